Background: an optimization exercise with open tools, aiming at small area and a short achievable clock period. Do not read the settings as production practice. Where RTL was checked, it was by simulation tests only, not by an equivalence proof against the original. The runs stand in the order in which they began. Some may have run side by side, so a run need not build on the results above it, and the first need not be the original design. The series may have gaps, and a smaller design here may also do less where the tests do not look. For runs 2 to 5, 7 to 11, 20, 24 to 26, 29 and 30, only the layout was checked, not whether the RTL still works. The clock port is modelled as an ideal driver; clocking choices that lean on that would not hold on a real chip. No activity file was given, so power comes from the tool's default toggle rates.

===== design/flow/config.mk =====
export PLATFORM = sky130hd
export DESIGN_NAME = top
export DESIGN_NICKNAME = top
export VERILOG_FILES = /design/flow/design.v
export SDC_FILE = /design/flow/constraint.sdc
export NUM_CORES = 8
export LEC_CHECK = 0
export CAP_MARGIN = 40
export CORE_MARGIN = 2
export CORE_UTILIZATION = 30
export SLEW_MARGIN = 40

===== design/flow/constraint.sdc =====
create_clock -name core_clock -period 13.0 [get_ports {clk_in}]
set_input_delay 2.6000 -clock core_clock [delete_from_list [all_inputs] [get_ports {clk_in}]]
set_output_delay 2.6000 -clock core_clock [all_outputs]
set_load 0.01 [all_outputs]

===== design/flow/design.v =====
module PE (
    clk_in,
    activation_in,
    weight_in,
    psum_in,
    activation_out,
    psum_out
);
parameter WIDTH = 14;
input                  clk_in;
input      [9-1:0]     activation_in;
input      [9-1:0]     weight_in;
input      [WIDTH-1:0] psum_in;
output reg [WIDTH-1:0] psum_out;
output reg [9-1:0]     activation_out;
reg                    partial_product [0:9-1];
reg        [4-1:0]     population_count;
integer i;
always @(*) begin
    for (i = 0; i < 9; i = i + 1) begin
        partial_product[i] = activation_in[i] ~^ weight_in[i];
    end
end
always @(*) begin
    population_count = partial_product[0] +
                       partial_product[1] +
                       partial_product[2] +
                       partial_product[3] +
                       partial_product[4] +
                       partial_product[5] +
                       partial_product[6] +
                       partial_product[7] +
                       partial_product[8];    
end
always @(*) begin
    psum_out = $signed(2 * population_count - 4'd9) + psum_in;
end
always @(posedge clk_in) begin
    activation_out <= activation_in;
end
endmodule
module PE_column (
    clk_in,
    activation_in,
    weight_in,
    psum_in,
    psum_out
);
parameter WIDTH = 14;
parameter O_CH  = 64;
input                            clk_in;
input      [9-1:0]               activation_in;  
input      [9*O_CH-1:0]          weight_in;
input      [WIDTH*O_CH-1:0]      psum_in;
output     [WIDTH*O_CH-1:0]      psum_out;
wire       [9-1:0] activation[0:O_CH];
integer i, j;
assign activation[0] = activation_in;
generate
    genvar k;
    for (k = 0; k < O_CH; k = k + 1) begin : PE
        PE PE (
            .clk_in(clk_in),
            .activation_in(activation[k]),
            .weight_in(weight_in[9*(O_CH-k)-1-:9]),
            .psum_in(psum_in[WIDTH*(O_CH-k)-1-:WIDTH]),
            .activation_out(activation[k+1]),
            .psum_out(psum_out[WIDTH*(O_CH-k)-1-:WIDTH])
        );
    end
endgenerate
endmodule
module top (
    clk_in,
    rst_in,          
    data_in,         
    load_weight_in,  
    in_valid_in,     
    pop_in,          
    sum_out
);
parameter WIDTH = 14;
parameter OUT_ROW_LENGTH = 4;
parameter O_CH = 64;
input                            clk_in, rst_in;
input      [9-1:0]               data_in;  
input                            load_weight_in;  
input                            in_valid_in;
input                            pop_in;
output     [WIDTH-1:0]           sum_out;  
reg        [6-1:0]               weight_count_w;  
reg        [6-1:0]               weight_count_r;  
reg        [9-1:0]               weight_w[0:O_CH-1];
reg        [9-1:0]               weight_r[0:O_CH-1];
reg                              in_valid_r[0:O_CH-2];
reg        [WIDTH-1:0]           psum_w[0:O_CH-1][0:OUT_ROW_LENGTH-1];  
reg        [WIDTH-1:0]           psum_r[0:O_CH-1][0:OUT_ROW_LENGTH-1];
reg        [9-1:0]               PE_column_activation_input;  
reg        [9*O_CH-1:0]          PE_column_weight_input;  
reg        [WIDTH*O_CH-1:0]      PE_column_psum_input;  
wire       [WIDTH*O_CH-1:0]      PE_column_psum_output;  
reg        [8-1:0]               pop_count_w;  
reg        [8-1:0]               pop_count_r;  
integer                          i, j, m, n, p, q, r, s, t, u, v, w, x, y, z, a;
always @(*) begin
    if (load_weight_in == 1'b1) begin
        weight_count_w = weight_count_r + 1;
    end
    else begin
        weight_count_w = 6'd0;
    end
end
always @(posedge clk_in) begin
    weight_count_r <= weight_count_w;
end
always @(*) begin
    for (i = 0; i < O_CH; i = i + 1) begin
        weight_w[i] = weight_r[i];
    end
    if (load_weight_in == 1'b1) begin
        weight_w[weight_count_r] = data_in;
    end
end
always @(posedge clk_in) begin
    for (j = 0; j < O_CH; j = j + 1) begin
        weight_r[j] <= weight_w[j];
    end
end
always @(posedge clk_in) begin
    if (rst_in == 1'b0) begin
       for (a = 0; a <= O_CH-2; a = a + 1) begin
            in_valid_r[a] <= 1'b0;
        end 
    end
    else begin
        in_valid_r[0] <= in_valid_in;
        for (m = 1; m <= O_CH-2; m = m + 1) begin
            in_valid_r[m] <= in_valid_r[m-1];
        end
    end
end
always @(*) begin
    for (n = 0; n <= O_CH-1; n = n + 1) begin
        for (p = 0; p <= OUT_ROW_LENGTH-1; p = p + 1) begin
            psum_w[n][p] = psum_r[n][p];
        end
    end
    if (in_valid_in == 1'b1) begin
        psum_w[0][0] = PE_column_psum_output[WIDTH*O_CH-1-:WIDTH];
        for (q = 1; q <= OUT_ROW_LENGTH-1; q = q + 1) begin
            psum_w[0][q] = psum_r[0][q-1];
        end
    end
    for (r = 1; r <= O_CH-1; r = r + 1) begin
        if (in_valid_r[r-1] == 1'b1) begin
            psum_w[r][0] = PE_column_psum_output[WIDTH*(O_CH-r)-1-:WIDTH];
            for (s = 1; s <= OUT_ROW_LENGTH-1; s = s + 1) begin
                psum_w[r][s] = psum_r[r][s-1];
            end    
        end
    end
end
always @(posedge clk_in) begin
    if (rst_in == 1'b0) begin
        for (t = 0; t <= O_CH-1; t = t + 1) begin
            for (u = 0; u <= OUT_ROW_LENGTH-1; u = u + 1) begin
                psum_r[t][u] <= {WIDTH{1'b0}};
            end
        end
    end
    else begin
        for (v = 0; v <= O_CH-1; v = v + 1) begin
            for (w = 0; w <= OUT_ROW_LENGTH-1; w = w + 1) begin
                psum_r[v][w] <= psum_w[v][w];
            end
        end
    end
end
always @(*) begin
    if (in_valid_in == 1'b1) begin
        PE_column_activation_input = data_in;
    end
    else begin
        PE_column_activation_input = 9'd0;
    end
end
always @(*) begin
    for (x = 0; x < O_CH; x = x + 1) begin
        PE_column_weight_input[9*(O_CH-x)-1-:9] = weight_r[x];
    end
end
always @(*) begin
    for (y = 0; y <= O_CH-1; y = y + 1) begin
        PE_column_psum_input[WIDTH*(O_CH-y)-1-:WIDTH] = psum_r[y][OUT_ROW_LENGTH-1];
    end
end
PE_column PE_column (
    .clk_in(clk_in),
    .activation_in(PE_column_activation_input),
    .weight_in(PE_column_weight_input),
    .psum_in(PE_column_psum_input),
    .psum_out(PE_column_psum_output)
);
always @(*) begin
    if (pop_in == 1'b1) begin
        pop_count_w = pop_count_r + 1;
    end
    else begin
        pop_count_w = 8'd0;
    end
end
always @(posedge clk_in) begin
    pop_count_r <= pop_count_w;
end
assign sum_out = psum_r[pop_count_r[7:2]][2'd3-pop_count_r[1:0]];
endmodule

===== design/flow/run.sh =====
#!/bin/bash
# synth_recipe.tcl (not shown) runs the flow's synth.tcl, then flattens the netlist and writes it again
# the make line also repeats each setting of config.mk as NAME=value (left out here)
make -C /OpenROAD-flow-scripts/flow DESIGN_CONFIG=/design/flow/config.mk WORK_HOME=/design/flow/orfs CLKGATE_MAP_FILE= SYNTH_SCRIPT=/design/flow/synth_recipe.tcl finish

==> results of run 1 <==
==> kinds of logic (layout without fill, tap and decap cells) <==
kind of cell             after synthesis  in the layout  share of synthesized area, %
AND/OR/NAND/NOR                     6653           6653                          15.5
flip-flops                          4804           4804                          42.0
AO/OA/AOI/OAI                       4310           4310                          12.6
multiplexers                        3226           3226                          13.3
buffers and inverters               2191           3293                          3.48
XOR/XNOR                            1374           1374                          4.95
adder cells (fa/ha/maj)             1352           1352                          8.15
other                                  0            552                             0
==> cell type report <==
type,instances,area [um2]
clock inverters,238,3400
diodes,552,1380
clock buffers,884,17700
flip-flops and latches,4804,102000
well taps,10800,13500
fillers,81100,518000
inverters,861,3230
repair buffers,1310,11300
multi-input cells,16900,136000
==> synthesized netlist by cell type, types with 27 or more instances <==
cell type,number
a31oi_1,86
o21ai_0,556
a22o_1,207
o211ai_1,98
mux2i_1,3222
dfxtp_1,4228
or2_2,30
buf_1,114
or4_1,27
a221oi_1,115
nor2_1,841
xor2_1,581
a32oi_1,88
nor4_1,123
o21a_1,189
and2_1,117
a22oi_1,1271
nand2b_1,109
or3_1,75
nand3_1,307
nor3b_1,69
o22ai_1,224
a41o_1,42
ha_1,968
a21oi_1,584
nand4_1,196
nor2b_1,3436
a211oi_1,147
nor3_1,430
and3_1,91
a222oi_1,134
buf_2,110
a21boi_0,70
fa_1,384
clkbuf_1,1089
inv_1,860
nand3b_1,147
nand2_1,587
edfxtp_1,576
xnor2_1,793
o211a_1,93
o41ai_1,128
o21bai_1,61
a21o_1,85
==> layer usage <==
layer	share of wire (%)	up-vias	global-route usage (%)
met1	40	122000	63.1
li1	-	87400	-
met2	35	22300	61.4
met4	7.9	164	33.2
met3	17	4994	34.0
met5	0.24	-	5.19
==> worst max-delay path by stage <==
| stage | slack, ns | start | cells past startpoint | end |
|---|---|---|---|---|
| final | 2.53 | pop_count_r[3] | 13 | sum_out[4] |
| after detailed placement | 3.52 | in_valid_in | 23 | psum_r[0][13] |
| after floorplan | 4.71 | in_valid_in | 22 | psum_r[0][12] |
| after global routing | 3.05 | pop_count_r[5] | 13 | sum_out[4] |
| after global placement | 3.10 | in_valid_in | 23 | psum_r[0][13] |
| after CTS | 3.04 | pop_count_r[5] | 13 | sum_out[4] |
==> power by group <==
group / switching (mW) / total [mW] / leakage (nW) / internal (mW)
Clock: 7.97 / 18.5 / 10.3 / 10.5
Sequential: 0.393 / 15.7 / 39.6 / 15.3
Combinational: 17.8 / 25.7 / 49.6 / 7.88
Total: 26.1 / 59.8 / 99.5 / 33.7
==> worst reg2reg max path, delay by kind of cell, from the launching register on <==
kind	cells	cell delay (ns)
AO/OA/AOI/OAI	5	2.75
XOR/XNOR	4	1.27
adder cells (fa/ha/maj)	6	3.47
buffers and inverters	2	0.12
flip-flops	1	0.38
AND/OR/NAND/NOR	1	0.11
==> sequential cells by signal, indices dropped and copies added, names as in the netlist <==
register                        flops
psum_r                           3584
weight_r                          576
PE_column.PE.PE.activation_out    567
in_valid_r                         63
pop_count_r                         8
weight_count_r                      6
==> impl_metrics.json, run 1 <==
{
  "synthTopCellsByArea": "dfxtp_1, mux2i_1, nor2b_1",
  "slew-limit-headroom_pct": 20.3,
  "dp_hpwl_um": 1770000,
  "io_buffer_count": 27,
  "antenna_found_initial": 653,
  "synth_top_area_share_pct": 34.8,
  "fmax_mhz": 95.6,
  "final_common_cell": "dfxtp_1",
  "regToRegSetupSlack_ns": 4.83,
  "cts_max_path_buffers": 4,
  "min_path_type": "reg2reg",
  "timing.rr.start": "weight_r[19][3]",
  "boundaryPins": 28,
  "worst_slew_pin_slew_ns": 1.19,
  "area_growth_pct": 18.9,
  "grt_max_degree": 202,
  "dp.cells": 34600,
  "place_ws_ns": 3.52,
  "postLayoutCoreUtil_pct": 35.8,
  "fin_crit_ns": 10.47,
  "syn_avg_cell_area_um2": 10.2,
  "cts_buffers": 614,
  "fin_crit_sh_pct": 80.5,
  "drive_gt1_share_pct": 12.6,
  "path_cells": "buf_4 -> nand3b_4 -> buf_4 -> nor2_4 -> buf_4 -> nor4_1 -> nand4_1 -> nor3_1 -> nand4_1 -> nor4b_4 -> buf_4 -> a2111o_1 -> clkdlybuf4s50_1",
  "synthesis.area_mm2": 0.243,
  "synth-main-ff-cell": "dfxtp_1",
  "ys_async_sr_fraction_pct": 0,
  "synth_edf_count": 576,
  "worstRegToRegCells": 18,
  "maxSlewViolCount": 0,
  "die_y_um": 904,
  "final_cell_mix": "dfxtp_1, nor2b_1, mux2i_1, a22oi_1, buf_4",
  "ctsHoldBuffers": 0,
  "clockRootBuffer": "clkbuf_16",
  "cp.required_ns": 10.40,
  "yosysWarnings": 9,
  "status": "complete, no violations",
  "final_area_mm2": 0.289,
  "cp-end-kind": "primary output",
  "drt-total-wl_um": 2170000,
  "rsz0062_at_grt": "no",
  "setup_tns_ns": 0,
  "setup_violations": 0,
  "drv_cap": 0,
  "viasPerCell": 6.51,
  "hold_viol_final": 0,
  "ir_drop_v": 0.000280,
  "cts_resized": 0,
  "nets": 25900,
  "p_leak_nw": 99.5,
  "hold_end": "PE_column.PE[9].PE.activation_out[5]",
  "post_drt_wl_per_cell_um": 59.8,
  "cts.sinks": 4804,
  "synth_seq_cells": 4804,
  "syn_inst": 23900,
  "die_w_um": 904,
  "instances_no_fill": 36400,
  "initial_utilization_pct": 30.1,
  "cp_num_buf_inv": 5,
  "yosysSeqAreaShare_pct": 42.0,
  "whs_ns": 0.345,
  "grt_pass1_wl_um": 2580000,
  "num_vias": 237000,
  "rows": 330,
  "clk_latency_ns": 1.23,
  "holdCritStartpoint": "PE_column.PE[8].PE.activation_out[5]",
  "cts-htree-levels": 6,
  "yosysUniqueCellTypes": 94,
  "powerDensity_mw_per_mm2": 207,
  "placedInstanceArea_mm2": 0.266,
  "die-area_mm2": 0.817,
  "drc_errors": 0,
  "grt_remaining_overflow": 0,
  "core_area_mm2": 0.807,
  "drt_iter0_drc": 45500,
  "drtAntennaViolNets": 0,
  "rr_endpoint": "psum_r[76][10]",
  "finalWorstSetupSlack_ns": 2.53,
  "drtPass1Iterations": 10,
  "yosysTopAreaCell": "dfxtp_1",
  "place.gp.congestion": 1.21,
  "grt_pass1_vias": 196000,
  "cpMostUsedCell": "buf_4",
  "path_max_fanout": 24,
  "crit_type": "reg2out",
  "track_usage_pct": 50.7,
  "cts_setup_buffers": 0,
  "max_stage_delay_ns": 0.89,
  "start_kind": "flop",
  "finalClockSkew_ns": 0.0947,
  "crit_arrival_ns": 7.87,
  "cp_top_family": "buffers and inverters",
  "slowest_stage": "a2111o_1",
  "p_total_mw": 59.8,
  "hold_depth": 0,
  "clkSlewWorstSetupHoldPaths_ns": 0.06,
  "cts_tree": "yes"
}
==> inputs of run 2 (changes only) <==
==> design/flow/design.v (replaced) <==
module PE (
    activation_in,
    weight_in,
    psum_in,
    psum_out
);
parameter WIDTH = 14;
input      [9-1:0]     activation_in;
input      [9-1:0]     weight_in;
input      [WIDTH-1:0] psum_in;
output     [WIDTH-1:0] psum_out;
wire       [9-1:0]     match = activation_in ~^ weight_in;
wire       [4-1:0]     population_count = match[0] + match[1] + match[2] +
                                          match[3] + match[4] + match[5] +
                                          match[6] + match[7] + match[8];
assign psum_out = psum_in + {population_count, 1'b0} - 9;
endmodule
module PE_column (
    clk_in,
    rst_in,
    active_in,
    activation_in,
    load_in,
    data_in,
    sel_in,
    zero_out,
    psum_out
);
parameter WIDTH = 14;
input                    clk_in;
input                    rst_in;
input                    active_in;
input      [9-1:0]       activation_in;
input                    load_in;
input      [9-1:0]       data_in;
input      [2-1:0]       sel_in;
output                   zero_out;
output     [WIDTH-1:0]   psum_out;
reg        [9-1:0]       weight_r;
reg        [4-1:0]       zero_r;
reg        [WIDTH-1:0]   psum_r [0:3];
wire       [WIDTH-1:0]   oldest = zero_r[3] ? {WIDTH{1'b0}} : psum_r[3];
wire       [WIDTH-1:0]   sum;
PE #(.WIDTH(WIDTH)) PE (
    .activation_in(activation_in),
    .weight_in(weight_r),
    .psum_in(oldest),
    .psum_out(sum)
);
always @(posedge clk_in) begin
    if (load_in) weight_r <= data_in;
end
always @(posedge clk_in) begin
    if (!rst_in) zero_r <= 4'b1111;
    else if (active_in) zero_r <= {zero_r[2:0], 1'b0};
end
always @(posedge clk_in) begin
    if (active_in) begin
        psum_r[0] <= sum;
        psum_r[1] <= psum_r[0];
        psum_r[2] <= psum_r[1];
        psum_r[3] <= psum_r[2];
    end
end
assign zero_out = zero_r[~sel_in];
assign psum_out = psum_r[~sel_in];
endmodule
module top (
    clk_in,
    rst_in,
    data_in,
    load_weight_in,
    in_valid_in,
    pop_in,
    sum_out
);
parameter WIDTH = 14;
parameter O_CH = 64;
input                            clk_in, rst_in;
input      [9-1:0]               data_in;
input                            load_weight_in;
input                            in_valid_in;
input                            pop_in;
output     [WIDTH-1:0]           sum_out;
reg        [6-1:0]               weight_count_r;
reg        [8-1:0]               pop_count_r;
reg        [9-1:0]               activation_r [1:O_CH-1];
reg                              in_valid_r   [1:O_CH-1];
wire       [WIDTH-1:0]           row_sum  [0:O_CH-1];
wire                             row_zero [0:O_CH-1];
always @(posedge clk_in) begin
    weight_count_r <= load_weight_in ? weight_count_r + 6'd1 : 6'd0;
    pop_count_r    <= pop_in ? pop_count_r + 8'd1 : 8'd0;
end
integer m;
always @(posedge clk_in) begin
    activation_r[1] <= data_in;
    in_valid_r[1]   <= rst_in & in_valid_in;
    for (m = 2; m < O_CH; m = m + 1) begin
        activation_r[m] <= activation_r[m-1];
        in_valid_r[m]   <= rst_in & in_valid_r[m-1];
    end
end
genvar k;
generate
    for (k = 0; k < O_CH; k = k + 1) begin : ROW
        PE_column #(.WIDTH(WIDTH)) PE_column (
            .clk_in(clk_in),
            .rst_in(rst_in),
            .active_in(k == 0 ? in_valid_in : in_valid_r[k == 0 ? 1 : k]),
            .activation_in(k == 0 ? data_in : activation_r[k == 0 ? 1 : k]),
            .load_in(load_weight_in && weight_count_r == k),
            .data_in(data_in),
            .sel_in(pop_count_r[1:0]),
            .zero_out(row_zero[k]),
            .psum_out(row_sum[k])
        );
    end
endgenerate
wire [5:0] row_sel = pop_count_r[7:2];
assign sum_out = row_zero[row_sel] ? {WIDTH{1'b0}} : row_sum[row_sel];
endmodule
==> run 2 against run 1 <==
  * Still clean
  * Wire length decreased by 58%
  * Sequential share of layout area increased by 18 points
  * Final area down 7.9%
  * Sequential power grew 17%
  * Critical path depth fell by 2
  * Global-route usage is 28 points lower
  * Setup slack gained 0.49 ns
  * Synthesized cell count decreased by 26%
  * Maximum frequency grew 5.0%
  * Critical path type unchanged
  * Critical endpoint is now sum_out[13]
==> impl_metrics.json, run 2 <==
{
  "cts.sinks": 5060,
  "min_path_type": "reg2reg",
  "fmax_mhz": 100,
  "dp_hpwl_um": 681000,
  "drive_gt1_share_pct": 8.81,
  "synthTopCellsByArea": "edfxtp_1, dfxtp_1, ha_1",
  "antenna_found_initial": 125,
  "die-area_mm2": 0.779,
  "grt_max_degree": 136,
  "cp.required_ns": 10.40,
  "instances_no_fill": 28800,
  "p_leak_nw": 99.7,
  "synth_most_common_cell": "edfxtp_1",
  "hold_viol_final": 0,
  "regToRegSetupSlack_ns": 6.10,
  "slowest_stage": "nor4_1",
  "drtPass1Iterations": 17,
  "drt-total-wl_um": 923000,
  "clockRootBuffer": "clkbuf_16",
  "setup.worst_path.end": "sum_out[13]",
  "drc_errors": 0,
  "nFillCells": 74500,
  "synth_top_area_share_pct": 53.9,
  "area_growth_pct": 14.8,
  "timing.rr.start": "ROW[17].PE_column.weight_r[3]",
  "place.gp.congestion": 1.06,
  "reg_top3": "ROW.PE_column.psum_r: 3584 flops, ROW.PE_column.weight_r: 576 flops, activation_r: 567 flops",
  "max_stage_delay_ns": 0.79,
  "fin_crit_ns": 9.97,
  "seqCellArea_mm2": 0.143,
  "multi_input_area_mm2": 0.0813,
  "yosysUniqueCellTypes": 86,
  "drtAntennaViolNets": 0,
  "start_kind": "flop",
  "io_buffer_count": 27,
  "yosysTopAreaCell": "edfxtp_1",
  "cp-end-kind": "primary output",
  "die_w_um": 883,
  "synth_seq_cells": 5060,
  "rsz0062_at_grt": "no",
  "cts_buffers": 555,
  "ys_async_sr_fraction_pct": 0,
  "maxSlewViolCount": 0,
  "syn_inst": 17700,
  "rows": 322,
  "clkSlewWorstSetupHoldPaths_ns": 0.06,
  "setup_tns_ns": 0,
  "place_ws_ns": 4.24,
  "regMostFlops": "ROW.PE_column.psum_r",
  "nets": 19600,
  "whs_ns": 0.349,
  "core_area_mm2": 0.769,
  "synthTopCellsByCount": "edfxtp_1, inv_1, ha_1",
  "synth_edf_count": 4160,
  "viasPerCell": 5.53,
  "die_y_um": 883,
  "drv_cap": 0,
  "crit_type": "reg2out",
  "synthesis.area_mm2": 0.232,
  "finalClockSkew_ns": 0.0712,
  "path_max_fanout": 108,
  "worstRegToRegCells": 20,
  "cts_max_path_buffers": 4,
  "yosysWarnings": 7,
  "ctsHoldBuffers": 0,
  "boundaryPins": 28,
  "cts_setup_buffers": 0,
  "grt_pass1_vias": 149000,
  "path_cells": "ha_4 -> inv_8 -> buf_12 -> buf_4 -> o21ai_0 -> o22ai_1 -> nor4_1 -> o2111ai_1 -> nor3_1 -> a221oi_1 -> clkdlybuf4s50_1",
  "track_usage_pct": 22.8,
  "final_cell_mix": "edfxtp_1, inv_1, ha_1, xnor2_1, nand2_1",
  "cts-htree-levels": 6,
  "cts_tree": "yes",
  "syn_avg_cell_area_um2": 13.1,
  "synth-main-ff-cell": "edfxtp_1",
  "final_common_cell": "edfxtp_1",
  "drt_iter0_drc": 27800,
  "grt_pass1_wl_um": 1240000,
  "rr_endpoint": "ROW[17].PE_column.psum_r[0][13]",
  "status": "complete, no violations",
  "clk_latency_ns": 1.14,
  "startpoint": "pop_count_r[0]",
  "dp.cells": 27700,
  "crit_arrival_ns": 7.37,
  "grt_remaining_overflow": 0,
  "cts_resized": 0,
  "finalWorstSetupSlack_ns": 3.03,
  "post_drt_wl_per_cell_um": 32.1,
  "yosysSeqAreaShare_pct": 61.7,
  "worst_slew_pin_slew_ns": 1.07,
  "initial_utilization_pct": 30.1,
  "setup_violations": 0,
  "powerDensity_mw_per_mm2": 166,
  "slew-limit-headroom_pct": 28.7,
  "num_vias": 159000,
  "largest_reg_flops": 3584,
  "fin_crit_sh_pct": 76.7,
  "ir_drop_v": 0.000170
}
## run 2: changes by cell type in the layout (fill, tap and decap cells not counted), moves of 290 or more
cell	change
mux2i_1	-3032
nor2b_1	-3183
buf_4	-758
a22oi_1	-1036
a21oi_1	+290
dfxtp_1	-3148
edfxtp_1	+3584
inv_1	+773
diode_2	-458
nand2b_1	+684
a222oi_1	+724
## run 2: per-layer routing
metal	global-route usage (%)	wire length, um
met5	0	306
met4	15.0	73200
met3	7.94	127000
met2	32.3	378000
met1	29.5	345000
## run 2: report_power, final
group,internal [mW],switching [mW]
registers,18.2,0.136
logic,3.56,6.28
clock network,8.94,7.02
total,30.7,13.4
## run 2: kinds of logic after synthesis
logic type	share of synthesized area, %
AO/OA/AOI/OAI	10.9
XOR/XNOR	5.36
adder cells (fa/ha/maj)	9.58
buffers and inverters	3.81
flip-flops	61.7
multiplexers	0.821
AND/OR/NAND/NOR	7.81
## run 2: through the flow
stage / total power, mW / util (%) / area (um2)
finish: 44.1 / 34.6 / 266000
global route: 45.4 / 34.6 / 266000
CTS: 43.9 / 34.5 / 265000
detailed placement: 28.2 / 32.2 / 248000
global placement: 28.0 / 32.0 / 246000
floorplan: 24.3 / - / 232000
## run 2: critical path, delay by kind of cell (launching register included)
kind | cells | cell delay [ns]
flip-flops | 1 | 0.66
AO/OA/AOI/OAI | 4 | 1.79
adder cells (fa/ha/maj) | 1 | 0.69
AND/OR/NAND/NOR | 2 | 1.30
buffers and inverters | 4 | 1.63
## run 2: cell type report
| cell class | count | area share (%) |
|---|---|---|
| diodes | 94 | 0.0884 |
| clock buffers | 749 | 5.73 |
| clock inverters | 261 | 1.02 |
| inverters | 1626 | 2.30 |
| multi-input cells | 10300 | 30.5 |
| flip-flops and latches | 5060 | 53.8 |
| well taps | 10200 | 4.80 |
| repair buffers | 486 | 1.74 |
## run 2: worst min path at each step
stage               slack (ns)             endpoint  cells past startpoint                 from
floorplan                 0.35  activation_r[10][0]                      0   activation_r[9][0]
CTS                       0.35  activation_r[10][3]                      0   activation_r[9][3]
finish                    0.35  activation_r[46][7]                      0  activation_r[45][7]
global route              0.36  activation_r[42][7]                      0  activation_r[41][7]
global placement          0.35   activation_r[2][3]                      0   activation_r[1][3]
detailed placement        0.35  activation_r[21][3]                      0  activation_r[20][3]
==> inputs of run 3 (changes only) <==
==> design/flow/design.v (replaced) <==
module PE_count (
    activation_in,
    weight_in,
    e_out
);
input      [9-1:0]     activation_in;
input      [9-1:0]     weight_in;
output     [4-1:0]     e_out;
wire       [9-1:0]     m = activation_in ~^ weight_in;
wire       [4-1:0]     population_count;
PE_popcount PE_popcount (.m(m), .count(population_count));
assign e_out = population_count - 4'd5;
endmodule
module PE_popcount (
    m,
    count
);
input      [9-1:0]     m;
output     [4-1:0]     count;
function [1:0] fa;   
    input x, y, z;
    fa = {(x & y) | (x & z) | (y & z), x ^ y ^ z};
endfunction
wire       [1:0]       f1 = fa(m[0], m[1], m[2]);
wire       [1:0]       f2 = fa(m[3], m[4], m[5]);
wire       [1:0]       f3 = fa(m[6], m[7], m[8]);
wire       [1:0]       f4 = fa(f1[0], f2[0], f3[0]);     
wire       [1:0]       f5 = fa(f1[1], f2[1], f3[1]);     
wire                   h_s = f4[1] ^ f5[0];              
wire                   h_c = f4[1] & f5[0];              
assign count = {f5[1] & h_c, f5[1] ^ h_c, h_s, f4[0]};
endmodule
module PE (
    e_in,
    psum_in,
    psum_out
);
parameter WIDTH = 14;
input      [4-1:0]     e_in;
input      [WIDTH-1:0] psum_in;
output     [WIDTH-1:0] psum_out;
wire       [WIDTH-2:0] u = psum_in[WIDTH-1:1];
wire                   b = psum_in[0];
wire       [4:0]       c;
wire       [3:0]       lo;
assign c[0] = b;
genvar i;
generate
    for (i = 0; i < 4; i = i + 1) begin : LO
        assign lo[i]  = u[i] ^ e_in[i] ^ c[i];
        assign c[i+1] = (u[i] & e_in[i]) | (u[i] & c[i]) | (e_in[i] & c[i]);
    end
endgenerate
wire                   up = c[4] & ~e_in[3];
wire                   dn = ~c[4] & e_in[3];
wire       [WIDTH-6:0] hi = u[WIDTH-2:4];
wire       [WIDTH-5:0] all1, all0;
wire       [WIDTH-6:0] hi_out;
assign all1[0] = 1'b1;
assign all0[0] = 1'b1;
generate
    for (i = 0; i < WIDTH-5; i = i + 1) begin : HI
        assign all1[i+1]  = all1[i] & hi[i];
        assign all0[i+1]  = all0[i] & ~hi[i];
        assign hi_out[i]  = hi[i] ^ ((up & all1[i]) | (dn & all0[i]));
    end
endgenerate
assign psum_out = {hi_out, lo, ~b};
endmodule
module PE_fast (
    activation_in,
    weight_in,
    psum_in,
    psum_out
);
parameter WIDTH = 14;
input      [9-1:0]     activation_in;
input      [9-1:0]     weight_in;
input      [WIDTH-1:0] psum_in;
output reg [WIDTH-1:0] psum_out;
wire       [4-1:0]     population_count;
reg        [10-1:0]    one_hot;
PE_popcount PE_popcount (.m(activation_in ~^ weight_in), .count(population_count));
integer p;
always @(*) begin
    for (p = 0; p < 10; p = p + 1)
        one_hot[p] = (population_count == p);
    psum_out = {WIDTH{1'b0}};
    for (p = 0; p < 10; p = p + 1)
        psum_out = psum_out | ({WIDTH{one_hot[p]}} & (psum_in + 2 * p - 9));
end
endmodule
module PE_column (
    clk_in,
    rst_in,
    active_in,
    activation_in,
    load_in,
    data_in,
    count_out,
    e_out,
    psum_out,
    sum_out
);
parameter WIDTH = 14;
parameter FIRST = 0;
input                    clk_in;
input                    rst_in;
input                    active_in;       
input      [9-1:0]       activation_in;   
input                    load_in;         
input      [9-1:0]       data_in;
output     [3-1:0]       count_out;
output     [4-1:0]       e_out;           
output     [4*WIDTH-1:0] psum_out;        
output     [WIDTH-1:0]   sum_out;         
reg        [9-1:0]       weight_r;
wire       [9-1:0]       weight_next = ({9{load_in}} & data_in) | ({9{~load_in}} & weight_r);
reg        [3-1:0]       count_r;
reg        [WIDTH-1:0]   psum_r [0:3];
wire       [WIDTH-1:0]   oldest = {WIDTH{count_r[2]}} & psum_r[3];
wire       [WIDTH-1:0]   sum;
always @(posedge clk_in) begin
    weight_r <= weight_next;
end
generate
    if (FIRST) begin : F
        assign e_out = 4'd0;
        PE_fast #(.WIDTH(WIDTH)) PE (
            .activation_in(activation_in),
            .weight_in(weight_r),
            .psum_in(oldest),
            .psum_out(sum)
        );
    end
    else begin : N
        wire [4-1:0] e;
        reg  [4-1:0] e_r;
        PE_count PE_count (
            .activation_in(activation_in),
            .weight_in(weight_next),
            .e_out(e)
        );
        always @(posedge clk_in) begin
            e_r <= e;
        end
        assign e_out = e_r;
        PE #(.WIDTH(WIDTH)) PE (
            .e_in(e_r),
            .psum_in(oldest),
            .psum_out(sum)
        );
    end
endgenerate
always @(posedge clk_in) begin
    if (!rst_in) count_r <= 3'd0;
    else if (active_in && !count_r[2]) count_r <= count_r + 3'd1;
end
always @(posedge clk_in) begin
    if (active_in) begin
        psum_r[0] <= sum;
        psum_r[1] <= psum_r[0];
        psum_r[2] <= psum_r[1];
        psum_r[3] <= psum_r[2];
    end
end
assign count_out = count_r;
assign psum_out = {psum_r[3], psum_r[2], psum_r[1], psum_r[0]};
assign sum_out  = sum;
endmodule
module top (
    clk_in,
    rst_in,
    data_in,
    load_weight_in,
    in_valid_in,
    pop_in,
    sum_out
);
parameter WIDTH = 14;
parameter O_CH = 64;
input                            clk_in, rst_in;
input      [9-1:0]               data_in;
input                            load_weight_in;
input                            in_valid_in;
input                            pop_in;
output     [WIDTH-1:0]           sum_out;
reg        [6-1:0]               weight_count_r;
reg        [8-1:0]               pop_count_r;      
reg        [6-1:0]               next_row_r;       
reg                              next_row0_r;      
reg        [4-1:0]               pixel_r;          
reg        [WIDTH-1:0]           out_r;
reg        [9-1:0]               activation_r [1:O_CH-2];
reg                              in_valid_r   [1:O_CH-1];
wire       [4*WIDTH-1:0]         row_psum  [0:O_CH-1];
wire       [3-1:0]               row_count [0:O_CH-1];
wire       [4-1:0]               row_e     [0:O_CH-1];
wire       [WIDTH-1:0]           row_sum   [0:O_CH-1];
wire                             row_active [0:O_CH-1];
always @(posedge clk_in) begin
    weight_count_r <= load_weight_in ? weight_count_r + 6'd1 : 6'd0;
end
integer m;
always @(posedge clk_in) begin
    activation_r[1] <= data_in;
    for (m = 2; m <= O_CH-2; m = m + 1) begin
        activation_r[m] <= activation_r[m-1];
    end
    in_valid_r[1] <= rst_in & in_valid_in;
    for (m = 2; m <= O_CH-1; m = m + 1) begin
        in_valid_r[m] <= rst_in & in_valid_r[m-1];
    end
end
genvar k;
generate
    for (k = 0; k < O_CH; k = k + 1) begin : ROW
        assign row_active[k] = (k == 0) ? in_valid_in : in_valid_r[(k == 0) ? 1 : k];
        PE_column #(.WIDTH(WIDTH), .FIRST(k == 0)) PE_column (
            .clk_in(clk_in),
            .rst_in(rst_in),
            .active_in(row_active[k]),
            .activation_in((k <= 1) ? data_in : activation_r[(k <= 1) ? 1 : k-1]),
            .load_in(load_weight_in && weight_count_r == k),
            .data_in(data_in),
            .count_out(row_count[k]),
            .e_out(row_e[k]),
            .psum_out(row_psum[k]),
            .sum_out(row_sum[k])
        );
    end
endgenerate
always @(posedge clk_in) begin
    pop_count_r <= pop_in ? pop_count_r + 8'd1 : 8'd0;
    next_row_r  <= pop_in ? next_row_plus[7:2] : 6'd0;
    next_row0_r <= pop_in ? (next_row_plus[7:2] == 6'd0) : 1'b1;
    pixel_r     <= pop_in ? {pixel_r[2:0], pixel_r[3]} : 4'b0001;
end
wire       [8-1:0]               next_row_plus = pop_count_r + 8'd2;
function [WIDTH-1:0] next_sum;
    input [4*WIDTH-1:0] psum;
    input [3-1:0]       count;
    input [WIDTH-1:0]   sum;
    input               active;
    input [4-1:0]       slot_oh;
    reg   [4*WIDTH-1:0] cleared;
    reg   [WIDTH-1:0]   idle, moved;
    integer j;
    begin
        for (j = 0; j < 4; j = j + 1)
            cleared[j*WIDTH +: WIDTH] = {WIDTH{count > j}} & psum[j*WIDTH +: WIDTH];
        idle  = {WIDTH{1'b0}};
        moved = {WIDTH{slot_oh[0]}} & sum;
        for (j = 0; j < 4; j = j + 1)
            idle = idle | ({WIDTH{slot_oh[j]}} & cleared[j*WIDTH +: WIDTH]);
        for (j = 1; j < 4; j = j + 1)
            moved = moved | ({WIDTH{slot_oh[j]}} & cleared[(j-1)*WIDTH +: WIDTH]);
        next_sum = active ? moved : idle;
    end
endfunction
reg        [4*WIDTH-1:0]         sel_psum;
reg        [3-1:0]               sel_count;
reg        [4-1:0]               sel_e;
reg                              sel_active;
integer r;
always @(*) begin
    sel_psum   = {4*WIDTH{1'b0}};
    sel_count  = 3'd0;
    sel_e      = 4'd0;
    sel_active = 1'b0;
    for (r = 1; r < O_CH; r = r + 1) begin
        if (next_row_r == r) begin
            sel_psum   = sel_psum   | row_psum[r];
            sel_count  = sel_count  | row_count[r];
            sel_e      = sel_e      | row_e[r];
            sel_active = sel_active | row_active[r];
        end
    end
end
wire       [WIDTH-1:0]           sel_sum;
PE #(.WIDTH(WIDTH)) PE (
    .e_in(sel_e),
    .psum_in({WIDTH{sel_count[2]}} & sel_psum[4*WIDTH-1:3*WIDTH]),
    .psum_out(sel_sum)
);
wire       [4-1:0]               next_slot = {pixel_r[3], pixel_r[0], pixel_r[1], pixel_r[2]};
always @(posedge clk_in) begin
    if (!rst_in)
        out_r <= {WIDTH{1'b0}};
    else if (!pop_in)
        out_r <= next_sum(row_psum[0], row_count[0], row_sum[0], in_valid_in, 4'b1000);
    else if (next_row0_r)
        out_r <= next_sum(row_psum[0], row_count[0], row_sum[0], in_valid_in, next_slot);
    else
        out_r <= next_sum(sel_psum, sel_count, sel_sum, sel_active, next_slot);
end
assign sum_out = out_r;
endmodule
==> design/flow/flow/run.sh (new file) <==
#!/bin/bash
# Layout: the standard ORFS flow (standard.sh), with repair_timing aiming
# for extra setup slack so that the achieved period shrinks, and a leaner
# clock tree. The SDC (clock period, I/O delays, loads) is the standard flow's, unchanged.
set -euo pipefail
bash standard.sh \
    SETUP_SLACK_MARGIN=8.5 \
    finish > orfs_make.log 2>&1
==> design/flow/standard.sh (new file) <==
#!/bin/bash
# synth_recipe.tcl (not shown) runs the flow's synth.tcl, then flattens the netlist and writes it again
# the make line also repeats each setting of config.mk as NAME=value (left out here)
make -C /OpenROAD-flow-scripts/flow DESIGN_CONFIG=/design/flow/config.mk WORK_HOME=/design/flow/orfs CLKGATE_MAP_FILE= SYNTH_SCRIPT=/design/flow/synth_recipe.tcl "${@:-finish}"
--- a/design/flow/config.mk
+++ b/design/flow/config.mk
@@ -6,6 +6,6 @@
 export NUM_CORES = 8
 export LEC_CHECK = 0
-export CAP_MARGIN = 40
+export CAP_MARGIN = 20
 export CORE_MARGIN = 2
-export CORE_UTILIZATION = 30
-export SLEW_MARGIN = 40
+export CORE_UTILIZATION = 55
+export SLEW_MARGIN = 20
removed: design/flow/run.sh
==> run 3 against run 2 <==
  * The flow now stops in global routing
  * Synthesized cell count decreased by 0.31%
  * Area after synthesis decreased by 1.3%
==> impl_metrics.json, run 3 <==
{
  "grt_max_degree": 87,
  "failed_stage": "global routing",
  "track_usage_pct": 88.3,
  "tool.error": "[ERROR GRT-0116] Global routing finished with congestion. Check the congestion regions in the DRC Viewer.",
  "dp.cells": 22700,
  "yosysSeqAreaShare_pct": 61.8,
  "die_w_um": 649,
  "yosys.area_share.simple_pct": 10.2,
  "synth-main-ff-cell": "edfxtp_1",
  "rows": 236,
  "synth_top_family_by_area": "simple AND/OR/NAND/NOR gates",
  "initial_utilization_pct": 55.3,
  "io_buffer_count": 27,
  "syn_avg_cell_area_um2": 13.0,
  "synthesis.area_mm2": 0.229,
  "synth_most_common_cell": "edfxtp_1",
  "die_y_um": 649,
  "synthTopCellsByCount": "edfxtp_1, dfxtp_1, a22oi_1",
  "clockRootBuffer": "clkbuf_16",
  "ctsHoldBuffers": 0,
  "synth_compound_area_share_pct": 10.2,
  "ys_async_sr_fraction_pct": 0,
  "yosysUniqueCellTypes": 90,
  "synthXorXnorAreaFrac_pct": 4.28,
  "boundaryPins": 28,
  "cts-htree-levels": 6,
  "grt_remaining_overflow": 6021,
  "cts_max_path_buffers": 4,
  "muxShareOfSynthArea_pct": 3.28,
  "grt_pass1_wl_um": 2530000,
  "place_ws_ns": 4.92,
  "synth_seq_cells": 5264,
  "cts_buffers": 553,
  "syn_inst": 17600,
  "status": "did not finish",
  "placedInstanceArea_mm2": 0.244,
  "grt_pass1_vias": 230000,
  "dp_hpwl_um": 1130000,
  "yosysWarnings": 11,
  "synth_top_area_share_pct": 47.2,
  "synth_adder_area_share_pct": 7.21,
  "place.gp.congestion": 1.29,
  "synth_edf_count": 3593,
  "yosysTopAreaCell": "edfxtp_1",
  "cts.sinks": 5264,
  "synthTopCellsByArea": "edfxtp_1, dfxtp_1, fa_1"
}
-- run 3: cell count changes after synthesis, sizes merged, moves of 331 or more --
cell and change:
nand2b -721, a22oi +1237, and2 +347, ha -764, a222oi -815, edfxtp -567
xnor2 -591, nand3 +814, inv -879, o22ai -349, dfxtp +771, nor2 -331
a21oi -401, mux2 +584
-- run 3: repair_timing --
item | CTS
endpoints found under the setup margin | 870
resized for setup | 2056
setup buffers | 651
pin swaps | 492
cloned | 70
-- run 3: layer usage --
layer	GRT usage, %	GRT overflow
met3	80.3	415
met1	88.9	336
met2	97.7	3373
met4	86.4	1858
met5	58.4	39
-- run 3: logic make-up after synthesis --
group / after synthesis
buffers and inverters: 1755
multiplexers: 676
AO/OA/AOI/OAI: 3296
adder cells (fa/ha/maj): 973
AND/OR/NAND/NOR: 4536
flip-flops: 5264
XOR/XNOR: 1117
-- run 3: stage by stage --
| step | util, % | hold WS (ns) |
|---|---|---|
| 3_5_place_dp | 59.0 | 0.353 |
| 2_1_floorplan | - | 0.349 |
| 3_3_place_gp | 59.0 | 0.352 |
| 4_1_cts | 67.5 | 0.350 |
-- run 3: worst max path at each step --
stage | from | end | slack [ns] | cells past startpoint
2_1_floorplan | data_in[1] | out_r[6] | 6.66 | 20
3_3_place_gp | next_row_r[2] | out_r[11] | 5.03 | 19
3_5_place_dp | next_row_r[2] | out_r[11] | 4.92 | 20
4_1_cts | next_row_r[1] | out_r[11] | 7.42 | 20
-- run 3: power by group through the flow --
stage	sequential [mW]	combinational, mW	clock, mW
floorplan	19.4	4.76	0
global placement	20.7	8.41	0
detailed placement	20.7	8.80	0
CTS	20.3	10.5	16.4
==> inputs of run 4 (changes only) <==
--- a/design/flow/design.v
+++ b/design/flow/design.v
@@ -6,16 +6,34 @@
 input      [9-1:0]     activation_in;
 input      [9-1:0]     weight_in;
-output     [4-1:0]     e_out;
-wire       [9-1:0]     m = activation_in ~^ weight_in;
-wire       [4-1:0]     population_count;
-PE_popcount PE_popcount (.m(m), .count(population_count));
-assign e_out = population_count - 4'd5;
+output reg [4-1:0]     e_out;
+wire       [4-1:0]     partial;
+PE_popcount PE_popcount (.m(activation_in ~^ weight_in), .partial(partial));
+always @(*) begin
+    case (partial)
+        4'b0000: e_out = 4'd11;   
+        4'b0001: e_out = 4'd12;
+        4'b0010: e_out = 4'd13;
+        4'b0011: e_out = 4'd14;
+        4'b0100: e_out = 4'd13;
+        4'b0101: e_out = 4'd14;
+        4'b0110: e_out = 4'd15;
+        4'b0111: e_out = 4'd0;
+        4'b1000: e_out = 4'd15;
+        4'b1001: e_out = 4'd0;
+        4'b1010: e_out = 4'd1;
+        4'b1011: e_out = 4'd2;
+        4'b1100: e_out = 4'd1;
+        4'b1101: e_out = 4'd2;
+        4'b1110: e_out = 4'd3;
+        default: e_out = 4'd4;
+    endcase
+end
 endmodule
 module PE_popcount (
     m,
-    count
+    partial
 );
 input      [9-1:0]     m;
-output     [4-1:0]     count;
+output     [4-1:0]     partial;
 function [1:0] fa;   
     input x, y, z;
@@ -27,7 +45,5 @@
 wire       [1:0]       f4 = fa(f1[0], f2[0], f3[0]);     
 wire       [1:0]       f5 = fa(f1[1], f2[1], f3[1]);     
-wire                   h_s = f4[1] ^ f5[0];              
-wire                   h_c = f4[1] & f5[0];              
-assign count = {f5[1] & h_c, f5[1] ^ h_c, h_s, f4[0]};
+assign partial = {f5[1], f5[0], f4[1], f4[0]};
 endmodule
 module PE (
@@ -79,11 +95,27 @@
 input      [WIDTH-1:0] psum_in;
 output reg [WIDTH-1:0] psum_out;
-wire       [4-1:0]     population_count;
+wire       [4-1:0]     partial;
 reg        [10-1:0]    one_hot;
-PE_popcount PE_popcount (.m(activation_in ~^ weight_in), .count(population_count));
+PE_popcount PE_popcount (.m(activation_in ~^ weight_in), .partial(partial));
 integer p;
 always @(*) begin
-    for (p = 0; p < 10; p = p + 1)
-        one_hot[p] = (population_count == p);
+    case (partial)   
+        4'b0000: one_hot = 10'b0000000001;
+        4'b0001: one_hot = 10'b0000000010;
+        4'b0010: one_hot = 10'b0000000100;
+        4'b0011: one_hot = 10'b0000001000;
+        4'b0100: one_hot = 10'b0000000100;
+        4'b0101: one_hot = 10'b0000001000;
+        4'b0110: one_hot = 10'b0000010000;
+        4'b0111: one_hot = 10'b0000100000;
+        4'b1000: one_hot = 10'b0000010000;
+        4'b1001: one_hot = 10'b0000100000;
+        4'b1010: one_hot = 10'b0001000000;
+        4'b1011: one_hot = 10'b0010000000;
+        4'b1100: one_hot = 10'b0001000000;
+        4'b1101: one_hot = 10'b0010000000;
+        4'b1110: one_hot = 10'b0100000000;
+        default: one_hot = 10'b1000000000;
+    endcase
     psum_out = {WIDTH{1'b0}};
     for (p = 0; p < 10; p = p + 1)
@@ -186,8 +218,6 @@
 input                            pop_in;
 output     [WIDTH-1:0]           sum_out;
-reg        [6-1:0]               weight_count_r;
-reg        [8-1:0]               pop_count_r;      
-reg        [6-1:0]               next_row_r;       
-reg                              next_row0_r;      
+reg        [O_CH-1:0]            weight_row_r;     
+reg        [O_CH-1:0]            next_row_r;       
 reg        [4-1:0]               pixel_r;          
 reg        [WIDTH-1:0]           out_r;
@@ -200,5 +230,6 @@
 wire                             row_active [0:O_CH-1];
 always @(posedge clk_in) begin
-    weight_count_r <= load_weight_in ? weight_count_r + 6'd1 : 6'd0;
+    weight_row_r <= load_weight_in ? {weight_row_r[O_CH-2:0], weight_row_r[O_CH-1]}
+                                   : {{O_CH-1{1'b0}}, 1'b1};
 end
 integer m;
@@ -222,5 +253,5 @@
             .active_in(row_active[k]),
             .activation_in((k <= 1) ? data_in : activation_r[(k <= 1) ? 1 : k-1]),
-            .load_in(load_weight_in && weight_count_r == k),
+            .load_in(load_weight_in && weight_row_r[k]),
             .data_in(data_in),
             .count_out(row_count[k]),
@@ -232,10 +263,8 @@
 endgenerate
 always @(posedge clk_in) begin
-    pop_count_r <= pop_in ? pop_count_r + 8'd1 : 8'd0;
-    next_row_r  <= pop_in ? next_row_plus[7:2] : 6'd0;
-    next_row0_r <= pop_in ? (next_row_plus[7:2] == 6'd0) : 1'b1;
+    next_row_r  <= !pop_in ? {{O_CH-1{1'b0}}, 1'b1} :
+                   pixel_r[2] ? {next_row_r[O_CH-2:0], next_row_r[O_CH-1]} : next_row_r;
     pixel_r     <= pop_in ? {pixel_r[2:0], pixel_r[3]} : 4'b0001;
 end
-wire       [8-1:0]               next_row_plus = pop_count_r + 8'd2;
 function [WIDTH-1:0] next_sum;
     input [4*WIDTH-1:0] psum;
@@ -270,5 +299,5 @@
     sel_active = 1'b0;
     for (r = 1; r < O_CH; r = r + 1) begin
-        if (next_row_r == r) begin
+        if (next_row_r[r]) begin
             sel_psum   = sel_psum   | row_psum[r];
             sel_count  = sel_count  | row_count[r];
@@ -278,10 +307,6 @@
     end
 end
-wire       [WIDTH-1:0]           sel_sum;
-PE #(.WIDTH(WIDTH)) PE (
-    .e_in(sel_e),
-    .psum_in({WIDTH{sel_count[2]}} & sel_psum[4*WIDTH-1:3*WIDTH]),
-    .psum_out(sel_sum)
-);
+wire       [WIDTH-1:0]           sel_sum = ({WIDTH{sel_count[2]}} & sel_psum[4*WIDTH-1:3*WIDTH]) +
+                                           {{WIDTH-5{sel_e[3]}}, sel_e, 1'b1};
 wire       [4-1:0]               next_slot = {pixel_r[3], pixel_r[0], pixel_r[1], pixel_r[2]};
 always @(posedge clk_in) begin
@@ -290,5 +315,5 @@
     else if (!pop_in)
         out_r <= next_sum(row_psum[0], row_count[0], row_sum[0], in_valid_in, 4'b1000);
-    else if (next_row0_r)
+    else if (next_row_r[0])
         out_r <= next_sum(row_psum[0], row_count[0], row_sum[0], in_valid_in, next_slot);
     else
--- a/design/flow/config.mk
+++ b/design/flow/config.mk
@@ -8,4 +8,4 @@
 export CAP_MARGIN = 20
 export CORE_MARGIN = 2
-export CORE_UTILIZATION = 55
+export CORE_UTILIZATION = 48
 export SLEW_MARGIN = 20
==> run 4 against run 3 <==
  * The run again fails in global routing
  * Synthesized cell count decreased by 1.9%
  * Area after synthesis grew 1.3%
==> impl_metrics.json, run 4 <==
{
  "status": "did not finish",
  "failed_stage": "global routing",
  "tool.error": "[ERROR GRT-0116] Global routing finished with congestion. Check the congestion regions in the DRC Viewer.",
  "track_usage_pct": 74.6,
  "synth_seq_cells": 5371,
  "synth-main-ff-cell": "edfxtp_1",
  "die_w_um": 699,
  "initial_utilization_pct": 48.1,
  "yosysSeqAreaShare_pct": 61.9,
  "yosysWarnings": 12,
  "place.gp.congestion": 1.19,
  "ys_async_sr_fraction_pct": 0,
  "synthTopCellsByCount": "edfxtp_1, dfxtp_1, nand2_1",
  "syn_avg_cell_area_um2": 13.4,
  "synth_edf_count": 3593,
  "synthTopCellsByArea": "edfxtp_1, dfxtp_1, fa_1",
  "die_y_um": 699,
  "cts-htree-levels": 6,
  "syn_inst": 17300,
  "synth_top_area_share_pct": 46.6,
  "synth_most_common_cell": "edfxtp_1",
  "cts.sinks": 5371,
  "clockRootBuffer": "clkbuf_16",
  "yosysTopAreaCell": "edfxtp_1",
  "cts_buffers": 579,
  "grt_max_degree": 135,
  "cts_max_path_buffers": 4,
  "grt_pass1_vias": 205000,
  "io_buffer_count": 27,
  "grt_pass1_wl_um": 2390000,
  "synthesis.area_mm2": 0.232,
  "ctsHoldBuffers": 0,
  "boundaryPins": 28,
  "grt_remaining_overflow": 481,
  "yosysUniqueCellTypes": 90,
  "rows": 255,
  "dp_hpwl_um": 1170000
}
-- run 4: power groups by stage --
| stage | registers, mW | logic (mW) | clock network [mW] |
|---|---|---|---|
| global placement | 20.5 | 5.74 | 0 |
| detailed placement | 20.5 | 5.90 | 0 |
| CTS | 20.2 | 6.81 | 17.1 |
| floorplan | 19.5 | 2.91 | 0 |
-- run 4: per-layer routing --
| layer | track usage (%) | GRT overflow |
|---|---|---|
| met1 | 76.1 | 2 |
| met2 | 86.9 | 242 |
| met3 | 64.1 | 3 |
| met4 | 70.2 | 234 |
| met5 | 36.0 | 0 |
-- run 4: timing repair --
action | 4_1_cts
setup buffers | 395
setup endpoints to repair | 732
resized for setup | 1893
gates cloned | 34
pin swaps | 353
-- run 4: logic make-up after synthesis --
group,Yosys count,share of synthesized area [%]
adders and majority gates,1033,7.44
DFF,5371,61.9
buffers and inverters,1922,3.17
and+or+nand+nor,3408,7.58
xor gates and xnor gates,836,3.17
muxes,764,3.94
AOI/OAI and AO/OA,3950,12.8
-- run 4: stage by stage --
stage | cell area (um2) | utilization (%) | total power [mW] | instances | worst slack [ns]
global placement | 246000 | 51.0 | 26.2 | 23500 | 5.01
detailed placement | 246000 | 51.0 | 26.4 | 23500 | 5.24
floorplan | 235000 | - | 22.4 | 17300 | 6.88
CTS | 276000 | 57.4 | 44.1 | 25000 | 7.73
-- run 4: worst max-delay path by stage --
| stage | endpoint | startpoint |
|---|---|---|
| 3_3_place_gp | out_r[9] | data_in[6] |
| 2_1_floorplan | out_r[8] | data_in[6] |
| 3_5_place_dp | out_r[9] | data_in[6] |
| 4_1_cts | out_r[12] | data_in[4] |
==> inputs of run 5 (changes only) <==
--- a/design/flow/design.v
+++ b/design/flow/design.v
@@ -2,31 +2,10 @@
     activation_in,
     weight_in,
-    e_out
+    partial_out
 );
 input      [9-1:0]     activation_in;
 input      [9-1:0]     weight_in;
-output reg [4-1:0]     e_out;
-wire       [4-1:0]     partial;
-PE_popcount PE_popcount (.m(activation_in ~^ weight_in), .partial(partial));
-always @(*) begin
-    case (partial)
-        4'b0000: e_out = 4'd11;   
-        4'b0001: e_out = 4'd12;
-        4'b0010: e_out = 4'd13;
-        4'b0011: e_out = 4'd14;
-        4'b0100: e_out = 4'd13;
-        4'b0101: e_out = 4'd14;
-        4'b0110: e_out = 4'd15;
-        4'b0111: e_out = 4'd0;
-        4'b1000: e_out = 4'd15;
-        4'b1001: e_out = 4'd0;
-        4'b1010: e_out = 4'd1;
-        4'b1011: e_out = 4'd2;
-        4'b1100: e_out = 4'd1;
-        4'b1101: e_out = 4'd2;
-        4'b1110: e_out = 4'd3;
-        default: e_out = 4'd4;
-    endcase
-end
+output     [4-1:0]     partial_out;
+PE_popcount PE_popcount (.m(activation_in ~^ weight_in), .partial(partial_out));
 endmodule
 module PE_popcount (
@@ -48,12 +27,34 @@
 endmodule
 module PE (
-    e_in,
+    partial_in,
     psum_in,
-    psum_out
+    psum_out,
+    e_out
 );
 parameter WIDTH = 14;
-input      [4-1:0]     e_in;
+input      [4-1:0]     partial_in;
 input      [WIDTH-1:0] psum_in;
 output     [WIDTH-1:0] psum_out;
+output reg [4-1:0]     e_out;
+always @(*) begin
+    case (partial_in)
+        4'b0000: e_out = 4'd11;   
+        4'b0001: e_out = 4'd12;
+        4'b0010: e_out = 4'd13;
+        4'b0011: e_out = 4'd14;
+        4'b0100: e_out = 4'd13;
+        4'b0101: e_out = 4'd14;
+        4'b0110: e_out = 4'd15;
+        4'b0111: e_out = 4'd0;
+        4'b1000: e_out = 4'd15;
+        4'b1001: e_out = 4'd0;
+        4'b1010: e_out = 4'd1;
+        4'b1011: e_out = 4'd2;
+        4'b1100: e_out = 4'd1;
+        4'b1101: e_out = 4'd2;
+        4'b1110: e_out = 4'd3;
+        default: e_out = 4'd4;
+    endcase
+end
 wire       [WIDTH-2:0] u = psum_in[WIDTH-1:1];
 wire                   b = psum_in[0];
@@ -64,10 +65,10 @@
 generate
     for (i = 0; i < 4; i = i + 1) begin : LO
-        assign lo[i]  = u[i] ^ e_in[i] ^ c[i];
-        assign c[i+1] = (u[i] & e_in[i]) | (u[i] & c[i]) | (e_in[i] & c[i]);
+        assign lo[i]  = u[i] ^ e_out[i] ^ c[i];
+        assign c[i+1] = (u[i] & e_out[i]) | (u[i] & c[i]) | (e_out[i] & c[i]);
     end
 endgenerate
-wire                   up = c[4] & ~e_in[3];
-wire                   dn = ~c[4] & e_in[3];
+wire                   up = c[4] & ~e_out[3];
+wire                   dn = ~c[4] & e_out[3];
 wire       [WIDTH-6:0] hi = u[WIDTH-2:4];
 wire       [WIDTH-5:0] all1, all0;
@@ -84,4 +85,15 @@
 assign psum_out = {hi_out, lo, ~b};
 endmodule
+module PE_quick (
+    e_in,
+    psum_in,
+    psum_out
+);
+parameter WIDTH = 14;
+input      [4-1:0]     e_in;
+input      [WIDTH-1:0] psum_in;
+output     [WIDTH-1:0] psum_out;
+assign psum_out = psum_in + {{WIDTH-5{e_in[3]}}, e_in, 1'b1};
+endmodule
 module PE_fast (
     activation_in,
@@ -94,33 +106,61 @@
 input      [9-1:0]     weight_in;
 input      [WIDTH-1:0] psum_in;
-output reg [WIDTH-1:0] psum_out;
-wire       [4-1:0]     partial;
-reg        [10-1:0]    one_hot;
-PE_popcount PE_popcount (.m(activation_in ~^ weight_in), .partial(partial));
+output     [WIDTH-1:0] psum_out;
+wire       [6-1:0]     groups;
+wire       [10*WIDTH-1:0] candidates;
+PE_groups PE_groups (.m(activation_in ~^ weight_in), .groups(groups));
+PE_candidates #(.WIDTH(WIDTH)) PE_candidates (.psum_in(psum_in), .candidates(candidates));
+PE_pick #(.WIDTH(WIDTH)) PE_pick (.groups(groups), .candidates(candidates), .psum_out(psum_out));
+endmodule
+module PE_groups (
+    m,
+    groups
+);
+input      [9-1:0]     m;
+output     [6-1:0]     groups;
+function [1:0] fa;   
+    input x, y, z;
+    fa = {(x & y) | (x & z) | (y & z), x ^ y ^ z};
+endfunction
+assign groups = {fa(m[6], m[7], m[8]), fa(m[3], m[4], m[5]), fa(m[0], m[1], m[2])};
+endmodule
+module PE_candidates (
+    psum_in,
+    candidates
+);
+parameter WIDTH = 14;
+input      [WIDTH-1:0] psum_in;
+output reg [10*WIDTH-1:0] candidates;
 integer p;
 always @(*) begin
-    case (partial)   
-        4'b0000: one_hot = 10'b0000000001;
-        4'b0001: one_hot = 10'b0000000010;
-        4'b0010: one_hot = 10'b0000000100;
-        4'b0011: one_hot = 10'b0000001000;
-        4'b0100: one_hot = 10'b0000000100;
-        4'b0101: one_hot = 10'b0000001000;
-        4'b0110: one_hot = 10'b0000010000;
-        4'b0111: one_hot = 10'b0000100000;
-        4'b1000: one_hot = 10'b0000010000;
-        4'b1001: one_hot = 10'b0000100000;
-        4'b1010: one_hot = 10'b0001000000;
-        4'b1011: one_hot = 10'b0010000000;
-        4'b1100: one_hot = 10'b0001000000;
-        4'b1101: one_hot = 10'b0010000000;
-        4'b1110: one_hot = 10'b0100000000;
-        default: one_hot = 10'b1000000000;
-    endcase
-    psum_out = {WIDTH{1'b0}};
     for (p = 0; p < 10; p = p + 1)
-        psum_out = psum_out | ({WIDTH{one_hot[p]}} & (psum_in + 2 * p - 9));
+        candidates[p*WIDTH +: WIDTH] = psum_in + 2 * p - 9;
 end
 endmodule
+module PE_pick (
+    groups,
+    candidates,
+    psum_out
+);
+parameter WIDTH = 14;
+input      [6-1:0]     groups;
+input      [10*WIDTH-1:0] candidates;
+output     [WIDTH-1:0] psum_out;
+wire       [1:0]       ga = groups[1:0];
+wire       [1:0]       gb = groups[3:2];
+wire       [1:0]       gc = groups[5:4];
+wire       [7*WIDTH-1:0] x;    
+wire       [4*WIDTH-1:0] y;    
+genvar s;
+generate
+    for (s = 0; s < 7; s = s + 1) begin : X
+        assign x[s*WIDTH +: WIDTH] = candidates[(s + gc)*WIDTH +: WIDTH];
+    end
+    for (s = 0; s < 4; s = s + 1) begin : Y
+        assign y[s*WIDTH +: WIDTH] = x[(s + gb)*WIDTH +: WIDTH];
+    end
+endgenerate
+assign psum_out = y[ga*WIDTH +: WIDTH];
+endmodule
 module PE_column (
     clk_in,
@@ -172,14 +212,14 @@
             .activation_in(activation_in),
             .weight_in(weight_next),
-            .e_out(e)
+            .partial_out(e)
         );
         always @(posedge clk_in) begin
             e_r <= e;
         end
-        assign e_out = e_r;
         PE #(.WIDTH(WIDTH)) PE (
-            .e_in(e_r),
+            .partial_in(e_r),
             .psum_in(oldest),
-            .psum_out(sum)
+            .psum_out(sum),
+            .e_out(e_out)
         );
     end
@@ -267,57 +307,170 @@
     pixel_r     <= pop_in ? {pixel_r[2:0], pixel_r[3]} : 4'b0001;
 end
-function [WIDTH-1:0] next_sum;
+wire       [4*WIDTH-1:0]         sel_psum;
+wire       [3-1:0]               sel_count;
+wire       [4-1:0]               sel_e;
+wire                             sel_active;
+wire       [(O_CH-1)*4*WIDTH-1:0] all_psum;
+wire       [(O_CH-1)*3-1:0]      all_count;
+wire       [(O_CH-1)*4-1:0]      all_e;
+wire       [O_CH-2:0]            all_active;
+generate
+    for (k = 1; k < O_CH; k = k + 1) begin : GATHER
+        assign all_psum[(k-1)*4*WIDTH +: 4*WIDTH] = row_psum[k];
+        assign all_count[(k-1)*3 +: 3]            = row_count[k];
+        assign all_e[(k-1)*4 +: 4]                = row_e[k];
+        assign all_active[k-1]                    = row_active[k];
+    end
+endgenerate
+read_mux #(.WIDTH(WIDTH), .ROWS(O_CH-1)) read_mux (
+    .select(next_row_r[O_CH-1:1]),
+    .psum_in(all_psum), .count_in(all_count), .e_in(all_e), .active_in(all_active),
+    .psum_out(sel_psum), .count_out(sel_count), .e_out(sel_e), .active_out(sel_active)
+);
+wire       [WIDTH-1:0]           sel_sum;
+PE_quick #(.WIDTH(WIDTH)) PE_quick (
+    .e_in(sel_e),
+    .psum_in({WIDTH{sel_count[2]}} & sel_psum[4*WIDTH-1:3*WIDTH]),
+    .psum_out(sel_sum)
+);
+wire       [4-1:0]               next_slot = {pixel_r[3], pixel_r[0], pixel_r[1], pixel_r[2]};
+wire       [WIDTH-1:0]           early;
+wire                             take_row0_sum, take_sel_sum;
+read_terms #(.WIDTH(WIDTH)) read_terms (
+    .rst_in(rst_in), .pop_in(pop_in), .row0_in(next_row_r[0]), .slot_in(next_slot),
+    .row0_psum(row_psum[0]), .row0_count(row_count[0]), .row0_active(in_valid_in),
+    .sel_psum(sel_psum), .sel_count(sel_count), .sel_active(sel_active),
+    .early(early), .take_row0_sum(take_row0_sum), .take_sel_sum(take_sel_sum)
+);
+always @(posedge clk_in) begin
+    out_r <= early | ({WIDTH{take_row0_sum}} & row_sum[0]) | ({WIDTH{take_sel_sum}} & sel_sum);
+end
+assign sum_out = out_r;
+endmodule
+module read_mux (
+    select,
+    psum_in,
+    count_in,
+    e_in,
+    active_in,
+    psum_out,
+    count_out,
+    e_out,
+    active_out
+);
+parameter WIDTH = 14;
+parameter ROWS = 63;
+localparam D = 4*WIDTH + 3 + 4 + 1;   
+input      [ROWS-1:0]            select;
+input      [ROWS*4*WIDTH-1:0]    psum_in;
+input      [ROWS*3-1:0]          count_in;
+input      [ROWS*4-1:0]          e_in;
+input      [ROWS-1:0]            active_in;
+output     [4*WIDTH-1:0]         psum_out;
+output     [3-1:0]               count_out;
+output     [4-1:0]               e_out;
+output                           active_out;
+wire       [64*D-1:0]            rows;
+wire       [64-1:0]              sel = {{64-ROWS{1'b0}}, select};
+genvar r;
+generate
+    for (r = 0; r < 64; r = r + 1) begin : ROW
+        if (r < ROWS)
+            assign rows[r*D +: D] = {active_in[r], e_in[r*4 +: 4], count_in[r*3 +: 3],
+                                     psum_in[r*4*WIDTH +: 4*WIDTH]};
+        else
+            assign rows[r*D +: D] = {D{1'b0}};
+    end
+endgenerate
+wire       [32*D-1:0]            l1;    
+wire       [8*D-1:0]             l2;    
+wire       [4*D-1:0]             l3;    
+wire       [D-1:0]               l4;
+generate
+    for (r = 0; r < 32; r = r + 1) begin : L1
+        read_aoi #(.D(D)) node (.s0(sel[2*r]), .d0(rows[2*r*D +: D]),
+                                .s1(sel[2*r+1]), .d1(rows[(2*r+1)*D +: D]),
+                                .y(l1[r*D +: D]));
+    end
+    for (r = 0; r < 8; r = r + 1) begin : L2
+        read_nand4 #(.D(D)) node (.a(l1[4*r*D +: D]), .b(l1[(4*r+1)*D +: D]),
+                                  .c(l1[(4*r+2)*D +: D]), .d(l1[(4*r+3)*D +: D]),
+                                  .y(l2[r*D +: D]));
+    end
+    for (r = 0; r < 4; r = r + 1) begin : L3
+        read_nor2 #(.D(D)) node (.a(l2[2*r*D +: D]), .b(l2[(2*r+1)*D +: D]),
+                                 .y(l3[r*D +: D]));
+    end
+endgenerate
+read_nand4 #(.D(D)) L4 (.a(l3[0 +: D]), .b(l3[D +: D]), .c(l3[2*D +: D]), .d(l3[3*D +: D]),
+                        .y(l4));
+assign {active_out, e_out, count_out, psum_out} = l4;
+endmodule
+module read_aoi (s0, d0, s1, d1, y);
+parameter D = 1;
+input            s0, s1;
+input  [D-1:0]   d0, d1;
+output [D-1:0]   y;
+assign y = ~(({D{s0}} & d0) | ({D{s1}} & d1));
+endmodule
+module read_nand4 (a, b, c, d, y);
+parameter D = 1;
+input  [D-1:0]   a, b, c, d;
+output [D-1:0]   y;
+assign y = ~(a & b & c & d);
+endmodule
+module read_nor2 (a, b, y);
+parameter D = 1;
+input  [D-1:0]   a, b;
+output [D-1:0]   y;
+assign y = ~(a | b);
+endmodule
+module read_terms (
+    rst_in,
+    pop_in,
+    row0_in,
+    slot_in,
+    row0_psum,
+    row0_count,
+    row0_active,
+    sel_psum,
+    sel_count,
+    sel_active,
+    early,
+    take_row0_sum,
+    take_sel_sum
+);
+parameter WIDTH = 14;
+input                            rst_in, pop_in, row0_in;
+input      [4-1:0]               slot_in;
+input      [4*WIDTH-1:0]         row0_psum, sel_psum;
+input      [3-1:0]               row0_count, sel_count;
+input                            row0_active, sel_active;
+output     [WIDTH-1:0]           early;
+output                           take_row0_sum, take_sel_sum;
+function [WIDTH-1:0] kept;    
     input [4*WIDTH-1:0] psum;
     input [3-1:0]       count;
-    input [WIDTH-1:0]   sum;
     input               active;
-    input [4-1:0]       slot_oh;
-    reg   [4*WIDTH-1:0] cleared;
-    reg   [WIDTH-1:0]   idle, moved;
+    input [4-1:0]       slot;
+    reg   [WIDTH-1:0]   v;
     integer j;
     begin
-        for (j = 0; j < 4; j = j + 1)
-            cleared[j*WIDTH +: WIDTH] = {WIDTH{count > j}} & psum[j*WIDTH +: WIDTH];
-        idle  = {WIDTH{1'b0}};
-        moved = {WIDTH{slot_oh[0]}} & sum;
-        for (j = 0; j < 4; j = j + 1)
-            idle = idle | ({WIDTH{slot_oh[j]}} & cleared[j*WIDTH +: WIDTH]);
-        for (j = 1; j < 4; j = j + 1)
-            moved = moved | ({WIDTH{slot_oh[j]}} & cleared[(j-1)*WIDTH +: WIDTH]);
-        next_sum = active ? moved : idle;
-    end
-endfunction
-reg        [4*WIDTH-1:0]         sel_psum;
-reg        [3-1:0]               sel_count;
-reg        [4-1:0]               sel_e;
-reg                              sel_active;
-integer r;
-always @(*) begin
-    sel_psum   = {4*WIDTH{1'b0}};
-    sel_count  = 3'd0;
-    sel_e      = 4'd0;
-    sel_active = 1'b0;
-    for (r = 1; r < O_CH; r = r + 1) begin
-        if (next_row_r[r]) begin
-            sel_psum   = sel_psum   | row_psum[r];
-            sel_count  = sel_count  | row_count[r];
-            sel_e      = sel_e      | row_e[r];
-            sel_active = sel_active | row_active[r];
+        v = {WIDTH{1'b0}};
+        for (j = 0; j < 4; j = j + 1) begin
+            if (!active && count > j)
+                v = v | ({WIDTH{slot[j]}} & psum[j*WIDTH +: WIDTH]);
+            if (active && j > 0 && count > j - 1)
+                v = v | ({WIDTH{slot[j]}} & psum[(j-1)*WIDTH +: WIDTH]);
         end
+        kept = v;
     end
-end
-wire       [WIDTH-1:0]           sel_sum = ({WIDTH{sel_count[2]}} & sel_psum[4*WIDTH-1:3*WIDTH]) +
-                                           {{WIDTH-5{sel_e[3]}}, sel_e, 1'b1};
-wire       [4-1:0]               next_slot = {pixel_r[3], pixel_r[0], pixel_r[1], pixel_r[2]};
-always @(posedge clk_in) begin
-    if (!rst_in)
-        out_r <= {WIDTH{1'b0}};
-    else if (!pop_in)
-        out_r <= next_sum(row_psum[0], row_count[0], row_sum[0], in_valid_in, 4'b1000);
-    else if (next_row_r[0])
-        out_r <= next_sum(row_psum[0], row_count[0], row_sum[0], in_valid_in, next_slot);
-    else
-        out_r <= next_sum(sel_psum, sel_count, sel_sum, sel_active, next_slot);
-end
-assign sum_out = out_r;
+endfunction
+wire       [4-1:0]               slot = pop_in ? slot_in : 4'b1000;
+wire                             use_row0 = !pop_in || row0_in;
+assign early = {WIDTH{rst_in}} &
+               (use_row0 ? kept(row0_psum, row0_count, row0_active, slot)
+                         : kept(sel_psum, sel_count, sel_active, slot));
+assign take_row0_sum = rst_in & use_row0 & row0_active & slot[0];
+assign take_sel_sum  = rst_in & !use_row0 & sel_active & slot[0];
 endmodule
==> design/flow/flow/run.sh (replaced) <==
#!/bin/bash
# Layout: the standard ORFS flow (standard.sh) with these changes to how
# the layout is made; the SDC (clock period, I/O delays, loads) is the standard flow's.
#  - repair_timing aims for extra setup slack, so the achieved period shrinks,
#    and may swap cells across footprints;
#  - the clock tree uses larger sink clusters and no dummy loads;
#  - the port buffers are buf_4 cells.
# ORFS's own logs are in orfs/logs; make's output is in orfs_make.log.
set -euo pipefail
bash standard.sh \
    SETUP_SLACK_MARGIN=8.5 \
    MATCH_CELL_FOOTPRINT=0 \
    BUFFER_PORTS_ARGS="-buffer_cell sky130_fd_sc_hd__buf_4" \
    CTS_ARGS="-sink_clustering_enable -repair_clock_nets -dont_use_dummy_load -sink_clustering_size 20 -sink_clustering_max_diameter 100" \
    finish > orfs_make.log 2>&1
--- a/design/flow/config.mk
+++ b/design/flow/config.mk
@@ -8,4 +8,5 @@
 export CAP_MARGIN = 20
 export CORE_MARGIN = 2
-export CORE_UTILIZATION = 48
+export CORE_UTILIZATION = 40
 export SLEW_MARGIN = 20
+export SYNTH_HIERARCHICAL = 1
==> run 5 against run 4 <==
  * Now clean on timing, DRC and antenna
  * Area after synthesis up 4.2%
  * Synthesized cell count down 2.9%
==> impl_metrics.json, run 5 <==
{
  "status": "complete, no violations",
  "ir_drop_v": 0.000106,
  "die-area_mm2": 0.610,
  "crit_arrival_ns": 5.71,
  "antenna_found_initial": 29,
  "grt_pass1_vias": 135000,
  "cts_max_path_buffers": 4,
  "nFillCells": 54400,
  "startpoint": "next_row_r[2]",
  "clkSlewWorstSetupHoldPaths_ns": 0.08,
  "boundaryPins": 28,
  "die_w_um": 781,
  "max_stage_delay_ns": 0.95,
  "cp.required_ns": 13.88,
  "io_buffer_count": 27,
  "fin_crit_ns": 4.83,
  "initial_utilization_pct": 40.1,
  "instances_no_fill": 24800,
  "drtAntennaViolNets": 0,
  "placedInstanceArea_mm2": 0.249,
  "grt_remaining_overflow": 0,
  "slowest_stage": "nor2_1",
  "cts_tree": "yes",
  "cts.sinks": 5371,
  "hold_depth": 0,
  "grt_max_degree": 99,
  "drv_cap": 0,
  "yosysWarnings": 22,
  "track_usage_pct": 21.9,
  "slew-limit-headroom_pct": 13.2,
  "clk_latency_ns": 1.00,
  "cts_buffers": 311,
  "timing.rr.start": "next_row_r[2]",
  "clockRootBuffer": "clkbuf_16",
  "whs_ns": 0.289,
  "post_drt_wl_per_cell_um": 28.0,
  "worst_slew_pin_slew_ns": 1.30,
  "setup_tns_ns": 0,
  "hold_viol_final": 0,
  "cpMostUsedCell": "nand4_1",
  "core_area_mm2": 0.602,
  "drc_errors": 0,
  "grt_pass1_wl_um": 983000,
  "fmax_mhz": 207,
  "path_max_fanout": 61,
  "final_common_cell": "edfxtp_1",
  "dp.cells": 24400,
  "path_cells": "buf_4 -> a22oi_1 -> nand4_1 -> nor2_1 -> nand4_1 -> and2_1 -> ha_1 -> a21oi_1 -> nand2_1 -> o31a_1 -> o41ai_4 -> xnor2_2 -> a221o_1",
  "drive_gt1_share_pct": 17.6,
  "powerDensity_mw_per_mm2": 129,
  "ctsHoldBuffers": 0,
  "rsz0062_at_grt": "yes",
  "holdCritStartpoint": "activation_r[45][5]",
  "min_path_type": "reg2reg",
  "start_kind": "flop",
  "drtPass1Iterations": 6,
  "viasPerCell": 5.60,
  "setup_violations": 0,
  "reg_top3": "ROW.PE_column.psum_r: 3584 flops, ROW.PE_column.weight_r: 567 flops, activation_r: 558 flops",
  "syn_avg_cell_area_um2": 14.4,
  "cp-end-kind": "flop",
  "synthesis.area_mm2": 0.241,
  "hold_end": "activation_r[46][5]",
  "final_cell_mix": "edfxtp_1, a22oi_1, dfxtp_1, inv_1, and2_1",
  "finalClockSkew_ns": 0.158,
  "dp_hpwl_um": 494000,
  "crit_type": "reg2reg",
  "rows": 285,
  "die_y_um": 781,
  "rr_endpoint": "out_r[13]",
  "syn_inst": 16800,
  "postLayoutCoreUtil_pct": 43.0,
  "p_leak_nw": 87.7,
  "final_area_mm2": 0.259,
  "drt-total-wl_um": 694000,
  "largest_reg_flops": 3584,
  "fin_crit_sh_pct": 37.1,
  "area_growth_pct": 7.12,
  "maxSlewViolCount": 0,
  "regToRegSetupSlack_ns": 8.17,
  "worstRegToRegCells": 13,
  "num_vias": 139000,
  "cts-htree-levels": 5,
  "nets": 17700,
  "place.gp.congestion": 0.905,
  "regMostFlops": "ROW.PE_column.psum_r",
  "drt_iter0_drc": 15500
}
## run 5: critical path: cells and delay by family, from the launching register on
family                   cells  cell delay (ns)
buffers and inverters        1             0.34
adder cells (fa/ha/maj)      1             0.38
flip-flops                   1             0.38
AND/OR/NAND/NOR              5             2.18
XOR/XNOR                     1             0.21
AO/OA/AOI/OAI                5             1.25
## run 5: layer usage
layer	up-vias	global-route usage [%]	part of all wire (%)
met5	-	0	0.0078
met4	8	9.96	5.4
met3	961	3.28	7.3
met2	5169	32.9	44
met1	71500	31.3	44
li1	61200	-	-
## run 5: area by class of cell
type | instances | area (um2) | share of cell area, %
tap | 8036 | 10100 | 3.89
clock buffer | 311 | 7780 | 3.01
timing repair inverter | 1 | 5.00 | 0.00193
multi-input combinational | 9626 | 89900 | 34.8
antenna | 10 | 25.0 | 0.00967
inverter | 1055 | 3960 | 1.53
timing repair buffer | 363 | 3230 | 1.25
sequential | 5371 | 144000 | 55.6
## run 5: worst max-delay path by stage
stage,to,slack [ns],depth (start not counted)
floorplan,out_r[6],8.00,10
global placement,out_r[10],5.69,10
detailed placement,out_r[10],5.63,10
CTS,out_r[8],8.41,11
global route,out_r[13],8.29,11
finish,out_r[13],8.17,13
## run 5: power breakdown
part | total [mW] | switching (mW) | internal [mW] | leakage (nW)
Clock | 9.77 | 5.51 | 4.26 | 3.83
Combinational | 4.58 | 2.65 | 1.93 | 36.9
Sequential | 19.1 | 0.432 | 18.7 | 47.0
Total | 33.5 | 8.59 | 24.9 | 87.7
## run 5: repair_timing
| action | CTS | global route |
|---|---|---|
| buffers inserted | 12 | 21 |
| endpoints found under the setup margin | 237 | 69 |
| cloned | 8 | 22 |
| endpoints found under the hold margin | 0 | 0 |
| gates resized for setup | 140 | 69 |
| pin swaps | 26 | 46 |
## run 5: through the flow
stage | power (mW) | setup slack (ns)
floorplan | 22.5 | 8.00
global placement | 23.8 | 5.69
detailed placement | 23.9 | 5.63
CTS | 33.6 | 8.41
global route | 34.7 | 8.29
finish | 33.5 | 8.17
==> inputs of run 6 (changes only) <==
--- a/design/flow/design.v
+++ b/design/flow/design.v
@@ -361,5 +361,4 @@
 parameter WIDTH = 14;
 parameter ROWS = 63;
-localparam D = 4*WIDTH + 3 + 4 + 1;   
 input      [ROWS-1:0]            select;
 input      [ROWS*4*WIDTH-1:0]    psum_in;
@@ -367,62 +366,21 @@
 input      [ROWS*4-1:0]          e_in;
 input      [ROWS-1:0]            active_in;
-output     [4*WIDTH-1:0]         psum_out;
-output     [3-1:0]               count_out;
-output     [4-1:0]               e_out;
-output                           active_out;
-wire       [64*D-1:0]            rows;
-wire       [64-1:0]              sel = {{64-ROWS{1'b0}}, select};
-genvar r;
-generate
-    for (r = 0; r < 64; r = r + 1) begin : ROW
-        if (r < ROWS)
-            assign rows[r*D +: D] = {active_in[r], e_in[r*4 +: 4], count_in[r*3 +: 3],
-                                     psum_in[r*4*WIDTH +: 4*WIDTH]};
-        else
-            assign rows[r*D +: D] = {D{1'b0}};
+output reg [4*WIDTH-1:0]         psum_out;
+output reg [3-1:0]               count_out;
+output reg [4-1:0]               e_out;
+output reg                       active_out;
+integer r;
+always @(*) begin
+    psum_out   = {4*WIDTH{1'b0}};
+    count_out  = 3'd0;
+    e_out      = 4'd0;
+    active_out = 1'b0;
+    for (r = 0; r < ROWS; r = r + 1) begin
+        psum_out   = psum_out   | ({4*WIDTH{select[r]}} & psum_in[r*4*WIDTH +: 4*WIDTH]);
+        count_out  = count_out  | ({3{select[r]}} & count_in[r*3 +: 3]);
+        e_out      = e_out      | ({4{select[r]}} & e_in[r*4 +: 4]);
+        active_out = active_out | (select[r] & active_in[r]);
     end
-endgenerate
-wire       [32*D-1:0]            l1;    
-wire       [8*D-1:0]             l2;    
-wire       [4*D-1:0]             l3;    
-wire       [D-1:0]               l4;
-generate
-    for (r = 0; r < 32; r = r + 1) begin : L1
-        read_aoi #(.D(D)) node (.s0(sel[2*r]), .d0(rows[2*r*D +: D]),
-                                .s1(sel[2*r+1]), .d1(rows[(2*r+1)*D +: D]),
-                                .y(l1[r*D +: D]));
-    end
-    for (r = 0; r < 8; r = r + 1) begin : L2
-        read_nand4 #(.D(D)) node (.a(l1[4*r*D +: D]), .b(l1[(4*r+1)*D +: D]),
-                                  .c(l1[(4*r+2)*D +: D]), .d(l1[(4*r+3)*D +: D]),
-                                  .y(l2[r*D +: D]));
-    end
-    for (r = 0; r < 4; r = r + 1) begin : L3
-        read_nor2 #(.D(D)) node (.a(l2[2*r*D +: D]), .b(l2[(2*r+1)*D +: D]),
-                                 .y(l3[r*D +: D]));
-    end
-endgenerate
-read_nand4 #(.D(D)) L4 (.a(l3[0 +: D]), .b(l3[D +: D]), .c(l3[2*D +: D]), .d(l3[3*D +: D]),
-                        .y(l4));
-assign {active_out, e_out, count_out, psum_out} = l4;
-endmodule
-module read_aoi (s0, d0, s1, d1, y);
-parameter D = 1;
-input            s0, s1;
-input  [D-1:0]   d0, d1;
-output [D-1:0]   y;
-assign y = ~(({D{s0}} & d0) | ({D{s1}} & d1));
-endmodule
-module read_nand4 (a, b, c, d, y);
-parameter D = 1;
-input  [D-1:0]   a, b, c, d;
-output [D-1:0]   y;
-assign y = ~(a & b & c & d);
-endmodule
-module read_nor2 (a, b, y);
-parameter D = 1;
-input  [D-1:0]   a, b;
-output [D-1:0]   y;
-assign y = ~(a | b);
+end
 endmodule
 module read_terms (
==> run 6 against run 5 <==
  * Sequential power about the same
  * Clock skew decreased by 0.031 ns
  * Critical path depth unchanged
  * Largest power group unchanged
  * Highest routed layer unchanged
==> impl_metrics.json, run 6 <==
{
  "status": "complete, no violations",
  "crit_arrival_ns": 6.16,
  "drt-total-wl_um": 722000,
  "drtAntennaViolNets": 0,
  "area_growth_pct": 9.25,
  "clk_latency_ns": 1.04,
  "rr_endpoint": "out_r[12]",
  "rsz0062_at_grt": "yes",
  "syn_inst": 16200,
  "holdCritStartpoint": "activation_r[50][4]",
  "reg_top3": "ROW.PE_column.psum_r: 3584 flops, ROW.PE_column.weight_r: 567 flops, activation_r: 558 flops",
  "max_stage_delay_ns": 0.95,
  "cts.sinks": 5371,
  "path_cells": "buf_6 -> a22o_1 -> a221oi_2 -> nand4_1 -> or4_4 -> and2_1 -> ha_1 -> a21o_1 -> a211oi_4 -> nor2_2 -> a31oi_4 -> xnor2_2 -> a221o_1",
  "cp.required_ns": 13.84,
  "maxSlewViolCount": 0,
  "fin_crit_sh_pct": 40.9,
  "setup_tns_ns": 0,
  "rows": 282,
  "grtUsageMet2_pct": 35.0,
  "gr-usage-met3_pct": 5.14,
  "synthesis.area_mm2": 0.237,
  "drv_cap": 0,
  "grt_pass1_vias": 133000,
  "dp.cells": 23500,
  "final_cell_mix": "edfxtp_1, dfxtp_1, and2_1, inv_1, a22o_1",
  "hold_viol_final": 0,
  "p_total_mw": 34.7,
  "grt_max_degree": 104,
  "drc_errors": 0,
  "initial_utilization_pct": 40.2,
  "path_max_fanout": 47,
  "cts_buffers": 312,
  "cts_max_path_buffers": 4,
  "grt.busiest_layer": "met2",
  "slew-limit-headroom_pct": 14.3,
  "io_buffer_count": 27,
  "worstRegToRegCells": 13,
  "cts_tree": "yes",
  "clockRootBuffer": "clkbuf_16",
  "postLayoutCoreUtil_pct": 43.9,
  "place_ws_ns": 5.20,
  "drtPass1Iterations": 7,
  "drive_gt1_share_pct": 17.4,
  "regMostFlops": "ROW.PE_column.psum_r",
  "instances_no_fill": 24200,
  "largest_reg_flops": 3584,
  "track_usage_pct": 23.1,
  "die_w_um": 774,
  "drt_iter0_drc": 17400,
  "finalClockSkew_ns": 0.127,
  "met1_usage_pct": 32.6,
  "place.gp.congestion": 1.02,
  "cp_num_buf_inv": 1,
  "worst_slew_pin_slew_ns": 1.29,
  "num_vias": 138000,
  "min_path_type": "reg2reg",
  "cp_top_family": "simple AND/OR/NAND/NOR gates",
  "syn_avg_cell_area_um2": 14.6,
  "clkSlewWorstSetupHoldPaths_ns": 0.09,
  "grt_pass1_wl_um": 1000000,
  "setup_violations": 0,
  "post_drt_wl_per_cell_um": 29.9,
  "powerDensity_mw_per_mm2": 134,
  "slowest_stage": "or4_4",
  "regToRegSetupSlack_ns": 7.68,
  "viasPerCell": 5.72,
  "boundaryPins": 28,
  "finalWorstSetupSlack_ns": 7.68,
  "fin_crit_ns": 5.32,
  "cts-htree-levels": 5,
  "fmax_mhz": 188,
  "p_leak_nw": 89.3,
  "nets": 17100,
  "dp_hpwl_um": 526000,
  "crit_type": "reg2reg",
  "hold_end": "activation_r[51][4]",
  "core_area_mm2": 0.590,
  "antenna_found_initial": 101,
  "start_kind": "flop",
  "final_common_cell": "edfxtp_1",
  "grt_remaining_overflow": 0,
  "ir_drop_v": 0.000111,
  "cp-end-kind": "flop",
  "hold_depth": 0,
  "timing.rr.start": "next_row_r[62]",
  "die_y_um": 774,
  "die-area_mm2": 0.598,
  "yosysWarnings": 23
}
-- run 6: what timing repair did --
item                       4_1_cts  5_1_grt
hold buffers                     0        0
gates cloned                    14       11
pin swaps                       77       53
setup buffers                   47       43
resized for setup              415      210
setup endpoints to repair      262       50
hold endpoints to repair         0        0
-- run 6: through the flow --
step	hold slack, ns	area (um2)
after global routing	0.333	258000
after CTS	0.328	257000
after global placement	0.354	247000
final	0.329	259000
after detailed placement	0.356	247000
after floorplan	0.350	240000
-- run 6: routing by layer --
metal  share of wire (%)  vias to the layer above  wire length, um
met1                  43                    71200           309000
li1                    -                    60200                -
met4                 3.8                       40            27300
met2                  45                     5830           321000
met3                 8.8                      939            63800
met5               0.043                        -              310
-- run 6: how the worst max path moves through the flow --
stage / from / end / slack, ns / cells past startpoint
floorplan: data_in[8] / out_r[6] / 8.00 / 10
detailed placement: data_in[6] / out_r[10] / 5.20 / 10
finish: next_row_r[62] / out_r[12] / 7.68 / 13
global placement: data_in[6] / out_r[10] / 5.26 / 10
global route: ROW[25].PE_column.N.e_r[0] / out_r[12] / 7.70 / 19
CTS: ROW[55].PE_column.N.e_r[0] / out_r[12] / 7.70 / 18
-- run 6: report_power, final --
part	switching (mW)	internal, mW	leakage, nW
Sequential	0.596	18.7	47.0
Clock	5.54	4.28	3.85
Combinational	3.32	2.24	38.5
Total	9.46	25.2	89.3
-- run 6: layout make-up --
cell class,count,area [um2]
clock buffer,312,7810
fill,52500,331000
timing repair buffer,421,4210
antenna,213,533
tap,7810,9770
inverter,1055,3990
multi-input combinational,8969,88600
sequential,5371,144000
==> inputs of run 7 (changes only) <==
==> design/flow/design.v: back to that of run 5 <==
--- a/design/flow/config.mk
+++ b/design/flow/config.mk
@@ -8,5 +8,5 @@
 export CAP_MARGIN = 20
 export CORE_MARGIN = 2
-export CORE_UTILIZATION = 40
+export CORE_UTILIZATION = 50
 export SLEW_MARGIN = 20
 export SYNTH_HIERARCHICAL = 1
==> run 7 against run 6 <==
  * Wire length fell by 4.2%
  * Area after synthesis rose by 1.9%
  * Utilization rose by 9.3 points
  * Critical endpoint is now out_r[4]
  * Largest power group unchanged
==> impl_metrics.json, run 7 <==
{
  "drive_gt1_share_pct": 17.2,
  "drtPass1Iterations": 6,
  "place.gp.congestion": 0.958,
  "post_drt_wl_per_cell_um": 29.9,
  "drc_errors": 0,
  "fmax_mhz": 205,
  "initial_utilization_pct": 50.1,
  "p_total_mw": 33.5,
  "syn_inst": 16800,
  "clockRootBuffer": "clkbuf_16",
  "cts_buffers": 309,
  "postLayoutCoreUtil_pct": 53.2,
  "cts.sinks": 5371,
  "drv_cap": 0,
  "num_vias": 138000,
  "p_leak_nw": 87.4,
  "setup_violations": 0,
  "maxSlewViolCount": 0,
  "die_y_um": 699,
  "max_stage_delay_ns": 1.00,
  "rsz0062_at_grt": "yes",
  "area_growth_pct": 6.05,
  "cts-htree-levels": 5,
  "final_common_cell": "edfxtp_1",
  "final_cell_mix": "edfxtp_1, a22oi_1, dfxtp_1, inv_1, and2_1",
  "path_cells": "buf_16 -> xnor2_4 -> fa_4 -> buf_16 -> buf_8 -> clkbuf_16 -> buf_12 -> mux4_2 -> o32a_1 -> o2111a_2 -> a221o_1",
  "hold_viol_final": 0,
  "placedInstanceArea_mm2": 0.247,
  "worst_slew_pin_slew_ns": 1.33,
  "crit_arrival_ns": 5.74,
  "start_kind": "input pin",
  "drt_iter0_drc": 15800,
  "syn_avg_cell_area_um2": 14.4,
  "cp.required_ns": 13.86,
  "die-area_mm2": 0.489,
  "cpMostUsedCell": "buf_16",
  "reg_top3": "ROW.PE_column.psum_r: 3584 flops, ROW.PE_column.weight_r: 567 flops, activation_r: 558 flops",
  "clkSlewWorstSetupHoldPaths_ns": 0.08,
  "whs_ns": 0.310,
  "drt-total-wl_um": 691000,
  "viasPerCell": 5.97,
  "track_usage_pct": 27.6,
  "core_area_mm2": 0.482,
  "boundaryPins": 28,
  "grt_max_degree": 194,
  "antenna_found_initial": 36,
  "rows": 255,
  "slew-limit-headroom_pct": 11.1,
  "cp-end-kind": "flop",
  "fin_crit_ns": 4.88,
  "die_w_um": 699,
  "cp_num_buf_inv": 5,
  "largest_reg_flops": 3584,
  "finalClockSkew_ns": 0.115,
  "regMostFlops": "ROW.PE_column.psum_r",
  "min_path_type": "reg2reg",
  "io_buffer_count": 27,
  "grt_pass1_wl_um": 980000,
  "cts_max_path_buffers": 4,
  "cts_tree": "yes",
  "setup_tns_ns": 0,
  "synthesis.area_mm2": 0.241,
  "status": "complete, no violations",
  "nets": 17600,
  "fin_crit_sh_pct": 37.5,
  "grt_remaining_overflow": 0,
  "grt_pass1_vias": 134000,
  "powerDensity_mw_per_mm2": 131,
  "clk_latency_ns": 1.02,
  "ir_drop_v": 0.000110,
  "drtAntennaViolNets": 0,
  "slowest_stage": "fa_4",
  "cp_top_family": "adder cells",
  "dp_hpwl_um": 499000,
  "path_max_fanout": 5,
  "crit_type": "in2reg",
  "final_area_mm2": 0.256,
  "yosysWarnings": 22
}
[run 7: where the power goes]
part / switching, mW / internal (mW)
Combinational: 2.68 / 1.96
Clock: 5.48 / 4.24
Sequential: 0.436 / 18.7
[run 7: final timing paths]
kind | depth (start not counted) | from | endpoint | slack, ns
worst min register to register | 0 | activation_r[40][3] | activation_r[41][3] | 0.31
worst max register to register | 11 | next_row_r[2] | out_r[10] | 8.24
worst max-delay path | 11 | data_in[6] | out_r[4] | 8.12
worst min-delay path | 0 | activation_r[40][3] | activation_r[41][3] | 0.31
[run 7: timing repair]
action | 4_1_cts | 5_1_grt
setup buffers | 19 | 7
gates cloned | 10 | 1
endpoints found under the setup margin | 227 | 43
hold buffers | 0 | 0
pin swaps | 21 | 22
resized for setup | 151 | 50
[run 7: per-stage QoR]
| stage | std cells | setup WS, ns |
|---|---|---|
| after global placement | 22700 | 5.70 |
| after CTS | 23100 | 8.24 |
| after global routing | 23100 | 8.17 |
| after floorplan | 16800 | 8.00 |
| after detailed placement | 22700 | 5.69 |
| final | 23100 | 8.12 |
[run 7: metal layers]
layer	track usage, %	part of all wire [%]	vias to the layer above
li1	-	-	61100
met1	40.4	44	70800
met2	40.5	43	5305
met3	6.06	8.6	823
met4	10.1	4.3	6
met5	0	0.037	-
[run 7: cell type report]
type,count,area [um2]
tap,6425,8040
sequential,5371,144000
multi-input combinational,9609,89800
inverter,1055,3960
antenna,8,20.0
fill,40100,226000
clock buffer,309,7730
timing repair buffer,320,2820
==> inputs of run 8 (changes only) <==
--- a/design/flow/design.v
+++ b/design/flow/design.v
@@ -87,4 +87,5 @@
 module PE_quick (
     e_in,
+    valid_in,
     psum_in,
     psum_out
@@ -92,7 +93,64 @@
 parameter WIDTH = 14;
 input      [4-1:0]     e_in;
+input                  valid_in;       
 input      [WIDTH-1:0] psum_in;
 output     [WIDTH-1:0] psum_out;
-assign psum_out = psum_in + {{WIDTH-5{e_in[3]}}, e_in, 1'b1};
+wire       [4:0]       lo;
+wire                   up, dn;
+wire       [WIDTH-6:0] hi_up, hi_dn;
+PE_quick_lo PE_quick_lo (.e_in(e_in), .psum_in(psum_in[4:0]), .lo(lo), .up(up), .dn(dn));
+PE_quick_hi #(.WIDTH(WIDTH)) PE_quick_hi (.hi(psum_in[WIDTH-1:5]), .hi_up(hi_up), .hi_dn(hi_dn));
+PE_quick_pick #(.WIDTH(WIDTH)) PE_quick_pick (
+    .e_in(e_in), .valid_in(valid_in), .lo(lo), .up(up), .dn(dn),
+    .hi(psum_in[WIDTH-1:5]), .hi_up(hi_up), .hi_dn(hi_dn), .psum_out(psum_out)
+);
+endmodule
+module PE_quick_lo (
+    e_in,
+    psum_in,
+    lo,
+    up,
+    dn
+);
+input      [4-1:0]     e_in;
+input      [4:0]       psum_in;
+output     [4:0]       lo;
+output                 up, dn;
+wire       [6:0]       t = {2'b00, psum_in} + {{2{e_in[3]}}, e_in, 1'b1};    
+assign lo = t[4:0];
+assign up = ~t[6] & t[5];
+assign dn = t[6];
+endmodule
+module PE_quick_hi (
+    hi,
+    hi_up,
+    hi_dn
+);
+parameter WIDTH = 14;
+input      [WIDTH-6:0] hi;
+output     [WIDTH-6:0] hi_up, hi_dn;
+assign hi_up = hi + 1'b1;
+assign hi_dn = hi - 1'b1;
+endmodule
+module PE_quick_pick (
+    e_in,
+    valid_in,
+    lo,
+    up,
+    dn,
+    hi,
+    hi_up,
+    hi_dn,
+    psum_out
+);
+parameter WIDTH = 14;
+input      [4-1:0]     e_in;
+input                  valid_in;
+input      [4:0]       lo;
+input                  up, dn;
+input      [WIDTH-6:0] hi, hi_up, hi_dn;
+output     [WIDTH-1:0] psum_out;
+wire       [WIDTH-1:0] full = {up ? hi_up : (dn ? hi_dn : hi), lo};
+assign psum_out = valid_in ? full : {{WIDTH-5{e_in[3]}}, e_in, 1'b1};
 endmodule
 module PE_fast (
@@ -331,5 +389,6 @@
 PE_quick #(.WIDTH(WIDTH)) PE_quick (
     .e_in(sel_e),
-    .psum_in({WIDTH{sel_count[2]}} & sel_psum[4*WIDTH-1:3*WIDTH]),
+    .valid_in(sel_count[2]),
+    .psum_in(sel_psum[4*WIDTH-1:3*WIDTH]),
     .psum_out(sel_sum)
 );
--- a/design/flow/config.mk
+++ b/design/flow/config.mk
@@ -8,5 +8,5 @@
 export CAP_MARGIN = 20
 export CORE_MARGIN = 2
-export CORE_UTILIZATION = 50
+export CORE_UTILIZATION = 40
 export SLEW_MARGIN = 20
 export SYNTH_HIERARCHICAL = 1
==> run 8 against run 7 <==
  * Still clean on timing, DRC and antenna
  * First-iteration DRC count increased by 5.4%
  * Non-clock buffer count increased by 83
  * Combinational power increased by 3%
  * Register-to-register slack got worse by 0.06 ns
  * Synthesized cell count increased by 0.10%
  * Sequential share of layout area decreased by 0.70 points
  * Highest routed layer unchanged
==> impl_metrics.json, run 8 <==
{
  "status": "complete, no violations",
  "swShare_pct": 25.9,
  "finalClockSkew_ns": 0.109,
  "final_common_cell": "edfxtp_1",
  "io_buffer_count": 27,
  "drtPass1Iterations": 6,
  "switchingPower_mw": 8.72,
  "power_frac_seq_pct": 56.8,
  "clockRootBuffer": "clkbuf_16",
  "p_int_mw": 25.0,
  "grt_pass1_wl_um": 988000,
  "setup_tns_ns": 0,
  "whs_ns": 0.329,
  "crit_arrival_ns": 5.67,
  "die_w_um": 781,
  "syn_avg_cell_area_um2": 14.4,
  "track_usage_pct": 22.0,
  "ctsHoldBuffers": 0,
  "fmax_mhz": 207,
  "cts_buffers": 311,
  "worst_slew_pin_slew_ns": 1.30,
  "pwr-share-clk_pct": 29.0,
  "initial_utilization_pct": 40.1,
  "drtAntennaViolNets": 0,
  "dp_hpwl_um": 503000,
  "place.gp.congestion": 0.941,
  "instances_no_fill": 24800,
  "ir_drop_v": 0.000102,
  "crit_type": "reg2reg",
  "rsz0062_at_grt": "yes",
  "post_drt_wl_per_cell_um": 28.1,
  "setup_violations": 0,
  "boundaryPins": 28,
  "yosysWarnings": 22,
  "place_ws_ns": 6.28,
  "maxSlewViolCount": 0,
  "slew-limit-headroom_pct": 13.2,
  "hold_viol_final": 0,
  "path_max_fanout": 45,
  "nFillCells": 54000,
  "nets": 17700,
  "pwr-share-comb_pct": 14.2,
  "antenna_found_initial": 31,
  "area_growth_pct": 7.28,
  "num_vias": 139000,
  "die-area_mm2": 0.611,
  "cts.sinks": 5371,
  "rows": 285,
  "syn_inst": 16800,
  "postLayoutCoreUtil_pct": 43.1,
  "core_area_mm2": 0.602,
  "finalWorstSetupSlack_ns": 8.18,
  "fin_crit_sh_pct": 37.1,
  "clkSlewWorstSetupHoldPaths_ns": 0.08,
  "die_y_um": 781,
  "grt_remaining_overflow": 0,
  "fin_crit_ns": 4.82,
  "p_leak_nw": 88.0,
  "drc_errors": 0,
  "powerDensity_mw_per_mm2": 130,
  "viasPerCell": 5.62,
  "start_kind": "flop",
  "drt-total-wl_um": 697000,
  "grt_max_degree": 81,
  "reg_top3": "ROW.PE_column.psum_r: 3584 flops, ROW.PE_column.weight_r: 567 flops, activation_r: 558 flops",
  "drv_cap": 0,
  "grt_pass1_vias": 136000,
  "cp.required_ns": 13.85,
  "cp-end-kind": "flop",
  "clk_latency_ns": 1.02,
  "dp.cells": 24400,
  "final_cell_mix": "edfxtp_1, a22oi_1, dfxtp_1, inv_1, and2_1",
  "startpoint": "next_row_r[56]",
  "cts_max_path_buffers": 4,
  "largest_reg_flops": 3584,
  "synthesis.area_mm2": 0.242,
  "cts_tree": "yes",
  "timing.rr.start": "next_row_r[56]",
  "drt_iter0_drc": 16700,
  "drive_gt1_share_pct": 17.9,
  "holdCritStartpoint": "activation_r[9][5]",
  "regMostFlops": "ROW.PE_column.psum_r",
  "min_path_type": "reg2reg",
  "cts-htree-levels": 5
}
run 8: final timing paths:
check | endpoint | slack, ns | cells past startpoint
worst max-delay path | out_r[11] | 8.18 | 10
worst min-delay path | activation_r[10][5] | 0.33 | 0
worst max register to register | out_r[11] | 8.18 | 10
worst min register to register | activation_r[10][5] | 0.33 | 0
run 8: worst max-delay path, cell delays in order, from the launching register on:
cell	delay [ns]
dfxtp_2	0.48
buf_4	0.40
a22oi_1	0.31
nand4_1	0.51
nor2_4	0.68
nand4_1	0.34
o311a_4	0.61
a221oi_1	0.54
buf_4	0.25
o22ai_1	0.12
a221o_1	0.33
run 8: repair_timing:
item	CTS	global route
buffers inserted	41	6
endpoints found under the setup margin	242	71
pin swaps	35	15
cloned	7	4
gates resized for setup	215	54
run 8: final cells by class:
class | count | area, um2 | share of cell area (%)
flip-flops and latches | 5371 | 144000 | 55.4
multi-input cells | 9616 | 90100 | 34.7
well taps | 8036 | 10100 | 3.88
clock buffers | 311 | 7780 | 3.00
inverters | 1058 | 3980 | 1.53
repair buffers | 403 | 3650 | 1.41
diodes | 14 | 35.0 | 0.0135
run 8: power by group through the flow:
stage	clock network, mW	logic, mW	registers [mW]
finish	9.78	4.78	19.1
global route	10.5	5.21	19.2
CTS	9.98	4.69	19.1
detailed placement	0	4.48	19.5
global placement	0	4.40	19.5
floorplan	0	3.22	19.3
run 8: routing by layer:
layer / track usage [%] / vias to the layer above / part of all wire [%]
met2: 33.9 / 5262 / 45
met1: 31.5 / 71900 / 44
met5: 0 / - / 0.0090
met4: 7.47 / 12 / 3.9
met3: 3.87 / 856 / 7.8
li1: - / 61300 / -
run 8: through the flow:
stage | power [mW] | area (um2)
after floorplan | 22.5 | 245000
after global placement | 23.9 | 250000
after detailed placement | 24.0 | 250000
after CTS | 33.8 | 259000
after global routing | 34.9 | 259000
final | 33.7 | 259000
==> inputs of run 9 (changes only) <==
--- a/design/flow/design.v
+++ b/design/flow/design.v
@@ -165,21 +165,56 @@
 input      [WIDTH-1:0] psum_in;
 output     [WIDTH-1:0] psum_out;
-wire       [6-1:0]     groups;
 wire       [10*WIDTH-1:0] candidates;
-PE_groups PE_groups (.m(activation_in ~^ weight_in), .groups(groups));
 PE_candidates #(.WIDTH(WIDTH)) PE_candidates (.psum_in(psum_in), .candidates(candidates));
-PE_pick #(.WIDTH(WIDTH)) PE_pick (.groups(groups), .candidates(candidates), .psum_out(psum_out));
+wire       [7*WIDTH-1:0] x;    
+wire       [4*WIDTH-1:0] y;    
+genvar s;
+generate
+    for (s = 0; s < 7; s = s + 1) begin : X
+        wire [4-1:0] c;
+        PE_count3 #(.COPY(s)) count_c (.a(activation_in[8:6]), .w(weight_in[8:6]), .one_hot(c));
+        PE_pick4 #(.WIDTH(WIDTH)) pick (.one_hot(c), .in(candidates[s*WIDTH +: 4*WIDTH]),
+                                        .out(x[s*WIDTH +: WIDTH]));
+    end
+    for (s = 0; s < 4; s = s + 1) begin : Y
+        wire [4-1:0] b;
+        PE_count3 #(.COPY(s)) count_b (.a(activation_in[5:3]), .w(weight_in[5:3]), .one_hot(b));
+        PE_pick4 #(.WIDTH(WIDTH)) pick (.one_hot(b), .in(x[s*WIDTH +: 4*WIDTH]),
+                                        .out(y[s*WIDTH +: WIDTH]));
+    end
+endgenerate
+wire       [4-1:0]     a;
+PE_count3 #(.COPY(0)) count_a (.a(activation_in[2:0]), .w(weight_in[2:0]), .one_hot(a));
+PE_pick4 #(.WIDTH(WIDTH)) pick (.one_hot(a), .in(y), .out(psum_out));
 endmodule
-module PE_groups (
-    m,
-    groups
-);
-input      [9-1:0]     m;
-output     [6-1:0]     groups;
-function [1:0] fa;   
-    input x, y, z;
-    fa = {(x & y) | (x & z) | (y & z), x ^ y ^ z};
-endfunction
-assign groups = {fa(m[6], m[7], m[8]), fa(m[3], m[4], m[5]), fa(m[0], m[1], m[2])};
+module PE_count3 (
+    a,
+    w,
+    one_hot
+);
+parameter COPY = 0;
+input      [3-1:0]     a, w;
+output reg [4-1:0]     one_hot;
+wire       [3-1:0]     m = a ~^ w;
+always @(*) begin
+    case (m)
+        3'b000:                   one_hot = 4'b0001;
+        3'b001, 3'b010, 3'b100:   one_hot = 4'b0010;
+        3'b011, 3'b101, 3'b110:   one_hot = 4'b0100;
+        default:                  one_hot = 4'b1000;
+    endcase
+end
+endmodule
+module PE_pick4 (
+    one_hot,
+    in,
+    out
+);
+parameter WIDTH = 14;
+input      [4-1:0]     one_hot;
+input      [4*WIDTH-1:0] in;
+output     [WIDTH-1:0] out;
+assign out = ({WIDTH{one_hot[0]}} & in[0 +: WIDTH]) | ({WIDTH{one_hot[1]}} & in[WIDTH +: WIDTH]) |
+             ({WIDTH{one_hot[2]}} & in[2*WIDTH +: WIDTH]) | ({WIDTH{one_hot[3]}} & in[3*WIDTH +: WIDTH]);
 endmodule
 module PE_candidates (
@@ -196,29 +231,4 @@
 end
 endmodule
-module PE_pick (
-    groups,
-    candidates,
-    psum_out
-);
-parameter WIDTH = 14;
-input      [6-1:0]     groups;
-input      [10*WIDTH-1:0] candidates;
-output     [WIDTH-1:0] psum_out;
-wire       [1:0]       ga = groups[1:0];
-wire       [1:0]       gb = groups[3:2];
-wire       [1:0]       gc = groups[5:4];
-wire       [7*WIDTH-1:0] x;    
-wire       [4*WIDTH-1:0] y;    
-genvar s;
-generate
-    for (s = 0; s < 7; s = s + 1) begin : X
-        assign x[s*WIDTH +: WIDTH] = candidates[(s + gc)*WIDTH +: WIDTH];
-    end
-    for (s = 0; s < 4; s = s + 1) begin : Y
-        assign y[s*WIDTH +: WIDTH] = x[(s + gb)*WIDTH +: WIDTH];
-    end
-endgenerate
-assign psum_out = y[ga*WIDTH +: WIDTH];
-endmodule
 module PE_column (
     clk_in,
@@ -318,4 +328,7 @@
 reg        [O_CH-1:0]            weight_row_r;     
 reg        [O_CH-1:0]            next_row_r;       
+reg        [O_CH-1:0]            next2_row_r;      
+reg        [3-1:0]               ctl_count_r;      
+reg                              ctl_active_r;     
 reg        [4-1:0]               pixel_r;          
 reg        [WIDTH-1:0]           out_r;
@@ -363,26 +376,46 @@
     next_row_r  <= !pop_in ? {{O_CH-1{1'b0}}, 1'b1} :
                    pixel_r[2] ? {next_row_r[O_CH-2:0], next_row_r[O_CH-1]} : next_row_r;
+    next2_row_r <= !pop_in ? {{O_CH-1{1'b0}}, 1'b1} :
+                   pixel_r[1] ? {next2_row_r[O_CH-2:0], next2_row_r[O_CH-1]} : next2_row_r;
     pixel_r     <= pop_in ? {pixel_r[2:0], pixel_r[3]} : 4'b0001;
 end
+wire       [3-1:0]               pre_count;
+wire                             pre_active, pre_active_above;
+wire       [(O_CH-1)*3-1:0]      all_count;
+wire       [O_CH-2:0]            all_active, all_active_above;
+generate
+    for (k = 1; k < O_CH; k = k + 1) begin : GATHER_CTL
+        assign all_count[(k-1)*3 +: 3]  = row_count[k];
+        assign all_active[k-1]          = row_active[k];
+        assign all_active_above[k-1]    = (k == 1) ? 1'b0 : row_active[(k == 1) ? 0 : k-1];
+    end
+endgenerate
+read_ctl #(.ROWS(O_CH-1)) read_ctl (
+    .select(next2_row_r[O_CH-1:1]),
+    .count_in(all_count), .active_in(all_active), .above_in(all_active_above),
+    .count_out(pre_count), .active_out(pre_active), .above_out(pre_active_above)
+);
+always @(posedge clk_in) begin
+    ctl_active_r <= rst_in & (next2_row_r[1] ? in_valid_in : pre_active_above);
+    if (!rst_in) ctl_count_r <= 3'd0;
+    else if (pre_active && !pre_count[2]) ctl_count_r <= pre_count + 3'd1;
+    else ctl_count_r <= pre_count;
+end
 wire       [4*WIDTH-1:0]         sel_psum;
-wire       [3-1:0]               sel_count;
 wire       [4-1:0]               sel_e;
-wire                             sel_active;
+wire       [3-1:0]               sel_count = ctl_count_r;
+wire                             sel_active = ctl_active_r;
 wire       [(O_CH-1)*4*WIDTH-1:0] all_psum;
-wire       [(O_CH-1)*3-1:0]      all_count;
 wire       [(O_CH-1)*4-1:0]      all_e;
-wire       [O_CH-2:0]            all_active;
 generate
     for (k = 1; k < O_CH; k = k + 1) begin : GATHER
         assign all_psum[(k-1)*4*WIDTH +: 4*WIDTH] = row_psum[k];
-        assign all_count[(k-1)*3 +: 3]            = row_count[k];
         assign all_e[(k-1)*4 +: 4]                = row_e[k];
-        assign all_active[k-1]                    = row_active[k];
     end
 endgenerate
 read_mux #(.WIDTH(WIDTH), .ROWS(O_CH-1)) read_mux (
     .select(next_row_r[O_CH-1:1]),
-    .psum_in(all_psum), .count_in(all_count), .e_in(all_e), .active_in(all_active),
-    .psum_out(sel_psum), .count_out(sel_count), .e_out(sel_e), .active_out(sel_active)
+    .psum_in(all_psum), .e_in(all_e),
+    .psum_out(sel_psum), .e_out(sel_e)
 );
 wire       [WIDTH-1:0]           sel_sum;
@@ -410,24 +443,16 @@
     select,
     psum_in,
-    count_in,
     e_in,
-    active_in,
     psum_out,
-    count_out,
-    e_out,
-    active_out
+    e_out
 );
 parameter WIDTH = 14;
 parameter ROWS = 63;
-localparam D = 4*WIDTH + 3 + 4 + 1;   
+localparam D = 4*WIDTH + 4;   
 input      [ROWS-1:0]            select;
 input      [ROWS*4*WIDTH-1:0]    psum_in;
-input      [ROWS*3-1:0]          count_in;
 input      [ROWS*4-1:0]          e_in;
-input      [ROWS-1:0]            active_in;
 output     [4*WIDTH-1:0]         psum_out;
-output     [3-1:0]               count_out;
 output     [4-1:0]               e_out;
-output                           active_out;
 wire       [64*D-1:0]            rows;
 wire       [64-1:0]              sel = {{64-ROWS{1'b0}}, select};
@@ -436,6 +461,5 @@
     for (r = 0; r < 64; r = r + 1) begin : ROW
         if (r < ROWS)
-            assign rows[r*D +: D] = {active_in[r], e_in[r*4 +: 4], count_in[r*3 +: 3],
-                                     psum_in[r*4*WIDTH +: 4*WIDTH]};
+            assign rows[r*D +: D] = {e_in[r*4 +: 4], psum_in[r*4*WIDTH +: 4*WIDTH]};
         else
             assign rows[r*D +: D] = {D{1'b0}};
@@ -464,5 +488,32 @@
 read_nand4 #(.D(D)) L4 (.a(l3[0 +: D]), .b(l3[D +: D]), .c(l3[2*D +: D]), .d(l3[3*D +: D]),
                         .y(l4));
-assign {active_out, e_out, count_out, psum_out} = l4;
+assign {e_out, psum_out} = l4;
+endmodule
+module read_ctl (
+    select,
+    count_in,
+    active_in,
+    above_in,
+    count_out,
+    active_out,
+    above_out
+);
+parameter ROWS = 63;
+input      [ROWS-1:0]            select;
+input      [ROWS*3-1:0]          count_in;
+input      [ROWS-1:0]            active_in, above_in;
+output reg [3-1:0]               count_out;
+output reg                       active_out, above_out;
+integer r;
+always @(*) begin
+    count_out  = 3'd0;
+    active_out = 1'b0;
+    above_out  = 1'b0;
+    for (r = 0; r < ROWS; r = r + 1) begin
+        count_out  = count_out  | ({3{select[r]}} & count_in[r*3 +: 3]);
+        active_out = active_out | (select[r] & active_in[r]);
+        above_out  = above_out  | (select[r] & above_in[r]);
+    end
+end
 endmodule
 module read_aoi (s0, d0, s1, d1, y);
==> run 9 against run 8 <==
  * Still clean on timing, DRC and antenna
  * Total power up 0.63%
  * Sequential cell count up 68
  * Maximum frequency up 5.0%
  * Final cell count up 2.2%
==> impl_metrics.json, run 9 <==
{
  "status": "complete, no violations",
  "initial_utilization_pct": 40.2,
  "setup_violations": 0,
  "cts.sinks": 5439,
  "grt_pass1_vias": 140000,
  "clk_latency_ns": 1.05,
  "clockRootBuffer": "clkbuf_16",
  "area_growth_pct": 6.76,
  "largest_reg_flops": 3584,
  "drt-total-wl_um": 757000,
  "slew-limit-headroom_pct": 12.6,
  "grt_max_degree": 195,
  "finalWorstSetupSlack_ns": 8.41,
  "post_drt_wl_per_cell_um": 29.9,
  "fin_crit_ns": 4.59,
  "synthesis.area_mm2": 0.246,
  "cp-end-kind": "flop",
  "cp.required_ns": 13.93,
  "worst_slew_pin_slew_ns": 1.31,
  "drc_errors": 0,
  "drtAntennaViolNets": 0,
  "rsz0062_at_grt": "no",
  "final_cell_mix": "edfxtp_1, a22oi_1, dfxtp_1, inv_1, and2_1",
  "grt_pass1_wl_um": 1060000,
  "cts_buffers": 316,
  "min_path_type": "reg2reg",
  "drv_cap": 0,
  "crit_arrival_ns": 5.51,
  "finalClockSkew_ns": 0.119,
  "drt_iter0_drc": 18200,
  "place.gp.congestion": 1.02,
  "hold_viol_final": 0,
  "powerDensity_mw_per_mm2": 129,
  "drive_gt1_share_pct": 16.6,
  "viasPerCell": 5.73,
  "syn_avg_cell_area_um2": 14.2,
  "regMostFlops": "ROW.PE_column.psum_r",
  "place_ws_ns": 6.96,
  "dp_hpwl_um": 549000,
  "setup_tns_ns": 0,
  "crit_type": "in2reg",
  "instances_no_fill": 25400,
  "nets": 18200,
  "die_w_um": 788,
  "path_max_fanout": 30,
  "cts_max_path_buffers": 4,
  "dp.cells": 25000,
  "grt_remaining_overflow": 0,
  "drtPass1Iterations": 10,
  "num_vias": 145000,
  "p_leak_nw": 89.5,
  "syn_inst": 17400,
  "track_usage_pct": 23.5,
  "maxSlewViolCount": 0,
  "die-area_mm2": 0.621,
  "boundaryPins": 28,
  "rows": 287,
  "reg_top3": "ROW.PE_column.psum_r: 3584 flops, ROW.PE_column.weight_r: 567 flops, activation_r: 558 flops",
  "fin_crit_sh_pct": 35.3,
  "start_kind": "input pin",
  "die_y_um": 788,
  "cts-htree-levels": 5,
  "final_common_cell": "edfxtp_1",
  "yosysWarnings": 29,
  "ir_drop_v": 0.000106,
  "clkSlewWorstSetupHoldPaths_ns": 0.09,
  "antenna_found_initial": 51,
  "io_buffer_count": 27,
  "postLayoutCoreUtil_pct": 42.9,
  "core_area_mm2": 0.612,
  "ctsHoldBuffers": 0,
  "cts_tree": "yes",
  "fmax_mhz": 218
}
==> run 9: cell count changes in the layout (fill, tap and decap cells not counted), sizes merged, moves of 68 or more <==
cell	before	now
mux4	93	0
nand2	358	526
a221oi	28	101
a22oi	2048	2256
a22o	63	138
dfxtp	1778	1846
==> run 9: repair_timing <==
action	CTS	global route
endpoints found under the setup margin	164	56
resized for setup	138	145
buffers inserted	24	9
pin swaps	31	18
cloned	1	4
==> run 9: worst max-delay path, stage by stage <==
cell and delay [ns]:
buf_6 0.28, nor2b_4 0.70, a211oi_4 0.31, a221oi_1 0.99, o22ai_1 0.23, a221o_1 0.31
==> run 9: layout make-up <==
cell class	count	area (um2)
fillers	55300	349000
flip-flops and latches	5439	145000
multi-input cells	10100	92300
well taps	8092	10100
clock buffers	316	7910
inverters	1055	3960
repair buffers	345	2890
diodes	11	27.5
repair inverters	1	5.00
==> run 9: final timing paths <==
path | from | to | slack, ns | depth (start not counted)
max | pop_in | out_r[9] | 8.41 | 6
min | activation_r[50][2] | activation_r[51][2] | 0.31 | 0
max reg2reg | next_row_r[5] | out_r[3] | 8.45 | 11
min reg2reg | activation_r[50][2] | activation_r[51][2] | 0.31 | 0
==> run 9: power by group <==
group	switching (mW)	internal [mW]	leakage, nW	total, mW
Combinational	2.76	1.83	38.1	4.59
Sequential	0.477	18.9	47.5	19.4
Clock	5.62	4.33	3.89	9.95
==> run 9: through the flow <==
step / instance area (um2) / power, mW / hold WS [ns]
floorplan: 249000 / 22.7 / 0.350
detailed placement: 253000 / 24.2 / 0.358
CTS: 262000 / 34.0 / 0.320
finish: 262000 / 33.9 / 0.313
global placement: 253000 / 24.1 / 0.358
global route: 262000 / 35.1 / 0.324
==> run 9: metal layers <==
| layer | GRT usage [%] | up-vias | share of wire (%) |
|---|---|---|---|
| met5 | 0 | - | 0.012 |
| met4 | 10.2 | 10 | 5.3 |
| met3 | 5.37 | 1064 | 9.1 |
| met2 | 34.7 | 6351 | 43 |
| met1 | 33.1 | 74600 | 43 |
| li1 | - | 63200 | - |
==> inputs of run 10 (changes only) <==
--- a/design/flow/design.v
+++ b/design/flow/design.v
@@ -234,4 +234,5 @@
     clk_in,
     rst_in,
+    cleared_in,
     active_in,
     activation_in,
@@ -247,4 +248,5 @@
 input                    clk_in;
 input                    rst_in;
+input                    cleared_in;      
 input                    active_in;       
 input      [9-1:0]       activation_in;   
@@ -258,6 +260,9 @@
 wire       [9-1:0]       weight_next = ({9{load_in}} & data_in) | ({9{~load_in}} & weight_r);
 reg        [3-1:0]       count_r;
+wire       [3-1:0]       count = {3{~cleared_in}} & count_r;
+wire       [3-1:0]       count_next = (active_in && !count[2]) ? count + 3'd1 : count;
+reg                      full_r;          
 reg        [WIDTH-1:0]   psum_r [0:3];
-wire       [WIDTH-1:0]   oldest = {WIDTH{count_r[2]}} & psum_r[3];
+wire       [WIDTH-1:0]   oldest = {WIDTH{full_r}} & psum_r[3];
 wire       [WIDTH-1:0]   sum;
 always @(posedge clk_in) begin
@@ -294,6 +299,6 @@
 endgenerate
 always @(posedge clk_in) begin
-    if (!rst_in) count_r <= 3'd0;
-    else if (active_in && !count_r[2]) count_r <= count_r + 3'd1;
+    count_r <= count_next;
+    full_r  <= rst_in & count_next[2];
 end
 always @(posedge clk_in) begin
@@ -305,5 +310,5 @@
     end
 end
-assign count_out = count_r;
+assign count_out = count;
 assign psum_out = {psum_r[3], psum_r[2], psum_r[1], psum_r[0]};
 assign sum_out  = sum;
@@ -333,6 +338,7 @@
 reg        [4-1:0]               pixel_r;          
 reg        [WIDTH-1:0]           out_r;
+reg                              cleared_r;        
 reg        [9-1:0]               activation_r [1:O_CH-2];
-reg                              in_valid_r   [1:O_CH-1];
+reg                              in_valid_r   [1:O_CH-1];   
 wire       [4*WIDTH-1:0]         row_psum  [0:O_CH-1];
 wire       [3-1:0]               row_count [0:O_CH-1];
@@ -346,11 +352,12 @@
 integer m;
 always @(posedge clk_in) begin
+    cleared_r <= ~rst_in;
     activation_r[1] <= data_in;
     for (m = 2; m <= O_CH-2; m = m + 1) begin
         activation_r[m] <= activation_r[m-1];
     end
-    in_valid_r[1] <= rst_in & in_valid_in;
+    in_valid_r[1] <= in_valid_in;
     for (m = 2; m <= O_CH-1; m = m + 1) begin
-        in_valid_r[m] <= rst_in & in_valid_r[m-1];
+        in_valid_r[m] <= row_active[m-1];
     end
 end
@@ -358,8 +365,9 @@
 generate
     for (k = 0; k < O_CH; k = k + 1) begin : ROW
-        assign row_active[k] = (k == 0) ? in_valid_in : in_valid_r[(k == 0) ? 1 : k];
+        assign row_active[k] = (k == 0) ? in_valid_in : in_valid_r[(k == 0) ? 1 : k] & ~cleared_r;
         PE_column #(.WIDTH(WIDTH), .FIRST(k == 0)) PE_column (
             .clk_in(clk_in),
             .rst_in(rst_in),
+            .cleared_in(cleared_r),
             .active_in(row_active[k]),
             .activation_in((k <= 1) ? data_in : activation_r[(k <= 1) ? 1 : k-1]),
@@ -427,14 +435,28 @@
 );
 wire       [4-1:0]               next_slot = {pixel_r[3], pixel_r[0], pixel_r[1], pixel_r[2]};
-wire       [WIDTH-1:0]           early;
-wire                             take_row0_sum, take_sel_sum;
-read_terms #(.WIDTH(WIDTH)) read_terms (
-    .rst_in(rst_in), .pop_in(pop_in), .row0_in(next_row_r[0]), .slot_in(next_slot),
-    .row0_psum(row_psum[0]), .row0_count(row_count[0]), .row0_active(in_valid_in),
-    .sel_psum(sel_psum), .sel_count(sel_count), .sel_active(sel_active),
-    .early(early), .take_row0_sum(take_row0_sum), .take_sel_sum(take_sel_sum)
+wire       [WIDTH-1:0]           row0_pop, row0_hold, sel_kept;
+wire                             row0_take, sel_take;
+read_kept #(.WIDTH(WIDTH)) read_row0 (
+    .psum(row_psum[0]), .count(row_count[0]), .active(in_valid_in), .slot(next_slot),
+    .kept(row0_pop), .take(row0_take)
+);
+read_kept #(.WIDTH(WIDTH)) read_row0_hold (
+    .psum(row_psum[0]), .count(row_count[0]), .active(in_valid_in), .slot(4'b1000),
+    .kept(row0_hold), .take()
+);
+read_kept #(.WIDTH(WIDTH)) read_sel (
+    .psum(sel_psum), .count(sel_count), .active(sel_active), .slot(next_slot),
+    .kept(sel_kept), .take(sel_take)
+);
+wire       [WIDTH-1:0]           out_next;
+read_final #(.WIDTH(WIDTH)) read_final (
+    .rst_in(rst_in), .pop_in(pop_in), .row0_in(next_row_r[0]),
+    .row0_pop(row0_pop), .row0_take(row0_take), .row0_sum(row_sum[0]),
+    .row0_hold(row0_hold),
+    .sel_kept(sel_kept), .sel_take(sel_take), .sel_sum(sel_sum),
+    .out_next(out_next)
 );
 always @(posedge clk_in) begin
-    out_r <= early | ({WIDTH{take_row0_sum}} & row_sum[0]) | ({WIDTH{take_sel_sum}} & sel_sum);
+    out_r <= out_next;
 end
 assign sum_out = out_r;
@@ -536,51 +558,52 @@
 assign y = ~(a | b);
 endmodule
-module read_terms (
+module read_kept (
+    psum,
+    count,
+    active,
+    slot,
+    kept,
+    take
+);
+parameter WIDTH = 14;
+input      [4*WIDTH-1:0]         psum;
+input      [3-1:0]               count;
+input                            active;
+input      [4-1:0]               slot;
+output reg [WIDTH-1:0]           kept;
+output                           take;
+integer j;
+always @(*) begin
+    kept = {WIDTH{1'b0}};
+    for (j = 0; j < 4; j = j + 1) begin
+        if (!active && count > j)
+            kept = kept | ({WIDTH{slot[j]}} & psum[j*WIDTH +: WIDTH]);
+        if (active && j > 0 && count > j - 1)
+            kept = kept | ({WIDTH{slot[j]}} & psum[(j-1)*WIDTH +: WIDTH]);
+    end
+end
+assign take = active & slot[0];
+endmodule
+module read_final (
     rst_in,
     pop_in,
     row0_in,
-    slot_in,
-    row0_psum,
-    row0_count,
-    row0_active,
-    sel_psum,
-    sel_count,
-    sel_active,
-    early,
-    take_row0_sum,
-    take_sel_sum
+    row0_pop,
+    row0_take,
+    row0_sum,
+    row0_hold,
+    sel_kept,
+    sel_take,
+    sel_sum,
+    out_next
 );
 parameter WIDTH = 14;
 input                            rst_in, pop_in, row0_in;
-input      [4-1:0]               slot_in;
-input      [4*WIDTH-1:0]         row0_psum, sel_psum;
-input      [3-1:0]               row0_count, sel_count;
-input                            row0_active, sel_active;
-output     [WIDTH-1:0]           early;
-output                           take_row0_sum, take_sel_sum;
-function [WIDTH-1:0] kept;    
-    input [4*WIDTH-1:0] psum;
-    input [3-1:0]       count;
-    input               active;
-    input [4-1:0]       slot;
-    reg   [WIDTH-1:0]   v;
-    integer j;
-    begin
-        v = {WIDTH{1'b0}};
-        for (j = 0; j < 4; j = j + 1) begin
-            if (!active && count > j)
-                v = v | ({WIDTH{slot[j]}} & psum[j*WIDTH +: WIDTH]);
-            if (active && j > 0 && count > j - 1)
-                v = v | ({WIDTH{slot[j]}} & psum[(j-1)*WIDTH +: WIDTH]);
-        end
-        kept = v;
-    end
-endfunction
-wire       [4-1:0]               slot = pop_in ? slot_in : 4'b1000;
-wire                             use_row0 = !pop_in || row0_in;
-assign early = {WIDTH{rst_in}} &
-               (use_row0 ? kept(row0_psum, row0_count, row0_active, slot)
-                         : kept(sel_psum, sel_count, sel_active, slot));
-assign take_row0_sum = rst_in & use_row0 & row0_active & slot[0];
-assign take_sel_sum  = rst_in & !use_row0 & sel_active & slot[0];
+input      [WIDTH-1:0]           row0_pop, row0_sum, row0_hold;
+input                            row0_take, sel_take;
+input      [WIDTH-1:0]           sel_kept, sel_sum;
+output     [WIDTH-1:0]           out_next;
+wire       [WIDTH-1:0]           row0 = row0_pop | ({WIDTH{row0_take}} & row0_sum);
+wire       [WIDTH-1:0]           sel  = sel_kept | ({WIDTH{sel_take}} & sel_sum);
+assign out_next = {WIDTH{rst_in}} & (pop_in ? (row0_in ? row0 : sel) : row0_hold);
 endmodule
==> run 10 against run 9 <==
  * Still clean on timing, DRC and antenna
  * Non-clock buffer count grew 60
  * Sequential share of layout area shrank 0.61 points
  * Sequential power is essentially flat
  * Clock skew grew 0.0027 ns
  * Final area grew 1.9%
  * Clock power is essentially flat
  * Synthesized cell count grew 1.7%
  * Critical path type is now reg2reg
==> impl_metrics.json, run 10 <==
{
  "status": "complete, no violations",
  "clk_latency_ns": 1.04,
  "yosysWarnings": 28,
  "drive_gt1_share_pct": 17.5,
  "wl_met1_um": 309000,
  "die-area_mm2": 0.628,
  "drt_iter0_drc": 16700,
  "clockRootBuffer": "clkbuf_16",
  "cts_max_path_buffers": 4,
  "cts-htree-levels": 5,
  "cp.required_ns": 13.84,
  "grt_max_degree": 87,
  "fin_crit_ns": 4.70,
  "setup_tns_ns": 0,
  "cp-end-kind": "flop",
  "highest_layer": "met5",
  "reg_top3": "ROW.PE_column.psum_r: 3584 flops, ROW.PE_column.weight_r: 567 flops, activation_r: 558 flops",
  "drc_errors": 0,
  "nets": 18600,
  "worst_slew_pin_slew_ns": 1.33,
  "die_w_um": 792,
  "core_area_mm2": 0.619,
  "drtPass1Iterations": 7,
  "whs_ns": 0.292,
  "finalClockSkew_ns": 0.121,
  "track_usage_pct": 22.7,
  "timing.rr.start": "ROW[22].PE_column.N.e_r[0]",
  "drt-total-wl_um": 740000,
  "place_ws_ns": 6.31,
  "route.met2.wl_um": 335000,
  "wl_met3_um": 57600,
  "regMostFlops": "ROW.PE_column.psum_r",
  "p_leak_nw": 90.7,
  "post_drt_wl_per_cell_um": 28.5,
  "hold_viol_final": 0,
  "boundaryPins": 28,
  "grt_pass1_vias": 144000,
  "cts_buffers": 317,
  "place.gp.congestion": 0.970,
  "num_vias": 146000,
  "viasPerCell": 5.64,
  "initial_utilization_pct": 40.1,
  "powerDensity_mw_per_mm2": 128,
  "dp.cells": 25500,
  "setup_violations": 0,
  "finalWorstSetupSlack_ns": 8.30,
  "startpoint": "ROW[22].PE_column.N.e_r[0]",
  "syn_avg_cell_area_um2": 14.1,
  "cts.sinks": 5504,
  "crit_type": "reg2reg",
  "dp_hpwl_um": 530000,
  "cts_tree": "yes",
  "area_growth_pct": 7.58,
  "fmax_mhz": 213,
  "clkSlewWorstSetupHoldPaths_ns": 0.08,
  "fin_crit_sh_pct": 36.2,
  "ctsHoldBuffers": 0,
  "ir_drop_v": 0.000104,
  "grt_remaining_overflow": 0,
  "syn_inst": 17700,
  "maxSlewViolCount": 0,
  "io_buffer_count": 27,
  "holdCritStartpoint": "activation_r[35][4]",
  "crit_arrival_ns": 5.55,
  "largest_reg_flops": 3584,
  "antenna_found_initial": 43,
  "slew-limit-headroom_pct": 11.3,
  "rows": 289,
  "final_cell_mix": "edfxtp_1, dfxtp_1, a22oi_1, inv_1, and2_1",
  "drv_cap": 0,
  "rsz0062_at_grt": "yes",
  "grt_pass1_wl_um": 1050000,
  "p_total_mw": 34.3,
  "min_path_type": "reg2reg",
  "final_common_cell": "edfxtp_1",
  "synthesis.area_mm2": 0.249,
  "start_kind": "flop",
  "path_max_fanout": 5,
  "drtAntennaViolNets": 0,
  "die_y_um": 792,
  "instances_no_fill": 25900
}
## run 10: cell types whose count changed in the layout (fill, tap and decap cells not counted), sizes merged, moves of 56 or more
cell | previous run | this run
nand4bb | 65 | 1
o21ai | 148 | 81
a21oi | 77 | 11
and2 | 1154 | 1094
nor2b | 261 | 321
a21boi | 0 | 65
inv | 1054 | 1192
a22o | 138 | 216
mux2i | 407 | 350
buf | 341 | 397
a32o | 0 | 64
dfxtp | 1846 | 1911
nand2b | 13 | 137
o21bai | 0 | 64
## run 10: path summary, 6_finish.rpt
kind              cells past startpoint  slack [ns]                   to
setup reg to reg                     20        8.30            out_r[11]
hold / removal                        0        0.29  activation_r[36][4]
setup / recovery                     20        8.30            out_r[11]
hold reg to reg                       0        0.29  activation_r[36][4]
## run 10: worst max-delay path: stages (launching register included)
cell and delay [ns]:
dfxtp_4 0.36, inv_1 0.04, ha_1 0.20, inv_1 0.06
a21o_1 0.10, o21a_1 0.19, inv_2 0.09, a22oi_2 0.16
nand4_1 0.38, nor2_4 0.55, nand4_1 0.22, buf_4 0.20
ha_4 0.24, nand3b_1 0.18, o22ai_2 0.23, mux2i_4 0.31
nand2b_4 0.22, o211ai_2 0.13, a211oi_4 0.36, a31oi_1 0.07
a22o_1 0.27
## run 10: layer usage
metal	vias up	global-route usage (%)
li1	64300	-
met1	75100	31.0
met2	5660	35.6
met3	1049	4.19
met4	6	9.75
met5	-	0
## run 10: what timing repair did
action / in CTS / in global routing
pin swaps: 48 / 51
resized for setup: 268 / 138
gates cloned: 5 / 6
hold endpoints to repair: 0 / 0
setup buffers: 57 / 22
endpoints found under the setup margin: 141 / 42
## run 10: per-stage QoR
stage	util [%]	instance area, um2
floorplan	-	252000
global placement	41.5	257000
detailed placement	41.5	257000
CTS	43.0	266000
global route	43.2	267000
finish	43.2	267000
## run 10: report_power, final
group	internal [mW]	switching, mW	total [mW]	leakage [nW]
registers	19.1	0.419	19.5	45.7
clock network	4.34	5.65	10.0	3.91
logic	1.99	2.75	4.74	41.1
total	25.4	8.82	34.3	90.7
## run 10: final cells by class
class	instances	area, um2
fill	56100	352000
sequential	5504	146000
multi-input combinational	10200	94600
tap	8293	10400
clock buffer	317	7930
inverter	1193	4480
timing repair buffer	405	3620
antenna	23	57.6
timing repair inverter	1	5.00
==> inputs of run 11 (changes only) <==
--- a/design/flow/flow/run.sh
+++ b/design/flow/flow/run.sh
@@ -9,5 +9,5 @@
 set -euo pipefail
 bash standard.sh \
-    SETUP_SLACK_MARGIN=8.5 \
+    SETUP_SLACK_MARGIN=9.2 \
     MATCH_CELL_FOOTPRINT=0 \
     BUFFER_PORTS_ARGS="-buffer_cell sky130_fd_sc_hd__buf_4" \
==> run 11 against run 10 <==
  * Still clean on timing, DRC and antenna
  * Maximum frequency grew 4.0%
  * Clock power is essentially flat
  * Total power grew 2.8%
  * Area after synthesis is the same
  * Critical path depth shrank 2
  * Final cell count grew 1.0%
  * Clock skew grew 0.058 ns
  * Sequential share of layout area shrank 1.9 points
  * Die area is the same
  * Setup slack gained 0.18 ns
  * Critical path type unchanged
  * Highest routed layer unchanged
==> impl_metrics.json, run 11 <==
{
  "place.gp.congestion": 0.930,
  "cpMostUsedCell": "nand4_1",
  "worst_slew_pin_slew_ns": 1.31,
  "ctsHoldBuffers": 0,
  "crit_arrival_ns": 5.36,
  "cts_max_path_buffers": 4,
  "powerDensity_mw_per_mm2": 127,
  "drtPass1Iterations": 9,
  "drc_errors": 0,
  "cts_buffers": 317,
  "drtAntennaViolNets": 0,
  "final_area_mm2": 0.277,
  "cts-htree-levels": 5,
  "num_vias": 147000,
  "ir_drop_v": 0.000118,
  "placedInstanceArea_mm2": 0.257,
  "whs_ns": 0.265,
  "grt_pass1_wl_um": 1040000,
  "start_kind": "flop",
  "cp_num_buf_inv": 1,
  "area_growth_pct": 11.6,
  "path_cells": "inv_1 -> ha_1 -> mux2i_1 -> xor2_1 -> a22oi_2 -> nand4_1 -> nor2_4 -> nand4_1 -> ha_4 -> o21ai_4 -> a21oi_4 -> or3_4 -> and2_4 -> mux2i_4 -> o211ai_2 -> a211oi_4 -> a31oi_1 -> a22o_1",
  "boundaryPins": 28,
  "initial_utilization_pct": 40.1,
  "cp_top_family": "simple AND/OR/NAND/NOR gates",
  "fin_crit_ns": 4.52,
  "setup_violations": 0,
  "clkSlewWorstSetupHoldPaths_ns": 0.08,
  "regToRegSetupSlack_ns": 8.48,
  "antenna_found_initial": 45,
  "max_stage_delay_ns": 0.42,
  "setup_tns_ns": 0,
  "post_drt_wl_per_cell_um": 28.5,
  "nets": 18800,
  "drive_gt1_share_pct": 24.9,
  "viasPerCell": 5.62,
  "clockRootBuffer": "clkbuf_16",
  "status": "complete, no violations",
  "crit_type": "reg2reg",
  "final_common_cell": "edfxtp_1",
  "grt_remaining_overflow": 0,
  "maxSlewViolCount": 0,
  "fin_crit_sh_pct": 34.8,
  "io_buffer_count": 27,
  "slew-limit-headroom_pct": 12.5,
  "syn_avg_cell_area_um2": 14.1,
  "drv_cap": 0,
  "syn_inst": 17700,
  "die_y_um": 792,
  "timing.rr.start": "ROW[24].PE_column.N.e_r[0]",
  "slowest_stage": "or3_4",
  "hold_depth": 0,
  "finalClockSkew_ns": 0.180,
  "regMostFlops": "ROW.PE_column.psum_r",
  "yosysWarnings": 28,
  "final_cell_mix": "edfxtp_1, dfxtp_1, a22oi_1, inv_1, and2_1",
  "worstRegToRegCells": 18,
  "cp.required_ns": 13.84,
  "drt-total-wl_um": 748000,
  "clk_latency_ns": 1.04,
  "cp-end-kind": "flop",
  "die-area_mm2": 0.628,
  "dp_hpwl_um": 525000,
  "fmax_mhz": 221,
  "reg_top3": "ROW.PE_column.psum_r: 3584 flops, ROW.PE_column.weight_r: 567 flops, activation_r: 558 flops",
  "cts.sinks": 5504,
  "postLayoutCoreUtil_pct": 44.8,
  "rows": 289,
  "rsz0062_at_grt": "yes",
  "holdCritStartpoint": "activation_r[33][3]",
  "largest_reg_flops": 3584,
  "track_usage_pct": 22.7,
  "min_path_type": "reg2reg",
  "cts_tree": "yes",
  "synthesis.area_mm2": 0.249,
  "drt_iter0_drc": 16900,
  "path_max_fanout": 5,
  "core_area_mm2": 0.619,
  "p_leak_nw": 93.7,
  "hold_viol_final": 0,
  "grt_max_degree": 83,
  "rr_endpoint": "out_r[13]",
  "die_w_um": 792,
  "grt_pass1_vias": 143000,
  "hold_end": "activation_r[34][3]",
  "cp.depth": 18
}
run 11: worst register-to-register path, stage by stage (launching register included):
cell,delay [ns]
dfxtp_4,0.36
inv_1,0.04
ha_1,0.20
mux2i_1,0.17
xor2_1,0.19
a22oi_2,0.25
nand4_1,0.32
nor2_4,0.41
nand4_1,0.26
ha_4,0.29
o21ai_4,0.16
a21oi_4,0.05
or3_4,0.42
and2_4,0.24
mux2i_4,0.22
o211ai_2,0.14
a211oi_4,0.38
a31oi_1,0.08
a22o_1,0.23
run 11: how the worst max path moves through the flow:
stage	from	endpoint	slack [ns]
2_1_floorplan	cleared_r	ctl_count_r[1]	8.15
3_3_place_gp	data_in[4]	out_r[10]	6.65
3_5_place_dp	data_in[4]	out_r[0]	6.67
4_1_cts	next_row_r[9]	out_r[13]	8.61
5_1_grt	next_row_r[21]	out_r[13]	8.46
6_report	ROW[24].PE_column.N.e_r[0]	out_r[13]	8.48
run 11: per-layer routing:
layer  wire length (um)  track usage [%]  vias up  part of all wire, %
met5                 74                0        -               0.0099
met4              31700             7.71       12                  4.2
met3              54500             3.64      960                  7.3
met2             335000             35.1     5510                   45
met1             327000             32.4    75700                   44
li1                   -                -    65000                    -
run 11: metrics by stage:
| stage | setup slack [ns] | cells | total power [mW] |
|---|---|---|---|
| after global routing | 8.46 | 26200 | 36.4 |
| after detailed placement | 6.67 | 25500 | 24.4 |
| after CTS | 8.61 | 26000 | 34.8 |
| after global placement | 6.65 | 25500 | 24.3 |
| after floorplan | 8.15 | 17700 | 23.0 |
| final | 8.48 | 26200 | 35.2 |
run 11: timing repair:
item                       4_1_cts  5_1_grt
setup endpoints to repair      529      370
cloned                          67       33
gates resized for setup       1034     1015
pin swaps                      183      420
buffers inserted               107      123
run 11: power breakdown:
group	total [mW]	internal [mW]	switching, mW
logic	5.61	2.48	3.13
clock network	10.0	4.34	5.66
registers	19.6	19.1	0.464
total	35.2	26.0	9.26
run 11: area by class of cell:
type | count | area [um2]
antenna | 59 | 148
clock buffer | 317 | 7930
fill | 55200 | 342000
inverter | 1193 | 4530
multi-input combinational | 10300 | 101000
sequential | 5504 | 147000
tap | 8293 | 10400
timing repair buffer | 578 | 6510
==> inputs of run 12 (changes only) <==
--- a/design/flow/design.v
+++ b/design/flow/design.v
@@ -233,5 +233,4 @@
 module PE_column (
     clk_in,
-    rst_in,
     cleared_in,
     active_in,
@@ -247,5 +246,4 @@
 parameter FIRST = 0;
 input                    clk_in;
-input                    rst_in;
 input                    cleared_in;      
 input                    active_in;       
@@ -261,8 +259,6 @@
 reg        [3-1:0]       count_r;
 wire       [3-1:0]       count = {3{~cleared_in}} & count_r;
-wire       [3-1:0]       count_next = (active_in && !count[2]) ? count + 3'd1 : count;
-reg                      full_r;          
 reg        [WIDTH-1:0]   psum_r [0:3];
-wire       [WIDTH-1:0]   oldest = {WIDTH{full_r}} & psum_r[3];
+wire       [WIDTH-1:0]   oldest = {WIDTH{count[2]}} & psum_r[3];
 wire       [WIDTH-1:0]   sum;
 always @(posedge clk_in) begin
@@ -299,6 +295,5 @@
 endgenerate
 always @(posedge clk_in) begin
-    count_r <= count_next;
-    full_r  <= rst_in & count_next[2];
+    count_r <= (active_in && !count[2]) ? count + 3'd1 : count;
 end
 always @(posedge clk_in) begin
@@ -368,5 +363,4 @@
         PE_column #(.WIDTH(WIDTH), .FIRST(k == 0)) PE_column (
             .clk_in(clk_in),
-            .rst_in(rst_in),
             .cleared_in(cleared_r),
             .active_in(row_active[k]),
@@ -435,28 +429,14 @@
 );
 wire       [4-1:0]               next_slot = {pixel_r[3], pixel_r[0], pixel_r[1], pixel_r[2]};
-wire       [WIDTH-1:0]           row0_pop, row0_hold, sel_kept;
-wire                             row0_take, sel_take;
-read_kept #(.WIDTH(WIDTH)) read_row0 (
-    .psum(row_psum[0]), .count(row_count[0]), .active(in_valid_in), .slot(next_slot),
-    .kept(row0_pop), .take(row0_take)
-);
-read_kept #(.WIDTH(WIDTH)) read_row0_hold (
-    .psum(row_psum[0]), .count(row_count[0]), .active(in_valid_in), .slot(4'b1000),
-    .kept(row0_hold), .take()
-);
-read_kept #(.WIDTH(WIDTH)) read_sel (
-    .psum(sel_psum), .count(sel_count), .active(sel_active), .slot(next_slot),
-    .kept(sel_kept), .take(sel_take)
-);
-wire       [WIDTH-1:0]           out_next;
-read_final #(.WIDTH(WIDTH)) read_final (
-    .rst_in(rst_in), .pop_in(pop_in), .row0_in(next_row_r[0]),
-    .row0_pop(row0_pop), .row0_take(row0_take), .row0_sum(row_sum[0]),
-    .row0_hold(row0_hold),
-    .sel_kept(sel_kept), .sel_take(sel_take), .sel_sum(sel_sum),
-    .out_next(out_next)
+wire       [WIDTH-1:0]           early;
+wire                             take_row0_sum, take_sel_sum;
+read_terms #(.WIDTH(WIDTH)) read_terms (
+    .rst_in(rst_in), .pop_in(pop_in), .row0_in(next_row_r[0]), .slot_in(next_slot),
+    .row0_psum(row_psum[0]), .row0_count(row_count[0]), .row0_active(in_valid_in),
+    .sel_psum(sel_psum), .sel_count(sel_count), .sel_active(sel_active),
+    .early(early), .take_row0_sum(take_row0_sum), .take_sel_sum(take_sel_sum)
 );
 always @(posedge clk_in) begin
-    out_r <= out_next;
+    out_r <= early | ({WIDTH{take_row0_sum}} & row_sum[0]) | ({WIDTH{take_sel_sum}} & sel_sum);
 end
 assign sum_out = out_r;
@@ -558,52 +538,51 @@
 assign y = ~(a | b);
 endmodule
-module read_kept (
-    psum,
-    count,
-    active,
-    slot,
-    kept,
-    take
-);
-parameter WIDTH = 14;
-input      [4*WIDTH-1:0]         psum;
-input      [3-1:0]               count;
-input                            active;
-input      [4-1:0]               slot;
-output reg [WIDTH-1:0]           kept;
-output                           take;
-integer j;
-always @(*) begin
-    kept = {WIDTH{1'b0}};
-    for (j = 0; j < 4; j = j + 1) begin
-        if (!active && count > j)
-            kept = kept | ({WIDTH{slot[j]}} & psum[j*WIDTH +: WIDTH]);
-        if (active && j > 0 && count > j - 1)
-            kept = kept | ({WIDTH{slot[j]}} & psum[(j-1)*WIDTH +: WIDTH]);
-    end
-end
-assign take = active & slot[0];
-endmodule
-module read_final (
+module read_terms (
     rst_in,
     pop_in,
     row0_in,
-    row0_pop,
-    row0_take,
-    row0_sum,
-    row0_hold,
-    sel_kept,
-    sel_take,
-    sel_sum,
-    out_next
+    slot_in,
+    row0_psum,
+    row0_count,
+    row0_active,
+    sel_psum,
+    sel_count,
+    sel_active,
+    early,
+    take_row0_sum,
+    take_sel_sum
 );
 parameter WIDTH = 14;
 input                            rst_in, pop_in, row0_in;
-input      [WIDTH-1:0]           row0_pop, row0_sum, row0_hold;
-input                            row0_take, sel_take;
-input      [WIDTH-1:0]           sel_kept, sel_sum;
-output     [WIDTH-1:0]           out_next;
-wire       [WIDTH-1:0]           row0 = row0_pop | ({WIDTH{row0_take}} & row0_sum);
-wire       [WIDTH-1:0]           sel  = sel_kept | ({WIDTH{sel_take}} & sel_sum);
-assign out_next = {WIDTH{rst_in}} & (pop_in ? (row0_in ? row0 : sel) : row0_hold);
+input      [4-1:0]               slot_in;
+input      [4*WIDTH-1:0]         row0_psum, sel_psum;
+input      [3-1:0]               row0_count, sel_count;
+input                            row0_active, sel_active;
+output     [WIDTH-1:0]           early;
+output                           take_row0_sum, take_sel_sum;
+function [WIDTH-1:0] kept;    
+    input [4*WIDTH-1:0] psum;
+    input [3-1:0]       count;
+    input               active;
+    input [4-1:0]       slot;
+    reg   [WIDTH-1:0]   v;
+    integer j;
+    begin
+        v = {WIDTH{1'b0}};
+        for (j = 0; j < 4; j = j + 1) begin
+            if (!active && count > j)
+                v = v | ({WIDTH{slot[j]}} & psum[j*WIDTH +: WIDTH]);
+            if (active && j > 0 && count > j - 1)
+                v = v | ({WIDTH{slot[j]}} & psum[(j-1)*WIDTH +: WIDTH]);
+        end
+        kept = v;
+    end
+endfunction
+wire       [4-1:0]               slot = pop_in ? slot_in : 4'b1000;
+wire                             use_row0 = !pop_in || row0_in;
+assign early = {WIDTH{rst_in}} &
+               (use_row0 ? kept(row0_psum, row0_count, row0_active, slot)
+                         : kept(sel_psum, sel_count, sel_active, slot));
+assign take_row0_sum = rst_in & use_row0 & row0_active & slot[0];
+assign take_sel_sum  = rst_in & !use_row0 & sel_active & slot[0];
 endmodule
--- a/design/flow/flow/run.sh
+++ b/design/flow/flow/run.sh
@@ -9,5 +9,5 @@
 set -euo pipefail
 bash standard.sh \
-    SETUP_SLACK_MARGIN=9.2 \
+    SETUP_SLACK_MARGIN=8.0 \
     MATCH_CELL_FOOTPRINT=0 \
     BUFFER_PORTS_ARGS="-buffer_cell sky130_fd_sc_hd__buf_4" \
==> run 12 against run 11 <==
  * Clock skew fell by 0.066 ns
  * Die area fell by 2.1%
  * Via count fell by 1.1%
  * Synthesized cell count fell by 1.7%
  * Final area fell by 6.9%
  * Critical path depth fell by 4
  * Sequential share of layout area rose by 3.3 points
  * Utilization fell by 2.2 points
  * Register-to-register slack got worse by 0.55 ns
  * Setup slack got worse by 0.55 ns
  * Still clean
==> impl_metrics.json, run 12 <==
{
  "clkSlewWorstSetupHoldPaths_ns": 0.09,
  "postLayoutCoreUtil_pct": 42.6,
  "final_common_cell": "edfxtp_1",
  "syn_avg_cell_area_um2": 14.0,
  "cts_max_path_buffers": 4,
  "crit_arrival_ns": 5.97,
  "nets": 18200,
  "clk_latency_ns": 1.05,
  "path_max_fanout": 52,
  "regMostFlops": "ROW.PE_column.psum_r",
  "core_area_mm2": 0.606,
  "post_drt_wl_per_cell_um": 29.4,
  "drtPass1Iterations": 7,
  "finalClockSkew_ns": 0.114,
  "maxSlewViolCount": 0,
  "rr_endpoint": "out_r[13]",
  "final_cell_mix": "edfxtp_1, a22oi_1, dfxtp_1, xnor2_1, and2_1",
  "ir_drop_v": 0.000113,
  "p_leak_nw": 85.5,
  "placedInstanceArea_mm2": 0.250,
  "initial_utilization_pct": 40.1,
  "viasPerCell": 5.73,
  "clockRootBuffer": "clkbuf_16",
  "startpoint": "next_row_r[53]",
  "cts_tree": "yes",
  "setup.worst_path.end": "out_r[13]",
  "timing.rr.start": "next_row_r[53]",
  "boundaryPins": 28,
  "regToRegSetupSlack_ns": 7.93,
  "synthesis.area_mm2": 0.243,
  "syn_inst": 17400,
  "die_y_um": 784,
  "whs_ns": 0.303,
  "area_growth_pct": 6.16,
  "final_area_mm2": 0.258,
  "rows": 286,
  "fin_crit_sh_pct": 39.0,
  "grt_pass1_wl_um": 1050000,
  "cts-htree-levels": 5,
  "largest_reg_flops": 3584,
  "rsz0062_at_grt": "yes",
  "yosysWarnings": 29,
  "grt_pass1_vias": 141000,
  "slew-limit-headroom_pct": 4.44,
  "drt-total-wl_um": 746000,
  "dp_hpwl_um": 546000,
  "drv_cap": 0,
  "cp.required_ns": 13.89,
  "cts_buffers": 315,
  "place.gp.congestion": 0.985,
  "cts.sinks": 5440,
  "track_usage_pct": 23.4,
  "hold_viol_final": 0,
  "die-area_mm2": 0.614,
  "drive_gt1_share_pct": 15.0,
  "nFillCells": 55400,
  "worst_slew_pin_slew_ns": 1.43,
  "die_w_um": 784,
  "status": "complete, no violations",
  "fin_crit_ns": 5.07,
  "fmax_mhz": 197,
  "crit_type": "reg2reg",
  "start_kind": "flop",
  "grt_max_degree": 81,
  "drc_errors": 0,
  "antenna_found_initial": 77,
  "grt_remaining_overflow": 0,
  "drt_iter0_drc": 17300,
  "powerDensity_mw_per_mm2": 131,
  "worstRegToRegCells": 14,
  "min_path_type": "reg2reg",
  "setup_tns_ns": 0,
  "io_buffer_count": 27,
  "cp-end-kind": "flop",
  "setup_violations": 0,
  "drtAntennaViolNets": 0,
  "reg_top3": "ROW.PE_column.psum_r: 3584 flops, ROW.PE_column.weight_r: 567 flops, activation_r: 558 flops",
  "num_vias": 145000
}
==> run 12: metal layers <==
layer	global-route usage [%]	up-vias	wire length, um
met2	36.2	5868	334000
met5	0	-	80
met3	3.99	1068	59500
met1	33.0	75100	319000
li1	-	63500	-
met4	9.05	12	33700
==> run 12: where the power goes <==
group          switching [mW]  internal, mW  total [mW]
clock network            5.57          4.32        9.89
registers               0.415          18.9        19.3
logic                    2.75          1.77        4.52
total                    8.74          25.0        33.7
==> run 12: how the worst min path moves through the flow <==
stage | slack, ns | to | cells after the start | start
final | 0.30 | activation_r[2][7] | 0 | activation_r[1][7]
after CTS | 0.31 | activation_r[2][7] | 0 | activation_r[1][7]
after floorplan | 0.35 | activation_r[10][0] | 0 | activation_r[9][0]
after global routing | 0.31 | activation_r[2][7] | 0 | activation_r[1][7]
after detailed placement | 0.35 | activation_r[24][3] | 0 | activation_r[23][3]
after global placement | 0.35 | activation_r[26][3] | 0 | activation_r[25][3]
==> run 12: cell type report <==
| type | count | area (um2) | share of cell area [%] |
|---|---|---|---|
| inverter | 1056 | 3970 | 1.54 |
| multi-input combinational | 10100 | 88000 | 34.1 |
| antenna | 23 | 57.6 | 0.0223 |
| tap | 8064 | 10100 | 3.91 |
| sequential | 5440 | 145000 | 56.1 |
| clock buffer | 315 | 7880 | 3.05 |
| timing repair inverter | 1 | 5.00 | 0.00194 |
| timing repair buffer | 375 | 3260 | 1.26 |
==> run 12: worst max-delay path, cell delays in order (launching register included) <==
cell and delay (ns):
dfxtp_2 0.40, buf_4 0.35, a22oi_2 0.29, nand4_1 0.31, nor2_1 1.02, nand4_1 0.50
inv_1 0.17, fa_1 0.22, nand2b_2 0.14, a21oi_1 0.10, or3_1 0.37, and2_2 0.33
mux2i_1 0.30, o211ai_2 0.12, a221o_1 0.33
==> run 12: repair_timing <==
| action | in CTS | in global routing |
|---|---|---|
| cloned | 5 | 6 |
| endpoints found under the setup margin | 312 | 101 |
| pin swaps | 2 | 3 |
| gates resized for setup | 45 | 25 |
| hold buffers | 0 | 0 |
| buffers inserted | 5 | 10 |
==> run 12: stage by stage <==
step	total power, mW	instances	setup WS [ns]
3_5_place_dp	24.1	25000	6.69
2_1_floorplan	22.6	17400	6.13
3_3_place_gp	24.0	25000	6.76
6_report	33.7	25400	7.93
5_1_grt	34.9	25300	7.99
4_1_cts	33.9	25300	8.01
==> inputs of run 13 (changes only) <==
--- a/design/flow/flow/run.sh
+++ b/design/flow/flow/run.sh
@@ -9,7 +9,7 @@
 set -euo pipefail
 bash standard.sh \
-    SETUP_SLACK_MARGIN=8.0 \
+    SETUP_SLACK_MARGIN=8.5 \
     MATCH_CELL_FOOTPRINT=0 \
     BUFFER_PORTS_ARGS="-buffer_cell sky130_fd_sc_hd__buf_4" \
-    CTS_ARGS="-sink_clustering_enable -repair_clock_nets -dont_use_dummy_load -sink_clustering_size 20 -sink_clustering_max_diameter 100" \
+    CTS_ARGS="-sink_clustering_enable -repair_clock_nets -dont_use_dummy_load -sink_clustering_size 25 -sink_clustering_max_diameter 110" \
     finish > orfs_make.log 2>&1
==> run 13 against run 12 <==
  * Final area up 0.14%
  * Register-to-register slack better by 0.52 ns
  * First-iteration DRC count rose by 1.0%
  * Sequential power hardly changed
  * Wire length up 0.42%
  * Final cell count is essentially flat
  * Global-route usage barely moved
  * Via count about the same
  * Maximum frequency grew 10%
  * Synthesized cell count stayed put
  * Combinational power grew 2%
  * Critical path depth is 2 lower
==> impl_metrics.json, run 13 <==
{
  "grt_remaining_overflow": 0,
  "powerDensity_mw_per_mm2": 126,
  "grtUsageMet2_pct": 36.4,
  "crit_arrival_ns": 5.45,
  "yosysWarnings": 29,
  "slew-limit-headroom_pct": 12.7,
  "grt_pass1_wl_um": 1050000,
  "clk_latency_ns": 1.06,
  "fmax_mhz": 218,
  "cts_buffers": 245,
  "rsz0062_at_grt": "yes",
  "worst_slew_pin_slew_ns": 1.31,
  "drv_cap": 0,
  "fin_crit_sh_pct": 35.3,
  "fin_crit_ns": 4.59,
  "cts_max_path_buffers": 4,
  "syn_inst": 17400,
  "drive_gt1_share_pct": 16.5,
  "boundaryPins": 28,
  "hold_viol_final": 0,
  "clkSlewWorstSetupHoldPaths_ns": 0.10,
  "hold_depth": 0,
  "maxSlewViolCount": 0,
  "whs_ns": 0.306,
  "timing.rr.start": "next_row_r[45]",
  "viasPerCell": 5.74,
  "dp.cells": 25000,
  "num_vias": 145000,
  "drc_errors": 0,
  "io_buffer_count": 27,
  "path_max_fanout": 14,
  "cts-htree-levels": 4,
  "p_leak_nw": 85.4,
  "track_usage_pct": 23.5,
  "clockRootBuffer": "clkbuf_16",
  "cts.sinks": 5440,
  "regMostFlops": "ROW.PE_column.psum_r",
  "cp.required_ns": 13.86,
  "finalClockSkew_ns": 0.128,
  "setup_tns_ns": 0,
  "post_drt_wl_per_cell_um": 29.6,
  "die_y_um": 784,
  "min_path_type": "reg2reg",
  "antenna_found_initial": 76,
  "setup_violations": 0,
  "final_cell_mix": "edfxtp_1, a22oi_1, dfxtp_1, xnor2_1, and2_1",
  "place.gp.congestion": 0.985,
  "synthesis.area_mm2": 0.243,
  "die-area_mm2": 0.614,
  "drtPass1Iterations": 8,
  "start_kind": "input pin",
  "grt_pass1_vias": 141000,
  "setup.worst_path.end": "out_r[9]",
  "area_growth_pct": 6.31,
  "ir_drop_v": 0.000129,
  "final_common_cell": "edfxtp_1",
  "cts_tree": "yes",
  "met1_usage_pct": 32.7,
  "grt.busiest_layer": "met2",
  "regToRegSetupSlack_ns": 8.45,
  "reg_top3": "ROW.PE_column.psum_r: 3584 flops, ROW.PE_column.weight_r: 567 flops, activation_r: 558 flops",
  "die_w_um": 784,
  "dp_hpwl_um": 546000,
  "worstRegToRegCells": 12,
  "rows": 286,
  "syn_avg_cell_area_um2": 14.0,
  "largest_reg_flops": 3584,
  "crit_type": "in2reg",
  "status": "complete, no violations",
  "grt_max_degree": 81,
  "drt_iter0_drc": 17400,
  "gr-usage-met3_pct": 4.38,
  "drt-total-wl_um": 749000,
  "startpoint": "data_in[8]",
  "rr_endpoint": "out_r[13]",
  "core_area_mm2": 0.606,
  "nets": 18200,
  "initial_utilization_pct": 40.1,
  "cp-end-kind": "flop",
  "drtAntennaViolNets": 0,
  "instances_no_fill": 25300
}
-- run 13: layout make-up --
type	instances	area, um2
inverters	1056	3970
repair buffers	423	4170
flip-flops and latches	5440	145000
fillers	55400	348000
well taps	8064	10100
diodes	23	57.6
multi-input cells	10100	89200
repair inverters	1	5.00
clock buffers	245	6130
-- run 13: report_power, final --
part	internal, mW	leakage (nW)	total, mW	switching (mW)
registers	18.9	45.2	19.3	0.416
clock network	3.36	3.02	8.70	5.34
logic	1.83	37.1	4.62	2.79
-- run 13: metal layers --
metal / wire length (um) / vias to the layer above
li1: - / 63400
met1: 317000 / 75100
met2: 335000 / 5894
met3: 62200 / 1052
met4: 34400 / 20
met5: 380 / -
-- run 13: worst max-delay path: stages --
cell	delay, ns
clkbuf_8	0.18
xnor2_4	0.36
xnor2_2	0.16
o21ai_1	0.08
buf_4	0.22
a22oi_2	0.35
nand2_2	0.19
a22oi_1	0.20
nand2_1	0.07
a22oi_1	0.28
nand2_2	0.16
a221o_1	0.36
-- run 13: how the worst min path moves through the flow --
stage / start / end
detailed placement: activation_r[23][3] / activation_r[24][3]
finish: activation_r[46][3] / activation_r[47][3]
CTS: activation_r[46][3] / activation_r[47][3]
global placement: activation_r[25][3] / activation_r[26][3]
global route: activation_r[46][5] / activation_r[47][5]
floorplan: activation_r[9][0] / activation_r[10][0]
-- run 13: per-stage QoR --
step	area, um2	worst slack (ns)	total power, mW	util, %
2_1_floorplan	244000	6.13	22.6	-
3_3_place_gp	249000	6.76	24.0	41.2
3_5_place_dp	250000	6.69	24.1	41.2
4_1_cts	257000	8.44	32.7	42.4
5_1_grt	259000	8.41	33.8	42.7
6_report	259000	8.41	32.6	42.7
-- run 13: timing repair --
action	4_1_cts	5_1_grt
setup endpoints to repair	681	277
pin swaps	14	45
hold buffers	0	0
buffers inserted	35	18
cloned	16	8
resized for setup	219	293
==> inputs of run 14 (changes only) <==
--- a/design/flow/flow/run.sh
+++ b/design/flow/flow/run.sh
@@ -9,7 +9,7 @@
 set -euo pipefail
 bash standard.sh \
-    SETUP_SLACK_MARGIN=8.5 \
+    SETUP_SLACK_MARGIN=9.0 \
     MATCH_CELL_FOOTPRINT=0 \
     BUFFER_PORTS_ARGS="-buffer_cell sky130_fd_sc_hd__buf_4" \
-    CTS_ARGS="-sink_clustering_enable -repair_clock_nets -dont_use_dummy_load -sink_clustering_size 25 -sink_clustering_max_diameter 110" \
+    CTS_ARGS="-sink_clustering_enable -repair_clock_nets -dont_use_dummy_load -sink_clustering_size 22 -sink_clustering_max_diameter 105" \
     finish > orfs_make.log 2>&1
--- a/design/flow/config.mk
+++ b/design/flow/config.mk
@@ -11,2 +11,3 @@
 export SLEW_MARGIN = 20
 export SYNTH_HIERARCHICAL = 1
+export TNS_END_PERCENT = 30
==> run 14 against run 13 <==
  * Sequential cell count did not move
  * Non-clock buffer count rose by 459
  * Count of clock-buffer cells in the layout rose by 44
  * Largest cell class unchanged
==> impl_metrics.json, run 14 <==
{
  "ir_drop_v": 0.000112,
  "grt_pass1_wl_um": 1080000,
  "synthesis.area_mm2": 0.243,
  "placedInstanceArea_mm2": 0.250,
  "worst_slew_pin_slew_ns": 1.36,
  "nets": 18700,
  "cp_num_buf_inv": 2,
  "drive_gt1_share_pct": 24.6,
  "fin_crit_sh_pct": 34.4,
  "nFillCells": 54400,
  "slowest_stage": "a221o_1",
  "timing.rr.start": "next_row_r[17]",
  "cts_tree": "yes",
  "start_kind": "input pin",
  "clk_latency_ns": 1.03,
  "cts-htree-levels": 5,
  "cpMostUsedCell": "a22oi_1",
  "p_leak_nw": 89.3,
  "initial_utilization_pct": 40.1,
  "grt_pass1_vias": 144000,
  "drtPass1Iterations": 10,
  "final_cell_mix": "edfxtp_1, a22oi_1, dfxtp_1, xnor2_1, and2_1",
  "maxSlewViolCount": 0,
  "syn_avg_cell_area_um2": 14.0,
  "drv_cap": 0,
  "area_growth_pct": 11.1,
  "setup_violations": 0,
  "slew-limit-headroom_pct": 8.74,
  "boundaryPins": 28,
  "regToRegSetupSlack_ns": 8.72,
  "cp.depth": 12,
  "dp.cells": 25000,
  "worstRegToRegCells": 14,
  "drt-total-wl_um": 782000,
  "drtAntennaViolNets": 0,
  "die_y_um": 784,
  "dp_hpwl_um": 546000,
  "finalClockSkew_ns": 0.106,
  "powerDensity_mw_per_mm2": 126,
  "path_cells": "buf_16 -> xnor2_4 -> xnor2_4 -> mux2i_4 -> buf_6 -> a22oi_1 -> nand2_1 -> a22oi_1 -> nand2_1 -> a22oi_1 -> nand2_2 -> a221o_1",
  "grt_max_degree": 81,
  "die-area_mm2": 0.614,
  "status": "complete, no violations",
  "min_path_type": "reg2reg",
  "drc_errors": 0,
  "cts_buffers": 289,
  "final_area_mm2": 0.270,
  "reg_top3": "ROW.PE_column.psum_r: 3584 flops, ROW.PE_column.weight_r: 567 flops, activation_r: 558 flops",
  "drt_iter0_drc": 17800,
  "post_drt_wl_per_cell_um": 30.2,
  "syn_inst": 17400,
  "track_usage_pct": 24.3,
  "io_buffer_count": 27,
  "startpoint": "data_in[8]",
  "yosysWarnings": 29,
  "cts_max_path_buffers": 4,
  "core_area_mm2": 0.606,
  "path_max_fanout": 7,
  "rr_endpoint": "out_r[11]",
  "die_w_um": 784,
  "cp_top_family": "compound AO/OA/AOI/OAI gates",
  "final_common_cell": "edfxtp_1",
  "cp.required_ns": 13.88,
  "clockRootBuffer": "clkbuf_16",
  "rsz0062_at_grt": "yes",
  "crit_type": "in2reg",
  "num_vias": 149000,
  "regMostFlops": "ROW.PE_column.psum_r",
  "cp-end-kind": "flop",
  "largest_reg_flops": 3584,
  "rows": 286,
  "fmax_mhz": 223,
  "max_stage_delay_ns": 0.41,
  "hold_depth": 0,
  "setup_tns_ns": 0,
  "hold_viol_final": 0,
  "grt_remaining_overflow": 0,
  "clkSlewWorstSetupHoldPaths_ns": 0.09,
  "cts.sinks": 5440,
  "instances_no_fill": 25900,
  "place.gp.congestion": 0.985,
  "antenna_found_initial": 77,
  "crit_arrival_ns": 5.36,
  "viasPerCell": 5.76,
  "fin_crit_ns": 4.48,
  "setup.worst_path.end": "out_r[1]"
}
[run 14: how the worst min path moves through the flow]
stage,startpoint,slack [ns],to
CTS,activation_r[1][7],0.30,activation_r[2][7]
detailed placement,activation_r[23][3],0.35,activation_r[24][3]
finish,activation_r[1][7],0.30,activation_r[2][7]
floorplan,activation_r[9][0],0.35,activation_r[10][0]
global placement,activation_r[25][3],0.35,activation_r[26][3]
global route,activation_r[1][7],0.30,activation_r[2][7]
[run 14: area by class of cell]
type                            instances  area [um2]  area share (%)
Sequential cell                      5440      145000            53.7
Multi-Input combinational cell      10100       94000            34.8
Tap cell                             8064       10100            3.73
Timing Repair Buffer                  882        9490            3.51
Clock buffer                          289        7230            2.68
Inverter                             1056        4120            1.52
Antenna cell                           34        85.1          0.0315
Timing Repair inverter                  1        5.00         0.00185
[run 14: metal layers]
metal	routed length (um)	GRT usage (%)	up-vias
li1	-	-	64500
met1	330000	34.0	77000
met2	346000	37.0	6479
met3	67300	4.60	1169
met4	38600	10.2	8
met5	57	0	-
[run 14: where the power goes]
| part | switching, mW | internal, mW |
|---|---|---|
| registers | 0.404 | 18.9 |
| clock network | 5.51 | 3.98 |
| logic | 3.05 | 2.22 |
[run 14: timing repair]
action / CTS / global route
cloned: 48 / 18
hold buffers: 0 / 0
setup endpoints to repair: 850 / 608
buffers inserted: 236 / 245
pin swaps: 227 / 290
gates resized for setup: 1289 / 965
[run 14: metrics by stage]
step	setup slack (ns)	hold slack (ns)	total power, mW	util (%)
floorplan	6.13	0.350	22.6	-
global placement	6.76	0.354	24.0	41.2
detailed placement	6.69	0.355	24.1	41.2
CTS	8.72	0.303	33.9	43.6
global route	8.63	0.300	35.3	44.6
finish	8.52	0.300	34.1	44.6
==> inputs of run 15 (changes only) <==
--- a/design/flow/config.mk
+++ b/design/flow/config.mk
@@ -11,3 +11,3 @@
 export SLEW_MARGIN = 20
 export SYNTH_HIERARCHICAL = 1
-export TNS_END_PERCENT = 30
+export TNS_END_PERCENT = 10
==> run 15 against run 14 <==
  * Still clean on timing, DRC and antenna
  * Wire length is 1.1% lower
  * Utilization is 0.59 points lower
  * Critical path depth stayed put
  * Final cell count is 0.65% lower
  * Setup slack better by 0.045 ns
  * Largest cell class unchanged
==> impl_metrics.json, run 15 <==
{
  "clk_latency_ns": 1.03,
  "rsz0062_at_grt": "yes",
  "nFillCells": 54600,
  "rows": 286,
  "syn_avg_cell_area_um2": 14.0,
  "post_drt_wl_per_cell_um": 30.1,
  "drive_gt1_share_pct": 21.9,
  "slew-limit-headroom_pct": 9.79,
  "drtAntennaViolNets": 0,
  "fmax_mhz": 226,
  "crit_arrival_ns": 5.27,
  "cts_tree": "yes",
  "die_y_um": 784,
  "placedInstanceArea_mm2": 0.250,
  "syn_inst": 17400,
  "grt_remaining_overflow": 0,
  "final_cell_mix": "edfxtp_1, a22oi_1, dfxtp_1, xnor2_1, and2_1",
  "cp.required_ns": 13.84,
  "fin_crit_sh_pct": 34.1,
  "p_leak_nw": 88.2,
  "die_w_um": 784,
  "boundaryPins": 28,
  "yosysWarnings": 29,
  "setup_violations": 0,
  "crit_type": "in2reg",
  "min_path_type": "reg2reg",
  "cts-htree-levels": 5,
  "drt_iter0_drc": 17300,
  "hold_end": "activation_r[2][7]",
  "grt_max_degree": 81,
  "postLayoutCoreUtil_pct": 44.0,
  "final_area_mm2": 0.267,
  "die-area_mm2": 0.614,
  "hold_depth": 0,
  "fin_crit_ns": 4.43,
  "nets": 18500,
  "place.gp.congestion": 0.985,
  "whs_ns": 0.299,
  "grt_pass1_wl_um": 1070000,
  "hold_viol_final": 0,
  "finalClockSkew_ns": 0.108,
  "area_growth_pct": 9.58,
  "final_common_cell": "edfxtp_1",
  "maxSlewViolCount": 0,
  "drt-total-wl_um": 773000,
  "synthesis.area_mm2": 0.243,
  "num_vias": 148000,
  "reg_top3": "ROW.PE_column.psum_r: 3584 flops, ROW.PE_column.weight_r: 567 flops, activation_r: 558 flops",
  "drv_cap": 0,
  "largest_reg_flops": 3584,
  "path_cells": "buf_16 -> xnor2_4 -> xnor2_4 -> o21ai_4 -> buf_6 -> a22oi_2 -> nand2_2 -> a22oi_1 -> nand2_1 -> a22oi_2 -> nand2_2 -> a221o_1",
  "initial_utilization_pct": 40.1,
  "clkSlewWorstSetupHoldPaths_ns": 0.09,
  "powerDensity_mw_per_mm2": 127,
  "drc_errors": 0,
  "instances_no_fill": 25700,
  "drtPass1Iterations": 7,
  "core_area_mm2": 0.606,
  "path_max_fanout": 7,
  "slowest_stage": "a221o_1",
  "worst_slew_pin_slew_ns": 1.35,
  "rr_endpoint": "out_r[12]",
  "setup_tns_ns": 0,
  "dp_hpwl_um": 546000,
  "cp-end-kind": "flop",
  "regMostFlops": "ROW.PE_column.psum_r",
  "antenna_found_initial": 76,
  "clockRootBuffer": "clkbuf_16",
  "io_buffer_count": 27,
  "dp.cells": 25000,
  "cts_buffers": 289,
  "cts_max_path_buffers": 4,
  "regToRegSetupSlack_ns": 8.71,
  "timing.rr.start": "ROW[50].PE_column.N.e_r[0]",
  "track_usage_pct": 23.9,
  "worstRegToRegCells": 18,
  "max_stage_delay_ns": 0.36,
  "status": "complete, no violations",
  "viasPerCell": 5.74,
  "ir_drop_v": 0.000112,
  "grt_pass1_vias": 143000,
  "holdCritStartpoint": "activation_r[1][7]",
  "start_kind": "input pin",
  "cts.sinks": 5440
}
==> run 15: cell type report <==
class,instances,area (um2),area share [%]
repair buffers,726,7760,2.91
flip-flops and latches,5440,145000,54.4
multi-input cells,10100,92200,34.6
clock buffers,289,7230,2.71
repair inverters,1,5.00,0.00188
inverters,1056,4060,1.52
well taps,8064,10100,3.78
diodes,27,67.6,0.0253
==> run 15: routing by layer <==
metal | part of all wire, % | GRT usage (%)
met5 | 0.12 | 0
met4 | 5.0 | 9.54
met3 | 8.6 | 4.49
met2 | 44 | 36.7
met1 | 42 | 33.5
==> run 15: stage by stage <==
step / total power [mW] / setup WS, ns
after floorplan: 22.6 / 6.13
after global placement: 24.0 / 6.76
after detailed placement: 24.1 / 6.69
after CTS: 33.8 / 8.72
after global routing: 35.0 / 8.64
final: 33.8 / 8.57
==> run 15: what timing repair did <==
item	CTS	global route
buffers inserted	174	156
cloned	30	25
resized for setup	987	673
endpoints found under the hold margin	0	0
hold buffers	0	0
setup endpoints to repair	850	669
pin swaps	167	177
==> run 15: where the power goes <==
| group | internal, mW | switching (mW) |
|---|---|---|
| clock | 3.98 | 5.49 |
| sequential | 18.9 | 0.408 |
| combinational | 2.07 | 2.96 |
==> run 15: how the worst max path moves through the flow <==
| stage | from | to | slack [ns] |
|---|---|---|---|
| floorplan | cleared_r | ctl_count_r[1] | 6.13 |
| global placement | data_in[8] | ROW[22].PE_column.N.e_r[0] | 6.76 |
| detailed placement | cleared_r | ROW[9].PE_column.psum_r[0][11] | 6.69 |
| finish | data_in[6] | out_r[9] | 8.57 |
| global route | data_in[7] | out_r[0] | 8.64 |
| CTS | cleared_r | ROW[23].PE_column.psum_r[0][13] | 8.72 |
==> run 15: critical path, delay by kind of cell <==
family                    cells  cell delay, ns
AOI/OAI and AO/OA             5            1.25
xor gates and xnor gates      2            0.56
and+or+nand+nor               3            0.42
buffers and inverters         2            0.30
==> inputs of run 16 (changes only) <==
--- a/design/flow/flow/run.sh
+++ b/design/flow/flow/run.sh
@@ -9,5 +9,5 @@
 set -euo pipefail
 bash standard.sh \
-    SETUP_SLACK_MARGIN=9.0 \
+    SETUP_SLACK_MARGIN=9.3 \
     MATCH_CELL_FOOTPRINT=0 \
     BUFFER_PORTS_ARGS="-buffer_cell sky130_fd_sc_hd__buf_4" \
--- a/design/flow/config.mk
+++ b/design/flow/config.mk
@@ -11,3 +11,3 @@
 export SLEW_MARGIN = 20
 export SYNTH_HIERARCHICAL = 1
-export TNS_END_PERCENT = 10
+export TNS_END_PERCENT = 5
==> run 16 against run 15 <==
  * Final cell count down 0.22%
  * Critical path depth unchanged
  * Sequential power about the same
  * Critical endpoint is now out_r[4]
  * Final area down 0.48%
  * Via count down 0.24%
  * Total power about the same
  * Clock power about the same
  * Hold slack about the same
==> impl_metrics.json, run 16 <==
{
  "status": "complete, no violations",
  "p_leak_nw": 87.7,
  "crit_type": "in2reg",
  "powerDensity_mw_per_mm2": 127,
  "grt_pass1_wl_um": 1070000,
  "yosysWarnings": 29,
  "slowest_stage": "a221o_1",
  "drive_gt1_share_pct": 21.2,
  "die_w_um": 784,
  "wl_met3_um": 64100,
  "area_growth_pct": 9.06,
  "largest_reg_flops": 3584,
  "regMostFlops": "ROW.PE_column.psum_r",
  "path_max_fanout": 7,
  "drv_cap": 0,
  "rr_endpoint": "ROW[61].PE_column.psum_r[0][13]",
  "finalWorstSetupSlack_ns": 8.59,
  "antenna_found_initial": 74,
  "synthesis.area_mm2": 0.243,
  "syn_avg_cell_area_um2": 14.0,
  "grt_remaining_overflow": 0,
  "route.met2.wl_um": 339000,
  "cts.sinks": 5440,
  "ir_drop_v": 0.000110,
  "boundaryPins": 28,
  "highest_layer": "met5",
  "cp.required_ns": 13.83,
  "initial_utilization_pct": 40.1,
  "rows": 286,
  "p_total_mw": 33.8,
  "die_y_um": 784,
  "syn_inst": 17400,
  "finalClockSkew_ns": 0.0963,
  "cts_max_path_buffers": 4,
  "setup_violations": 0,
  "place.gp.congestion": 0.985,
  "viasPerCell": 5.74,
  "drt-total-wl_um": 764000,
  "holdCritStartpoint": "activation_r[1][7]",
  "postLayoutCoreUtil_pct": 43.8,
  "regToRegSetupSlack_ns": 8.66,
  "power_frac_seq_pct": 57.2,
  "dp_hpwl_um": 546000,
  "crit_arrival_ns": 5.25,
  "clkSlewWorstSetupHoldPaths_ns": 0.08,
  "cp_top_family": "compound AO/OA/AOI/OAI gates",
  "start_kind": "input pin",
  "hold_viol_final": 0,
  "timing.rr.start": "cleared_r",
  "placedInstanceArea_mm2": 0.250,
  "die-area_mm2": 0.614,
  "num_vias": 147000,
  "hold_depth": 0,
  "p_int_mw": 25.0,
  "maxSlewViolCount": 0,
  "worstRegToRegCells": 18,
  "drt_iter0_drc": 17400,
  "track_usage_pct": 23.9,
  "grt_pass1_vias": 143000,
  "max_stage_delay_ns": 0.39,
  "core_area_mm2": 0.606,
  "nets": 18500,
  "switchingPower_mw": 8.84,
  "fmax_mhz": 227,
  "cts-htree-levels": 5,
  "fin_crit_ns": 4.41,
  "min_path_type": "reg2reg",
  "cp_num_buf_inv": 2,
  "drtAntennaViolNets": 0,
  "fin_crit_sh_pct": 34.0,
  "cts_buffers": 289,
  "worst_slew_pin_slew_ns": 1.34,
  "cp-end-kind": "flop",
  "clockRootBuffer": "clkbuf_16",
  "wl_met1_um": 323000,
  "post_drt_wl_per_cell_um": 29.8,
  "slew-limit-headroom_pct": 10.2,
  "clk_latency_ns": 1.03,
  "ctsHoldBuffers": 0,
  "path_cells": "buf_16 -> xnor2_4 -> xnor2_4 -> mux2i_4 -> buf_6 -> a22oi_2 -> nand2_2 -> a22oi_1 -> nand2_1 -> a22oi_2 -> nand2_2 -> a221o_1",
  "swShare_pct": 26.2,
  "final_cell_mix": "edfxtp_1, dfxtp_1, a22oi_1, xnor2_1, and2_1",
  "pwr-share-clk_pct": 28.0,
  "drc_errors": 0,
  "drtPass1Iterations": 12,
  "rsz0062_at_grt": "yes",
  "place_ws_ns": 6.69,
  "final_common_cell": "edfxtp_1",
  "pwr-share-comb_pct": 14.8,
  "grt_max_degree": 81,
  "io_buffer_count": 27,
  "setup_tns_ns": 0,
  "cts_tree": "yes",
  "reg_top3": "ROW.PE_column.psum_r: 3584 flops, ROW.PE_column.weight_r: 567 flops, activation_r: 558 flops",
  "final_area_mm2": 0.265,
  "hold_end": "activation_r[2][7]"
}
## run 16: metal layers
metal  vias up  track usage, %
li1      64000               -
met2      6061            36.7
met3      1182            4.32
met5         -               0
met4        14            9.52
met1     76000            33.5
## run 16: area by class of cell
| type | instances | area (um2) |
|---|---|---|
| diodes | 34 | 85.1 |
| clock buffers | 289 | 7230 |
| fillers | 54700 | 341000 |
| inverters | 1056 | 4040 |
| multi-input cells | 10100 | 91800 |
| flip-flops and latches | 5440 | 145000 |
| well taps | 8064 | 10100 |
| repair buffers | 665 | 6940 |
| repair inverters | 1 | 5.00 |
## run 16: worst max path at each step
| stage | from | endpoint | slack (ns) | depth (start not counted) |
|---|---|---|---|---|
| after floorplan | cleared_r | ctl_count_r[1] | 6.13 | 7 |
| after global placement | data_in[8] | ROW[22].PE_column.N.e_r[0] | 6.76 | 8 |
| after detailed placement | cleared_r | ROW[9].PE_column.psum_r[0][11] | 6.69 | 19 |
| after CTS | cleared_r | ROW[23].PE_column.psum_r[0][13] | 8.72 | 18 |
| after global routing | cleared_r | ROW[52].PE_column.psum_r[0][13] | 8.62 | 19 |
| final | data_in[6] | out_r[4] | 8.59 | 12 |
## run 16: timing repair
action,4_1_cts,5_1_grt
buffers inserted,173,111
endpoints found under the setup margin,1389,796
pin swaps,172,159
endpoints found under the hold margin,0,0
resized for setup,1007,495
cloned,30,8
## run 16: worst reg2reg max path, stage by stage, from the launching register on
cell and delay, ns:
dfxtp_4 0.42, buf_16 0.19, buf_16 0.17, nor2b_2 0.18, buf_4 0.28, and2_1 0.24, inv_2 0.07, fa_1 0.41
inv_1 0.09, fa_1 0.18, inv_1 0.06, fa_1 0.45, inv_1 0.12, fa_2 0.23, ha_1 0.24, and4_2 0.28
and3_2 0.25, a31oi_1 0.16, xnor2_1 0.15
## run 16: power groups by stage
stage | combinational, mW | sequential (mW) | clock (mW)
6_report | 5.00 | 19.3 | 9.47
5_1_grt | 5.43 | 19.4 | 10.2
4_1_cts | 4.82 | 19.3 | 9.66
3_5_place_dp | 4.42 | 19.7 | 0
3_3_place_gp | 4.33 | 19.7 | 0
2_1_floorplan | 3.12 | 19.5 | 0
## run 16: metrics by stage
step	hold WS (ns)	std cells
6_report	0.299	25600
5_1_grt	0.300	25600
4_1_cts	0.303	25500
3_5_place_dp	0.355	25000
3_3_place_gp	0.354	25000
2_1_floorplan	0.350	17400
==> inputs of run 17 (changes only) <==
--- a/design/flow/design.v
+++ b/design/flow/design.v
@@ -233,4 +233,5 @@
 module PE_column (
     clk_in,
+    rst_in,
     cleared_in,
     active_in,
@@ -246,4 +247,5 @@
 parameter FIRST = 0;
 input                    clk_in;
+input                    rst_in;
 input                    cleared_in;      
 input                    active_in;       
@@ -259,6 +261,8 @@
 reg        [3-1:0]       count_r;
 wire       [3-1:0]       count = {3{~cleared_in}} & count_r;
+wire       [3-1:0]       count_next = (active_in && !count[2]) ? count + 3'd1 : count;
+reg                      full_r;          
 reg        [WIDTH-1:0]   psum_r [0:3];
-wire       [WIDTH-1:0]   oldest = {WIDTH{count[2]}} & psum_r[3];
+wire       [WIDTH-1:0]   oldest = {WIDTH{full_r}} & psum_r[3];
 wire       [WIDTH-1:0]   sum;
 always @(posedge clk_in) begin
@@ -295,5 +299,6 @@
 endgenerate
 always @(posedge clk_in) begin
-    count_r <= (active_in && !count[2]) ? count + 3'd1 : count;
+    count_r <= count_next;
+    full_r  <= rst_in & count_next[2];
 end
 always @(posedge clk_in) begin
@@ -328,5 +333,5 @@
 reg        [O_CH-1:0]            weight_row_r;     
 reg        [O_CH-1:0]            next_row_r;       
-reg        [O_CH-1:0]            next2_row_r;      
+wire       [O_CH-1:0]            next2_row;        
 reg        [3-1:0]               ctl_count_r;      
 reg                              ctl_active_r;     
@@ -363,4 +368,5 @@
         PE_column #(.WIDTH(WIDTH), .FIRST(k == 0)) PE_column (
             .clk_in(clk_in),
+            .rst_in(rst_in),
             .cleared_in(cleared_r),
             .active_in(row_active[k]),
@@ -378,8 +384,7 @@
     next_row_r  <= !pop_in ? {{O_CH-1{1'b0}}, 1'b1} :
                    pixel_r[2] ? {next_row_r[O_CH-2:0], next_row_r[O_CH-1]} : next_row_r;
-    next2_row_r <= !pop_in ? {{O_CH-1{1'b0}}, 1'b1} :
-                   pixel_r[1] ? {next2_row_r[O_CH-2:0], next2_row_r[O_CH-1]} : next2_row_r;
     pixel_r     <= pop_in ? {pixel_r[2:0], pixel_r[3]} : 4'b0001;
 end
+assign next2_row = pixel_r[2] ? {next_row_r[O_CH-2:0], next_row_r[O_CH-1]} : next_row_r;
 wire       [3-1:0]               pre_count;
 wire                             pre_active, pre_active_above;
@@ -394,10 +399,10 @@
 endgenerate
 read_ctl #(.ROWS(O_CH-1)) read_ctl (
-    .select(next2_row_r[O_CH-1:1]),
+    .select(next2_row[O_CH-1:1]),
     .count_in(all_count), .active_in(all_active), .above_in(all_active_above),
     .count_out(pre_count), .active_out(pre_active), .above_out(pre_active_above)
 );
 always @(posedge clk_in) begin
-    ctl_active_r <= rst_in & (next2_row_r[1] ? in_valid_in : pre_active_above);
+    ctl_active_r <= rst_in & (next2_row[1] ? in_valid_in : pre_active_above);
     if (!rst_in) ctl_count_r <= 3'd0;
     else if (pre_active && !pre_count[2]) ctl_count_r <= pre_count + 3'd1;
--- a/design/flow/flow/run.sh
+++ b/design/flow/flow/run.sh
@@ -9,5 +9,5 @@
 set -euo pipefail
 bash standard.sh \
-    SETUP_SLACK_MARGIN=9.3 \
+    SETUP_SLACK_MARGIN=9.0 \
     MATCH_CELL_FOOTPRINT=0 \
     BUFFER_PORTS_ARGS="-buffer_cell sky130_fd_sc_hd__buf_4" \
--- a/design/flow/config.mk
+++ b/design/flow/config.mk
@@ -11,3 +11,3 @@
 export SLEW_MARGIN = 20
 export SYNTH_HIERARCHICAL = 1
-export TNS_END_PERCENT = 5
+export TNS_END_PERCENT = 10
==> run 17 against run 16 <==
  * Critical path depth shrank 4
  * Critical endpoint is now out_r[2]
  * Maximum frequency grew 0.97%
  * Sequential share of layout area grew 0.27 points
  * Sequential cell count is the same
  * Clock power grew 0.6%
  * Final cell count shrank 0.61%
  * Still clean on timing, DRC and antenna
  * Largest power group unchanged
  * Critical path type is now reg2reg
  * Hold slack gained 0.030 ns
  * Via count shrank 1.5%
==> impl_metrics.json, run 17 <==
{
  "status": "complete, no violations",
  "crit_type": "reg2reg",
  "grt_pass1_wl_um": 1050000,
  "cp-end-kind": "flop",
  "die_y_um": 788,
  "clockRootBuffer": "clkbuf_16",
  "ctsHoldBuffers": 0,
  "final_cell_mix": "edfxtp_1, a22oi_1, dfxtp_1, xnor2_1, inv_1",
  "grt_max_degree": 68,
  "cts_buffers": 291,
  "setup_violations": 0,
  "grt_remaining_overflow": 0,
  "finalClockSkew_ns": 0.126,
  "min_path_type": "reg2reg",
  "drc_errors": 0,
  "post_drt_wl_per_cell_um": 29.7,
  "largest_reg_flops": 3584,
  "viasPerCell": 5.69,
  "boundaryPins": 28,
  "antenna_found_initial": 65,
  "drt_iter0_drc": 18300,
  "hold_viol_final": 0,
  "initial_utilization_pct": 40.2,
  "fin_crit_sh_pct": 33.6,
  "dp_hpwl_um": 548000,
  "met1_usage_pct": 32.3,
  "fin_crit_ns": 4.37,
  "syn_avg_cell_area_um2": 14.2,
  "reg_top3": "ROW.PE_column.psum_r: 3584 flops, ROW.PE_column.weight_r: 567 flops, activation_r: 558 flops",
  "p_leak_nw": 89.2,
  "drtPass1Iterations": 7,
  "crit_arrival_ns": 5.23,
  "nFillCells": 55000,
  "finalWorstSetupSlack_ns": 8.63,
  "fmax_mhz": 229,
  "cp.required_ns": 13.86,
  "powerDensity_mw_per_mm2": 128,
  "num_vias": 145000,
  "place_ws_ns": 6.71,
  "gr-usage-met3_pct": 4.51,
  "drt-total-wl_um": 757000,
  "grt_pass1_vias": 140000,
  "cts.sinks": 5440,
  "p_total_mw": 33.9,
  "grtUsageMet2_pct": 35.9,
  "cts_max_path_buffers": 4,
  "die-area_mm2": 0.621,
  "drive_gt1_share_pct": 17.6,
  "final_common_cell": "edfxtp_1",
  "clkSlewWorstSetupHoldPaths_ns": 0.09,
  "clk_latency_ns": 1.05,
  "synthesis.area_mm2": 0.246,
  "start_kind": "flop",
  "ir_drop_v": 0.000120,
  "rsz0062_at_grt": "yes",
  "grt.busiest_layer": "met2",
  "place.gp.congestion": 1.02,
  "syn_inst": 17300,
  "maxSlewViolCount": 0,
  "area_growth_pct": 7.49,
  "drv_cap": 0,
  "slew-limit-headroom_pct": 12.4,
  "worst_slew_pin_slew_ns": 1.31,
  "path_max_fanout": 49,
  "setup_tns_ns": 0,
  "io_buffer_count": 27,
  "yosysWarnings": 29,
  "placedInstanceArea_mm2": 0.252,
  "final_area_mm2": 0.264,
  "regMostFlops": "ROW.PE_column.psum_r",
  "cts-htree-levels": 5,
  "die_w_um": 788,
  "nets": 18300,
  "rows": 287,
  "core_area_mm2": 0.612,
  "drtAntennaViolNets": 0,
  "track_usage_pct": 23.4,
  "cts_tree": "yes"
}
==> run 17: worst max-delay path, stage by stage (launching register included) <==
cell and delay (ns):
dfxtp_4 0.45, buf_8 0.24, a22oi_1 0.31, nand4_1 0.32, nor2_1 1.08, nand4_1 0.51, a221oi_1 0.71, o22ai_1 0.20
a221o_1 0.28
==> run 17: final timing paths <==
check                 startpoint                  end  slack [ns]  cells after the start
min reg2reg  activation_r[22][4]  activation_r[23][4]        0.33                      0
max reg2reg       next_row_r[23]             out_r[2]        8.63                      8
max               next_row_r[23]             out_r[2]        8.63                      8
min          activation_r[22][4]  activation_r[23][4]        0.33                      0
==> run 17: power breakdown <==
part	internal (mW)	switching, mW	leakage, nW
Combinational	2.10	2.91	40.4
Sequential	18.9	0.421	45.2
Clock	4.01	5.53	3.59
==> run 17: cell type report <==
cell class | count | area [um2] | area share (%)
antenna | 32 | 80.1 | 0.0303
tap | 8092 | 10100 | 3.83
sequential | 5440 | 145000 | 55.0
clock buffer | 291 | 7280 | 2.76
timing repair buffer | 477 | 4420 | 1.67
timing repair inverter | 1 | 5.00 | 0.00189
inverter | 1121 | 4240 | 1.61
multi-input combinational | 10000 | 92800 | 35.1
==> run 17: repair_timing <==
item | in CTS | in global routing
resized for setup | 377 | 563
pin swaps | 33 | 145
endpoints found under the setup margin | 389 | 429
setup buffers | 47 | 99
gates cloned | 17 | 6
==> run 17: metrics by stage <==
step,util [%],std cells,hold WS (ns)
floorplan,-,17400,0.350
global placement,41.2,25000,0.357
detailed placement,41.2,25000,0.355
CTS,42.7,25400,0.329
global route,43.2,25500,0.329
finish,43.2,25500,0.329
==> run 17: per-layer routing <==
metal / up-vias / share of wire, %
met3: 1101 / 8.1
li1: 63500 / -
met1: 74400 / 42
met4: 24 / 5.5
met5: - / 0.023
met2: 6057 / 44
==> inputs of run 18 (changes only) <==
--- a/design/flow/flow/run.sh
+++ b/design/flow/flow/run.sh
@@ -9,5 +9,5 @@
 set -euo pipefail
 bash standard.sh \
-    SETUP_SLACK_MARGIN=9.0 \
+    SETUP_SLACK_MARGIN=9.3 \
     MATCH_CELL_FOOTPRINT=0 \
     BUFFER_PORTS_ARGS="-buffer_cell sky130_fd_sc_hd__buf_4" \
--- a/design/flow/config.mk
+++ b/design/flow/config.mk
@@ -11,3 +11,3 @@
 export SLEW_MARGIN = 20
 export SYNTH_HIERARCHICAL = 1
-export TNS_END_PERCENT = 10
+export TNS_END_PERCENT = 5
==> run 18 against run 17 <==
  * Via count up 0.39%
  * Global-route usage grew 0.19 points
  * Final area up 0.34%
  * Setup slack improved by 0.017 ns
  * Sequential share of layout area shrank 0.21 points
  * Critical path depth stayed put
  * Clock skew shrank 0.0012 ns
  * Hold slack improved by 0.0013 ns
  * First-iteration DRC count increased by 1.0%
  * Sequential power hardly changed
  * Sequential cell count unchanged
  * Clock power about the same
  * Critical endpoint unchanged
  * Largest cell class unchanged
  * Highest routed layer unchanged
==> impl_metrics.json, run 18 <==
{
  "placedInstanceArea_mm2": 0.252,
  "core_area_mm2": 0.612,
  "nets": 18400,
  "viasPerCell": 5.71,
  "cts_buffers": 291,
  "cpMostUsedCell": "nand4_1",
  "cts_max_path_buffers": 4,
  "instances_no_fill": 25500,
  "ctsHoldBuffers": 0,
  "slew-limit-headroom_pct": 10.7,
  "die-area_mm2": 0.621,
  "area_growth_pct": 7.85,
  "p_int_mw": 24.9,
  "cts.sinks": 5440,
  "slowest_stage": "nor2_1",
  "grt_pass1_wl_um": 1060000,
  "max_stage_delay_ns": 1.09,
  "pwr-share-comb_pct": 14.4,
  "fin_crit_sh_pct": 33.5,
  "grt_max_degree": 68,
  "grt_remaining_overflow": 0,
  "largest_reg_flops": 3584,
  "dp_hpwl_um": 548000,
  "drt-total-wl_um": 762000,
  "worst_slew_pin_slew_ns": 1.34,
  "rows": 287,
  "power_frac_seq_pct": 57.3,
  "drive_gt1_share_pct": 18.0,
  "track_usage_pct": 23.6,
  "clk_latency_ns": 1.04,
  "min_path_type": "reg2reg",
  "crit_arrival_ns": 5.21,
  "start_kind": "flop",
  "p_leak_nw": 90.0,
  "num_vias": 146000,
  "status": "complete, no violations",
  "powerDensity_mw_per_mm2": 127,
  "regMostFlops": "ROW.PE_column.psum_r",
  "cts-htree-levels": 5,
  "clkSlewWorstSetupHoldPaths_ns": 0.09,
  "drtAntennaViolNets": 0,
  "path_max_fanout": 49,
  "dp.cells": 25000,
  "reg_top3": "ROW.PE_column.psum_r: 3584 flops, ROW.PE_column.weight_r: 567 flops, activation_r: 558 flops",
  "die_w_um": 788,
  "rsz0062_at_grt": "yes",
  "final_area_mm2": 0.265,
  "p_total_mw": 33.8,
  "syn_inst": 17300,
  "cts_tree": "yes",
  "cp-end-kind": "flop",
  "swShare_pct": 26.2,
  "hold_viol_final": 0,
  "setup_violations": 0,
  "synthesis.area_mm2": 0.246,
  "fin_crit_ns": 4.35,
  "io_buffer_count": 27,
  "setup_tns_ns": 0,
  "cp_num_buf_inv": 1,
  "place.gp.congestion": 1.02,
  "path_cells": "buf_8 -> a22oi_1 -> nand4_1 -> nor2_1 -> nand4_1 -> a221oi_1 -> o22ai_1 -> a221o_1",
  "crit_type": "reg2reg",
  "ir_drop_v": 0.000119,
  "post_drt_wl_per_cell_um": 29.9,
  "nFillCells": 54900,
  "initial_utilization_pct": 40.2,
  "drt_iter0_drc": 18500,
  "seqCellArea_mm2": 0.145,
  "switchingPower_mw": 8.83,
  "clockRootBuffer": "clkbuf_16",
  "drtPass1Iterations": 8,
  "pwr-share-clk_pct": 28.2,
  "yosysWarnings": 29,
  "fmax_mhz": 230,
  "grt_pass1_vias": 141000,
  "multi_input_area_mm2": 0.0935,
  "final_common_cell": "edfxtp_1",
  "boundaryPins": 28,
  "cp_top_family": "simple AND/OR/NAND/NOR gates",
  "final_cell_mix": "edfxtp_1, a22oi_1, dfxtp_1, inv_1, and2_1",
  "cp.required_ns": 13.85,
  "syn_avg_cell_area_um2": 14.2,
  "die_y_um": 788,
  "finalClockSkew_ns": 0.125,
  "drv_cap": 0,
  "antenna_found_initial": 67,
  "maxSlewViolCount": 0,
  "drc_errors": 0
}
## run 18: worst reg2reg max path, cell delays in order (launching register included)
cell	delay (ns)
dfxtp_4	0.46
buf_8	0.27
a22oi_1	0.35
nand4_1	0.31
nor2_1	1.09
nand4_1	0.52
a221oi_1	0.70
o22ai_1	0.19
a221o_1	0.28
## run 18: power by group through the flow
stage | Sequential (mW) | Clock [mW] | Combinational [mW]
3_3_place_gp | 19.7 | 0 | 4.26
3_5_place_dp | 19.7 | 0 | 4.34
2_1_floorplan | 19.5 | 0 | 3.12
6_report | 19.4 | 9.54 | 4.87
4_1_cts | 19.4 | 9.71 | 4.55
5_1_grt | 19.4 | 10.2 | 5.31
## run 18: path summary, 6_finish.rpt
kind	from	end	slack (ns)	cells after the start
min	activation_r[22][4]	activation_r[23][4]	0.33	0
max reg2reg	next_row_r[23]	out_r[2]	8.65	8
min reg2reg	activation_r[22][4]	activation_r[23][4]	0.33	0
max	next_row_r[23]	out_r[2]	8.65	8
## run 18: cell type report
class	instances	share of cell area (%)
flip-flops and latches	5440	54.8
diodes	30	0.0283
well taps	8092	3.82
repair buffers	468	1.75
clock buffers	291	2.75
repair inverters	1	0.00189
multi-input cells	10100	35.3
inverters	1121	1.60
## run 18: per-stage QoR
stage                     utilization, %  hold WS [ns]  setup slack [ns]
final                               43.3         0.330              8.65
after CTS                           42.9         0.329              8.65
after global placement              41.2         0.357              6.74
after global routing                43.3         0.329              8.66
after floorplan                        -         0.350              8.15
after detailed placement            41.2         0.355              6.71
## run 18: layer usage
metal	vias to the layer above	routed length, um	GRT usage (%)
met5	-	174	0
met4	14	42400	10.6
met3	1122	61500	4.40
met2	6157	338000	36.2
met1	74700	319000	32.6
li1	63600	-	-
## run 18: timing repair
| action | in CTS | in global routing |
|---|---|---|
| setup endpoints to repair | 895 | 683 |
| hold endpoints to repair | 0 | 0 |
| resized for setup | 564 | 467 |
| pin swaps | 99 | 106 |
| setup buffers | 59 | 69 |
| cloned | 50 | 4 |
==> inputs of run 19 (changes only) <==
--- a/design/flow/flow/run.sh
+++ b/design/flow/flow/run.sh
@@ -9,5 +9,5 @@
 set -euo pipefail
 bash standard.sh \
-    SETUP_SLACK_MARGIN=9.3 \
+    SETUP_SLACK_MARGIN=9.0 \
     MATCH_CELL_FOOTPRINT=0 \
     BUFFER_PORTS_ARGS="-buffer_cell sky130_fd_sc_hd__buf_4" \
--- a/design/flow/config.mk
+++ b/design/flow/config.mk
@@ -8,6 +8,6 @@
 export CAP_MARGIN = 20
 export CORE_MARGIN = 2
-export CORE_UTILIZATION = 40
+export CORE_UTILIZATION = 36
 export SLEW_MARGIN = 20
 export SYNTH_HIERARCHICAL = 1
-export TNS_END_PERCENT = 5
+export TNS_END_PERCENT = 10
==> run 19 against run 18 <==
  * Sequential share of layout area is 0.14 points lower
  * Global-route usage is 2.2 points lower
  * Final area increased by 0.26%
  * Maximum frequency fell by 5.2%
  * Critical endpoint is now out_r[7]
  * Area after synthesis unchanged
  * Still clean on timing, DRC and antenna
==> impl_metrics.json, run 19 <==
{
  "ir_drop_v": 0.000106,
  "area_growth_pct": 8.13,
  "worst_slew_pin_slew_ns": 1.38,
  "syn_avg_cell_area_um2": 14.2,
  "rsz0062_at_grt": "yes",
  "cts_max_path_buffers": 4,
  "post_drt_wl_per_cell_um": 29.1,
  "num_vias": 146000,
  "hold_viol_final": 0,
  "drtAntennaViolNets": 0,
  "drtPass1Iterations": 6,
  "die_y_um": 830,
  "core_area_mm2": 0.681,
  "grt_pass1_wl_um": 1070000,
  "rows": 303,
  "largest_reg_flops": 3584,
  "postLayoutCoreUtil_pct": 39.1,
  "startpoint": "next_row_r[50]",
  "grt_remaining_overflow": 0,
  "p_leak_nw": 89.4,
  "path_max_fanout": 51,
  "fin_crit_sh_pct": 35.3,
  "drc_errors": 0,
  "grt_pass1_vias": 142000,
  "min_path_type": "reg2reg",
  "regMostFlops": "ROW.PE_column.psum_r",
  "final_cell_mix": "edfxtp_1, a22oi_1, dfxtp_1, inv_1, xnor2_1",
  "clkSlewWorstSetupHoldPaths_ns": 0.09,
  "cp-end-kind": "flop",
  "cts-htree-levels": 5,
  "timing.rr.start": "next_row_r[50]",
  "hold_depth": 0,
  "cts_tree": "yes",
  "nFillCells": 63400,
  "drv_cap": 0,
  "fmax_mhz": 218,
  "final_common_cell": "edfxtp_1",
  "fin_crit_ns": 4.59,
  "setup_violations": 0,
  "hold_end": "activation_r[54][1]",
  "drt-total-wl_um": 769000,
  "drive_gt1_share_pct": 17.3,
  "die_w_um": 830,
  "antenna_found_initial": 64,
  "crit_arrival_ns": 5.44,
  "slew-limit-headroom_pct": 7.81,
  "yosysWarnings": 29,
  "track_usage_pct": 21.4,
  "clockRootBuffer": "clkbuf_16",
  "cp.required_ns": 13.85,
  "status": "complete, no violations",
  "viasPerCell": 5.53,
  "io_buffer_count": 27,
  "reg_top3": "ROW.PE_column.psum_r: 3584 flops, ROW.PE_column.weight_r: 567 flops, activation_r: 558 flops",
  "ctsHoldBuffers": 0,
  "place.gp.congestion": 0.970,
  "cts_buffers": 290,
  "setup_tns_ns": 0,
  "synthesis.area_mm2": 0.246,
  "maxSlewViolCount": 0,
  "holdCritStartpoint": "activation_r[53][1]",
  "drt_iter0_drc": 17500,
  "initial_utilization_pct": 36.1,
  "rr_endpoint": "out_r[7]",
  "syn_inst": 17300,
  "powerDensity_mw_per_mm2": 127,
  "grt_max_degree": 168,
  "die-area_mm2": 0.689,
  "boundaryPins": 28,
  "worstRegToRegCells": 10,
  "crit_type": "reg2reg",
  "cts.sinks": 5440,
  "dp_hpwl_um": 552000,
  "nets": 18300,
  "clk_latency_ns": 1.03,
  "regToRegSetupSlack_ns": 8.41,
  "start_kind": "flop",
  "finalClockSkew_ns": 0.0941
}
-- run 19: metal layers --
layer / wire length (um) / global-route usage (%) / vias to the layer above
met5: 192 / 0.0758 / -
met4: 42000 / 10.2 / 20
met3: 66100 / 4.40 / 1100
met2: 329000 / 31.5 / 6309
met1: 331000 / 30.1 / 75300
li1: - / - / 63500
-- run 19: worst max-delay path, cell delays in order (launching register included) --
cell	delay [ns]
dfxtp_2	0.46
buf_4	0.36
a22oi_1	0.32
nand4_1	0.60
nor2_1	1.06
nand4_1	0.17
o211ai_1	0.15
o32ai_1	0.12
a221oi_1	0.57
o22ai_1	0.18
a221o_1	0.30
-- run 19: where the power goes --
part,internal [mW],total (mW),leakage [nW],switching [mW]
registers,18.9,19.3,45.2,0.391
logic,2.03,4.92,40.6,2.88
clock network,4.00,9.52,3.57,5.52
-- run 19: through the flow --
step / area [um2] / setup slack (ns) / hold WS, ns / instances / power (mW)
floorplan: 246000 / 8.15 / 0.350 / 17400 / 22.6
global placement: 253000 / 6.58 / 0.356 / 25900 / 24.0
detailed placement: 253000 / 6.62 / 0.356 / 25900 / 24.1
CTS: 264000 / 8.68 / 0.347 / 26300 / 33.8
global route: 266000 / 8.54 / 0.360 / 26400 / 34.9
finish: 266000 / 8.41 / 0.346 / 26400 / 33.7
-- run 19: worst max path at each step --
stage,to,slack [ns]
floorplan,ctl_count_r[1],8.15
global placement,out_r[7],6.58
detailed placement,out_r[7],6.62
CTS,out_r[11],8.68
global route,out_r[11],8.54
finish,out_r[7],8.41
-- run 19: cell type report --
cell class	instances	area, um2	area share, %
timing repair buffer	474	4790	1.80
multi-input combinational	10000	92900	35.0
antenna	58	145	0.0546
tap	8997	11300	4.24
inverter	1121	4220	1.59
sequential	5440	145000	54.6
clock buffer	290	7260	2.73
-- run 19: what timing repair did --
action / in CTS / in global routing
setup buffers: 119 / 30
endpoints found under the setup margin: 405 / 376
resized for setup: 735 / 196
gates cloned: 24 / 2
pin swaps: 151 / 100
==> inputs of run 20 (changes only) <==
--- a/design/flow/design.v
+++ b/design/flow/design.v
@@ -259,8 +259,8 @@
 reg        [9-1:0]       weight_r;
 wire       [9-1:0]       weight_next = ({9{load_in}} & data_in) | ({9{~load_in}} & weight_r);
-reg        [3-1:0]       count_r;
-wire       [3-1:0]       count = {3{~cleared_in}} & count_r;
+reg        [2-1:0]       count_r;
+reg                      full_r;
+wire       [3-1:0]       count = {full_r, {2{~cleared_in}} & count_r};
 wire       [3-1:0]       count_next = (active_in && !count[2]) ? count + 3'd1 : count;
-reg                      full_r;          
 reg        [WIDTH-1:0]   psum_r [0:3];
 wire       [WIDTH-1:0]   oldest = {WIDTH{full_r}} & psum_r[3];
@@ -299,5 +299,5 @@
 endgenerate
 always @(posedge clk_in) begin
-    count_r <= count_next;
+    count_r <= count_next[1:0];
     full_r  <= rst_in & count_next[2];
 end
@@ -331,5 +331,6 @@
 input                            pop_in;
 output     [WIDTH-1:0]           sum_out;
-reg        [O_CH-1:0]            weight_row_r;     
+reg        [6-1:0]               weight_count_r;   
+wire       [O_CH-1:0]            weight_row;       
 reg        [O_CH-1:0]            next_row_r;       
 wire       [O_CH-1:0]            next2_row;        
@@ -347,7 +348,7 @@
 wire                             row_active [0:O_CH-1];
 always @(posedge clk_in) begin
-    weight_row_r <= load_weight_in ? {weight_row_r[O_CH-2:0], weight_row_r[O_CH-1]}
-                                   : {{O_CH-1{1'b0}}, 1'b1};
+    weight_count_r <= load_weight_in ? weight_count_r + 6'd1 : 6'd0;
 end
+decode64 decode64 (.in(weight_count_r), .out(weight_row));
 integer m;
 always @(posedge clk_in) begin
@@ -372,5 +373,5 @@
             .active_in(row_active[k]),
             .activation_in((k <= 1) ? data_in : activation_r[(k <= 1) ? 1 : k-1]),
-            .load_in(load_weight_in && weight_row_r[k]),
+            .load_in(load_weight_in && weight_row[k]),
             .data_in(data_in),
             .count_out(row_count[k]),
@@ -497,4 +498,19 @@
 assign {e_out, psum_out} = l4;
 endmodule
+module decode64 (
+    in,
+    out
+);
+input      [6-1:0]               in;
+output     [64-1:0]              out;
+wire       [8-1:0]               lo = 8'd1 << in[2:0];
+wire       [8-1:0]               hi = 8'd1 << in[5:3];
+genvar i;
+generate
+    for (i = 0; i < 64; i = i + 1) begin : D
+        assign out[i] = hi[i/8] & lo[i%8];
+    end
+endgenerate
+endmodule
 module read_ctl (
     select,
--- a/design/flow/config.mk
+++ b/design/flow/config.mk
@@ -8,5 +8,5 @@
 export CAP_MARGIN = 20
 export CORE_MARGIN = 2
-export CORE_UTILIZATION = 36
+export CORE_UTILIZATION = 40
 export SLEW_MARGIN = 20
 export SYNTH_HIERARCHICAL = 1
==> run 20 against run 19 <==
  * Largest cell class unchanged
  * Area after synthesis down 2.0%
  * Sequential power about the same
  * Critical path type unchanged
  * Global-route usage up 2.8 points
  * Largest power group unchanged
  * Clock skew up 0.025 ns
  * Sequential share of layout area up 0.58 points
  * Synthesized cell count down 1.6%
  * Highest routed layer unchanged
==> impl_metrics.json, run 20 <==
{
  "clockRootBuffer": "clkbuf_16",
  "cp_num_buf_inv": 2,
  "swShare_pct": 27.0,
  "antenna_found_initial": 56,
  "clk_latency_ns": 1.05,
  "nets": 18000,
  "initial_utilization_pct": 40.2,
  "viasPerCell": 5.72,
  "die-area_mm2": 0.608,
  "final_cell_mix": "edfxtp_1, a22oi_1, dfxtp_1, xnor2_1, inv_1",
  "post_drt_wl_per_cell_um": 30.6,
  "cts-htree-levels": 5,
  "final_common_cell": "edfxtp_1",
  "dp_hpwl_um": 554000,
  "cts_buffers": 285,
  "p_leak_nw": 88.4,
  "synthesis.area_mm2": 0.241,
  "track_usage_pct": 24.1,
  "die_y_um": 780,
  "start_kind": "flop",
  "rsz0062_at_grt": "yes",
  "grt_remaining_overflow": 0,
  "nFillCells": 54600,
  "drtPass1Iterations": 8,
  "p_total_mw": 33.9,
  "syn_inst": 17100,
  "largest_reg_flops": 3584,
  "place.gp.congestion": 1.01,
  "drc_errors": 0,
  "drv_cap": 0,
  "ir_drop_v": 0.000102,
  "die_w_um": 780,
  "num_vias": 143000,
  "path_max_fanout": 5,
  "path_cells": "inv_1 -> ha_1 -> mux2i_1 -> xor2_1 -> a22oi_2 -> nand4_1 -> nor2_4 -> nand4_1 -> buf_6 -> ha_4 -> o21ai_4 -> a21oi_4 -> o21ai_1 -> and2_4 -> mux2i_2 -> o211ai_2 -> a221o_1",
  "pwr-share-comb_pct": 16.1,
  "min_path_type": "reg2reg",
  "fmax_mhz": 229,
  "io_buffer_count": 27,
  "powerDensity_mw_per_mm2": 131,
  "core_area_mm2": 0.599,
  "fin_crit_ns": 4.37,
  "regMostFlops": "ROW.PE_column.psum_r",
  "cts.sinks": 5318,
  "finalWorstSetupSlack_ns": 8.63,
  "grt_max_degree": 63,
  "cpMostUsedCell": "nand4_1",
  "drive_gt1_share_pct": 17.9,
  "hold_viol_final": 0,
  "grt_pass1_vias": 139000,
  "grt_pass1_wl_um": 1060000,
  "boundaryPins": 28,
  "worst_slew_pin_slew_ns": 1.42,
  "p_int_mw": 24.7,
  "max_stage_delay_ns": 0.42,
  "syn_avg_cell_area_um2": 14.1,
  "drt-total-wl_um": 766000,
  "finalClockSkew_ns": 0.119,
  "drtAntennaViolNets": 0,
  "cp-end-kind": "flop",
  "cts_tree": "yes",
  "place_ws_ns": 6.83,
  "maxSlewViolCount": 0,
  "pwr-share-clk_pct": 27.6,
  "drt_iter0_drc": 17000,
  "postLayoutCoreUtil_pct": 43.2,
  "area_growth_pct": 7.38,
  "rows": 284,
  "yosysWarnings": 29,
  "cp.required_ns": 13.84,
  "slew-limit-headroom_pct": 5.29,
  "switchingPower_mw": 9.14,
  "setup_tns_ns": 0,
  "fin_crit_sh_pct": 33.6,
  "clkSlewWorstSetupHoldPaths_ns": 0.08,
  "cts_max_path_buffers": 4,
  "slowest_stage": "dfxtp_2",
  "crit_arrival_ns": 5.21,
  "cp_top_family": "compound AO/OA/AOI/OAI gates",
  "crit_type": "reg2reg",
  "setup_violations": 0,
  "ctsHoldBuffers": 0,
  "reg_top3": "ROW.PE_column.psum_r: 3584 flops, ROW.PE_column.weight_r: 567 flops, activation_r: 558 flops",
  "power_frac_seq_pct": 56.3,
  "status": "complete, no violations"
}
[run 20: power groups by stage]
stage,clock network (mW),logic (mW),registers (mW)
detailed placement,0,4.88,19.4
finish,9.34,5.45,19.1
CTS,9.53,5.17,19.1
floorplan,0,3.34,19.2
global placement,0,4.78,19.4
global route,10.0,5.86,19.1
[run 20: layer usage]
layer | global-route usage (%) | vias up | wire, um | share of wire [%]
li1 | - | 62100 | - | -
met1 | 34.1 | 74200 | 327000 | 43
met2 | 36.3 | 5902 | 333000 | 44
met3 | 4.86 | 1060 | 65100 | 8.5
met4 | 10.1 | 14 | 39600 | 5.2
met5 | 0.345 | - | 389 | 0.051
[run 20: timing repair]
item	CTS	global route
resized for setup	521	358
cloned	22	5
pin swaps	116	113
setup endpoints to repair	380	453
buffers inserted	80	44
[run 20: final cells by class]
class / count / area [um2] / share of cell area, %
flip-flops and latches: 5318 / 143000 / 55.2
repair inverters: 1 / 5.00 / 0.00194
clock buffers: 285 / 7130 / 2.76
well taps: 8008 / 10000 / 3.88
inverters: 1057 / 3980 / 1.54
diodes: 27 / 67.6 / 0.0261
repair buffers: 468 / 4760 / 1.84
multi-input cells: 9881 / 89900 / 34.8
[run 20: path summary, 6_finish.rpt]
path	startpoint	end	slack, ns	cells after the start
worst max register to register	ROW[2].PE_column.N.e_r[0]	out_r[8]	8.63	17
worst max-delay path	ROW[2].PE_column.N.e_r[0]	out_r[8]	8.63	17
worst min-delay path	activation_r[27][3]	activation_r[28][3]	0.28	0
worst min register to register	activation_r[27][3]	activation_r[28][3]	0.28	0
[run 20: stage by stage]
| step | hold WS (ns) | cell area, um2 | cells |
|---|---|---|---|
| floorplan | 0.350 | 241000 | 17100 |
| global placement | 0.355 | 246000 | 24600 |
| detailed placement | 0.355 | 246000 | 24600 |
| CTS | 0.312 | 256000 | 25000 |
| global route | 0.303 | 259000 | 25000 |
| finish | 0.284 | 259000 | 25000 |
==> inputs of run 21 (changes only) <==
--- a/design/flow/design.v
+++ b/design/flow/design.v
@@ -331,6 +331,5 @@
 input                            pop_in;
 output     [WIDTH-1:0]           sum_out;
-reg        [6-1:0]               weight_count_r;   
-wire       [O_CH-1:0]            weight_row;       
+reg        [O_CH-1:0]            weight_row_r;     
 reg        [O_CH-1:0]            next_row_r;       
 wire       [O_CH-1:0]            next2_row;        
@@ -348,7 +347,7 @@
 wire                             row_active [0:O_CH-1];
 always @(posedge clk_in) begin
-    weight_count_r <= load_weight_in ? weight_count_r + 6'd1 : 6'd0;
+    weight_row_r <= load_weight_in ? {weight_row_r[O_CH-2:0], weight_row_r[O_CH-1]}
+                                   : {{O_CH-1{1'b0}}, 1'b1};
 end
-decode64 decode64 (.in(weight_count_r), .out(weight_row));
 integer m;
 always @(posedge clk_in) begin
@@ -373,5 +372,5 @@
             .active_in(row_active[k]),
             .activation_in((k <= 1) ? data_in : activation_r[(k <= 1) ? 1 : k-1]),
-            .load_in(load_weight_in && weight_row[k]),
+            .load_in(load_weight_in && weight_row_r[k]),
             .data_in(data_in),
             .count_out(row_count[k]),
@@ -498,19 +497,4 @@
 assign {e_out, psum_out} = l4;
 endmodule
-module decode64 (
-    in,
-    out
-);
-input      [6-1:0]               in;
-output     [64-1:0]              out;
-wire       [8-1:0]               lo = 8'd1 << in[2:0];
-wire       [8-1:0]               hi = 8'd1 << in[5:3];
-genvar i;
-generate
-    for (i = 0; i < 64; i = i + 1) begin : D
-        assign out[i] = hi[i/8] & lo[i%8];
-    end
-endgenerate
-endmodule
 module read_ctl (
     select,
--- a/design/flow/flow/run.sh
+++ b/design/flow/flow/run.sh
@@ -9,5 +9,5 @@
 set -euo pipefail
 bash standard.sh \
-    SETUP_SLACK_MARGIN=9.0 \
+    SETUP_SLACK_MARGIN=8.8 \
     MATCH_CELL_FOOTPRINT=0 \
     BUFFER_PORTS_ARGS="-buffer_cell sky130_fd_sc_hd__buf_4" \
==> run 21 against run 20 <==
  * Now fails the layout checks on max-capacitance violations
  * Area after synthesis increased by 0.42%
  * Sequential cell count up 58
  * Maximum frequency fell by 0.63%
  * Via count is 0.68% higher
  * Die area is 0.42% higher
  * Critical path depth is 8 lower
  * Highest routed layer unchanged
  * Critical path type unchanged
  * Register-to-register slack worse by 0.03 ns
  * Setup slack lost 0.028 ns
  * Final area fell by 0.15%
==> impl_metrics.json, run 21 <==
{
  "slew-limit-headroom_pct": -6.95,
  "setup_tns_ns": 0,
  "wl_met1_um": 323000,
  "path_cells": "buf_4 -> buf_4 -> a22oi_1 -> nand4_1 -> nor2_1 -> nand4_1 -> a221oi_2 -> o22ai_1 -> a221o_1",
  "syn_inst": 17100,
  "nFillCells": 54700,
  "initial_utilization_pct": 40.1,
  "syn_avg_cell_area_um2": 14.1,
  "reg_top3": "ROW.PE_column.psum_r: 3584 flops, ROW.PE_column.weight_r: 567 flops, activation_r: 558 flops",
  "num_vias": 144000,
  "drc_errors": 0,
  "track_usage_pct": 23.8,
  "rows": 285,
  "rsz0062_at_grt": "yes",
  "setup_violations": 0,
  "ctsHoldBuffers": 0,
  "dp_hpwl_um": 545000,
  "drv_cap": 1,
  "io_buffer_count": 27,
  "final_area_mm2": 0.258,
  "wl_met3_um": 71400,
  "fin_crit_sh_pct": 33.8,
  "grt_max_degree": 64,
  "startpoint": "next_row_r[37]",
  "status": "finished with violations",
  "max_stage_delay_ns": 0.97,
  "area_growth_pct": 6.77,
  "synthesis.area_mm2": 0.242,
  "grt_pass1_vias": 140000,
  "route.met2.wl_um": 324000,
  "boundaryPins": 28,
  "placedInstanceArea_mm2": 0.248,
  "cp.required_ns": 13.86,
  "die-area_mm2": 0.611,
  "antenna_found_initial": 56,
  "nets": 18000,
  "viasPerCell": 5.75,
  "finalClockSkew_ns": 0.129,
  "clockRootBuffer": "clkbuf_16",
  "die_y_um": 781,
  "final_cell_mix": "edfxtp_1, a22oi_1, dfxtp_1, xnor2_1, and2_1",
  "cts_tree": "yes",
  "die_w_um": 781,
  "cts_buffers": 285,
  "cts.sinks": 5376,
  "place.gp.congestion": 1.00,
  "start_kind": "flop",
  "cts-htree-levels": 5,
  "grt_remaining_overflow": 0,
  "fin_crit_ns": 4.40,
  "drt-total-wl_um": 754000,
  "violations": "max-capacitance violations",
  "crit_type": "reg2reg",
  "worst_slew_pin_slew_ns": 1.60,
  "cp-end-kind": "flop",
  "drtPass1Iterations": 8,
  "drive_gt1_share_pct": 16.7,
  "drt_iter0_drc": 18300,
  "core_area_mm2": 0.602,
  "yosysWarnings": 29,
  "cts_max_path_buffers": 4,
  "largest_reg_flops": 3584,
  "post_drt_wl_per_cell_um": 30.1,
  "clkSlewWorstSetupHoldPaths_ns": 0.10,
  "maxSlewViolCount": 7,
  "slowest_stage": "nor2_1",
  "regMostFlops": "ROW.PE_column.psum_r",
  "p_leak_nw": 88.6,
  "fmax_mhz": 227,
  "postLayoutCoreUtil_pct": 42.9,
  "drtAntennaViolNets": 0,
  "crit_arrival_ns": 5.26,
  "final_common_cell": "edfxtp_1",
  "highest_layer": "met5",
  "path_max_fanout": 32,
  "hold_viol_final": 0,
  "min_path_type": "reg2reg",
  "holdCritStartpoint": "activation_r[28][4]",
  "powerDensity_mw_per_mm2": 129,
  "timing.rr.start": "next_row_r[37]",
  "clk_latency_ns": 1.06,
  "grt_pass1_wl_um": 1050000,
  "ir_drop_v": 0.000119
}
-- run 21: path summary, 6_finish.rpt --
path	slack (ns)	endpoint	cells after the start
worst max-delay path	8.60	out_r[12]	9
worst min-delay path	0.33	activation_r[29][4]	0
worst max register to register	8.60	out_r[12]	9
worst min register to register	0.33	activation_r[29][4]	0
-- run 21: timing repair --
item,4_1_cts,5_1_grt
cloned,9,6
gates resized for setup,404,118
endpoints found under the setup margin,278,200
pin swaps,57,35
setup buffers,68,14
-- run 21: routing by layer --
layer / vias up / global-route usage, %
li1: 62200 / -
met1: 74500 / 33.7
met2: 6512 / 35.4
met3: 1185 / 5.52
met4: 20 / 8.92
met5: - / 0.893
-- run 21: cell type report --
cell class                 instances  area [um2]  area share [%]
multi-input combinational       9843       89000            34.5
timing repair buffer             456        4070            1.58
tap                             8036       10100            3.89
clock buffer                     285        7130            2.76
sequential                      5376      144000            55.7
antenna                           37        92.6          0.0359
timing repair inverter             1        5.00         0.00194
inverter                        1057        3980            1.54
-- run 21: power breakdown --
| part | leakage, nW | internal (mW) | switching (mW) |
|---|---|---|---|
| combinational | 38.1 | 1.90 | 2.89 |
| clock | 3.51 | 3.93 | 5.45 |
| sequential | 47.0 | 18.7 | 0.480 |
| total | 88.6 | 24.5 | 8.81 |
-- run 21: worst max-delay path: cells and delay by family (launching register included) --
| family | cells | cell delay [ns] |
|---|---|---|
| flip-flops | 1 | 0.32 |
| AO/OA/AOI/OAI | 4 | 1.55 |
| buffers and inverters | 2 | 0.61 |
| AND/OR/NAND/NOR | 3 | 1.69 |
-- run 21: per-stage QoR --
stage / setup WS, ns / total power [mW] / hold WS [ns] / cells
2_1_floorplan: 8.29 / 22.4 / 0.350 / 17200
3_5_place_dp: 6.46 / 24.0 / 0.355 / 24700
3_3_place_gp: 6.53 / 23.9 / 0.354 / 24700
4_1_cts: 8.65 / 33.4 / 0.336 / 25000
5_1_grt: 8.58 / 34.5 / 0.343 / 25100
6_report: 8.60 / 33.4 / 0.332 / 25100
==> inputs of run 22 (changes only) <==
--- a/design/flow/flow/run.sh
+++ b/design/flow/flow/run.sh
@@ -9,5 +9,5 @@
 set -euo pipefail
 bash standard.sh \
-    SETUP_SLACK_MARGIN=8.8 \
+    SETUP_SLACK_MARGIN=9.0 \
     MATCH_CELL_FOOTPRINT=0 \
     BUFFER_PORTS_ARGS="-buffer_cell sky130_fd_sc_hd__buf_4" \
--- a/design/flow/config.mk
+++ b/design/flow/config.mk
@@ -9,4 +9,5 @@
 export CORE_MARGIN = 2
 export CORE_UTILIZATION = 40
+export PLACE_DENSITY = 0.7
 export SLEW_MARGIN = 20
 export SYNTH_HIERARCHICAL = 1
==> run 22 against run 21 <==
  * Hold slack lost 0.043 ns
  * Now clean on timing, DRC and antenna
  * First-iteration DRC count grew 2.3%
  * Clock power shrank 0.9%
  * Final cell count is essentially flat
==> impl_metrics.json, run 22 <==
{
  "drc_errors": 0,
  "synthesis.area_mm2": 0.242,
  "finalClockSkew_ns": 0.110,
  "post_drt_wl_per_cell_um": 29.1,
  "wl_met1_um": 294000,
  "whs_ns": 0.289,
  "setup_tns_ns": 0,
  "initial_utilization_pct": 40.1,
  "powerDensity_mw_per_mm2": 129,
  "highest_layer": "met5",
  "crit_arrival_ns": 5.44,
  "place.gp.congestion": 1.04,
  "worst_slew_pin_slew_ns": 1.26,
  "grt_max_degree": 67,
  "rsz0062_at_grt": "yes",
  "cts_max_path_buffers": 4,
  "postLayoutCoreUtil_pct": 43.2,
  "io_buffer_count": 27,
  "largest_reg_flops": 3584,
  "p_leak_nw": 89.1,
  "grt_pass1_vias": 142000,
  "drt_iter0_drc": 18700,
  "dp_hpwl_um": 519000,
  "reg_top3": "ROW.PE_column.psum_r: 3584 flops, ROW.PE_column.weight_r: 567 flops, activation_r: 558 flops",
  "start_kind": "flop",
  "path_max_fanout": 42,
  "cts_buffers": 285,
  "drv_cap": 0,
  "cts-htree-levels": 5,
  "dp.cells": 24600,
  "final_common_cell": "edfxtp_1",
  "nets": 18000,
  "boundaryPins": 28,
  "setup_violations": 0,
  "route.met2.wl_um": 323000,
  "syn_inst": 17100,
  "cts.sinks": 5376,
  "min_path_type": "reg2reg",
  "status": "complete, no violations",
  "core_area_mm2": 0.602,
  "final_cell_mix": "edfxtp_1, a22oi_1, dfxtp_1, xnor2_1, and2_1",
  "syn_avg_cell_area_um2": 14.1,
  "maxSlewViolCount": 0,
  "clk_latency_ns": 1.01,
  "drtAntennaViolNets": 0,
  "viasPerCell": 5.81,
  "rows": 285,
  "slew-limit-headroom_pct": 15.9,
  "antenna_found_initial": 52,
  "ir_drop_v": 0.000109,
  "yosysWarnings": 29,
  "ctsHoldBuffers": 0,
  "wl_met3_um": 72000,
  "fmax_mhz": 218,
  "die-area_mm2": 0.611,
  "clockRootBuffer": "clkbuf_16",
  "track_usage_pct": 22.9,
  "drtPass1Iterations": 12,
  "clkSlewWorstSetupHoldPaths_ns": 0.09,
  "cp-end-kind": "flop",
  "cts_tree": "yes",
  "nFillCells": 53900,
  "die_w_um": 781,
  "drt-total-wl_um": 730000,
  "instances_no_fill": 25100,
  "fin_crit_sh_pct": 35.2,
  "cp.required_ns": 13.86,
  "grt_remaining_overflow": 0,
  "grt_pass1_wl_um": 1030000,
  "die_y_um": 781,
  "hold_viol_final": 0,
  "fin_crit_ns": 4.58,
  "p_total_mw": 33.6,
  "area_growth_pct": 7.69,
  "num_vias": 146000,
  "crit_type": "reg2reg",
  "regMostFlops": "ROW.PE_column.psum_r",
  "drive_gt1_share_pct": 18.6
}
-- run 22: cell types whose count changed in the layout (fill, tap and decap cells not counted), sizes merged --
cell | previous run | this run
diode | 37 | 29
o21ai | 85 | 87
buf | 448 | 458
nor2b | 259 | 260
clkbuf | 293 | 298
and2 | 1153 | 1154
mux2i | 220 | 217
inv | 1056 | 1054
clkinvlp | 2 | 4
-- run 22: worst paths after layout --
path	from	slack [ns]	endpoint	cells after the start
setup reg to reg	next_row_r[18]	8.42	out_r[2]	8
hold / removal	activation_r[35][4]	0.29	activation_r[36][4]	0
hold reg to reg	activation_r[35][4]	0.29	activation_r[36][4]	0
setup / recovery	next_row_r[18]	8.42	out_r[2]	8
-- run 22: worst max-delay path, stage by stage (launching register included) --
cell and delay, ns:
dfxtp_2 0.49, buf_4 0.40, a22oi_1 0.29, nand4_1 0.27
nor2_1 0.93, nand4_1 0.81, a221oi_2 0.82, o22ai_1 0.15
a221o_1 0.27
-- run 22: timing repair --
action	4_1_cts	5_1_grt
cloned	20	1
buffers inserted	116	38
pin swaps	160	91
resized for setup	738	262
endpoints found under the setup margin	396	436
-- run 22: power breakdown --
| part | leakage [nW] | internal (mW) | switching (mW) |
|---|---|---|---|
| Clock | 3.51 | 3.92 | 5.37 |
| Sequential | 47.0 | 18.7 | 0.428 |
| Combinational | 38.6 | 2.13 | 3.03 |
| Total | 89.1 | 24.8 | 8.83 |
-- run 22: layout make-up --
type                            count  area, um2  area share, %
Inverter                         1057       3980           1.53
Timing Repair Buffer              471       4580           1.76
Sequential cell                  5376     144000           55.3
Tap cell                         8036      10100           3.86
Timing Repair inverter              1       5.00        0.00192
Antenna cell                       29       72.6         0.0279
Clock buffer                      285       7130           2.74
Multi-Input combinational cell   9844      90600           34.8
-- run 22: stage by stage --
stage	area [um2]	setup WS (ns)
after floorplan	243000	8.29
after global placement	248000	6.91
after detailed placement	248000	6.94
after CTS	259000	8.78
after global routing	260000	8.66
final	260000	8.42
-- run 22: metal layers --
layer / global-route usage [%] / vias up
li1: - / 62300
met1: 30.9 / 74800
met2: 34.9 / 7355
met3: 5.78 / 1317
met4: 10.6 / 26
met5: 0.274 / -
==> inputs of run 23 (changes only) <==
--- a/design/flow/flow/run.sh
+++ b/design/flow/flow/run.sh
@@ -5,8 +5,10 @@
 #    and may swap cells across footprints;
 #  - the clock tree uses larger sink clusters and no dummy loads;
-#  - the port buffers are buf_4 cells.
+#  - the port buffers are buf_4 cells;
+#  - fanout is limited to 16 from global placement on (flow/max_fanout.tcl).
 # ORFS's own logs are in orfs/logs; make's output is in orfs_make.log.
 set -euo pipefail
 bash standard.sh \
+    PRE_GLOBAL_PLACE_TCL="$PWD/flow/max_fanout.tcl" \
     SETUP_SLACK_MARGIN=9.0 \
     MATCH_CELL_FOOTPRINT=0 \
==> design/flow/flow/max_fanout.tcl (new file) <==
set_max_fanout 16 [current_design]
--- a/design/flow/config.mk
+++ b/design/flow/config.mk
@@ -9,5 +9,4 @@
 export CORE_MARGIN = 2
 export CORE_UTILIZATION = 40
-export PLACE_DENSITY = 0.7
 export SLEW_MARGIN = 20
 export SYNTH_HIERARCHICAL = 1
==> run 23 against run 22 <==
  * The layout now fails its checks (max-capacitance violations, max-slew violations)
  * Clock power up 0.8%
  * Final area up 1.4%
  * Synthesized cell count unchanged
  * Clock skew up 0.021 ns
  * First-iteration DRC count down 8.8%
  * Maximum frequency up 5.1%
  * Critical path type unchanged
  * Highest routed layer unchanged
==> impl_metrics.json, run 23 <==
{
  "antenna_found_initial": 42,
  "pwr-share-clk_pct": 27.9,
  "powerDensity_mw_per_mm2": 127,
  "grt_max_degree": 61,
  "drv_cap": 2,
  "crit_arrival_ns": 5.22,
  "start_kind": "flop",
  "die_y_um": 781,
  "slew-limit-headroom_pct": -14.1,
  "path_max_fanout": 16,
  "max_stage_delay_ns": 0.44,
  "place.gp.congestion": 1.05,
  "syn_inst": 17100,
  "ir_drop_v": 0.000112,
  "ctsHoldBuffers": 0,
  "path_cells": "buf_4 -> buf_4 -> a22oi_1 -> nand4_1 -> nor2_1 -> nand4_1 -> inv_1 -> ha_4 -> nand3b_1 -> o22ai_2 -> mux2i_4 -> nand2b_4 -> o211ai_2 -> a221o_1",
  "drtPass1Iterations": 7,
  "reg_top3": "ROW.PE_column.psum_r: 3584 flops, ROW.PE_column.weight_r: 567 flops, activation_r: 558 flops",
  "drt_iter0_drc": 17100,
  "fmax_mhz": 229,
  "setup.worst_path.end": "out_r[11]",
  "crit_type": "reg2reg",
  "num_vias": 145000,
  "final_common_cell": "edfxtp_1",
  "setup_violations": 0,
  "violations": "max-capacitance violations, max-slew violations",
  "grt_pass1_vias": 140000,
  "whs_ns": 0.304,
  "switchingPower_mw": 8.80,
  "rows": 285,
  "status": "finished with violations",
  "fin_crit_ns": 4.36,
  "yosysWarnings": 29,
  "dp_hpwl_um": 561000,
  "core_area_mm2": 0.602,
  "fin_crit_sh_pct": 33.5,
  "rsz0062_at_grt": "yes",
  "grt_remaining_overflow": 0,
  "cp-end-kind": "flop",
  "regMostFlops": "ROW.PE_column.psum_r",
  "cts_tree": "yes",
  "maxSlewViolCount": 12,
  "cts.sinks": 5376,
  "nets": 18500,
  "min_path_type": "reg2reg",
  "clk_latency_ns": 1.03,
  "final_cell_mix": "edfxtp_1, a22oi_1, dfxtp_1, and2_1, inv_1",
  "grt_pass1_wl_um": 1030000,
  "track_usage_pct": 23.1,
  "initial_utilization_pct": 40.1,
  "clockRootBuffer": "clkbuf_16",
  "drc_errors": 0,
  "die_w_um": 781,
  "cts-htree-levels": 5,
  "cp_num_buf_inv": 3,
  "power_frac_seq_pct": 57.2,
  "startpoint": "next_row_r[5]",
  "viasPerCell": 5.65,
  "rr_endpoint": "out_r[11]",
  "worst_slew_pin_slew_ns": 1.70,
  "drtAntennaViolNets": 0,
  "area_growth_pct": 9.20,
  "cts_buffers": 285,
  "die-area_mm2": 0.611,
  "clkSlewWorstSetupHoldPaths_ns": 0.10,
  "cts_max_path_buffers": 4,
  "cp_top_family": "simple AND/OR/NAND/NOR gates",
  "drive_gt1_share_pct": 20.9,
  "synthesis.area_mm2": 0.242,
  "drt-total-wl_um": 737000,
  "cp.depth": 14,
  "worstRegToRegCells": 14,
  "p_leak_nw": 92.1,
  "pwr-share-comb_pct": 14.9,
  "regToRegSetupSlack_ns": 8.64,
  "largest_reg_flops": 3584,
  "swShare_pct": 26.2,
  "syn_avg_cell_area_um2": 14.1,
  "cp.required_ns": 13.86,
  "setup_tns_ns": 0,
  "finalClockSkew_ns": 0.131,
  "p_int_mw": 24.8,
  "post_drt_wl_per_cell_um": 28.8,
  "slowest_stage": "dfxtp_1",
  "io_buffer_count": 27,
  "boundaryPins": 28,
  "hold_viol_final": 0,
  "timing.rr.start": "next_row_r[5]"
}
-- run 23: changes by cell type in the layout (fill, tap and decap cells not counted), moves of 28 or more --
| cell | delta |
|---|---|
| buf_4 | +478 |
| mux2_2 | -81 |
| mux2_4 | +81 |
| xnor2_2 | +78 |
| xnor2_1 | -74 |
| nor2b_4 | -62 |
| nor2b_2 | +61 |
| dfxtp_1 | +50 |
| a22oi_1 | +46 |
| a22oi_2 | -46 |
| fa_1 | -30 |
| fa_2 | +30 |
| dfxtp_2 | -28 |
-- run 23: layout make-up --
cell class	instances	area, um2
fillers	53900	338000
clock buffers	285	7130
flip-flops and latches	5376	144000
well taps	8036	10100
repair buffers	957	8210
inverters	1057	3980
multi-input cells	9858	90700
diodes	32	80.1
-- run 23: per-layer routing --
layer,vias up,GRT usage [%],part of all wire (%)
li1,63300,-,-
met1,74400,32.9,43
met2,6050,35.0,44
met3,1056,5.06,9.1
met4,8,7.62,4.1
met5,-,1.20,0.093
-- run 23: worst min path at each step --
| stage | start | endpoint | slack [ns] | depth (start not counted) |
|---|---|---|---|---|
| floorplan | activation_r[9][0] | activation_r[10][0] | 0.35 | 0 |
| global placement | activation_r[1][1] | activation_r[2][1] | 0.36 | 0 |
| detailed placement | activation_r[33][5] | activation_r[34][5] | 0.36 | 0 |
| CTS | activation_r[48][6] | activation_r[49][6] | 0.31 | 0 |
| global route | activation_r[60][4] | activation_r[61][4] | 0.32 | 0 |
| finish | activation_r[3][3] | activation_r[4][3] | 0.30 | 0 |
-- run 23: through the flow --
step / util, % / std cells / setup WS (ns) / power, mW / area, um2
final: 43.8 / 25600 / 8.64 / 33.6 / 264000
after global routing: 43.8 / 25600 / 8.68 / 34.7 / 264000
after CTS: 43.5 / 25500 / 8.73 / 33.5 / 262000
after detailed placement: 41.6 / 25100 / 7.02 / 23.9 / 251000
after global placement: 41.6 / 25100 / 6.79 / 23.9 / 251000
after floorplan: - / 17200 / 8.29 / 22.4 / 243000
-- run 23: what timing repair did --
| item | CTS | global route |
|---|---|---|
| endpoints found under the setup margin | 357 | 408 |
| pin swaps | 150 | 147 |
| cloned | 21 | 16 |
| buffers inserted | 119 | 48 |
| gates resized for setup | 746 | 358 |
-- run 23: power by group through the flow --
stage | Clock, mW | Combinational, mW | Sequential, mW
5_1_grt | 10.1 | 5.41 | 19.2
3_5_place_dp | 0 | 4.36 | 19.6
3_3_place_gp | 0 | 4.29 | 19.6
4_1_cts | 9.54 | 4.73 | 19.2
6_report | 9.36 | 4.99 | 19.2
2_1_floorplan | 0 | 3.09 | 19.3
==> inputs of run 24 (changes only) <==
--- a/design/flow/design.v
+++ b/design/flow/design.v
@@ -464,5 +464,5 @@
 wire       [64*D-1:0]            rows;
 wire       [64-1:0]              sel = {{64-ROWS{1'b0}}, select};
-genvar r;
+genvar r, b;
 generate
     for (r = 0; r < 64; r = r + 1) begin : ROW
@@ -479,7 +479,9 @@
 generate
     for (r = 0; r < 32; r = r + 1) begin : L1
-        read_aoi #(.D(D)) node (.s0(sel[2*r]), .d0(rows[2*r*D +: D]),
-                                .s1(sel[2*r+1]), .d1(rows[(2*r+1)*D +: D]),
-                                .y(l1[r*D +: D]));
+        for (b = 0; b < 3; b = b + 1) begin : S
+            read_aoi #(.D(D/3)) node (.s0(sel[2*r]), .d0(rows[2*r*D + b*(D/3) +: D/3]),
+                                      .s1(sel[2*r+1]), .d1(rows[(2*r+1)*D + b*(D/3) +: D/3]),
+                                      .y(l1[r*D + b*(D/3) +: D/3]));
+        end
     end
     for (r = 0; r < 8; r = r + 1) begin : L2
--- a/design/flow/flow/run.sh
+++ b/design/flow/flow/run.sh
@@ -5,10 +5,8 @@
 #    and may swap cells across footprints;
 #  - the clock tree uses larger sink clusters and no dummy loads;
-#  - the port buffers are buf_4 cells;
-#  - fanout is limited to 16 from global placement on (flow/max_fanout.tcl).
+#  - the port buffers are buf_4 cells.
 # ORFS's own logs are in orfs/logs; make's output is in orfs_make.log.
 set -euo pipefail
 bash standard.sh \
-    PRE_GLOBAL_PLACE_TCL="$PWD/flow/max_fanout.tcl" \
     SETUP_SLACK_MARGIN=9.0 \
     MATCH_CELL_FOOTPRINT=0 \
--- a/design/flow/config.mk
+++ b/design/flow/config.mk
@@ -6,8 +6,8 @@
 export NUM_CORES = 8
 export LEC_CHECK = 0
-export CAP_MARGIN = 20
+export CAP_MARGIN = 30
 export CORE_MARGIN = 2
 export CORE_UTILIZATION = 40
-export SLEW_MARGIN = 20
+export SLEW_MARGIN = 30
 export SYNTH_HIERARCHICAL = 1
 export TNS_END_PERCENT = 10
removed: design/flow/flow/max_fanout.tcl
==> run 24 against run 23 <==
  * Now clean on timing, DRC and antenna
  * Total power decreased by 1.3%
  * Clock power about the same
  * Non-clock buffer count decreased by 486
  * Clock skew decreased by 0.028 ns
  * Setup slack got worse by 0.10 ns
  * Hold slack got worse by 0.027 ns
  * Maximum frequency decreased by 2.3%
  * Register-to-register slack got worse by 0.10 ns
  * Utilization decreased by 0.34 points
==> impl_metrics.json, run 24 <==
{
  "grt_max_degree": 129,
  "cts-htree-levels": 5,
  "drt-total-wl_um": 752000,
  "place.gp.congestion": 0.983,
  "rows": 283,
  "p_leak_nw": 88.9,
  "antenna_found_initial": 68,
  "track_usage_pct": 23.7,
  "cts_max_path_buffers": 4,
  "regMostFlops": "ROW.PE_column.psum_r",
  "min_path_type": "reg2reg",
  "setup_violations": 0,
  "crit_arrival_ns": 5.32,
  "hold_viol_final": 0,
  "boundaryPins": 28,
  "swShare_pct": 25.9,
  "seqCellArea_mm2": 0.144,
  "drc_errors": 0,
  "instances_no_fill": 24900,
  "slew-limit-headroom_pct": 18.8,
  "die-area_mm2": 0.601,
  "clk_latency_ns": 1.03,
  "num_vias": 144000,
  "p_int_mw": 24.5,
  "syn_avg_cell_area_um2": 14.0,
  "grt_pass1_vias": 138000,
  "initial_utilization_pct": 40.1,
  "switchingPower_mw": 8.58,
  "yosysWarnings": 29,
  "cp-end-kind": "flop",
  "grt_remaining_overflow": 0,
  "power_frac_seq_pct": 57.7,
  "finalClockSkew_ns": 0.103,
  "dp.cells": 24400,
  "multi_input_area_mm2": 0.0885,
  "rsz0062_at_grt": "yes",
  "pwr-share-clk_pct": 28.2,
  "whs_ns": 0.277,
  "core_area_mm2": 0.593,
  "path_max_fanout": 56,
  "cts_buffers": 284,
  "regToRegSetupSlack_ns": 8.54,
  "final_common_cell": "edfxtp_1",
  "maxSlewViolCount": 0,
  "fin_crit_sh_pct": 34.3,
  "clockRootBuffer": "clkbuf_16",
  "drv_cap": 0,
  "cp.required_ns": 13.86,
  "fmax_mhz": 224,
  "start_kind": "flop",
  "reg_top3": "ROW.PE_column.psum_r: 3584 flops, ROW.PE_column.weight_r: 567 flops, activation_r: 558 flops",
  "crit_type": "reg2reg",
  "drive_gt1_share_pct": 16.2,
  "io_buffer_count": 27,
  "pwr-share-comb_pct": 14.1,
  "post_drt_wl_per_cell_um": 30.2,
  "powerDensity_mw_per_mm2": 128,
  "setup_tns_ns": 0,
  "viasPerCell": 5.80,
  "place_ws_ns": 6.78,
  "final_cell_mix": "edfxtp_1, a22oi_1, dfxtp_1, xnor2_1, and2_1",
  "finalWorstSetupSlack_ns": 8.54,
  "die_w_um": 776,
  "worst_slew_pin_slew_ns": 1.21,
  "syn_inst": 17000,
  "clkSlewWorstSetupHoldPaths_ns": 0.09,
  "ctsHoldBuffers": 0,
  "drtAntennaViolNets": 0,
  "nets": 18000,
  "cts_tree": "yes",
  "ir_drop_v": 0.000114,
  "drt_iter0_drc": 18800,
  "dp_hpwl_um": 534000,
  "cts.sinks": 5376,
  "status": "complete, no violations",
  "grt_pass1_wl_um": 1040000,
  "largest_reg_flops": 3584,
  "die_y_um": 776,
  "fin_crit_ns": 4.46,
  "area_growth_pct": 8.41,
  "drtPass1Iterations": 10,
  "synthesis.area_mm2": 0.238,
  "nFillCells": 53500
}
-- run 24: routing by layer --
metal / share of wire [%] / global-route usage, % / vias to the layer above
li1: - / - / 62300
met4: 5.0 / 9.12 / 18
met5: 0.016 / 0 / -
met1: 42 / 33.5 / 74300
met2: 44 / 36.2 / 6658
met3: 9.3 / 4.64 / 1224
-- run 24: final cells by class --
| type | instances | share of cell area [%] |
|---|---|---|
| sequential | 5376 | 55.7 |
| multi-input combinational | 9852 | 34.3 |
| tap | 7837 | 3.80 |
| clock buffer | 284 | 2.75 |
| timing repair buffer | 471 | 1.84 |
| inverter | 1057 | 1.54 |
| antenna | 34 | 0.0330 |
| timing repair inverter | 1 | 0.00194 |
-- run 24: metrics by stage --
| step | cell area [um2] | utilization, % | total power [mW] |
|---|---|---|---|
| floorplan | 239000 | - | 22.3 |
| global placement | 246000 | 41.4 | 23.7 |
| detailed placement | 246000 | 41.4 | 23.7 |
| CTS | 255000 | 43.1 | 33.1 |
| global route | 258000 | 43.5 | 34.3 |
| finish | 258000 | 43.5 | 33.1 |
-- run 24: what timing repair did --
action	4_1_cts	5_1_grt
setup buffers	67	62
pin swaps	64	127
gates cloned	16	12
setup endpoints to repair	405	370
gates resized for setup	505	365
-- run 24: worst paths after layout --
check,from,endpoint,cells after the start
setup / recovery,next_row_r[50],out_r[13],13
hold / removal,activation_r[22][1],activation_r[23][1],0
setup reg to reg,next_row_r[50],out_r[13],13
hold reg to reg,activation_r[22][1],activation_r[23][1],0
-- run 24: power groups by stage --
stage | Clock (mW) | Sequential [mW] | Combinational (mW)
after floorplan | 0 | 19.3 | 3.05
after global placement | 0 | 19.5 | 4.16
after detailed placement | 0 | 19.5 | 4.24
after CTS | 9.52 | 19.1 | 4.41
after global routing | 10.0 | 19.2 | 5.05
final | 9.35 | 19.1 | 4.65
-- run 24: critical path, stage by stage (launching register included) --
cell	delay, ns
dfxtp_2	0.43
buf_8	0.25
a22oi_1	0.37
nand4_1	0.40
nor2_2	0.51
nand4_1	0.31
ha_1	0.45
nand2b_2	0.11
a21oi_2	0.08
or3_4	0.40
mux2i_4	0.26
nand2b_4	0.24
o211ai_2	0.08
a221o_1	0.34
==> inputs of run 25 (changes only) <==
--- a/design/flow/design.v
+++ b/design/flow/design.v
@@ -333,4 +333,6 @@
 reg        [O_CH-1:0]            weight_row_r;     
 reg        [O_CH-1:0]            next_row_r;       
+reg        [O_CH-1:0]            next_row_b_r;     
+reg        [O_CH-1:0]            next_row_c_r;     
 wire       [O_CH-1:0]            next2_row;        
 reg        [3-1:0]               ctl_count_r;      
@@ -384,4 +386,8 @@
     next_row_r  <= !pop_in ? {{O_CH-1{1'b0}}, 1'b1} :
                    pixel_r[2] ? {next_row_r[O_CH-2:0], next_row_r[O_CH-1]} : next_row_r;
+    next_row_b_r <= !pop_in ? {{O_CH-1{1'b0}}, 1'b1} :
+                   pixel_r[2] ? {next_row_b_r[O_CH-2:0], next_row_b_r[O_CH-1]} : next_row_b_r;
+    next_row_c_r <= !pop_in ? {{O_CH-1{1'b0}}, 1'b1} :
+                   pixel_r[2] ? {next_row_c_r[O_CH-2:0], next_row_c_r[O_CH-1]} : next_row_c_r;
     pixel_r     <= pop_in ? {pixel_r[2:0], pixel_r[3]} : 4'b0001;
 end
@@ -422,5 +428,5 @@
 endgenerate
 read_mux #(.WIDTH(WIDTH), .ROWS(O_CH-1)) read_mux (
-    .select(next_row_r[O_CH-1:1]),
+    .select({next_row_c_r[O_CH-1:1], next_row_b_r[O_CH-1:1], next_row_r[O_CH-1:1]}),
     .psum_in(all_psum), .e_in(all_e),
     .psum_out(sel_psum), .e_out(sel_e)
@@ -457,5 +463,5 @@
 parameter ROWS = 63;
 localparam D = 4*WIDTH + 4;   
-input      [ROWS-1:0]            select;
+input      [3*ROWS-1:0]          select;      
 input      [ROWS*4*WIDTH-1:0]    psum_in;
 input      [ROWS*4-1:0]          e_in;
@@ -463,5 +469,7 @@
 output     [4-1:0]               e_out;
 wire       [64*D-1:0]            rows;
-wire       [64-1:0]              sel = {{64-ROWS{1'b0}}, select};
+wire       [3*64-1:0]            sel = {{64-ROWS{1'b0}}, select[2*ROWS +: ROWS],
+                                        {64-ROWS{1'b0}}, select[ROWS +: ROWS],
+                                        {64-ROWS{1'b0}}, select[0 +: ROWS]};
 genvar r, b;
 generate
@@ -480,6 +488,6 @@
     for (r = 0; r < 32; r = r + 1) begin : L1
         for (b = 0; b < 3; b = b + 1) begin : S
-            read_aoi #(.D(D/3)) node (.s0(sel[2*r]), .d0(rows[2*r*D + b*(D/3) +: D/3]),
-                                      .s1(sel[2*r+1]), .d1(rows[(2*r+1)*D + b*(D/3) +: D/3]),
+            read_aoi #(.D(D/3)) node (.s0(sel[b*64 + 2*r]), .d0(rows[2*r*D + b*(D/3) +: D/3]),
+                                      .s1(sel[b*64 + 2*r+1]), .d1(rows[(2*r+1)*D + b*(D/3) +: D/3]),
                                       .y(l1[r*D + b*(D/3) +: D/3]));
         end
==> run 25 against run 24 <==
  * Clock power up 2.8%
  * Critical path depth up 6
  * Wire length grew 9.4%
  * First-iteration DRC count rose by 5.1%
  * Largest cell class unchanged
==> impl_metrics.json, run 25 <==
{
  "status": "complete, no violations",
  "path_cells": "inv_2 -> ha_4 -> inv_2 -> a21o_1 -> o21a_4 -> inv_4 -> a22oi_2 -> nand4_1 -> nor2_4 -> nand4_1 -> buf_6 -> buf_4 -> ha_4 -> or3_4 -> mux2i_4 -> nand2b_4 -> buf_12 -> o211ai_4 -> a221o_1",
  "dp_hpwl_um": 595000,
  "path_max_fanout": 5,
  "fin_crit_ns": 4.55,
  "finalClockSkew_ns": 0.126,
  "initial_utilization_pct": 40.1,
  "drtAntennaViolNets": 0,
  "area_growth_pct": 8.72,
  "powerDensity_mw_per_mm2": 129,
  "placedInstanceArea_mm2": 0.251,
  "synthesis.area_mm2": 0.243,
  "crit_type": "reg2reg",
  "p_int_mw": 25.2,
  "whs_ns": 0.327,
  "fmax_mhz": 220,
  "clockRootBuffer": "clkbuf_16",
  "pwr-share-comb_pct": 14.5,
  "start_kind": "flop",
  "final_area_mm2": 0.264,
  "setup_violations": 0,
  "post_drt_wl_per_cell_um": 32.0,
  "regMostFlops": "ROW.PE_column.psum_r",
  "drv_cap": 0,
  "grt_pass1_wl_um": 1130000,
  "slowest_stage": "nand4_1",
  "worst_slew_pin_slew_ns": 1.19,
  "syn_inst": 17400,
  "drive_gt1_share_pct": 16.3,
  "largest_reg_flops": 3584,
  "grt_pass1_vias": 145000,
  "antenna_found_initial": 63,
  "max_stage_delay_ns": 0.55,
  "final_cell_mix": "edfxtp_1, a22oi_1, dfxtp_1, and2_1, xnor2_1",
  "postLayoutCoreUtil_pct": 43.6,
  "dp.cells": 25100,
  "p_total_mw": 34.1,
  "io_buffer_count": 27,
  "yosysWarnings": 29,
  "viasPerCell": 5.83,
  "p_leak_nw": 91.1,
  "cts_max_path_buffers": 4,
  "die_y_um": 783,
  "nFillCells": 54900,
  "cp-end-kind": "flop",
  "grt_remaining_overflow": 0,
  "reg_top3": "ROW.PE_column.psum_r: 3584 flops, ROW.PE_column.weight_r: 567 flops, activation_r: 558 flops",
  "rows": 286,
  "switchingPower_mw": 8.96,
  "cts_buffers": 291,
  "drt-total-wl_um": 822000,
  "crit_arrival_ns": 5.44,
  "die-area_mm2": 0.613,
  "core_area_mm2": 0.606,
  "instances_no_fill": 25700,
  "finalWorstSetupSlack_ns": 8.45,
  "cts_tree": "yes",
  "clkSlewWorstSetupHoldPaths_ns": 0.09,
  "die_w_um": 783,
  "maxSlewViolCount": 0,
  "final_common_cell": "edfxtp_1",
  "boundaryPins": 28,
  "rsz0062_at_grt": "yes",
  "power_frac_seq_pct": 57.3,
  "min_path_type": "reg2reg",
  "ctsHoldBuffers": 0,
  "drc_errors": 0,
  "track_usage_pct": 25.8,
  "cts.sinks": 5504,
  "cts-htree-levels": 5,
  "pwr-share-clk_pct": 28.2,
  "swShare_pct": 26.3,
  "clk_latency_ns": 1.04,
  "slew-limit-headroom_pct": 20.4,
  "cp.required_ns": 13.88,
  "grt_max_degree": 66,
  "setup_tns_ns": 0,
  "fin_crit_sh_pct": 35.0,
  "syn_avg_cell_area_um2": 13.9,
  "num_vias": 150000,
  "ir_drop_v": 0.000112,
  "place_ws_ns": 6.71,
  "hold_viol_final": 0,
  "drtPass1Iterations": 10,
  "drt_iter0_drc": 19800,
  "place.gp.congestion": 1.01,
  "nets": 18500
}
## run 25: what timing repair did
item                       4_1_cts  5_1_grt
gates cloned                    25        4
setup buffers                  100       63
gates resized for setup        569      299
setup endpoints to repair      357      317
pin swaps                       92      116
## run 25: worst max-delay path: cells and delay by family, from the launching register on
family                     cells  cell delay, ns
muxes                          1            0.20
buffers and inverters          6            0.58
adders and majority gates      2            0.32
DFF                            1            0.36
AOI/OAI and AO/OA              5            1.02
and+or+nand+nor                5            1.88
## run 25: path summary, 6_finish.rpt
| check | startpoint | endpoint | slack, ns | cells past startpoint |
|---|---|---|---|---|
| hold reg to reg | activation_r[45][3] | activation_r[46][3] | 0.33 | 0 |
| setup reg to reg | ROW[36].PE_column.N.e_r[0] | out_r[9] | 8.45 | 19 |
| setup / recovery | ROW[36].PE_column.N.e_r[0] | out_r[9] | 8.45 | 19 |
| hold / removal | activation_r[45][3] | activation_r[46][3] | 0.33 | 0 |
## run 25: power by group through the flow
stage | logic (mW) | clock network (mW) | registers (mW)
after floorplan | 3.07 | 0 | 19.7
after global placement | 4.28 | 0 | 20.0
after detailed placement | 4.37 | 0 | 20.0
after CTS | 4.71 | 9.76 | 19.6
after global routing | 5.36 | 10.3 | 19.6
final | 4.95 | 9.61 | 19.6
## run 25: cell type report
| type | instances | area [um2] | area share (%) |
|---|---|---|---|
| Sequential cell | 5504 | 146000 | 55.4 |
| Multi-Input combinational cell | 10100 | 90500 | 34.3 |
| Tap cell | 8064 | 10100 | 3.82 |
| Clock buffer | 291 | 7280 | 2.76 |
| Timing Repair Buffer | 606 | 5630 | 2.13 |
| Inverter | 1057 | 4010 | 1.52 |
| Antenna cell | 32 | 80.1 | 0.0303 |
| Timing Repair inverter | 1 | 5.00 | 0.00190 |
## run 25: metal layers
layer | part of all wire [%] | GRT usage (%) | vias up
met3 | 9.9 | 6.01 | 1283
li1 | - | - | 63800
met5 | 0.032 | 0.0783 | -
met2 | 43 | 38.6 | 7218
met1 | 40 | 35.0 | 77300
met4 | 6.2 | 13.6 | 22
==> inputs of run 26 (changes only) <==
--- a/design/flow/design.v
+++ b/design/flow/design.v
@@ -30,5 +30,5 @@
     psum_in,
     psum_out,
-    e_out
+    low_out
 );
 parameter WIDTH = 14;
@@ -36,5 +36,6 @@
 input      [WIDTH-1:0] psum_in;
 output     [WIDTH-1:0] psum_out;
-output reg [4-1:0]     e_out;
+output     [6-1:0]     low_out;        
+reg        [4-1:0]     e_out;
 always @(*) begin
     case (partial_in)
@@ -84,7 +85,8 @@
 endgenerate
 assign psum_out = {hi_out, lo, ~b};
+assign low_out  = {up, dn, lo};
 endmodule
-module PE_quick (
-    e_in,
+module PE_finish (
+    low_in,
     valid_in,
     psum_in,
@@ -92,33 +94,16 @@
 );
 parameter WIDTH = 14;
-input      [4-1:0]     e_in;
-input                  valid_in;       
+input      [6-1:0]     low_in;         
+input                  valid_in;
 input      [WIDTH-1:0] psum_in;
 output     [WIDTH-1:0] psum_out;
-wire       [4:0]       lo;
-wire                   up, dn;
+wire       [WIDTH-6:0] hi = {WIDTH-5{valid_in}} & psum_in[WIDTH-1:5];
 wire       [WIDTH-6:0] hi_up, hi_dn;
-PE_quick_lo PE_quick_lo (.e_in(e_in), .psum_in(psum_in[4:0]), .lo(lo), .up(up), .dn(dn));
-PE_quick_hi #(.WIDTH(WIDTH)) PE_quick_hi (.hi(psum_in[WIDTH-1:5]), .hi_up(hi_up), .hi_dn(hi_dn));
-PE_quick_pick #(.WIDTH(WIDTH)) PE_quick_pick (
-    .e_in(e_in), .valid_in(valid_in), .lo(lo), .up(up), .dn(dn),
-    .hi(psum_in[WIDTH-1:5]), .hi_up(hi_up), .hi_dn(hi_dn), .psum_out(psum_out)
-);
-endmodule
-module PE_quick_lo (
-    e_in,
-    psum_in,
-    lo,
-    up,
-    dn
+PE_quick_hi #(.WIDTH(WIDTH)) PE_quick_hi (.hi(hi), .hi_up(hi_up), .hi_dn(hi_dn));
+PE_finish_pick #(.WIDTH(WIDTH)) PE_finish_pick (
+    .up(low_in[5]), .dn(low_in[4]), .hi(hi), .hi_up(hi_up), .hi_dn(hi_dn),
+    .hi_out(psum_out[WIDTH-1:5])
 );
-input      [4-1:0]     e_in;
-input      [4:0]       psum_in;
-output     [4:0]       lo;
-output                 up, dn;
-wire       [6:0]       t = {2'b00, psum_in} + {{2{e_in[3]}}, e_in, 1'b1};    
-assign lo = t[4:0];
-assign up = ~t[6] & t[5];
-assign dn = t[6];
+assign psum_out[4:0] = {low_in[3:0], ~(valid_in & psum_in[0])};
 endmodule
 module PE_quick_hi (
@@ -133,8 +118,5 @@
 assign hi_dn = hi - 1'b1;
 endmodule
-module PE_quick_pick (
-    e_in,
-    valid_in,
-    lo,
+module PE_finish_pick (
     up,
     dn,
@@ -142,15 +124,11 @@
     hi_up,
     hi_dn,
-    psum_out
+    hi_out
 );
 parameter WIDTH = 14;
-input      [4-1:0]     e_in;
-input                  valid_in;
-input      [4:0]       lo;
 input                  up, dn;
 input      [WIDTH-6:0] hi, hi_up, hi_dn;
-output     [WIDTH-1:0] psum_out;
-wire       [WIDTH-1:0] full = {up ? hi_up : (dn ? hi_dn : hi), lo};
-assign psum_out = valid_in ? full : {{WIDTH-5{e_in[3]}}, e_in, 1'b1};
+output     [WIDTH-6:0] hi_out;
+assign hi_out = up ? hi_up : (dn ? hi_dn : hi);
 endmodule
 module PE_fast (
@@ -254,5 +232,5 @@
 input      [9-1:0]       data_in;
 output     [3-1:0]       count_out;
-output     [4-1:0]       e_out;           
+output     [6-1:0]       e_out;           
 output     [4*WIDTH-1:0] psum_out;        
 output     [WIDTH-1:0]   sum_out;         
@@ -271,5 +249,5 @@
 generate
     if (FIRST) begin : F
-        assign e_out = 4'd0;
+        assign e_out = 6'd0;
         PE_fast #(.WIDTH(WIDTH)) PE (
             .activation_in(activation_in),
@@ -294,5 +272,5 @@
             .psum_in(oldest),
             .psum_out(sum),
-            .e_out(e_out)
+            .low_out(e_out)
         );
     end
@@ -333,6 +311,4 @@
 reg        [O_CH-1:0]            weight_row_r;     
 reg        [O_CH-1:0]            next_row_r;       
-reg        [O_CH-1:0]            next_row_b_r;     
-reg        [O_CH-1:0]            next_row_c_r;     
 wire       [O_CH-1:0]            next2_row;        
 reg        [3-1:0]               ctl_count_r;      
@@ -345,5 +321,5 @@
 wire       [4*WIDTH-1:0]         row_psum  [0:O_CH-1];
 wire       [3-1:0]               row_count [0:O_CH-1];
-wire       [4-1:0]               row_e     [0:O_CH-1];
+wire       [6-1:0]               row_e     [0:O_CH-1];
 wire       [WIDTH-1:0]           row_sum   [0:O_CH-1];
 wire                             row_active [0:O_CH-1];
@@ -386,8 +362,4 @@
     next_row_r  <= !pop_in ? {{O_CH-1{1'b0}}, 1'b1} :
                    pixel_r[2] ? {next_row_r[O_CH-2:0], next_row_r[O_CH-1]} : next_row_r;
-    next_row_b_r <= !pop_in ? {{O_CH-1{1'b0}}, 1'b1} :
-                   pixel_r[2] ? {next_row_b_r[O_CH-2:0], next_row_b_r[O_CH-1]} : next_row_b_r;
-    next_row_c_r <= !pop_in ? {{O_CH-1{1'b0}}, 1'b1} :
-                   pixel_r[2] ? {next_row_c_r[O_CH-2:0], next_row_c_r[O_CH-1]} : next_row_c_r;
     pixel_r     <= pop_in ? {pixel_r[2:0], pixel_r[3]} : 4'b0001;
 end
@@ -416,23 +388,23 @@
 end
 wire       [4*WIDTH-1:0]         sel_psum;
-wire       [4-1:0]               sel_e;
+wire       [6-1:0]               sel_e;
 wire       [3-1:0]               sel_count = ctl_count_r;
 wire                             sel_active = ctl_active_r;
 wire       [(O_CH-1)*4*WIDTH-1:0] all_psum;
-wire       [(O_CH-1)*4-1:0]      all_e;
+wire       [(O_CH-1)*6-1:0]      all_e;
 generate
     for (k = 1; k < O_CH; k = k + 1) begin : GATHER
         assign all_psum[(k-1)*4*WIDTH +: 4*WIDTH] = row_psum[k];
-        assign all_e[(k-1)*4 +: 4]                = row_e[k];
+        assign all_e[(k-1)*6 +: 6]                = row_e[k];
     end
 endgenerate
 read_mux #(.WIDTH(WIDTH), .ROWS(O_CH-1)) read_mux (
-    .select({next_row_c_r[O_CH-1:1], next_row_b_r[O_CH-1:1], next_row_r[O_CH-1:1]}),
+    .select(next_row_r[O_CH-1:1]),
     .psum_in(all_psum), .e_in(all_e),
     .psum_out(sel_psum), .e_out(sel_e)
 );
 wire       [WIDTH-1:0]           sel_sum;
-PE_quick #(.WIDTH(WIDTH)) PE_quick (
-    .e_in(sel_e),
+PE_finish #(.WIDTH(WIDTH)) PE_finish (
+    .low_in(sel_e),
     .valid_in(sel_count[2]),
     .psum_in(sel_psum[4*WIDTH-1:3*WIDTH]),
@@ -462,19 +434,17 @@
 parameter WIDTH = 14;
 parameter ROWS = 63;
-localparam D = 4*WIDTH + 4;   
-input      [3*ROWS-1:0]          select;      
+localparam D = 4*WIDTH + 6;   
+input      [ROWS-1:0]            select;
 input      [ROWS*4*WIDTH-1:0]    psum_in;
-input      [ROWS*4-1:0]          e_in;
+input      [ROWS*6-1:0]          e_in;
 output     [4*WIDTH-1:0]         psum_out;
-output     [4-1:0]               e_out;
+output     [6-1:0]               e_out;
 wire       [64*D-1:0]            rows;
-wire       [3*64-1:0]            sel = {{64-ROWS{1'b0}}, select[2*ROWS +: ROWS],
-                                        {64-ROWS{1'b0}}, select[ROWS +: ROWS],
-                                        {64-ROWS{1'b0}}, select[0 +: ROWS]};
-genvar r, b;
+wire       [64-1:0]              sel = {{64-ROWS{1'b0}}, select};
+genvar r;
 generate
     for (r = 0; r < 64; r = r + 1) begin : ROW
         if (r < ROWS)
-            assign rows[r*D +: D] = {e_in[r*4 +: 4], psum_in[r*4*WIDTH +: 4*WIDTH]};
+            assign rows[r*D +: D] = {e_in[r*6 +: 6], psum_in[r*4*WIDTH +: 4*WIDTH]};
         else
             assign rows[r*D +: D] = {D{1'b0}};
@@ -487,9 +457,13 @@
 generate
     for (r = 0; r < 32; r = r + 1) begin : L1
-        for (b = 0; b < 3; b = b + 1) begin : S
-            read_aoi #(.D(D/3)) node (.s0(sel[b*64 + 2*r]), .d0(rows[2*r*D + b*(D/3) +: D/3]),
-                                      .s1(sel[b*64 + 2*r+1]), .d1(rows[(2*r+1)*D + b*(D/3) +: D/3]),
-                                      .y(l1[r*D + b*(D/3) +: D/3]));
-        end
+        read_aoi #(.D(21)) node0 (.s0(sel[2*r]), .d0(rows[2*r*D +: 21]),
+                                  .s1(sel[2*r+1]), .d1(rows[(2*r+1)*D +: 21]),
+                                  .y(l1[r*D +: 21]));
+        read_aoi #(.D(21)) node1 (.s0(sel[2*r]), .d0(rows[2*r*D + 21 +: 21]),
+                                  .s1(sel[2*r+1]), .d1(rows[(2*r+1)*D + 21 +: 21]),
+                                  .y(l1[r*D + 21 +: 21]));
+        read_aoi #(.D(D-42)) node2 (.s0(sel[2*r]), .d0(rows[2*r*D + 42 +: D-42]),
+                                    .s1(sel[2*r+1]), .d1(rows[(2*r+1)*D + 42 +: D-42]),
+                                    .y(l1[r*D + 42 +: D-42]));
     end
     for (r = 0; r < 8; r = r + 1) begin : L2
==> run 26 against run 25 <==
  * The layout now fails its checks (max-capacitance violations, max-slew violations)
  * Global-route usage shrank 1.2 points
  * Wire length shrank 4.2%
  * Utilization grew 0.12 points
  * Maximum frequency shrank 4.3%
  * Sequential cell count shrank 128
  * Area after synthesis shrank 1.0%
  * First-iteration DRC count grew 2.4%
  * Count of clock-buffer cells in the layout shrank 6
  * Final area shrank 0.96%
  * Synthesized cell count shrank 0.96%
  * Sequential share of layout area shrank 0.44 points
  * Critical path type unchanged
  * Critical endpoint unchanged
  * Largest power group unchanged
==> impl_metrics.json, run 26 <==
{
  "status": "finished with violations",
  "violations": "max-capacitance violations, max-slew violations",
  "cp-end-kind": "flop",
  "drtAntennaViolNets": 0,
  "clkSlewWorstSetupHoldPaths_ns": 0.09,
  "reg_top3": "ROW.PE_column.psum_r: 3584 flops, ROW.PE_column.weight_r: 567 flops, activation_r: 558 flops",
  "cts_buffers": 285,
  "cts_max_path_buffers": 4,
  "rsz0062_at_grt": "yes",
  "cts-htree-levels": 5,
  "worst_slew_pin_slew_ns": 1.50,
  "syn_inst": 17300,
  "clockRootBuffer": "clkbuf_16",
  "crit_type": "reg2reg",
  "antenna_found_initial": 75,
  "grt_max_degree": 85,
  "postLayoutCoreUtil_pct": 43.7,
  "whs_ns": 0.314,
  "hold_viol_final": 0,
  "final_common_cell": "edfxtp_1",
  "boundaryPins": 28,
  "ctsHoldBuffers": 0,
  "met1_usage_pct": 34.8,
  "drc_errors": 0,
  "viasPerCell": 5.88,
  "min_path_type": "reg2reg",
  "regMostFlops": "ROW.PE_column.psum_r",
  "fmax_mhz": 210,
  "num_vias": 148000,
  "finalClockSkew_ns": 0.102,
  "setup_tns_ns": 0,
  "path_cells": "buf_12 -> and2_4 -> fa_2 -> fa_2 -> inv_2 -> fa_2 -> fa_2 -> ha_4 -> a22oi_2 -> nand4_1 -> nor2_4 -> nand4_1 -> buf_4 -> buf_6 -> mux2i_1 -> o21ai_1 -> a221o_1",
  "drt_iter0_drc": 20300,
  "cts_tree": "yes",
  "grt.busiest_layer": "met2",
  "drt-total-wl_um": 788000,
  "nets": 18000,
  "start_kind": "flop",
  "die-area_mm2": 0.607,
  "initial_utilization_pct": 40.2,
  "gr-usage-met3_pct": 4.88,
  "maxSlewViolCount": 14,
  "area_growth_pct": 8.78,
  "slew-limit-headroom_pct": -0.0613,
  "dp_hpwl_um": 559000,
  "holdCritStartpoint": "activation_r[1][2]",
  "path_max_fanout": 4,
  "grtUsageMet2_pct": 37.1,
  "crit_arrival_ns": 5.66,
  "ir_drop_v": 0.000116,
  "cp_top_family": "simple AND/OR/NAND/NOR gates",
  "grt_pass1_vias": 140000,
  "largest_reg_flops": 3584,
  "post_drt_wl_per_cell_um": 31.3,
  "final_cell_mix": "edfxtp_1, a22oi_1, dfxtp_1, and2_1, xnor2_1",
  "setup_violations": 0,
  "p_total_mw": 33.9,
  "synthesis.area_mm2": 0.240,
  "syn_avg_cell_area_um2": 13.9,
  "die_w_um": 779,
  "track_usage_pct": 24.7,
  "core_area_mm2": 0.598,
  "powerDensity_mw_per_mm2": 129,
  "cp.required_ns": 13.90,
  "yosysWarnings": 29,
  "drive_gt1_share_pct": 17.4,
  "fin_crit_sh_pct": 36.6,
  "io_buffer_count": 27,
  "drv_cap": 1,
  "p_leak_nw": 89.4,
  "die_y_um": 779,
  "cp_num_buf_inv": 4,
  "cts.sinks": 5376,
  "clk_latency_ns": 1.03,
  "slowest_stage": "nand4_1",
  "grt_remaining_overflow": 0,
  "place.gp.congestion": 0.967,
  "timing.rr.start": "ROW[8].PE_column.full_r",
  "max_stage_delay_ns": 0.63,
  "startpoint": "ROW[8].PE_column.full_r",
  "cpMostUsedCell": "fa_2",
  "grt_pass1_wl_um": 1080000,
  "fin_crit_ns": 4.76,
  "rows": 284,
  "drtPass1Iterations": 9,
  "nFillCells": 53900
}
==> run 26: worst paths after layout <==
check,end,slack (ns),cells past startpoint
setup / recovery,out_r[9],8.24,17
hold / removal,activation_r[2][2],0.31,0
setup reg to reg,out_r[9],8.24,17
hold reg to reg,activation_r[2][2],0.31,0
==> run 26: stage by stage <==
step | cell area [um2] | instances | setup WS (ns)
floorplan | 241000 | 17300 | 8.29
detailed placement | 246000 | 24500 | 6.64
finish | 262000 | 25100 | 8.24
global route | 261000 | 25100 | 8.37
global placement | 245000 | 24500 | 6.71
CTS | 256000 | 24900 | 8.45
==> run 26: timing repair <==
action	4_1_cts	5_1_grt
gates resized for setup	640	667
buffers inserted	34	160
cloned	37	24
pin swaps	164	266
endpoints found under the setup margin	523	321
==> run 26: final cells by class <==
cell class / instances / area (um2) / share of cell area, %
Multi-Input combinational cell: 10000 / 90900 / 34.8
Sequential cell: 5376 / 144000 / 55.0
Antenna cell: 42 / 105 / 0.0402
Tap cell: 8008 / 10000 / 3.83
Clock buffer: 285 / 7130 / 2.73
Timing Repair Buffer: 612 / 6450 / 2.47
Inverter: 800 / 3010 / 1.15
Timing Repair inverter: 1 / 5.00 / 0.00191
==> run 26: layer usage <==
| layer | share of wire (%) | routed length (um) | up-vias |
|---|---|---|---|
| met5 | 0.018 | 141 | - |
| met4 | 5.5 | 43500 | 20 |
| met3 | 9.9 | 78000 | 1365 |
| met2 | 43 | 341000 | 7651 |
| met1 | 41 | 325000 | 76100 |
| li1 | - | - | 62700 |
==> run 26: report_power, final <==
| part | switching (mW) | internal [mW] |
|---|---|---|
| registers | 0.381 | 18.7 |
| clock network | 5.47 | 3.93 |
| logic | 3.19 | 2.19 |
==> inputs of run 27 (changes only) <==
==> design/flow/design.v: back to that of run 21 <==
--- a/design/flow/config.mk
+++ b/design/flow/config.mk
@@ -6,8 +6,8 @@
 export NUM_CORES = 8
 export LEC_CHECK = 0
-export CAP_MARGIN = 30
+export CAP_MARGIN = 20
 export CORE_MARGIN = 2
-export CORE_UTILIZATION = 40
-export SLEW_MARGIN = 30
+export CORE_UTILIZATION = 41
+export SLEW_MARGIN = 20
 export SYNTH_HIERARCHICAL = 1
 export TNS_END_PERCENT = 10
==> run 27 against run 26 <==
  * Now clean on timing, DRC and antenna
  * Sequential share of layout area fell by 0.089 points
  * Sequential cell count did not move
  * Non-clock buffer count fell by 94
  * Wire length fell by 1.7%
  * Via count fell by 1.5%
  * First-iteration DRC count fell by 7.0%
  * Register-to-register slack improved by 0.25 ns
  * Combinational power fell by 4.5%
  * Final area rose by 0.18%
  * Synthesized cell count fell by 1.1%
  * Total power fell by 0.52%
  * Largest cell class unchanged
  * Highest routed layer unchanged
==> impl_metrics.json, run 27 <==
{
  "core_area_mm2": 0.589,
  "rsz0062_at_grt": "yes",
  "drtAntennaViolNets": 0,
  "min_path_type": "reg2reg",
  "worstRegToRegCells": 16,
  "crit_arrival_ns": 5.35,
  "hold_viol_final": 0,
  "track_usage_pct": 24.7,
  "start_kind": "flop",
  "p_int_mw": 24.7,
  "die-area_mm2": 0.596,
  "cp.required_ns": 13.84,
  "drc_errors": 0,
  "final_area_mm2": 0.262,
  "path_max_fanout": 44,
  "synthesis.area_mm2": 0.242,
  "nets": 18100,
  "grt_pass1_wl_um": 1060000,
  "startpoint": "next_row_r[30]",
  "setup_violations": 0,
  "p_leak_nw": 90.2,
  "cts.sinks": 5376,
  "power_frac_seq_pct": 56.9,
  "dp_hpwl_um": 553000,
  "syn_inst": 17100,
  "antenna_found_initial": 56,
  "setup_tns_ns": 0,
  "swShare_pct": 26.6,
  "yosysWarnings": 29,
  "finalClockSkew_ns": 0.0968,
  "die_y_um": 772,
  "holdCritStartpoint": "activation_r[44][6]",
  "path_cells": "buf_4 -> buf_12 -> a22oi_1 -> nand4_1 -> nor2_4 -> nand4_1 -> buf_4 -> inv_1 -> fa_1 -> nand2b_2 -> a21oi_4 -> or3_4 -> mux2i_4 -> nand2b_4 -> o211ai_2 -> a221o_1",
  "area_growth_pct": 8.34,
  "postLayoutCoreUtil_pct": 44.5,
  "instances_no_fill": 25000,
  "clk_latency_ns": 1.00,
  "clkSlewWorstSetupHoldPaths_ns": 0.10,
  "initial_utilization_pct": 41.1,
  "pwr-share-clk_pct": 27.9,
  "drt_iter0_drc": 18900,
  "drive_gt1_share_pct": 19.1,
  "status": "complete, no violations",
  "ir_drop_v": 0.000103,
  "slew-limit-headroom_pct": 11.1,
  "cp-end-kind": "flop",
  "cts_buffers": 285,
  "timing.rr.start": "next_row_r[30]",
  "io_buffer_count": 27,
  "slowest_stage": "nor2_4",
  "final_common_cell": "edfxtp_1",
  "drt-total-wl_um": 774000,
  "cts_max_path_buffers": 4,
  "fmax_mhz": 222,
  "cp_top_family": "simple AND/OR/NAND/NOR gates",
  "worst_slew_pin_slew_ns": 1.33,
  "maxSlewViolCount": 0,
  "clockRootBuffer": "clkbuf_16",
  "placedInstanceArea_mm2": 0.247,
  "hold_depth": 0,
  "post_drt_wl_per_cell_um": 31.0,
  "largest_reg_flops": 3584,
  "grt_max_degree": 64,
  "drtPass1Iterations": 8,
  "die_w_um": 772,
  "cp_num_buf_inv": 4,
  "grt_remaining_overflow": 0,
  "pwr-share-comb_pct": 15.2,
  "final_cell_mix": "edfxtp_1, a22oi_1, dfxtp_1, and2_1, inv_1",
  "regMostFlops": "ROW.PE_column.psum_r",
  "reg_top3": "ROW.PE_column.psum_r: 3584 flops, ROW.PE_column.weight_r: 567 flops, activation_r: 558 flops",
  "crit_type": "reg2reg",
  "rows": 282,
  "fin_crit_sh_pct": 34.7,
  "ctsHoldBuffers": 0,
  "boundaryPins": 28,
  "fin_crit_ns": 4.51,
  "place.gp.congestion": 0.985,
  "cts-htree-levels": 5,
  "num_vias": 146000,
  "cp.depth": 16,
  "switchingPower_mw": 8.94,
  "powerDensity_mw_per_mm2": 129,
  "drv_cap": 0,
  "viasPerCell": 5.83,
  "grt_pass1_vias": 139000,
  "cts_tree": "yes",
  "dp.cells": 24400,
  "syn_avg_cell_area_um2": 14.1,
  "max_stage_delay_ns": 0.39
}
## run 27: layout make-up
cell class              count  area (um2)
inverters                1057        3990
fillers                 52500      327000
clock buffers             285        7130
multi-input cells        9877       91800
repair inverters            1        5.00
flip-flops and latches   5376      144000
well taps                7810        9770
diodes                     36        90.1
repair buffers            518        5350
## run 27: metal layers
| layer | up-vias | track usage (%) | share of wire, % |
|---|---|---|---|
| li1 | 62500 | - | - |
| met1 | 75300 | 35.2 | 42 |
| met2 | 6737 | 37.3 | 44 |
| met3 | 1055 | 5.06 | 9.8 |
| met4 | 22 | 8.88 | 4.3 |
| met5 | - | 0 | 0.019 |
## run 27: worst reg2reg max path: cells and delay by family, from the launching register on
kind                       cells  cell delay (ns)
buffers and inverters          4             0.96
and+or+nand+nor                6             1.74
DFF                            1             0.32
AOI/OAI and AO/OA              4             0.80
adders and majority gates      1             0.25
muxes                          1             0.30
## run 27: final timing paths
path	end	slack [ns]
max	out_r[12]	8.49
max reg2reg	out_r[12]	8.49
min	activation_r[45][6]	0.33
min reg2reg	activation_r[45][6]	0.33
## run 27: power groups by stage
stage	combinational (mW)	sequential (mW)	clock (mW)
floorplan	3.09	19.3	0
global placement	4.38	19.5	0
detailed placement	4.46	19.5	0
CTS	4.76	19.1	9.52
global route	5.51	19.2	10.0
finish	5.14	19.2	9.38
## run 27: per-stage QoR
| step | worst slack (ns) | power [mW] | hold WS (ns) |
|---|---|---|---|
| 2_1_floorplan | 8.29 | 22.4 | 0.350 |
| 3_3_place_gp | 6.52 | 23.9 | 0.353 |
| 3_5_place_dp | 6.44 | 24.0 | 0.355 |
| 4_1_cts | 8.65 | 33.4 | 0.341 |
| 5_1_grt | 8.54 | 34.8 | 0.341 |
| 6_report | 8.49 | 33.7 | 0.330 |
## run 27: repair_timing
action,in CTS,in global routing
resized for setup,677,440
cloned,37,37
endpoints found under the setup margin,403,499
pin swaps,147,176
setup buffers,83,82
==> inputs of run 28 (changes only) <==
--- a/design/flow/flow/run.sh
+++ b/design/flow/flow/run.sh
@@ -12,4 +12,4 @@
     MATCH_CELL_FOOTPRINT=0 \
     BUFFER_PORTS_ARGS="-buffer_cell sky130_fd_sc_hd__buf_4" \
-    CTS_ARGS="-sink_clustering_enable -repair_clock_nets -dont_use_dummy_load -sink_clustering_size 22 -sink_clustering_max_diameter 105" \
+    CTS_ARGS="-sink_clustering_enable -repair_clock_nets -dont_use_dummy_load -sink_clustering_size 24 -sink_clustering_max_diameter 108" \
     finish > orfs_make.log 2>&1
--- a/design/flow/config.mk
+++ b/design/flow/config.mk
@@ -8,5 +8,5 @@
 export CAP_MARGIN = 20
 export CORE_MARGIN = 2
-export CORE_UTILIZATION = 41
+export CORE_UTILIZATION = 40
 export SLEW_MARGIN = 20
 export SYNTH_HIERARCHICAL = 1
==> run 28 against run 27 <==
  * Utilization decreased by 1.3 points
  * Synthesized cell count unchanged
  * Final area decreased by 0.65%
  * Hold slack got worse by 0.019 ns
  * Sequential cell count unchanged
  * Sequential power about the same
  * Critical path depth decreased by 6
  * Clock power decreased by 3.5%
  * Sequential share of layout area increased by 0.37 points
  * Wire length decreased by 0.88%
  * Area after synthesis unchanged
  * Clock skew increased by 0.0036 ns
  * Largest power group unchanged
  * Highest routed layer unchanged
==> impl_metrics.json, run 28 <==
{
  "grt_remaining_overflow": 0,
  "worst_slew_pin_slew_ns": 1.43,
  "core_area_mm2": 0.602,
  "drtPass1Iterations": 8,
  "crit_arrival_ns": 5.24,
  "grtUsageMet2_pct": 35.7,
  "viasPerCell": 5.78,
  "syn_inst": 17100,
  "finalWorstSetupSlack_ns": 8.63,
  "initial_utilization_pct": 40.1,
  "grt_pass1_wl_um": 1060000,
  "drv_cap": 0,
  "clk_latency_ns": 1.03,
  "worstRegToRegCells": 10,
  "cp_top_family": "simple AND/OR/NAND/NOR gates",
  "powerDensity_mw_per_mm2": 128,
  "slowest_stage": "nor2_2",
  "dp.cells": 24700,
  "grt_pass1_vias": 140000,
  "final_common_cell": "edfxtp_1",
  "rows": 285,
  "nets": 18100,
  "p_int_mw": 24.4,
  "cts_tree": "yes",
  "cp-end-kind": "flop",
  "final_cell_mix": "edfxtp_1, a22oi_1, dfxtp_1, xnor2_1, and2_1",
  "met1_usage_pct": 34.0,
  "drive_gt1_share_pct": 18.5,
  "rsz0062_at_grt": "yes",
  "antenna_found_initial": 66,
  "cp.required_ns": 13.87,
  "io_buffer_count": 27,
  "swShare_pct": 26.6,
  "timing.rr.start": "next_row_r[63]",
  "grt_max_degree": 64,
  "start_kind": "flop",
  "cts_buffers": 264,
  "gr-usage-met3_pct": 5.69,
  "fin_crit_ns": 4.37,
  "syn_avg_cell_area_um2": 14.1,
  "maxSlewViolCount": 0,
  "cts.sinks": 5376,
  "status": "complete, no violations",
  "pwr-share-comb_pct": 15.1,
  "slew-limit-headroom_pct": 4.97,
  "crit_type": "reg2reg",
  "holdCritStartpoint": "activation_r[10][2]",
  "num_vias": 145000,
  "area_growth_pct": 7.63,
  "regToRegSetupSlack_ns": 8.63,
  "setup_violations": 0,
  "regMostFlops": "ROW.PE_column.psum_r",
  "hold_depth": 0,
  "boundaryPins": 28,
  "cts_max_path_buffers": 4,
  "clockRootBuffer": "clkbuf_16",
  "switchingPower_mw": 8.87,
  "p_leak_nw": 89.2,
  "reg_top3": "ROW.PE_column.psum_r: 3584 flops, ROW.PE_column.weight_r: 567 flops, activation_r: 558 flops",
  "hold_viol_final": 0,
  "min_path_type": "reg2reg",
  "fmax_mhz": 229,
  "fin_crit_sh_pct": 33.6,
  "largest_reg_flops": 3584,
  "drt-total-wl_um": 767000,
  "yosysWarnings": 29,
  "max_stage_delay_ns": 0.85,
  "power_frac_seq_pct": 57.7,
  "synthesis.area_mm2": 0.242,
  "track_usage_pct": 24.0,
  "nFillCells": 54600,
  "rr_endpoint": "out_r[13]",
  "instances_no_fill": 25200,
  "drtAntennaViolNets": 0,
  "post_drt_wl_per_cell_um": 30.5,
  "drc_errors": 0,
  "finalClockSkew_ns": 0.100,
  "pwr-share-clk_pct": 27.2,
  "place_ws_ns": 6.46,
  "setup_tns_ns": 0,
  "die_y_um": 781,
  "path_cells": "buf_6 -> a22oi_2 -> nand4_1 -> nor2_2 -> nand4_1 -> nand2_1 -> o21ai_0 -> o21ai_0 -> a32oi_1 -> a221o_1",
  "cp_num_buf_inv": 1,
  "ir_drop_v": 0.0000979,
  "place.gp.congestion": 1.00,
  "die-area_mm2": 0.611,
  "die_w_um": 781,
  "hold_end": "activation_r[11][2]",
  "grt.busiest_layer": "met2",
  "drt_iter0_drc": 18700,
  "dp_hpwl_um": 545000,
  "cts-htree-levels": 5,
  "clkSlewWorstSetupHoldPaths_ns": 0.10,
  "path_max_fanout": 41
}
-- run 28: changes by cell type in the layout (fill, tap and decap cells not counted), moves of 23 or more --
cell       before   now
a22oi_1      1741  1702
mux2_2        493   567
buf_4         364   410
a22oi_2       515   554
xnor2_2       220   101
clkbuf_16     306   280
xnor2_1       935  1065
buf_12         42    19
mux2_4        204   130
-- run 28: layout make-up --
| class | count | area, um2 | share of cell area [%] |
|---|---|---|---|
| clock buffer | 264 | 6610 | 2.54 |
| tap | 8036 | 10100 | 3.86 |
| antenna | 28 | 70.1 | 0.0269 |
| timing repair inverter | 1 | 5.00 | 0.00192 |
| sequential | 5376 | 144000 | 55.3 |
| timing repair buffer | 548 | 5370 | 2.06 |
| inverter | 1057 | 3980 | 1.53 |
| multi-input combinational | 9858 | 90300 | 34.7 |
-- run 28: worst max-delay path by stage --
stage	start	end	slack (ns)	cells past startpoint
3_3_place_gp	ROW[40].PE_column.N.e_r[0]	out_r[7]	6.53	17
6_report	next_row_r[63]	out_r[13]	8.63	10
2_1_floorplan	load_weight_in	ROW[22].PE_column.N.e_r[0]	8.29	8
5_1_grt	ROW[39].PE_column.N.e_r[1]	out_r[7]	8.64	18
4_1_cts	pixel_r[2]	ctl_count_r[0]	8.67	9
3_5_place_dp	ROW[40].PE_column.N.e_r[0]	out_r[6]	6.46	17
-- run 28: metal layers --
metal	vias to the layer above	share of wire [%]
li1	62400	-
met1	75100	43
met2	6676	43
met3	1166	9.7
met4	14	4.7
met5	-	0.066
-- run 28: what timing repair did --
item	CTS	global route
resized for setup	512	393
hold buffers	0	0
cloned	27	18
pin swaps	89	135
setup buffers	85	74
endpoints found under the setup margin	409	429
-- run 28: stage by stage --
stage	hold WS [ns]	util (%)	area [um2]	total power, mW
finish	0.310	43.2	260000	33.3
global placement	0.354	41.2	248000	23.9
detailed placement	0.355	41.2	248000	24.0
global route	0.318	43.2	260000	34.4
CTS	0.317	42.7	257000	33.1
floorplan	0.350	-	243000	22.4
-- run 28: power groups by stage --
stage	registers [mW]	clock network, mW	logic [mW]
after global placement	19.6	0	4.35
after global routing	19.2	9.72	5.41
after floorplan	19.3	0	3.09
after detailed placement	19.6	0	4.44
after CTS	19.2	9.21	4.71
final	19.2	9.05	5.02
==> inputs of run 29 (changes only) <==
--- a/design/flow/design.v
+++ b/design/flow/design.v
@@ -474,7 +474,9 @@
 endgenerate
 wire       [32*D-1:0]            l1;    
-wire       [8*D-1:0]             l2;    
-wire       [4*D-1:0]             l3;    
-wire       [D-1:0]               l4;
+wire       [16*D-1:0]            l2;    
+wire       [8*D-1:0]             l3;    
+wire       [4*D-1:0]             l4;    
+wire       [2*D-1:0]             l5;    
+wire       [D-1:0]               l6;
 generate
     for (r = 0; r < 32; r = r + 1) begin : L1
@@ -483,17 +485,19 @@
                                 .y(l1[r*D +: D]));
     end
-    for (r = 0; r < 8; r = r + 1) begin : L2
-        read_nand4 #(.D(D)) node (.a(l1[4*r*D +: D]), .b(l1[(4*r+1)*D +: D]),
-                                  .c(l1[(4*r+2)*D +: D]), .d(l1[(4*r+3)*D +: D]),
-                                  .y(l2[r*D +: D]));
-    end
-    for (r = 0; r < 4; r = r + 1) begin : L3
-        read_nor2 #(.D(D)) node (.a(l2[2*r*D +: D]), .b(l2[(2*r+1)*D +: D]),
-                                 .y(l3[r*D +: D]));
+    for (r = 0; r < 16; r = r + 1) begin : L2
+        read_nand2 #(.D(D)) node (.a(l1[2*r*D +: D]), .b(l1[(2*r+1)*D +: D]), .y(l2[r*D +: D]));
+    end
+    for (r = 0; r < 8; r = r + 1) begin : L3
+        read_nor2 #(.D(D)) node (.a(l2[2*r*D +: D]), .b(l2[(2*r+1)*D +: D]), .y(l3[r*D +: D]));
+    end
+    for (r = 0; r < 4; r = r + 1) begin : L4
+        read_nand2 #(.D(D)) node (.a(l3[2*r*D +: D]), .b(l3[(2*r+1)*D +: D]), .y(l4[r*D +: D]));
+    end
+    for (r = 0; r < 2; r = r + 1) begin : L5
+        read_nor2 #(.D(D)) node (.a(l4[2*r*D +: D]), .b(l4[(2*r+1)*D +: D]), .y(l5[r*D +: D]));
     end
 endgenerate
-read_nand4 #(.D(D)) L4 (.a(l3[0 +: D]), .b(l3[D +: D]), .c(l3[2*D +: D]), .d(l3[3*D +: D]),
-                        .y(l4));
-assign {e_out, psum_out} = l4;
+read_nand2 #(.D(D)) L6 (.a(l5[0 +: D]), .b(l5[D +: D]), .y(l6));
+assign {e_out, psum_out} = l6;
 endmodule
 module read_ctl (
@@ -531,9 +535,9 @@
 assign y = ~(({D{s0}} & d0) | ({D{s1}} & d1));
 endmodule
-module read_nand4 (a, b, c, d, y);
+module read_nand2 (a, b, y);
 parameter D = 1;
-input  [D-1:0]   a, b, c, d;
+input  [D-1:0]   a, b;
 output [D-1:0]   y;
-assign y = ~(a & b & c & d);
+assign y = ~(a & b);
 endmodule
 module read_nor2 (a, b, y);
--- a/design/flow/flow/run.sh
+++ b/design/flow/flow/run.sh
@@ -12,4 +12,4 @@
     MATCH_CELL_FOOTPRINT=0 \
     BUFFER_PORTS_ARGS="-buffer_cell sky130_fd_sc_hd__buf_4" \
-    CTS_ARGS="-sink_clustering_enable -repair_clock_nets -dont_use_dummy_load -sink_clustering_size 24 -sink_clustering_max_diameter 108" \
+    CTS_ARGS="-sink_clustering_enable -repair_clock_nets -dont_use_dummy_load -sink_clustering_size 22 -sink_clustering_max_diameter 105" \
     finish > orfs_make.log 2>&1
==> run 29 against run 28 <==
  * Wire length shrank 7.2%
  * First-iteration DRC count shrank 21%
  * Clock skew shrank 0.035 ns
  * Largest power group unchanged
  * Die area grew 1.1%
  * Global-route usage shrank 1.8 points
  * Total power shrank 0.52%
  * Critical path depth is the same
  * Sequential cell count is the same
  * Area after synthesis grew 1.1%
==> impl_metrics.json, run 29 <==
{
  "status": "complete, no violations",
  "fmax_mhz": 225,
  "synthesis.area_mm2": 0.244,
  "post_drt_wl_per_cell_um": 27.3,
  "worstRegToRegCells": 10,
  "grt_pass1_vias": 141000,
  "finalClockSkew_ns": 0.0650,
  "slew-limit-headroom_pct": 9.55,
  "die-area_mm2": 0.618,
  "antenna_found_initial": 34,
  "drv_cap": 0,
  "cts.sinks": 5376,
  "drtPass1Iterations": 8,
  "clockRootBuffer": "clkbuf_16",
  "hold_end": "activation_r[59][1]",
  "start_kind": "flop",
  "clk_latency_ns": 1.00,
  "cp-end-kind": "flop",
  "grt_remaining_overflow": 0,
  "grt_pass1_wl_um": 1010000,
  "min_path_type": "reg2reg",
  "nets": 19000,
  "regMostFlops": "ROW.PE_column.psum_r",
  "viasPerCell": 5.50,
  "track_usage_pct": 22.2,
  "crit_arrival_ns": 5.33,
  "rows": 287,
  "slowest_stage": "nor2_1",
  "powerDensity_mw_per_mm2": 126,
  "cts_buffers": 284,
  "die_y_um": 786,
  "io_buffer_count": 27,
  "fin_crit_ns": 4.45,
  "crit_type": "reg2reg",
  "clkSlewWorstSetupHoldPaths_ns": 0.09,
  "hold_viol_final": 0,
  "path_cells": "buf_6 -> a22oi_1 -> nand2_1 -> nor2_1 -> nand2_1 -> nor2_1 -> nand2_1 -> a221oi_1 -> o22ai_1 -> a221o_1",
  "num_vias": 144000,
  "hold_depth": 0,
  "dp_hpwl_um": 512000,
  "setup_tns_ns": 0,
  "timing.rr.start": "next_row_r[39]",
  "fin_crit_sh_pct": 34.3,
  "cts-htree-levels": 5,
  "ir_drop_v": 0.000102,
  "maxSlewViolCount": 0,
  "final_common_cell": "edfxtp_1",
  "grt_max_degree": 72,
  "initial_utilization_pct": 40.1,
  "max_stage_delay_ns": 0.99,
  "reg_top3": "ROW.PE_column.psum_r: 3584 flops, ROW.PE_column.weight_r: 567 flops, activation_r: 558 flops",
  "core_area_mm2": 0.610,
  "yosysWarnings": 29,
  "cts_tree": "yes",
  "die_w_um": 786,
  "finalWorstSetupSlack_ns": 8.55,
  "area_growth_pct": 7.11,
  "drt-total-wl_um": 712000,
  "p_leak_nw": 95.0,
  "regToRegSetupSlack_ns": 8.55,
  "cpMostUsedCell": "nand2_1",
  "rr_endpoint": "out_r[12]",
  "worst_slew_pin_slew_ns": 1.35,
  "placedInstanceArea_mm2": 0.250,
  "holdCritStartpoint": "activation_r[58][1]",
  "syn_inst": 18200,
  "setup_violations": 0,
  "postLayoutCoreUtil_pct": 43.0,
  "drc_errors": 0,
  "drtAntennaViolNets": 0,
  "syn_avg_cell_area_um2": 13.5,
  "rsz0062_at_grt": "yes",
  "final_area_mm2": 0.262,
  "drive_gt1_share_pct": 16.8,
  "whs_ns": 0.335,
  "path_max_fanout": 48,
  "drt_iter0_drc": 14700,
  "final_cell_mix": "edfxtp_1, a22oi_1, dfxtp_1, nand2_1, xnor2_1",
  "place.gp.congestion": 0.952,
  "place_ws_ns": 6.66,
  "largest_reg_flops": 3584,
  "cp.required_ns": 13.88,
  "cts_max_path_buffers": 4,
  "boundaryPins": 28
}
==> run 29: worst max-delay path by stage <==
stage | startpoint | to | cells past startpoint
after detailed placement | data_in[4] | out_r[5] | 10
after floorplan | load_weight_in | ROW[22].PE_column.N.e_r[0] | 8
after CTS | cleared_r | ctl_count_r[1] | 12
after global placement | data_in[4] | out_r[5] | 10
final | next_row_r[39] | out_r[12] | 10
after global routing | data_in[8] | out_r[3] | 13
==> run 29: area by class of cell <==
type	instances	area, um2
clock buffers	284	7110
repair inverters	1	5.00
well taps	8092	10100
diodes	19	47.5
repair buffers	362	3810
fillers	55800	348000
multi-input cells	10900	93000
flip-flops and latches	5376	144000
inverters	1057	3970
==> run 29: power breakdown <==
| group | internal, mW | switching [mW] |
|---|---|---|
| registers | 18.7 | 0.429 |
| clock network | 3.92 | 5.42 |
| logic | 1.87 | 2.75 |
| total | 24.5 | 8.60 |
==> run 29: per-stage QoR <==
| step | total power [mW] | std cells |
|---|---|---|
| after floorplan | 22.4 | 18200 |
| after detailed placement | 23.8 | 25700 |
| final | 33.1 | 26100 |
| after global placement | 23.7 | 25700 |
| after CTS | 33.2 | 26100 |
| after global routing | 34.3 | 26100 |
==> run 29: critical path, delay by kind of cell, from the launching register on <==
kind / cells / cell delay (ns)
buffers and inverters: 1 / 0.27
DFF: 1 / 0.45
and+or+nand+nor: 5 / 1.97
AOI/OAI and AO/OA: 4 / 1.56
==> run 29: timing repair <==
item	4_1_cts	5_1_grt
setup endpoints to repair	368	461
hold buffers	0	0
endpoints found under the hold margin	0	0
buffers inserted	33	25
cloned	27	9
gates resized for setup	569	334
pin swaps	126	84
==> run 29: routing by layer <==
| metal | GRT usage, % | part of all wire [%] | up-vias |
|---|---|---|---|
| li1 | - | - | 64200 |
| met1 | 31.0 | 44 | 73800 |
| met2 | 35.2 | 46 | 4999 |
| met3 | 3.98 | 7.1 | 839 |
| met4 | 7.08 | 3.6 | 4 |
| met5 | 0 | 0.0032 | - |
==> inputs of run 30 (changes only) <==
--- a/design/flow/design.v
+++ b/design/flow/design.v
@@ -86,5 +86,5 @@
 endmodule
 module PE_quick (
-    e_in,
+    partial_in,
     valid_in,
     psum_in,
@@ -92,8 +92,10 @@
 );
 parameter WIDTH = 14;
-input      [4-1:0]     e_in;
+input      [4-1:0]     partial_in;     
 input                  valid_in;       
 input      [WIDTH-1:0] psum_in;
 output     [WIDTH-1:0] psum_out;
+wire       [4-1:0]     e_in;           
+PE_lookup PE_lookup (.partial_in(partial_in), .e_out(e_in));
 wire       [4:0]       lo;
 wire                   up, dn;
@@ -106,4 +108,31 @@
 );
 endmodule
+module PE_lookup (
+    partial_in,
+    e_out
+);
+input      [4-1:0]     partial_in;
+output reg [4-1:0]     e_out;
+always @(*) begin
+    case (partial_in)
+        4'b0000: e_out = 4'd11;   
+        4'b0001: e_out = 4'd12;
+        4'b0010: e_out = 4'd13;
+        4'b0011: e_out = 4'd14;
+        4'b0100: e_out = 4'd13;
+        4'b0101: e_out = 4'd14;
+        4'b0110: e_out = 4'd15;
+        4'b0111: e_out = 4'd0;
+        4'b1000: e_out = 4'd15;
+        4'b1001: e_out = 4'd0;
+        4'b1010: e_out = 4'd1;
+        4'b1011: e_out = 4'd2;
+        4'b1100: e_out = 4'd1;
+        4'b1101: e_out = 4'd2;
+        4'b1110: e_out = 4'd3;
+        default: e_out = 4'd4;
+    endcase
+end
+endmodule
 module PE_quick_lo (
     e_in,
@@ -290,9 +319,10 @@
             e_r <= e;
         end
+        assign e_out = e_r;
         PE #(.WIDTH(WIDTH)) PE (
             .partial_in(e_r),
             .psum_in(oldest),
             .psum_out(sum),
-            .e_out(e_out)
+            .e_out()
         );
     end
@@ -333,4 +363,6 @@
 reg        [O_CH-1:0]            weight_row_r;     
 reg        [O_CH-1:0]            next_row_r;       
+reg        [O_CH-1:0]            next_row_b_r;     
+reg        [O_CH-1:0]            next_row_c_r;     
 wire       [O_CH-1:0]            next2_row;        
 reg        [3-1:0]               ctl_count_r;      
@@ -384,4 +416,8 @@
     next_row_r  <= !pop_in ? {{O_CH-1{1'b0}}, 1'b1} :
                    pixel_r[2] ? {next_row_r[O_CH-2:0], next_row_r[O_CH-1]} : next_row_r;
+    next_row_b_r <= !pop_in ? {{O_CH-1{1'b0}}, 1'b1} :
+                   pixel_r[2] ? {next_row_b_r[O_CH-2:0], next_row_b_r[O_CH-1]} : next_row_b_r;
+    next_row_c_r <= !pop_in ? {{O_CH-1{1'b0}}, 1'b1} :
+                   pixel_r[2] ? {next_row_c_r[O_CH-2:0], next_row_c_r[O_CH-1]} : next_row_c_r;
     pixel_r     <= pop_in ? {pixel_r[2:0], pixel_r[3]} : 4'b0001;
 end
@@ -422,5 +458,5 @@
 endgenerate
 read_mux #(.WIDTH(WIDTH), .ROWS(O_CH-1)) read_mux (
-    .select(next_row_r[O_CH-1:1]),
+    .select({next_row_c_r[O_CH-1:1], next_row_b_r[O_CH-1:1], next_row_r[O_CH-1:1]}),
     .psum_in(all_psum), .e_in(all_e),
     .psum_out(sel_psum), .e_out(sel_e)
@@ -428,5 +464,5 @@
 wire       [WIDTH-1:0]           sel_sum;
 PE_quick #(.WIDTH(WIDTH)) PE_quick (
-    .e_in(sel_e),
+    .partial_in(sel_e),
     .valid_in(sel_count[2]),
     .psum_in(sel_psum[4*WIDTH-1:3*WIDTH]),
@@ -457,5 +493,5 @@
 parameter ROWS = 63;
 localparam D = 4*WIDTH + 4;   
-input      [ROWS-1:0]            select;
+input      [3*ROWS-1:0]          select;      
 input      [ROWS*4*WIDTH-1:0]    psum_in;
 input      [ROWS*4-1:0]          e_in;
@@ -463,6 +499,8 @@
 output     [4-1:0]               e_out;
 wire       [64*D-1:0]            rows;
-wire       [64-1:0]              sel = {{64-ROWS{1'b0}}, select};
-genvar r;
+wire       [3*64-1:0]            sel = {{64-ROWS{1'b0}}, select[2*ROWS +: ROWS],
+                                        {64-ROWS{1'b0}}, select[ROWS +: ROWS],
+                                        {64-ROWS{1'b0}}, select[0 +: ROWS]};
+genvar r, b;
 generate
     for (r = 0; r < 64; r = r + 1) begin : ROW
@@ -474,30 +512,28 @@
 endgenerate
 wire       [32*D-1:0]            l1;    
-wire       [16*D-1:0]            l2;    
-wire       [8*D-1:0]             l3;    
-wire       [4*D-1:0]             l4;    
-wire       [2*D-1:0]             l5;    
-wire       [D-1:0]               l6;
+wire       [8*D-1:0]             l2;    
+wire       [4*D-1:0]             l3;    
+wire       [D-1:0]               l4;
 generate
     for (r = 0; r < 32; r = r + 1) begin : L1
-        read_aoi #(.D(D)) node (.s0(sel[2*r]), .d0(rows[2*r*D +: D]),
-                                .s1(sel[2*r+1]), .d1(rows[(2*r+1)*D +: D]),
-                                .y(l1[r*D +: D]));
-    end
-    for (r = 0; r < 16; r = r + 1) begin : L2
-        read_nand2 #(.D(D)) node (.a(l1[2*r*D +: D]), .b(l1[(2*r+1)*D +: D]), .y(l2[r*D +: D]));
-    end
-    for (r = 0; r < 8; r = r + 1) begin : L3
-        read_nor2 #(.D(D)) node (.a(l2[2*r*D +: D]), .b(l2[(2*r+1)*D +: D]), .y(l3[r*D +: D]));
-    end
-    for (r = 0; r < 4; r = r + 1) begin : L4
-        read_nand2 #(.D(D)) node (.a(l3[2*r*D +: D]), .b(l3[(2*r+1)*D +: D]), .y(l4[r*D +: D]));
+        for (b = 0; b < 3; b = b + 1) begin : S
+            read_aoi #(.D(D/3)) node (.s0(sel[b*64 + 2*r]), .d0(rows[2*r*D + b*(D/3) +: D/3]),
+                                      .s1(sel[b*64 + 2*r+1]), .d1(rows[(2*r+1)*D + b*(D/3) +: D/3]),
+                                      .y(l1[r*D + b*(D/3) +: D/3]));
+        end
     end
-    for (r = 0; r < 2; r = r + 1) begin : L5
-        read_nor2 #(.D(D)) node (.a(l4[2*r*D +: D]), .b(l4[(2*r+1)*D +: D]), .y(l5[r*D +: D]));
+    for (r = 0; r < 8; r = r + 1) begin : L2
+        read_nand4 #(.D(D)) node (.a(l1[4*r*D +: D]), .b(l1[(4*r+1)*D +: D]),
+                                  .c(l1[(4*r+2)*D +: D]), .d(l1[(4*r+3)*D +: D]),
+                                  .y(l2[r*D +: D]));
+    end
+    for (r = 0; r < 4; r = r + 1) begin : L3
+        read_nor2 #(.D(D)) node (.a(l2[2*r*D +: D]), .b(l2[(2*r+1)*D +: D]),
+                                 .y(l3[r*D +: D]));
     end
 endgenerate
-read_nand2 #(.D(D)) L6 (.a(l5[0 +: D]), .b(l5[D +: D]), .y(l6));
-assign {e_out, psum_out} = l6;
+read_nand4 #(.D(D)) L4 (.a(l3[0 +: D]), .b(l3[D +: D]), .c(l3[2*D +: D]), .d(l3[3*D +: D]),
+                        .y(l4));
+assign {e_out, psum_out} = l4;
 endmodule
 module read_ctl (
@@ -535,9 +571,9 @@
 assign y = ~(({D{s0}} & d0) | ({D{s1}} & d1));
 endmodule
-module read_nand2 (a, b, y);
+module read_nand4 (a, b, c, d, y);
 parameter D = 1;
-input  [D-1:0]   a, b;
+input  [D-1:0]   a, b, c, d;
 output [D-1:0]   y;
-assign y = ~(a & b);
+assign y = ~(a & b & c & d);
 endmodule
 module read_nor2 (a, b, y);
==> run 30 against run 29 <==
  * The layout now fails its checks (max-capacitance violations, max-slew violations)
  * Sequential share of layout area increased by 0.83 points
  * Clock power increased by 3.0%
  * Sequential power increased by 3%
  * Area after synthesis decreased by 0.71%
  * Clock skew increased by 0.020 ns
  * Register-to-register slack got worse by 0.33 ns
  * Maximum frequency decreased by 6.9%
  * Synthesized cell count decreased by 4.3%
  * Combinational power decreased by 3%
  * Non-clock buffer count increased by 170
  * Utilization increased by 0.37 points
  * Count of clock-buffer cells in the layout increased by 9
==> impl_metrics.json, run 30 <==
{
  "antenna_found_initial": 44,
  "powerDensity_mw_per_mm2": 128,
  "drtPass1Iterations": 7,
  "final_cell_mix": "edfxtp_1, a22oi_1, dfxtp_1, xnor2_1, and2_1",
  "pwr-share-comb_pct": 13.2,
  "rr_endpoint": "out_r[13]",
  "initial_utilization_pct": 40.1,
  "fmax_mhz": 209,
  "swShare_pct": 25.7,
  "dp.cells": 25100,
  "cts-htree-levels": 5,
  "ir_drop_v": 0.000105,
  "fin_crit_ns": 4.78,
  "holdCritStartpoint": "activation_r[8][7]",
  "p_leak_nw": 90.2,
  "die_y_um": 783,
  "io_buffer_count": 27,
  "cts_max_path_buffers": 4,
  "area_growth_pct": 8.04,
  "max_stage_delay_ns": 0.88,
  "cpMostUsedCell": "nand4_1",
  "start_kind": "flop",
  "reg_top3": "ROW.PE_column.psum_r: 3584 flops, ROW.PE_column.weight_r: 567 flops, activation_r: 558 flops",
  "grt_remaining_overflow": 0,
  "path_max_fanout": 18,
  "grt_pass1_vias": 144000,
  "syn_inst": 17400,
  "cts.sinks": 5504,
  "num_vias": 149000,
  "boundaryPins": 28,
  "die-area_mm2": 0.613,
  "cp.required_ns": 13.88,
  "regToRegSetupSlack_ns": 8.22,
  "largest_reg_flops": 3584,
  "clkSlewWorstSetupHoldPaths_ns": 0.09,
  "cts_buffers": 293,
  "post_drt_wl_per_cell_um": 31.7,
  "place.gp.congestion": 1.06,
  "min_path_type": "reg2reg",
  "power_frac_seq_pct": 58.2,
  "dp_hpwl_um": 580000,
  "setup_violations": 0,
  "hold_depth": 0,
  "core_area_mm2": 0.605,
  "path_cells": "buf_4 -> a22oi_1 -> nand4_1 -> nor2_2 -> nand4_1 -> inv_1 -> ha_1 -> nand2b_1 -> or3b_1 -> xnor2_1 -> mux2i_2 -> o211ai_2 -> a221o_1",
  "crit_type": "reg2reg",
  "worstRegToRegCells": 13,
  "drt_iter0_drc": 19800,
  "yosysWarnings": 30,
  "drtAntennaViolNets": 0,
  "drive_gt1_share_pct": 14.6,
  "cp_top_family": "simple AND/OR/NAND/NOR gates",
  "synthesis.area_mm2": 0.243,
  "p_int_mw": 25.0,
  "switchingPower_mw": 8.66,
  "track_usage_pct": 25.2,
  "cp-end-kind": "flop",
  "drt-total-wl_um": 811000,
  "regMostFlops": "ROW.PE_column.psum_r",
  "cts_tree": "yes",
  "viasPerCell": 5.84,
  "status": "finished with violations",
  "maxSlewViolCount": 5,
  "fin_crit_sh_pct": 36.8,
  "drc_errors": 0,
  "slew-limit-headroom_pct": -1.65,
  "cp_num_buf_inv": 2,
  "grt_max_degree": 119,
  "clockRootBuffer": "clkbuf_16",
  "hold_viol_final": 0,
  "timing.rr.start": "next_row_c_r[46]",
  "grt_pass1_wl_um": 1110000,
  "nets": 18400,
  "final_common_cell": "edfxtp_1",
  "rows": 286,
  "syn_avg_cell_area_um2": 14.0,
  "rsz0062_at_grt": "yes",
  "finalClockSkew_ns": 0.0850,
  "instances_no_fill": 25500,
  "worst_slew_pin_slew_ns": 1.52,
  "pwr-share-clk_pct": 28.6,
  "setup_tns_ns": 0,
  "crit_arrival_ns": 5.66,
  "drv_cap": 4,
  "slowest_stage": "nor2_2",
  "clk_latency_ns": 1.03,
  "die_w_um": 783,
  "violations": "max-capacitance violations, max-slew violations",
  "hold_end": "activation_r[9][7]"
}
==> run 30: worst max path at each step <==
stage / from / endpoint / slack [ns] / cells after the start
floorplan: load_weight_in / ROW[22].PE_column.N.e_r[0] / 8.29 / 8
global placement: load_weight_in / ROW[44].PE_column.N.e_r[0] / 6.88 / 7
detailed placement: load_weight_in / ROW[43].PE_column.N.e_r[0] / 6.84 / 7
CTS: next_row_c_r[43] / out_r[6] / 8.47 / 16
global route: next_row_c_r[34] / out_r[7] / 8.38 / 16
finish: next_row_c_r[46] / out_r[13] / 8.22 / 13
==> run 30: routing by layer <==
layer / global-route usage [%] / up-vias / wire length [um]
met2: 38.5 / 7316 / 356000
met4: 11.4 / 18 / 45000
met1: 34.0 / 76900 / 329000
met5: 0.384 / - / 733
li1: - / 63600 / -
met3: 6.25 / 1418 / 80300
==> run 30: through the flow <==
stage / worst slack [ns] / hold slack [ns] / power, mW / utilization (%) / area, um2
2_1_floorplan: 8.29 / 0.350 / 22.7 / - / 244000
3_3_place_gp: 6.88 / 0.353 / 24.0 / 41.5 / 251000
3_5_place_dp: 6.84 / 0.356 / 24.1 / 41.5 / 251000
4_1_cts: 8.47 / 0.313 / 33.6 / 42.9 / 260000
5_1_grt: 8.38 / 0.326 / 34.8 / 43.3 / 262000
6_report: 8.22 / 0.311 / 33.7 / 43.3 / 262000
==> run 30: repair_timing <==
action                                  CTS  global route
gates cloned                             15             9
resized for setup                       196           357
endpoints found under the hold margin     0             0
pin swaps                                30           133
hold buffers                              0             0
endpoints found under the setup margin  373           447
buffers inserted                         19            65
==> run 30: power by group through the flow <==
| stage | sequential, mW | combinational [mW] | clock, mW |
|---|---|---|---|
| floorplan | 19.7 | 3.00 | 0 |
| global route | 19.6 | 4.89 | 10.3 |
| CTS | 19.6 | 4.24 | 9.78 |
| global placement | 20.0 | 4.05 | 0 |
| detailed placement | 20.0 | 4.14 | 0 |
| finish | 19.6 | 4.46 | 9.62 |
==> run 30: worst register-to-register path: cells and delay by family, from the launching register on <==
| kind | cells | cell delay, ns |
|---|---|---|
| simple gates | 5 | 2.37 |
| compound gates | 3 | 0.75 |
| buf+inv | 2 | 0.58 |
| flops | 1 | 0.44 |
| fa+ha+maj | 1 | 0.23 |
| mux | 1 | 0.18 |
| xor+xnor | 1 | 0.15 |
==> run 30: final cells by class <==
| cell class | instances | area [um2] |
|---|---|---|
| well taps | 8064 | 10100 |
| clock buffers | 293 | 7330 |
| diodes | 31 | 77.6 |
| multi-input cells | 10100 | 89800 |
| repair inverters | 1 | 5.00 |
| inverters | 998 | 3750 |
| flip-flops and latches | 5504 | 146000 |
| fillers | 54700 | 343000 |
| repair buffers | 532 | 5040 |
==> inputs of run 31 (changes only) <==
==> design/flow/design.v: back to that of run 21 <==
--- a/design/flow/flow/run.sh
+++ b/design/flow/flow/run.sh
@@ -5,8 +5,12 @@
 #    and may swap cells across footprints;
 #  - the clock tree uses larger sink clusters and no dummy loads;
-#  - the port buffers are buf_4 cells.
+#  - the port buffers are buf_4 cells;
+#  - the timing repairs after CTS and global routing estimate wires with 30%
+#    more capacitance (flow/pessimistic_rc.tcl).
 # ORFS's own logs are in orfs/logs; make's output is in orfs_make.log.
 set -euo pipefail
 bash standard.sh \
+    PRE_CTS_TCL="$PWD/flow/pessimistic_rc.tcl" \
+    PRE_GLOBAL_ROUTE_TCL="$PWD/flow/pessimistic_rc.tcl" \
     SETUP_SLACK_MARGIN=9.0 \
     MATCH_CELL_FOOTPRINT=0 \
==> design/flow/flow/pessimistic_rc.tcl (new file) <==
set rc_scale 1.3
foreach {layer c r} {
  li1  1.499e-04   7.176e-02
  met1 1.72375E-04 8.929e-04
  met2 1.36233E-04 8.929e-04
  met3 2.14962E-04 1.567e-04
  met4 1.48128E-04 1.567e-04
  met5 1.54087E-04 1.781e-05
} {
  set_layer_rc -layer $layer -capacitance [expr {$c * $rc_scale}] -resistance $r
}
set_wire_rc -signal -layer met1
set_wire_rc -clock -layer met3
==> run 31 against run 30 <==
  * Count of clock-buffer cells in the layout is 8 lower
  * Critical endpoint is now ROW[33].PE_column.psum_r[0][11]
  * Critical path type unchanged
  * First-iteration DRC count is 9.8% lower
  * Largest cell class unchanged
  * Utilization grew 0.12 points
  * The run now finishes clean
  * Clock power fell by 2.6%
==> impl_metrics.json, run 31 <==
{
  "place.gp.congestion": 1.00,
  "swShare_pct": 26.5,
  "cts_tree": "yes",
  "grt_pass1_vias": 141000,
  "cts.sinks": 5376,
  "drt_iter0_drc": 17900,
  "final_cell_mix": "edfxtp_1, a22oi_1, dfxtp_1, xnor2_1, and2_1",
  "antenna_found_initial": 63,
  "cpMostUsedCell": "buf_4",
  "final_common_cell": "edfxtp_1",
  "power_frac_seq_pct": 57.0,
  "synthesis.area_mm2": 0.242,
  "cp.required_ns": 13.76,
  "fin_crit_sh_pct": 34.8,
  "start_kind": "flop",
  "nets": 18100,
  "maxSlewViolCount": 0,
  "clk_latency_ns": 1.07,
  "status": "complete, no violations",
  "slew-limit-headroom_pct": 29.8,
  "largest_reg_flops": 3584,
  "die-area_mm2": 0.611,
  "io_buffer_count": 27,
  "whs_ns": 0.333,
  "die_y_um": 781,
  "grt_pass1_wl_um": 1060000,
  "pwr-share-comb_pct": 15.2,
  "boundaryPins": 28,
  "cp_top_family": "buffers and inverters",
  "grt_remaining_overflow": 0,
  "rows": 285,
  "cp_num_buf_inv": 18,
  "setup_violations": 0,
  "drtAntennaViolNets": 0,
  "drive_gt1_share_pct": 19.1,
  "fin_crit_ns": 4.53,
  "cp-end-kind": "flop",
  "dp_hpwl_um": 545000,
  "ir_drop_v": 0.000120,
  "fmax_mhz": 221,
  "drv_cap": 0,
  "finalWorstSetupSlack_ns": 8.47,
  "min_path_type": "reg2reg",
  "pwr-share-clk_pct": 27.8,
  "setup_tns_ns": 0,
  "rsz0062_at_grt": "yes",
  "cts_buffers": 285,
  "p_leak_nw": 89.9,
  "syn_avg_cell_area_um2": 14.1,
  "die_w_um": 781,
  "max_stage_delay_ns": 0.51,
  "num_vias": 145000,
  "drt-total-wl_um": 764000,
  "finalClockSkew_ns": 0.132,
  "drtPass1Iterations": 7,
  "crit_arrival_ns": 5.29,
  "place_ws_ns": 6.46,
  "track_usage_pct": 24.1,
  "path_max_fanout": 4,
  "regMostFlops": "ROW.PE_column.psum_r",
  "area_growth_pct": 8.21,
  "switchingPower_mw": 8.92,
  "slowest_stage": "or4b_4",
  "clkSlewWorstSetupHoldPaths_ns": 0.09,
  "core_area_mm2": 0.602,
  "initial_utilization_pct": 40.1,
  "drc_errors": 0,
  "grt_max_degree": 64,
  "hold_viol_final": 0,
  "reg_top3": "ROW.PE_column.psum_r: 3584 flops, ROW.PE_column.weight_r: 567 flops, activation_r: 558 flops",
  "crit_type": "reg2reg",
  "worst_slew_pin_slew_ns": 1.05,
  "post_drt_wl_per_cell_um": 30.3,
  "yosysWarnings": 29,
  "p_int_mw": 24.8,
  "syn_inst": 17100,
  "powerDensity_mw_per_mm2": 129,
  "ctsHoldBuffers": 0,
  "viasPerCell": 5.75
}
[run 31: layout make-up]
type	count	area, um2
Antenna cell	35	87.6
Fill cell	54400	341000
Inverter	1057	3980
Tap cell	8036	10100
Timing Repair Buffer	580	6040
Sequential cell	5376	144000
Clock buffer	285	7130
Multi-Input combinational cell	9841	90400
Timing Repair inverter	1	5.00
[run 31: path summary, 6_finish.rpt]
check / start / cells past startpoint / slack, ns / endpoint
setup / recovery: ROW[33].PE_column.N.e_r[0] / 26 / 8.47 / ROW[33].PE_column.psum_r[0][11]
hold / removal: activation_r[28][4] / 0 / 0.33 / activation_r[29][4]
setup reg to reg: ROW[33].PE_column.N.e_r[0] / 26 / 8.47 / ROW[33].PE_column.psum_r[0][11]
hold reg to reg: activation_r[28][4] / 0 / 0.33 / activation_r[29][4]
[run 31: worst register-to-register path: stages, from the launching register on]
cell and delay, ns:
dfxtp_4 0.36, buf_4 0.13, ha_2 0.22, o21a_4 0.20, inv_4 0.05, buf_4 0.13
buf_6 0.10, buf_4 0.12, buf_4 0.12, buf_4 0.12, buf_4 0.12, buf_4 0.12
buf_4 0.13, buf_6 0.11, buf_6 0.11, buf_4 0.12, buf_4 0.12, buf_4 0.12
buf_4 0.12, buf_6 0.11, fa_2 0.35, inv_2 0.10, ha_4 0.13, or4b_4 0.51
nor3_4 0.24, mux2i_1 0.12, xnor2_1 0.14
[run 31: what timing repair did]
action / CTS / global route
endpoints found under the setup margin: 659 / 580
pin swaps: 92 / 115
gates cloned: 21 / 3
endpoints found under the hold margin: 0 / 0
resized for setup: 523 / 528
setup buffers: 114 / 65
[run 31: routing by layer]
metal	global-route usage [%]	routed length, um	part of all wire, %
met5	0.407	186	0.024
met1	34.1	325000	43
met2	35.9	330000	43
met3	5.63	74500	9.8
met4	8.96	35000	4.6
[run 31: stage by stage]
step	area, um2	util (%)	cells	total power [mW]
floorplan	243000	-	17200	22.4
global placement	248000	41.2	24700	23.9
detailed placement	248000	41.2	24700	24.0
CTS	259000	42.9	25100	34.8
global route	262000	43.4	25200	36.4
finish	262000	43.4	25200	33.7
[run 31: power groups by stage]
stage          clock network (mW)  registers (mW)  logic [mW]
6_report                     9.37            19.2        5.11
5_1_grt                      11.0            19.3        6.08
4_1_cts                      10.3            19.3        5.18
3_5_place_dp                    0            19.6        4.44
3_3_place_gp                    0            19.6        4.35
2_1_floorplan                   0            19.3        3.09
==> inputs of run 32 (changes only) <==
--- a/design/flow/flow/run.sh
+++ b/design/flow/flow/run.sh
@@ -6,10 +6,9 @@
 #  - the clock tree uses larger sink clusters and no dummy loads;
 #  - the port buffers are buf_4 cells;
-#  - the timing repairs after CTS and global routing estimate wires with 30%
+#  - the timing repair after global routing estimates wires with 30%
 #    more capacitance (flow/pessimistic_rc.tcl).
 # ORFS's own logs are in orfs/logs; make's output is in orfs_make.log.
 set -euo pipefail
 bash standard.sh \
-    PRE_CTS_TCL="$PWD/flow/pessimistic_rc.tcl" \
     PRE_GLOBAL_ROUTE_TCL="$PWD/flow/pessimistic_rc.tcl" \
     SETUP_SLACK_MARGIN=9.0 \
==> run 32 against run 31 <==
  * Maximum frequency grew 4.8%
  * Clock skew fell by 0.0090 ns
  * Area after synthesis stayed put
  * Setup slack better by 0.21 ns
  * Final area grew 0.18%
  * Synthesized cell count unchanged
  * Largest cell class unchanged
  * Hold slack better by 0.00080 ns
  * Clock power hardly changed
  * Critical path type unchanged
  * Register-to-register slack improved by 0.21 ns
  * Via count is 0.35% higher
  * Highest routed layer unchanged
  * Critical endpoint is now out_r[7]
==> impl_metrics.json, run 32 <==
{
  "cp.required_ns": 13.85,
  "viasPerCell": 5.77,
  "drv_cap": 0,
  "worstRegToRegCells": 14,
  "seqCellArea_mm2": 0.144,
  "clockRootBuffer": "clkbuf_16",
  "rsz0062_at_grt": "yes",
  "synthesis.area_mm2": 0.242,
  "io_buffer_count": 27,
  "drive_gt1_share_pct": 19.3,
  "dp_hpwl_um": 545000,
  "status": "complete, no violations",
  "grt_max_degree": 64,
  "cts_buffers": 285,
  "syn_inst": 17100,
  "antenna_found_initial": 58,
  "fmax_mhz": 232,
  "whs_ns": 0.334,
  "postLayoutCoreUtil_pct": 43.5,
  "final_area_mm2": 0.262,
  "worst_slew_pin_slew_ns": 1.20,
  "reg_top3": "ROW.PE_column.psum_r: 3584 flops, ROW.PE_column.weight_r: 567 flops, activation_r: 558 flops",
  "finalClockSkew_ns": 0.123,
  "core_area_mm2": 0.602,
  "place_ws_ns": 6.46,
  "slew-limit-headroom_pct": 19.7,
  "largest_reg_flops": 3584,
  "clk_latency_ns": 1.06,
  "cts_max_path_buffers": 4,
  "drtPass1Iterations": 9,
  "instances_no_fill": 25200,
  "regMostFlops": "ROW.PE_column.psum_r",
  "grt_pass1_wl_um": 1070000,
  "finalWorstSetupSlack_ns": 8.68,
  "initial_utilization_pct": 40.1,
  "drt_iter0_drc": 18700,
  "place.gp.congestion": 1.00,
  "holdCritStartpoint": "activation_r[28][4]",
  "p_leak_nw": 90.1,
  "fin_crit_sh_pct": 33.2,
  "boundaryPins": 28,
  "timing.rr.start": "next_row_r[9]",
  "clkSlewWorstSetupHoldPaths_ns": 0.09,
  "track_usage_pct": 24.1,
  "cts_tree": "yes",
  "setup_violations": 0,
  "yosysWarnings": 29,
  "rows": 285,
  "drc_errors": 0,
  "multi_input_area_mm2": 0.0909,
  "area_growth_pct": 8.40,
  "crit_type": "reg2reg",
  "dp.cells": 24700,
  "num_vias": 145000,
  "powerDensity_mw_per_mm2": 128,
  "die_w_um": 781,
  "grt_remaining_overflow": 0,
  "drt-total-wl_um": 767000,
  "fin_crit_ns": 4.32,
  "cp-end-kind": "flop",
  "syn_avg_cell_area_um2": 14.1,
  "die-area_mm2": 0.611,
  "hold_viol_final": 0,
  "maxSlewViolCount": 0,
  "grt_pass1_vias": 141000,
  "rr_endpoint": "out_r[7]",
  "cts.sinks": 5376,
  "drtAntennaViolNets": 0,
  "cts-htree-levels": 5,
  "hold_end": "activation_r[29][4]",
  "nFillCells": 54400,
  "die_y_um": 781,
  "final_common_cell": "edfxtp_1",
  "ir_drop_v": 0.000122,
  "p_total_mw": 33.7,
  "regToRegSetupSlack_ns": 8.68,
  "path_max_fanout": 43,
  "post_drt_wl_per_cell_um": 30.4,
  "crit_arrival_ns": 5.17,
  "placedInstanceArea_mm2": 0.248,
  "min_path_type": "reg2reg",
  "hold_depth": 0,
  "nets": 18100,
  "setup_tns_ns": 0,
  "start_kind": "flop",
  "final_cell_mix": "edfxtp_1, a22oi_1, dfxtp_1, and2_1, xnor2_1"
}
run 32: where the power goes:
part | total [mW] | switching [mW] | leakage, nW | internal (mW)
clock network | 9.38 | 5.45 | 3.51 | 3.93
registers | 19.2 | 0.473 | 47.0 | 18.7
logic | 5.10 | 3.02 | 39.6 | 2.08
total | 33.7 | 8.94 | 90.1 | 24.7
run 32: layout make-up:
cell class	instances	share of cell area (%)
multi-input combinational	9855	34.7
clock buffer	285	2.72
inverter	1057	1.52
antenna	32	0.0306
timing repair inverter	1	0.00191
timing repair buffer	574	2.31
tap	8036	3.84
sequential	5376	54.9
run 32: worst max-delay path, stage by stage, from the launching register on:
cell and delay [ns]:
dfxtp_2 0.73, buf_4 0.63, a22oi_1 0.21, nand4_1 0.27
nor2_1 0.16, nand4_1 0.10, buf_4 0.22, inv_1 0.10
ha_4 0.25, nand3b_1 0.17, o22ai_2 0.22, mux2i_4 0.34
nand2b_4 0.24, o211ai_2 0.09, a221o_1 0.34
run 32: how the worst max path moves through the flow:
| stage | start | end | slack, ns |
|---|---|---|---|
| final | next_row_r[9] | out_r[7] | 8.68 |
| after global routing | ROW[33].PE_column.N.e_r[0] | out_r[7] | 8.18 |
| after CTS | ROW[33].PE_column.N.e_r[0] | out_r[5] | 8.74 |
| after detailed placement | ROW[40].PE_column.N.e_r[0] | out_r[6] | 6.46 |
| after global placement | ROW[40].PE_column.N.e_r[0] | out_r[7] | 6.53 |
| after floorplan | load_weight_in | ROW[22].PE_column.N.e_r[0] | 8.29 |
run 32: layer usage:
metal  track usage, %  wire length (um)  up-vias  part of all wire [%]
li1                 -                 -    62500                     -
met1             34.1            326000    75100                    43
met2             35.7            329000     6690                    43
met3             5.83             74100     1187                   9.7
met4             9.25             36300       12                   4.7
met5            0.893               758        -                 0.099
run 32: timing repair:
action,in CTS,in global routing
setup buffers,92,72
pin swaps,91,105
hold buffers,0,0
endpoints found under the hold margin,0,0
resized for setup,552,550
cloned,38,5
endpoints found under the setup margin,399,535

afterwards: timing with drivers on the ports:
In the flow no input, the clock included, has a driving cell. The finished layouts below were timed again as built, in two steps. Step 1, drivers: a clkbuf_16 drives clk_in and a buf_2 each remaining input, both assumed. Step 2 moves the port delays by t, midway between the first and last clock arrival at a register: inputs arrive t later, outputs are due t later. That takes back most of the time a late clock gives input paths. Three values: ideal, step 1, step 2; two values: the first two.
run | t (ns) | setup slack, ns | worst setup path at the end
run 1 | 1.337 | 2.535 / 2.387 / 3.356 | input to register
run 2 | 1.233 | 3.029 / 2.895 / 4.121 | input to register
run 5 | 1.069 | 8.172 / 8.172 / 7.187 | input to register
run 6 | 1.093 | 7.680 / 7.680 / 7.050 | input to register
run 7 | 1.065 | 8.122 / 8.180 / 7.115 | input to register
run 8 | 1.110 | 8.180 / 8.180 / 7.196 | input to register
run 9 | 1.104 | 8.411 / 8.393 / 7.289 | input to register
run 10 | 1.095 | 8.297 / 8.297 / 7.358 | input to register
run 11 | 1.084 | 8.479 / 8.479 / 7.506 | input to register
run 12 | 1.114 | 7.929 / 7.929 / 6.945 | input to register
run 13 | 1.105 | 8.409 / 8.451 / 7.400 | input to register
run 14 | 1.109 | 8.522 / 8.294 / 7.185 | input to register
run 15 | 1.095 | 8.568 / 8.328 / 7.232 | input to register
run 16 | 1.107 | 8.586 / 8.330 / 7.224 | input to register
run 17 | 1.142 | 8.629 / 8.529 / 7.387 | input to register
run 18 | 1.131 | 8.645 / 8.108 / 6.976 | input to register
run 19 | 1.114 | 8.408 / 8.408 / 7.349 | input to register
run 20 | 1.109 | 8.629 / 8.339 / 7.230 | input to register
run 21 | 1.099 | 8.601 / 8.459 / 7.360 | input to register
run 22 | 1.092 | 8.420 / 8.420 / 7.409 | input to register
run 23 | 1.095 | 8.642 / 8.623 / 7.528 | input to register
run 24 | 1.091 | 8.540 / 8.302 / 7.211 | input to register
run 25 | 1.109 | 8.448 / 8.341 / 7.232 | input to register
run 26 | 1.093 | 8.244 / 8.244 / 7.181 | input to register
run 27 | 1.091 | 8.495 / 8.365 / 7.274 | input to register
run 28 | 1.090 | 8.629 / 8.495 / 7.405 | input to register
run 29 | 1.112 | 8.546 / 8.436 / 7.324 | input to register
run 30 | 1.133 | 8.216 / 8.216 / 7.216 | input to register
run 31 | 1.102 | 8.473 / 8.473 / 7.405 | input to register
run 32 | 1.100 | 8.681 / 8.497 / 7.397 | input to register
The setup slack of run 18, which loses most, moves by -0.537 ns with the drivers and by -1.669 ns with both steps.
